Source: an optimization exercise on an open RTL-to-GDS flow (aim: small area and a short achievable clock period). Production flows keep margins and buffers that such runs may drop. At most, simulation tests tie the RTL to the original design; equivalence was not proved. Order is by start time. A run may have started before the one above it ended, and the first run may already hold edits. The series may have gaps, and a smaller design here may also do less where the tests do not look. For runs 2 to 7, 11 to 13, 19 to 22, 25, 26, 29, 31, 33 and 37 to 49, only the layout was checked, not whether the RTL still works. The clock port is modelled as an ideal driver; clocking choices that lean on that would not hold on a real chip. Power and IR drop assume default switching activity.

===== flow/design.v =====
module mul_pipe(
	input [15:0] numA59,
	input [15:0] numB59,
	input clk_59,
	input reset_59,
	output reg [15:0] Acc_result_59
);
reg sign_A, sign_A1, sign_A2;
reg sign_B, sign_B1, sign_B2;
reg sign_C, sign_C1, sign_C2, sign_C3;
reg [4:0] expA, expA1, expB, expB1;
reg [4:0] expC, expC1, expC2, expC3, expC4, expC5;
reg [9:0] manA, manB, manA1, manB1, manA2, manB2;
reg [10:0] normanA, normanB, normanA1, normanB1;
reg [21:0] proC, proC1;
reg [9:0] manC, manC1, manC2;
always@(numA59,numB59) begin
	sign_A = numA59[15]; 
	sign_B = numB59[15];
	expA   = numA59[14:10];
	expB   = numB59[14:10]; 
	manB = numB59[9:0];
	manA = numA59[9:0];
end
always@(posedge clk_59) begin
	sign_A1 <= sign_A;
	sign_B1 <= sign_B;
	expA1 <= expA;
	expB1 <= expB;
	manA1 <= manA;
	manB1 <= manB;
end
always@(sign_A1, sign_B1, expA1, expB1, manA1, manB1) begin
	if(({sign_A1, expA1, manA1} == 16'b0) || ({sign_B1, expB1, manB1} == 16'b0)) begin	
		sign_C = 0;
		expC = 5'b0;
		normanA = 11'b0; 
		normanB = 11'b0; end
	else begin
		sign_C = sign_A1 ^ sign_B1;
		expC = expA1 + expB1 - 5'b01111;
		normanA = {1'b1, manA1};
		normanB = {1'b1, manB1}; end 
end
always@(posedge clk_59) begin
	sign_C1 <= sign_C;
	expC1 <= expC;
	normanA1 <= normanA;
	normanB1 <= normanB;
end
always@(sign_C1, expC1, normanA1, normanB1) begin
	proC = normanA1 * normanB1;
end
always@(posedge clk_59) begin
	sign_C2 <= sign_C1;
	expC2 <= expC1;
	proC1 <= proC;
end
always@(sign_C2, expC2, proC1) begin
	casex(proC1)
		22'b1xxxxxxxxxxxxxxxxxxxxx:
			  begin
			    manC = proC1[20:11];
			    expC3 = expC2 + 1;
			  end
		22'b01xxxxxxxxxxxxxxxxxxxx:
			  begin
			    manC = proC1[19:10];
			    expC3 = expC2;
			  end
		22'b001xxxxxxxxxxxxxxxxxxx:
			  begin
			    manC = proC1[18:9];
			    expC3 = expC2-1;
			  end
		22'b0001xxxxxxxxxxxxxxxxxx:
			  begin
			    manC = proC1[17:8];
			    expC3 = expC2-2;
			  end
		22'b00001xxxxxxxxxxxxxxxxx:
			  begin
			    manC = proC1[16:7];
			    expC3 = expC2-3;
			  end
		22'b000001xxxxxxxxxxxxxxxx:
			  begin
			    manC = proC1[15:6];
			    expC3 = expC2-4;
			  end
		22'b0000001xxxxxxxxxxxxxxx:
			  begin
			    manC = proC1[14:5];
			    expC3 = expC2-5;
			  end
		22'b00000001xxxxxxxxxxxxxx:
			  begin
			    manC = proC1[13:4];
			    expC3 = expC2-6;
			  end
		22'b000000001xxxxxxxxxxxxx:
			  begin
			    manC = proC1[12:3];
			    expC3 = expC2-7;
			  end
		22'b0000000001xxxxxxxxxxxx:
			  begin
			    manC = proC1[11:2];
			    expC3 = expC2-8;
			  end
		22'b00000000001xxxxxxxxxxx:
			  begin
			    manC = proC1[10:1];
			    expC3 = expC2-9;
			  end
		22'b000000000001xxxxxxxxxx:
			  begin
			    manC = proC1[9:0];
			    expC3 = expC2-10;
			  end
		22'b0000000000001xxxxxxxxx:
			  begin
			    manC = {proC1[8:0],1'b0};
			    expC3 = expC2-11;
			  end
		22'b00000000000001xxxxxxxx:
			  begin
			    manC = {proC1[7:0],2'b00};
			    expC3 = expC2-12;
			  end
		22'b000000000000001xxxxxxx:
			  begin
			    manC = {proC1[6:0],3'b000};
			    expC3 = expC2-13;
			  end
		22'b0000000000000001xxxxxx:
			  begin
			    manC = {proC1[5:0],4'b0000};
			    expC3 = expC2-14;
			  end
		22'b00000000000000001xxxxx:
			  begin
			    manC = {proC1[4:0],5'b0000};
			    expC3 = expC2-15;
			  end
		22'b000000000000000001xxxx:
			  begin
			    manC = {proC1[3:0],6'b0};
			    expC3 = expC2-16;
			  end
		22'b0000000000000000001xxx:
			  begin
			    manC = {proC1[2:0],7'b0};
			    expC3 = expC2-17;
			  end
		22'b00000000000000000001xx:
			  begin
			    manC = {proC1[1:0],8'b0};
			    expC3 = expC2-18;
			  end
		22'b000000000000000000001x:
			  begin
			    manC = {proC1[0],9'b0};
			    expC3 = expC2-19;
			  end
		default:
			  begin
			    manC = 10'b0;
			    expC3 = 5'b0; end
		endcase
end
always@(posedge clk_59) begin
	sign_C3 <= sign_C2;
	manC1 <= manC;
	expC4 <= expC3;
end
always@(sign_C3, manC1, expC4) begin
	Acc_result_59 = {sign_C3, expC4, manC1};
end
endmodule

===== flow/run.sh =====
#!/bin/bash
# synth_recipe.tcl (not shown) runs the flow's synth.tcl, then flattens the netlist and writes it again
# the make line also repeats each setting of config.mk as NAME=value (left out here)
make -C /OpenROAD-flow-scripts/flow DESIGN_CONFIG=/design/flow/config.mk WORK_HOME=/design/flow/orfs CLKGATE_MAP_FILE= SYNTH_SCRIPT=/design/flow/synth_recipe.tcl finish

===== flow/config.mk =====
export PLATFORM = sky130hd
export DESIGN_NAME = mul_pipe
export DESIGN_NICKNAME = mul_pipe
export VERILOG_FILES = /design/flow/design.v
export SDC_FILE = /design/flow/constraint.sdc
export NUM_CORES = 4
export LEC_CHECK = 0
export CAP_MARGIN = 20
export CORE_MARGIN = 2
export CORE_UTILIZATION = 40
export SLEW_MARGIN = 20

===== flow/constraint.sdc =====
create_clock -name core_clock -period 5.0 [get_ports {clk_59}]
set_input_delay 1.0000 -clock core_clock [delete_from_list [all_inputs] [get_ports {clk_59}]]
set_output_delay 1.0000 -clock core_clock [all_outputs]
set_load 0.01 [all_outputs]

==> impl_metrics.py, run 1 <==
metrics = {
    "placed_design": {
        "dp_cells": 1274,
        "pre_cts_ws_ps": -24.5,
        "dp_hpwl_um": 15400,
        "place.gp.congestion": 0.929,
        "io_buffers": 48,
    },
    "yosys": {
        "syn_nets": 1167,
        "synth_cell_type_count": 68,
        "ys_seq_area_share_pct": 24.0,
        "yosys-top-cells-count": "131 x inv_1, 103 x dfxtp_1, 102 x nand2_1, 84 x fa_1, 72 x ha_1",
        "synth.top_cell.area_share_pct": 24.0,
        "synth_edf_count": 0,
        "synthFlopType": "dfxtp_1",
        "yosys_register_bits": 103,
        "netlist_area_sq_mm": 0.00858,
        "synth_top_cell_by_area": "dfxtp_1",
        "yosysWarnings": 1,
        "synth_cells": 977,
        "synth_area_leaders": "dfxtp_1 24%, fa_1 20%, ha_1 11%",
        "avgSynthCellArea_sq_um": 8.78,
        "synth.most_common_cell": "inv_1",
        "async_reset_ff_share_pct": 0,
    },
    "power_and_ir_drop": {
        "leakage_nw": 4.53,
        "powerDensity_mw_per_mm2": 557,
        "vdd_drop_max_uv": 262,
    },
    "worst_setup_path": {
        "worst_r2r_path_depth": 16,
        "cp-start-kind": "flip-flop",
        "required_ps": 5280,
        "crit_chain": "nand2_1 > fa_1 > fa_1 > fa_1 > inv_1 > fa_1 > inv_1 > fa_1 > inv_1 > ha_1 > or3_1 > o211ai_1 > a31oi_2 > a211o_1 > a21oi_2 > xor2_1",
        "r2r-end": "proC1[21]",
        "crit_buf_inv": 3,
        "r2r_slack_ps": 200,
        "crit_path_end_kind": "flip-flop",
        "cp_slowest_cell": "fa_1",
        "r2r_start": "normanB1[2]",
        "crit_fanout": 7,
        "cp.arrival_ps": 5080,
        "slowest_delay_ps": 550,
        "startpoint": "normanB1[2]",
        "cp_common_cell": "fa_1",
        "crit_family": "adder cells",
        "crit_type": "reg -> reg",
    },
    "layout": {
        "area_growth_pct": 15.1,
        "antenna_cells": 0,
        "drive_gt1_share_pct": 10.5,
        "fin_cells": 1292,
        "nets": 1202,
    },
    "sta": {
        "finalClockSkew_ps": 12.4,
        "hold_viol": 0,
        "slew_headroom_pct": 41.3,
        "finalCritPeriodShare_pct": 96.0,
        "rsz0062_at_grt": "no",
        "drv_slew": 0,
        "period_minus_slack_ps": 4800,
        "worst_slack_ps": 199,
        "worst_slew_pin_slew_ps": 878,
        "fmax_mhz": 208,
        "finalSetupViolCount": 0,
        "setup_tns_ps": 0,
        "whs_ps": 330,
    },
    "clock_tree": {
        "clk_pin_slew_worst_paths_ps": 80,
        "cts_buffer_depth": 2,
        "cts_tree": "done",
        "cts_root_buf": "clkbuf_16",
        "numCtsBuffers": 9,
        "htree_levels": 3,
        "clock_sinks": 103,
        "clk_latency_ps": 370,
    },
    "route": {
        "drc": 0,
        "vias": 6743,
        "wl_per_cell_um": 15.2,
        "drt_iter0_markers": 431,
        "drtAntennaViolNets": 0,
        "wl_um": 19600,
        "drt_first_pass_iters": 5,
        "viasPerCell": 5.22,
    },
    "floorplan": {
        "start_util_pct": 40.8,
        "fp.dieW_um": 150,
        "dieHeight_um": 150,
        "rows": 53,
        "dieArea_sq_mm": 0.0226,
        "io_pins": 50,
        "core_area_sq_mm": 0.0210,
    },
    "min_path": {
        "hold_start": "expC1[2]",
        "hp-class": "reg -> reg",
        "whs_path_depth": 0,
        "min_to": "expC2[2]",
    },
    "job": {
        "max_cap_viol_count": 0,
    },
    "global_route": {
        "grt_pass1_wl_um": 33000,
        "grt_pass1_vias": 6796,
        "grt_usage_pct": 18.3,
        "grt_max_degree": 26,
        "antenna_found_initial": 0,
        "grt_overflow": 0,
    },
    "status": {
        "status": "finished clean",
    },
}
layout by cell type (no fill, tap or decap), types with 4 or more instances in the layout:
| cell type | n |
|---|---|
| o21ai_0 | 27 |
| or2_2 | 4 |
| nor4_1 | 13 |
| fa_1 | 83 |
| clkdlybuf4s50_1 | 48 |
| nand2_1 | 102 |
| nor2_1 | 35 |
| a221oi_1 | 14 |
| dfxtp_1 | 86 |
| buf_4 | 44 |
| clkbuf_16 | 9 |
| and2_1 | 70 |
| a22oi_1 | 11 |
| nand3_1 | 16 |
| a31o_2 | 4 |
| dfxtp_2 | 6 |
| o211ai_1 | 7 |
| a222oi_1 | 9 |
| a21o_1 | 10 |
| dfxtp_4 | 11 |
| nor3_1 | 12 |
| and3_1 | 31 |
| xnor2_1 | 15 |
| a211oi_1 | 4 |
| nor2b_1 | 12 |
| xor2_1 | 10 |
| inv_1 | 131 |
| a21oi_1 | 40 |
| ha_1 | 69 |
| o221ai_1 | 4 |
| o22ai_1 | 4 |
| nand4_1 | 5 |
registers in the layout, summed over array words and instances (netlist names), 5 cells and up:
register	count
expC4	5
proC1	22
manA1	10
expC2	5
expC1	5
expA1	5
normanA1	11
normanB1	10
manB1	10
expB1	5
manC1	10
stage by stage:
step / total power, mW / utilization [%] / area (sq um)
floorplan: 3.71 / - / 8580
global placement: 4.57 / 44.9 / 9430
detailed placement: 4.60 / 44.9 / 9430
CTS: 5.40 / 46.5 / 9770
global route: 6.06 / 47.0 / 9880
finish: 5.50 / 47.0 / 9880
kinds of logic (layout without fill, tap and decap cells):
| logic type | Yosys count | in the layout | synth area share (%) |
|---|---|---|---|
| fa+ha+maj | 156 | 156 | 30.1 |
| xor+xnor | 25 | 25 | 2.55 |
| simple gates | 325 | 325 | 20.1 |
| buf+inv | 199 | 239 | 9.09 |
| flops | 103 | 103 | 24.0 |
| compound gates | 166 | 166 | 13.7 |
| mux | 3 | 3 | 0.365 |
per-layer routing:
| metal | track usage [%] | part of all wire, % |
|---|---|---|
| met3 | 2.73 | 5.1 |
| met4 | 6.98 | 3.2 |
| met1 | 23.7 | 45 |
| met5 | 0 | 0 |
| met2 | 31.0 | 46 |
report_power, final:
part / switching [mW] / internal, mW / leakage [nW]
logic: 1.76 / 1.65 / 3.50
registers: 0.311 / 1.05 / 0.872
clock network: 0.365 / 0.370 / 0.157
worst max-delay path by stage:
stage | to | slack [ps] | cells after the start
2_1_floorplan | proC1[21] | 250 | 17
3_3_place_gp | proC1[20] | -10 | 16
3_5_place_dp | proC1[20] | -20 | 15
4_1_cts | proC1[21] | 3 | 17
5_1_grt | proC1[21] | 4 | 16
6_report | proC1[21] | 200 | 16
what timing repair did:
action | in CTS | in global routing
hold buffers | 0 | 0
setup buffers | 0 | 2
setup endpoints to repair | 3 | 6
resized for setup | 4 | 34
pin swaps | 0 | 8
worst register-to-register path, delay by kind of cell (launching register included):
kind                     cells  cell delay [ps]
buffers and inverters        3              140
XOR/XNOR                     1              170
AND/OR/NAND/NOR              2              420
AO/OA/AOI/OAI                4              960
adder cells (fa/ha/maj)      6             2660
flip-flops                   1              400
final cells by class:
| cell class | instances | area, sq um |
|---|---|---|
| fillers | 2026 | 11100 |
| multi-input cells | 675 | 5790 |
| clock inverters | 7 | 98.8 |
| repair buffers | 92 | 811 |
| inverters | 131 | 492 |
| clock buffers | 9 | 225 |
| flip-flops and latches | 103 | 2110 |
| well taps | 275 | 344 |
==> run 2: too many edits to list; what changed since run 1 <==
flow/design.v: 180 -> 250 lines; modules unchanged: 0
  mul_pipe: edited, 180 -> 250 lines, shown in part
==> module mul_pipe as of run 2, first 41 of 250 lines <==
module mul_pipe(
	input [15:0] numA59,
	input [15:0] numB59,
	input clk_59,
	input reset_59,
	output reg [15:0] Acc_result_59
);
wire z1 = (numA59 == 16'h0000) | (numB59 == 16'h0000);
wire s1 = numA59[15] ^ numB59[15];
wire [4:0] e1 = numA59[14:10] + numB59[14:10] + 5'd17;
wire [10:0] bb = {1'b1, numB59[9:0]};
wire [4:0] one1, two1, neg1;
genvar gi;
generate for (gi = 0; gi < 5; gi = gi + 1) begin : benc
	wire b0 = (gi == 0) ? 1'b0 : bb[2*gi-1];
	wire b1 = bb[2*gi];
	wire b2 = bb[2*gi+1];
	assign one1[gi] = b1 ^ b0;
	assign two1[gi] = (b2 & ~b1 & ~b0) | (~b2 & b1 & b0);
	assign neg1[gi] = b2 & ~(b1 & b0);
end endgenerate
reg z2, s2; reg [4:0] e2; reg [9:0] ma2; reg [4:0] one2, two2, neg2; reg b9_2;
always @(posedge clk_59) begin
	z2 <= z1; s2 <= s1; e2 <= e1; ma2 <= numA59[9:0];
	one2 <= one1; two2 <= two1; neg2 <= neg1; b9_2 <= numB59[9];
end
wire pp1 = ((one2[0] & ma2[0])) ^ neg2[0];
wire pp2 = ((one2[0] & ma2[1]) | (two2[0] & ma2[0])) ^ neg2[0];
wire pp3 = ((one2[0] & ma2[2]) | (two2[0] & ma2[1])) ^ neg2[0];
wire pp4 = ((one2[0] & ma2[3]) | (two2[0] & ma2[2])) ^ neg2[0];
wire pp5 = ((one2[0] & ma2[4]) | (two2[0] & ma2[3])) ^ neg2[0];
wire pp6 = ((one2[0] & ma2[5]) | (two2[0] & ma2[4])) ^ neg2[0];
wire pp7 = ((one2[0] & ma2[6]) | (two2[0] & ma2[5])) ^ neg2[0];
wire pp8 = ((one2[0] & ma2[7]) | (two2[0] & ma2[6])) ^ neg2[0];
wire pp9 = ((one2[0] & ma2[8]) | (two2[0] & ma2[7])) ^ neg2[0];
wire pp10 = ((one2[0] & ma2[9]) | (two2[0] & ma2[8])) ^ neg2[0];
wire pp11 = (one2[0] | (two2[0] & ma2[9])) ^ neg2[0];
wire pp12 = (two2[0]) ^ neg2[0];
wire pp13 = ((one2[1] & ma2[0])) ^ neg2[1];
wire pp14 = ((one2[1] & ma2[1]) | (two2[1] & ma2[0])) ^ neg2[1];
wire pp15 = ((one2[1] & ma2[2]) | (two2[1] & ma2[1])) ^ neg2[1];
==> impl_metrics.py, run 2 <==
metrics = {
    "clock_tree": {
        "numCtsBuffers": 17,
        "cts_resized": 0,
        "cts_buffer_depth": 2,
        "clock_sinks": 126,
        "htree_levels": 4,
        "clk_pin_slew_worst_paths_ps": 60,
        "hold_buffers": 0,
        "cts_tree": "done",
        "cts_root_buf": "clkbuf_16",
        "post_cts_buffers": 0,
        "clk_latency_ps": 410,
    },
    "layout": {
        "final_cell_mix": "126 x dfxtp_1, 59 x xnor2_1, 51 x ha_1, 48 x clkdlybuf4s50_1",
        "drive_gt1_share_pct": 6.50,
        "fin_area_sq_mm": 0.00733,
        "nets": 716,
        "area_growth_pct": 19.4,
        "reg.largest.list": "t3: 44 flops, Acc_result_59: 16 flops, ma2: 10 flops",
        "regMostFlops": "t3",
        "final_common_cell": "dfxtp_1",
        "largest_reg_flops": 44,
        "antenna_cells": 0,
    },
    "yosys": {
        "syn_nets": 677,
        "avgSynthCellArea_sq_um": 11.2,
        "async_reset_ff_share_pct": 0,
        "synth_top_cell_by_area": "dfxtp_1",
        "synthAdderAreaFrac_pct": 24.7,
        "synth_edf_count": 0,
        "synth_cell_type_count": 39,
        "yosys-top-cells-count": "126 x dfxtp_1, 59 x xnor2_1, 51 x ha_1, 44 x a22oi_1, 44 x fa_1",
        "ys_seq_area_share_pct": 41.1,
        "synthFlopType": "dfxtp_1",
        "synth.most_common_cell": "dfxtp_1",
        "synth_top_family_by_area": "adder cells",
        "synth_cells": 548,
        "netlist_area_sq_mm": 0.00614,
        "synth_compound_area_share_pct": 9.50,
        "synthMuxAreaShare_pct": 2.94,
        "yosys.area_share.simple_pct": 6.56,
        "synth-xor-area-share_pct": 10.7,
        "yosysWarnings": 1,
        "yosys_register_bits": 126,
        "synth.top_cell.area_share_pct": 41.1,
        "synth_area_leaders": "dfxtp_1 41%, fa_1 14%, ha_1 10%",
    },
    "worst_setup_path": {
        "cp.arrival_ps": 2920,
        "cp_slowest_cell": "fa_1",
        "crit_type": "reg -> reg",
        "r2r_start": "cs4",
        "cp-start-kind": "flip-flop",
        "crit_path_end_kind": "flip-flop",
        "r2r_slack_ps": 2370,
        "startpoint": "cs4",
        "required_ps": 5290,
        "critPathCapture": "Acc_result_59[14]",
        "worst_r2r_path_depth": 12,
        "crit_fanout": 11,
        "r2r-end": "Acc_result_59[14]",
        "crit_chain": "inv_1 > fa_1 > nand2b_1 > a21oi_1 > o32ai_1 > or2_4 > inv_1 > ha_1 > ha_1 > nand3_1 > xor2_1 > nor2_1",
        "slowest_delay_ps": 450,
    },
    "placed_design": {
        "dp_hpwl_um": 8380,
        "io_buffers": 48,
        "place_area_sq_mm": 0.00674,
        "place.gp.congestion": 0.833,
    },
    "global_route": {
        "grt_overflow": 0,
        "grt_max_degree": 17,
        "grt_pass1_vias": 3979,
        "grt_pass1_wl_um": 18700,
        "antenna_found_initial": 0,
        "grt_usage_pct": 14.8,
    },
    "floorplan": {
        "dieArea_sq_mm": 0.0164,
        "io_pins": 50,
        "fp.dieW_um": 128,
        "start_util_pct": 40.7,
        "core_area_sq_mm": 0.0151,
        "rows": 45,
        "dieHeight_um": 128,
    },
    "sta": {
        "period_minus_slack_ps": 2630,
        "rsz0062_at_grt": "no",
        "fmax_mhz": 380,
        "finalSetupViolCount": 0,
        "slew_headroom_pct": 43.0,
        "whs_ps": 325,
        "drv_slew": 0,
        "worst_slew_pin_slew_ps": 853,
        "setup_tns_ps": 0,
        "hold_viol": 0,
        "finalCritPeriodShare_pct": 52.6,
        "finalClockSkew_ps": 8.29,
    },
    "job": {
        "max_cap_viol_count": 0,
    },
    "power_and_ir_drop": {
        "vdd_drop_max_uv": 289,
        "powerDensity_mw_per_mm2": 630,
        "total_power_mw": 4.62,
        "leakage_nw": 3.12,
    },
    "route": {
        "viasPerCell": 4.96,
        "wl_um": 11200,
        "vias": 3905,
        "drt_iter0_markers": 198,
        "drtAntennaViolNets": 0,
        "wl_per_cell_um": 14.2,
        "drc": 0,
        "drt_first_pass_iters": 4,
    },
    "min_path": {
        "hp-class": "reg -> reg",
        "hold_start": "e3[1]",
    },
    "status": {
        "status": "finished clean",
    },
}
## run 2: cell count changes in the layout (fill, tap and decap cells not counted), sizes merged, moves of 40 or more
cell   before  now
fa         84   44
buf        44    0
nand2     102   17
and2       70    1
inv       136   52
xnor2      15   59
## run 2: worst min path at each step
| stage | to | slack, ps | cells after the start |
|---|---|---|---|
| 6_report | e4[1] | 330 | 0 |
| 5_1_grt | e3[1] | 330 | 0 |
| 4_1_cts | z4 | 330 | 0 |
| 3_5_place_dp | e3[3] | 310 | 0 |
| 3_3_place_gp | z4 | 310 | 0 |
| 2_1_floorplan | e3[0] | 310 | 0 |
## run 2: cell type report
cell class | instances | area (sq um)
Clock inverter | 14 | 149
Timing Repair Buffer | 48 | 480
Sequential cell | 126 | 2520
Clock buffer | 18 | 439
Multi-Input combinational cell | 351 | 3340
Fill cell | 1398 | 7760
Inverter | 43 | 161
Tap cell | 188 | 235
## run 2: report_power, final
part,internal (mW),switching [mW],total [mW]
logic,0.932,0.961,1.89
registers,1.36,0.165,1.53
clock network,0.717,0.476,1.19
## run 2: logic make-up after synthesis
logic type | after synthesis
AOI/OAI and AO/OA | 87
adders and majority gates | 95
buffers and inverters | 71
DFF | 126
muxes | 17
and+or+nand+nor | 77
xor gates and xnor gates | 75
## run 2: per-layer routing
layer | global-route usage (%) | vias to the layer above | wire, um
met2 | 23.3 | 111 | 5240
met3 | 4.22 | 14 | 533
met5 | 0 | - | 0
met1 | 18.2 | 1850 | 5270
li1 | - | 1930 | -
met4 | 8.53 | 0 | 146
## run 2: per-stage QoR
| stage | setup slack (ps) | util (%) | instances |
|---|---|---|---|
| 2_1_floorplan | 2630 | - | 548 |
| 3_3_place_gp | 2370 | 44.7 | 756 |
| 3_5_place_dp | 2360 | 44.7 | 756 |
| 4_1_cts | 2380 | 48.6 | 788 |
| 5_1_grt | 2230 | 48.6 | 788 |
| 6_report | 2370 | 48.6 | 788 |
## run 2: worst max-delay path: cells and delay by family (launching register included)
kind	cells	cell delay, ps
buffers and inverters	2	210
adder cells (fa/ha/maj)	3	840
AND/OR/NAND/NOR	4	650
XOR/XNOR	1	130
AO/OA/AOI/OAI	2	390
flip-flops	1	300
==> run 3: changes to the inputs <==
--- a/flow/design.v
+++ b/flow/design.v
@@ -234,14 +234,11 @@
 wire c202 = t3[40] & t3[41];
 wire s203 = t3[42] ^ t3[43];
 wire c204 = t3[42] & t3[43];
-wire [16:5] sl3 = {1'b0, c190, c188, c186, c184, c182, c180, c178, c176, c174, c172, t3[2]} + {1'b0, s191, s189, s187, s185, s183, s181, s179, s177, s175, s173, s171};
-reg [15:10] pl4; reg cs4; reg [21:16] xh4, yh4; reg z4, s4; reg [4:0] e4;
-always @(posedge clk_59) begin
-	z4 <= z3; s4 <= s3; e4 <= e3; pl4 <= sl3[15:10]; cs4 <= sl3[16];
-	xh4 <= {c202, c200, c198, c196, c194, c192}; yh4 <= {s203, s201, s199, s197, s195, s193};
-end
-wire [21:16] ph4 = xh4 + yh4 + cs4;
-wire [21:10] q4 = {ph4, pl4};
+wire [22:5] sl3 = {1'b0, c202, c200, c198, c196, c194, c192, c190, c188, c186, c184, c182, c180, c178, c176, c174, c172, t3[2]} + {1'b0, s203, s201, s199, s197, s195, s193, s191, s189, s187, s185, s183, s181, s179, s177, s175, s173, s171};
+reg [21:10] q4; reg z4, s4; reg [4:0] e4;
+always @(posedge clk_59) begin
+	z4 <= z3; s4 <= s3; e4 <= e3; q4 <= sl3[21:10];
+end
 wire [9:0] m4 = q4[21] ? q4[20:11] : q4[19:10];
 wire [4:0] x4 = e4 + {4'd0, q4[21]};
 always @(posedge clk_59) begin
==> impl_metrics.py, run 3 <==
metrics = {
    "yosys": {
        "netlist_area_sq_mm": 0.00613,
        "async_reset_ff_share_pct": 0,
        "avgSynthCellArea_sq_um": 11.2,
        "synth.most_common_cell": "dfxtp_1",
        "ys_seq_area_share_pct": 38.9,
        "synthAdderAreaFrac_pct": 24.3,
        "yosysWarnings": 1,
        "synth_area_leaders": "dfxtp_1 39%, fa_1 14%, ha_1 11%",
        "yosys-top-cells-count": "119 x dfxtp_1, 63 x xnor2_1, 52 x ha_1, 44 x a22oi_1, 42 x fa_1",
        "synth_top_cell_by_area": "dfxtp_1",
        "synth_compound_area_share_pct": 12.0,
        "synth_top_family_by_area": "adder cells",
        "synthMuxAreaShare_pct": 3.51,
        "synth_cell_type_count": 43,
        "synth.top_cell.area_share_pct": 38.9,
        "synth-xor-area-share_pct": 10.7,
        "synth_cells": 548,
        "yosys.area_share.simple_pct": 6.31,
        "synthFlopType": "dfxtp_1",
        "synth_edf_count": 0,
        "syn_nets": 676,
        "yosys_register_bits": 119,
    },
    "clock_tree": {
        "cts_root_buf": "clkbuf_16",
        "numCtsBuffers": 17,
        "cts_buffer_depth": 2,
        "cts_resized": 0,
        "clock_sinks": 119,
        "clk_pin_slew_worst_paths_ps": 50,
        "post_cts_buffers": 0,
        "hold_buffers": 0,
        "cts_tree": "done",
        "clk_latency_ps": 410,
        "htree_levels": 4,
    },
    "worst_setup_path": {
        "cp-start-kind": "flip-flop",
        "crit_fanout": 11,
        "r2r_slack_ps": 2430,
        "crit_type": "reg -> reg",
        "cp_slowest_cell": "dfxtp_1",
        "crit_family": "adder cells",
        "slowest_delay_ps": 770,
        "crit_buf_inv": 2,
        "cp.arrival_ps": 2840,
        "crit_chain": "inv_1 > xnor2_1 > fa_1 > inv_1 > fa_1",
        "crit_path_end_kind": "flip-flop",
        "required_ps": 5270,
    },
    "layout": {
        "fin_util_pct": 48.4,
        "final_cell_mix": "119 x dfxtp_1, 63 x xnor2_1, 52 x ha_1, 48 x clkdlybuf4s50_1, 44 x a22oi_1",
        "final_common_cell": "dfxtp_1",
        "antenna_cells": 0,
        "largest_reg_flops": 44,
        "nets": 713,
        "area_growth_pct": 19.3,
        "fin_cells": 784,
        "reg.largest.list": "t3: 44 flops, Acc_result_59: 16 flops, q4: 12 flops",
        "drive_gt1_share_pct": 7.05,
        "regMostFlops": "t3",
    },
    "route": {
        "drc": 0,
        "wl_um": 12100,
        "vias": 3909,
        "drt_first_pass_iters": 4,
        "drt_iter0_markers": 282,
        "drtAntennaViolNets": 0,
        "viasPerCell": 4.99,
        "wl_per_cell_um": 15.4,
    },
    "placed_design": {
        "dp_cells": 754,
        "io_buffers": 48,
        "dp_hpwl_um": 8890,
        "place.gp.congestion": 0.901,
    },
    "sta": {
        "whs_ps": 323,
        "finalSetupViolCount": 0,
        "drv_slew": 0,
        "worst_slew_pin_slew_ps": 880,
        "finalCritPeriodShare_pct": 51.4,
        "setup_tns_ps": 0,
        "hold_viol": 0,
        "rsz0062_at_grt": "no",
        "slew_headroom_pct": 41.3,
        "period_minus_slack_ps": 2570,
        "finalClockSkew_ps": 7.47,
        "fmax_mhz": 389,
    },
    "status": {
        "status": "finished clean",
    },
    "power_and_ir_drop": {
        "powerDensity_mw_per_mm2": 665,
        "vdd_drop_max_uv": 291,
        "leakage_nw": 3.11,
        "total_power_mw": 4.86,
    },
    "floorplan": {
        "io_pins": 50,
        "dieHeight_um": 128,
        "core_area_sq_mm": 0.0151,
        "fp.dieW_um": 128,
        "dieArea_sq_mm": 0.0163,
        "rows": 45,
        "start_util_pct": 40.6,
    },
    "global_route": {
        "grt_usage_pct": 16.1,
        "grt_pass1_vias": 4083,
        "grt_overflow": 0,
        "grt_max_degree": 17,
        "grt_pass1_wl_um": 20400,
        "antenna_found_initial": 0,
    },
    "job": {
        "max_cap_viol_count": 0,
    },
    "min_path": {
        "hp-class": "reg -> reg",
    },
}
-- run 3: cell count changes in the layout (fill, tap and decap cells not counted), moves of 5 or more --
cell / previous run / this run
o21ai_0: 12 / 7
inv_1: 43 / 37
nor2_1: 16 / 21
inv_6: 6 / 0
nand2_1: 17 / 12
a21o_1: 4 / 12
dfxtp_1: 126 / 119
mux2i_1: 12 / 17
-- run 3: kinds of logic (layout without fill, tap and decap cells) --
group | after synthesis | count (layout)
AO/OA/AOI/OAI | 98 | 98
flip-flops | 119 | 119
adder cells (fa/ha/maj) | 94 | 94
buffers and inverters | 67 | 115
AND/OR/NAND/NOR | 74 | 74
XOR/XNOR | 75 | 75
multiplexers | 21 | 21
-- run 3: layout make-up --
| cell class | count | area, sq um |
|---|---|---|
| fillers | 1381 | 7780 |
| multi-input cells | 362 | 3490 |
| flip-flops and latches | 119 | 2380 |
| repair buffers | 48 | 480 |
| clock buffers | 21 | 460 |
| well taps | 188 | 235 |
| inverters | 37 | 139 |
| clock inverters | 9 | 126 |
-- run 3: worst paths after layout --
check | from | end | cells after the start
setup / recovery | neg2[2] | t3[15] | 5
hold / removal | e3[4] | e4[4] | 0
setup reg to reg | neg2[2] | t3[15] | 5
hold reg to reg | e3[4] | e4[4] | 0
-- run 3: through the flow --
stage / instance area, sq um / worst slack (ps)
after global routing: 7310 / 2370
after CTS: 7310 / 2480
final: 7310 / 2430
after detailed placement: 6720 / 2350
after floorplan: 6130 / 2760
after global placement: 6720 / 2360
-- run 3: power by group --
part	leakage, nW	switching, mW	total (mW)	internal, mW
combinational	1.82	1.11	2.18	1.07
sequential	1.00	0.195	1.48	1.29
clock	0.289	0.395	1.19	0.799
total	3.11	1.70	4.86	3.16
-- run 3: routing by layer --
metal | vias up | global-route usage, % | routed length, um
li1 | 1937 | - | -
met2 | 86 | 26.0 | 5800
met1 | 1868 | 20.3 | 5620
met5 | - | 0 | 0
met4 | 0 | 7.30 | 218
met3 | 18 | 4.26 | 460
==> run 4: changes to the inputs <==
--- a/flow/design.v
+++ b/flow/design.v
@@ -240,7 +240,8 @@
 	z4 <= z3; s4 <= s3; e4 <= e3; q4 <= sl3[21:10];
 end
 wire [9:0] m4 = q4[21] ? q4[20:11] : q4[19:10];
-wire [4:0] x4 = e4 + {4'd0, q4[21]};
+wire [4:0] e4p = e4 + 5'd1;
+wire [4:0] x4 = q4[21] ? e4p : e4;
 always @(posedge clk_59) begin
 	Acc_result_59 <= z4 ? 16'h0000 : {s4, x4, m4};
 end
--- a/flow/config.mk
+++ b/flow/config.mk
@@ -8,4 +8,5 @@
 export CAP_MARGIN = 20
 export CORE_MARGIN = 2
 export CORE_UTILIZATION = 40
+export SETUP_SLACK_MARGIN = 3.0
 export SLEW_MARGIN = 20
==> impl_metrics.py, run 4 <==
metrics = {
    "power_and_ir_drop": {
        "powerDensity_mw_per_mm2": 678,
        "leakage_nw": 3.20,
        "total_power_mw": 5.28,
        "vdd_drop_max_uv": 333,
    },
    "floorplan": {
        "start_util_pct": 40.7,
        "io_pins": 50,
        "core_area_sq_mm": 0.0151,
        "fp.dieW_um": 128,
        "dieArea_sq_mm": 0.0164,
        "dieHeight_um": 128,
        "rows": 45,
    },
    "sta": {
        "hold_viol": 0,
        "finalSetupViolCount": 0,
        "slew_headroom_pct": 47.9,
        "fmax_mhz": 419,
        "finalCritPeriodShare_pct": 47.8,
        "finalClockSkew_ps": 8.95,
        "worst_slew_pin_slew_ps": 780,
        "setup_tns_ps": 0,
        "drv_slew": 0,
        "rsz0062_at_grt": "yes",
        "period_minus_slack_ps": 2390,
    },
    "worst_setup_path": {
        "cp-start-kind": "flip-flop",
        "startpoint": "t3[5]",
        "crit_type": "reg -> reg",
        "r2r_start": "t3[5]",
        "crit_fanout": 6,
        "cp.arrival_ps": 2670,
        "required_ps": 5280,
        "crit_path_end_kind": "flip-flop",
    },
    "route": {
        "drt_iter0_markers": 273,
        "wl_um": 12800,
        "drtAntennaViolNets": 0,
        "drt_first_pass_iters": 4,
        "drc": 0,
        "vias": 4189,
        "wl_per_cell_um": 15.5,
        "viasPerCell": 5.08,
    },
    "yosys": {
        "yosys_register_bits": 119,
        "yosys-top-cells-count": "119 x dfxtp_1, 62 x xnor2_1, 51 x ha_1, 46 x a22oi_1, 42 x fa_1",
        "synth_top_cell_by_area": "dfxtp_1",
        "async_reset_ff_share_pct": 0,
        "synthFlopType": "dfxtp_1",
        "synth.top_cell.area_share_pct": 38.7,
        "netlist_area_sq_mm": 0.00615,
        "avgSynthCellArea_sq_um": 10.8,
        "synth_area_leaders": "dfxtp_1 39%, fa_1 14%, ha_1 10%",
        "synth.most_common_cell": "dfxtp_1",
        "synth_cell_type_count": 44,
        "ys_seq_area_share_pct": 38.7,
        "syn_nets": 694,
        "yosysWarnings": 1,
        "synth_edf_count": 0,
        "synth_cells": 567,
    },
    "clock_tree": {
        "htree_levels": 4,
        "cts_buffer_depth": 2,
        "clock_sinks": 119,
        "hold_buffers": 0,
        "cts_tree": "done",
        "clk_pin_slew_worst_paths_ps": 50,
        "clk_latency_ps": 410,
        "cts_root_buf": "clkbuf_16",
        "numCtsBuffers": 17,
    },
    "placed_design": {
        "io_buffers": 48,
        "place.gp.congestion": 0.869,
        "dp_hpwl_um": 9310,
        "dp_cells": 770,
    },
    "layout": {
        "area_growth_pct": 26.7,
        "reg.largest.list": "t3: 44 flops, Acc_result_59: 16 flops, q4: 12 flops",
        "fin_cells": 824,
        "largest_reg_flops": 44,
        "nets": 750,
        "fin_util_pct": 51.6,
        "regMostFlops": "t3",
        "final_common_cell": "dfxtp_1",
        "final_cell_mix": "92 x dfxtp_1, 61 x xnor2_1, 42 x a22oi_1, 41 x fa_1, 39 x ha_1",
        "antenna_cells": 0,
        "drive_gt1_share_pct": 19.5,
    },
    "job": {
        "max_cap_viol_count": 0,
    },
    "global_route": {
        "antenna_found_initial": 0,
        "grt_overflow": 0,
        "grt_pass1_wl_um": 20800,
        "grt_max_degree": 17,
        "grt_pass1_vias": 4355,
        "grt_usage_pct": 16.6,
    },
    "min_path": {
        "hp-class": "reg -> reg",
        "hold_start": "e2[0]",
    },
    "status": {
        "status": "finished clean",
    },
}
-- run 4: worst paths after layout --
check / end / slack, ps / cells past startpoint
setup / recovery: q4[21] / 2610 / 9
hold / removal: e3[0] / 330 / 0
setup reg to reg: q4[21] / 2610 / 9
hold reg to reg: e3[0] / 330 / 0
-- run 4: kinds of logic after synthesis --
| logic type | after synthesis | synth area share [%] |
|---|---|---|
| multiplexers | 20 | 3.32 |
| buffers and inverters | 69 | 4.25 |
| flip-flops | 119 | 38.7 |
| AO/OA/AOI/OAI | 100 | 11.1 |
| XOR/XNOR | 77 | 11.0 |
| adder cells (fa/ha/maj) | 93 | 24.1 |
| AND/OR/NAND/NOR | 89 | 7.53 |
-- run 4: layout make-up --
cell class	instances	area (sq um)
repair buffers	70	668
inverters	36	143
well taps	188	235
fillers	1319	7300
flip-flops and latches	119	2450
clock buffers	19	453
multi-input cells	379	3740
clock inverters	13	101
-- run 4: per-stage QoR --
| step | area (sq um) | setup WS [ps] | hold WS [ps] |
|---|---|---|---|
| after floorplan | 6220 | 2700 | 310 |
| after global placement | 6800 | 2430 | 313 |
| after detailed placement | 6800 | 2410 | 314 |
| after CTS | 7600 | 2580 | 328 |
| after global routing | 7790 | 2500 | 329 |
| final | 7790 | 2610 | 326 |
-- run 4: power breakdown --
group	internal [mW]	total (mW)	switching (mW)	leakage [nW]
Combinational	1.37	2.70	1.33	1.94
Sequential	1.29	1.49	0.196	1.01
Clock	0.660	1.09	0.432	0.250
Total	3.33	5.28	1.96	3.20
-- run 4: critical path, stage by stage, from the launching register on --
cell      delay (ps)
dfxtp_2          320
inv_2             40
fa_1             540
inv_2             50
ha_4             150
a311oi_2         250
o21bai_2         130
a221o_2          410
o311ai_2         260
nand4_1          110
-- run 4: layer usage --
metal	share of wire (%)	GRT usage [%]
met1	46	20.7
met5	0	0
met2	48	26.5
met4	1.6	8.21
met3	4.6	4.59
-- run 4: repair_timing --
item	in CTS	in global routing
resized for setup	78	37
pin swaps	13	13
buffers inserted	11	11
endpoints found under the setup margin	61	34
hold endpoints to repair	0	0
==> run 5: changes to the inputs <==
--- a/flow/config.mk
+++ b/flow/config.mk
@@ -5,6 +5,7 @@
 export SDC_FILE = /design/flow/constraint.sdc
 export NUM_CORES = 4
 export LEC_CHECK = 0
+export ABC_CLOCK_PERIOD_IN_PS = 1800
 export CAP_MARGIN = 20
 export CORE_MARGIN = 2
 export CORE_UTILIZATION = 40
==> impl_metrics.py, run 5 <==
metrics = {
    "sta": {
        "fmax_mhz": 419,
        "slew_headroom_pct": 47.9,
        "worst_slew_pin_slew_ps": 780,
        "hold_viol": 0,
        "period_minus_slack_ps": 2390,
        "rsz0062_at_grt": "yes",
        "finalCritPeriodShare_pct": 47.8,
        "finalSetupViolCount": 0,
        "setup_tns_ps": 0,
        "finalClockSkew_ps": 8.95,
        "drv_slew": 0,
    },
    "floorplan": {
        "dieArea_sq_mm": 0.0164,
        "rows": 45,
        "core_area_sq_mm": 0.0151,
        "dieHeight_um": 128,
        "io_pins": 50,
        "fp.dieW_um": 128,
        "start_util_pct": 40.7,
    },
    "layout": {
        "regMostFlops": "t3",
        "fillers": 1319,
        "fin_util_pct": 51.6,
        "final_common_cell": "dfxtp_1",
        "fin_cells": 824,
        "multi_input_area_sq_mm": 0.00374,
        "antenna_cells": 0,
        "ff_latch_area_sq_mm": 0.00245,
        "largest_reg_flops": 44,
        "final_cell_mix": "92 x dfxtp_1, 61 x xnor2_1, 42 x a22oi_1, 41 x fa_1, 39 x ha_1",
        "drive_gt1_share_pct": 19.5,
        "fin_area_sq_mm": 0.00779,
        "reg.largest.list": "t3: 44 flops, Acc_result_59: 16 flops, q4: 12 flops",
        "area_growth_pct": 26.7,
        "nets": 750,
    },
    "route": {
        "drtAntennaViolNets": 0,
        "drc": 0,
        "wl_per_cell_um": 15.5,
        "drt_iter0_markers": 273,
        "wl_um": 12800,
        "drt_first_pass_iters": 4,
        "viasPerCell": 5.08,
        "vias": 4189,
    },
    "yosys": {
        "synth_cell_type_count": 44,
        "synth.most_common_cell": "dfxtp_1",
        "synth_edf_count": 0,
        "synth_cells": 567,
        "synth_area_leaders": "dfxtp_1 39%, fa_1 14%, ha_1 10%",
        "ys_seq_area_share_pct": 38.7,
        "netlist_area_sq_mm": 0.00615,
        "avgSynthCellArea_sq_um": 10.8,
        "yosys_register_bits": 119,
        "syn_nets": 694,
        "yosys-top-cells-count": "119 x dfxtp_1, 62 x xnor2_1, 51 x ha_1, 46 x a22oi_1, 42 x fa_1",
        "yosysWarnings": 1,
        "synth.top_cell.area_share_pct": 38.7,
        "synthFlopType": "dfxtp_1",
        "synth_top_cell_by_area": "dfxtp_1",
        "async_reset_ff_share_pct": 0,
    },
    "placed_design": {
        "place.gp.congestion": 0.869,
        "io_buffers": 48,
        "dp_hpwl_um": 9310,
        "place_area_sq_mm": 0.00680,
        "dp_cells": 770,
    },
    "global_route": {
        "grt_max_degree": 17,
        "grt_overflow": 0,
        "antenna_found_initial": 0,
        "grt_pass1_wl_um": 20800,
        "grt_pass1_vias": 4355,
        "grt_usage_pct": 16.6,
    },
    "min_path": {
        "hp-class": "reg -> reg",
    },
    "worst_setup_path": {
        "required_ps": 5280,
        "r2r_start": "t3[5]",
        "crit_path_end_kind": "flip-flop",
        "startpoint": "t3[5]",
        "r2r-end": "q4[21]",
        "critPathCapture": "q4[21]",
        "crit_type": "reg -> reg",
        "cp.arrival_ps": 2670,
        "r2r_slack_ps": 2610,
        "worst_r2r_path_depth": 9,
        "cp-start-kind": "flip-flop",
        "crit_fanout": 6,
    },
    "clock_tree": {
        "clk_pin_slew_worst_paths_ps": 50,
        "cts_buffer_depth": 2,
        "cts_root_buf": "clkbuf_16",
        "cts_tree": "done",
        "htree_levels": 4,
        "clock_sinks": 119,
        "hold_buffers": 0,
        "numCtsBuffers": 17,
        "clk_latency_ps": 410,
    },
    "power_and_ir_drop": {
        "vdd_drop_max_uv": 333,
        "leakage_nw": 3.20,
        "powerDensity_mw_per_mm2": 678,
    },
    "job": {
        "max_cap_viol_count": 0,
    },
    "status": {
        "status": "finished clean",
    },
}
[run 5: cell counts after synthesis]
Identical to the previous run, type by type.
[run 5: final cells by class]
cell class	instances	area share [%]
multi-input cells	379	48.0
flip-flops and latches	119	31.5
inverters	36	1.83
clock inverters	13	1.30
clock buffers	19	5.81
well taps	188	3.02
repair buffers	70	8.57
[run 5: logic make-up after synthesis]
kind of cell / synth area share, %
compound gates: 11.1
simple gates: 7.53
flops: 38.7
fa+ha+maj: 24.1
buf+inv: 4.25
xor+xnor: 11.0
mux: 3.32
[run 5: timing repair]
item | CTS | global route
pin swaps | 13 | 13
buffers inserted | 11 | 11
endpoints found under the setup margin | 61 | 34
gates resized for setup | 78 | 37
[run 5: how the worst min path moves through the flow]
stage / from / to / slack [ps] / cells past startpoint
2_1_floorplan: e2[0] / e3[0] / 310 / 0
3_3_place_gp: z2 / z3 / 310 / 0
3_5_place_dp: e3[1] / e4[1] / 310 / 0
4_1_cts: e3[1] / e4[1] / 330 / 0
5_1_grt: e2[0] / e3[0] / 330 / 0
6_report: e2[0] / e3[0] / 330 / 0
[run 5: metal layers]
metal	GRT usage (%)	share of wire, %
met3	4.59	4.6
met5	0	0
met2	26.5	48
met1	20.7	46
met4	8.21	1.6
[run 5: through the flow]
step	power (mW)	hold WS [ps]	setup WS, ps
final	5.28	326	2610
after global routing	5.68	329	2500
after CTS	5.21	328	2580
after detailed placement	3.75	314	2410
after global placement	3.71	313	2430
after floorplan	3.20	310	2700
[run 5: power breakdown]
part	internal, mW	switching (mW)	total [mW]
sequential	1.29	0.196	1.49
combinational	1.37	1.33	2.70
clock	0.660	0.432	1.09
total	3.33	1.96	5.28
[run 5: worst max-delay path: stages (launching register included)]
cell	delay [ps]
dfxtp_2	320
inv_2	40
fa_1	540
inv_2	50
ha_4	150
a311oi_2	250
o21bai_2	130
a221o_2	410
o311ai_2	260
nand4_1	110
==> run 6: changes to the inputs <==
--- a/flow/design.v
+++ b/flow/design.v
@@ -234,11 +234,14 @@
 wire c202 = t3[40] & t3[41];
 wire s203 = t3[42] ^ t3[43];
 wire c204 = t3[42] & t3[43];
-wire [22:5] sl3 = {1'b0, c202, c200, c198, c196, c194, c192, c190, c188, c186, c184, c182, c180, c178, c176, c174, c172, t3[2]} + {1'b0, s203, s201, s199, s197, s195, s193, s191, s189, s187, s185, s183, s181, s179, s177, s175, s173, s171};
-reg [21:10] q4; reg z4, s4; reg [4:0] e4;
-always @(posedge clk_59) begin
-	z4 <= z3; s4 <= s3; e4 <= e3; q4 <= sl3[21:10];
-end
+wire [14:5] sl3 = {1'b0, c186, c184, c182, c180, c178, c176, c174, c172, t3[2]} + {1'b0, s187, s185, s183, s181, s179, s177, s175, s173, s171};
+reg [13:10] pl4; reg cs4; reg [21:14] xh4, yh4; reg z4, s4; reg [4:0] e4;
+always @(posedge clk_59) begin
+	z4 <= z3; s4 <= s3; e4 <= e3; pl4 <= sl3[13:10]; cs4 <= sl3[14];
+	xh4 <= {c202, c200, c198, c196, c194, c192, c190, c188}; yh4 <= {s203, s201, s199, s197, s195, s193, s191, s189};
+end
+wire [21:14] ph4 = xh4 + yh4 + cs4;
+wire [21:10] q4 = {ph4, pl4};
 wire [9:0] m4 = q4[21] ? q4[20:11] : q4[19:10];
 wire [4:0] e4p = e4 + 5'd1;
 wire [4:0] x4 = q4[21] ? e4p : e4;
--- a/flow/config.mk
+++ b/flow/config.mk
@@ -5,7 +5,6 @@
 export SDC_FILE = /design/flow/constraint.sdc
 export NUM_CORES = 4
 export LEC_CHECK = 0
-export ABC_CLOCK_PERIOD_IN_PS = 1800
 export CAP_MARGIN = 20
 export CORE_MARGIN = 2
 export CORE_UTILIZATION = 40
==> impl_metrics.py, run 6 <==
metrics = {
    "route": {
        "drc": 0,
        "wl_um": 11900,
        "drt_first_pass_iters": 6,
        "drtAntennaViolNets": 0,
        "drt_iter0_markers": 205,
        "vias": 4000,
        "viasPerCell": 4.65,
        "wl_per_cell_um": 13.8,
    },
    "global_route": {
        "grt_overflow": 0,
        "grt_pass1_wl_um": 19900,
        "grt_usage_pct": 15.4,
        "grt_pass1_vias": 4115,
        "antenna_found_initial": 0,
        "grt_max_degree": 27,
    },
    "layout": {
        "regMostFlops": "t3",
        "nets": 759,
        "fin_area_sq_mm": 0.00812,
        "antenna_cells": 0,
        "reg.largest.list": "t3: 44 flops, Acc_result_59: 16 flops, ma2: 10 flops",
        "fillers": 1343,
        "area_growth_pct": 27.3,
        "largest_reg_flops": 44,
        "drive_gt1_share_pct": 21.3,
        "final_cell_mix": "100 x dfxtp_1, 55 x xnor2_1, 44 x ha_1, 43 x inv_1, 42 x fa_1",
        "final_common_cell": "dfxtp_1",
        "fin_cells": 860,
    },
    "yosys": {
        "synth.top_cell.area_share_pct": 40.2,
        "synth_top_cell_by_area": "dfxtp_1",
        "synth.most_common_cell": "dfxtp_1",
        "synth_cell_type_count": 44,
        "avgSynthCellArea_sq_um": 11.3,
        "netlist_area_sq_mm": 0.00638,
        "synth_area_leaders": "dfxtp_1 40%, fa_1 14%, ha_1 9.8%",
        "syn_nets": 693,
        "async_reset_ff_share_pct": 0,
        "synth_cells": 565,
        "yosys_register_bits": 128,
        "yosys-top-cells-count": "128 x dfxtp_1, 57 x xnor2_1, 50 x ha_1, 48 x inv_1",
        "synthFlopType": "dfxtp_1",
        "synth_edf_count": 0,
        "ys_seq_area_share_pct": 40.2,
        "yosysWarnings": 1,
    },
    "worst_setup_path": {
        "cp-start-kind": "flip-flop",
        "cp_slowest_cell": "or4_1",
        "crit_buf_inv": 1,
        "crit_type": "reg -> reg",
        "cp.arrival_ps": 2480,
        "slowest_delay_ps": 430,
        "crit_path_end_kind": "flip-flop",
        "crit_fanout": 3,
        "required_ps": 5360,
        "crit_family": "adder cells",
        "crit_chain": "fa_2 > inv_1 > fa_1 > nor2b_1 > o31a_1 > or4_1 > a41oi_2 > mux2_4",
    },
    "floorplan": {
        "rows": 46,
        "start_util_pct": 40.6,
        "dieHeight_um": 130,
        "io_pins": 50,
        "core_area_sq_mm": 0.0157,
        "dieArea_sq_mm": 0.0170,
        "fp.dieW_um": 130,
    },
    "sta": {
        "finalClockSkew_ps": 11.5,
        "setup_tns_ps": 0,
        "rsz0062_at_grt": "yes",
        "worst_slew_pin_slew_ps": 832,
        "finalSetupViolCount": 0,
        "drv_slew": 0,
        "finalCritPeriodShare_pct": 42.4,
        "fmax_mhz": 471,
        "period_minus_slack_ps": 2120,
        "worst_slack_ps": 2880,
        "slew_headroom_pct": 44.5,
        "hold_viol": 0,
    },
    "min_path": {
        "hp-class": "reg -> reg",
    },
    "placed_design": {
        "dp_hpwl_um": 8530,
        "place_area_sq_mm": 0.00705,
        "place.gp.congestion": 0.877,
        "pre_cts_ws_ps": 2400,
        "io_buffers": 48,
        "dp_cells": 799,
    },
    "clock_tree": {
        "clock_sinks": 128,
        "clk_pin_slew_worst_paths_ps": 60,
        "numCtsBuffers": 17,
        "clk_latency_ps": 420,
        "cts_buffer_depth": 2,
        "cts_root_buf": "clkbuf_16",
        "htree_levels": 4,
        "cts_tree": "done",
    },
    "power_and_ir_drop": {
        "total_power_mw": 4.94,
        "powerDensity_mw_per_mm2": 608,
        "leakage_nw": 3.44,
        "vdd_drop_max_uv": 278,
    },
    "job": {
        "max_cap_viol_count": 0,
    },
    "status": {
        "status": "finished clean",
    },
}
[run 6: cell types whose count changed after synthesis, sizes merged, moves of 4 or more]
cell | before | now
a211oi | 0 | 4
a21oi | 19 | 10
dfxtp | 119 | 128
inv | 36 | 48
mux2 | 3 | 13
nand2b | 5 | 11
nand3 | 1 | 6
nand4 | 9 | 3
nor2 | 26 | 16
xnor2 | 62 | 58
xor2 | 15 | 11
[run 6: final timing paths]
path,endpoint,slack (ps),cells after the start,startpoint
setup / recovery,Acc_result_59[9],2880,8,yh4[14]
hold / removal,e4[0],320,0,e3[0]
setup reg to reg,Acc_result_59[9],2880,8,yh4[14]
hold reg to reg,e4[0],320,0,e3[0]
[run 6: logic make-up (layout without fill, tap and decap cells)]
logic type      Yosys count  after routing  synth area share (%)
flops                   128            128                  40.2
compound gates           83             83                  9.38
simple gates             86             86                  7.34
xor+xnor                 69             69                  9.89
fa+ha+maj                94             94                  23.6
buf+inv                  78            157                  4.85
mux                      27             27                  4.73
[run 6: where the power goes]
part	switching, mW	total, mW	internal (mW)
registers	0.164	1.55	1.38
logic	0.945	2.12	1.17
clock network	0.474	1.27	0.799
total	1.58	4.94	3.35
[run 6: per-stage QoR]
stage	hold slack (ps)	utilization (%)
after floorplan	310	-
after global placement	313	44.8
after detailed placement	312	44.8
after CTS	326	50.4
after global routing	333	51.7
final	323	51.7
[run 6: cell type report]
cell class | count | area (sq um) | share of cell area, %
clock buffer | 17 | 425 | 5.24
clock inverter | 15 | 195 | 2.40
inverter | 48 | 188 | 2.31
multi-input combinational | 359 | 3670 | 45.2
sequential | 128 | 2640 | 32.5
tap | 216 | 270 | 3.33
timing repair buffer | 77 | 738 | 9.09
[run 6: what timing repair did]
item,in CTS,in global routing
buffers inserted,13,16
gates resized for setup,73,36
endpoints found under the setup margin,69,45
hold buffers,0,0
pin swaps,11,12
[run 6: worst register-to-register path: stages (launching register included)]
cell	delay, ps
dfxtp_2	320
fa_2	410
inv_1	80
fa_1	180
nor2b_1	70
o31a_1	270
or4_1	430
a41oi_2	150
mux2_4	160
[run 6: metal layers]
layer	wire length, um	track usage (%)
met5	0	0
met4	231	8.22
met1	5750	20.5
met3	433	3.65
met2	5460	23.2
==> run 7: changes to the inputs <==
--- a/flow/design.v
+++ b/flow/design.v
@@ -234,13 +234,13 @@
 wire c202 = t3[40] & t3[41];
 wire s203 = t3[42] ^ t3[43];
 wire c204 = t3[42] & t3[43];
-wire [14:5] sl3 = {1'b0, c186, c184, c182, c180, c178, c176, c174, c172, t3[2]} + {1'b0, s187, s185, s183, s181, s179, s177, s175, s173, s171};
-reg [13:10] pl4; reg cs4; reg [21:14] xh4, yh4; reg z4, s4; reg [4:0] e4;
-always @(posedge clk_59) begin
-	z4 <= z3; s4 <= s3; e4 <= e3; pl4 <= sl3[13:10]; cs4 <= sl3[14];
-	xh4 <= {c202, c200, c198, c196, c194, c192, c190, c188}; yh4 <= {s203, s201, s199, s197, s195, s193, s191, s189};
-end
-wire [21:14] ph4 = xh4 + yh4 + cs4;
+wire [16:5] sl3 = {1'b0, c190, c188, c186, c184, c182, c180, c178, c176, c174, c172, t3[2]} + {1'b0, s191, s189, s187, s185, s183, s181, s179, s177, s175, s173, s171};
+reg [15:10] pl4; reg cs4; reg [21:16] xh4, yh4; reg z4, s4; reg [4:0] e4;
+always @(posedge clk_59) begin
+	z4 <= z3; s4 <= s3; e4 <= e3; pl4 <= sl3[15:10]; cs4 <= sl3[16];
+	xh4 <= {c202, c200, c198, c196, c194, c192}; yh4 <= {s203, s201, s199, s197, s195, s193};
+end
+wire [21:16] ph4 = xh4 + yh4 + cs4;
 wire [21:10] q4 = {ph4, pl4};
 wire [9:0] m4 = q4[21] ? q4[20:11] : q4[19:10];
 wire [4:0] e4p = e4 + 5'd1;
==> impl_metrics.py, run 7 <==
metrics = {
    "sta": {
        "worst_slack_ps": 2740,
        "whs_ps": 324,
        "finalClockSkew_ps": 6.45,
        "drv_slew": 0,
        "setup_tns_ps": 0,
        "fmax_mhz": 443,
        "hold_viol": 0,
        "slew_headroom_pct": 41.5,
        "worst_slew_pin_slew_ps": 877,
        "period_minus_slack_ps": 2260,
        "finalSetupViolCount": 0,
        "finalCritPeriodShare_pct": 45.2,
        "rsz0062_at_grt": "yes",
    },
    "floorplan": {
        "rows": 45,
        "dieHeight_um": 128,
        "fp.dieW_um": 128,
        "start_util_pct": 40.7,
        "dieArea_sq_mm": 0.0164,
        "io_pins": 50,
        "core_area_sq_mm": 0.0151,
    },
    "placed_design": {
        "dp_hpwl_um": 9160,
        "pre_cts_ws_ps": 2400,
        "io_buffers": 48,
        "place.gp.congestion": 0.897,
        "place_area_sq_mm": 0.00683,
        "dp_cells": 764,
    },
    "layout": {
        "reg.largest.list": "t3: 44 flops, Acc_result_59: 16 flops, ma2: 10 flops",
        "antenna_cells": 0,
        "drive_gt1_share_pct": 24.6,
        "fillers": 1350,
        "final_cell_mix": "98 x dfxtp_1, 59 x xnor2_1, 42 x ha_1",
        "largest_reg_flops": 44,
        "final_common_cell": "dfxtp_1",
        "fin_cells": 819,
        "fin_util_pct": 52.8,
        "fin_area_sq_mm": 0.00800,
        "regMostFlops": "t3",
        "area_growth_pct": 29.7,
        "nets": 746,
    },
    "worst_setup_path": {
        "crit_fanout": 3,
        "crit_type": "reg -> reg",
        "required_ps": 5300,
        "cp-start-kind": "flip-flop",
        "r2r_slack_ps": 2740,
        "worst_r2r_path_depth": 7,
        "crit_path_end_kind": "flip-flop",
        "cp.arrival_ps": 2560,
        "r2r_start": "t3[5]",
        "r2r-end": "pl4[14]",
    },
    "yosys": {
        "synth_area_leaders": "dfxtp_1 41%, fa_1 14%, ha_1 10%",
        "yosys-top-cells-count": "126 x dfxtp_1, 59 x xnor2_1, 50 x ha_1, 45 x inv_1",
        "synth_cells": 559,
        "ys_seq_area_share_pct": 40.9,
        "netlist_area_sq_mm": 0.00617,
        "synth_top_cell_by_area": "dfxtp_1",
        "synth.most_common_cell": "dfxtp_1",
        "syn_nets": 687,
        "synth_edf_count": 0,
        "avgSynthCellArea_sq_um": 11.0,
        "synth_cell_type_count": 42,
        "synthFlopType": "dfxtp_1",
        "synth.top_cell.area_share_pct": 40.9,
        "yosys_register_bits": 126,
        "yosysWarnings": 1,
        "async_reset_ff_share_pct": 0,
    },
    "power_and_ir_drop": {
        "p_sw_mw": 1.85,
        "vdd_drop_max_uv": 289,
        "powerDensity_mw_per_mm2": 637,
        "power_frac_comb_pct": 45.2,
        "total_power_mw": 5.09,
        "clock_power_share_pct": 24.4,
        "leakage_nw": 3.27,
        "seqPwrFrac_pct": 30.4,
        "swShare_pct": 36.3,
        "p_int_mw": 3.25,
    },
    "global_route": {
        "grt_overflow": 0,
        "grt_max_degree": 18,
        "grt_pass1_wl_um": 21300,
        "antenna_found_initial": 0,
        "grt_pass1_vias": 4393,
        "grt_usage_pct": 16.9,
    },
    "clock_tree": {
        "clk_latency_ps": 410,
        "numCtsBuffers": 17,
        "clock_sinks": 126,
        "hold_buffers": 0,
        "clk_pin_slew_worst_paths_ps": 60,
        "htree_levels": 4,
        "cts_buffer_depth": 2,
        "cts_root_buf": "clkbuf_16",
        "cts_tree": "done",
    },
    "min_path": {
        "hold_start": "s2",
        "hp-class": "reg -> reg",
        "min_to": "s3",
        "whs_path_depth": 0,
    },
    "route": {
        "drt_iter0_markers": 272,
        "wl_um": 13200,
        "vias": 4212,
        "drtAntennaViolNets": 0,
        "drc": 0,
        "drt_first_pass_iters": 5,
        "viasPerCell": 5.14,
        "wl_per_cell_um": 16.1,
    },
    "status": {
        "status": "finished clean",
    },
    "job": {
        "max_cap_viol_count": 0,
    },
}
run 7: cell count changes in the layout (fill, tap and decap cells not counted), moves of 4 or more:
cell      previous run  this run
a21oi_1              7        14
a21oi_2              2        10
buf_12               5         0
inv_6                7         3
mux2_4               7         0
mux2i_1             13         6
nand2_1             13         9
nand2b_1            11         4
nand3_2              0         6
nor2_1              15         7
nor2b_1             13         9
o21ai_2              1         6
xnor2_1             55        59
run 7: how the worst max path moves through the flow:
stage	from	cells after the start	end
2_1_floorplan	t3[5]	7	pl4[14]
3_3_place_gp	numA59[11]	5	e2[3]
3_5_place_dp	numA59[11]	5	e2[3]
4_1_cts	t3[5]	7	pl4[14]
5_1_grt	t3[5]	7	pl4[15]
6_report	t3[5]	7	pl4[14]
run 7: routing by layer:
layer | vias to the layer above | wire, um | track usage (%)
met4 | 0 | 273 | 7.43
met3 | 25 | 653 | 4.84
met5 | - | 0 | 0
met1 | 2030 | 5570 | 19.6
li1 | 2033 | - | -
met2 | 124 | 6670 | 29.1
run 7: final cells by class:
| type | count | area [sq um] | area share, % |
|---|---|---|---|
| Clock inverter | 15 | 185 | 2.31 |
| Sequential cell | 126 | 2590 | 32.4 |
| Tap cell | 188 | 235 | 2.94 |
| Clock buffer | 17 | 425 | 5.32 |
| Multi-Input combinational cell | 357 | 3750 | 46.9 |
| Inverter | 45 | 176 | 2.20 |
| Timing Repair Buffer | 71 | 636 | 7.94 |
run 7: cell families after synthesis:
logic type                 Yosys count  share of synthesized area [%]
xor gates and xnor gates            70                           9.94
buffers and inverters               77                           4.75
and+or+nand+nor                     70                           6.19
adders and majority gates           94                           24.4
muxes                                9                           1.52
DFF                                126                           40.9
AOI/OAI and AO/OA                  113                           12.3
run 7: power by group through the flow:
| stage | clock network (mW) | registers, mW | logic [mW] |
|---|---|---|---|
| after CTS | 1.27 | 1.54 | 1.99 |
| after global routing | 1.32 | 1.58 | 2.60 |
| final | 1.24 | 1.55 | 2.31 |
| after global placement | 0 | 1.55 | 1.79 |
| after detailed placement | 0 | 1.56 | 1.83 |
| after floorplan | 0 | 1.51 | 1.37 |
run 7: what timing repair did:
action                     CTS  global route
buffers inserted             8            14
resized for setup           76            74
cloned                       1             0
setup endpoints to repair   74            46
pin swaps                   14            22
hold endpoints to repair     0             0
run 7: critical path, stage by stage, from the launching register on:
cell and delay (ps):
dfxtp_2 320, fa_1 510, ha_4 290, nand4_1 190
a2111oi_4 450, o31a_1 210, nor2_1 60, xnor2_1 110
==> run 8: changes to the inputs <==
--- a/flow/design.v
+++ b/flow/design.v
@@ -240,7 +240,8 @@
 	z4 <= z3; s4 <= s3; e4 <= e3; pl4 <= sl3[15:10]; cs4 <= sl3[16];
 	xh4 <= {c202, c200, c198, c196, c194, c192}; yh4 <= {s203, s201, s199, s197, s195, s193};
 end
-wire [21:16] ph4 = xh4 + yh4 + cs4;
+wire [6:0] ph4c = {xh4, cs4} + {yh4, cs4};
+wire [21:16] ph4 = ph4c[6:1];
 wire [21:10] q4 = {ph4, pl4};
 wire [9:0] m4 = q4[21] ? q4[20:11] : q4[19:10];
 wire [4:0] e4p = e4 + 5'd1;
==> flow/flow/run.sh (new file) <==
#!/bin/bash
# Standard ORFS layout, with plain buffers (instead of the default delay-style
# buffer) on the input and output ports.
set -euo pipefail
export BUFFER_PORTS_ARGS="-buffer_cell sky130_fd_sc_hd__buf_2"
bash standard.sh synth > synth.log 2>&1
bash standard.sh > layout.log 2>&1
==> flow/standard.sh (new file) <==
#!/bin/bash
# synth_recipe.tcl (not shown) runs the flow's synth.tcl, then flattens the netlist and writes it again
# the make line also repeats each setting of config.mk as NAME=value (left out here)
make -C /OpenROAD-flow-scripts/flow DESIGN_CONFIG=/design/flow/config.mk WORK_HOME=/design/flow/orfs CLKGATE_MAP_FILE= SYNTH_SCRIPT=/design/flow/synth_recipe.tcl "${@:-finish}"
removed: flow/run.sh
==> impl_metrics.py, run 8 <==
metrics = {
    "worst_setup_path": {
        "cp.arrival_ps": 2350,
        "required_ps": 5260,
        "crit_type": "reg -> reg",
        "crit_path_end_kind": "flip-flop",
        "crit_fanout": 6,
        "cp-start-kind": "flip-flop",
    },
    "route": {
        "viasPerCell": 5.16,
        "wl_um": 13100,
        "drt_iter0_markers": 180,
        "drt_first_pass_iters": 5,
        "vias": 4275,
        "drc": 0,
        "wl_per_cell_um": 15.8,
        "drtAntennaViolNets": 0,
    },
    "layout": {
        "regMostFlops": "t3",
        "fin_cells": 829,
        "reg.largest.list": "t3: 44 flops, Acc_result_59: 16 flops, ma2: 10 flops",
        "area_growth_pct": 27.1,
        "largest_reg_flops": 44,
        "final_cell_mix": "94 x dfxtp_1, 60 x xnor2_1, 50 x buf_2, 42 x a22oi_1, 42 x ha_1",
        "fillers": 1340,
        "nets": 756,
        "drive_gt1_share_pct": 32.8,
        "final_common_cell": "dfxtp_1",
        "antenna_cells": 0,
    },
    "sta": {
        "finalClockSkew_ps": 11.4,
        "finalSetupViolCount": 0,
        "fmax_mhz": 478,
        "period_minus_slack_ps": 2090,
        "setup_tns_ps": 0,
        "worst_slew_pin_slew_ps": 863,
        "drv_slew": 0,
        "finalCritPeriodShare_pct": 41.8,
        "rsz0062_at_grt": "yes",
        "worst_slack_ps": 2910,
        "hold_viol": 0,
        "slew_headroom_pct": 42.4,
    },
    "clock_tree": {
        "clk_latency_ps": 410,
        "cts_root_buf": "clkbuf_16",
        "numCtsBuffers": 17,
        "cts_tree": "done",
        "clock_sinks": 126,
        "htree_levels": 4,
        "clk_pin_slew_worst_paths_ps": 60,
        "cts_buffer_depth": 2,
    },
    "yosys": {
        "synth_edf_count": 0,
        "synth_area_leaders": "dfxtp_1 41%, fa_1 14%, ha_1 10%",
        "yosys-top-cells-count": "126 x dfxtp_1, 61 x xnor2_1, 51 x ha_1, 44 x a22oi_1, 43 x fa_1",
        "synth.most_common_cell": "dfxtp_1",
        "synth.top_cell.area_share_pct": 40.6,
        "synthFlopType": "dfxtp_1",
        "synth_top_cell_by_area": "dfxtp_1",
        "netlist_area_sq_mm": 0.00621,
        "synth_cells": 563,
        "avgSynthCellArea_sq_um": 11.0,
        "yosysWarnings": 1,
        "synth_cell_type_count": 44,
        "syn_nets": 691,
        "async_reset_ff_share_pct": 0,
        "yosys_register_bits": 126,
        "ys_seq_area_share_pct": 40.6,
    },
    "global_route": {
        "busiest_layer": "met2",
        "grt_max_degree": 18,
        "grt_pass1_wl_um": 21200,
        "use_met1_pct": 20.6,
        "grt_overflow": 0,
        "grt.met2_usage_pct": 27.1,
        "antenna_found_initial": 0,
        "use_met3_pct": 4.45,
        "grt_usage_pct": 16.3,
        "grt_pass1_vias": 4353,
    },
    "placed_design": {
        "dp_hpwl_um": 9230,
        "place.gp.congestion": 0.861,
        "dp_cells": 768,
        "io_buffers": 48,
        "pre_cts_ws_ps": 2500,
    },
    "power_and_ir_drop": {
        "vdd_drop_max_uv": 287,
        "leakage_nw": 3.33,
        "powerDensity_mw_per_mm2": 669,
    },
    "status": {
        "status": "finished clean",
    },
    "floorplan": {
        "io_pins": 50,
        "start_util_pct": 40.9,
        "core_area_sq_mm": 0.0152,
        "fp.dieW_um": 129,
        "rows": 45,
        "dieArea_sq_mm": 0.0165,
        "dieHeight_um": 129,
    },
    "job": {
        "max_cap_viol_count": 0,
    },
    "min_path": {
        "hp-class": "reg -> reg",
    },
}
-- run 8: metal layers --
layer	up-vias	wire length [um]
met5	-	0
met2	125	6320
met1	2064	5790
met4	0	285
li1	2063	-
met3	23	654
-- run 8: timing repair --
item,CTS,global route
setup endpoints to repair,52,29
buffers inserted,10,17
pin swaps,19,26
hold buffers,0,0
cloned,0,2
resized for setup,62,56
-- run 8: kinds of logic (layout without fill, tap and decap cells) --
kind of cell	after synthesis	after routing	share of synthesized area, %
buffers and inverters	73	150	4.47
xor gates and xnor gates	74	74	10.4
muxes	10	10	1.69
DFF	126	126	40.6
adders and majority gates	94	94	24.1
and+or+nand+nor	72	73	6.57
AOI/OAI and AO/OA	114	114	12.1
-- run 8: final timing paths --
| check | slack, ps | to | start | cells past startpoint |
|---|---|---|---|---|
| max reg2reg | 2910 | Acc_result_59[10] | cs4 | 9 |
| min reg2reg | 320 | e4[4] | e3[4] | 0 |
| min | 320 | e4[4] | e3[4] | 0 |
| max | 2910 | Acc_result_59[10] | cs4 | 9 |
-- run 8: area by class of cell --
type | instances | area [sq um] | area share, %
inverters | 41 | 161 | 2.04
clock buffers | 17 | 425 | 5.39
multi-input cells | 365 | 3790 | 48.0
well taps | 188 | 235 | 2.98
flip-flops and latches | 126 | 2610 | 33.0
clock inverters | 15 | 195 | 2.47
repair buffers | 77 | 483 | 6.12
-- run 8: worst max-delay path, cell delays in order, from the launching register on --
cell and delay (ps):
dfxtp_2 340, inv_2 40, fa_2 380, nand2b_4 180, a2111oi_4 340, buf_4 200, nor2_4 70, buf_4 170
a21oi_1 140, nor3_1 70
-- run 8: stage by stage --
step | power [mW] | cell area (sq um) | util (%) | hold WS (ps)
global placement | 3.34 | 6630 | 43.6 | 309
finish | 5.28 | 7900 | 51.9 | 322
floorplan | 2.95 | 6280 | - | 310
CTS | 4.99 | 7510 | 49.4 | 324
detailed placement | 3.41 | 6630 | 43.6 | 312
global route | 5.69 | 7900 | 51.9 | 330
-- run 8: where the power goes --
group / internal, mW / switching (mW)
combinational: 1.20 / 1.25
sequential: 1.37 / 0.185
clock: 0.802 / 0.479
total: 3.37 / 1.91
==> run 9: changes to the inputs <==
==> flow/run.sh (new file) <==
#!/bin/bash
# synth_recipe.tcl (not shown) runs the flow's synth.tcl, then flattens the netlist and writes it again
# the make line also repeats each setting of config.mk as NAME=value (left out here)
make -C /OpenROAD-flow-scripts/flow DESIGN_CONFIG=/design/flow/config.mk WORK_HOME=/design/flow/orfs CLKGATE_MAP_FILE= SYNTH_SCRIPT=/design/flow/synth_recipe.tcl finish
removed: flow/flow/run.sh
removed: flow/standard.sh
==> impl_metrics.py, run 9 <==
metrics = {
    "status": {
        "status": "finished clean",
    },
    "global_route": {
        "grt_pass1_wl_um": 20900,
        "grt_usage_pct": 16.2,
        "antenna_found_initial": 0,
        "grt_max_degree": 18,
        "grt_pass1_vias": 4192,
        "grt_overflow": 0,
    },
    "worst_setup_path": {
        "slowest_delay_ps": 580,
        "r2r-end": "pl4[11]",
        "crit_family": "adder cells",
        "worst_r2r_path_depth": 7,
        "crit_type": "reg -> reg",
        "r2r_slack_ps": 3000,
        "cp-start-kind": "flip-flop",
        "cp.arrival_ps": 2340,
        "crit_path_end_kind": "flip-flop",
        "r2r_start": "t3[5]",
        "crit_chain": "fa_1 > ha_4 > a21oi_2 > a21boi_2 > or2_4 > a311oi_2 > xnor2_1",
        "crit_fanout": 2,
        "cp_slowest_cell": "fa_1",
        "required_ps": 5330,
        "crit_buf_inv": 0,
    },
    "placed_design": {
        "io_buffers": 48,
        "dp_hpwl_um": 9100,
        "place.gp.congestion": 0.873,
        "pre_cts_ws_ps": 2410,
    },
    "yosys": {
        "netlist_area_sq_mm": 0.00621,
        "syn_nets": 691,
        "yosys-top-cells-count": "126 x dfxtp_1, 61 x xnor2_1, 51 x ha_1, 44 x a22oi_1, 43 x fa_1",
        "avgSynthCellArea_sq_um": 11.0,
        "synth_top_cell_by_area": "dfxtp_1",
        "yosys_register_bits": 126,
        "synthFlopType": "dfxtp_1",
        "ys_seq_area_share_pct": 40.6,
        "synth_cells": 563,
        "synth.top_cell.area_share_pct": 40.6,
        "synth.most_common_cell": "dfxtp_1",
        "synth_cell_type_count": 44,
        "yosysWarnings": 1,
        "synth_area_leaders": "dfxtp_1 41%, fa_1 14%, ha_1 10%",
        "synth_edf_count": 0,
        "async_reset_ff_share_pct": 0,
    },
    "layout": {
        "fillers": 1326,
        "largest_reg_flops": 44,
        "reg.largest.list": "t3: 44 flops, Acc_result_59: 16 flops, ma2: 10 flops",
        "final_common_cell": "dfxtp_1",
        "final_cell_mix": "92 x dfxtp_1, 56 x xnor2_1, 41 x fa_1, 40 x a22oi_1, 40 x ha_1",
        "antenna_cells": 0,
        "multi_input_area_sq_mm": 0.00380,
        "nets": 756,
        "regMostFlops": "t3",
        "drive_gt1_share_pct": 25.4,
        "area_growth_pct": 29.9,
        "ff_latch_area_sq_mm": 0.00262,
    },
    "route": {
        "drc": 0,
        "wl_per_cell_um": 15.6,
        "viasPerCell": 4.99,
        "drt_first_pass_iters": 4,
        "drtAntennaViolNets": 0,
        "wl_um": 13000,
        "drt_iter0_markers": 213,
        "vias": 4133,
    },
    "floorplan": {
        "rows": 45,
        "core_area_sq_mm": 0.0152,
        "io_pins": 50,
        "dieHeight_um": 129,
        "fp.dieW_um": 129,
        "start_util_pct": 40.9,
        "dieArea_sq_mm": 0.0165,
    },
    "min_path": {
        "hold_start": "s3",
        "min_to": "s4",
        "hp-class": "reg -> reg",
        "whs_path_depth": 0,
    },
    "clock_tree": {
        "clk_latency_ps": 410,
        "cts_root_buf": "clkbuf_16",
        "clock_sinks": 126,
        "htree_levels": 4,
        "hold_buffers": 0,
        "cts_buffer_depth": 2,
        "numCtsBuffers": 17,
        "cts_tree": "done",
        "clk_pin_slew_worst_paths_ps": 60,
    },
    "sta": {
        "setup_tns_ps": 0,
        "slew_headroom_pct": 49.4,
        "worst_slack_ps": 3000,
        "worst_slew_pin_slew_ps": 758,
        "drv_slew": 0,
        "finalSetupViolCount": 0,
        "finalClockSkew_ps": 11.7,
        "period_minus_slack_ps": 2000,
        "finalCritPeriodShare_pct": 40.1,
        "hold_viol": 0,
        "fmax_mhz": 499,
        "rsz0062_at_grt": "yes",
        "whs_ps": 326,
    },
    "power_and_ir_drop": {
        "leakage_nw": 3.32,
        "powerDensity_mw_per_mm2": 642,
        "vdd_drop_max_uv": 283,
    },
    "job": {
        "max_cap_viol_count": 0,
    },
}
run 9: what timing repair did:
item | CTS | global route
pin swaps | 28 | 25
endpoints found under the setup margin | 72 | 43
cloned | 1 | 1
gates resized for setup | 99 | 59
buffers inserted | 10 | 17
hold endpoints to repair | 0 | 0
run 9: layout make-up:
type	instances	area share (%)
Clock buffer	18	5.32
Timing Repair Buffer	77	8.89
Tap cell	188	2.92
Inverter	41	2.00
Sequential cell	126	32.4
Multi-Input combinational cell	365	47.1
Clock inverter	14	1.36
run 9: cells by family (layout without fill, tap and decap cells):
family	Yosys count	after routing	share of synthesized area, %
adders and majority gates	94	94	24.1
AOI/OAI and AO/OA	114	114	12.1
DFF	126	126	40.6
xor gates and xnor gates	74	74	10.4
and+or+nand+nor	72	73	6.57
buffers and inverters	73	150	4.47
muxes	10	10	1.69
run 9: routing by layer:
metal / global-route usage, % / share of wire, % / up-vias
met3: 3.70 / 3.7 / 18
met1: 20.9 / 47 / 1957
li1: - / - / 2063
met5: 0 / 0 / -
met4: 5.82 / 1.8 / 0
met2: 26.8 / 47 / 95
run 9: per-stage QoR:
stage	power, mW	cell area, sq um	cells	util, %
after global routing	5.56	8070	829	53.1
after floorplan	2.95	6280	563	-
after CTS	4.95	7720	811	50.8
after detailed placement	3.47	6870	768	45.2
final	5.18	8070	829	53.1
after global placement	3.41	6870	768	45.2
run 9: where the power goes:
part | internal (mW) | total, mW | switching, mW
Clock | 0.642 | 1.11 | 0.466
Combinational | 1.30 | 2.52 | 1.22
Sequential | 1.37 | 1.55 | 0.186
Total | 3.31 | 5.18 | 1.87
run 9: how the worst max path moves through the flow:
stage / end / start / slack, ps / cells past startpoint
floorplan: t3[2] / ma2[2] / 2920 / 8
finish: pl4[11] / t3[5] / 3000 / 7
global placement: e2[3] / numA59[11] / 2420 / 5
CTS: pl4[11] / t3[7] / 2940 / 7
detailed placement: e2[3] / numA59[11] / 2410 / 5
global route: pl4[11] / t3[5] / 2920 / 7
==> run 10: changes to the inputs <==
--- a/flow/config.mk
+++ b/flow/config.mk
@@ -8,5 +8,6 @@
 export CAP_MARGIN = 20
 export CORE_MARGIN = 2
 export CORE_UTILIZATION = 40
+export CTS_BUF_LIST = sky130_fd_sc_hd__clkbuf_8
 export SETUP_SLACK_MARGIN = 3.0
 export SLEW_MARGIN = 20
==> impl_metrics.py, run 10 <==
metrics = {
    "status": {
        "status": "finished clean",
    },
    "sta": {
        "hold_viol": 0,
        "setup_tns_ps": 0,
        "finalSetupViolCount": 0,
        "finalClockSkew_ps": 14.2,
        "drv_slew": 0,
        "fmax_mhz": 487,
        "slew_headroom_pct": 52.7,
        "rsz0062_at_grt": "yes",
        "finalCritPeriodShare_pct": 41.1,
        "worst_slew_pin_slew_ps": 708,
        "period_minus_slack_ps": 2050,
    },
    "yosys": {
        "yosys_register_bits": 126,
        "synth_cells": 563,
        "synth_edf_count": 0,
        "async_reset_ff_share_pct": 0,
        "synth.top_cell.area_share_pct": 40.6,
        "synth_top_cell_by_area": "dfxtp_1",
        "yosys-top-cells-count": "126 x dfxtp_1, 61 x xnor2_1, 51 x ha_1, 44 x a22oi_1, 43 x fa_1",
        "synth.most_common_cell": "dfxtp_1",
        "ys_seq_area_share_pct": 40.6,
        "synth_cell_type_count": 44,
        "synth_area_leaders": "dfxtp_1 41%, fa_1 14%, ha_1 10%",
        "yosysWarnings": 1,
        "synthFlopType": "dfxtp_1",
        "syn_nets": 691,
        "avgSynthCellArea_sq_um": 11.0,
        "netlist_area_sq_mm": 0.00621,
    },
    "clock_tree": {
        "numCtsBuffers": 17,
        "cts_tree": "done",
        "htree_levels": 4,
        "clk_latency_ps": 440,
        "cts_buffer_depth": 2,
        "clk_pin_slew_worst_paths_ps": 70,
        "hold_buffers": 0,
        "cts_root_buf": "clkbuf_8",
        "clock_sinks": 126,
    },
    "route": {
        "wl_met3_um": 587,
        "drt_iter0_markers": 177,
        "viasPerCell": 5.04,
        "wl_per_cell_um": 15.7,
        "drc": 0,
        "drtAntennaViolNets": 0,
        "top_layer_used": "met4",
        "wl_um": 13000,
        "drt_first_pass_iters": 6,
        "wl_met2_um": 6080,
        "wirelength_met1_um": 6050,
        "vias": 4175,
    },
    "global_route": {
        "grt_pass1_wl_um": 20700,
        "grt_pass1_vias": 4130,
        "grt_usage_pct": 16.2,
        "antenna_found_initial": 0,
        "grt_max_degree": 18,
        "grt_overflow": 0,
    },
    "power_and_ir_drop": {
        "power_frac_comb_pct": 50.7,
        "vdd_drop_max_uv": 244,
        "powerDensity_mw_per_mm2": 605,
        "clock_power_share_pct": 16.5,
        "leakage_nw": 3.21,
        "swShare_pct": 38.1,
        "p_int_mw": 2.91,
        "seqPwrFrac_pct": 32.8,
        "p_sw_mw": 1.79,
    },
    "floorplan": {
        "dieHeight_um": 129,
        "rows": 45,
        "io_pins": 50,
        "dieArea_sq_mm": 0.0165,
        "start_util_pct": 40.9,
        "core_area_sq_mm": 0.0152,
        "fp.dieW_um": 129,
    },
    "worst_setup_path": {
        "crit_fanout": 2,
        "crit_path_end_kind": "flip-flop",
        "cp-start-kind": "flip-flop",
        "cp.arrival_ps": 2410,
        "required_ps": 5350,
        "r2r_start": "t3[5]",
        "crit_type": "reg -> reg",
        "startpoint": "t3[5]",
    },
    "layout": {
        "nets": 756,
        "fin_util_pct": 51.0,
        "final_common_cell": "dfxtp_1",
        "regMostFlops": "t3",
        "antenna_cells": 0,
        "final_cell_mix": "93 x dfxtp_1, 57 x xnor2_1, 41 x fa_1, 40 x a22oi_1, 40 x ha_1",
        "drive_gt1_share_pct": 26.5,
        "largest_reg_flops": 44,
        "fillers": 1378,
        "reg.largest.list": "t3: 44 flops, Acc_result_59: 16 flops, ma2: 10 flops",
        "area_growth_pct": 24.9,
    },
    "placed_design": {
        "dp_hpwl_um": 9100,
        "io_buffers": 48,
        "place.gp.congestion": 0.873,
    },
    "min_path": {
        "hold_start": "s3",
        "hp-class": "reg -> reg",
    },
    "job": {
        "max_cap_viol_count": 0,
    },
}
[run 10: power groups by stage]
stage	Combinational, mW	Clock (mW)	Sequential (mW)
finish	2.38	0.774	1.54
global route	2.64	0.851	1.58
CTS	2.19	0.803	1.55
detailed placement	1.90	0	1.57
global placement	1.85	0	1.56
floorplan	1.43	0	1.52
[run 10: path summary, 6_finish.rpt]
| check | endpoint | slack [ps] | depth (start not counted) |
|---|---|---|---|
| max reg2reg | pl4[10] | 2950 | 7 |
| min | s4 | 330 | 0 |
| max | pl4[10] | 2950 | 7 |
| min reg2reg | s4 | 330 | 0 |
[run 10: critical path: stages, from the launching register on]
cell	delay, ps
dfxtp_2	320
fa_1	580
ha_4	210
a21oi_2	130
a21boi_2	100
or2_4	250
a21oi_1	240
xnor2_1	150
[run 10: per-stage QoR]
stage	area (sq um)	power [mW]	hold slack, ps	std cells	setup slack [ps]
after floorplan	6280	2.95	310	563	2920
after global placement	6870	3.41	310	768	2420
after detailed placement	6870	3.47	315	768	2410
after CTS	7500	4.54	334	809	2920
after global routing	7760	5.07	340	829	2900
final	7760	4.69	330	829	2950
[run 10: per-layer routing]
metal / track usage (%) / vias up
li1: - / 2062
met1: 21.0 / 1969
met2: 26.2 / 121
met3: 4.20 / 23
met4: 5.88 / 0
met5: 0 / -
[run 10: final cells by class]
class                   instances  area [sq um]  area share, %
well taps                     188           235           3.03
clock buffers                  17           234           3.02
inverters                      41           161           2.08
repair buffers                 77           647           8.34
flip-flops and latches        126          2620           33.7
multi-input cells             365          3750           48.3
clock inverters                15           114           1.47
[run 10: kinds of logic (layout without fill, tap and decap cells)]
group | count (synthesis) | count (layout) | synth area share, %
XOR/XNOR | 74 | 74 | 10.4
AO/OA/AOI/OAI | 114 | 114 | 12.1
adder cells (fa/ha/maj) | 94 | 94 | 24.1
multiplexers | 10 | 10 | 1.69
buffers and inverters | 73 | 150 | 4.47
flip-flops | 126 | 126 | 40.6
AND/OR/NAND/NOR | 72 | 73 | 6.57
[run 10: repair_timing]
item	CTS	global route
cloned	1	1
setup endpoints to repair	73	44
buffers inserted	8	19
pin swaps	26	23
gates resized for setup	126	52
==> run 11: changes to the inputs <==
--- a/flow/design.v
+++ b/flow/design.v
@@ -235,13 +235,16 @@
 wire s203 = t3[42] ^ t3[43];
 wire c204 = t3[42] & t3[43];
 wire [16:5] sl3 = {1'b0, c190, c188, c186, c184, c182, c180, c178, c176, c174, c172, t3[2]} + {1'b0, s191, s189, s187, s185, s183, s181, s179, s177, s175, s173, s171};
-reg [15:10] pl4; reg cs4; reg [21:16] xh4, yh4; reg z4, s4; reg [4:0] e4;
+wire [21:16] xh3 = {c202, c200, c198, c196, c194, c192};
+wire [21:16] yh3 = {s203, s201, s199, s197, s195, s193};
+wire [21:16] h0 = xh3 + yh3;
+wire [21:16] h1 = xh3 + yh3 + 1'b1;
+reg [15:10] pl4; reg cs4; reg [21:16] h04, h14; reg z4, s4; reg [4:0] e4;
 always @(posedge clk_59) begin
 	z4 <= z3; s4 <= s3; e4 <= e3; pl4 <= sl3[15:10]; cs4 <= sl3[16];
-	xh4 <= {c202, c200, c198, c196, c194, c192}; yh4 <= {s203, s201, s199, s197, s195, s193};
-end
-wire [6:0] ph4c = {xh4, cs4} + {yh4, cs4};
-wire [21:16] ph4 = ph4c[6:1];
+	h04 <= h0; h14 <= h1;
+end
+wire [21:16] ph4 = cs4 ? h14 : h04;
 wire [21:10] q4 = {ph4, pl4};
 wire [9:0] m4 = q4[21] ? q4[20:11] : q4[19:10];
 wire [4:0] e4p = e4 + 5'd1;
==> impl_metrics.py, run 11 <==
metrics = {
    "status": {
        "status": "finished clean",
    },
    "worst_setup_path": {
        "crit_chain": "fa_1 > ha_2 > inv_2 > fa_2 > nor2b_1 > o21a_1 > nor3_2 > nand4bb_1 > xnor2_1",
        "crit_fanout": 3,
        "crit_buf_inv": 1,
        "crit_type": "reg -> reg",
        "required_ps": 5340,
        "cp.arrival_ps": 2650,
        "cp_slowest_cell": "fa_1",
        "crit_path_end_kind": "flip-flop",
        "r2r_slack_ps": 2690,
        "slowest_delay_ps": 540,
        "cp-start-kind": "flip-flop",
        "crit_family": "adder cells",
    },
    "yosys": {
        "synth_edf_count": 0,
        "yosys_register_bits": 126,
        "synth_cell_type_count": 36,
        "synthFlopType": "dfxtp_1",
        "avgSynthCellArea_sq_um": 11.1,
        "synth_area_leaders": "dfxtp_1 40%, fa_1 14%, ha_1 10%",
        "yosys-top-cells-count": "126 x dfxtp_1, 65 x xnor2_1, 52 x ha_1, 44 x a22oi_1, 43 x fa_1",
        "yosysWarnings": 1,
        "synth.most_common_cell": "dfxtp_1",
        "synth.top_cell.area_share_pct": 40.4,
        "synth_cells": 561,
        "async_reset_ff_share_pct": 0,
        "synth_top_cell_by_area": "dfxtp_1",
        "netlist_area_sq_mm": 0.00625,
        "syn_nets": 690,
        "ys_seq_area_share_pct": 40.4,
    },
    "route": {
        "drt_iter0_markers": 146,
        "wl_um": 12000,
        "drt_first_pass_iters": 4,
        "wl_per_cell_um": 14.4,
        "viasPerCell": 4.77,
        "drc": 0,
        "vias": 3988,
        "drtAntennaViolNets": 0,
    },
    "power_and_ir_drop": {
        "vdd_drop_max_uv": 264,
        "clock_power_share_pct": 17.2,
        "p_sw_mw": 1.77,
        "power_frac_comb_pct": 49.5,
        "powerDensity_mw_per_mm2": 628,
        "leakage_nw": 3.16,
        "swShare_pct": 37.2,
        "p_int_mw": 2.99,
        "seqPwrFrac_pct": 33.3,
    },
    "layout": {
        "antenna_cells": 0,
        "fillers": 1424,
        "nets": 742,
        "fin_cells": 836,
        "fin_area_sq_mm": 0.00758,
        "area_growth_pct": 21.3,
        "drive_gt1_share_pct": 21.9,
        "reg.largest.list": "t3: 44 flops, Acc_result_59: 16 flops, ma2: 10 flops",
        "final_cell_mix": "96 x dfxtp_1, 60 x xnor2_1, 42 x ha_1, 41 x fa_1, 40 x inv_1",
        "largest_reg_flops": 44,
        "regMostFlops": "t3",
        "final_common_cell": "dfxtp_1",
    },
    "global_route": {
        "antenna_found_initial": 0,
        "grt_usage_pct": 15.9,
        "grt_overflow": 0,
        "grt_max_degree": 17,
        "grt_pass1_vias": 4203,
        "grt_pass1_wl_um": 20300,
    },
    "floorplan": {
        "start_util_pct": 41.0,
        "rows": 45,
        "fp.dieW_um": 129,
        "dieArea_sq_mm": 0.0166,
        "dieHeight_um": 129,
        "io_pins": 50,
        "core_area_sq_mm": 0.0153,
    },
    "job": {
        "max_cap_viol_count": 0,
    },
    "clock_tree": {
        "clk_latency_ps": 450,
        "cts_root_buf": "clkbuf_8",
        "clock_sinks": 126,
        "clk_pin_slew_worst_paths_ps": 80,
        "hold_buffers": 0,
        "htree_levels": 4,
        "cts_tree": "done",
        "cts_buffer_depth": 2,
        "numCtsBuffers": 17,
    },
    "placed_design": {
        "place_area_sq_mm": 0.00692,
        "io_buffers": 48,
        "dp_cells": 791,
        "place.gp.congestion": 0.858,
        "dp_hpwl_um": 8870,
    },
    "sta": {
        "hold_viol": 0,
        "period_minus_slack_ps": 2310,
        "finalCritPeriodShare_pct": 46.2,
        "rsz0062_at_grt": "yes",
        "slew_headroom_pct": 48.5,
        "setup_tns_ps": 0,
        "finalSetupViolCount": 0,
        "finalClockSkew_ps": 8.68,
        "fmax_mhz": 433,
        "drv_slew": 0,
        "worst_slew_pin_slew_ps": 751,
    },
    "min_path": {
        "hp-class": "reg -> reg",
    },
}
## run 11: cell types whose count changed in the layout (fill, tap and decap cells not counted), sizes merged, moves of 6 or more
cell,before,now
a211oi,2,8
nor2,5,14
nand3,14,4
buf,42,30
o21ai,19,7
mux2i,6,12
a21oi,28,19
nand2,9,21
## run 11: what timing repair did
| action | 4_1_cts | 5_1_grt |
|---|---|---|
| gates resized for setup | 116 | 32 |
| endpoints found under the setup margin | 58 | 27 |
| hold endpoints to repair | 0 | 0 |
| pin swaps | 19 | 18 |
| buffers inserted | 4 | 10 |
## run 11: through the flow
stage	power [mW]	util [%]	worst slack [ps]	hold slack, ps
after floorplan	3.16	-	2830	310
after global placement	3.63	45.4	2440	312
after detailed placement	3.69	45.4	2410	313
after CTS	4.70	48.5	2660	329
after global routing	5.20	49.7	2580	331
final	4.76	49.7	2690	327
## run 11: final timing paths
path	startpoint	cells after the start	to
worst max register to register	t3[30]	9	h14[21]
worst min-delay path	e2[1]	0	e3[1]
worst max-delay path	t3[30]	9	h14[21]
worst min register to register	e2[1]	0	e3[1]
## run 11: cells by family after synthesis
logic type,Yosys count,share of synthesized area (%)
compound gates,93,10.6
xor+xnor,82,11.5
fa+ha+maj,95,24.2
buf+inv,74,4.56
flops,126,40.4
mux,17,2.82
simple gates,74,6.02
## run 11: power by group through the flow
| stage | clock, mW | sequential [mW] | combinational (mW) |
|---|---|---|---|
| after detailed placement | 0 | 1.61 | 2.08 |
| after floorplan | 0 | 1.56 | 1.60 |
| after CTS | 0.844 | 1.59 | 2.27 |
| after global placement | 0 | 1.60 | 2.03 |
| final | 0.818 | 1.58 | 2.36 |
| after global routing | 0.886 | 1.63 | 2.69 |
## run 11: layout make-up
type	instances	area (sq um)	area share, %
multi-input cells	361	3660	48.2
clock buffers	17	234	3.09
inverters	45	171	2.26
repair buffers	62	510	6.73
flip-flops and latches	126	2610	34.4
well taps	211	264	3.48
clock inverters	14	136	1.80
## run 11: routing by layer
layer	up-vias	global-route usage, %	wire length (um)
li1	1996	-	-
met2	83	25.3	5620
met1	1891	20.4	5690
met4	0	6.65	263
met3	18	4.50	468
met5	-	0	0
==> run 12: changes to the inputs <==
--- a/flow/design.v
+++ b/flow/design.v
@@ -234,17 +234,17 @@
 wire c202 = t3[40] & t3[41];
 wire s203 = t3[42] ^ t3[43];
 wire c204 = t3[42] & t3[43];
-wire [16:5] sl3 = {1'b0, c190, c188, c186, c184, c182, c180, c178, c176, c174, c172, t3[2]} + {1'b0, s191, s189, s187, s185, s183, s181, s179, s177, s175, s173, s171};
-wire [21:16] xh3 = {c202, c200, c198, c196, c194, c192};
-wire [21:16] yh3 = {s203, s201, s199, s197, s195, s193};
-wire [21:16] h0 = xh3 + yh3;
-wire [21:16] h1 = xh3 + yh3 + 1'b1;
-reg [15:10] pl4; reg cs4; reg [21:16] h04, h14; reg z4, s4; reg [4:0] e4;
-always @(posedge clk_59) begin
-	z4 <= z3; s4 <= s3; e4 <= e3; pl4 <= sl3[15:10]; cs4 <= sl3[16];
+wire [14:5] sl3 = {1'b0, c186, c184, c182, c180, c178, c176, c174, c172, t3[2]} + {1'b0, s187, s185, s183, s181, s179, s177, s175, s173, s171};
+wire [21:14] xh3 = {c202, c200, c198, c196, c194, c192, c190, c188};
+wire [21:14] yh3 = {s203, s201, s199, s197, s195, s193, s191, s189};
+wire [21:14] h0 = xh3 + yh3;
+wire [21:14] h1 = xh3 + yh3 + 1'b1;
+reg [13:10] pl4; reg cs4; reg [21:14] h04, h14; reg z4, s4; reg [4:0] e4;
+always @(posedge clk_59) begin
+	z4 <= z3; s4 <= s3; e4 <= e3; pl4 <= sl3[13:10]; cs4 <= sl3[14];
 	h04 <= h0; h14 <= h1;
 end
-wire [21:16] ph4 = cs4 ? h14 : h04;
+wire [21:14] ph4 = cs4 ? h14 : h04;
 wire [21:10] q4 = {ph4, pl4};
 wire [9:0] m4 = q4[21] ? q4[20:11] : q4[19:10];
 wire [4:0] e4p = e4 + 5'd1;
--- a/flow/config.mk
+++ b/flow/config.mk
@@ -7,7 +7,9 @@
 export LEC_CHECK = 0
 export CAP_MARGIN = 20
 export CORE_MARGIN = 2
-export CORE_UTILIZATION = 40
-export CTS_BUF_LIST = sky130_fd_sc_hd__clkbuf_8
+export CORE_UTILIZATION = 60
+export CTS_BUF_LIST = sky130_fd_sc_hd__clkbuf_4 sky130_fd_sc_hd__clkbuf_8
+export CTS_CLUSTER_DIAMETER = 60
+export CTS_CLUSTER_SIZE = 30
 export SETUP_SLACK_MARGIN = 3.0
 export SLEW_MARGIN = 20
==> impl_metrics.py, run 12 <==
metrics = {
    "route": {
        "wl_um": 12300,
        "drt_iter0_markers": 209,
        "viasPerCell": 5.50,
        "drtAntennaViolNets": 0,
        "vias": 4257,
        "drt_first_pass_iters": 7,
        "drc": 0,
        "wl_per_cell_um": 15.9,
    },
    "floorplan": {
        "dieHeight_um": 107,
        "rows": 37,
        "dieArea_sq_mm": 0.0115,
        "io_pins": 50,
        "core_area_sq_mm": 0.0103,
        "fp.dieW_um": 107,
        "start_util_pct": 61.7,
    },
    "worst_setup_path": {
        "cp.arrival_ps": 2840,
        "worst_r2r_path_depth": 8,
        "crit_type": "reg -> reg",
        "startpoint": "t3[26]",
        "crit_fanout": 3,
        "r2r_start": "t3[26]",
        "r2r-end": "h14[21]",
        "required_ps": 5320,
        "crit_path_end_kind": "flip-flop",
        "cp-start-kind": "flip-flop",
        "r2r_slack_ps": 2480,
        "critPathCapture": "h14[21]",
    },
    "clock_tree": {
        "cts_root_buf": "clkbuf_8",
        "cts_tree": "done",
        "htree_levels": 4,
        "clk_pin_slew_worst_paths_ps": 80,
        "hold_buffers": 0,
        "clock_sinks": 128,
        "numCtsBuffers": 17,
        "clk_latency_ps": 430,
        "cts_buffer_depth": 2,
    },
    "yosys": {
        "synth.top_cell.area_share_pct": 40.2,
        "netlist_area_sq_mm": 0.00637,
        "synth_top_cell_by_area": "dfxtp_1",
        "synth_cells": 562,
        "yosys_register_bits": 128,
        "syn_nets": 691,
        "synth.most_common_cell": "dfxtp_1",
        "ys_seq_area_share_pct": 40.2,
        "yosysWarnings": 1,
        "synth_area_leaders": "dfxtp_1 40%, fa_1 14%, ha_1 10%",
        "async_reset_ff_share_pct": 0,
        "synth_edf_count": 0,
        "yosys-top-cells-count": "128 x dfxtp_1, 63 x xnor2_1, 52 x ha_1, 44 x a22oi_1, 43 x fa_1",
        "synthFlopType": "dfxtp_1",
        "synth_cell_type_count": 41,
        "avgSynthCellArea_sq_um": 11.3,
    },
    "global_route": {
        "grt_max_degree": 17,
        "antenna_found_initial": 0,
        "grt_pass1_vias": 4245,
        "grt_overflow": 0,
        "grt_usage_pct": 22.2,
        "grt_pass1_wl_um": 19600,
    },
    "sta": {
        "finalCritPeriodShare_pct": 50.5,
        "worst_slack_ps": 2480,
        "worst_slew_pin_slew_ps": 682,
        "finalClockSkew_ps": 10.2,
        "period_minus_slack_ps": 2520,
        "fmax_mhz": 396,
        "finalSetupViolCount": 0,
        "setup_tns_ps": 0,
        "slew_headroom_pct": 54.4,
        "rsz0062_at_grt": "yes",
        "whs_ps": 328,
        "drv_slew": 0,
        "hold_viol": 0,
    },
    "layout": {
        "drive_gt1_share_pct": 24.1,
        "fin_util_pct": 75.9,
        "regMostFlops": "t3",
        "area_growth_pct": 23.0,
        "nets": 754,
        "final_common_cell": "dfxtp_1",
        "antenna_cells": 0,
        "final_cell_mix": "97 x dfxtp_1, 62 x xnor2_1, 42 x a22oi_1, 41 x ha_1, 40 x fa_1",
        "largest_reg_flops": 44,
        "reg.largest.list": "t3: 44 flops, Acc_result_59: 16 flops, ma2: 10 flops",
        "fillers": 674,
    },
    "power_and_ir_drop": {
        "powerDensity_mw_per_mm2": 718,
        "vdd_drop_max_uv": 420,
        "leakage_nw": 3.31,
    },
    "min_path": {
        "hp-class": "reg -> reg",
        "hold_start": "e2[4]",
    },
    "job": {
        "max_cap_viol_count": 0,
    },
    "placed_design": {
        "io_buffers": 48,
        "place.gp.congestion": 0.913,
        "dp_hpwl_um": 8640,
        "pre_cts_ws_ps": 2410,
    },
    "status": {
        "status": "finished clean",
    },
}
==> run 12: critical path, cell delays in order (launching register included) <==
cell	delay, ps
dfxtp_2	340
fa_2	450
ha_4	180
fa_2	340
a211o_1	330
a2111oi_4	310
nand3b_4	200
nand4_1	110
xnor2_1	140
==> run 12: stage by stage <==
stage / instances / total power [mW] / area (sq um)
final: 774 / 5.62 / 7830
after global routing: 774 / 6.00 / 7830
after CTS: 751 / 5.19 / 7560
after detailed placement: 715 / 3.91 / 6950
after global placement: 715 / 3.79 / 6950
after floorplan: 562 / 3.32 / 6430
==> run 12: per-layer routing <==
metal  vias up  share of wire, %  GRT usage [%]
met3        18               5.5           5.35
li1       2055                 -              -
met1      2049                43           27.7
met4         0               1.7           9.65
met2       135                49           36.9
met5         -                 0              0
==> run 12: power by group <==
part           total [mW]  internal (mW)  switching [mW]
Combinational        3.05           1.54            1.51
Clock               0.947          0.549           0.398
Sequential           1.63           1.42           0.207
==> run 12: area by class of cell <==
cell class	count	area [sq um]	share of cell area (%)
multi-input cells	367	3830	48.9
flip-flops and latches	128	2630	33.6
repair buffers	75	623	7.96
clock buffers	21	289	3.69
well taps	136	170	2.17
clock inverters	11	153	1.95
inverters	36	135	1.73
==> run 12: logic make-up after synthesis <==
kind of cell	after synthesis	share of synthesized area, %
AND/OR/NAND/NOR	71	6.03
AO/OA/AOI/OAI	99	11.3
flip-flops	128	40.2
adder cells (fa/ha/maj)	95	23.7
multiplexers	22	3.56
buffers and inverters	67	3.99
XOR/XNOR	80	11.1
==> run 12: how the worst min path moves through the flow <==
| stage | end | slack (ps) | cells past startpoint |
|---|---|---|---|
| CTS | s3 | 330 | 0 |
| detailed placement | s3 | 310 | 0 |
| floorplan | e3[0] | 310 | 0 |
| global placement | z3 | 310 | 0 |
| finish | e3[4] | 330 | 0 |
| global route | e3[4] | 340 | 0 |
==> run 12: timing repair <==
action | 4_1_cts | 5_1_grt
pin swaps | 6 | 21
gates resized for setup | 97 | 48
endpoints found under the setup margin | 61 | 39
setup buffers | 4 | 23
endpoints found under the hold margin | 0 | 0
==> run 13: changes to the inputs <==
--- a/flow/design.v
+++ b/flow/design.v
@@ -234,17 +234,18 @@
 wire c202 = t3[40] & t3[41];
 wire s203 = t3[42] ^ t3[43];
 wire c204 = t3[42] & t3[43];
-wire [14:5] sl3 = {1'b0, c186, c184, c182, c180, c178, c176, c174, c172, t3[2]} + {1'b0, s187, s185, s183, s181, s179, s177, s175, s173, s171};
-wire [21:14] xh3 = {c202, c200, c198, c196, c194, c192, c190, c188};
-wire [21:14] yh3 = {s203, s201, s199, s197, s195, s193, s191, s189};
-wire [21:14] h0 = xh3 + yh3;
-wire [21:14] h1 = xh3 + yh3 + 1'b1;
-reg [13:10] pl4; reg cs4; reg [21:14] h04, h14; reg z4, s4; reg [4:0] e4;
-always @(posedge clk_59) begin
-	z4 <= z3; s4 <= s3; e4 <= e3; pl4 <= sl3[13:10]; cs4 <= sl3[14];
+wire [16:5] sl3 = {1'b0, c190, c188, c186, c184, c182, c180, c178, c176, c174, c172, t3[2]} + {1'b0, s191, s189, s187, s185, s183, s181, s179, s177, s175, s173, s171};
+wire [21:16] xh3 = {c202, c200, c198, c196, c194, c192};
+wire [21:16] yh3 = {s203, s201, s199, s197, s195, s193};
+wire [21:16] h0 = xh3 + yh3;
+wire [6:0] h1c = {xh3, 1'b1} + {yh3, 1'b1};
+wire [21:16] h1 = h1c[6:1];
+reg [15:10] pl4; reg cs4; reg [21:16] h04, h14; reg z4, s4; reg [4:0] e4;
+always @(posedge clk_59) begin
+	z4 <= z3; s4 <= s3; e4 <= e3; pl4 <= sl3[15:10]; cs4 <= sl3[16];
 	h04 <= h0; h14 <= h1;
 end
-wire [21:14] ph4 = cs4 ? h14 : h04;
+wire [21:16] ph4 = cs4 ? h14 : h04;
 wire [21:10] q4 = {ph4, pl4};
 wire [9:0] m4 = q4[21] ? q4[20:11] : q4[19:10];
 wire [4:0] e4p = e4 + 5'd1;
==> impl_metrics.py, run 13 <==
metrics = {
    "clock_tree": {
        "clk_pin_slew_worst_paths_ps": 80,
        "cts_root_buf": "clkbuf_8",
        "cts_buffer_depth": 2,
        "clk_latency_ps": 440,
        "hold_buffers": 0,
        "cts_tree": "done",
        "htree_levels": 4,
        "clock_sinks": 126,
        "numCtsBuffers": 17,
    },
    "worst_setup_path": {
        "critPathCapture": "cs4",
        "crit_family": "compound AO/OA/AOI/OAI gates",
        "crit_path_end_kind": "flip-flop",
        "crit_chain": "fa_1 > ha_4 > a21o_1 > a21o_1 > o211a_1 > a211o_1",
        "cp.arrival_ps": 2440,
        "r2r_slack_ps": 2900,
        "cp_common_cell": "a21o_1",
        "required_ps": 5330,
        "r2r_start": "t3[12]",
        "crit_buf_inv": 0,
        "cp_slowest_cell": "fa_1",
        "cp-start-kind": "flip-flop",
        "r2r-end": "cs4",
        "crit_type": "reg -> reg",
        "crit_fanout": 4,
        "slowest_delay_ps": 570,
        "worst_r2r_path_depth": 6,
        "cp.depth": 6,
        "startpoint": "t3[12]",
    },
    "yosys": {
        "synth_edf_count": 0,
        "synthAdderAreaFrac_pct": 24.0,
        "ys_seq_area_share_pct": 39.5,
        "netlist_area_sq_mm": 0.00638,
        "avgSynthCellArea_sq_um": 11.0,
        "syn_nets": 712,
        "synth_cell_type_count": 39,
        "yosysWarnings": 1,
        "yosys_register_bits": 126,
        "synth.most_common_cell": "dfxtp_1",
        "yosys.area_share.simple_pct": 6.41,
        "synthMuxAreaShare_pct": 3.00,
        "synth_top_cell_by_area": "dfxtp_1",
        "synth-xor-area-share_pct": 10.8,
        "synthFlopType": "dfxtp_1",
        "synth_top_family_by_area": "adder cells",
        "async_reset_ff_share_pct": 0,
        "synth_area_leaders": "dfxtp_1 40%, fa_1 14%, ha_1 10%",
        "synth.top_cell.area_share_pct": 39.5,
        "yosys-top-cells-count": "126 x dfxtp_1, 63 x xnor2_1, 52 x ha_1, 47 x inv_1",
        "synth_cells": 582,
        "synth_compound_area_share_pct": 11.2,
    },
    "route": {
        "drt_first_pass_iters": 5,
        "wl_per_cell_um": 16.6,
        "drtAntennaViolNets": 0,
        "wl_um": 13100,
        "vias": 4483,
        "viasPerCell": 5.66,
        "drc": 0,
        "drt_iter0_markers": 303,
    },
    "global_route": {
        "grt_max_degree": 17,
        "grt_overflow": 0,
        "antenna_found_initial": 0,
        "grt_pass1_vias": 4543,
        "grt_pass1_wl_um": 21200,
        "grt_usage_pct": 24.2,
    },
    "layout": {
        "area_growth_pct": 21.7,
        "reg.largest.list": "t3: 44 flops, Acc_result_59: 16 flops, ma2: 10 flops",
        "final_cell_mix": "92 x dfxtp_1, 63 x xnor2_1, 42 x a22oi_1, 41 x fa_1, 39 x ha_1",
        "regMostFlops": "t3",
        "nets": 773,
        "final_common_cell": "dfxtp_1",
        "largest_reg_flops": 44,
        "antenna_cells": 0,
        "drive_gt1_share_pct": 23.6,
        "fillers": 718,
    },
    "sta": {
        "hold_viol": 0,
        "finalCritPeriodShare_pct": 42.1,
        "slew_headroom_pct": 54.0,
        "finalClockSkew_ps": 8.39,
        "fmax_mhz": 476,
        "worst_slack_ps": 2900,
        "setup_tns_ps": 0,
        "drv_slew": 0,
        "rsz0062_at_grt": "yes",
        "finalSetupViolCount": 0,
        "period_minus_slack_ps": 2100,
        "worst_slew_pin_slew_ps": 689,
    },
    "floorplan": {
        "dieArea_sq_mm": 0.0115,
        "io_pins": 50,
        "dieHeight_um": 107,
        "rows": 37,
        "start_util_pct": 61.8,
        "core_area_sq_mm": 0.0103,
        "fp.dieW_um": 107,
    },
    "status": {
        "status": "finished clean",
    },
    "power_and_ir_drop": {
        "clock_power_share_pct": 17.8,
        "p_sw_mw": 2.08,
        "powerDensity_mw_per_mm2": 691,
        "leakage_nw": 3.29,
        "p_int_mw": 3.29,
        "seqPwrFrac_pct": 29.5,
        "swShare_pct": 38.7,
        "power_frac_comb_pct": 52.8,
        "vdd_drop_max_uv": 464,
    },
    "min_path": {
        "hold_start": "e2[4]",
        "hp-class": "reg -> reg",
        "whs_path_depth": 0,
    },
    "placed_design": {
        "io_buffers": 48,
        "pre_cts_ws_ps": 2400,
        "place.gp.congestion": 0.916,
        "dp_hpwl_um": 9150,
    },
    "job": {
        "max_cap_viol_count": 0,
    },
}
run 13: layout make-up:
cell class                 instances  area, sq um  area share [%]
clock buffer                      17          234            3.01
clock inverter                    15          201            2.59
inverter                          47          184            2.37
multi-input combinational        377         3770            48.6
sequential                       126         2600            33.5
tap                              136          170            2.19
timing repair buffer              74          608            7.82
run 13: cells by family (layout without fill, tap and decap cells):
kind of cell	Yosys count	count (layout)
AOI/OAI and AO/OA	105	105
xor gates and xnor gates	79	79
adders and majority gates	96	96
and+or+nand+nor	79	79
muxes	18	18
DFF	126	126
buffers and inverters	79	153
run 13: timing repair:
| action | CTS | global route |
|---|---|---|
| gates resized for setup | 98 | 58 |
| endpoints found under the setup margin | 58 | 42 |
| endpoints found under the hold margin | 0 | 0 |
| buffers inserted | 4 | 22 |
| pin swaps | 7 | 16 |
run 13: worst min path at each step:
stage | to | slack (ps)
floorplan | e3[0] | 310
global placement | e3[2] | 310
detailed placement | s4 | 310
CTS | s4 | 330
global route | s4 | 330
finish | e3[4] | 330
run 13: power by group through the flow:
stage          Clock [mW]  Sequential (mW)  Combinational (mW)
2_1_floorplan           0             1.55                1.75
3_3_place_gp            0             1.60                2.17
3_5_place_dp            0             1.61                2.28
4_1_cts             0.973             1.59                2.46
5_1_grt              1.02             1.62                3.14
6_report            0.953             1.58                2.83
run 13: routing by layer:
layer  vias up  part of all wire [%]  routed length, um  global-route usage [%]
li1       2099                     -                  -                       -
met1      2174                    42               5560                    29.2
met2       173                    49               6500                    40.1
met3        37                   5.6                737                    5.96
met4         0                   2.6                347                    12.3
met5         -                     0                  0                       0
run 13: stage by stage:
step | area, sq um | hold WS [ps] | util [%] | power [mW] | cells
5_1_grt | 7770 | 333 | 75.3 | 5.78 | 792
3_3_place_gp | 6950 | 310 | 67.4 | 3.77 | 734
3_5_place_dp | 6950 | 312 | 67.4 | 3.89 | 734
6_report | 7770 | 330 | 75.3 | 5.37 | 792
2_1_floorplan | 6450 | 310 | - | 3.30 | 582
4_1_cts | 7520 | 328 | 72.9 | 5.03 | 770
==> run 14: changes to the inputs <==
--- a/flow/design.v
+++ b/flow/design.v
@@ -235,17 +235,13 @@
 wire s203 = t3[42] ^ t3[43];
 wire c204 = t3[42] & t3[43];
 wire [16:5] sl3 = {1'b0, c190, c188, c186, c184, c182, c180, c178, c176, c174, c172, t3[2]} + {1'b0, s191, s189, s187, s185, s183, s181, s179, s177, s175, s173, s171};
-wire [21:16] xh3 = {c202, c200, c198, c196, c194, c192};
-wire [21:16] yh3 = {s203, s201, s199, s197, s195, s193};
-wire [21:16] h0 = xh3 + yh3;
-wire [6:0] h1c = {xh3, 1'b1} + {yh3, 1'b1};
-wire [21:16] h1 = h1c[6:1];
-reg [15:10] pl4; reg cs4; reg [21:16] h04, h14; reg z4, s4; reg [4:0] e4;
+reg [15:10] pl4; reg cs4; reg [21:16] xh4, yh4; reg z4, s4; reg [4:0] e4;
 always @(posedge clk_59) begin
 	z4 <= z3; s4 <= s3; e4 <= e3; pl4 <= sl3[15:10]; cs4 <= sl3[16];
-	h04 <= h0; h14 <= h1;
-end
-wire [21:16] ph4 = cs4 ? h14 : h04;
+	xh4 <= {c202, c200, c198, c196, c194, c192}; yh4 <= {s203, s201, s199, s197, s195, s193};
+end
+wire [6:0] ph4c = {xh4, cs4} + {yh4, cs4};
+wire [21:16] ph4 = ph4c[6:1];
 wire [21:10] q4 = {ph4, pl4};
 wire [9:0] m4 = q4[21] ? q4[20:11] : q4[19:10];
 wire [4:0] e4p = e4 + 5'd1;
==> impl_metrics.py, run 14 <==
metrics = {
    "sta": {
        "slew_headroom_pct": 53.6,
        "worst_slew_pin_slew_ps": 696,
        "whs_ps": 329,
        "setup_tns_ps": 0,
        "period_minus_slack_ps": 2040,
        "fmax_mhz": 490,
        "drv_slew": 0,
        "finalClockSkew_ps": 14.2,
        "finalSetupViolCount": 0,
        "hold_viol": 0,
        "rsz0062_at_grt": "yes",
        "finalCritPeriodShare_pct": 40.8,
    },
    "layout": {
        "final_cell_mix": "96 x dfxtp_1, 59 x xnor2_1, 43 x a22oi_1, 41 x fa_1, 41 x ha_1",
        "final_common_cell": "dfxtp_1",
        "fin_area_sq_mm": 0.00765,
        "area_growth_pct": 23.2,
        "fin_cells": 773,
        "antenna_cells": 0,
        "regMostFlops": "t3",
        "reg.largest.list": "t3: 44 flops, Acc_result_59: 16 flops, ma2: 10 flops",
        "fillers": 751,
        "nets": 752,
        "largest_reg_flops": 44,
        "drive_gt1_share_pct": 25.6,
    },
    "yosys": {
        "synth.most_common_cell": "dfxtp_1",
        "synth-xor-area-share_pct": 10.4,
        "synthMuxAreaShare_pct": 1.69,
        "synth_cell_type_count": 44,
        "yosysWarnings": 1,
        "synthFlopType": "dfxtp_1",
        "synth.top_cell.area_share_pct": 40.6,
        "synth_top_cell_by_area": "dfxtp_1",
        "synth_compound_area_share_pct": 12.1,
        "synth_area_leaders": "dfxtp_1 41%, fa_1 14%, ha_1 10%",
        "synth_cells": 563,
        "synth_top_family_by_area": "adder cells",
        "synth_edf_count": 0,
        "synthAdderAreaFrac_pct": 24.1,
        "syn_nets": 691,
        "netlist_area_sq_mm": 0.00621,
        "async_reset_ff_share_pct": 0,
        "avgSynthCellArea_sq_um": 11.0,
        "yosys-top-cells-count": "126 x dfxtp_1, 61 x xnor2_1, 51 x ha_1, 44 x a22oi_1, 43 x fa_1",
        "yosys_register_bits": 126,
        "ys_seq_area_share_pct": 40.6,
        "yosys.area_share.simple_pct": 6.57,
    },
    "worst_setup_path": {
        "crit_type": "reg -> reg",
        "required_ps": 5320,
        "cp.arrival_ps": 2360,
        "r2r_start": "t3[5]",
        "crit_path_end_kind": "flip-flop",
        "critPathCapture": "pl4[11]",
        "worst_r2r_path_depth": 7,
        "r2r_slack_ps": 2960,
        "crit_fanout": 2,
        "r2r-end": "pl4[11]",
        "cp-start-kind": "flip-flop",
        "startpoint": "t3[5]",
    },
    "global_route": {
        "grt_usage_pct": 23.8,
        "use_met3_pct": 6.56,
        "grt_pass1_wl_um": 20400,
        "grt_overflow": 0,
        "use_met1_pct": 28.4,
        "grt_max_degree": 18,
        "grt_pass1_vias": 4251,
        "busiest_layer": "met2",
        "antenna_found_initial": 0,
        "grt.met2_usage_pct": 40.1,
    },
    "floorplan": {
        "rows": 37,
        "start_util_pct": 61.0,
        "dieHeight_um": 106,
        "fp.dieW_um": 106,
        "core_area_sq_mm": 0.0102,
        "dieArea_sq_mm": 0.0112,
        "io_pins": 50,
    },
    "power_and_ir_drop": {
        "seqPwrFrac_pct": 32.6,
        "p_sw_mw": 1.74,
        "vdd_drop_max_uv": 364,
        "swShare_pct": 36.8,
        "leakage_nw": 3.18,
        "clock_power_share_pct": 18.9,
        "powerDensity_mw_per_mm2": 618,
        "p_int_mw": 2.99,
        "power_frac_comb_pct": 48.5,
    },
    "route": {
        "drt_first_pass_iters": 5,
        "wl_per_cell_um": 16.2,
        "wl_um": 12600,
        "drt_iter0_markers": 200,
        "drtAntennaViolNets": 0,
        "drc": 0,
        "viasPerCell": 5.55,
        "vias": 4294,
    },
    "placed_design": {
        "dp_hpwl_um": 8810,
        "io_buffers": 48,
        "place_area_sq_mm": 0.00680,
        "dp_cells": 716,
        "place.gp.congestion": 0.886,
    },
    "clock_tree": {
        "cts_root_buf": "clkbuf_8",
        "hold_buffers": 0,
        "numCtsBuffers": 17,
        "htree_levels": 4,
        "clock_sinks": 126,
        "clk_pin_slew_worst_paths_ps": 70,
        "cts_buffer_depth": 2,
        "cts_tree": "done",
        "clk_latency_ps": 440,
    },
    "min_path": {
        "hp-class": "reg -> reg",
    },
    "status": {
        "status": "finished clean",
    },
    "job": {
        "max_cap_viol_count": 0,
    },
}
==> run 14: cell count changes after synthesis, sizes merged, moves of 4 or more <==
| cell | delta |
|---|---|
| nand3 | +11 |
| nor2 | -9 |
| nand2b | +4 |
| o21ai | +11 |
| a211oi | -5 |
| nand4 | -4 |
| nand2 | -12 |
| inv | -6 |
| mux2i | -6 |
==> run 14: worst min path at each step <==
stage,start,to,slack [ps],cells after the start
after CTS,e2[1],e3[1],330,0
after global routing,e3[3],e4[3],330,0
after floorplan,e2[0],e3[0],310,0
after global placement,e2[3],e3[3],310,0
final,e2[2],e3[2],330,0
after detailed placement,e2[1],e3[1],310,0
==> run 14: layout make-up <==
| class | instances | area, sq um | share of cell area, % |
|---|---|---|---|
| Tap cell | 136 | 170 | 2.22 |
| Clock inverter | 8 | 105 | 1.37 |
| Clock buffer | 24 | 312 | 4.07 |
| Inverter | 41 | 161 | 2.11 |
| Multi-Input combinational cell | 365 | 3720 | 48.6 |
| Sequential cell | 126 | 2590 | 33.9 |
| Timing Repair Buffer | 73 | 589 | 7.70 |
==> run 14: kinds of logic after synthesis <==
group / count (synthesis)
flops: 126
compound gates: 114
fa+ha+maj: 94
xor+xnor: 74
buf+inv: 73
simple gates: 72
mux: 10
==> run 14: worst max-delay path, cell delays in order, from the launching register on <==
cell	delay, ps
dfxtp_2	320
fa_1	580
ha_4	220
a21oi_2	130
a21boi_2	100
or2_4	250
a311oi_2	230
xnor2_1	100
==> run 14: power by group through the flow <==
stage | Combinational (mW) | Sequential [mW] | Clock, mW
2_1_floorplan | 1.43 | 1.52 | 0
3_3_place_gp | 1.83 | 1.55 | 0
3_5_place_dp | 1.90 | 1.56 | 0
4_1_cts | 2.16 | 1.54 | 0.918
5_1_grt | 2.56 | 1.58 | 0.956
6_report | 2.29 | 1.54 | 0.895
==> run 14: through the flow <==
stage	worst slack, ps	utilization, %	power (mW)
finish	2960	75.1	4.73
global route	2860	75.1	5.10
CTS	2920	73.1	4.62
detailed placement	2330	66.8	3.46
global placement	2400	66.8	3.38
floorplan	2920	-	2.95
==> run 14: timing repair <==
item                       in CTS  in global routing
cloned                          0                  1
setup endpoints to repair      72                 43
pin swaps                      16                 20
setup buffers                   5                 19
gates resized for setup       112                 51
==> run 14: layer usage <==
layer  share of wire [%]  up-vias  wire (um)
met3                 5.8       20        725
met5                   0        -          0
met4                 1.8        0        230
met2                  49      140       6210
met1                  43     2075       5380
li1                    -     2059          -
==> run 15: changes to the inputs <==
==> flow/flow/run.sh (new file) <==
#!/bin/bash
# Standard ORFS layout, with plain buffers (instead of the default delay-style
# buffer) on the input and output ports.
set -euo pipefail
export BUFFER_PORTS_ARGS="-buffer_cell sky130_fd_sc_hd__buf_1"
bash standard.sh synth > synth.log 2>&1
bash standard.sh > layout.log 2>&1
==> flow/standard.sh (new file) <==
#!/bin/bash
# synth_recipe.tcl (not shown) runs the flow's synth.tcl, then flattens the netlist and writes it again
# the make line also repeats each setting of config.mk as NAME=value (left out here)
make -C /OpenROAD-flow-scripts/flow DESIGN_CONFIG=/design/flow/config.mk WORK_HOME=/design/flow/orfs CLKGATE_MAP_FILE= SYNTH_SCRIPT=/design/flow/synth_recipe.tcl "${@:-finish}"
removed: flow/run.sh
==> impl_metrics.py, run 15 <==
metrics = {
    "status": {
        "status": "finished clean",
    },
    "worst_setup_path": {
        "cp-start-kind": "flip-flop",
        "required_ps": 5370,
        "r2r-end": "pl4[11]",
        "r2r_start": "t3[5]",
        "r2r_slack_ps": 2940,
        "crit_path_end_kind": "flip-flop",
        "startpoint": "t3[5]",
        "cp.arrival_ps": 2430,
        "crit_fanout": 2,
        "crit_type": "reg -> reg",
        "worst_r2r_path_depth": 7,
        "critPathCapture": "pl4[11]",
    },
    "power_and_ir_drop": {
        "vdd_drop_max_uv": 316,
        "powerDensity_mw_per_mm2": 650,
        "leakage_nw": 3.04,
    },
    "yosys": {
        "synth_top_cell_by_area": "dfxtp_1",
        "synth_area_leaders": "dfxtp_1 41%, fa_1 14%, ha_1 10%",
        "synthFlopType": "dfxtp_1",
        "synth_cells": 563,
        "syn_nets": 691,
        "synth.most_common_cell": "dfxtp_1",
        "yosys-top-cells-count": "126 x dfxtp_1, 61 x xnor2_1, 51 x ha_1, 44 x a22oi_1, 43 x fa_1",
        "ys_seq_area_share_pct": 40.6,
        "netlist_area_sq_mm": 0.00621,
        "synth.top_cell.area_share_pct": 40.6,
        "yosys_register_bits": 126,
        "avgSynthCellArea_sq_um": 11.0,
        "yosysWarnings": 1,
        "async_reset_ff_share_pct": 0,
        "synth_edf_count": 0,
        "synth_cell_type_count": 44,
    },
    "floorplan": {
        "dieHeight_um": 106,
        "core_area_sq_mm": 0.0102,
        "rows": 37,
        "dieArea_sq_mm": 0.0112,
        "start_util_pct": 61.0,
        "io_pins": 50,
        "fp.dieW_um": 106,
    },
    "sta": {
        "period_minus_slack_ps": 2060,
        "finalClockSkew_ps": 6.69,
        "hold_viol": 0,
        "finalSetupViolCount": 0,
        "finalCritPeriodShare_pct": 41.1,
        "drv_slew": 0,
        "worst_slack_ps": 2940,
        "slew_headroom_pct": 57.1,
        "fmax_mhz": 486,
        "rsz0062_at_grt": "yes",
        "worst_slew_pin_slew_ps": 637,
        "setup_tns_ps": 0,
    },
    "layout": {
        "drive_gt1_share_pct": 21.2,
        "largest_reg_flops": 44,
        "antenna_cells": 0,
        "area_growth_pct": 19.2,
        "ff_latch_area_sq_mm": 0.00259,
        "multi_input_area_sq_mm": 0.00364,
        "nets": 751,
        "final_common_cell": "dfxtp_1",
        "reg.largest.list": "t3: 44 flops, Acc_result_59: 16 flops, ma2: 10 flops",
        "fillers": 740,
        "final_cell_mix": "95 x dfxtp_1, 61 x xnor2_1, 48 x buf_1, 43 x ha_1",
        "regMostFlops": "t3",
    },
    "route": {
        "wl_per_cell_um": 15.8,
        "viasPerCell": 5.48,
        "vias": 4228,
        "drc": 0,
        "drtAntennaViolNets": 0,
        "drt_iter0_markers": 202,
        "wl_um": 12200,
        "drt_first_pass_iters": 5,
    },
    "global_route": {
        "antenna_found_initial": 1,
        "grt_overflow": 0,
        "grt_usage_pct": 23.3,
        "grt_pass1_vias": 4140,
        "grt_pass1_wl_um": 20100,
        "grt_max_degree": 18,
    },
    "clock_tree": {
        "cts_tree": "done",
        "clk_latency_ps": 440,
        "numCtsBuffers": 17,
        "hold_buffers": 0,
        "clock_sinks": 126,
        "clk_pin_slew_worst_paths_ps": 70,
        "htree_levels": 4,
        "cts_root_buf": "clkbuf_8",
        "cts_buffer_depth": 2,
    },
    "job": {
        "max_cap_viol_count": 0,
    },
    "min_path": {
        "whs_path_depth": 0,
        "hold_start": "e2[3]",
        "hp-class": "reg -> reg",
    },
    "placed_design": {
        "place.gp.congestion": 0.871,
        "io_buffers": 48,
        "pre_cts_ws_ps": 2520,
        "dp_hpwl_um": 8650,
    },
}
-- run 15: area by class of cell --
cell class,instances,area share (%)
multi-input combinational,364,49.2
sequential,126,34.9
timing repair buffer,73,4.95
clock buffer,22,3.92
clock inverter,10,2.48
tap,136,2.30
inverter,41,2.18
-- run 15: cell families (layout without fill, tap and decap cells) --
| group | count (synthesis) | count (layout) | synth area share [%] |
|---|---|---|---|
| xor+xnor | 74 | 74 | 10.4 |
| mux | 10 | 10 | 1.69 |
| flops | 126 | 126 | 40.6 |
| compound gates | 114 | 114 | 12.1 |
| buf+inv | 73 | 146 | 4.47 |
| simple gates | 72 | 72 | 6.57 |
| fa+ha+maj | 94 | 94 | 24.1 |
-- run 15: worst min path at each step --
stage,endpoint,slack (ps)
floorplan,e3[0],310
global placement,s3,310
detailed placement,e3[3],310
CTS,e3[3],330
global route,e3[2],330
finish,e3[3],330
-- run 15: worst max-delay path, stage by stage (launching register included) --
cell and delay, ps:
dfxtp_2 320, fa_1 570, ha_4 210, a21oi_2 130
a21boi_2 110, or2_4 250, a311oi_2 260, xnor2_1 140
-- run 15: report_power, final --
group	total [mW]	switching (mW)	internal (mW)
logic	2.24	1.14	1.10
registers	1.54	0.174	1.36
clock network	1.03	0.391	0.644
total	4.81	1.71	3.10
-- run 15: metal layers --
| metal | vias to the layer above | GRT usage (%) | share of wire (%) |
|---|---|---|---|
| met3 | 14 | 6.93 | 5.5 |
| met4 | 0 | 9.30 | 1.4 |
| li1 | 2046 | - | - |
| met1 | 2042 | 29.6 | 44 |
| met5 | - | 0 | 0 |
| met2 | 126 | 37.5 | 49 |
-- run 15: per-stage QoR --
step                hold WS (ps)  utilization, %  power [mW]  instance area (sq um)  instances
CTS                          329            70.4        4.62                   7170        753
detailed placement           313            63.8        3.37                   6500        716
floorplan                    310               -        2.95                   6280        563
global placement             310            63.8        3.30                   6500        716
finish                       328            72.7        4.81                   7400        772
global route                 333            72.7        5.19                   7400        772
-- run 15: what timing repair did --
item | CTS | global route
gates resized for setup | 55 | 28
setup endpoints to repair | 52 | 25
setup buffers | 5 | 19
pin swaps | 13 | 21
==> run 16: changes to the inputs <==
==> flow/run.sh (new file) <==
#!/bin/bash
# synth_recipe.tcl (not shown) runs the flow's synth.tcl, then flattens the netlist and writes it again
# the make line also repeats each setting of config.mk as NAME=value (left out here)
make -C /OpenROAD-flow-scripts/flow DESIGN_CONFIG=/design/flow/config.mk WORK_HOME=/design/flow/orfs CLKGATE_MAP_FILE= SYNTH_SCRIPT=/design/flow/synth_recipe.tcl finish
--- a/flow/config.mk
+++ b/flow/config.mk
@@ -7,9 +7,9 @@
 export LEC_CHECK = 0
 export CAP_MARGIN = 20
 export CORE_MARGIN = 2
-export CORE_UTILIZATION = 60
+export CORE_UTILIZATION = 70
 export CTS_BUF_LIST = sky130_fd_sc_hd__clkbuf_4 sky130_fd_sc_hd__clkbuf_8
 export CTS_CLUSTER_DIAMETER = 60
 export CTS_CLUSTER_SIZE = 30
-export SETUP_SLACK_MARGIN = 3.0
+export SETUP_SLACK_MARGIN = 2.9
 export SLEW_MARGIN = 20
removed: flow/flow/run.sh
removed: flow/standard.sh
==> impl_metrics.py, run 16 <==
metrics = {
    "clock_tree": {
        "clk_pin_slew_worst_paths_ps": 80,
        "clock_sinks": 126,
        "numCtsBuffers": 17,
        "clk_latency_ps": 430,
        "cts_tree": "done",
        "htree_levels": 4,
        "hold_buffers": 0,
        "cts_root_buf": "clkbuf_8",
        "cts_buffer_depth": 2,
    },
    "route": {
        "drc": 0,
        "wl_um": 14800,
        "drtAntennaViolNets": 0,
        "drt_iter0_markers": 315,
        "vias": 4508,
        "wl_per_cell_um": 20.0,
        "viasPerCell": 6.08,
        "drt_first_pass_iters": 5,
    },
    "sta": {
        "worst_slew_pin_slew_ps": 702,
        "finalSetupViolCount": 0,
        "period_minus_slack_ps": 2290,
        "drv_slew": 0,
        "rsz0062_at_grt": "yes",
        "hold_viol": 0,
        "whs_ps": 332,
        "slew_headroom_pct": 53.1,
        "setup_tns_ps": 0,
        "finalClockSkew_ps": 14.7,
        "finalCritPeriodShare_pct": 45.8,
        "fmax_mhz": 436,
    },
    "status": {
        "status": "finished clean",
    },
    "floorplan": {
        "io_pins": 50,
        "core_area_sq_mm": 0.00868,
        "dieHeight_um": 98.2,
        "start_util_pct": 71.6,
        "fp.dieW_um": 98.2,
        "dieArea_sq_mm": 0.00964,
        "rows": 34,
    },
    "worst_setup_path": {
        "crit_buf_inv": 3,
        "cp.arrival_ps": 2580,
        "crit_family": "compound AO/OA/AOI/OAI gates",
        "cp_slowest_cell": "a2111oi_4",
        "crit_fanout": 6,
        "cp-start-kind": "flip-flop",
        "crit_chain": "inv_1 > fa_2 > nand2b_4 > a2111oi_4 > nor2_1 > buf_6 > buf_4 > a21oi_1 > a311oi_1",
        "slowest_delay_ps": 440,
        "crit_path_end_kind": "flip-flop",
        "crit_type": "reg -> reg",
        "required_ps": 5290,
    },
    "min_path": {
        "hp-class": "reg -> reg",
    },
    "power_and_ir_drop": {
        "maxPowerGroup": "combinational cells",
        "total_power_mw": 4.90,
        "pg_clk_uw": 862,
        "power_frac_comb_pct": 50.6,
        "p_seq_mw": 1.56,
        "p_sw_mw": 2.00,
        "comb_power_mw": 2.48,
        "powerDensity_mw_per_mm2": 652,
        "seqPwrFrac_pct": 31.8,
        "p_int_mw": 2.89,
        "swShare_pct": 40.9,
        "leakage_nw": 3.18,
        "clock_power_share_pct": 17.6,
        "vdd_drop_max_uv": 335,
    },
    "global_route": {
        "antenna_found_initial": 0,
        "grt_pass1_vias": 4558,
        "grt_overflow": 0,
        "grt_usage_pct": 28.9,
        "grt_pass1_wl_um": 21900,
        "grt_max_degree": 18,
    },
    "yosys": {
        "synth_edf_count": 0,
        "synthFlopType": "dfxtp_1",
        "synth_top_cell_by_area": "dfxtp_1",
        "synth_area_leaders": "dfxtp_1 41%, fa_1 14%, ha_1 10%",
        "synth_cells": 563,
        "yosysWarnings": 1,
        "netlist_area_sq_mm": 0.00621,
        "async_reset_ff_share_pct": 0,
        "synth_cell_type_count": 44,
        "avgSynthCellArea_sq_um": 11.0,
        "synth.top_cell.area_share_pct": 40.6,
        "ys_seq_area_share_pct": 40.6,
        "yosys_register_bits": 126,
        "synth.most_common_cell": "dfxtp_1",
        "yosys-top-cells-count": "126 x dfxtp_1, 61 x xnor2_1, 51 x ha_1, 44 x a22oi_1, 43 x fa_1",
        "syn_nets": 691,
    },
    "layout": {
        "largest_reg_flops": 44,
        "final_common_cell": "dfxtp_1",
        "reg.largest.list": "t3: 44 flops, Acc_result_59: 16 flops, ma2: 10 flops",
        "area_growth_pct": 21.0,
        "antenna_cells": 0,
        "final_cell_mix": "98 x dfxtp_1, 60 x xnor2_1, 44 x a22oi_1, 44 x ha_1, 41 x fa_1",
        "fillers": 433,
        "nets": 749,
        "regMostFlops": "t3",
        "drive_gt1_share_pct": 19.6,
    },
    "placed_design": {
        "dp_hpwl_um": 9140,
        "io_buffers": 48,
        "place.gp.congestion": 0.922,
    },
    "job": {
        "max_cap_viol_count": 0,
    },
}
==> run 16: cell count changes in the layout (fill, tap and decap cells not counted), sizes merged <==
cell	delta
buf	-49
clkdlybuf4s50	+26
dlygate4sd2	+19
inv	+9
clkbuf	-6
bufinv	-4
dlymetal6s2s	+3
clkinv	-2
clkinvlp	+2
==> run 16: worst register-to-register path, stage by stage (launching register included) <==
cell and delay, ps:
dfxtp_2 350, inv_1 60, fa_2 390, nand2b_4 180, a2111oi_4 440, nor2_1 140, buf_6 170, buf_4 150
a21oi_1 180, a311oi_1 90
==> run 16: what timing repair did <==
| action | CTS | global route |
|---|---|---|
| endpoints found under the hold margin | 0 | 0 |
| cloned | 0 | 0 |
| pin swaps | 7 | 18 |
| resized for setup | 58 | 41 |
| setup buffers | 4 | 17 |
| endpoints found under the setup margin | 60 | 24 |
==> run 16: worst paths after layout <==
kind	depth (start not counted)	end	slack [ps]	startpoint
max	9	Acc_result_59[5]	2710	cs4
min	0	e4[0]	330	e3[0]
max reg2reg	9	Acc_result_59[5]	2710	cs4
min reg2reg	0	e4[0]	330	e3[0]
==> run 16: layer usage <==
metal  up-vias  wire length [um]  GRT usage, %
li1       2042                 -             -
met1      2161              5740          34.6
met2       250              7460          49.9
met3        55              1100          8.59
met4         0               500          10.1
met5         -                 0             0
==> run 16: cell type report <==
| class | count | area [sq um] | area share, % |
|---|---|---|---|
| multi-input cells | 364 | 3620 | 48.2 |
| flip-flops and latches | 126 | 2570 | 34.2 |
| repair buffers | 71 | 644 | 8.58 |
| clock buffers | 17 | 234 | 3.11 |
| inverters | 41 | 158 | 2.10 |
| clock inverters | 15 | 151 | 2.02 |
| well taps | 108 | 135 | 1.80 |
==> run 16: cells by family after synthesis <==
kind of cell / Yosys count / share of synthesized area (%)
and+or+nand+nor: 72 / 6.57
adders and majority gates: 94 / 24.1
muxes: 10 / 1.69
xor gates and xnor gates: 74 / 10.4
buffers and inverters: 73 / 4.47
AOI/OAI and AO/OA: 114 / 12.1
DFF: 126 / 40.6
==> run 16: metrics by stage <==
step                utilization [%]  cell area (sq um)  worst slack [ps]  std cells
floorplan                         -               6230              2890        563
finish                         86.6               7510              2710        742
global route                   86.6               7510              2700        742
CTS                            83.5               7240              2900        725
global placement               77.6               6740              2380        689
detailed placement             77.6               6740              2350        689
==> run 17: changes to the inputs <==
==> flow/flow/run.sh (new file) <==
#!/bin/bash
# Standard ORFS layout, with plain buffers (instead of the default delay-style
# buffer) on the input and output ports.
set -euo pipefail
export BUFFER_PORTS_ARGS="-buffer_cell sky130_fd_sc_hd__buf_1"
bash standard.sh synth > synth.log 2>&1
bash standard.sh > layout.log 2>&1
==> flow/standard.sh (new file) <==
#!/bin/bash
# synth_recipe.tcl (not shown) runs the flow's synth.tcl, then flattens the netlist and writes it again
# the make line also repeats each setting of config.mk as NAME=value (left out here)
make -C /OpenROAD-flow-scripts/flow DESIGN_CONFIG=/design/flow/config.mk WORK_HOME=/design/flow/orfs CLKGATE_MAP_FILE= SYNTH_SCRIPT=/design/flow/synth_recipe.tcl "${@:-finish}"
--- a/flow/config.mk
+++ b/flow/config.mk
@@ -7,9 +7,9 @@
 export LEC_CHECK = 0
 export CAP_MARGIN = 20
 export CORE_MARGIN = 2
-export CORE_UTILIZATION = 70
+export CORE_UTILIZATION = 60
 export CTS_BUF_LIST = sky130_fd_sc_hd__clkbuf_4 sky130_fd_sc_hd__clkbuf_8
 export CTS_CLUSTER_DIAMETER = 60
 export CTS_CLUSTER_SIZE = 30
-export SETUP_SLACK_MARGIN = 2.9
+export SETUP_SLACK_MARGIN = 3.15
 export SLEW_MARGIN = 20
removed: flow/run.sh
==> impl_metrics.py, run 17 <==
metrics = {
    "yosys": {
        "synth_edf_count": 0,
        "synth_top_cell_by_area": "dfxtp_1",
        "syn_nets": 691,
        "synth_compound_area_share_pct": 12.1,
        "synth_top_family_by_area": "adder cells",
        "yosysWarnings": 1,
        "synth_cell_type_count": 44,
        "synth_area_leaders": "dfxtp_1 41%, fa_1 14%, ha_1 10%",
        "synthAdderAreaFrac_pct": 24.1,
        "async_reset_ff_share_pct": 0,
        "yosys-top-cells-count": "126 x dfxtp_1, 61 x xnor2_1, 51 x ha_1, 44 x a22oi_1, 43 x fa_1",
        "synthMuxAreaShare_pct": 1.69,
        "netlist_area_sq_mm": 0.00621,
        "synth-xor-area-share_pct": 10.4,
        "yosys_register_bits": 126,
        "synth.most_common_cell": "dfxtp_1",
        "avgSynthCellArea_sq_um": 11.0,
        "yosys.area_share.simple_pct": 6.57,
        "synthFlopType": "dfxtp_1",
        "synth_cells": 563,
        "ys_seq_area_share_pct": 40.6,
        "synth.top_cell.area_share_pct": 40.6,
    },
    "clock_tree": {
        "clock_sinks": 126,
        "clk_latency_ps": 440,
        "numCtsBuffers": 17,
        "cts_tree": "done",
        "cts_root_buf": "clkbuf_8",
        "htree_levels": 4,
        "cts_buffer_depth": 2,
        "clk_pin_slew_worst_paths_ps": 80,
    },
    "power_and_ir_drop": {
        "powerDensity_mw_per_mm2": 623,
        "clock_power_share_pct": 17.8,
        "seqPwrFrac_pct": 29.9,
        "swShare_pct": 37.8,
        "leakage_nw": 3.44,
        "vdd_drop_max_uv": 371,
        "p_int_mw": 3.25,
        "p_sw_mw": 1.98,
        "power_frac_comb_pct": 52.3,
    },
    "route": {
        "drt_iter0_markers": 331,
        "wl_um": 15400,
        "drt_first_pass_iters": 4,
        "drc": 0,
        "viasPerCell": 5.64,
        "drtAntennaViolNets": 0,
        "wl_per_cell_um": 18.9,
        "vias": 4598,
    },
    "sta": {
        "slew_headroom_pct": 44.6,
        "rsz0062_at_grt": "yes",
        "finalCritPeriodShare_pct": 41.7,
        "fmax_mhz": 479,
        "period_minus_slack_ps": 2090,
        "setup_tns_ps": 0,
        "drv_slew": 0,
        "finalClockSkew_ps": 17.3,
        "finalSetupViolCount": 0,
        "worst_slew_pin_slew_ps": 830,
        "hold_viol": 0,
    },
    "placed_design": {
        "place_area_sq_mm": 0.00660,
        "io_buffers": 48,
        "dp_hpwl_um": 8930,
        "place.gp.congestion": 0.835,
    },
    "floorplan": {
        "dieHeight_um": 106,
        "rows": 37,
        "core_area_sq_mm": 0.0102,
        "start_util_pct": 61.0,
        "dieArea_sq_mm": 0.0112,
        "io_pins": 50,
        "fp.dieW_um": 106,
    },
    "worst_setup_path": {
        "cp-start-kind": "flip-flop",
        "r2r_slack_ps": 2910,
        "crit_fanout": 7,
        "required_ps": 5310,
        "crit_type": "reg -> reg",
        "cp.arrival_ps": 2400,
        "crit_path_end_kind": "flip-flop",
        "worst_r2r_path_depth": 7,
    },
    "global_route": {
        "antenna_found_initial": 0,
        "grt_usage_pct": 25.7,
        "grt_overflow": 0,
        "grt_pass1_vias": 4382,
        "grt_pass1_wl_um": 22000,
        "grt_max_degree": 18,
    },
    "layout": {
        "fin_area_sq_mm": 0.00839,
        "drive_gt1_share_pct": 43.2,
        "nets": 794,
        "final_common_cell": "dfxtp_1",
        "regMostFlops": "t3",
        "area_growth_pct": 35.1,
        "final_cell_mix": "93 x dfxtp_1, 50 x buf_4, 45 x xnor2_1, 38 x ha_1, 33 x inv_1",
        "reg.largest.list": "t3: 44 flops, Acc_result_59: 16 flops, ma2: 10 flops",
        "largest_reg_flops": 44,
        "antenna_cells": 0,
    },
    "min_path": {
        "hp-class": "reg -> reg",
        "whs_path_depth": 0,
    },
    "job": {
        "max_cap_viol_count": 0,
    },
    "status": {
        "status": "finished clean",
    },
}
-- run 17: cell count changes in the layout (fill, tap and decap cells not counted), sizes merged --
cell	delta
buf	+93
clkdlybuf4s50	-26
dlygate4sd2	-19
inv	-5
clkinv	+3
dlymetal6s2s	-3
bufinv	+2
-- run 17: path summary, 6_finish.rpt --
path	endpoint	from
min	z4	z3
max	t3[2]	two2[1]
max reg2reg	t3[2]	two2[1]
min reg2reg	z4	z3
-- run 17: per-layer routing --
layer  wire [um]  share of wire (%)  GRT usage (%)  vias to the layer above
met3         850                5.5           5.75                       45
met2        7650                 50           42.9                      166
li1            -                  -              -                     2140
met1        6500                 42           33.5                     2247
met4         423                2.7           8.18                        0
met5           0                  0              0                        -
-- run 17: power groups by stage --
stage	clock [mW]	combinational [mW]	sequential, mW
3_5_place_dp	0	1.95	1.58
5_1_grt	0.987	2.98	1.59
6_report	0.930	2.73	1.56
4_1_cts	0.937	2.40	1.55
3_3_place_gp	0	1.90	1.57
2_1_floorplan	0	1.57	1.52
-- run 17: cell families after synthesis --
kind of cell	Yosys count
DFF	126
AOI/OAI and AO/OA	114
adders and majority gates	94
xor gates and xnor gates	74
buffers and inverters	73
and+or+nand+nor	72
muxes	10
-- run 17: final cells by class --
class / instances / area, sq um
clock buffers: 17 / 234
clock inverters: 15 / 185
fillers: 564 / 1790
inverters: 41 / 161
multi-input cells: 364 / 4200
flip-flops and latches: 126 / 2630
well taps: 136 / 170
repair buffers: 116 / 812
-- run 17: critical path: stages (launching register included) --
cell     delay, ps
dfxtp_4        400
buf_4          180
a22oi_1        240
xnor2_1        140
ha_1           210
ha_1           280
ha_1           300
a21o_1         210
-- run 17: what timing repair did --
action / 4_1_cts / 5_1_grt
cloned: 0 / 0
hold buffers: 0 / 0
setup endpoints to repair: 76 / 58
buffers inserted: 45 / 22
pin swaps: 62 / 56
resized for setup: 139 / 90
-- run 17: through the flow --
stage               hold slack (ps)  util [%]  instances  power, mW  worst slack (ps)
floorplan                       310         -        563       3.08              3000
global placement                310      64.8        716       3.47              2500
detailed placement              314      64.8        716       3.53              2510
CTS                             333      76.6        793       4.89              2960
global route                    334      82.4        815       5.56              2870
finish                          330      82.4        815       5.22              2910
==> run 18: changes to the inputs <==
--- a/flow/config.mk
+++ b/flow/config.mk
@@ -11,5 +11,5 @@
 export CTS_BUF_LIST = sky130_fd_sc_hd__clkbuf_4 sky130_fd_sc_hd__clkbuf_8
 export CTS_CLUSTER_DIAMETER = 60
 export CTS_CLUSTER_SIZE = 30
-export SETUP_SLACK_MARGIN = 3.15
+export SETUP_SLACK_MARGIN = 3.3
 export SLEW_MARGIN = 20
==> impl_metrics.py, run 18 <==
metrics = {
    "yosys": {
        "yosysWarnings": 1,
        "synth_cell_type_count": 44,
        "synth_top_cell_by_area": "dfxtp_1",
        "yosys-top-cells-count": "126 x dfxtp_1, 61 x xnor2_1, 51 x ha_1, 44 x a22oi_1, 43 x fa_1",
        "avgSynthCellArea_sq_um": 11.0,
        "async_reset_ff_share_pct": 0,
        "synth.top_cell.area_share_pct": 40.6,
        "synthFlopType": "dfxtp_1",
        "ys_seq_area_share_pct": 40.6,
        "netlist_area_sq_mm": 0.00621,
        "synth_area_leaders": "dfxtp_1 41%, fa_1 14%, ha_1 10%",
        "syn_nets": 691,
        "yosys_register_bits": 126,
        "synth_cells": 563,
        "synth.most_common_cell": "dfxtp_1",
        "synth_edf_count": 0,
    },
    "route": {
        "wirelength_met1_um": 7160,
        "viasPerCell": 5.97,
        "drt_iter0_markers": 385,
        "wl_met3_um": 1210,
        "top_layer_used": "met4",
        "vias": 4951,
        "drt_first_pass_iters": 5,
        "wl_per_cell_um": 21.8,
        "drtAntennaViolNets": 0,
        "wl_um": 18000,
        "drc": 0,
        "wl_met2_um": 8800,
    },
    "floorplan": {
        "core_area_sq_mm": 0.0102,
        "dieArea_sq_mm": 0.0112,
        "fp.dieW_um": 106,
        "start_util_pct": 61.0,
        "dieHeight_um": 106,
        "io_pins": 50,
        "rows": 37,
    },
    "sta": {
        "worst_slew_pin_slew_ps": 806,
        "finalClockSkew_ps": 14.6,
        "finalSetupViolCount": 0,
        "period_minus_slack_ps": 2130,
        "fmax_mhz": 469,
        "slew_headroom_pct": 46.2,
        "finalCritPeriodShare_pct": 42.6,
        "hold_viol": 0,
        "setup_tns_ps": 0,
        "drv_slew": 0,
        "rsz0062_at_grt": "yes",
    },
    "layout": {
        "fin_area_sq_mm": 0.00893,
        "drive_gt1_share_pct": 50.4,
        "reg.largest.list": "t3: 44 flops, Acc_result_59: 16 flops, ma2: 10 flops",
        "regMostFlops": "t3",
        "fin_util_pct": 87.7,
        "largest_reg_flops": 44,
        "antenna_cells": 0,
        "area_growth_pct": 43.8,
        "final_cell_mix": "92 x dfxtp_1, 46 x buf_4, 38 x xnor2_1, 36 x a22oi_2, 30 x buf_1",
        "nets": 808,
        "final_common_cell": "dfxtp_1",
    },
    "placed_design": {
        "place.gp.congestion": 0.867,
        "io_buffers": 48,
        "place_area_sq_mm": 0.00680,
        "dp_hpwl_um": 8710,
    },
    "clock_tree": {
        "cts_tree": "done",
        "cts_buffer_depth": 2,
        "numCtsBuffers": 17,
        "clk_latency_ps": 440,
        "clock_sinks": 126,
        "htree_levels": 4,
        "hold_buffers": 0,
        "clk_pin_slew_worst_paths_ps": 80,
        "cts_root_buf": "clkbuf_8",
    },
    "global_route": {
        "grt_pass1_wl_um": 23500,
        "antenna_found_initial": 0,
        "grt_overflow": 0,
        "grt_usage_pct": 27.4,
        "grt_pass1_vias": 4670,
        "grt_max_degree": 18,
    },
    "worst_setup_path": {
        "cp-start-kind": "flip-flop",
        "crit_fanout": 7,
        "cp.arrival_ps": 2460,
        "worst_r2r_path_depth": 7,
        "crit_type": "reg -> reg",
        "crit_path_end_kind": "flip-flop",
        "required_ps": 5330,
    },
    "min_path": {
        "whs_path_depth": 0,
        "hp-class": "reg -> reg",
    },
    "power_and_ir_drop": {
        "leakage_nw": 3.60,
        "powerDensity_mw_per_mm2": 600,
        "vdd_drop_max_uv": 454,
    },
    "job": {
        "max_cap_viol_count": 0,
    },
    "status": {
        "status": "finished clean",
    },
}
## run 18: worst paths after layout
check | from | slack [ps] | to
worst max-delay path | one2[0] | 2870 | t3[2]
worst min-delay path | z3 | 330 | z4
worst max register to register | one2[0] | 2870 | t3[2]
worst min register to register | z3 | 330 | z4
## run 18: power by group
group | leakage (nW) | internal [mW] | switching [mW]
logic | 2.32 | 1.43 | 1.40
clock network | 0.213 | 0.536 | 0.422
registers | 1.07 | 1.37 | 0.204
## run 18: timing repair
action | CTS | global route
resized for setup | 142 | 91
hold endpoints to repair | 0 | 0
setup buffers | 53 | 27
setup endpoints to repair | 82 | 71
pin swaps | 56 | 76
cloned | 1 | 1
## run 18: critical path, stage by stage (launching register included)
cell,delay (ps)
dfxtp_4,410
buf_4,130
a22oi_2,80
xnor2_1,370
fa_2,530
inv_2,100
ha_4,210
a21o_1,180
## run 18: cells by family after synthesis
kind of cell	share of synthesized area (%)
compound gates	12.1
xor+xnor	10.4
fa+ha+maj	24.1
buf+inv	4.47
flops	40.6
mux	1.69
simple gates	6.57
## run 18: per-layer routing
layer	global-route usage, %	vias to the layer above
met5	0	-
met4	12.0	0
met3	6.49	86
met2	45.3	269
met1	34.4	2426
li1	-	2170
## run 18: layout make-up
class	count	area [sq um]
Multi-Input combinational cell	365	4490
Sequential cell	126	2630
Fill cell	433	1250
Timing Repair Buffer	129	1050
Clock buffer	20	275
Tap cell	136	170
Inverter	41	161
Clock inverter	12	155
## run 18: metrics by stage
stage | worst slack (ps) | hold slack (ps) | total power [mW] | cells
2_1_floorplan | 3000 | 310 | 3.21 | 563
3_3_place_gp | 2580 | 311 | 3.52 | 715
3_5_place_dp | 2560 | 313 | 3.60 | 715
4_1_cts | 2970 | 331 | 4.82 | 801
5_1_grt | 2820 | 334 | 5.70 | 829
6_report | 2870 | 331 | 5.36 | 829
==> run 19: changes to the inputs <==
--- a/flow/design.v
+++ b/flow/design.v
@@ -235,13 +235,42 @@
 wire s203 = t3[42] ^ t3[43];
 wire c204 = t3[42] & t3[43];
 wire [16:5] sl3 = {1'b0, c190, c188, c186, c184, c182, c180, c178, c176, c174, c172, t3[2]} + {1'b0, s191, s189, s187, s185, s183, s181, s179, s177, s175, s173, s171};
-reg [15:10] pl4; reg cs4; reg [21:16] xh4, yh4; reg z4, s4; reg [4:0] e4;
+wire [21:16] xh3 = {c202, c200, c198, c196, c194, c192};
+wire [21:16] yh3 = {s203, s201, s199, s197, s195, s193};
+reg [15:10] pl4; reg cs4; reg [21:16] g4, p4; reg z4, s4; reg [4:0] e4;
 always @(posedge clk_59) begin
 	z4 <= z3; s4 <= s3; e4 <= e3; pl4 <= sl3[15:10]; cs4 <= sl3[16];
-	xh4 <= {c202, c200, c198, c196, c194, c192}; yh4 <= {s203, s201, s199, s197, s195, s193};
-end
-wire [6:0] ph4c = {xh4, cs4} + {yh4, cs4};
-wire [21:16] ph4 = ph4c[6:1];
+	g4 <= xh3 & yh3; p4 <= xh3 ^ yh3;
+end
+wire kg0_1 = g4[17] | (p4[17] & g4[16]);
+wire kp0_1 = p4[17] & p4[16];
+wire kg0_2 = g4[18] | (p4[18] & g4[17]);
+wire kp0_2 = p4[18] & p4[17];
+wire kg0_3 = g4[19] | (p4[19] & g4[18]);
+wire kp0_3 = p4[19] & p4[18];
+wire kg0_4 = g4[20] | (p4[20] & g4[19]);
+wire kp0_4 = p4[20] & p4[19];
+wire kg0_5 = g4[21] | (p4[21] & g4[20]);
+wire kp0_5 = p4[21] & p4[20];
+wire kg1_2 = kg0_2 | (kp0_2 & g4[16]);
+wire kp1_2 = kp0_2 & p4[16];
+wire kg1_3 = kg0_3 | (kp0_3 & kg0_1);
+wire kp1_3 = kp0_3 & kp0_1;
+wire kg1_4 = kg0_4 | (kp0_4 & kg0_2);
+wire kp1_4 = kp0_4 & kp0_2;
+wire kg1_5 = kg0_5 | (kp0_5 & kg0_3);
+wire kp1_5 = kp0_5 & kp0_3;
+wire kg2_4 = kg1_4 | (kp1_4 & g4[16]);
+wire kp2_4 = kp1_4 & p4[16];
+wire kg2_5 = kg1_5 | (kp1_5 & kg0_1);
+wire kp2_5 = kp1_5 & kp0_1;
+wire hc0 = g4[16] | (p4[16] & cs4);
+wire hc1 = kg0_1 | (kp0_1 & cs4);
+wire hc2 = kg1_2 | (kp1_2 & cs4);
+wire hc3 = kg1_3 | (kp1_3 & cs4);
+wire hc4 = kg2_4 | (kp2_4 & cs4);
+wire hc5 = kg2_5 | (kp2_5 & cs4);
+wire [21:16] ph4 = {p4[21] ^ hc4, p4[20] ^ hc3, p4[19] ^ hc2, p4[18] ^ hc1, p4[17] ^ hc0, p4[16] ^ cs4};
 wire [21:10] q4 = {ph4, pl4};
 wire [9:0] m4 = q4[21] ? q4[20:11] : q4[19:10];
 wire [4:0] e4p = e4 + 5'd1;
--- a/flow/config.mk
+++ b/flow/config.mk
@@ -11,5 +11,5 @@
 export CTS_BUF_LIST = sky130_fd_sc_hd__clkbuf_4 sky130_fd_sc_hd__clkbuf_8
 export CTS_CLUSTER_DIAMETER = 60
 export CTS_CLUSTER_SIZE = 30
-export SETUP_SLACK_MARGIN = 3.3
+export SETUP_SLACK_MARGIN = 3.0
 export SLEW_MARGIN = 20
==> impl_metrics.py, run 19 <==
metrics = {
    "worst_setup_path": {
        "crit_path_end_kind": "flip-flop",
        "crit_fanout": 3,
        "cp-start-kind": "flip-flop",
        "slowest_delay_ps": 580,
        "cp_slowest_cell": "fa_1",
        "crit_buf_inv": 0,
        "crit_family": "adder cells",
        "crit_chain": "fa_1 > ha_4 > a211oi_4 > nor2_1 > a311o_1 > a211oi_2 > xnor2_1",
        "required_ps": 5360,
        "crit_type": "reg -> reg",
        "cp.arrival_ps": 2580,
    },
    "yosys": {
        "async_reset_ff_share_pct": 0,
        "synth_cells": 554,
        "avgSynthCellArea_sq_um": 11.4,
        "yosys-top-cells-count": "125 x dfxtp_1, 61 x xnor2_1, 52 x ha_1, 44 x a22oi_1, 42 x fa_1",
        "synth_area_leaders": "dfxtp_1 40%, fa_1 13%, ha_1 10%",
        "synth_edf_count": 0,
        "netlist_area_sq_mm": 0.00629,
        "synth_top_cell_by_area": "dfxtp_1",
        "syn_nets": 682,
        "yosys_register_bits": 125,
        "synthMuxAreaShare_pct": 4.69,
        "yosysWarnings": 1,
        "synth.most_common_cell": "dfxtp_1",
        "ys_seq_area_share_pct": 39.8,
        "synth-xor-area-share_pct": 10.1,
        "synth_compound_area_share_pct": 10.3,
        "synth_top_family_by_area": "adder cells",
        "synthAdderAreaFrac_pct": 23.7,
        "yosys.area_share.simple_pct": 7.18,
        "synthFlopType": "dfxtp_1",
        "synth.top_cell.area_share_pct": 39.8,
        "synth_cell_type_count": 43,
    },
    "floorplan": {
        "fp.dieW_um": 106,
        "dieHeight_um": 106,
        "start_util_pct": 61.5,
        "core_area_sq_mm": 0.0102,
        "dieArea_sq_mm": 0.0113,
        "rows": 37,
        "io_pins": 50,
    },
    "route": {
        "wl_um": 12300,
        "wl_per_cell_um": 16.1,
        "drtAntennaViolNets": 0,
        "vias": 4131,
        "drc": 0,
        "viasPerCell": 5.41,
        "drt_iter0_markers": 179,
        "drt_first_pass_iters": 5,
    },
    "layout": {
        "fin_util_pct": 71.7,
        "regMostFlops": "t3",
        "final_cell_mix": "98 x dfxtp_1, 60 x xnor2_1, 48 x buf_1, 47 x ha_1, 40 x fa_1",
        "nets": 743,
        "fin_cells": 764,
        "area_growth_pct": 16.5,
        "drive_gt1_share_pct": 18.9,
        "reg.largest.list": "t3: 44 flops, Acc_result_59: 16 flops, ma2: 10 flops",
        "antenna_cells": 0,
        "fin_area_sq_mm": 0.00733,
        "largest_reg_flops": 44,
        "final_common_cell": "dfxtp_1",
    },
    "placed_design": {
        "io_buffers": 48,
        "pre_cts_ws_ps": 2540,
        "place_area_sq_mm": 0.00656,
        "dp_cells": 709,
        "dp_hpwl_um": 8730,
        "place.gp.congestion": 0.849,
    },
    "sta": {
        "slew_headroom_pct": 56.5,
        "worst_slack_ps": 2790,
        "whs_ps": 327,
        "rsz0062_at_grt": "yes",
        "worst_slew_pin_slew_ps": 651,
        "fmax_mhz": 452,
        "setup_tns_ps": 0,
        "drv_slew": 0,
        "finalSetupViolCount": 0,
        "period_minus_slack_ps": 2210,
        "hold_viol": 0,
        "finalCritPeriodShare_pct": 44.3,
        "finalClockSkew_ps": 10.4,
    },
    "power_and_ir_drop": {
        "seqPwrFrac_pct": 34.7,
        "p_int_mw": 2.89,
        "clock_power_share_pct": 21.0,
        "power_frac_comb_pct": 44.2,
        "vdd_drop_max_uv": 402,
        "swShare_pct": 35.7,
        "powerDensity_mw_per_mm2": 612,
        "p_sw_mw": 1.60,
        "leakage_nw": 3.07,
        "total_power_mw": 4.49,
    },
    "global_route": {
        "grt_pass1_vias": 4039,
        "grt_pass1_wl_um": 19900,
        "use_met1_pct": 29.5,
        "antenna_found_initial": 0,
        "grt_max_degree": 25,
        "busiest_layer": "met2",
        "use_met3_pct": 5.09,
        "grt_overflow": 0,
        "grt_usage_pct": 23.0,
        "grt.met2_usage_pct": 38.6,
    },
    "clock_tree": {
        "cts_tree": "done",
        "clock_sinks": 125,
        "clk_latency_ps": 440,
        "cts_buffer_depth": 2,
        "htree_levels": 4,
        "hold_buffers": 0,
        "numCtsBuffers": 17,
        "cts_root_buf": "clkbuf_8",
        "clk_pin_slew_worst_paths_ps": 80,
    },
    "job": {
        "max_cap_viol_count": 0,
    },
    "min_path": {
        "hp-class": "reg -> reg",
    },
    "status": {
        "status": "finished clean",
    },
}
-- run 19: changes by cell type after synthesis, sizes merged, moves of 3 or more --
cell and change:
nand2b +8, clkbuf -3, inv -4, mux2 +7, nor2 +14, nand2 +4, a21o -3, o21ai -8
a21oi -17, nand3 -11, mux2i +10
-- run 19: power by group through the flow --
stage | Combinational [mW] | Clock, mW | Sequential (mW)
floorplan | 1.38 | 0 | 1.53
global placement | 1.69 | 0 | 1.57
detailed placement | 1.74 | 0 | 1.58
CTS | 1.93 | 0.958 | 1.57
global route | 2.25 | 1.01 | 1.59
finish | 1.99 | 0.944 | 1.56
-- run 19: path summary, 6_finish.rpt --
path | from | to | slack (ps) | cells past startpoint
max | t3[10] | pl4[15] | 2790 | 7
min | z3 | z4 | 330 | 0
max reg2reg | t3[10] | pl4[15] | 2790 | 7
min reg2reg | z3 | z4 | 330 | 0
-- run 19: area by class of cell --
| type | instances | area (sq um) |
|---|---|---|
| Clock inverter | 14 | 179 |
| Sequential cell | 125 | 2570 |
| Tap cell | 136 | 170 |
| Timing Repair Buffer | 71 | 364 |
| Fill cell | 762 | 2900 |
| Multi-Input combinational cell | 363 | 3650 |
| Clock buffer | 18 | 248 |
| Inverter | 37 | 146 |
-- run 19: per-layer routing --
layer  wire length (um)  share of wire, %
met5                  0                 0
met4                153               1.2
met3                720               5.9
met2               5950                48
met1               5450                44
-- run 19: worst reg2reg max path: stages (launching register included) --
cell      delay [ps]
dfxtp_2          330
fa_1             580
ha_4             220
a211oi_4         210
nor2_1            70
a311o_1          310
a211oi_2         270
xnor2_1          160
-- run 19: cell families (layout without fill, tap and decap cells) --
group | Yosys count | count (layout)
buffers and inverters | 66 | 140
AOI/OAI and AO/OA | 86 | 86
DFF | 125 | 125
adders and majority gates | 94 | 94
xor gates and xnor gates | 72 | 72
and+or+nand+nor | 84 | 84
muxes | 27 | 27
-- run 19: what timing repair did --
item,in CTS,in global routing
endpoints found under the setup margin,47,17
gates resized for setup,34,24
setup buffers,4,19
gates cloned,0,0
pin swaps,2,14
==> run 20: changes to the inputs <==
--- a/flow/design.v
+++ b/flow/design.v
@@ -234,43 +234,29 @@
 wire c202 = t3[40] & t3[41];
 wire s203 = t3[42] ^ t3[43];
 wire c204 = t3[42] & t3[43];
-wire [16:5] sl3 = {1'b0, c190, c188, c186, c184, c182, c180, c178, c176, c174, c172, t3[2]} + {1'b0, s191, s189, s187, s185, s183, s181, s179, s177, s175, s173, s171};
-wire [21:16] xh3 = {c202, c200, c198, c196, c194, c192};
-wire [21:16] yh3 = {s203, s201, s199, s197, s195, s193};
-reg [15:10] pl4; reg cs4; reg [21:16] g4, p4; reg z4, s4; reg [4:0] e4;
-always @(posedge clk_59) begin
-	z4 <= z3; s4 <= s3; e4 <= e3; pl4 <= sl3[15:10]; cs4 <= sl3[16];
+wire [18:5] sl3 = {1'b0, c194, c192, c190, c188, c186, c184, c182, c180, c178, c176, c174, c172, t3[2]} + {1'b0, s195, s193, s191, s189, s187, s185, s183, s181, s179, s177, s175, s173, s171};
+wire [21:18] xh3 = {c202, c200, c198, c196};
+wire [21:18] yh3 = {s203, s201, s199, s197};
+reg [17:10] pl4; reg cs4; reg [21:18] g4, p4; reg z4, s4; reg [4:0] e4;
+always @(posedge clk_59) begin
+	z4 <= z3; s4 <= s3; e4 <= e3; pl4 <= sl3[17:10]; cs4 <= sl3[18];
 	g4 <= xh3 & yh3; p4 <= xh3 ^ yh3;
 end
-wire kg0_1 = g4[17] | (p4[17] & g4[16]);
-wire kp0_1 = p4[17] & p4[16];
-wire kg0_2 = g4[18] | (p4[18] & g4[17]);
-wire kp0_2 = p4[18] & p4[17];
-wire kg0_3 = g4[19] | (p4[19] & g4[18]);
-wire kp0_3 = p4[19] & p4[18];
-wire kg0_4 = g4[20] | (p4[20] & g4[19]);
-wire kp0_4 = p4[20] & p4[19];
-wire kg0_5 = g4[21] | (p4[21] & g4[20]);
-wire kp0_5 = p4[21] & p4[20];
-wire kg1_2 = kg0_2 | (kp0_2 & g4[16]);
-wire kp1_2 = kp0_2 & p4[16];
+wire kg0_1 = g4[19] | (p4[19] & g4[18]);
+wire kp0_1 = p4[19] & p4[18];
+wire kg0_2 = g4[20] | (p4[20] & g4[19]);
+wire kp0_2 = p4[20] & p4[19];
+wire kg0_3 = g4[21] | (p4[21] & g4[20]);
+wire kp0_3 = p4[21] & p4[20];
+wire kg1_2 = kg0_2 | (kp0_2 & g4[18]);
+wire kp1_2 = kp0_2 & p4[18];
 wire kg1_3 = kg0_3 | (kp0_3 & kg0_1);
 wire kp1_3 = kp0_3 & kp0_1;
-wire kg1_4 = kg0_4 | (kp0_4 & kg0_2);
-wire kp1_4 = kp0_4 & kp0_2;
-wire kg1_5 = kg0_5 | (kp0_5 & kg0_3);
-wire kp1_5 = kp0_5 & kp0_3;
-wire kg2_4 = kg1_4 | (kp1_4 & g4[16]);
-wire kp2_4 = kp1_4 & p4[16];
-wire kg2_5 = kg1_5 | (kp1_5 & kg0_1);
-wire kp2_5 = kp1_5 & kp0_1;
-wire hc0 = g4[16] | (p4[16] & cs4);
+wire hc0 = g4[18] | (p4[18] & cs4);
 wire hc1 = kg0_1 | (kp0_1 & cs4);
 wire hc2 = kg1_2 | (kp1_2 & cs4);
 wire hc3 = kg1_3 | (kp1_3 & cs4);
-wire hc4 = kg2_4 | (kp2_4 & cs4);
-wire hc5 = kg2_5 | (kp2_5 & cs4);
-wire [21:16] ph4 = {p4[21] ^ hc4, p4[20] ^ hc3, p4[19] ^ hc2, p4[18] ^ hc1, p4[17] ^ hc0, p4[16] ^ cs4};
+wire [21:18] ph4 = {p4[21] ^ hc2, p4[20] ^ hc1, p4[19] ^ hc0, p4[18] ^ cs4};
 wire [21:10] q4 = {ph4, pl4};
 wire [9:0] m4 = q4[21] ? q4[20:11] : q4[19:10];
 wire [4:0] e4p = e4 + 5'd1;
==> impl_metrics.py, run 20 <==
metrics = {
    "status": {
        "status": "finished clean",
    },
    "global_route": {
        "grt_usage_pct": 24.6,
        "grt_pass1_vias": 4380,
        "grt.met2_usage_pct": 40.3,
        "use_met3_pct": 5.64,
        "grt_pass1_wl_um": 21400,
        "antenna_found_initial": 0,
        "grt_overflow": 0,
        "use_met1_pct": 31.8,
        "grt_max_degree": 18,
        "busiest_layer": "met2",
    },
    "worst_setup_path": {
        "cp.arrival_ps": 2470,
        "crit_type": "reg -> reg",
        "required_ps": 5330,
        "r2r_slack_ps": 2870,
        "r2r-end": "pl4[15]",
        "worst_r2r_path_depth": 6,
        "crit_path_end_kind": "flip-flop",
        "crit_fanout": 4,
        "r2r_start": "t3[13]",
        "cp-start-kind": "flip-flop",
    },
    "yosys": {
        "synth.top_cell.area_share_pct": 39.2,
        "avgSynthCellArea_sq_um": 10.8,
        "synth_cells": 582,
        "netlist_area_sq_mm": 0.00628,
        "ys_seq_area_share_pct": 39.2,
        "synth.most_common_cell": "dfxtp_1",
        "synth_area_leaders": "dfxtp_1 39%, fa_1 13%, ha_1 10%",
        "yosys-top-cells-count": "123 x dfxtp_1, 62 x xnor2_1, 52 x ha_1, 44 x a22oi_1, 42 x fa_1",
        "synth_edf_count": 0,
        "synth_top_cell_by_area": "dfxtp_1",
        "yosysWarnings": 1,
        "async_reset_ff_share_pct": 0,
        "syn_nets": 710,
        "synthFlopType": "dfxtp_1",
        "yosys_register_bits": 123,
        "synth_cell_type_count": 43,
    },
    "clock_tree": {
        "cts_buffer_depth": 2,
        "clock_sinks": 123,
        "clk_pin_slew_worst_paths_ps": 70,
        "numCtsBuffers": 17,
        "clk_latency_ps": 440,
        "hold_buffers": 0,
        "cts_tree": "done",
        "cts_root_buf": "clkbuf_8",
        "htree_levels": 4,
    },
    "layout": {
        "largest_reg_flops": 44,
        "multi_input_area_sq_mm": 0.00388,
        "nets": 761,
        "drive_gt1_share_pct": 19.3,
        "fillers": 725,
        "final_common_cell": "dfxtp_1",
        "antenna_cells": 0,
        "final_cell_mix": "95 x dfxtp_1, 61 x xnor2_1, 48 x buf_1",
        "regMostFlops": "t3",
        "area_growth_pct": 19.3,
        "fin_util_pct": 73.2,
        "ff_latch_area_sq_mm": 0.00253,
        "reg.largest.list": "t3: 44 flops, Acc_result_59: 16 flops, ma2: 10 flops",
        "fin_area_sq_mm": 0.00749,
    },
    "placed_design": {
        "io_buffers": 48,
        "place_area_sq_mm": 0.00664,
        "dp_hpwl_um": 9170,
        "place.gp.congestion": 0.901,
    },
    "sta": {
        "slew_headroom_pct": 40.1,
        "period_minus_slack_ps": 2130,
        "rsz0062_at_grt": "yes",
        "setup_tns_ps": 0,
        "hold_viol": 0,
        "finalCritPeriodShare_pct": 42.7,
        "fmax_mhz": 469,
        "worst_slew_pin_slew_ps": 896,
        "drv_slew": 0,
        "finalClockSkew_ps": 8.68,
        "finalSetupViolCount": 0,
    },
    "power_and_ir_drop": {
        "clock_power_share_pct": 17.1,
        "total_power_mw": 5.71,
        "seqPwrFrac_pct": 26.5,
        "p_int_mw": 3.49,
        "leakage_nw": 3.01,
        "swShare_pct": 38.8,
        "p_sw_mw": 2.21,
        "power_frac_comb_pct": 56.4,
        "vdd_drop_max_uv": 455,
        "powerDensity_mw_per_mm2": 762,
    },
    "floorplan": {
        "io_pins": 50,
        "dieArea_sq_mm": 0.0113,
        "dieHeight_um": 106,
        "fp.dieW_um": 106,
        "start_util_pct": 61.4,
        "rows": 37,
        "core_area_sq_mm": 0.0102,
    },
    "route": {
        "drtAntennaViolNets": 0,
        "viasPerCell": 5.69,
        "wl_per_cell_um": 16.7,
        "drt_iter0_markers": 236,
        "vias": 4439,
        "drc": 0,
        "drt_first_pass_iters": 5,
        "wl_um": 13000,
    },
    "job": {
        "max_cap_viol_count": 0,
    },
    "min_path": {
        "hp-class": "reg -> reg",
        "whs_path_depth": 0,
        "min_to": "e3[2]",
        "hold_start": "e2[2]",
    },
}
==> run 20: how the worst max path moves through the flow <==
stage	from	end	slack, ps	cells past startpoint
finish	t3[13]	pl4[15]	2870	6
CTS	t3[13]	pl4[15]	2870	6
global route	t3[13]	pl4[17]	2810	6
detailed placement	neg2[2]	t3[15]	2520	5
global placement	neg2[2]	t3[15]	2560	5
floorplan	t3[13]	pl4[15]	2920	6
==> run 20: worst max-delay path, cell delays in order (launching register included) <==
cell and delay (ps):
dfxtp_2 320, fa_1 590, ha_4 240, a211oi_4 270
o21bai_4 120, a2111oi_4 280, and4b_1 220
==> run 20: layout make-up <==
cell class,instances,area share (%)
clock inverter,9,2.17
timing repair buffer,65,4.21
clock buffer,21,3.86
inverter,36,1.90
sequential,123,33.8
tap,136,2.27
multi-input combinational,390,51.8
==> run 20: power groups by stage <==
stage	logic, mW	registers, mW	clock network [mW]
2_1_floorplan	1.95	1.49	0
3_3_place_gp	2.33	1.53	0
3_5_place_dp	2.40	1.54	0
4_1_cts	2.91	1.52	0.990
5_1_grt	3.56	1.55	1.03
6_report	3.22	1.51	0.975
==> run 20: kinds of logic after synthesis <==
kind of cell | count (synthesis) | synth area share, %
xor+xnor | 70 | 9.76
buf+inv | 69 | 4.12
compound gates | 132 | 13.9
fa+ha+maj | 94 | 23.7
mux | 13 | 2.17
simple gates | 81 | 7.15
flops | 123 | 39.2
==> run 20: metal layers <==
metal  up-vias  routed length [um]
met5         -                   0
met4         0                 291
met3        31                 736
met2       159                6300
met1      2115                5690
li1       2134                   -
==> run 20: what timing repair did <==
action | CTS | global route
setup buffers | 10 | 6
resized for setup | 53 | 31
pin swaps | 7 | 11
endpoints found under the hold margin | 0 | 0
setup endpoints to repair | 36 | 18
==> run 20: through the flow <==
stage | setup WS [ps] | hold WS [ps] | std cells
2_1_floorplan | 2920 | 310 | 582
3_3_place_gp | 2560 | 311 | 734
3_5_place_dp | 2520 | 312 | 734
4_1_cts | 2870 | 328 | 774
5_1_grt | 2810 | 330 | 780
6_report | 2870 | 328 | 780
==> run 21: changes to the inputs <==
--- a/flow/design.v
+++ b/flow/design.v
@@ -195,68 +195,100 @@
 wire c169 = (nn65 & pr76) | (nn65 & c165) | (pr76 & c165);
 wire s170 = ~pr77;
 wire [5:0] lowsum = {1'b0, s82, c79, pp13, pp2, pp1} + {1'b0, s84, s80, s78, 1'b0, neg2[0]};
+wire hx171 = lowsum[5] ^ s86;
+wire ha172 = lowsum[5] & s86;
+wire hx173 = c93 ^ c95;
+wire ha174 = c93 & c95;
+wire hx175 = s110 ^ s108;
+wire ha176 = s110 & s108;
+wire hx177 = c111 ^ c109;
+wire ha178 = c111 & c109;
+wire hx179 = s126 ^ c123;
+wire ha180 = s126 & c123;
+wire hx181 = s132 ^ c129;
+wire ha182 = s132 & c129;
+wire hx183 = s138 ^ c135;
+wire ha184 = s138 & c135;
+wire hx185 = s152 ^ c149;
+wire ha186 = s152 & c149;
+wire hx187 = s158 ^ c153;
+wire ha188 = s158 & c153;
 reg [43:0] t3; reg z3, s3; reg [4:0] e3;
 always @(posedge clk_59) begin
 	z3 <= z2; s3 <= s2; e3 <= e2;
-	t3 <= {s170, c169, s168, c167, s166, c163, s162, c159, c155, c153, s158, s154, c149, s152, s148, c141, s140, c135, s138, s134, c129, s132, s128, c123, s126, s122, c117, s120, s116, c109, c111, c105, s108, s110, s104, c99, s98, c95, c93, s94, s92, lowsum[5], s88, s86};
-end
-wire s171 = t3[0] ^ t3[1];
-wire c172 = t3[0] & t3[1];
-wire s173 = t3[3] ^ t3[4];
-wire c174 = t3[3] & t3[4];
-wire s175 = t3[5] ^ t3[6] ^ t3[7];
-wire c176 = (t3[5] & t3[6]) | (t3[5] & t3[7]) | (t3[6] & t3[7]);
-wire s177 = t3[8] ^ t3[9];
-wire c178 = t3[8] & t3[9];
-wire s179 = t3[10] ^ t3[11] ^ t3[12];
-wire c180 = (t3[10] & t3[11]) | (t3[10] & t3[12]) | (t3[11] & t3[12]);
-wire s181 = t3[13] ^ t3[14] ^ t3[15];
-wire c182 = (t3[13] & t3[14]) | (t3[13] & t3[15]) | (t3[14] & t3[15]);
-wire s183 = t3[16] ^ t3[17] ^ t3[18];
-wire c184 = (t3[16] & t3[17]) | (t3[16] & t3[18]) | (t3[17] & t3[18]);
-wire s185 = t3[19] ^ t3[20] ^ t3[21];
-wire c186 = (t3[19] & t3[20]) | (t3[19] & t3[21]) | (t3[20] & t3[21]);
-wire s187 = t3[22] ^ t3[23] ^ t3[24];
-wire c188 = (t3[22] & t3[23]) | (t3[22] & t3[24]) | (t3[23] & t3[24]);
-wire s189 = t3[25] ^ t3[26] ^ t3[27];
-wire c190 = (t3[25] & t3[26]) | (t3[25] & t3[27]) | (t3[26] & t3[27]);
-wire s191 = t3[28] ^ t3[29];
-wire c192 = t3[28] & t3[29];
-wire s193 = t3[30] ^ t3[31] ^ t3[32];
-wire c194 = (t3[30] & t3[31]) | (t3[30] & t3[32]) | (t3[31] & t3[32]);
-wire s195 = t3[33] ^ t3[34] ^ t3[35];
-wire c196 = (t3[33] & t3[34]) | (t3[33] & t3[35]) | (t3[34] & t3[35]);
-wire s197 = t3[36] ^ t3[37];
-wire c198 = t3[36] & t3[37];
-wire s199 = t3[38] ^ t3[39];
-wire c200 = t3[38] & t3[39];
-wire s201 = t3[40] ^ t3[41];
-wire c202 = t3[40] & t3[41];
-wire s203 = t3[42] ^ t3[43];
-wire c204 = t3[42] & t3[43];
-wire [18:5] sl3 = {1'b0, c194, c192, c190, c188, c186, c184, c182, c180, c178, c176, c174, c172, t3[2]} + {1'b0, s195, s193, s191, s189, s187, s185, s183, s181, s179, s177, s175, s173, s171};
-wire [21:18] xh3 = {c202, c200, c198, c196};
-wire [21:18] yh3 = {s203, s201, s199, s197};
-reg [17:10] pl4; reg cs4; reg [21:18] g4, p4; reg z4, s4; reg [4:0] e4;
-always @(posedge clk_59) begin
-	z4 <= z3; s4 <= s3; e4 <= e3; pl4 <= sl3[17:10]; cs4 <= sl3[18];
+	t3 <= {s170, c169, s168, c167, s166, c163, s162, c159, c155, ha188, hx187, s154, ha186, hx185, s148, c141, s140, ha184, hx183, s134, ha182, hx181, s128, ha180, hx179, s122, c117, s120, s116, ha178, hx177, c105, ha176, hx175, s104, c99, s98, ha174, hx173, s94, s92, s88, ha172, hx171};
+end
+wire s189 = t3[0] ^ t3[2];
+wire c190 = t3[1] | (t3[0] & t3[2]);
+wire s191 = t3[5] ^ t3[7];
+wire c192 = t3[6] | (t3[5] & t3[7]);
+wire s193 = t3[10] ^ t3[12];
+wire c194 = t3[11] | (t3[10] & t3[12]);
+wire s195 = t3[13] ^ t3[15];
+wire c196 = t3[14] | (t3[13] & t3[15]);
+wire s197 = t3[19] ^ t3[21];
+wire c198 = t3[20] | (t3[19] & t3[21]);
+wire s199 = t3[22] ^ t3[24];
+wire c200 = t3[23] | (t3[22] & t3[24]);
+wire s201 = t3[25] ^ t3[27];
+wire c202 = t3[26] | (t3[25] & t3[27]);
+wire s203 = t3[30] ^ t3[32];
+wire c204 = t3[31] | (t3[30] & t3[32]);
+wire s205 = t3[33] ^ t3[35];
+wire c206 = t3[34] | (t3[33] & t3[35]);
+wire s207 = t3[3] ^ t3[4];
+wire c208 = t3[3] & t3[4];
+wire s209 = t3[8] ^ t3[9];
+wire c210 = t3[8] & t3[9];
+wire s211 = t3[16] ^ t3[17] ^ t3[18];
+wire c212 = (t3[16] & t3[17]) | (t3[16] & t3[18]) | (t3[17] & t3[18]);
+wire s213 = t3[28] ^ t3[29];
+wire c214 = t3[28] & t3[29];
+wire s215 = t3[36] ^ t3[37];
+wire c216 = t3[36] & t3[37];
+wire s217 = t3[38] ^ t3[39];
+wire c218 = t3[38] & t3[39];
+wire s219 = t3[40] ^ t3[41];
+wire c220 = t3[40] & t3[41];
+wire s221 = t3[42] ^ t3[43];
+wire c222 = t3[42] & t3[43];
+wire [16:5] sl3 = {1'b0, c202, c200, c198, s197, c196, c194, s193, c192, s191, c190, s189} + {1'b0, s213, s201, s199, c212, s211, s195, c210, s209, c208, s207, 1'b0};
+wire [21:16] xh3 = {c220, c218, c216, c206, c204, s203};
+wire [21:16] yh3 = {s221, s219, s217, s215, s205, c214};
+reg [15:10] pl4; reg cs4; reg [21:16] g4, p4; reg z4, s4; reg [4:0] e4;
+always @(posedge clk_59) begin
+	z4 <= z3; s4 <= s3; e4 <= e3; pl4 <= sl3[15:10]; cs4 <= sl3[16];
 	g4 <= xh3 & yh3; p4 <= xh3 ^ yh3;
 end
-wire kg0_1 = g4[19] | (p4[19] & g4[18]);
-wire kp0_1 = p4[19] & p4[18];
-wire kg0_2 = g4[20] | (p4[20] & g4[19]);
-wire kp0_2 = p4[20] & p4[19];
-wire kg0_3 = g4[21] | (p4[21] & g4[20]);
-wire kp0_3 = p4[21] & p4[20];
-wire kg1_2 = kg0_2 | (kp0_2 & g4[18]);
-wire kp1_2 = kp0_2 & p4[18];
+wire kg0_1 = g4[17] | (p4[17] & g4[16]);
+wire kp0_1 = p4[17] & p4[16];
+wire kg0_2 = g4[18] | (p4[18] & g4[17]);
+wire kp0_2 = p4[18] & p4[17];
+wire kg0_3 = g4[19] | (p4[19] & g4[18]);
+wire kp0_3 = p4[19] & p4[18];
+wire kg0_4 = g4[20] | (p4[20] & g4[19]);
+wire kp0_4 = p4[20] & p4[19];
+wire kg0_5 = g4[21] | (p4[21] & g4[20]);
+wire kp0_5 = p4[21] & p4[20];
+wire kg1_2 = kg0_2 | (kp0_2 & g4[16]);
+wire kp1_2 = kp0_2 & p4[16];
 wire kg1_3 = kg0_3 | (kp0_3 & kg0_1);
 wire kp1_3 = kp0_3 & kp0_1;
-wire hc0 = g4[18] | (p4[18] & cs4);
+wire kg1_4 = kg0_4 | (kp0_4 & kg0_2);
+wire kp1_4 = kp0_4 & kp0_2;
+wire kg1_5 = kg0_5 | (kp0_5 & kg0_3);
+wire kp1_5 = kp0_5 & kp0_3;
+wire kg2_4 = kg1_4 | (kp1_4 & g4[16]);
+wire kp2_4 = kp1_4 & p4[16];
+wire kg2_5 = kg1_5 | (kp1_5 & kg0_1);
+wire kp2_5 = kp1_5 & kp0_1;
+wire hc0 = g4[16] | (p4[16] & cs4);
 wire hc1 = kg0_1 | (kp0_1 & cs4);
 wire hc2 = kg1_2 | (kp1_2 & cs4);
 wire hc3 = kg1_3 | (kp1_3 & cs4);
-wire [21:18] ph4 = {p4[21] ^ hc2, p4[20] ^ hc1, p4[19] ^ hc0, p4[18] ^ cs4};
+wire hc4 = kg2_4 | (kp2_4 & cs4);
+wire hc5 = kg2_5 | (kp2_5 & cs4);
+wire [21:16] ph4 = {p4[21] ^ hc4, p4[20] ^ hc3, p4[19] ^ hc2, p4[18] ^ hc1, p4[17] ^ hc0, p4[16] ^ cs4};
 wire [21:10] q4 = {ph4, pl4};
 wire [9:0] m4 = q4[21] ? q4[20:11] : q4[19:10];
 wire [4:0] e4p = e4 + 5'd1;
==> impl_metrics.py, run 21 <==
metrics = {
    "status": {
        "status": "finished clean",
    },
    "layout": {
        "nets": 767,
        "fin_cells": 781,
        "reg.largest.list": "t3: 44 flops, Acc_result_59: 16 flops, ma2: 10 flops",
        "regMostFlops": "t3",
        "area_growth_pct": 24.5,
        "final_common_cell": "dfxtp_1",
        "drive_gt1_share_pct": 27.9,
        "final_cell_mix": "97 x dfxtp_1, 54 x xnor2_1, 51 x ha_1, 48 x buf_1, 39 x inv_1",
        "antenna_cells": 0,
        "fillers": 687,
        "fin_util_pct": 76.1,
        "largest_reg_flops": 44,
    },
    "route": {
        "vias": 4161,
        "drt_first_pass_iters": 4,
        "drc": 0,
        "drt_iter0_markers": 177,
        "wl_per_cell_um": 15.7,
        "wl_um": 12300,
        "drtAntennaViolNets": 0,
        "viasPerCell": 5.33,
    },
    "floorplan": {
        "fp.dieW_um": 106,
        "dieHeight_um": 106,
        "rows": 37,
        "start_util_pct": 61.1,
        "dieArea_sq_mm": 0.0112,
        "core_area_sq_mm": 0.0102,
        "io_pins": 50,
    },
    "sta": {
        "fmax_mhz": 476,
        "finalSetupViolCount": 0,
        "hold_viol": 0,
        "worst_slack_ps": 2900,
        "finalCritPeriodShare_pct": 42.0,
        "worst_slew_pin_slew_ps": 695,
        "drv_slew": 0,
        "slew_headroom_pct": 53.6,
        "rsz0062_at_grt": "yes",
        "setup_tns_ps": 0,
        "finalClockSkew_ps": 12.5,
        "period_minus_slack_ps": 2100,
    },
    "yosys": {
        "synth_cells": 555,
        "synth.top_cell.area_share_pct": 40.2,
        "synth.most_common_cell": "dfxtp_1",
        "syn_nets": 690,
        "async_reset_ff_share_pct": 0,
        "yosys_register_bits": 125,
        "yosysWarnings": 1,
        "netlist_area_sq_mm": 0.00622,
        "yosys-top-cells-count": "125 x dfxtp_1, 67 x ha_1, 60 x xnor2_1, 44 x a22oi_1, 41 x inv_1",
        "ys_seq_area_share_pct": 40.2,
        "synth_area_leaders": "dfxtp_1 40%, ha_1 13%, fa_1 11%",
        "synth_edf_count": 0,
        "synth_cell_type_count": 41,
        "synth_top_cell_by_area": "dfxtp_1",
        "synthFlopType": "dfxtp_1",
        "avgSynthCellArea_sq_um": 11.2,
    },
    "global_route": {
        "grt_max_degree": 19,
        "grt_pass1_wl_um": 20600,
        "grt_overflow": 0,
        "grt_usage_pct": 23.9,
        "antenna_found_initial": 0,
        "grt_pass1_vias": 4305,
    },
    "clock_tree": {
        "cts_root_buf": "clkbuf_8",
        "numCtsBuffers": 17,
        "cts_buffer_depth": 2,
        "clock_sinks": 125,
        "clk_latency_ps": 430,
        "hold_buffers": 0,
        "htree_levels": 4,
        "cts_tree": "done",
        "clk_pin_slew_worst_paths_ps": 80,
    },
    "placed_design": {
        "io_buffers": 48,
        "pre_cts_ws_ps": 2520,
        "dp_hpwl_um": 8570,
        "place.gp.congestion": 0.903,
        "dp_cells": 710,
    },
    "worst_setup_path": {
        "slowest_delay_ps": 490,
        "crit_path_end_kind": "flip-flop",
        "crit_type": "reg -> reg",
        "cp_common_cell": "fa_2",
        "critPathCapture": "t3[19]",
        "r2r-end": "t3[19]",
        "worst_r2r_path_depth": 6,
        "required_ps": 5390,
        "cp.arrival_ps": 2490,
        "cp_slowest_cell": "fa_2",
        "startpoint": "ma2[9]",
        "cp-start-kind": "flip-flop",
        "crit_chain": "buf_12 > a22oi_2 > xnor2_2 > fa_2 > fa_2 > ha_4",
        "r2r_start": "ma2[9]",
        "r2r_slack_ps": 2900,
        "crit_fanout": 7,
    },
    "power_and_ir_drop": {
        "vdd_drop_max_uv": 425,
        "powerDensity_mw_per_mm2": 568,
        "leakage_nw": 3.30,
        "total_power_mw": 4.40,
    },
    "min_path": {
        "hp-class": "reg -> reg",
    },
    "job": {
        "max_cap_viol_count": 0,
    },
}
-- run 21: cell count changes in the layout (fill, tap and decap cells not counted), sizes merged, moves of 14 or more --
| cell | before | now |
|---|---|---|
| buf | 65 | 87 |
| a21oi | 31 | 13 |
| o21ai | 26 | 9 |
| ha | 52 | 67 |
| inv | 34 | 49 |
| nand3 | 16 | 2 |
-- run 21: stage by stage --
| stage | hold slack (ps) | cell area, sq um |
|---|---|---|
| after floorplan | 310 | 6420 |
| after global routing | 335 | 7750 |
| final | 330 | 7750 |
| after detailed placement | 312 | 6560 |
| after CTS | 330 | 7450 |
| after global placement | 310 | 6560 |
-- run 21: what timing repair did --
item,CTS,global route
buffers inserted,27,12
gates resized for setup,71,31
setup endpoints to repair,37,28
pin swaps,19,32
-- run 21: critical path: cells and delay by family (launching register included) --
kind                     cells  cell delay (ps)
flip-flops                   1              370
XOR/XNOR                     1              140
adder cells (fa/ha/maj)      3             1190
AO/OA/AOI/OAI                1              220
buffers and inverters        1              140
-- run 21: area by class of cell --
type                       count  area, sq um  area share (%)
multi-input combinational    359         3840            49.6
sequential                   125         2590            33.5
timing repair buffer          87          572            7.38
clock buffer                  17          234            3.02
clock inverter                15          173            2.23
tap                          136          170            2.20
inverter                      42          163            2.10
-- run 21: where the power goes --
part | switching [mW] | leakage [nW] | internal [mW]
Sequential | 0.180 | 1.06 | 1.35
Combinational | 0.941 | 2.04 | 1.03
Clock | 0.441 | 0.197 | 0.458
-- run 21: worst min-delay path by stage --
stage,from,endpoint,slack (ps),cells after the start
4_1_cts,e3[4],e4[4],330,0
6_report,e3[2],e4[2],330,0
3_3_place_gp,e2[2],e3[2],310,0
2_1_floorplan,e2[0],e3[0],310,0
3_5_place_dp,e2[3],e3[3],310,0
5_1_grt,e3[2],e4[2],340,0
-- run 21: kinds of logic after synthesis --
logic type | synth area share (%)
muxes | 3.50
and+or+nand+nor | 6.05
AOI/OAI and AO/OA | 10.3
xor gates and xnor gates | 11.1
DFF | 40.2
adders and majority gates | 24.4
buffers and inverters | 4.42
-- run 21: metal layers --
| layer | up-vias | routed length [um] | global-route usage (%) | part of all wire, % |
|---|---|---|---|---|
| met4 | 0 | 157 | 9.40 | 1.3 |
| met5 | - | 0 | 0 | 0 |
| met3 | 18 | 566 | 5.07 | 4.6 |
| met1 | 1997 | 5450 | 30.3 | 44 |
| met2 | 108 | 6090 | 40.0 | 50 |
| li1 | 2038 | - | - | - |
==> run 22: changes to the inputs <==
--- a/flow/design.v
+++ b/flow/design.v
@@ -203,58 +203,60 @@
 wire ha176 = s110 & s108;
 wire hx177 = c111 ^ c109;
 wire ha178 = c111 & c109;
-wire hx179 = s126 ^ c123;
-wire ha180 = s126 & c123;
-wire hx181 = s132 ^ c129;
-wire ha182 = s132 & c129;
-wire hx183 = s138 ^ c135;
-wire ha184 = s138 & c135;
-wire hx185 = s152 ^ c149;
-wire ha186 = s152 & c149;
-wire hx187 = s158 ^ c153;
-wire ha188 = s158 & c153;
+wire hx179 = s120 ^ c117;
+wire ha180 = s120 & c117;
+wire hx181 = s126 ^ c123;
+wire ha182 = s126 & c123;
+wire hx183 = s132 ^ c129;
+wire ha184 = s132 & c129;
+wire hx185 = s138 ^ c135;
+wire ha186 = s138 & c135;
+wire hx187 = s152 ^ c149;
+wire ha188 = s152 & c149;
+wire hx189 = s158 ^ c153;
+wire ha190 = s158 & c153;
 reg [43:0] t3; reg z3, s3; reg [4:0] e3;
 always @(posedge clk_59) begin
 	z3 <= z2; s3 <= s2; e3 <= e2;
-	t3 <= {s170, c169, s168, c167, s166, c163, s162, c159, c155, ha188, hx187, s154, ha186, hx185, s148, c141, s140, ha184, hx183, s134, ha182, hx181, s128, ha180, hx179, s122, c117, s120, s116, ha178, hx177, c105, ha176, hx175, s104, c99, s98, ha174, hx173, s94, s92, s88, ha172, hx171};
+	t3 <= {s170, c169, s168, c167, s166, c163, s162, c159, c155, ha190, hx189, s154, ha188, hx187, s148, c141, s140, ha186, hx185, s134, ha184, hx183, s128, ha182, hx181, s122, ha180, hx179, s116, ha178, hx177, c105, ha176, hx175, s104, c99, s98, ha174, hx173, s94, s92, s88, ha172, hx171};
 end
-wire s189 = t3[0] ^ t3[2];
-wire c190 = t3[1] | (t3[0] & t3[2]);
-wire s191 = t3[5] ^ t3[7];
-wire c192 = t3[6] | (t3[5] & t3[7]);
-wire s193 = t3[10] ^ t3[12];
-wire c194 = t3[11] | (t3[10] & t3[12]);
-wire s195 = t3[13] ^ t3[15];
-wire c196 = t3[14] | (t3[13] & t3[15]);
-wire s197 = t3[19] ^ t3[21];
-wire c198 = t3[20] | (t3[19] & t3[21]);
-wire s199 = t3[22] ^ t3[24];
-wire c200 = t3[23] | (t3[22] & t3[24]);
-wire s201 = t3[25] ^ t3[27];
-wire c202 = t3[26] | (t3[25] & t3[27]);
-wire s203 = t3[30] ^ t3[32];
-wire c204 = t3[31] | (t3[30] & t3[32]);
-wire s205 = t3[33] ^ t3[35];
-wire c206 = t3[34] | (t3[33] & t3[35]);
-wire s207 = t3[3] ^ t3[4];
-wire c208 = t3[3] & t3[4];
-wire s209 = t3[8] ^ t3[9];
-wire c210 = t3[8] & t3[9];
-wire s211 = t3[16] ^ t3[17] ^ t3[18];
-wire c212 = (t3[16] & t3[17]) | (t3[16] & t3[18]) | (t3[17] & t3[18]);
-wire s213 = t3[28] ^ t3[29];
-wire c214 = t3[28] & t3[29];
-wire s215 = t3[36] ^ t3[37];
-wire c216 = t3[36] & t3[37];
-wire s217 = t3[38] ^ t3[39];
-wire c218 = t3[38] & t3[39];
-wire s219 = t3[40] ^ t3[41];
-wire c220 = t3[40] & t3[41];
-wire s221 = t3[42] ^ t3[43];
-wire c222 = t3[42] & t3[43];
-wire [16:5] sl3 = {1'b0, c202, c200, c198, s197, c196, c194, s193, c192, s191, c190, s189} + {1'b0, s213, s201, s199, c212, s211, s195, c210, s209, c208, s207, 1'b0};
-wire [21:16] xh3 = {c220, c218, c216, c206, c204, s203};
-wire [21:16] yh3 = {s221, s219, s217, s215, s205, c214};
+wire s191 = t3[0] ^ t3[2];
+wire c192 = t3[1] | (t3[0] & t3[2]);
+wire s193 = t3[5] ^ t3[7];
+wire c194 = t3[6] | (t3[5] & t3[7]);
+wire s195 = t3[10] ^ t3[12];
+wire c196 = t3[11] | (t3[10] & t3[12]);
+wire s197 = t3[13] ^ t3[15];
+wire c198 = t3[14] | (t3[13] & t3[15]);
+wire s199 = t3[16] ^ t3[18];
+wire c200 = t3[17] | (t3[16] & t3[18]);
+wire s201 = t3[19] ^ t3[21];
+wire c202 = t3[20] | (t3[19] & t3[21]);
+wire s203 = t3[22] ^ t3[24];
+wire c204 = t3[23] | (t3[22] & t3[24]);
+wire s205 = t3[25] ^ t3[27];
+wire c206 = t3[26] | (t3[25] & t3[27]);
+wire s207 = t3[30] ^ t3[32];
+wire c208 = t3[31] | (t3[30] & t3[32]);
+wire s209 = t3[33] ^ t3[35];
+wire c210 = t3[34] | (t3[33] & t3[35]);
+wire s211 = t3[3] ^ t3[4];
+wire c212 = t3[3] & t3[4];
+wire s213 = t3[8] ^ t3[9];
+wire c214 = t3[8] & t3[9];
+wire s215 = t3[28] ^ t3[29];
+wire c216 = t3[28] & t3[29];
+wire s217 = t3[36] ^ t3[37];
+wire c218 = t3[36] & t3[37];
+wire s219 = t3[38] ^ t3[39];
+wire c220 = t3[38] & t3[39];
+wire s221 = t3[40] ^ t3[41];
+wire c222 = t3[40] & t3[41];
+wire s223 = t3[42] ^ t3[43];
+wire c224 = t3[42] & t3[43];
+wire [16:5] sl3 = {1'b0, c206, c204, c202, c200, c198, c196, s195, c194, s193, c192, s191} + {1'b0, s215, s205, s203, s201, s199, s197, c214, s213, c212, s211, 1'b0};
+wire [21:16] xh3 = {c222, c220, c218, c210, c208, s207};
+wire [21:16] yh3 = {s223, s221, s219, s217, s209, c216};
 reg [15:10] pl4; reg cs4; reg [21:16] g4, p4; reg z4, s4; reg [4:0] e4;
 always @(posedge clk_59) begin
 	z4 <= z3; s4 <= s3; e4 <= e3; pl4 <= sl3[15:10]; cs4 <= sl3[16];
==> impl_metrics.py, run 22 <==
metrics = {
    "yosys": {
        "synth_cells": 555,
        "synth-xor-area-share_pct": 11.1,
        "synthAdderAreaFrac_pct": 24.5,
        "synth.most_common_cell": "dfxtp_1",
        "synth_top_family_by_area": "adder cells",
        "yosys.area_share.simple_pct": 6.15,
        "ys_seq_area_share_pct": 40.2,
        "yosys-top-cells-count": "125 x dfxtp_1, 69 x ha_1, 61 x xnor2_1, 44 x a22oi_1, 40 x inv_1",
        "netlist_area_sq_mm": 0.00623,
        "synth_cell_type_count": 39,
        "yosysWarnings": 1,
        "yosys_register_bits": 125,
        "synth_edf_count": 0,
        "syn_nets": 691,
        "synthMuxAreaShare_pct": 3.50,
        "synth_top_cell_by_area": "dfxtp_1",
        "synth_compound_area_share_pct": 10.3,
        "avgSynthCellArea_sq_um": 11.2,
        "async_reset_ff_share_pct": 0,
        "synthFlopType": "dfxtp_1",
        "synth_area_leaders": "dfxtp_1 40%, ha_1 14%, fa_1 11%",
        "synth.top_cell.area_share_pct": 40.2,
    },
    "route": {
        "vias": 4184,
        "drt_first_pass_iters": 4,
        "viasPerCell": 5.41,
        "wl_um": 12300,
        "drtAntennaViolNets": 0,
        "drt_iter0_markers": 168,
        "wl_per_cell_um": 15.9,
        "drc": 0,
    },
    "worst_setup_path": {
        "worst_r2r_path_depth": 6,
        "r2r_slack_ps": 2880,
        "slowest_delay_ps": 550,
        "crit_fanout": 3,
        "r2r-end": "t3[30]",
        "cp_slowest_cell": "fa_1",
        "required_ps": 5340,
        "r2r_start": "b9_2",
        "cp-start-kind": "flip-flop",
        "crit_type": "reg -> reg",
        "cp.arrival_ps": 2460,
        "crit_chain": "mux2_4 > fa_1 > inv_2 > fa_1 > inv_2 > ha_4",
        "crit_path_end_kind": "flip-flop",
    },
    "sta": {
        "rsz0062_at_grt": "yes",
        "period_minus_slack_ps": 2120,
        "slew_headroom_pct": 51.1,
        "drv_slew": 0,
        "hold_viol": 0,
        "finalClockSkew_ps": 10.1,
        "worst_slack_ps": 2880,
        "whs_ps": 330,
        "worst_slew_pin_slew_ps": 733,
        "finalCritPeriodShare_pct": 42.5,
        "finalSetupViolCount": 0,
        "setup_tns_ps": 0,
        "fmax_mhz": 471,
    },
    "clock_tree": {
        "clk_pin_slew_worst_paths_ps": 80,
        "numCtsBuffers": 17,
        "cts_root_buf": "clkbuf_8",
        "cts_buffer_depth": 2,
        "clk_latency_ps": 440,
        "clock_sinks": 125,
        "cts_tree": "done",
        "htree_levels": 4,
    },
    "power_and_ir_drop": {
        "vdd_drop_max_uv": 354,
        "powerDensity_mw_per_mm2": 570,
        "leakage_nw": 3.24,
    },
    "global_route": {
        "grt_pass1_vias": 4164,
        "grt_overflow": 0,
        "grt_pass1_wl_um": 19600,
        "grt_max_degree": 19,
        "antenna_found_initial": 0,
        "grt_usage_pct": 22.8,
    },
    "min_path": {
        "whs_path_depth": 0,
        "hp-class": "reg -> reg",
        "min_to": "e4[2]",
        "hold_start": "e3[2]",
    },
    "layout": {
        "largest_reg_flops": 44,
        "nets": 761,
        "antenna_cells": 0,
        "drive_gt1_share_pct": 27.4,
        "reg.largest.list": "t3: 44 flops, Acc_result_59: 16 flops, ma2: 10 flops",
        "final_cell_mix": "97 x dfxtp_1, 54 x xnor2_1, 54 x ha_1, 48 x buf_1, 34 x inv_1",
        "regMostFlops": "t3",
        "fin_area_sq_mm": 0.00765,
        "final_common_cell": "dfxtp_1",
        "fillers": 719,
        "area_growth_pct": 22.8,
    },
    "floorplan": {
        "dieArea_sq_mm": 0.0112,
        "fp.dieW_um": 106,
        "dieHeight_um": 106,
        "core_area_sq_mm": 0.0102,
        "rows": 37,
        "start_util_pct": 61.1,
        "io_pins": 50,
    },
    "placed_design": {
        "io_buffers": 48,
        "pre_cts_ws_ps": 2340,
        "place_area_sq_mm": 0.00657,
        "place.gp.congestion": 0.895,
        "dp_hpwl_um": 8260,
    },
    "job": {
        "max_cap_viol_count": 0,
    },
    "status": {
        "status": "finished clean",
    },
}
## run 22: cell type report
| type | count | area, sq um | area share, % |
|---|---|---|---|
| repair buffers | 80 | 497 | 6.50 |
| clock inverters | 14 | 150 | 1.96 |
| flip-flops and latches | 125 | 2600 | 34.0 |
| inverters | 40 | 158 | 2.06 |
| multi-input cells | 361 | 3820 | 50.0 |
| well taps | 136 | 170 | 2.23 |
| clock buffers | 18 | 248 | 3.24 |
## run 22: per-stage QoR
stage                     utilization (%)  cells  power [mW]
final                                75.1    774        4.36
after CTS                            71.4    758        4.12
after floorplan                         -    555        2.81
after global routing                 75.1    774        4.72
after global placement               64.5    710        3.09
after detailed placement             64.5    710        3.15
## run 22: worst max path at each step
stage | from | depth (start not counted) | slack, ps | to
2_1_floorplan | ma2[4] | 8 | 2880 | t3[0]
3_3_place_gp | neg2[2] | 6 | 2370 | t3[30]
3_5_place_dp | neg2[2] | 6 | 2340 | t3[30]
4_1_cts | t3[5] | 9 | 2890 | cs4
5_1_grt | ma2[7] | 5 | 2830 | t3[10]
6_report | b9_2 | 6 | 2880 | t3[30]
## run 22: critical path, delay by kind of cell (launching register included)
family                     cells  cell delay (ps)
buffers and inverters          2               80
DFF                            1              380
adders and majority gates      3             1260
muxes                          1              310
## run 22: routing by layer
metal | vias to the layer above | track usage (%) | wire length [um]
li1 | 2023 | - | -
met1 | 2007 | 29.4 | 5410
met2 | 133 | 37.7 | 6040
met3 | 21 | 5.44 | 635
met4 | 0 | 7.80 | 187
met5 | - | 0 | 0
## run 22: logic make-up (layout without fill, tap and decap cells)
group	after synthesis	in the layout
adder cells (fa/ha/maj)	102	102
flip-flops	125	125
XOR/XNOR	77	77
buffers and inverters	69	152
AND/OR/NAND/NOR	72	72
multiplexers	21	21
AO/OA/AOI/OAI	89	89
## run 22: power by group
| part | total, mW | switching, mW | internal [mW] |
|---|---|---|---|
| Sequential | 1.53 | 0.179 | 1.35 |
| Clock | 0.873 | 0.447 | 0.426 |
| Combinational | 1.96 | 0.924 | 1.04 |
## run 22: repair_timing
item	4_1_cts	5_1_grt
hold buffers	0	0
gates cloned	0	0
setup endpoints to repair	42	24
pin swaps	19	33
resized for setup	65	44
setup buffers	16	16
--- run 23: outline of the changes from run 22 ---
flow/design.v: 301 -> 295 lines; modules unchanged: 0
  mul_pipe: edited, 301 -> 295 lines, shown in part
==> module mul_pipe, changes in run 23, first 47 of 175 lines <==
@@ -195,102 +195,96 @@
 wire c169 = (nn65 & pr76) | (nn65 & c165) | (pr76 & c165);
 wire s170 = ~pr77;
 wire [5:0] lowsum = {1'b0, s82, c79, pp13, pp2, pp1} + {1'b0, s84, s80, s78, 1'b0, neg2[0]};
-wire hx171 = lowsum[5] ^ s86;
-wire ha172 = lowsum[5] & s86;
-wire hx173 = c93 ^ c95;
-wire ha174 = c93 & c95;
-wire hx175 = s110 ^ s108;
-wire ha176 = s110 & s108;
-wire hx177 = c111 ^ c109;
-wire ha178 = c111 & c109;
-wire hx179 = s120 ^ c117;
-wire ha180 = s120 & c117;
-wire hx181 = s126 ^ c123;
-wire ha182 = s126 & c123;
-wire hx183 = s132 ^ c129;
-wire ha184 = s132 & c129;
-wire hx185 = s138 ^ c135;
-wire ha186 = s138 & c135;
-wire hx187 = s152 ^ c149;
-wire ha188 = s152 & c149;
-wire hx189 = s158 ^ c153;
-wire ha190 = s158 & c153;
 reg [43:0] t3; reg z3, s3; reg [4:0] e3;
 always @(posedge clk_59) begin
 	z3 <= z2; s3 <= s2; e3 <= e2;
-	t3 <= {s170, c169, s168, c167, s166, c163, s162, c159, c155, ha190, hx189, s154, ha188, hx187, s148, c141, s140, ha186, hx185, s134, ha184, hx183, s128, ha182, hx181, s122, ha180, hx179, s116, ha178, hx177, c105, ha176, hx175, s104, c99, s98, ha174, hx173, s94, s92, s88, ha172, hx171};
-end
-wire s191 = t3[0] ^ t3[2];
-wire c192 = t3[1] | (t3[0] & t3[2]);
-wire s193 = t3[5] ^ t3[7];
-wire c194 = t3[6] | (t3[5] & t3[7]);
-wire s195 = t3[10] ^ t3[12];
-wire c196 = t3[11] | (t3[10] & t3[12]);
-wire s197 = t3[13] ^ t3[15];
-wire c198 = t3[14] | (t3[13] & t3[15]);
-wire s199 = t3[16] ^ t3[18];
-wire c200 = t3[17] | (t3[16] & t3[18]);
-wire s201 = t3[19] ^ t3[21];
-wire c202 = t3[20] | (t3[19] & t3[21]);
-wire s203 = t3[22] ^ t3[24];
-wire c204 = t3[23] | (t3[22] & t3[24]);
-wire s205 = t3[25] ^ t3[27];
-wire c206 = t3[26] | (t3[25] & t3[27]);
-wire s207 = t3[30] ^ t3[32];
-wire c208 = t3[31] | (t3[30] & t3[32]);
==> impl_metrics.py, run 23 <==
metrics = {
    "worst_setup_path": {
        "cp.depth": 5,
        "worst_r2r_path_depth": 5,
        "slowest_delay_ps": 540,
        "cp-start-kind": "flip-flop",
        "r2r_start": "ma2[6]",
        "required_ps": 5310,
        "crit_type": "reg -> reg",
        "crit_fanout": 12,
        "crit_buf_inv": 1,
        "crit_chain": "a22oi_1 > xnor2_1 > fa_1 > inv_1 > fa_1",
        "cp.arrival_ps": 2290,
        "cp_common_cell": "fa_1",
        "r2r_slack_ps": 3020,
        "cp_slowest_cell": "fa_1",
        "r2r-end": "t3[15]",
        "startpoint": "ma2[6]",
        "crit_family": "adder cells",
        "crit_path_end_kind": "flip-flop",
    },
    "yosys": {
        "synth_cell_type_count": 41,
        "synth.top_cell.area_share_pct": 40.8,
        "synth_edf_count": 0,
        "ys_seq_area_share_pct": 40.8,
        "synth_cells": 564,
        "yosys_register_bits": 127,
        "async_reset_ff_share_pct": 0,
        "syn_nets": 692,
        "synth_area_leaders": "dfxtp_1 41%, fa_1 14%, ha_1 10%",
        "synth_top_cell_by_area": "dfxtp_1",
        "yosysWarnings": 1,
        "synthFlopType": "dfxtp_1",
        "synth.most_common_cell": "dfxtp_1",
        "yosys-top-cells-count": "127 x dfxtp_1, 60 x xnor2_1, 52 x ha_1, 45 x a22oi_1, 42 x fa_1",
        "avgSynthCellArea_sq_um": 11.0,
        "netlist_area_sq_mm": 0.00623,
    },
    "placed_design": {
        "dp_hpwl_um": 8760,
        "io_buffers": 48,
        "place.gp.congestion": 0.880,
    },
    "layout": {
        "final_cell_mix": "100 x dfxtp_1, 58 x xnor2_1, 48 x buf_1, 47 x ha_1, 44 x a22oi_1",
        "ff_latch_area_sq_mm": 0.00261,
        "area_growth_pct": 16.9,
        "antenna_cells": 0,
        "reg.largest.list": "t3: 44 flops, Acc_result_59: 16 flops, ma2: 10 flops",
        "fillers": 778,
        "nets": 748,
        "final_common_cell": "dfxtp_1",
        "regMostFlops": "t3",
        "largest_reg_flops": 44,
        "fin_util_pct": 71.5,
        "drive_gt1_share_pct": 17.4,
        "multi_input_area_sq_mm": 0.00354,
    },
    "clock_tree": {
        "clock_sinks": 127,
        "cts_tree": "done",
        "cts_buffer_depth": 2,
        "clk_pin_slew_worst_paths_ps": 90,
        "htree_levels": 4,
        "cts_root_buf": "clkbuf_8",
        "clk_latency_ps": 450,
        "numCtsBuffers": 17,
    },
    "sta": {
        "finalSetupViolCount": 0,
        "hold_viol": 0,
        "finalClockSkew_ps": 18.7,
        "finalCritPeriodShare_pct": 39.5,
        "rsz0062_at_grt": "yes",
        "setup_tns_ps": 0,
        "fmax_mhz": 506,
        "period_minus_slack_ps": 1980,
        "drv_slew": 0,
        "worst_slew_pin_slew_ps": 607,
        "slew_headroom_pct": 59.4,
    },
    "power_and_ir_drop": {
        "vdd_drop_max_uv": 255,
        "total_power_mw": 4.31,
        "leakage_nw": 3.02,
        "powerDensity_mw_per_mm2": 592,
    },
    "route": {
        "drc": 0,
        "viasPerCell": 5.50,
        "drt_iter0_markers": 202,
        "vias": 4231,
        "drt_first_pass_iters": 5,
        "drtAntennaViolNets": 0,
        "wl_per_cell_um": 15.7,
        "wl_um": 12000,
    },
    "global_route": {
        "grt_usage_pct": 22.7,
        "grt_pass1_vias": 4104,
        "grt_max_degree": 18,
        "grt_overflow": 0,
        "grt_pass1_wl_um": 19500,
        "antenna_found_initial": 0,
    },
    "floorplan": {
        "dieHeight_um": 106,
        "fp.dieW_um": 106,
        "io_pins": 50,
        "rows": 37,
        "start_util_pct": 61.1,
        "core_area_sq_mm": 0.0102,
        "dieArea_sq_mm": 0.0112,
    },
    "min_path": {
        "whs_path_depth": 0,
        "hp-class": "reg -> reg",
        "hold_start": "s3",
        "min_to": "s4",
    },
    "job": {
        "max_cap_viol_count": 0,
    },
    "status": {
        "status": "finished clean",
    },
}
==> run 23: cell types whose count changed after synthesis, sizes merged, moves of 4 or more <==
cell | before | now
a21oi | 13 | 27
fa | 33 | 42
ha | 69 | 52
mux2i | 15 | 5
nand3 | 2 | 12
nor2 | 19 | 10
o21ai | 9 | 21
or2 | 10 | 0
xor2 | 15 | 11
==> run 23: power breakdown <==
group          internal, mW  leakage [nW]  switching (mW)
combinational         0.834          1.72           0.882
clock                 0.562         0.227           0.451
sequential             1.37          1.07           0.209
total                  2.77          3.02            1.54
==> run 23: area by class of cell <==
class | count | area share [%]
multi-input cells | 365 | 48.6
inverters | 39 | 2.11
flip-flops and latches | 127 | 35.8
clock buffers | 17 | 3.21
well taps | 136 | 2.34
repair buffers | 70 | 4.88
clock inverters | 15 | 3.03
==> run 23: per-layer routing <==
metal / global-route usage, % / up-vias / part of all wire, %
li1: - / 2056 / -
met1: 28.9 / 2018 / 45
met2: 37.4 / 141 / 47
met3: 5.94 / 16 / 5.5
met4: 8.36 / 0 / 1.9
met5: 0 / - / 0
==> run 23: worst max path at each step <==
stage	endpoint
after global routing	t3[15]
after CTS	t3[15]
final	t3[15]
after detailed placement	t3[15]
after global placement	t3[9]
after floorplan	t3[2]
==> run 23: per-stage QoR <==
| stage | instances | hold slack [ps] | cell area, sq um | setup WS [ps] |
|---|---|---|---|---|
| after floorplan | 564 | 310 | 6280 | 2920 |
| after global placement | 716 | 311 | 6500 | 2550 |
| after detailed placement | 716 | 312 | 6500 | 2560 |
| after CTS | 752 | 326 | 7090 | 2990 |
| after global routing | 769 | 333 | 7280 | 2930 |
| final | 769 | 324 | 7280 | 3020 |
==> run 23: timing repair <==
| item | 4_1_cts | 5_1_grt |
|---|---|---|
| endpoints found under the hold margin | 0 | 0 |
| resized for setup | 39 | 16 |
| buffers inserted | 4 | 17 |
| pin swaps | 4 | 8 |
| hold buffers | 0 | 0 |
| setup endpoints to repair | 35 | 15 |
==> run 23: cell families (layout without fill, tap and decap cells) <==
family                   after synthesis  after routing  synth area share (%)
flip-flops                           127            127                  40.8
AO/OA/AOI/OAI                        119            119                  13.0
adder cells (fa/ha/maj)               94             94                  24.0
buffers and inverters                 72            141                  4.40
XOR/XNOR                              71             71                  9.99
AND/OR/NAND/NOR                       71             71                  6.17
multiplexers                          10             10                  1.71
==> run 24: changes to the inputs <==
--- a/flow/config.mk
+++ b/flow/config.mk
@@ -5,6 +5,7 @@
 export SDC_FILE = /design/flow/constraint.sdc
 export NUM_CORES = 4
 export LEC_CHECK = 0
+export ABC_AREA = 1
 export CAP_MARGIN = 20
 export CORE_MARGIN = 2
 export CORE_UTILIZATION = 60
==> impl_metrics.py, run 24 <==
metrics = {
    "placed_design": {
        "io_buffers": 48,
        "dp_hpwl_um": 9940,
        "place.gp.congestion": 0.958,
    },
    "layout": {
        "ff_latch_area_sq_mm": 0.00259,
        "reg.largest.list": "t3: 44 flops, Acc_result_59: 16 flops, ma2: 10 flops",
        "largest_reg_flops": 44,
        "fillers": 817,
        "final_cell_mix": "107 x dfxtp_1, 90 x nand2_1, 71 x inv_1, 61 x xor2_1, 48 x buf_1",
        "regMostFlops": "t3",
        "multi_input_area_sq_mm": 0.00364,
        "final_common_cell": "dfxtp_1",
        "fin_util_pct": 72.2,
        "antenna_cells": 0,
        "nets": 872,
        "area_growth_pct": 16.0,
        "drive_gt1_share_pct": 19.8,
    },
    "yosys": {
        "synth_area_leaders": "dfxtp_1 39%, fa_1 13%, ha_1 10%",
        "avgSynthCellArea_sq_um": 9.57,
        "synthFlopType": "dfxtp_1",
        "async_reset_ff_share_pct": 0,
        "syn_nets": 805,
        "yosys-top-cells-count": "127 x dfxtp_1, 91 x nand2_1, 80 x inv_1, 62 x xor2_1, 52 x ha_1",
        "synth.most_common_cell": "dfxtp_1",
        "ys_seq_area_share_pct": 39.2,
        "netlist_area_sq_mm": 0.00648,
        "synth_cells": 677,
        "yosysWarnings": 1,
        "synth_edf_count": 0,
        "synth_cell_type_count": 32,
        "synth.top_cell.area_share_pct": 39.2,
        "yosys_register_bits": 127,
        "synth_top_cell_by_area": "dfxtp_1",
    },
    "worst_setup_path": {
        "critPathCapture": "t3[15]",
        "r2r_slack_ps": 2870,
        "slowest_delay_ps": 430,
        "r2r_start": "ma2[2]",
        "crit_path_end_kind": "flip-flop",
        "startpoint": "ma2[2]",
        "cp_slowest_cell": "fa_1",
        "cp-start-kind": "flip-flop",
        "crit_fanout": 7,
        "cp_common_cell": "fa_1",
        "r2r-end": "t3[15]",
        "crit_chain": "clkinvlp_4 > buf_4 > o22ai_1 > xor2_1 > fa_1 > inv_1 > fa_1",
        "cp.arrival_ps": 2430,
        "worst_r2r_path_depth": 7,
        "required_ps": 5300,
        "crit_type": "reg -> reg",
    },
    "global_route": {
        "grt_usage_pct": 25.8,
        "grt_overflow": 0,
        "grt_pass1_vias": 5074,
        "antenna_found_initial": 0,
        "grt_pass1_wl_um": 22900,
        "grt_max_degree": 23,
    },
    "clock_tree": {
        "cts_tree": "done",
        "numCtsBuffers": 17,
        "clock_sinks": 127,
        "cts_root_buf": "clkbuf_8",
        "clk_latency_ps": 440,
        "clk_pin_slew_worst_paths_ps": 80,
        "htree_levels": 4,
        "cts_buffer_depth": 2,
    },
    "sta": {
        "fmax_mhz": 469,
        "rsz0062_at_grt": "yes",
        "hold_viol": 0,
        "slew_headroom_pct": 65.0,
        "finalSetupViolCount": 0,
        "finalClockSkew_ps": 14.7,
        "worst_slew_pin_slew_ps": 524,
        "period_minus_slack_ps": 2130,
        "drv_slew": 0,
        "setup_tns_ps": 0,
        "finalCritPeriodShare_pct": 42.7,
    },
    "route": {
        "drt_first_pass_iters": 4,
        "drt_iter0_markers": 323,
        "drtAntennaViolNets": 0,
        "wl_um": 13600,
        "wl_per_cell_um": 15.3,
        "drc": 0,
        "vias": 4748,
        "viasPerCell": 5.32,
    },
    "floorplan": {
        "rows": 37,
        "dieArea_sq_mm": 0.0116,
        "dieHeight_um": 108,
        "core_area_sq_mm": 0.0104,
        "fp.dieW_um": 108,
        "start_util_pct": 62.2,
        "io_pins": 50,
    },
    "power_and_ir_drop": {
        "vdd_drop_max_uv": 432,
        "leakage_nw": 3.51,
        "powerDensity_mw_per_mm2": 583,
    },
    "status": {
        "status": "finished clean",
    },
    "job": {
        "max_cap_viol_count": 0,
    },
    "min_path": {
        "hp-class": "reg -> reg",
        "whs_path_depth": 0,
        "hold_start": "z3",
    },
}
run 24: power breakdown:
| part | internal, mW | leakage (nW) | total [mW] | switching [mW] |
|---|---|---|---|---|
| clock network | 0.377 | 0.201 | 0.855 | 0.478 |
| registers | 1.37 | 1.07 | 1.57 | 0.198 |
| logic | 0.819 | 2.24 | 1.96 | 1.14 |
| total | 2.56 | 3.51 | 4.38 | 1.82 |
run 24: cell families after synthesis:
| family | Yosys count | share of synthesized area, % |
|---|---|---|
| xor gates and xnor gates | 73 | 9.86 |
| AOI/OAI and AO/OA | 77 | 7.16 |
| and+or+nand+nor | 196 | 13.9 |
| adders and majority gates | 94 | 23.0 |
| buffers and inverters | 110 | 6.85 |
| DFF | 127 | 39.2 |
run 24: critical path, delay by kind of cell, from the launching register on:
family / cells / cell delay (ps)
AO/OA/AOI/OAI: 1 / 150
flip-flops: 1 / 350
adder cells (fa/ha/maj): 2 / 850
XOR/XNOR: 1 / 200
buffers and inverters: 3 / 460
run 24: worst min path at each step:
| stage | endpoint | slack [ps] |
|---|---|---|
| after detailed placement | z3 | 310 |
| final | z4 | 330 |
| after global placement | e4[0] | 310 |
| after floorplan | e3[0] | 310 |
| after CTS | s3 | 330 |
| after global routing | s3 | 330 |
run 24: stage by stage:
step	worst slack, ps	hold slack [ps]	total power [mW]	instance area, sq um	std cells
after floorplan	3000	310	2.96	6520	677
after global placement	2570	310	3.29	6770	844
after CTS	2910	331	4.29	7400	890
after detailed placement	2550	313	3.40	6770	844
final	2870	331	4.38	7520	893
after global routing	2780	331	4.79	7520	893
run 24: final cells by class:
class	count	area share [%]
clock buffer	17	3.11
inverter	93	5.34
clock inverter	15	2.15
sequential	127	34.5
multi-input combinational	440	48.5
tap	136	2.26
timing repair inverter	4	0.283
timing repair buffer	61	3.91
run 24: what timing repair did:
item                       4_1_cts  5_1_grt
buffers inserted                10        3
hold buffers                     0        0
resized for setup               58       25
setup endpoints to repair       35       23
pin swaps                        2       13
cloned                           4        0
run 24: routing by layer:
metal  up-vias  GRT usage [%]  share of wire [%]
met5         -              0                  0
met3        25           6.63                5.1
li1       2321              -                  -
met2       145           45.0                 50
met1      2257           30.9                 43
met4         0           9.25                1.9
==> run 25: changes to the inputs <==
--- a/flow/design.v
+++ b/flow/design.v
@@ -234,30 +234,34 @@
 wire c202 = t3[40] & t3[41];
 wire s203 = t3[42] ^ t3[43];
 wire c204 = t3[42] & t3[43];
-wire [14:5] sl3 = {1'b0, c186, c184, c182, c180, c178, c176, c174, c172, t3[2]} + {1'b0, s187, s185, s183, s181, s179, s177, s175, s173, s171};
-wire [21:14] xh3 = {c202, c200, c198, c196, c194, c192, c190, c188};
-wire [21:14] yh3 = {s203, s201, s199, s197, s195, s193, s191, s189};
-reg [13:10] pl4; reg cs4; reg [21:14] g4, p4; reg z4, s4; reg [4:0] e4;
+wire [12:5] sl3 = {1'b0, c182, c180, c178, c176, c174, c172, t3[2]} + {1'b0, s183, s181, s179, s177, s175, s173, s171};
+wire [21:12] xh3 = {c202, c200, c198, c196, c194, c192, c190, c188, c186, c184};
+wire [21:12] yh3 = {s203, s201, s199, s197, s195, s193, s191, s189, s187, s185};
+reg [11:10] pl4; reg cs4; reg [21:12] g4, p4; reg z4, s4; reg [4:0] e4;
 always @(posedge clk_59) begin
-	z4 <= z3; s4 <= s3; e4 <= e3; pl4 <= sl3[13:10]; cs4 <= sl3[14];
+	z4 <= z3; s4 <= s3; e4 <= e3; pl4 <= sl3[11:10]; cs4 <= sl3[12];
 	g4 <= xh3 & yh3; p4 <= xh3 ^ yh3;
 end
-wire kg0_1 = g4[15] | (p4[15] & g4[14]);
-wire kp0_1 = p4[15] & p4[14];
-wire kg0_2 = g4[16] | (p4[16] & g4[15]);
-wire kp0_2 = p4[16] & p4[15];
-wire kg0_3 = g4[17] | (p4[17] & g4[16]);
-wire kp0_3 = p4[17] & p4[16];
-wire kg0_4 = g4[18] | (p4[18] & g4[17]);
-wire kp0_4 = p4[18] & p4[17];
-wire kg0_5 = g4[19] | (p4[19] & g4[18]);
-wire kp0_5 = p4[19] & p4[18];
-wire kg0_6 = g4[20] | (p4[20] & g4[19]);
-wire kp0_6 = p4[20] & p4[19];
-wire kg0_7 = g4[21] | (p4[21] & g4[20]);
-wire kp0_7 = p4[21] & p4[20];
-wire kg1_2 = kg0_2 | (kp0_2 & g4[14]);
-wire kp1_2 = kp0_2 & p4[14];
+wire kg0_1 = g4[13] | (p4[13] & g4[12]);
+wire kp0_1 = p4[13] & p4[12];
+wire kg0_2 = g4[14] | (p4[14] & g4[13]);
+wire kp0_2 = p4[14] & p4[13];
+wire kg0_3 = g4[15] | (p4[15] & g4[14]);
+wire kp0_3 = p4[15] & p4[14];
+wire kg0_4 = g4[16] | (p4[16] & g4[15]);
+wire kp0_4 = p4[16] & p4[15];
+wire kg0_5 = g4[17] | (p4[17] & g4[16]);
+wire kp0_5 = p4[17] & p4[16];
+wire kg0_6 = g4[18] | (p4[18] & g4[17]);
+wire kp0_6 = p4[18] & p4[17];
+wire kg0_7 = g4[19] | (p4[19] & g4[18]);
+wire kp0_7 = p4[19] & p4[18];
+wire kg0_8 = g4[20] | (p4[20] & g4[19]);
+wire kp0_8 = p4[20] & p4[19];
+wire kg0_9 = g4[21] | (p4[21] & g4[20]);
+wire kp0_9 = p4[21] & p4[20];
+wire kg1_2 = kg0_2 | (kp0_2 & g4[12]);
+wire kp1_2 = kp0_2 & p4[12];
 wire kg1_3 = kg0_3 | (kp0_3 & kg0_1);
 wire kp1_3 = kp0_3 & kp0_1;
 wire kg1_4 = kg0_4 | (kp0_4 & kg0_2);
@@ -268,15 +272,27 @@
 wire kp1_6 = kp0_6 & kp0_4;
 wire kg1_7 = kg0_7 | (kp0_7 & kg0_5);
 wire kp1_7 = kp0_7 & kp0_5;
-wire kg2_4 = kg1_4 | (kp1_4 & g4[14]);
-wire kp2_4 = kp1_4 & p4[14];
+wire kg1_8 = kg0_8 | (kp0_8 & kg0_6);
+wire kp1_8 = kp0_8 & kp0_6;
+wire kg1_9 = kg0_9 | (kp0_9 & kg0_7);
+wire kp1_9 = kp0_9 & kp0_7;
+wire kg2_4 = kg1_4 | (kp1_4 & g4[12]);
+wire kp2_4 = kp1_4 & p4[12];
 wire kg2_5 = kg1_5 | (kp1_5 & kg0_1);
 wire kp2_5 = kp1_5 & kp0_1;
 wire kg2_6 = kg1_6 | (kp1_6 & kg1_2);
 wire kp2_6 = kp1_6 & kp1_2;
 wire kg2_7 = kg1_7 | (kp1_7 & kg1_3);
 wire kp2_7 = kp1_7 & kp1_3;
-wire hc0 = g4[14] | (p4[14] & cs4);
+wire kg2_8 = kg1_8 | (kp1_8 & kg1_4);
+wire kp2_8 = kp1_8 & kp1_4;
+wire kg2_9 = kg1_9 | (kp1_9 & kg1_5);
+wire kp2_9 = kp1_9 & kp1_5;
+wire kg3_8 = kg2_8 | (kp2_8 & g4[12]);
+wire kp3_8 = kp2_8 & p4[12];
+wire kg3_9 = kg2_9 | (kp2_9 & kg0_1);
+wire kp3_9 = kp2_9 & kp0_1;
+wire hc0 = g4[12] | (p4[12] & cs4);
 wire hc1 = kg0_1 | (kp0_1 & cs4);
 wire hc2 = kg1_2 | (kp1_2 & cs4);
 wire hc3 = kg1_3 | (kp1_3 & cs4);
@@ -284,7 +300,9 @@
 wire hc5 = kg2_5 | (kp2_5 & cs4);
 wire hc6 = kg2_6 | (kp2_6 & cs4);
 wire hc7 = kg2_7 | (kp2_7 & cs4);
-wire [21:14] ph4 = {p4[21] ^ hc6, p4[20] ^ hc5, p4[19] ^ hc4, p4[18] ^ hc3, p4[17] ^ hc2, p4[16] ^ hc1, p4[15] ^ hc0, p4[14] ^ cs4};
+wire hc8 = kg3_8 | (kp3_8 & cs4);
+wire hc9 = kg3_9 | (kp3_9 & cs4);
+wire [21:12] ph4 = {p4[21] ^ hc8, p4[20] ^ hc7, p4[19] ^ hc6, p4[18] ^ hc5, p4[17] ^ hc4, p4[16] ^ hc3, p4[15] ^ hc2, p4[14] ^ hc1, p4[13] ^ hc0, p4[12] ^ cs4};
 wire [21:10] q4 = {ph4, pl4};
 wire [9:0] m4 = q4[21] ? q4[20:11] : q4[19:10];
 wire [4:0] e4p = e4 + 5'd1;
--- a/flow/config.mk
+++ b/flow/config.mk
@@ -5,7 +5,6 @@
 export SDC_FILE = /design/flow/constraint.sdc
 export NUM_CORES = 4
 export LEC_CHECK = 0
-export ABC_AREA = 1
 export CAP_MARGIN = 20
 export CORE_MARGIN = 2
 export CORE_UTILIZATION = 60
==> impl_metrics.py, run 25 <==
metrics = {
    "clock_tree": {
        "numCtsBuffers": 17,
        "cts_root_buf": "clkbuf_8",
        "hold_buffers": 0,
        "cts_tree": "done",
        "clk_latency_ps": 430,
        "clock_sinks": 129,
        "htree_levels": 4,
        "cts_buffer_depth": 2,
        "clk_pin_slew_worst_paths_ps": 80,
    },
    "global_route": {
        "grt_usage_pct": 23.4,
        "grt_pass1_wl_um": 20500,
        "grt_overflow": 0,
        "antenna_found_initial": 0,
        "grt_pass1_vias": 4216,
        "grt_max_degree": 17,
    },
    "placed_design": {
        "place.gp.congestion": 0.860,
        "pre_cts_ws_ps": 2430,
        "dp_hpwl_um": 8740,
        "io_buffers": 48,
    },
    "layout": {
        "nets": 765,
        "fillers": 758,
        "largest_reg_flops": 44,
        "final_common_cell": "dfxtp_1",
        "area_growth_pct": 19.0,
        "regMostFlops": "t3",
        "drive_gt1_share_pct": 21.5,
        "antenna_cells": 0,
        "final_cell_mix": "95 x dfxtp_1, 62 x xnor2_1, 48 x ha_1, 48 x buf_1, 41 x fa_1",
        "ff_latch_area_sq_mm": 0.00269,
        "reg.largest.list": "t3: 44 flops, Acc_result_59: 16 flops",
        "multi_input_area_sq_mm": 0.00360,
    },
    "floorplan": {
        "start_util_pct": 61.4,
        "fp.dieW_um": 107,
        "dieHeight_um": 107,
        "dieArea_sq_mm": 0.0114,
        "io_pins": 50,
        "core_area_sq_mm": 0.0103,
        "rows": 37,
    },
    "route": {
        "vias": 4225,
        "wl_um": 12500,
        "drtAntennaViolNets": 0,
        "drc": 0,
        "wl_per_cell_um": 15.9,
        "drt_iter0_markers": 237,
        "drt_first_pass_iters": 5,
        "viasPerCell": 5.38,
    },
    "yosys": {
        "netlist_area_sq_mm": 0.00631,
        "avgSynthCellArea_sq_um": 11.1,
        "yosys_register_bits": 129,
        "ys_seq_area_share_pct": 40.9,
        "synth_top_cell_by_area": "dfxtp_1",
        "yosys-top-cells-count": "129 x dfxtp_1, 64 x xnor2_1, 52 x ha_1, 44 x a22oi_1, 42 x fa_1",
        "synth_cell_type_count": 49,
        "synth.top_cell.area_share_pct": 40.9,
        "async_reset_ff_share_pct": 0,
        "synth_cells": 567,
        "synthFlopType": "dfxtp_1",
        "synth_edf_count": 0,
        "synth.most_common_cell": "dfxtp_1",
        "synth_area_leaders": "dfxtp_1 41%, fa_1 13%, ha_1 10%",
        "yosysWarnings": 1,
        "syn_nets": 695,
    },
    "sta": {
        "finalClockSkew_ps": 15.6,
        "fmax_mhz": 499,
        "finalCritPeriodShare_pct": 40.1,
        "setup_tns_ps": 0,
        "period_minus_slack_ps": 2000,
        "slew_headroom_pct": 51.3,
        "worst_slack_ps": 3000,
        "hold_viol": 0,
        "worst_slew_pin_slew_ps": 730,
        "rsz0062_at_grt": "yes",
        "drv_slew": 0,
        "finalSetupViolCount": 0,
    },
    "power_and_ir_drop": {
        "total_power_mw": 4.40,
        "leakage_nw": 3.12,
        "vdd_drop_max_uv": 326,
        "powerDensity_mw_per_mm2": 586,
    },
    "worst_setup_path": {
        "crit_fanout": 5,
        "crit_path_end_kind": "flip-flop",
        "r2r-end": "Acc_result_59[9]",
        "cp-start-kind": "flip-flop",
        "worst_r2r_path_depth": 7,
        "r2r_slack_ps": 3000,
        "r2r_start": "cs4",
        "required_ps": 5320,
        "cp.arrival_ps": 2320,
        "crit_type": "reg -> reg",
    },
    "min_path": {
        "hold_start": "s3",
        "whs_path_depth": 0,
        "min_to": "s4",
        "hp-class": "reg -> reg",
    },
    "status": {
        "status": "finished clean",
    },
    "job": {
        "max_cap_viol_count": 0,
    },
}
[run 25: cells by family (layout without fill, tap and decap cells)]
group	count (synthesis)	in the layout	synth area share (%)
muxes	12	12	2.00
adders and majority gates	94	94	23.6
AOI/OAI and AO/OA	107	107	12.0
DFF	129	129	40.9
and+or+nand+nor	80	80	6.66
xor gates and xnor gates	74	74	10.4
buffers and inverters	71	154	4.42
[run 25: report_power, final]
part           leakage [nW]  internal, mW  switching, mW  total [mW]
clock network         0.222         0.565          0.423       0.988
logic                  1.80         0.904          0.859        1.76
registers              1.09          1.40          0.248        1.65
[run 25: how the worst max path moves through the flow]
stage / start / to / slack [ps] / cells past startpoint
finish: cs4 / Acc_result_59[9] / 3000 / 7
CTS: p4[12] / Acc_result_59[4] / 2980 / 7
floorplan: one2[0] / t3[2] / 2940 / 8
global placement: p4[12] / Acc_result_59[4] / 2470 / 6
detailed placement: p4[12] / Acc_result_59[4] / 2430 / 6
global route: g4[1] / Acc_result_59[9] / 2900 / 7
[run 25: worst max-delay path: stages, from the launching register on]
cell,delay [ps]
dfxtp_4,360
a211oi_4,300
o21ai_2,120
a21oi_4,210
buf_12,130
xnor2_4,70
or4_1,520
and4_1,170
[run 25: final cells by class]
type | instances | share of cell area [%]
clock inverter | 14 | 2.71
clock buffer | 18 | 3.30
tap | 136 | 2.27
inverter | 41 | 2.15
timing repair buffer | 81 | 5.88
multi-input combinational | 367 | 48.0
sequential | 129 | 35.7
[run 25: repair_timing]
action	in CTS	in global routing
pin swaps	3	16
endpoints found under the hold margin	0	0
endpoints found under the setup margin	47	22
setup buffers	15	18
gates resized for setup	41	42
[run 25: per-layer routing]
metal	global-route usage, %	vias up	wire length (um)	part of all wire, %
li1	-	2075	-	-
met1	32.2	2008	5790	46
met2	36.6	124	5910	47
met3	4.90	18	602	4.8
met4	8.35	0	172	1.4
met5	0	-	0	0
[run 25: per-stage QoR]
step | instances | cell area [sq um] | hold slack [ps] | utilization (%)
after floorplan | 567 | 6360 | 310 | -
after global placement | 721 | 6580 | 311 | 64.0
after detailed placement | 721 | 6580 | 312 | 64.0
after CTS | 768 | 7240 | 330 | 70.4
after global routing | 786 | 7510 | 335 | 73.1
final | 786 | 7510 | 329 | 73.1
## Run 26: large edit since run 25, in outline
flow/design.v: 313 -> 353 lines; modules unchanged: 0
  mul_pipe: edited, 313 -> 353 lines, shown in part
==> module mul_pipe as of run 26, first 41 of 353 lines <==
module mul_pipe(
	input [15:0] numA59,
	input [15:0] numB59,
	input clk_59,
	input reset_59,
	output reg [15:0] Acc_result_59
);
wire z1 = (numA59 == 16'h0000) | (numB59 == 16'h0000);
wire s1 = numA59[15] ^ numB59[15];
wire [4:0] e1 = numA59[14:10] + numB59[14:10] + 5'd17;
wire [10:0] bb = {1'b1, numB59[9:0]};
wire [4:0] one1, two1, neg1;
genvar gi;
generate for (gi = 0; gi < 5; gi = gi + 1) begin : benc
	wire b0 = (gi == 0) ? 1'b0 : bb[2*gi-1];
	wire b1 = bb[2*gi];
	wire b2 = bb[2*gi+1];
	assign one1[gi] = b1 ^ b0;
	assign two1[gi] = (b2 & ~b1 & ~b0) | (~b2 & b1 & b0);
	assign neg1[gi] = b2 & ~(b1 & b0);
end endgenerate
reg z2, s2; reg [4:0] e2; reg [9:0] ma2; reg [4:0] one2, two2, neg2; reg b9_2;
always @(posedge clk_59) begin
	z2 <= z1; s2 <= s1; e2 <= e1; ma2 <= numA59[9:0];
	one2 <= one1; two2 <= two1; neg2 <= neg1; b9_2 <= numB59[9];
end
wire pp1 = ((one2[0] & ma2[0])) ^ neg2[0];
wire pp2 = ((one2[0] & ma2[1]) | (two2[0] & ma2[0])) ^ neg2[0];
wire pp3 = ((one2[0] & ma2[2]) | (two2[0] & ma2[1])) ^ neg2[0];
wire pp4 = ((one2[0] & ma2[3]) | (two2[0] & ma2[2])) ^ neg2[0];
wire pp5 = ((one2[0] & ma2[4]) | (two2[0] & ma2[3])) ^ neg2[0];
wire pp6 = ((one2[0] & ma2[5]) | (two2[0] & ma2[4])) ^ neg2[0];
wire pp7 = ((one2[0] & ma2[6]) | (two2[0] & ma2[5])) ^ neg2[0];
wire pp8 = ((one2[0] & ma2[7]) | (two2[0] & ma2[6])) ^ neg2[0];
wire pp9 = ((one2[0] & ma2[8]) | (two2[0] & ma2[7])) ^ neg2[0];
wire pp10 = ((one2[0] & ma2[9]) | (two2[0] & ma2[8])) ^ neg2[0];
wire pp11 = (one2[0] | (two2[0] & ma2[9])) ^ neg2[0];
wire pp12 = (two2[0]) ^ neg2[0];
wire pp13 = ((one2[1] & ma2[0])) ^ neg2[1];
wire pp14 = ((one2[1] & ma2[1]) | (two2[1] & ma2[0])) ^ neg2[1];
wire pp15 = ((one2[1] & ma2[2]) | (two2[1] & ma2[1])) ^ neg2[1];
==> impl_metrics.py, run 26 <==
metrics = {
    "layout": {
        "reg.largest.list": "t3: 51 flops, Acc_result_59: 16 flops",
        "final_common_cell": "dfxtp_1",
        "multi_input_area_sq_mm": 0.00380,
        "regMostFlops": "t3",
        "final_cell_mix": "104 x dfxtp_1, 68 x ha_1, 56 x xnor2_1, 56 x inv_1, 48 x buf_1",
        "drive_gt1_share_pct": 16.6,
        "area_growth_pct": 13.3,
        "nets": 804,
        "fin_util_pct": 70.0,
        "antenna_cells": 0,
        "ff_latch_area_sq_mm": 0.00279,
        "largest_reg_flops": 51,
        "fillers": 859,
    },
    "power_and_ir_drop": {
        "powerDensity_mw_per_mm2": 570,
        "clock_power_share_pct": 18.3,
        "p_int_mw": 2.78,
        "seqPwrFrac_pct": 39.0,
        "p_sw_mw": 1.58,
        "power_frac_comb_pct": 42.7,
        "vdd_drop_max_uv": 590,
        "total_power_mw": 4.36,
        "swShare_pct": 36.2,
        "leakage_nw": 3.34,
    },
    "global_route": {
        "antenna_found_initial": 0,
        "grt_pass1_vias": 4425,
        "grt_usage_pct": 22.8,
        "grt_overflow": 0,
        "grt_max_degree": 19,
        "grt_pass1_wl_um": 21000,
    },
    "sta": {
        "whs_ps": 329,
        "fmax_mhz": 492,
        "hold_viol": 0,
        "period_minus_slack_ps": 2030,
        "finalClockSkew_ps": 12.1,
        "rsz0062_at_grt": "yes",
        "slew_headroom_pct": 51.6,
        "drv_slew": 0,
        "worst_slack_ps": 2970,
        "setup_tns_ps": 0,
        "finalCritPeriodShare_pct": 40.7,
        "finalSetupViolCount": 0,
        "worst_slew_pin_slew_ps": 724,
    },
    "route": {
        "drc": 0,
        "wl_um": 12500,
        "viasPerCell": 5.43,
        "drt_iter0_markers": 283,
        "vias": 4381,
        "drtAntennaViolNets": 0,
        "wl_per_cell_um": 15.5,
        "drt_first_pass_iters": 5,
    },
    "worst_setup_path": {
        "required_ps": 5360,
        "r2r_start": "t3[17]",
        "crit_path_end_kind": "flip-flop",
        "crit_fanout": 2,
        "cp-start-kind": "flip-flop",
        "cp.arrival_ps": 2390,
        "worst_r2r_path_depth": 8,
        "startpoint": "t3[17]",
        "crit_type": "reg -> reg",
    },
    "floorplan": {
        "core_area_sq_mm": 0.0109,
        "io_pins": 50,
        "dieArea_sq_mm": 0.0121,
        "start_util_pct": 61.8,
        "rows": 38,
        "fp.dieW_um": 110,
        "dieHeight_um": 110,
    },
    "placed_design": {
        "pre_cts_ws_ps": 2690,
        "dp_hpwl_um": 9090,
        "place.gp.congestion": 0.880,
        "io_buffers": 48,
    },
    "yosys": {
        "yosys-top-cells-count": "136 x dfxtp_1, 72 x ha_1, 60 x inv_1, 56 x xnor2_1, 44 x a22oi_1",
        "ys_seq_area_share_pct": 40.3,
        "yosys_register_bits": 136,
        "synth_cell_type_count": 42,
        "syn_nets": 757,
        "async_reset_ff_share_pct": 0,
        "synth_top_cell_by_area": "dfxtp_1",
        "yosysWarnings": 1,
        "avgSynthCellArea_sq_um": 11.1,
        "synthFlopType": "dfxtp_1",
        "netlist_area_sq_mm": 0.00676,
        "synth.top_cell.area_share_pct": 40.3,
        "synth_area_leaders": "dfxtp_1 40%, ha_1 13%, fa_1 13%",
        "synth_cells": 608,
        "synth.most_common_cell": "dfxtp_1",
        "synth_edf_count": 0,
    },
    "job": {
        "max_cap_viol_count": 0,
    },
    "clock_tree": {
        "clk_latency_ps": 440,
        "numCtsBuffers": 17,
        "clk_pin_slew_worst_paths_ps": 70,
        "cts_buffer_depth": 2,
        "cts_root_buf": "clkbuf_8",
        "htree_levels": 4,
        "cts_tree": "done",
        "clock_sinks": 136,
    },
    "min_path": {
        "whs_path_depth": 0,
        "hold_start": "s3",
        "hp-class": "reg -> reg",
    },
    "status": {
        "status": "finished clean",
    },
}
-- run 26: cell families (layout without fill, tap and decap cells) --
| family | Yosys count | count (layout) | synth area share, % |
|---|---|---|---|
| flops | 136 | 136 | 40.3 |
| xor+xnor | 74 | 74 | 9.59 |
| fa+ha+maj | 115 | 115 | 26.1 |
| compound gates | 119 | 119 | 12.0 |
| simple gates | 59 | 59 | 5.04 |
| mux | 10 | 10 | 1.56 |
| buf+inv | 95 | 154 | 5.43 |
-- run 26: layout make-up --
class                           instances  area share (%)
Tap cell                              140            2.29
Clock inverter                          9            1.03
Sequential cell                       136            36.5
Clock buffer                           22            3.55
Inverter                               62            3.12
Timing Repair Buffer                   61            3.84
Multi-Input combinational cell        377            49.7
-- run 26: what timing repair did --
item                                    4_1_cts  5_1_grt
pin swaps                                     8        7
setup buffers                                 5        7
hold buffers                                  0        0
endpoints found under the setup margin       47       16
gates resized for setup                      37       27
-- run 26: through the flow --
| step | area [sq um] | std cells |
|---|---|---|
| finish | 7650 | 807 |
| global route | 7650 | 807 |
| CTS | 7510 | 800 |
| detailed placement | 7040 | 764 |
| global placement | 7040 | 764 |
| floorplan | 6820 | 608 |
-- run 26: final timing paths --
| kind | endpoint | slack [ps] |
|---|---|---|
| max | pl4[11] | 2970 |
| min | s4 | 330 |
| max reg2reg | pl4[11] | 2970 |
| min reg2reg | s4 | 330 |
-- run 26: critical path, stage by stage, from the launching register on --
cell	delay [ps]
dfxtp_2	320
inv_2	30
fa_1	480
fa_1	510
inv_2	50
ha_4	260
inv_2	40
o21bai_4	140
xor2_1	130
-- run 26: per-layer routing --
metal	GRT usage (%)	wire (um)	vias to the layer above
met5	0	0	-
met2	36.1	5960	119
li1	-	-	2147
met1	30.4	5820	2099
met4	8.66	161	0
met3	5.53	572	16
-- run 26: power groups by stage --
| stage | sequential [mW] | clock, mW | combinational (mW) |
|---|---|---|---|
| 6_report | 1.70 | 0.799 | 1.86 |
| 5_1_grt | 1.75 | 0.875 | 2.14 |
| 4_1_cts | 1.70 | 0.825 | 1.80 |
| 3_5_place_dp | 1.72 | 0 | 1.64 |
| 3_3_place_gp | 1.71 | 0 | 1.58 |
| 2_1_floorplan | 1.66 | 0 | 1.27 |
==> run 27: changes to the inputs <==
==> flow/design.v: back to that of run 23 <==
--- a/flow/config.mk
+++ b/flow/config.mk
@@ -11,5 +11,5 @@
 export CTS_BUF_LIST = sky130_fd_sc_hd__clkbuf_4 sky130_fd_sc_hd__clkbuf_8
 export CTS_CLUSTER_DIAMETER = 60
 export CTS_CLUSTER_SIZE = 30
-export SETUP_SLACK_MARGIN = 3.0
+export SETUP_SLACK_MARGIN = 3.1
 export SLEW_MARGIN = 20
==> impl_metrics.py, run 27 <==
metrics = {
    "status": {
        "status": "finished clean",
    },
    "global_route": {
        "use_met3_pct": 5.13,
        "busiest_layer": "met2",
        "use_met1_pct": 29.2,
        "grt.met2_usage_pct": 39.5,
        "antenna_found_initial": 0,
        "grt_pass1_vias": 4248,
        "grt_max_degree": 18,
        "grt_pass1_wl_um": 20100,
        "grt_overflow": 0,
        "grt_usage_pct": 23.4,
    },
    "layout": {
        "largest_reg_flops": 44,
        "nets": 761,
        "antenna_cells": 0,
        "regMostFlops": "t3",
        "final_cell_mix": "95 x dfxtp_1, 52 x xnor2_1, 45 x ha_1, 36 x fa_1, 35 x inv_1",
        "reg.largest.list": "t3: 44 flops, Acc_result_59: 16 flops, ma2: 10 flops",
        "final_common_cell": "dfxtp_1",
        "area_growth_pct": 23.3,
        "drive_gt1_share_pct": 28.3,
    },
    "floorplan": {
        "dieArea_sq_mm": 0.0112,
        "start_util_pct": 61.1,
        "rows": 37,
        "fp.dieW_um": 106,
        "io_pins": 50,
        "core_area_sq_mm": 0.0102,
        "dieHeight_um": 106,
    },
    "route": {
        "vias": 4333,
        "wl_per_cell_um": 16.4,
        "drc": 0,
        "drt_iter0_markers": 188,
        "drt_first_pass_iters": 5,
        "viasPerCell": 5.54,
        "wl_um": 12800,
        "drtAntennaViolNets": 0,
    },
    "yosys": {
        "yosys_register_bits": 127,
        "synth_edf_count": 0,
        "synth_cells": 564,
        "synth_cell_type_count": 41,
        "avgSynthCellArea_sq_um": 11.0,
        "synth_area_leaders": "dfxtp_1 41%, fa_1 14%, ha_1 10%",
        "async_reset_ff_share_pct": 0,
        "synthFlopType": "dfxtp_1",
        "synth.top_cell.area_share_pct": 40.8,
        "synth.most_common_cell": "dfxtp_1",
        "ys_seq_area_share_pct": 40.8,
        "yosysWarnings": 1,
        "synth_top_cell_by_area": "dfxtp_1",
        "netlist_area_sq_mm": 0.00623,
        "yosys-top-cells-count": "127 x dfxtp_1, 60 x xnor2_1, 52 x ha_1, 45 x a22oi_1, 42 x fa_1",
        "syn_nets": 692,
    },
    "clock_tree": {
        "htree_levels": 4,
        "numCtsBuffers": 17,
        "cts_root_buf": "clkbuf_8",
        "hold_buffers": 0,
        "cts_buffer_depth": 2,
        "cts_tree": "done",
        "clk_pin_slew_worst_paths_ps": 80,
        "clk_latency_ps": 440,
        "clock_sinks": 127,
    },
    "power_and_ir_drop": {
        "powerDensity_mw_per_mm2": 566,
        "total_power_mw": 4.35,
        "leakage_nw": 3.19,
        "vdd_drop_max_uv": 322,
    },
    "worst_setup_path": {
        "crit_type": "reg -> reg",
        "cp_slowest_cell": "fa_1",
        "crit_fanout": 3,
        "slowest_delay_ps": 570,
        "crit_chain": "fa_1 > ha_4 > and3_4 > a21oi_4 > o211ai_1 > a211oi_1 > a21oi_1",
        "crit_family": "adder cells",
        "crit_buf_inv": 0,
        "required_ps": 5320,
        "crit_path_end_kind": "flip-flop",
        "cp.arrival_ps": 2260,
        "cp-start-kind": "flip-flop",
    },
    "placed_design": {
        "dp_hpwl_um": 8750,
        "io_buffers": 48,
        "place.gp.congestion": 0.898,
    },
    "sta": {
        "slew_headroom_pct": 59.7,
        "fmax_mhz": 513,
        "finalCritPeriodShare_pct": 39.0,
        "worst_slew_pin_slew_ps": 604,
        "hold_viol": 0,
        "finalClockSkew_ps": 12.7,
        "drv_slew": 0,
        "rsz0062_at_grt": "yes",
        "finalSetupViolCount": 0,
        "setup_tns_ps": 0,
        "period_minus_slack_ps": 1950,
    },
    "min_path": {
        "hp-class": "reg -> reg",
    },
    "job": {
        "max_cap_viol_count": 0,
    },
}
run 27: area by class of cell:
class	count	area (sq um)
repair buffers	83	531
inverters	39	154
fillers	686	2510
clock inverters	12	159
multi-input cells	365	3750
flip-flops and latches	127	2650
well taps	136	170
clock buffers	20	269
run 27: metal layers:
metal  share of wire, %  up-vias
met5                  0        -
met4                2.0        0
li1                   -     2086
met1                 44     2072
met2                 49      148
met3                5.0       27
run 27: worst paths after layout:
| path | start | endpoint | slack [ps] | cells past startpoint |
|---|---|---|---|---|
| setup / recovery | t3[10] | pl4[12] | 3050 | 7 |
| hold / removal | e3[2] | e4[2] | 320 | 0 |
| hold reg to reg | e3[2] | e4[2] | 320 | 0 |
| setup reg to reg | t3[10] | pl4[12] | 3050 | 7 |
run 27: logic make-up (layout without fill, tap and decap cells):
group / after synthesis / after routing / share of synthesized area (%)
flip-flops: 127 / 127 / 40.8
adder cells (fa/ha/maj): 94 / 94 / 24.0
AND/OR/NAND/NOR: 71 / 71 / 6.17
buffers and inverters: 72 / 154 / 4.40
AO/OA/AOI/OAI: 119 / 119 / 13.0
multiplexers: 10 / 10 / 1.71
XOR/XNOR: 71 / 71 / 9.99
run 27: where the power goes:
group | switching [mW] | total (mW) | leakage, nW | internal (mW)
clock | 0.411 | 0.938 | 0.213 | 0.527
combinational | 0.920 | 1.83 | 1.90 | 0.906
sequential | 0.211 | 1.58 | 1.08 | 1.37
run 27: through the flow:
stage / util, % / hold slack (ps) / std cells / instance area (sq um) / worst slack, ps
after CTS: 71.7 / 323 / 766 / 7310 / 3040
after global routing: 75.4 / 331 / 782 / 7680 / 2960
after detailed placement: 64.3 / 312 / 716 / 6550 / 2540
after global placement: 64.3 / 310 / 716 / 6550 / 2560
after floorplan: - / 310 / 564 / 6360 / 3000
final: 75.4 / 321 / 782 / 7680 / 3050
run 27: repair_timing:
item                       CTS  global route
pin swaps                   12            27
gates resized for setup     71            60
setup buffers               18            16
setup endpoints to repair   68            36
run 27: worst reg2reg max path, stage by stage (launching register included):
cell and delay, ps:
dfxtp_2 320, fa_1 570, ha_4 210, and3_4 170
a21oi_4 120, o211ai_1 120, a211oi_1 260, a21oi_1 60
==> run 28: changes to the inputs <==
--- a/flow/config.mk
+++ b/flow/config.mk
@@ -11,5 +11,5 @@
 export CTS_BUF_LIST = sky130_fd_sc_hd__clkbuf_4 sky130_fd_sc_hd__clkbuf_8
 export CTS_CLUSTER_DIAMETER = 60
 export CTS_CLUSTER_SIZE = 30
-export SETUP_SLACK_MARGIN = 3.1
+export SETUP_SLACK_MARGIN = 3.2
 export SLEW_MARGIN = 20
==> impl_metrics.py, run 28 <==
metrics = {
    "yosys": {
        "yosys.area_share.simple_pct": 6.17,
        "yosys_register_bits": 127,
        "yosys-top-cells-count": "127 x dfxtp_1, 60 x xnor2_1, 52 x ha_1, 45 x a22oi_1, 42 x fa_1",
        "syn_nets": 692,
        "avgSynthCellArea_sq_um": 11.0,
        "synth.most_common_cell": "dfxtp_1",
        "synth_area_leaders": "dfxtp_1 41%, fa_1 14%, ha_1 10%",
        "synth_edf_count": 0,
        "synth_top_cell_by_area": "dfxtp_1",
        "synthFlopType": "dfxtp_1",
        "synth_cells": 564,
        "async_reset_ff_share_pct": 0,
        "synth_top_family_by_area": "adder cells",
        "yosysWarnings": 1,
        "netlist_area_sq_mm": 0.00623,
        "synth_compound_area_share_pct": 13.0,
        "ys_seq_area_share_pct": 40.8,
        "synthAdderAreaFrac_pct": 24.0,
        "synth_cell_type_count": 41,
        "synthMuxAreaShare_pct": 1.71,
        "synth.top_cell.area_share_pct": 40.8,
        "synth-xor-area-share_pct": 9.99,
    },
    "worst_setup_path": {
        "cp_slowest_cell": "fa_2",
        "crit_path_end_kind": "flip-flop",
        "critPathCapture": "t3[7]",
        "slowest_delay_ps": 430,
        "r2r_slack_ps": 2950,
        "crit_fanout": 7,
        "crit_type": "reg -> reg",
        "r2r-end": "t3[7]",
        "required_ps": 5300,
        "cp-start-kind": "flip-flop",
        "startpoint": "ma2[5]",
        "worst_r2r_path_depth": 6,
        "cp.arrival_ps": 2350,
        "r2r_start": "ma2[5]",
        "crit_chain": "buf_4 > a22oi_2 > xnor2_2 > fa_1 > inv_1 > fa_2",
    },
    "route": {
        "vias": 4654,
        "wl_met3_um": 924,
        "drtAntennaViolNets": 0,
        "wl_um": 15400,
        "drt_iter0_markers": 291,
        "wirelength_met1_um": 6330,
        "wl_per_cell_um": 18.9,
        "viasPerCell": 5.73,
        "top_layer_used": "met4",
        "wl_met2_um": 7580,
        "drt_first_pass_iters": 6,
        "drc": 0,
    },
    "clock_tree": {
        "clk_pin_slew_worst_paths_ps": 70,
        "clk_latency_ps": 430,
        "htree_levels": 4,
        "cts_tree": "done",
        "cts_buffer_depth": 2,
        "numCtsBuffers": 17,
        "clock_sinks": 127,
        "cts_root_buf": "clkbuf_8",
        "hold_buffers": 0,
    },
    "power_and_ir_drop": {
        "vdd_drop_max_uv": 356,
        "leakage_nw": 3.42,
        "total_power_mw": 4.54,
        "powerDensity_mw_per_mm2": 543,
    },
    "status": {
        "status": "finished clean",
    },
    "sta": {
        "rsz0062_at_grt": "yes",
        "finalCritPeriodShare_pct": 41.0,
        "hold_viol": 0,
        "finalClockSkew_ps": 11.1,
        "period_minus_slack_ps": 2050,
        "fmax_mhz": 488,
        "setup_tns_ps": 0,
        "worst_slew_pin_slew_ps": 715,
        "slew_headroom_pct": 52.3,
        "drv_slew": 0,
        "finalSetupViolCount": 0,
    },
    "layout": {
        "area_growth_pct": 34.2,
        "drive_gt1_share_pct": 41.6,
        "final_common_cell": "dfxtp_1",
        "largest_reg_flops": 44,
        "antenna_cells": 0,
        "nets": 793,
        "final_cell_mix": "90 x dfxtp_1, 45 x buf_4, 40 x xnor2_1, 36 x ha_1, 34 x a22oi_2",
        "reg.largest.list": "t3: 44 flops, Acc_result_59: 16 flops, ma2: 10 flops",
        "regMostFlops": "t3",
    },
    "floorplan": {
        "dieHeight_um": 106,
        "start_util_pct": 61.1,
        "fp.dieW_um": 106,
        "dieArea_sq_mm": 0.0112,
        "rows": 37,
        "core_area_sq_mm": 0.0102,
        "io_pins": 50,
    },
    "global_route": {
        "grt_overflow": 0,
        "grt_pass1_wl_um": 21700,
        "grt_usage_pct": 25.2,
        "grt_pass1_vias": 4546,
        "grt_max_degree": 18,
        "antenna_found_initial": 0,
    },
    "placed_design": {
        "dp_hpwl_um": 8640,
        "place.gp.congestion": 0.884,
        "io_buffers": 48,
    },
    "min_path": {
        "whs_path_depth": 0,
        "hp-class": "reg -> reg",
    },
    "job": {
        "max_cap_viol_count": 0,
    },
}
## run 28: cell types whose count changed in the layout (fill, tap and decap cells not counted), sizes merged
cell	delta
buf	+33
clkinv	-3
clkbuf	-1
clkinvlp	+1
## run 28: per-layer routing
layer | track usage (%) | vias up
li1 | - | 2151
met1 | 31.2 | 2235
met2 | 42.9 | 218
met3 | 5.38 | 50
met4 | 10.2 | 0
met5 | 0 | -
## run 28: critical path: cells and delay by family, from the launching register on
kind / cells / cell delay [ps]
buffers and inverters: 2 / 290
XOR/XNOR: 1 / 160
adder cells (fa/ha/maj): 2 / 840
AO/OA/AOI/OAI: 1 / 240
flip-flops: 1 / 390
## run 28: worst min-delay path by stage
| stage | startpoint | end | slack [ps] |
|---|---|---|---|
| 2_1_floorplan | e2[0] | e3[0] | 310 |
| 5_1_grt | e3[2] | e4[2] | 330 |
| 4_1_cts | e2[1] | e3[1] | 330 |
| 3_3_place_gp | e3[1] | e4[1] | 310 |
| 3_5_place_dp | e2[1] | e3[1] | 310 |
| 6_report | e3[2] | e4[2] | 330 |
## run 28: cell type report
type	instances	area [sq um]
Clock buffer	20	256
Clock inverter	10	140
Fill cell	549	1830
Inverter	39	154
Multi-Input combinational cell	365	4130
Sequential cell	127	2650
Tap cell	136	170
Timing Repair Buffer	115	850
## run 28: what timing repair did
action                     in CTS  in global routing
resized for setup             117                 94
setup buffers                  35                 32
setup endpoints to repair      72                 65
pin swaps                      31                 65
## run 28: cell families (layout without fill, tap and decap cells)
kind of cell               Yosys count  in the layout
muxes                               10             10
buffers and inverters               72            184
and+or+nand+nor                     71             71
adders and majority gates           94             94
DFF                                127            127
AOI/OAI and AO/OA                  119            119
xor gates and xnor gates            71             71
## run 28: power breakdown
part	switching (mW)	leakage (nW)	internal, mW
sequential	0.216	1.08	1.38
clock	0.391	0.195	0.504
combinational	1.02	2.15	1.02
## run 28: per-stage QoR
step	hold WS [ps]	util [%]	std cells	setup WS (ps)	area, sq um
2_1_floorplan	310	-	564	3000	6580
3_3_place_gp	312	65.1	715	2590	6630
3_5_place_dp	313	65.1	715	2530	6630
4_1_cts	329	75.5	780	3010	7690
5_1_grt	331	82.1	812	2910	8360
6_report	329	82.1	812	2950	8360
==> run 29: changes to the inputs <==
--- a/flow/design.v
+++ b/flow/design.v
@@ -17,7 +17,7 @@
 	wire b2 = bb[2*gi+1];
 	assign one1[gi] = b1 ^ b0;
 	assign two1[gi] = (b2 & ~b1 & ~b0) | (~b2 & b1 & b0);
-	assign neg1[gi] = b2 & ~(b1 & b0);
+	assign neg1[gi] = b2;   
 end endgenerate
 reg z2, s2; reg [4:0] e2; reg [9:0] ma2; reg [4:0] one2, two2, neg2; reg b9_2;
 always @(posedge clk_59) begin
--- a/flow/config.mk
+++ b/flow/config.mk
@@ -11,5 +11,5 @@
 export CTS_BUF_LIST = sky130_fd_sc_hd__clkbuf_4 sky130_fd_sc_hd__clkbuf_8
 export CTS_CLUSTER_DIAMETER = 60
 export CTS_CLUSTER_SIZE = 30
-export SETUP_SLACK_MARGIN = 3.2
+export SETUP_SLACK_MARGIN = 3.0
 export SLEW_MARGIN = 20
==> impl_metrics.py, run 29 <==
metrics = {
    "status": {
        "status": "finished clean",
    },
    "clock_tree": {
        "clock_sinks": 126,
        "hold_buffers": 0,
        "numCtsBuffers": 17,
        "cts_buffer_depth": 2,
        "htree_levels": 4,
        "cts_tree": "done",
        "cts_root_buf": "clkbuf_8",
        "clk_pin_slew_worst_paths_ps": 70,
        "clk_latency_ps": 440,
    },
    "yosys": {
        "synth_cells": 550,
        "synth_area_leaders": "dfxtp_1 41%, fa_1 13%, ha_1 9.8%",
        "yosys_register_bits": 126,
        "synth_compound_area_share_pct": 12.5,
        "yosys.area_share.simple_pct": 6.05,
        "avgSynthCellArea_sq_um": 11.2,
        "synth_top_cell_by_area": "dfxtp_1",
        "yosys-top-cells-count": "126 x dfxtp_1, 64 x xnor2_1, 48 x ha_1, 44 x a22oi_1, 41 x fa_1",
        "syn_nets": 673,
        "synth_cell_type_count": 46,
        "synthFlopType": "dfxtp_1",
        "async_reset_ff_share_pct": 0,
        "yosysWarnings": 1,
        "synthMuxAreaShare_pct": 2.10,
        "synth.most_common_cell": "dfxtp_1",
        "ys_seq_area_share_pct": 41.1,
        "synth-xor-area-share_pct": 11.1,
        "synth.top_cell.area_share_pct": 41.1,
        "synth_top_family_by_area": "adder cells",
        "netlist_area_sq_mm": 0.00614,
        "synth_edf_count": 0,
        "synthAdderAreaFrac_pct": 23.1,
    },
    "route": {
        "drt_iter0_markers": 229,
        "viasPerCell": 5.48,
        "vias": 4134,
        "drtAntennaViolNets": 0,
        "drc": 0,
        "drt_first_pass_iters": 5,
        "wl_um": 12000,
        "wl_per_cell_um": 15.9,
    },
    "global_route": {
        "grt_usage_pct": 22.8,
        "antenna_found_initial": 0,
        "busiest_layer": "met2",
        "grt_pass1_wl_um": 19400,
        "grt.met2_usage_pct": 37.3,
        "grt_max_degree": 20,
        "use_met3_pct": 6.49,
        "grt_overflow": 0,
        "use_met1_pct": 29.1,
        "grt_pass1_vias": 4059,
    },
    "sta": {
        "slew_headroom_pct": 51.4,
        "whs_ps": 326,
        "setup_tns_ps": 0,
        "rsz0062_at_grt": "yes",
        "finalSetupViolCount": 0,
        "fmax_mhz": 485,
        "drv_slew": 0,
        "finalCritPeriodShare_pct": 41.3,
        "hold_viol": 0,
        "period_minus_slack_ps": 2060,
        "finalClockSkew_ps": 14.0,
        "worst_slew_pin_slew_ps": 725,
    },
    "placed_design": {
        "dp_hpwl_um": 8610,
        "dp_cells": 701,
        "io_buffers": 48,
        "place.gp.congestion": 0.899,
    },
    "power_and_ir_drop": {
        "total_power_mw": 4.22,
        "powerDensity_mw_per_mm2": 587,
        "leakage_nw": 2.98,
        "vdd_drop_max_uv": 316,
    },
    "floorplan": {
        "dieHeight_um": 105,
        "core_area_sq_mm": 0.00986,
        "rows": 36,
        "start_util_pct": 62.3,
        "fp.dieW_um": 105,
        "dieArea_sq_mm": 0.0111,
        "io_pins": 50,
    },
    "layout": {
        "regMostFlops": "t3",
        "area_growth_pct": 17.0,
        "nets": 732,
        "fin_cells": 754,
        "reg.largest.list": "t3: 44 flops, Acc_result_59: 16 flops, ma2: 10 flops",
        "final_cell_mix": "99 x dfxtp_1, 61 x xnor2_1, 48 x buf_1, 44 x ha_1, 42 x a22oi_1",
        "drive_gt1_share_pct": 18.7,
        "final_common_cell": "dfxtp_1",
        "largest_reg_flops": 44,
        "antenna_cells": 0,
    },
    "worst_setup_path": {
        "crit_path_end_kind": "flip-flop",
        "cp-start-kind": "flip-flop",
        "startpoint": "t3[15]",
        "crit_buf_inv": 1,
        "required_ps": 5310,
        "crit_family": "adder cells",
        "crit_fanout": 2,
        "crit_chain": "fa_1 > ha_4 > a21o_1 > a21oi_2 > nand2_1 > buf_4 > o211ai_1 > o311ai_2",
        "slowest_delay_ps": 590,
        "cp.arrival_ps": 2370,
        "cp_slowest_cell": "fa_1",
        "r2r_start": "t3[15]",
        "crit_type": "reg -> reg",
    },
    "min_path": {
        "hp-class": "reg -> reg",
        "hold_start": "e2[2]",
    },
    "job": {
        "max_cap_viol_count": 0,
    },
}
## run 29: changes by cell type after synthesis, moves of 4 or more
cell,change
a21oi_1,-6
xnor2_1,+4
a21o_1,+4
ha_1,-4
inv_1,-7
## run 29: cell families after synthesis
group,Yosys count
xor gates and xnor gates,78
AOI/OAI and AO/OA,114
adders and majority gates,89
muxes,12
buffers and inverters,64
DFF,126
and+or+nand+nor,67
## run 29: path summary, 6_finish.rpt
check,slack [ps],depth (start not counted),endpoint
min,330,0,e3[2]
min reg2reg,330,0,e3[2]
max reg2reg,2940,8,pl4[13]
max,2940,8,pl4[13]
## run 29: repair_timing
item / CTS / global route
gates resized for setup: 40 / 23
setup buffers: 4 / 18
endpoints found under the setup margin: 39 / 17
pin swaps: 9 / 13
## run 29: area by class of cell
class / instances / area (sq um)
multi-input combinational: 360 / 3500
fill: 726 / 2680
sequential: 126 / 2600
timing repair buffer: 72 / 387
clock buffer: 22 / 303
tap: 133 / 166
inverter: 32 / 128
clock inverter: 9 / 108
## run 29: where the power goes
part	internal (mW)	switching (mW)
clock network	0.506	0.381
registers	1.35	0.199
logic	0.863	0.913
total	2.72	1.49
## run 29: stage by stage
step,util [%],area [sq um],setup WS [ps]
finish,72.9,7190,2940
global route,72.9,7190,2840
CTS,70.6,6960,2940
detailed placement,65.3,6440,2510
global placement,65.3,6440,2580
floorplan,-,6220,2980
## run 29: layer usage
metal	share of wire (%)	vias to the layer above
met5	0	-
met4	1.8	0
met3	5.1	20
met1	45	1971
li1	-	2017
met2	48	126
## run 29: worst reg2reg max path: cells and delay by family (launching register included)
family	cells	cell delay [ps]
adders and majority gates	2	810
AOI/OAI and AO/OA	4	590
DFF	1	320
buffers and inverters	1	130
and+or+nand+nor	1	80
==> run 30: changes to the inputs <==
--- a/flow/design.v
+++ b/flow/design.v
@@ -17,7 +17,7 @@
 	wire b2 = bb[2*gi+1];
 	assign one1[gi] = b1 ^ b0;
 	assign two1[gi] = (b2 & ~b1 & ~b0) | (~b2 & b1 & b0);
-	assign neg1[gi] = b2;   
+	assign neg1[gi] = b2 & ~(b1 & b0);
 end endgenerate
 reg z2, s2; reg [4:0] e2; reg [9:0] ma2; reg [4:0] one2, two2, neg2; reg b9_2;
 always @(posedge clk_59) begin
--- a/flow/config.mk
+++ b/flow/config.mk
@@ -7,9 +7,10 @@
 export LEC_CHECK = 0
 export CAP_MARGIN = 20
 export CORE_MARGIN = 2
-export CORE_UTILIZATION = 60
+export CORE_UTILIZATION = 70
 export CTS_BUF_LIST = sky130_fd_sc_hd__clkbuf_4 sky130_fd_sc_hd__clkbuf_8
 export CTS_CLUSTER_DIAMETER = 60
 export CTS_CLUSTER_SIZE = 30
+export PLACE_DENSITY = 0.75
 export SETUP_SLACK_MARGIN = 3.0
 export SLEW_MARGIN = 20
==> impl_metrics.py, run 30 <==
metrics = {
    "worst_setup_path": {
        "r2r_slack_ps": 3000,
        "r2r_start": "t3[15]",
        "slowest_delay_ps": 590,
        "critPathCapture": "pl4[13]",
        "crit_chain": "fa_1 > ha_4 > and3_4 > a21oi_4 > o211ai_1 > a21oi_2 > xnor2_1",
        "crit_fanout": 4,
        "crit_path_end_kind": "flip-flop",
        "cp-start-kind": "flip-flop",
        "worst_r2r_path_depth": 7,
        "crit_type": "reg -> reg",
        "cp.arrival_ps": 2320,
        "startpoint": "t3[15]",
        "cp_slowest_cell": "fa_1",
        "required_ps": 5320,
        "r2r-end": "pl4[13]",
    },
    "route": {
        "wl_per_cell_um": 16.8,
        "drc": 0,
        "vias": 4271,
        "drt_iter0_markers": 234,
        "viasPerCell": 5.83,
        "wl_um": 12300,
        "drt_first_pass_iters": 5,
        "drtAntennaViolNets": 0,
    },
    "floorplan": {
        "io_pins": 50,
        "start_util_pct": 71.8,
        "dieArea_sq_mm": 0.00967,
        "rows": 34,
        "fp.dieW_um": 98.3,
        "core_area_sq_mm": 0.00868,
        "dieHeight_um": 98.3,
    },
    "clock_tree": {
        "hold_buffers": 0,
        "numCtsBuffers": 17,
        "cts_root_buf": "clkbuf_8",
        "cts_buffer_depth": 2,
        "cts_tree": "done",
        "clock_sinks": 127,
        "htree_levels": 4,
        "clk_latency_ps": 440,
        "clk_pin_slew_worst_paths_ps": 80,
    },
    "yosys": {
        "synth_area_leaders": "dfxtp_1 41%, fa_1 14%, ha_1 10%",
        "synthFlopType": "dfxtp_1",
        "yosysWarnings": 1,
        "synth_cells": 564,
        "synth_top_family_by_area": "adder cells",
        "ys_seq_area_share_pct": 40.8,
        "yosys-top-cells-count": "127 x dfxtp_1, 60 x xnor2_1, 52 x ha_1, 45 x a22oi_1, 42 x fa_1",
        "synth_edf_count": 0,
        "synthMuxAreaShare_pct": 1.71,
        "yosys.area_share.simple_pct": 6.17,
        "synth_compound_area_share_pct": 13.0,
        "synth-xor-area-share_pct": 9.99,
        "synth.top_cell.area_share_pct": 40.8,
        "synth_top_cell_by_area": "dfxtp_1",
        "async_reset_ff_share_pct": 0,
        "netlist_area_sq_mm": 0.00623,
        "synth_cell_type_count": 41,
        "synth.most_common_cell": "dfxtp_1",
        "synthAdderAreaFrac_pct": 24.0,
        "yosys_register_bits": 127,
        "syn_nets": 692,
        "avgSynthCellArea_sq_um": 11.0,
    },
    "sta": {
        "fmax_mhz": 500,
        "hold_viol": 0,
        "finalClockSkew_ps": 16.8,
        "finalSetupViolCount": 0,
        "setup_tns_ps": 0,
        "finalCritPeriodShare_pct": 40.0,
        "rsz0062_at_grt": "yes",
        "worst_slew_pin_slew_ps": 582,
        "drv_slew": 0,
        "period_minus_slack_ps": 2000,
        "slew_headroom_pct": 61.2,
        "whs_ps": 324,
    },
    "placed_design": {
        "dp_hpwl_um": 8630,
        "place.gp.congestion": 0.885,
        "io_buffers": 48,
    },
    "layout": {
        "reg.largest.list": "t3: 44 flops, Acc_result_59: 16 flops, ma2: 10 flops",
        "final_cell_mix": "100 x dfxtp_1, 58 x xnor2_1, 48 x buf_1, 47 x ha_1, 43 x a22oi_1",
        "nets": 739,
        "area_growth_pct": 14.5,
        "multi_input_area_sq_mm": 0.00355,
        "fillers": 529,
        "ff_latch_area_sq_mm": 0.00261,
        "final_common_cell": "dfxtp_1",
        "antenna_cells": 0,
        "drive_gt1_share_pct": 16.5,
        "regMostFlops": "t3",
        "largest_reg_flops": 44,
    },
    "job": {
        "max_cap_viol_count": 0,
    },
    "global_route": {
        "grt_max_degree": 18,
        "grt_pass1_vias": 4390,
        "grt_pass1_wl_um": 20500,
        "grt_overflow": 0,
        "antenna_found_initial": 0,
        "grt_usage_pct": 26.7,
    },
    "power_and_ir_drop": {
        "p_sw_mw": 1.56,
        "leakage_nw": 2.95,
        "seqPwrFrac_pct": 38.1,
        "swShare_pct": 37.3,
        "vdd_drop_max_uv": 279,
        "power_frac_comb_pct": 41.4,
        "powerDensity_mw_per_mm2": 586,
        "clock_power_share_pct": 20.5,
        "p_int_mw": 2.62,
    },
    "min_path": {
        "whs_path_depth": 0,
        "hp-class": "reg -> reg",
    },
    "status": {
        "status": "finished clean",
    },
}
## run 30: changes by cell type after synthesis, moves of 4 or more
cell,before,now
a21oi_1,21,27
xnor2_1,64,60
ha_1,48,52
inv_1,32,39
a21o_1,10,6
## run 30: through the flow
| stage | cells | total power, mW | utilization [%] | setup WS, ps | cell area (sq um) |
|---|---|---|---|---|---|
| 2_1_floorplan | 564 | 2.72 | - | 2920 | 6280 |
| 3_3_place_gp | 688 | 3.03 | 74.5 | 2570 | 6470 |
| 3_5_place_dp | 688 | 3.11 | 74.5 | 2540 | 6470 |
| 4_1_cts | 724 | 4.07 | 80.2 | 3000 | 6960 |
| 5_1_grt | 732 | 4.53 | 82.1 | 2940 | 7130 |
| 6_report | 732 | 4.18 | 82.1 | 3000 | 7130 |
## run 30: cell families after synthesis
logic type | count (synthesis)
mux | 10
buf+inv | 72
fa+ha+maj | 94
xor+xnor | 71
simple gates | 71
compound gates | 119
flops | 127
## run 30: final cells by class
cell class              instances  area share (%)
inverters                      39            2.16
repair buffers                 61            4.07
clock inverters                14            2.05
flip-flops and latches        127            36.6
well taps                     108            1.90
clock buffers                  18            3.39
multi-input cells             365            49.8
## run 30: worst max-delay path, delay by kind of cell, from the launching register on
family | cells | cell delay (ps)
xor gates and xnor gates | 1 | 80
DFF | 1 | 330
AOI/OAI and AO/OA | 3 | 510
adders and majority gates | 2 | 820
and+or+nand+nor | 1 | 150
## run 30: how the worst min path moves through the flow
| stage | startpoint | slack (ps) | end |
|---|---|---|---|
| 4_1_cts | s3 | 320 | s4 |
| 3_3_place_gp | e3[4] | 310 | e4[4] |
| 6_report | s3 | 320 | s4 |
| 5_1_grt | s3 | 340 | s4 |
| 2_1_floorplan | e2[0] | 310 | e3[0] |
| 3_5_place_dp | e2[0] | 310 | e3[0] |
## run 30: repair_timing
item	in CTS	in global routing
setup buffers	4	8
setup endpoints to repair	42	25
gates resized for setup	35	23
pin swaps	2	7
## run 30: routing by layer
metal  track usage (%)  vias up  wire length [um]
li1                  -     2040                 -
met1              33.7     2025              5160
met2              45.2      181              6070
met3              5.94       25               834
met4              10.1        0               208
met5                 0        -                 0
## run 30: power groups by stage
stage,logic (mW),registers (mW),clock network (mW)
after global placement,1.44,1.59,0
final,1.73,1.59,0.857
after floorplan,1.17,1.55,0
after detailed placement,1.50,1.61,0
after global routing,1.99,1.63,0.913
after CTS,1.61,1.59,0.872
==> run 31: changes to the inputs <==
--- a/flow/design.v
+++ b/flow/design.v
@@ -17,7 +17,7 @@
 	wire b2 = bb[2*gi+1];
 	assign one1[gi] = b1 ^ b0;
 	assign two1[gi] = (b2 & ~b1 & ~b0) | (~b2 & b1 & b0);
-	assign neg1[gi] = b2 & ~(b1 & b0);
+	assign neg1[gi] = b2;   
 end endgenerate
 reg z2, s2; reg [4:0] e2; reg [9:0] ma2; reg [4:0] one2, two2, neg2; reg b9_2;
 always @(posedge clk_59) begin
==> impl_metrics.py, run 31 <==
metrics = {
    "global_route": {
        "antenna_found_initial": 0,
        "grt_usage_pct": 26.9,
        "grt_max_degree": 20,
        "grt_overflow": 0,
        "grt_pass1_wl_um": 20100,
        "grt_pass1_vias": 4273,
    },
    "yosys": {
        "synth_cell_type_count": 46,
        "syn_nets": 673,
        "synth_cells": 550,
        "yosysWarnings": 1,
        "netlist_area_sq_mm": 0.00614,
        "synth.top_cell.area_share_pct": 41.1,
        "avgSynthCellArea_sq_um": 11.2,
        "ys_seq_area_share_pct": 41.1,
        "yosys_register_bits": 126,
        "synthFlopType": "dfxtp_1",
        "synth_edf_count": 0,
        "yosys-top-cells-count": "126 x dfxtp_1, 64 x xnor2_1, 48 x ha_1, 44 x a22oi_1, 41 x fa_1",
        "synth_top_cell_by_area": "dfxtp_1",
        "synth_area_leaders": "dfxtp_1 41%, fa_1 13%, ha_1 9.8%",
        "async_reset_ff_share_pct": 0,
        "synth.most_common_cell": "dfxtp_1",
    },
    "floorplan": {
        "io_pins": 50,
        "start_util_pct": 71.5,
        "fp.dieW_um": 97.7,
        "core_area_sq_mm": 0.00859,
        "dieHeight_um": 97.7,
        "rows": 34,
        "dieArea_sq_mm": 0.00954,
    },
    "clock_tree": {
        "cts_root_buf": "clkbuf_8",
        "clock_sinks": 126,
        "clk_latency_ps": 440,
        "numCtsBuffers": 17,
        "cts_tree": "done",
        "clk_pin_slew_worst_paths_ps": 90,
        "htree_levels": 4,
        "cts_buffer_depth": 2,
    },
    "layout": {
        "final_common_cell": "dfxtp_1",
        "regMostFlops": "t3",
        "final_cell_mix": "98 x dfxtp_1, 59 x xnor2_1, 48 x buf_1, 44 x ha_1",
        "reg.largest.list": "t3: 44 flops, Acc_result_59: 16 flops, ma2: 10 flops",
        "largest_reg_flops": 44,
        "fillers": 507,
        "antenna_cells": 0,
        "drive_gt1_share_pct": 20.5,
        "nets": 734,
        "area_growth_pct": 17.1,
    },
    "route": {
        "wl_per_cell_um": 17.4,
        "drtAntennaViolNets": 0,
        "vias": 4280,
        "drc": 0,
        "drt_iter0_markers": 184,
        "wl_um": 12800,
        "drt_first_pass_iters": 5,
        "viasPerCell": 5.85,
    },
    "sta": {
        "setup_tns_ps": 0,
        "whs_ps": 322,
        "hold_viol": 0,
        "finalClockSkew_ps": 17.6,
        "finalSetupViolCount": 0,
        "fmax_mhz": 487,
        "worst_slew_pin_slew_ps": 660,
        "rsz0062_at_grt": "yes",
        "finalCritPeriodShare_pct": 41.1,
        "drv_slew": 0,
        "period_minus_slack_ps": 2050,
        "slew_headroom_pct": 55.9,
    },
    "worst_setup_path": {
        "required_ps": 5300,
        "r2r_slack_ps": 2950,
        "r2r-end": "pl4[13]",
        "crit_path_end_kind": "flip-flop",
        "crit_type": "reg -> reg",
        "cp.arrival_ps": 2360,
        "startpoint": "t3[15]",
        "crit_chain": "fa_1 > ha_4 > a21o_1 > a21oi_1 > nand2_1 > buf_4 > o211ai_1 > o311ai_2",
        "slowest_delay_ps": 580,
        "worst_r2r_path_depth": 8,
        "r2r_start": "t3[15]",
        "crit_fanout": 2,
        "cp_slowest_cell": "fa_1",
        "cp-start-kind": "flip-flop",
    },
    "placed_design": {
        "place.gp.congestion": 0.921,
        "dp_hpwl_um": 8380,
        "io_buffers": 48,
    },
    "status": {
        "status": "finished clean",
    },
    "power_and_ir_drop": {
        "vdd_drop_max_uv": 274,
        "powerDensity_mw_per_mm2": 588,
        "leakage_nw": 2.99,
        "total_power_mw": 4.23,
    },
    "min_path": {
        "whs_path_depth": 0,
        "hold_start": "s3",
        "min_to": "s4",
        "hp-class": "reg -> reg",
    },
    "job": {
        "max_cap_viol_count": 0,
    },
}
## run 31: cell types whose count changed after synthesis, sizes merged, moves of 3 or more
cell and change:
inv -7, a21o +4, nand4 +3, a21oi -5, xor2 +3, xnor2 +4
ha -4, a211oi -3
## run 31: worst max-delay path by stage
stage | end | slack [ps] | depth (start not counted)
final | pl4[13] | 2950 | 8
after global placement | t3[9] | 2580 | 5
after global routing | pl4[13] | 2830 | 8
after CTS | pl4[13] | 2940 | 7
after floorplan | t3[18] | 2980 | 4
after detailed placement | t3[9] | 2560 | 5
## run 31: logic make-up (layout without fill, tap and decap cells)
logic type,Yosys count,count (layout),synth area share (%)
mux,12,12,2.10
simple gates,67,67,6.05
fa+ha+maj,89,89,23.1
compound gates,114,114,12.5
xor+xnor,78,78,11.1
flops,126,126,41.1
buf+inv,64,138,3.97
## run 31: repair_timing
action,in CTS,in global routing
resized for setup,40,27
hold buffers,0,0
endpoints found under the setup margin,42,21
setup buffers,5,19
pin swaps,1,13
## run 31: routing by layer
| layer | wire, um | GRT usage, % | vias up |
|---|---|---|---|
| li1 | - | - | 2030 |
| met1 | 5330 | 34.1 | 2034 |
| met2 | 6290 | 45.1 | 185 |
| met3 | 913 | 5.90 | 31 |
| met4 | 223 | 10.6 | 0 |
| met5 | 0 | 0 | - |
## run 31: area by class of cell
| cell class | instances | area [sq um] | area share, % |
|---|---|---|---|
| Clock buffer | 18 | 248 | 3.44 |
| Timing Repair Buffer | 74 | 413 | 5.74 |
| Clock inverter | 14 | 148 | 2.05 |
| Multi-Input combinational cell | 360 | 3530 | 49.1 |
| Tap cell | 108 | 135 | 1.88 |
| Inverter | 32 | 128 | 1.77 |
| Sequential cell | 126 | 2590 | 36.0 |
## run 31: power by group
group	total [mW]	internal (mW)	switching [mW]	leakage, nW
combinational	1.78	0.861	0.921	1.73
clock	0.881	0.426	0.455	0.193
sequential	1.56	1.36	0.208	1.07
total	4.23	2.64	1.58	2.99
## run 31: per-stage QoR
stage                     instance area (sq um)  util, %  setup slack [ps]  instances
final                                      7190     83.7              2950        732
after global routing                       7190     83.7              2830        732
after CTS                                  6920     80.5              2940        713
after detailed placement                   6410     74.5              2560        676
after global placement                     6410     74.5              2580        676
after floorplan                            6220        -              2980        550
## run 31: worst max-delay path: cells and delay by family (launching register included)
| family | cells | cell delay, ps |
|---|---|---|
| buf+inv | 1 | 130 |
| fa+ha+maj | 2 | 800 |
| simple gates | 1 | 90 |
| flops | 1 | 330 |
| compound gates | 4 | 590 |
==> run 32: changes to the inputs <==
--- a/flow/design.v
+++ b/flow/design.v
@@ -17,7 +17,7 @@
 	wire b2 = bb[2*gi+1];
 	assign one1[gi] = b1 ^ b0;
 	assign two1[gi] = (b2 & ~b1 & ~b0) | (~b2 & b1 & b0);
-	assign neg1[gi] = b2;   
+	assign neg1[gi] = b2 & ~(b1 & b0);
 end endgenerate
 reg z2, s2; reg [4:0] e2; reg [9:0] ma2; reg [4:0] one2, two2, neg2; reg b9_2;
 always @(posedge clk_59) begin
--- a/flow/config.mk
+++ b/flow/config.mk
@@ -14,3 +14,4 @@
 export PLACE_DENSITY = 0.75
 export SETUP_SLACK_MARGIN = 3.0
 export SLEW_MARGIN = 20
+export TNS_END_PERCENT = 0
==> impl_metrics.py, run 32 <==
metrics = {
    "sta": {
        "period_minus_slack_ps": 2050,
        "setup_tns_ps": 0,
        "fmax_mhz": 488,
        "drv_slew": 0,
        "rsz0062_at_grt": "yes",
        "finalClockSkew_ps": 12.0,
        "worst_slew_pin_slew_ps": 636,
        "finalSetupViolCount": 0,
        "slew_headroom_pct": 57.5,
        "finalCritPeriodShare_pct": 41.0,
        "hold_viol": 0,
    },
    "clock_tree": {
        "hold_buffers": 0,
        "clk_pin_slew_worst_paths_ps": 80,
        "numCtsBuffers": 17,
        "clock_sinks": 127,
        "clk_latency_ps": 420,
        "cts_buffer_depth": 2,
        "htree_levels": 4,
        "cts_root_buf": "clkbuf_8",
        "cts_tree": "done",
    },
    "placed_design": {
        "place_area_sq_mm": 0.00644,
        "dp_cells": 687,
        "io_buffers": 48,
        "dp_hpwl_um": 8560,
        "place.gp.congestion": 0.899,
    },
    "global_route": {
        "grt_pass1_vias": 4201,
        "grt_overflow": 0,
        "grt_max_degree": 18,
        "grt_pass1_wl_um": 19800,
        "grt_usage_pct": 26.0,
        "antenna_found_initial": 0,
    },
    "yosys": {
        "synth_area_leaders": "dfxtp_1 41%, fa_1 14%, ha_1 10%",
        "synth.top_cell.area_share_pct": 40.8,
        "yosys-top-cells-count": "127 x dfxtp_1, 60 x xnor2_1, 52 x ha_1, 45 x a22oi_1, 42 x fa_1",
        "yosysWarnings": 1,
        "netlist_area_sq_mm": 0.00623,
        "synth.most_common_cell": "dfxtp_1",
        "async_reset_ff_share_pct": 0,
        "synth_top_cell_by_area": "dfxtp_1",
        "synth_cells": 564,
        "ys_seq_area_share_pct": 40.8,
        "synthFlopType": "dfxtp_1",
        "yosys_register_bits": 127,
        "synth_cell_type_count": 41,
        "syn_nets": 692,
        "avgSynthCellArea_sq_um": 11.0,
        "synth_edf_count": 0,
    },
    "worst_setup_path": {
        "cp-start-kind": "flip-flop",
        "crit_chain": "a22oi_1 > xnor2_1 > fa_1 > fa_1",
        "crit_family": "adder cells",
        "crit_type": "reg -> reg",
        "slowest_delay_ps": 610,
        "cp_slowest_cell": "dfxtp_1",
        "required_ps": 5300,
        "worst_r2r_path_depth": 4,
        "cp.arrival_ps": 2340,
        "crit_fanout": 11,
        "cp_common_cell": "fa_1",
        "crit_buf_inv": 0,
        "cp.depth": 4,
        "crit_path_end_kind": "flip-flop",
    },
    "floorplan": {
        "dieArea_sq_mm": 0.00967,
        "dieHeight_um": 98.3,
        "rows": 34,
        "start_util_pct": 71.8,
        "io_pins": 50,
        "fp.dieW_um": 98.3,
        "core_area_sq_mm": 0.00868,
    },
    "route": {
        "drt_first_pass_iters": 4,
        "drtAntennaViolNets": 0,
        "drt_iter0_markers": 230,
        "wl_per_cell_um": 16.5,
        "wl_um": 11800,
        "drc": 0,
        "vias": 4208,
        "viasPerCell": 5.84,
    },
    "layout": {
        "drive_gt1_share_pct": 13.1,
        "fin_area_sq_mm": 0.00698,
        "area_growth_pct": 12.0,
        "nets": 727,
        "reg.largest.list": "t3: 44 flops, Acc_result_59: 16 flops, ma2: 10 flops",
        "antenna_cells": 0,
        "fin_cells": 720,
        "largest_reg_flops": 44,
        "final_common_cell": "dfxtp_1",
        "fillers": 552,
        "regMostFlops": "t3",
        "final_cell_mix": "102 x dfxtp_1, 60 x xnor2_1, 49 x ha_1, 48 x buf_1, 44 x a22oi_1",
    },
    "status": {
        "status": "finished clean",
    },
    "job": {
        "max_cap_viol_count": 0,
    },
    "power_and_ir_drop": {
        "leakage_nw": 2.89,
        "powerDensity_mw_per_mm2": 603,
        "vdd_drop_max_uv": 276,
        "total_power_mw": 4.21,
    },
    "min_path": {
        "hp-class": "reg -> reg",
        "whs_path_depth": 0,
    },
}
-- run 32: changes by cell type after synthesis, sizes merged, moves of 3 or more --
cell	change
inv	+7
a21oi	+5
a21o	-4
ha	+4
xnor2	-4
a211oi	+3
nand4	-3
xor2	-3
-- run 32: timing repair --
action,CTS,global route
hold endpoints to repair,0,0
resized for setup,13,26
setup buffers,1,0
endpoints found under the setup margin,45,45
pin swaps,1,4
-- run 32: layout make-up --
class,count,area [sq um],area share (%)
flip-flops and latches,127,2580,37.0
inverters,39,146,2.10
multi-input cells,365,3500,50.1
clock inverters,14,181,2.60
well taps,108,135,1.94
clock buffers,18,248,3.55
repair buffers,49,188,2.69
-- run 32: cell families (layout without fill, tap and decap cells) --
| family | after synthesis | in the layout | synth area share, % |
|---|---|---|---|
| simple gates | 71 | 71 | 6.17 |
| mux | 10 | 10 | 1.71 |
| buf+inv | 72 | 120 | 4.40 |
| fa+ha+maj | 94 | 94 | 24.0 |
| compound gates | 119 | 119 | 13.0 |
| flops | 127 | 127 | 40.8 |
| xor+xnor | 71 | 71 | 9.99 |
-- run 32: power by group --
group	total [mW]	internal [mW]	switching [mW]
clock network	0.938	0.516	0.423
registers	1.59	1.37	0.220
logic	1.68	0.776	0.899
-- run 32: worst paths after layout --
path	endpoint	slack, ps	from
hold reg to reg	e4[2]	330	e3[2]
hold / removal	e4[2]	330	e3[2]
setup / recovery	t3[9]	2950	two2[1]
setup reg to reg	t3[9]	2950	two2[1]
-- run 32: stage by stage --
| stage | setup WS [ps] | util, % | hold slack (ps) |
|---|---|---|---|
| detailed placement | 2590 | 74.2 | 312 |
| global placement | 2610 | 74.2 | 312 |
| finish | 2950 | 80.4 | 328 |
| CTS | 2870 | 79.5 | 331 |
| floorplan | 2920 | - | 310 |
| global route | 2860 | 80.4 | 337 |
-- run 32: layer usage --
layer	wire, um	vias up	global-route usage (%)	part of all wire, %
met5	0	-	0	0
met4	223	0	8.96	1.9
met3	812	22	6.16	6.9
met2	5690	178	41.7	48
met1	5120	1997	35.0	43
li1	-	2011	-	-
==> run 33: changes to the inputs <==
--- a/flow/design.v
+++ b/flow/design.v
@@ -17,7 +17,7 @@
 	wire b2 = bb[2*gi+1];
 	assign one1[gi] = b1 ^ b0;
 	assign two1[gi] = (b2 & ~b1 & ~b0) | (~b2 & b1 & b0);
-	assign neg1[gi] = b2 & ~(b1 & b0);
+	assign neg1[gi] = b2;   
 end endgenerate
 reg z2, s2; reg [4:0] e2; reg [9:0] ma2; reg [4:0] one2, two2, neg2; reg b9_2;
 always @(posedge clk_59) begin
==> impl_metrics.py, run 33 <==
metrics = {
    "global_route": {
        "grt_usage_pct": 27.1,
        "grt_pass1_vias": 4321,
        "grt_max_degree": 24,
        "use_met1_pct": 33.5,
        "grt.met2_usage_pct": 45.6,
        "grt_pass1_wl_um": 20300,
        "antenna_found_initial": 0,
        "busiest_layer": "met2",
        "use_met3_pct": 6.69,
        "grt_overflow": 0,
    },
    "sta": {
        "finalClockSkew_ps": 15.1,
        "worst_slew_pin_slew_ps": 715,
        "setup_tns_ps": 0,
        "whs_ps": 325,
        "slew_headroom_pct": 52.0,
        "finalSetupViolCount": 0,
        "drv_slew": 0,
        "fmax_mhz": 466,
        "finalCritPeriodShare_pct": 42.9,
        "rsz0062_at_grt": "yes",
        "hold_viol": 0,
        "period_minus_slack_ps": 2140,
    },
    "yosys": {
        "synth_edf_count": 0,
        "synth.top_cell.area_share_pct": 41.1,
        "synth_cell_type_count": 46,
        "async_reset_ff_share_pct": 0,
        "syn_nets": 673,
        "yosys-top-cells-count": "126 x dfxtp_1, 64 x xnor2_1, 48 x ha_1, 44 x a22oi_1, 41 x fa_1",
        "ys_seq_area_share_pct": 41.1,
        "synth.most_common_cell": "dfxtp_1",
        "synth_cells": 550,
        "avgSynthCellArea_sq_um": 11.2,
        "yosys_register_bits": 126,
        "yosysWarnings": 1,
        "synth_top_cell_by_area": "dfxtp_1",
        "netlist_area_sq_mm": 0.00614,
        "synthFlopType": "dfxtp_1",
        "synth_area_leaders": "dfxtp_1 41%, fa_1 13%, ha_1 9.8%",
    },
    "clock_tree": {
        "cts_root_buf": "clkbuf_8",
        "numCtsBuffers": 17,
        "cts_tree": "done",
        "cts_buffer_depth": 2,
        "clk_pin_slew_worst_paths_ps": 90,
        "htree_levels": 4,
        "clock_sinks": 126,
        "clk_latency_ps": 440,
        "hold_buffers": 0,
    },
    "layout": {
        "antenna_cells": 0,
        "drive_gt1_share_pct": 14.0,
        "area_growth_pct": 12.0,
        "final_cell_mix": "101 x dfxtp_1, 64 x xnor2_1, 48 x buf_1, 44 x a22oi_1, 44 x ha_1",
        "reg.largest.list": "t3: 44 flops, Acc_result_59: 16 flops, ma2: 10 flops",
        "regMostFlops": "t3",
        "final_common_cell": "dfxtp_1",
        "nets": 711,
        "largest_reg_flops": 44,
    },
    "floorplan": {
        "dieHeight_um": 97.7,
        "rows": 34,
        "dieArea_sq_mm": 0.00954,
        "fp.dieW_um": 97.7,
        "core_area_sq_mm": 0.00859,
        "start_util_pct": 71.5,
        "io_pins": 50,
    },
    "route": {
        "drt_first_pass_iters": 5,
        "drt_iter0_markers": 205,
        "drc": 0,
        "drtAntennaViolNets": 0,
        "vias": 4178,
        "wl_per_cell_um": 17.3,
        "wl_um": 12300,
        "viasPerCell": 5.89,
    },
    "min_path": {
        "hp-class": "reg -> reg",
    },
    "worst_setup_path": {
        "cp-start-kind": "flip-flop",
        "required_ps": 5320,
        "crit_path_end_kind": "flip-flop",
        "crit_fanout": 3,
        "cp.arrival_ps": 2460,
        "crit_type": "reg -> reg",
    },
    "placed_design": {
        "dp_hpwl_um": 8700,
        "place.gp.congestion": 0.898,
        "io_buffers": 48,
    },
    "status": {
        "status": "finished clean",
    },
    "power_and_ir_drop": {
        "vdd_drop_max_uv": 336,
        "leakage_nw": 2.84,
        "powerDensity_mw_per_mm2": 619,
        "total_power_mw": 4.26,
    },
    "job": {
        "max_cap_viol_count": 0,
    },
}
run 33: cell types whose count changed in the layout (fill, tap and decap cells not counted), moves of 3 or more:
cell,before,now
inv_1,39,32
nand4_1,3,6
ha_1,49,44
a211oi_1,3,0
xnor2_1,60,64
a21oi_1,23,20
xor2_1,11,14
a21o_1,6,10
run 33: final timing paths:
path	from	end	slack [ps]	depth (start not counted)
max	t3[13]	cs4	2860	7
min	e3[3]	e4[3]	320	0
max reg2reg	t3[13]	cs4	2860	7
min reg2reg	e3[3]	e4[3]	320	0
run 33: critical path, stage by stage (launching register included):
cell	delay (ps)
dfxtp_2	330
fa_1	590
ha_4	220
a21o_1	160
a21oi_1	130
nand2_1	120
or2_4	280
a31o_4	220
run 33: cell families after synthesis:
group	Yosys count	synth area share [%]
mux	12	2.10
xor+xnor	78	11.1
simple gates	67	6.05
fa+ha+maj	89	23.1
buf+inv	64	3.97
compound gates	114	12.5
flops	126	41.1
run 33: report_power, final:
| part | internal (mW) | total [mW] | switching [mW] |
|---|---|---|---|
| logic | 0.846 | 1.81 | 0.964 |
| registers | 1.36 | 1.57 | 0.213 |
| clock network | 0.457 | 0.879 | 0.423 |
| total | 2.66 | 4.26 | 1.60 |
run 33: layout make-up:
| type | instances | area (sq um) |
|---|---|---|
| fillers | 557 | 1710 |
| clock inverters | 14 | 159 |
| clock buffers | 18 | 241 |
| well taps | 108 | 135 |
| flip-flops and latches | 126 | 2560 |
| multi-input cells | 360 | 3450 |
| inverters | 32 | 120 |
| repair buffers | 51 | 210 |
run 33: through the flow:
step / instance area (sq um) / std cells / setup slack (ps) / utilization, %
global route: 6880 / 709 / 2820 / 80.1
detailed placement: 6360 / 675 / 2220 / 74.0
finish: 6880 / 709 / 2860 / 80.1
floorplan: 6170 / 550 / 2920 / -
global placement: 6360 / 675 / 2260 / 74.0
CTS: 6820 / 708 / 2880 / 79.4
run 33: repair_timing:
action / in CTS / in global routing
pin swaps: 7 / 8
hold endpoints to repair: 0 / 0
gates cloned: 0 / 0
setup endpoints to repair: 43 / 35
resized for setup: 21 / 17
buffers inserted: 1 / 1
run 33: metal layers:
metal	wire (um)	part of all wire, %
met5	0	0
met4	216	1.8
met3	615	5.0
met2	6190	50
met1	5260	43
==> run 34: changes to the inputs <==
--- a/flow/design.v
+++ b/flow/design.v
@@ -17,7 +17,7 @@
 	wire b2 = bb[2*gi+1];
 	assign one1[gi] = b1 ^ b0;
 	assign two1[gi] = (b2 & ~b1 & ~b0) | (~b2 & b1 & b0);
-	assign neg1[gi] = b2;   
+	assign neg1[gi] = b2 & ~(b1 & b0);
 end endgenerate
 reg z2, s2; reg [4:0] e2; reg [9:0] ma2; reg [4:0] one2, two2, neg2; reg b9_2;
 always @(posedge clk_59) begin
--- a/flow/config.mk
+++ b/flow/config.mk
@@ -7,11 +7,10 @@
 export LEC_CHECK = 0
 export CAP_MARGIN = 20
 export CORE_MARGIN = 2
-export CORE_UTILIZATION = 70
+export CORE_UTILIZATION = 60
 export CTS_BUF_LIST = sky130_fd_sc_hd__clkbuf_4 sky130_fd_sc_hd__clkbuf_8
 export CTS_CLUSTER_DIAMETER = 60
 export CTS_CLUSTER_SIZE = 30
-export PLACE_DENSITY = 0.75
 export SETUP_SLACK_MARGIN = 3.0
 export SLEW_MARGIN = 20
 export TNS_END_PERCENT = 0
==> impl_metrics.py, run 34 <==
metrics = {
    "power_and_ir_drop": {
        "leakage_nw": 2.91,
        "total_power_mw": 4.07,
        "vdd_drop_max_uv": 373,
        "powerDensity_mw_per_mm2": 576,
    },
    "sta": {
        "finalClockSkew_ps": 14.8,
        "drv_slew": 0,
        "setup_tns_ps": 0,
        "slew_headroom_pct": 55.0,
        "finalSetupViolCount": 0,
        "finalCritPeriodShare_pct": 40.2,
        "fmax_mhz": 498,
        "hold_viol": 0,
        "worst_slew_pin_slew_ps": 674,
        "rsz0062_at_grt": "yes",
        "period_minus_slack_ps": 2010,
    },
    "layout": {
        "area_growth_pct": 13.4,
        "largest_reg_flops": 44,
        "antenna_cells": 0,
        "final_cell_mix": "100 x dfxtp_1, 56 x xnor2_1, 48 x ha_1, 48 x buf_1, 43 x a22oi_1",
        "ff_latch_area_sq_mm": 0.00259,
        "multi_input_area_sq_mm": 0.00354,
        "regMostFlops": "t3",
        "reg.largest.list": "t3: 44 flops, Acc_result_59: 16 flops, ma2: 10 flops",
        "drive_gt1_share_pct": 15.5,
        "nets": 733,
        "fillers": 788,
        "final_common_cell": "dfxtp_1",
    },
    "global_route": {
        "grt_pass1_vias": 4079,
        "grt_overflow": 0,
        "grt_pass1_wl_um": 19500,
        "grt_max_degree": 18,
        "antenna_found_initial": 0,
        "grt_usage_pct": 22.6,
    },
    "yosys": {
        "netlist_area_sq_mm": 0.00623,
        "synthFlopType": "dfxtp_1",
        "synth_top_cell_by_area": "dfxtp_1",
        "syn_nets": 692,
        "synth_area_leaders": "dfxtp_1 41%, fa_1 14%, ha_1 10%",
        "ys_seq_area_share_pct": 40.8,
        "yosys-top-cells-count": "127 x dfxtp_1, 60 x xnor2_1, 52 x ha_1, 45 x a22oi_1, 42 x fa_1",
        "yosys_register_bits": 127,
        "async_reset_ff_share_pct": 0,
        "synth_edf_count": 0,
        "synth_cells": 564,
        "synth_cell_type_count": 41,
        "avgSynthCellArea_sq_um": 11.0,
        "synth.top_cell.area_share_pct": 40.8,
        "synth.most_common_cell": "dfxtp_1",
        "yosysWarnings": 1,
    },
    "route": {
        "vias": 4155,
        "drtAntennaViolNets": 0,
        "wl_per_cell_um": 15.4,
        "viasPerCell": 5.51,
        "drt_iter0_markers": 183,
        "wl_um": 11600,
        "drc": 0,
        "drt_first_pass_iters": 4,
    },
    "placed_design": {
        "dp_hpwl_um": 8650,
        "place.gp.congestion": 0.876,
        "io_buffers": 48,
    },
    "clock_tree": {
        "numCtsBuffers": 17,
        "cts_buffer_depth": 2,
        "cts_tree": "done",
        "clk_pin_slew_worst_paths_ps": 80,
        "cts_root_buf": "clkbuf_8",
        "htree_levels": 4,
        "hold_buffers": 0,
        "clk_latency_ps": 440,
        "clock_sinks": 127,
    },
    "worst_setup_path": {
        "worst_r2r_path_depth": 5,
        "crit_type": "reg -> reg",
        "r2r_start": "ma2[4]",
        "crit_chain": "a22oi_1 > xnor2_2 > fa_1 > inv_1 > fa_1",
        "r2r_slack_ps": 2990,
        "r2r-end": "t3[9]",
        "cp.arrival_ps": 2320,
        "crit_fanout": 12,
        "required_ps": 5310,
        "slowest_delay_ps": 550,
        "cp-start-kind": "flip-flop",
        "cp_common_cell": "fa_1",
        "crit_path_end_kind": "flip-flop",
        "cp_slowest_cell": "fa_1",
    },
    "floorplan": {
        "dieHeight_um": 106,
        "io_pins": 50,
        "fp.dieW_um": 106,
        "dieArea_sq_mm": 0.0112,
        "core_area_sq_mm": 0.0102,
        "rows": 37,
        "start_util_pct": 61.1,
    },
    "min_path": {
        "hp-class": "reg -> reg",
        "min_to": "e3[4]",
        "whs_path_depth": 0,
        "hold_start": "e2[4]",
    },
    "status": {
        "status": "finished clean",
    },
    "job": {
        "max_cap_viol_count": 0,
    },
}
[run 34: cell types whose count changed in the layout (fill, tap and decap cells not counted), moves of 3 or more]
cell      before  now
buf_4          1    7
xnor2_2        0    4
xor2_1        14   11
a21oi_1       20   23
ha_1          44   48
a21o_1        10    6
inv_1         32   37
xnor2_1       64   56
a211oi_1       0    3
nand4_1        6    3
[run 34: power breakdown]
| part | leakage, nW | switching [mW] | internal, mW |
|---|---|---|---|
| Combinational | 1.66 | 0.873 | 0.774 |
| Clock | 0.182 | 0.422 | 0.413 |
| Sequential | 1.07 | 0.214 | 1.37 |
[run 34: stage by stage]
| stage | hold WS [ps] | instance area, sq um | cells | worst slack (ps) | util (%) |
|---|---|---|---|---|---|
| global route | 336 | 7060 | 754 | 2940 | 69.4 |
| detailed placement | 312 | 6470 | 715 | 2510 | 63.5 |
| floorplan | 310 | 6250 | 564 | 2920 | - |
| global placement | 312 | 6470 | 715 | 2610 | 63.5 |
| finish | 330 | 7060 | 754 | 2990 | 69.4 |
| CTS | 331 | 6870 | 747 | 2850 | 67.5 |
[run 34: worst max-delay path: cells and delay by family (launching register included)]
kind,cells,cell delay (ps)
adders and majority gates,2,980
DFF,1,490
AOI/OAI and AO/OA,1,180
buffers and inverters,1,60
xor gates and xnor gates,1,180
[run 34: cells by family after synthesis]
family	share of synthesized area, %
adders and majority gates	24.0
muxes	1.71
buffers and inverters	4.40
and+or+nand+nor	6.17
DFF	40.8
AOI/OAI and AO/OA	13.0
xor gates and xnor gates	9.99
[run 34: final cells by class]
| type | instances | area share [%] |
|---|---|---|
| Clock buffer | 19 | 3.52 |
| Clock inverter | 13 | 1.88 |
| Inverter | 39 | 2.18 |
| Multi-Input combinational cell | 365 | 50.1 |
| Sequential cell | 127 | 36.6 |
| Tap cell | 136 | 2.41 |
| Timing Repair Buffer | 55 | 3.29 |
[run 34: how the worst max path moves through the flow]
stage / start / end / cells after the start
finish: ma2[4] / t3[9] / 5
global route: neg2[3] / t3[9] / 5
CTS: neg2[3] / t3[15] / 5
detailed placement: neg2[2] / t3[9] / 5
global placement: neg2[3] / t3[15] / 5
floorplan: two2[0] / t3[2] / 8
[run 34: layer usage]
layer	share of wire, %	routed length [um]	track usage (%)
met5	0	0	0
met2	46	5370	36.4
met3	5.0	578	5.69
met4	1.6	189	8.27
met1	47	5450	29.6
[run 34: repair_timing]
item                                    in CTS  in global routing
hold endpoints to repair                     0                  0
pin swaps                                    0                  6
buffers inserted                             0                  7
endpoints found under the setup margin      46                 46
gates resized for setup                     10                 40
==> run 35: changes to the inputs <==
--- a/flow/config.mk
+++ b/flow/config.mk
@@ -11,6 +11,6 @@
 export CTS_BUF_LIST = sky130_fd_sc_hd__clkbuf_4 sky130_fd_sc_hd__clkbuf_8
 export CTS_CLUSTER_DIAMETER = 60
 export CTS_CLUSTER_SIZE = 30
-export SETUP_SLACK_MARGIN = 3.0
+export SETUP_SLACK_MARGIN = 3.1
 export SLEW_MARGIN = 20
 export TNS_END_PERCENT = 0
==> impl_metrics.py, run 35 <==
metrics = {
    "status": {
        "status": "finished clean",
    },
    "yosys": {
        "async_reset_ff_share_pct": 0,
        "ys_seq_area_share_pct": 40.8,
        "syn_nets": 692,
        "synth_cells": 564,
        "synth.top_cell.area_share_pct": 40.8,
        "avgSynthCellArea_sq_um": 11.0,
        "yosys-top-cells-count": "127 x dfxtp_1, 60 x xnor2_1, 52 x ha_1, 45 x a22oi_1, 42 x fa_1",
        "synth_area_leaders": "dfxtp_1 41%, fa_1 14%, ha_1 10%",
        "netlist_area_sq_mm": 0.00623,
        "synthFlopType": "dfxtp_1",
        "yosys_register_bits": 127,
        "yosysWarnings": 1,
        "synth_top_cell_by_area": "dfxtp_1",
        "synth_edf_count": 0,
        "synth_cell_type_count": 41,
        "synth.most_common_cell": "dfxtp_1",
    },
    "layout": {
        "final_common_cell": "dfxtp_1",
        "regMostFlops": "t3",
        "nets": 739,
        "largest_reg_flops": 44,
        "final_cell_mix": "101 x dfxtp_1, 59 x xnor2_1, 48 x ha_1, 48 x buf_1, 44 x a22oi_1",
        "drive_gt1_share_pct": 15.4,
        "antenna_cells": 0,
        "fin_area_sq_mm": 0.00714,
        "reg.largest.list": "t3: 44 flops, Acc_result_59: 16 flops, ma2: 10 flops",
        "area_growth_pct": 14.6,
    },
    "route": {
        "viasPerCell": 5.45,
        "drtAntennaViolNets": 0,
        "wl_um": 12000,
        "vias": 4140,
        "drc": 0,
        "drt_iter0_markers": 315,
        "wl_per_cell_um": 15.8,
        "drt_first_pass_iters": 5,
    },
    "worst_setup_path": {
        "cp-start-kind": "flip-flop",
        "r2r_slack_ps": 3020,
        "critPathCapture": "pl4[12]",
        "crit_type": "reg -> reg",
        "required_ps": 5320,
        "r2r_start": "t3[15]",
        "crit_path_end_kind": "flip-flop",
        "worst_r2r_path_depth": 7,
        "cp.arrival_ps": 2300,
        "startpoint": "t3[15]",
        "crit_fanout": 4,
        "r2r-end": "pl4[12]",
    },
    "clock_tree": {
        "htree_levels": 4,
        "hold_buffers": 0,
        "cts_root_buf": "clkbuf_8",
        "clk_latency_ps": 430,
        "clock_sinks": 127,
        "numCtsBuffers": 17,
        "cts_buffer_depth": 2,
        "clk_pin_slew_worst_paths_ps": 80,
        "cts_tree": "done",
    },
    "power_and_ir_drop": {
        "leakage_nw": 2.95,
        "power_frac_comb_pct": 39.0,
        "seqPwrFrac_pct": 38.0,
        "vdd_drop_max_uv": 255,
        "swShare_pct": 36.4,
        "p_sw_mw": 1.52,
        "powerDensity_mw_per_mm2": 585,
        "clock_power_share_pct": 23.0,
        "p_int_mw": 2.65,
    },
    "placed_design": {
        "dp_hpwl_um": 8740,
        "place_area_sq_mm": 0.00650,
        "place.gp.congestion": 0.852,
        "io_buffers": 48,
    },
    "sta": {
        "finalCritPeriodShare_pct": 39.7,
        "period_minus_slack_ps": 1980,
        "finalClockSkew_ps": 11.1,
        "finalSetupViolCount": 0,
        "drv_slew": 0,
        "rsz0062_at_grt": "yes",
        "setup_tns_ps": 0,
        "fmax_mhz": 504,
        "hold_viol": 0,
        "slew_headroom_pct": 59.8,
        "worst_slew_pin_slew_ps": 600,
    },
    "global_route": {
        "grt_pass1_vias": 4149,
        "grt_max_degree": 18,
        "grt_usage_pct": 23.2,
        "antenna_found_initial": 0,
        "grt_pass1_wl_um": 20000,
        "grt_overflow": 0,
    },
    "floorplan": {
        "core_area_sq_mm": 0.0102,
        "rows": 37,
        "start_util_pct": 61.1,
        "fp.dieW_um": 106,
        "dieArea_sq_mm": 0.0112,
        "io_pins": 50,
        "dieHeight_um": 106,
    },
    "min_path": {
        "whs_path_depth": 0,
        "hp-class": "reg -> reg",
        "hold_start": "z3",
    },
    "job": {
        "max_cap_viol_count": 0,
    },
}
-- run 35: cell types whose count changed in the layout (fill, tap and decap cells not counted), moves of 2 or more --
cell and delta:
buf_4 +6, bufinv_16 +2, inv_8 +3, xnor2_1 +3
clkinv_4 -2, dfxtp_2 -6, clkbuf_4 -2, xnor2_2 -3
dfxtp_4 +5
-- run 35: routing by layer --
metal	track usage, %	up-vias	wire, um
met5	0	-	0
met4	7.52	0	132
met3	5.75	17	701
met2	38.1	144	5620
met1	30.3	1935	5530
li1	-	2044	-
-- run 35: timing repair --
action                                  CTS  global route
gates resized for setup                  27            19
pin swaps                                 1             4
endpoints found under the setup margin   69            63
buffers inserted                          0            12
-- run 35: worst max-delay path, stage by stage (launching register included) --
cell and delay [ps]:
dfxtp_1 320, fa_1 580, ha_4 220, and3_1 170
a21oi_2 140, o211ai_1 160, a211oi_1 230, a21oi_1 60
-- run 35: cell type report --
cell class,instances,area (sq um)
clock buffer,17,234
clock inverter,15,201
fill,777,3050
inverter,39,154
multi-input combinational,365,3500
sequential,127,2600
tap,136,170
timing repair buffer,61,278
-- run 35: worst min-delay path by stage --
| stage | slack (ps) | endpoint |
|---|---|---|
| 2_1_floorplan | 310 | e3[0] |
| 3_3_place_gp | 310 | z4 |
| 3_5_place_dp | 310 | z4 |
| 4_1_cts | 330 | z4 |
| 5_1_grt | 340 | e4[1] |
| 6_report | 330 | z4 |
-- run 35: logic make-up (layout without fill, tap and decap cells) --
group | after synthesis | count (layout) | synth area share [%]
AO/OA/AOI/OAI | 119 | 119 | 13.0
XOR/XNOR | 71 | 71 | 9.99
adder cells (fa/ha/maj) | 94 | 94 | 24.0
buffers and inverters | 72 | 132 | 4.40
flip-flops | 127 | 127 | 40.8
multiplexers | 10 | 10 | 1.71
AND/OR/NAND/NOR | 71 | 71 | 6.17
-- run 35: power groups by stage --
stage / registers, mW / clock network (mW) / logic (mW)
global route: 1.62 / 1.03 / 1.88
detailed placement: 1.61 / 0 / 1.51
floorplan: 1.55 / 0 / 1.17
finish: 1.59 / 0.961 / 1.63
global placement: 1.59 / 0 / 1.46
CTS: 1.59 / 0.980 / 1.56
-- run 35: through the flow --
step	std cells	total power, mW	hold slack, ps	util, %	setup slack (ps)
4_1_cts	748	4.13	327	68.6	2950
3_3_place_gp	716	3.05	310	63.8	2560
5_1_grt	760	4.53	339	70.1	2940
3_5_place_dp	716	3.12	312	63.8	2530
2_1_floorplan	564	2.72	310	-	3000
6_report	760	4.17	328	70.1	3020
==> run 36: changes to the inputs <==
--- a/flow/config.mk
+++ b/flow/config.mk
@@ -11,6 +11,6 @@
 export CTS_BUF_LIST = sky130_fd_sc_hd__clkbuf_4 sky130_fd_sc_hd__clkbuf_8
 export CTS_CLUSTER_DIAMETER = 60
 export CTS_CLUSTER_SIZE = 30
-export SETUP_SLACK_MARGIN = 3.1
+export SETUP_SLACK_MARGIN = 3.2
 export SLEW_MARGIN = 20
 export TNS_END_PERCENT = 0
==> impl_metrics.py, run 36 <==
metrics = {
    "sta": {
        "hold_viol": 0,
        "finalClockSkew_ps": 10.1,
        "fmax_mhz": 506,
        "rsz0062_at_grt": "yes",
        "period_minus_slack_ps": 1980,
        "finalCritPeriodShare_pct": 39.5,
        "drv_slew": 0,
        "finalSetupViolCount": 0,
        "setup_tns_ps": 0,
        "slew_headroom_pct": 60.1,
        "worst_slew_pin_slew_ps": 596,
    },
    "yosys": {
        "synthFlopType": "dfxtp_1",
        "ys_seq_area_share_pct": 40.8,
        "synth_cells": 564,
        "yosys_register_bits": 127,
        "synth_top_cell_by_area": "dfxtp_1",
        "syn_nets": 692,
        "synth_area_leaders": "dfxtp_1 41%, fa_1 14%, ha_1 10%",
        "async_reset_ff_share_pct": 0,
        "synth.most_common_cell": "dfxtp_1",
        "avgSynthCellArea_sq_um": 11.0,
        "yosysWarnings": 1,
        "synth_cell_type_count": 41,
        "netlist_area_sq_mm": 0.00623,
        "synth.top_cell.area_share_pct": 40.8,
        "synth_edf_count": 0,
        "yosys-top-cells-count": "127 x dfxtp_1, 60 x xnor2_1, 52 x ha_1, 45 x a22oi_1, 42 x fa_1",
    },
    "power_and_ir_drop": {
        "powerDensity_mw_per_mm2": 590,
        "swShare_pct": 36.5,
        "p_int_mw": 2.68,
        "vdd_drop_max_uv": 254,
        "p_sw_mw": 1.54,
        "seqPwrFrac_pct": 37.6,
        "leakage_nw": 2.95,
        "clock_power_share_pct": 22.8,
        "power_frac_comb_pct": 39.6,
    },
    "layout": {
        "area_growth_pct": 14.8,
        "antenna_cells": 0,
        "final_common_cell": "dfxtp_1",
        "largest_reg_flops": 44,
        "nets": 738,
        "drive_gt1_share_pct": 15.7,
        "regMostFlops": "t3",
        "final_cell_mix": "100 x dfxtp_1, 59 x xnor2_1, 48 x ha_1, 48 x buf_1, 44 x a22oi_1",
        "fin_cells": 759,
        "reg.largest.list": "t3: 44 flops, Acc_result_59: 16 flops, ma2: 10 flops",
    },
    "worst_setup_path": {
        "cp.arrival_ps": 2300,
        "cp-start-kind": "flip-flop",
        "worst_r2r_path_depth": 7,
        "r2r_start": "t3[15]",
        "crit_type": "reg -> reg",
        "required_ps": 5320,
        "cp_slowest_cell": "fa_1",
        "r2r_slack_ps": 3020,
        "crit_fanout": 4,
        "crit_path_end_kind": "flip-flop",
        "crit_chain": "fa_1 > ha_4 > and3_4 > a21oi_4 > o211ai_1 > a211oi_1 > a21oi_1",
        "crit_buf_inv": 0,
        "r2r-end": "pl4[12]",
        "slowest_delay_ps": 590,
        "crit_family": "adder cells",
    },
    "clock_tree": {
        "hold_buffers": 0,
        "cts_tree": "done",
        "clk_pin_slew_worst_paths_ps": 80,
        "clock_sinks": 127,
        "numCtsBuffers": 17,
        "clk_latency_ps": 430,
        "cts_buffer_depth": 2,
        "htree_levels": 4,
        "cts_root_buf": "clkbuf_8",
    },
    "route": {
        "drtAntennaViolNets": 0,
        "vias": 4145,
        "viasPerCell": 5.46,
        "wl_um": 12000,
        "wl_per_cell_um": 15.8,
        "drc": 0,
        "drt_first_pass_iters": 5,
        "drt_iter0_markers": 269,
    },
    "min_path": {
        "min_to": "z4",
        "hold_start": "z3",
        "whs_path_depth": 0,
        "hp-class": "reg -> reg",
    },
    "global_route": {
        "grt_pass1_vias": 4200,
        "grt_usage_pct": 23.5,
        "grt_pass1_wl_um": 20200,
        "antenna_found_initial": 0,
        "grt_max_degree": 18,
        "grt_overflow": 0,
    },
    "floorplan": {
        "rows": 37,
        "dieHeight_um": 106,
        "fp.dieW_um": 106,
        "start_util_pct": 61.1,
        "io_pins": 50,
        "core_area_sq_mm": 0.0102,
        "dieArea_sq_mm": 0.0112,
    },
    "placed_design": {
        "dp_hpwl_um": 8740,
        "dp_cells": 716,
        "io_buffers": 48,
        "place.gp.congestion": 0.852,
    },
    "job": {
        "max_cap_viol_count": 0,
    },
    "status": {
        "status": "finished clean",
    },
}
-- run 36: layout make-up --
cell class	count	area, sq um
clock buffer	17	234
clock inverter	15	201
fill	781	3040
inverter	39	154
multi-input combinational	365	3520
sequential	127	2600
tap	136	170
timing repair buffer	60	270
-- run 36: metal layers --
layer | share of wire, % | GRT usage [%] | vias to the layer above | routed length (um)
met1 | 46 | 30.5 | 1943 | 5580
met3 | 5.2 | 6.00 | 23 | 625
met5 | 0 | 0 | - | 0
met2 | 47 | 38.6 | 141 | 5600
li1 | - | - | 2038 | -
met4 | 1.7 | 7.24 | 0 | 200
-- run 36: power by group through the flow --
stage | Combinational (mW) | Clock (mW) | Sequential, mW
floorplan | 1.17 | 0 | 1.55
global placement | 1.46 | 0 | 1.59
detailed placement | 1.51 | 0 | 1.61
CTS | 1.65 | 0.980 | 1.59
global route | 1.93 | 1.03 | 1.62
finish | 1.67 | 0.961 | 1.58
-- run 36: worst max path at each step --
stage                from      end  slack [ps]  cells past startpoint
6_report           t3[15]  pl4[12]        3020                      7
5_1_grt            t3[15]  pl4[12]        2950                      7
4_1_cts            t3[15]  pl4[12]        3040                      7
3_5_place_dp      neg2[2]   t3[15]        2530                      5
3_3_place_gp      neg2[2]   t3[15]        2560                      5
2_1_floorplan  numA59[11]    e2[3]        3000                      4
-- run 36: kinds of logic (layout without fill, tap and decap cells) --
family,after synthesis,count (layout),synth area share [%]
DFF,127,127,40.8
AOI/OAI and AO/OA,119,119,13.0
adders and majority gates,94,94,24.0
buffers and inverters,72,131,4.40
xor gates and xnor gates,71,71,9.99
and+or+nand+nor,71,71,6.17
muxes,10,10,1.71
-- run 36: what timing repair did --
item | in CTS | in global routing
buffers inserted | 10 | 1
pin swaps | 6 | 1
endpoints found under the setup margin | 73 | 64
gates resized for setup | 45 | 6
-- run 36: stage by stage --
step / utilization, % / hold WS, ps / setup slack (ps) / power [mW] / instance area, sq um
floorplan: - / 310 / 3000 / 2.72 / 6280
global placement: 63.8 / 310 / 2560 / 3.05 / 6500
detailed placement: 63.8 / 312 / 2530 / 3.12 / 6500
CTS: 69.9 / 327 / 3040 / 4.22 / 7120
global route: 70.2 / 339 / 2950 / 4.57 / 7150
finish: 70.2 / 328 / 3020 / 4.22 / 7150
==> run 37: changes to the inputs <==
--- a/flow/design.v
+++ b/flow/design.v
@@ -17,7 +17,7 @@
 	wire b2 = bb[2*gi+1];
 	assign one1[gi] = b1 ^ b0;
 	assign two1[gi] = (b2 & ~b1 & ~b0) | (~b2 & b1 & b0);
-	assign neg1[gi] = b2 & ~(b1 & b0);
+	assign neg1[gi] = b2;   
 end endgenerate
 reg z2, s2; reg [4:0] e2; reg [9:0] ma2; reg [4:0] one2, two2, neg2; reg b9_2;
 always @(posedge clk_59) begin
==> impl_metrics.py, run 37 <==
metrics = {
    "layout": {
        "reg.largest.list": "t3: 44 flops, Acc_result_59: 16 flops, ma2: 10 flops",
        "fin_util_pct": 70.8,
        "antenna_cells": 0,
        "largest_reg_flops": 44,
        "regMostFlops": "t3",
        "final_common_cell": "dfxtp_1",
        "area_growth_pct": 13.7,
        "fillers": 754,
        "final_cell_mix": "104 x dfxtp_1, 64 x xnor2_1, 48 x buf_1, 44 x a22oi_1, 44 x ha_1",
        "drive_gt1_share_pct": 14.0,
        "nets": 715,
    },
    "sta": {
        "slew_headroom_pct": 51.2,
        "fmax_mhz": 483,
        "worst_slack_ps": 2930,
        "drv_slew": 0,
        "period_minus_slack_ps": 2070,
        "finalSetupViolCount": 0,
        "hold_viol": 0,
        "finalClockSkew_ps": 12.7,
        "rsz0062_at_grt": "yes",
        "finalCritPeriodShare_pct": 41.4,
        "setup_tns_ps": 0,
        "worst_slew_pin_slew_ps": 727,
    },
    "route": {
        "wl_per_cell_um": 15.8,
        "drc": 0,
        "vias": 4064,
        "wl_um": 11700,
        "drt_first_pass_iters": 5,
        "drtAntennaViolNets": 0,
        "viasPerCell": 5.51,
        "drt_iter0_markers": 164,
    },
    "clock_tree": {
        "htree_levels": 4,
        "cts_tree": "done",
        "clk_latency_ps": 430,
        "numCtsBuffers": 17,
        "cts_buffer_depth": 2,
        "clk_pin_slew_worst_paths_ps": 70,
        "hold_buffers": 0,
        "cts_root_buf": "clkbuf_8",
        "clock_sinks": 126,
    },
    "floorplan": {
        "start_util_pct": 62.3,
        "dieHeight_um": 105,
        "io_pins": 50,
        "core_area_sq_mm": 0.00986,
        "rows": 36,
        "fp.dieW_um": 105,
        "dieArea_sq_mm": 0.0111,
    },
    "job": {
        "max_cap_viol_count": 0,
    },
    "min_path": {
        "hold_start": "e2[2]",
        "whs_path_depth": 0,
        "hp-class": "reg -> reg",
        "min_to": "e3[2]",
    },
    "yosys": {
        "synth_area_leaders": "dfxtp_1 41%, fa_1 13%, ha_1 9.8%",
        "netlist_area_sq_mm": 0.00614,
        "synth_edf_count": 0,
        "synth.most_common_cell": "dfxtp_1",
        "syn_nets": 673,
        "async_reset_ff_share_pct": 0,
        "yosys-top-cells-count": "126 x dfxtp_1, 64 x xnor2_1, 48 x ha_1, 44 x a22oi_1, 41 x fa_1",
        "ys_seq_area_share_pct": 41.1,
        "synthFlopType": "dfxtp_1",
        "synth.top_cell.area_share_pct": 41.1,
        "synth_cell_type_count": 46,
        "avgSynthCellArea_sq_um": 11.2,
        "yosysWarnings": 1,
        "yosys_register_bits": 126,
        "synth_top_cell_by_area": "dfxtp_1",
        "synth_cells": 550,
    },
    "worst_setup_path": {
        "crit_type": "reg -> reg",
        "r2r_slack_ps": 2930,
        "r2r_start": "t3[13]",
        "required_ps": 5330,
        "crit_path_end_kind": "flip-flop",
        "cp-start-kind": "flip-flop",
        "r2r-end": "cs4",
        "cp.arrival_ps": 2400,
        "worst_r2r_path_depth": 7,
        "crit_fanout": 4,
    },
    "placed_design": {
        "pre_cts_ws_ps": 2520,
        "place.gp.congestion": 0.901,
        "dp_hpwl_um": 8560,
        "io_buffers": 48,
    },
    "global_route": {
        "grt_pass1_vias": 4113,
        "grt_pass1_wl_um": 19700,
        "grt_overflow": 0,
        "grt_max_degree": 20,
        "antenna_found_initial": 0,
        "grt_usage_pct": 23.0,
    },
    "power_and_ir_drop": {
        "vdd_drop_max_uv": 297,
        "powerDensity_mw_per_mm2": 611,
        "leakage_nw": 2.88,
    },
    "status": {
        "status": "finished clean",
    },
}
-- run 37: repair_timing --
action                     CTS  global route
pin swaps                    0             8
gates resized for setup     25             7
buffers inserted             3             2
setup endpoints to repair   71            72
gates cloned                 0             0
-- run 37: final cells by class --
type / instances / area, sq um / share of cell area, %
Sequential cell: 126 / 2560 / 36.6
Inverter: 32 / 120 / 1.72
Multi-Input combinational cell: 360 / 3450 / 49.5
Tap cell: 133 / 166 / 2.38
Clock buffer: 17 / 234 / 3.35
Timing Repair Buffer: 55 / 240 / 3.44
Clock inverter: 15 / 209 / 2.99
-- run 37: metal layers --
layer  up-vias  global-route usage [%]  part of all wire [%]  wire length, um
met3        14                    6.49                   5.4              628
met4         0                    6.76                   1.2              137
met1      1953                    29.6                    46             5330
li1       1985                       -                     -                -
met5         -                       0                     0                0
met2       112                    37.8                    48             5580
-- run 37: cells by family after synthesis --
family / Yosys count / share of synthesized area [%]
mux: 12 / 2.10
xor+xnor: 78 / 11.1
flops: 126 / 41.1
compound gates: 114 / 12.5
fa+ha+maj: 89 / 23.1
simple gates: 67 / 6.05
buf+inv: 64 / 3.97
-- run 37: worst max path at each step --
stage               start      end  slack [ps]  cells after the start
2_1_floorplan  numA59[11]    e2[3]        3000                      4
3_3_place_gp      neg2[4]   t3[30]        2580                      4
3_5_place_dp      neg2[4]    t3[9]        2520                      6
4_1_cts            ma2[9]   t3[15]        2900                      4
5_1_grt             t3[3]  pl4[11]        2850                      7
6_report           t3[13]      cs4        2930                      7
-- run 37: power breakdown --
group,switching (mW),internal (mW)
combinational,0.892,0.848
sequential,0.202,1.36
clock,0.415,0.551
-- run 37: stage by stage --
| step | hold WS [ps] | cells | power [mW] | cell area [sq um] |
|---|---|---|---|---|
| floorplan | 310 | 550 | 2.77 | 6220 |
| global placement | 311 | 701 | 3.12 | 6440 |
| detailed placement | 312 | 701 | 3.19 | 6440 |
| CTS | 330 | 736 | 4.20 | 6940 |
| global route | 336 | 738 | 4.62 | 6980 |
| finish | 329 | 738 | 4.26 | 6980 |
-- run 37: worst max-delay path, cell delays in order, from the launching register on --
cell and delay, ps:
dfxtp_2 320, fa_1 590, ha_4 230, a21o_1 180, a21oi_2 110, nand2_1 70, or2_4 270, a31o_4 210
==> run 38: changes to the inputs <==
--- a/flow/design.v
+++ b/flow/design.v
@@ -234,57 +234,24 @@
 wire c202 = t3[40] & t3[41];
 wire s203 = t3[42] ^ t3[43];
 wire c204 = t3[42] & t3[43];
-wire [14:5] sl3 = {1'b0, c186, c184, c182, c180, c178, c176, c174, c172, t3[2]} + {1'b0, s187, s185, s183, s181, s179, s177, s175, s173, s171};
-wire [21:14] xh3 = {c202, c200, c198, c196, c194, c192, c190, c188};
-wire [21:14] yh3 = {s203, s201, s199, s197, s195, s193, s191, s189};
-reg [13:10] pl4; reg cs4; reg [21:14] g4, p4; reg z4, s4; reg [4:0] e4;
-always @(posedge clk_59) begin
-	z4 <= z3; s4 <= s3; e4 <= e3; pl4 <= sl3[13:10]; cs4 <= sl3[14];
-	g4 <= xh3 & yh3; p4 <= xh3 ^ yh3;
-end
-wire kg0_1 = g4[15] | (p4[15] & g4[14]);
-wire kp0_1 = p4[15] & p4[14];
-wire kg0_2 = g4[16] | (p4[16] & g4[15]);
-wire kp0_2 = p4[16] & p4[15];
-wire kg0_3 = g4[17] | (p4[17] & g4[16]);
-wire kp0_3 = p4[17] & p4[16];
-wire kg0_4 = g4[18] | (p4[18] & g4[17]);
-wire kp0_4 = p4[18] & p4[17];
-wire kg0_5 = g4[19] | (p4[19] & g4[18]);
-wire kp0_5 = p4[19] & p4[18];
-wire kg0_6 = g4[20] | (p4[20] & g4[19]);
-wire kp0_6 = p4[20] & p4[19];
-wire kg0_7 = g4[21] | (p4[21] & g4[20]);
-wire kp0_7 = p4[21] & p4[20];
-wire kg1_2 = kg0_2 | (kp0_2 & g4[14]);
-wire kp1_2 = kp0_2 & p4[14];
-wire kg1_3 = kg0_3 | (kp0_3 & kg0_1);
-wire kp1_3 = kp0_3 & kp0_1;
-wire kg1_4 = kg0_4 | (kp0_4 & kg0_2);
-wire kp1_4 = kp0_4 & kp0_2;
-wire kg1_5 = kg0_5 | (kp0_5 & kg0_3);
-wire kp1_5 = kp0_5 & kp0_3;
-wire kg1_6 = kg0_6 | (kp0_6 & kg0_4);
-wire kp1_6 = kp0_6 & kp0_4;
-wire kg1_7 = kg0_7 | (kp0_7 & kg0_5);
-wire kp1_7 = kp0_7 & kp0_5;
-wire kg2_4 = kg1_4 | (kp1_4 & g4[14]);
-wire kp2_4 = kp1_4 & p4[14];
-wire kg2_5 = kg1_5 | (kp1_5 & kg0_1);
-wire kp2_5 = kp1_5 & kp0_1;
-wire kg2_6 = kg1_6 | (kp1_6 & kg1_2);
-wire kp2_6 = kp1_6 & kp1_2;
-wire kg2_7 = kg1_7 | (kp1_7 & kg1_3);
-wire kp2_7 = kp1_7 & kp1_3;
-wire hc0 = g4[14] | (p4[14] & cs4);
-wire hc1 = kg0_1 | (kp0_1 & cs4);
-wire hc2 = kg1_2 | (kp1_2 & cs4);
-wire hc3 = kg1_3 | (kp1_3 & cs4);
-wire hc4 = kg2_4 | (kp2_4 & cs4);
-wire hc5 = kg2_5 | (kp2_5 & cs4);
-wire hc6 = kg2_6 | (kp2_6 & cs4);
-wire hc7 = kg2_7 | (kp2_7 & cs4);
-wire [21:14] ph4 = {p4[21] ^ hc6, p4[20] ^ hc5, p4[19] ^ hc4, p4[18] ^ hc3, p4[17] ^ hc2, p4[16] ^ hc1, p4[15] ^ hc0, p4[14] ^ cs4};
+wire [13:5] sl3 = {1'b0, c184, c182, c180, c178, c176, c174, c172, t3[2]} + {1'b0, s185, s183, s181, s179, s177, s175, s173, s171};
+wire [21:13] xh3 = {c202, c200, c198, c196, c194, c192, c190, c188, c186};
+wire [21:13] yh3 = {s203, s201, s199, s197, s195, s193, s191, s189, s187};
+wire [21:13] h3 = xh3 + yh3;
+reg [12:10] pl4; reg cs4; reg [21:13] h4; reg z4, s4; reg [4:0] e4;
+always @(posedge clk_59) begin
+	z4 <= z3; s4 <= s3; e4 <= e3; pl4 <= sl3[12:10]; cs4 <= sl3[13];
+	h4 <= h3;
+end
+wire io1 = h4[13];
+wire io2 = h4[13] & h4[14];
+wire io3 = h4[13] & h4[14] & h4[15];
+wire io4 = h4[13] & h4[14] & h4[15] & h4[16];
+wire io5 = h4[13] & h4[14] & h4[15] & h4[16] & h4[17];
+wire io6 = h4[13] & h4[14] & h4[15] & h4[16] & h4[17] & h4[18];
+wire io7 = h4[13] & h4[14] & h4[15] & h4[16] & h4[17] & h4[18] & h4[19];
+wire io8 = h4[13] & h4[14] & h4[15] & h4[16] & h4[17] & h4[18] & h4[19] & h4[20];
+wire [21:13] ph4 = {h4[21] ^ (cs4 & io8), h4[20] ^ (cs4 & io7), h4[19] ^ (cs4 & io6), h4[18] ^ (cs4 & io5), h4[17] ^ (cs4 & io4), h4[16] ^ (cs4 & io3), h4[15] ^ (cs4 & io2), h4[14] ^ (cs4 & io1), h4[13] ^ cs4};
 wire [21:10] q4 = {ph4, pl4};
 wire [9:0] m4 = q4[21] ? q4[20:11] : q4[19:10];
 wire [4:0] e4p = e4 + 5'd1;
==> impl_metrics.py, run 38 <==
metrics = {
    "worst_setup_path": {
        "required_ps": 5320,
        "crit_type": "reg -> reg",
        "cp-start-kind": "flip-flop",
        "crit_fanout": 12,
        "cp.arrival_ps": 2460,
        "worst_r2r_path_depth": 4,
        "crit_path_end_kind": "flip-flop",
    },
    "job": {
        "max_cap_viol_count": 0,
    },
    "power_and_ir_drop": {
        "powerDensity_mw_per_mm2": 594,
        "vdd_drop_max_uv": 279,
        "leakage_nw": 2.88,
        "total_power_mw": 4.13,
    },
    "yosys": {
        "synth_area_leaders": "dfxtp_1 38%, fa_1 14%, ha_1 9.7%",
        "synth_top_cell_by_area": "dfxtp_1",
        "synth.most_common_cell": "dfxtp_1",
        "netlist_area_sq_mm": 0.00620,
        "async_reset_ff_share_pct": 0,
        "ys_seq_area_share_pct": 38.4,
        "yosysWarnings": 1,
        "synth_edf_count": 0,
        "avgSynthCellArea_sq_um": 11.1,
        "syn_nets": 684,
        "yosys_register_bits": 119,
        "synth.top_cell.area_share_pct": 38.4,
        "yosys-top-cells-count": "119 x dfxtp_1, 66 x xnor2_1, 48 x ha_1, 44 x a22oi_1, 42 x fa_1",
        "synthFlopType": "dfxtp_1",
        "synth_cell_type_count": 45,
        "synth_cells": 560,
    },
    "layout": {
        "fin_cells": 747,
        "final_common_cell": "dfxtp_1",
        "nets": 722,
        "fin_util_pct": 68.2,
        "final_cell_mix": "109 x dfxtp_1, 66 x xnor2_1, 48 x buf_1, 44 x a22oi_1, 44 x ha_1",
        "multi_input_area_sq_mm": 0.00363,
        "fillers": 804,
        "largest_reg_flops": 44,
        "drive_gt1_share_pct": 10.3,
        "regMostFlops": "t3",
        "area_growth_pct": 12.0,
        "ff_latch_area_sq_mm": 0.00240,
        "antenna_cells": 0,
        "reg.largest.list": "t3: 44 flops, Acc_result_59: 16 flops, ma2: 10 flops",
    },
    "clock_tree": {
        "clock_sinks": 119,
        "cts_tree": "done",
        "htree_levels": 4,
        "clk_pin_slew_worst_paths_ps": 80,
        "hold_buffers": 0,
        "post_cts_buffers": 0,
        "numCtsBuffers": 17,
        "cts_root_buf": "clkbuf_8",
        "clk_latency_ps": 440,
        "cts_buffer_depth": 2,
    },
    "floorplan": {
        "start_util_pct": 60.9,
        "dieHeight_um": 106,
        "dieArea_sq_mm": 0.0112,
        "core_area_sq_mm": 0.0102,
        "rows": 37,
        "fp.dieW_um": 106,
        "io_pins": 50,
    },
    "route": {
        "drc": 0,
        "wl_um": 11700,
        "viasPerCell": 5.39,
        "wl_per_cell_um": 15.6,
        "drt_iter0_markers": 211,
        "drt_first_pass_iters": 5,
        "vias": 4025,
        "drtAntennaViolNets": 0,
    },
    "sta": {
        "period_minus_slack_ps": 2140,
        "slew_headroom_pct": 49.7,
        "fmax_mhz": 467,
        "rsz0062_at_grt": "yes",
        "worst_slack_ps": 2860,
        "finalCritPeriodShare_pct": 42.8,
        "finalClockSkew_ps": 9.98,
        "finalSetupViolCount": 0,
        "drv_slew": 0,
        "hold_viol": 0,
        "worst_slew_pin_slew_ps": 753,
        "setup_tns_ps": 0,
    },
    "min_path": {
        "whs_path_depth": 0,
        "hp-class": "reg -> reg",
    },
    "global_route": {
        "antenna_found_initial": 0,
        "grt_pass1_wl_um": 20300,
        "grt_overflow": 0,
        "grt_pass1_vias": 4210,
        "grt_usage_pct": 23.5,
        "grt_max_degree": 26,
    },
    "placed_design": {
        "pre_cts_ws_ps": 2530,
        "io_buffers": 48,
        "dp_hpwl_um": 8810,
        "dp_cells": 715,
        "place.gp.congestion": 0.859,
    },
    "status": {
        "status": "finished clean",
    },
}
==> run 38: logic make-up (layout without fill, tap and decap cells) <==
kind of cell / after synthesis / count (layout) / synth area share (%)
AOI/OAI and AO/OA: 108 / 108 / 11.8
adders and majority gates: 90 / 90 / 23.2
muxes: 19 / 19 / 3.23
xor gates and xnor gates: 81 / 81 / 11.6
DFF: 119 / 119 / 38.4
and+or+nand+nor: 79 / 79 / 7.79
buffers and inverters: 64 / 115 / 3.95
==> run 38: routing by layer <==
metal	wire [um]	vias to the layer above	global-route usage, %
met5	0	-	0
met4	140	0	9.02
met3	592	13	6.31
met2	5610	105	38.4
met1	5330	1901	29.7
li1	-	2006	-
==> run 38: cell type report <==
cell class | count | share of cell area [%]
Multi-Input combinational cell | 377 | 52.3
Sequential cell | 119 | 34.6
Clock buffer | 17 | 3.37
Timing Repair Buffer | 49 | 2.76
Clock inverter | 15 | 2.72
Tap cell | 136 | 2.45
Inverter | 34 | 1.84
==> run 38: path summary, 6_finish.rpt <==
kind | startpoint | end | slack, ps
setup / recovery | ma2[6] | t3[9] | 2860
hold / removal | z3 | z4 | 330
setup reg to reg | ma2[6] | t3[9] | 2860
hold reg to reg | z3 | z4 | 330
==> run 38: what timing repair did <==
action,in CTS,in global routing
resized for setup,14,0
hold endpoints to repair,0,0
endpoints found under the setup margin,61,64
==> run 38: report_power, final <==
part	switching, mW	internal [mW]	leakage (nW)
registers	0.215	1.28	1.00
clock network	0.411	0.504	0.214
logic	0.888	0.828	1.66
==> run 38: critical path, cell delays in order (launching register included) <==
cell and delay [ps]:
dfxtp_1 620, a22oi_1 180, xnor2_1 290, fa_1 490
fa_1 450
==> run 38: metrics by stage <==
step	hold WS, ps	instance area, sq um
2_1_floorplan	310	6280
3_3_place_gp	315	6500
3_5_place_dp	312	6500
4_1_cts	331	6950
5_1_grt	335	6950
6_report	329	6950
==> run 39: changes to the inputs <==
--- a/flow/design.v
+++ b/flow/design.v
@@ -234,24 +234,25 @@
 wire c202 = t3[40] & t3[41];
 wire s203 = t3[42] ^ t3[43];
 wire c204 = t3[42] & t3[43];
-wire [13:5] sl3 = {1'b0, c184, c182, c180, c178, c176, c174, c172, t3[2]} + {1'b0, s185, s183, s181, s179, s177, s175, s173, s171};
-wire [21:13] xh3 = {c202, c200, c198, c196, c194, c192, c190, c188, c186};
-wire [21:13] yh3 = {s203, s201, s199, s197, s195, s193, s191, s189, s187};
-wire [21:13] h3 = xh3 + yh3;
-reg [12:10] pl4; reg cs4; reg [21:13] h4; reg z4, s4; reg [4:0] e4;
-always @(posedge clk_59) begin
-	z4 <= z3; s4 <= s3; e4 <= e3; pl4 <= sl3[12:10]; cs4 <= sl3[13];
+wire [12:5] sl3 = {1'b0, c182, c180, c178, c176, c174, c172, t3[2]} + {1'b0, s183, s181, s179, s177, s175, s173, s171};
+wire [21:12] xh3 = {c202, c200, c198, c196, c194, c192, c190, c188, c186, c184};
+wire [21:12] yh3 = {s203, s201, s199, s197, s195, s193, s191, s189, s187, s185};
+wire [21:12] h3 = xh3 + yh3;
+reg [11:10] pl4; reg cs4; reg [21:12] h4; reg z4, s4; reg [4:0] e4;
+always @(posedge clk_59) begin
+	z4 <= z3; s4 <= s3; e4 <= e3; pl4 <= sl3[11:10]; cs4 <= sl3[12];
 	h4 <= h3;
 end
-wire io1 = h4[13];
-wire io2 = h4[13] & h4[14];
-wire io3 = h4[13] & h4[14] & h4[15];
-wire io4 = h4[13] & h4[14] & h4[15] & h4[16];
-wire io5 = h4[13] & h4[14] & h4[15] & h4[16] & h4[17];
-wire io6 = h4[13] & h4[14] & h4[15] & h4[16] & h4[17] & h4[18];
-wire io7 = h4[13] & h4[14] & h4[15] & h4[16] & h4[17] & h4[18] & h4[19];
-wire io8 = h4[13] & h4[14] & h4[15] & h4[16] & h4[17] & h4[18] & h4[19] & h4[20];
-wire [21:13] ph4 = {h4[21] ^ (cs4 & io8), h4[20] ^ (cs4 & io7), h4[19] ^ (cs4 & io6), h4[18] ^ (cs4 & io5), h4[17] ^ (cs4 & io4), h4[16] ^ (cs4 & io3), h4[15] ^ (cs4 & io2), h4[14] ^ (cs4 & io1), h4[13] ^ cs4};
+wire io1 = h4[12];
+wire io2 = h4[12] & h4[13];
+wire io3 = h4[12] & h4[13] & h4[14];
+wire io4 = h4[12] & h4[13] & h4[14] & h4[15];
+wire io5 = h4[12] & h4[13] & h4[14] & h4[15] & h4[16];
+wire io6 = h4[12] & h4[13] & h4[14] & h4[15] & h4[16] & h4[17];
+wire io7 = h4[12] & h4[13] & h4[14] & h4[15] & h4[16] & h4[17] & h4[18];
+wire io8 = h4[12] & h4[13] & h4[14] & h4[15] & h4[16] & h4[17] & h4[18] & h4[19];
+wire io9 = h4[12] & h4[13] & h4[14] & h4[15] & h4[16] & h4[17] & h4[18] & h4[19] & h4[20];
+wire [21:12] ph4 = {h4[21] ^ (cs4 & io9), h4[20] ^ (cs4 & io8), h4[19] ^ (cs4 & io7), h4[18] ^ (cs4 & io6), h4[17] ^ (cs4 & io5), h4[16] ^ (cs4 & io4), h4[15] ^ (cs4 & io3), h4[14] ^ (cs4 & io2), h4[13] ^ (cs4 & io1), h4[12] ^ cs4};
 wire [21:10] q4 = {ph4, pl4};
 wire [9:0] m4 = q4[21] ? q4[20:11] : q4[19:10];
 wire [4:0] e4p = e4 + 5'd1;
==> impl_metrics.py, run 39 <==
metrics = {
    "status": {
        "status": "finished clean",
    },
    "placed_design": {
        "place.gp.congestion": 0.873,
        "pre_cts_ws_ps": 2530,
        "dp_hpwl_um": 8300,
        "io_buffers": 48,
    },
    "yosys": {
        "async_reset_ff_share_pct": 0,
        "synth_edf_count": 0,
        "synth_area_leaders": "dfxtp_1 39%, fa_1 14%, xnor2_1 10%",
        "synth_cells": 558,
        "yosys_register_bits": 119,
        "synth.most_common_cell": "dfxtp_1",
        "netlist_area_sq_mm": 0.00607,
        "synth_cell_type_count": 43,
        "yosysWarnings": 1,
        "yosys-top-cells-count": "119 x dfxtp_1, 69 x xnor2_1, 48 x ha_1, 44 x a22oi_1, 42 x fa_1",
        "syn_nets": 682,
        "avgSynthCellArea_sq_um": 10.9,
        "synth.top_cell.area_share_pct": 39.3,
        "synthFlopType": "dfxtp_1",
        "ys_seq_area_share_pct": 39.3,
        "synth_top_cell_by_area": "dfxtp_1",
    },
    "sta": {
        "drv_slew": 0,
        "slew_headroom_pct": 55.0,
        "worst_slew_pin_slew_ps": 669,
        "finalCritPeriodShare_pct": 43.8,
        "hold_viol": 0,
        "finalSetupViolCount": 0,
        "fmax_mhz": 457,
        "period_minus_slack_ps": 2190,
        "setup_tns_ps": 0,
        "finalClockSkew_ps": 14.3,
        "worst_slack_ps": 2810,
        "rsz0062_at_grt": "yes",
    },
    "route": {
        "drt_first_pass_iters": 5,
        "drt_iter0_markers": 168,
        "drc": 0,
        "wl_per_cell_um": 15.1,
        "wl_um": 11200,
        "vias": 4059,
        "drtAntennaViolNets": 0,
        "viasPerCell": 5.45,
    },
    "clock_tree": {
        "clk_pin_slew_worst_paths_ps": 80,
        "numCtsBuffers": 17,
        "cts_tree": "done",
        "cts_root_buf": "clkbuf_8",
        "hold_buffers": 0,
        "clk_latency_ps": 430,
        "htree_levels": 4,
        "cts_buffer_depth": 2,
        "clock_sinks": 119,
    },
    "floorplan": {
        "dieArea_sq_mm": 0.0109,
        "dieHeight_um": 105,
        "fp.dieW_um": 105,
        "core_area_sq_mm": 0.00977,
        "io_pins": 50,
        "start_util_pct": 62.1,
        "rows": 36,
    },
    "layout": {
        "nets": 723,
        "drive_gt1_share_pct": 12.1,
        "final_cell_mix": "104 x dfxtp_1, 69 x xnor2_1, 48 x buf_1, 44 x a22oi_1, 43 x ha_1",
        "largest_reg_flops": 44,
        "area_growth_pct": 13.0,
        "reg.largest.list": "t3: 44 flops, Acc_result_59: 16 flops",
        "antenna_cells": 0,
        "final_common_cell": "dfxtp_1",
        "regMostFlops": "t3",
        "fillers": 745,
    },
    "worst_setup_path": {
        "required_ps": 5300,
        "crit_path_end_kind": "flip-flop",
        "crit_chain": "a22oi_1 > xnor2_1 > fa_1 > inv_1 > fa_1",
        "crit_fanout": 11,
        "cp-start-kind": "flip-flop",
        "crit_type": "reg -> reg",
        "cp.arrival_ps": 2490,
        "cp_slowest_cell": "dfxtp_1",
        "cp_common_cell": "fa_1",
        "slowest_delay_ps": 640,
    },
    "power_and_ir_drop": {
        "vdd_drop_max_uv": 308,
        "leakage_nw": 2.82,
        "swShare_pct": 36.9,
        "p_sw_mw": 1.56,
        "clock_power_share_pct": 21.2,
        "power_frac_comb_pct": 43.8,
        "p_int_mw": 2.67,
        "seqPwrFrac_pct": 35.0,
        "powerDensity_mw_per_mm2": 617,
    },
    "global_route": {
        "antenna_found_initial": 0,
        "grt_max_degree": 25,
        "grt_pass1_wl_um": 19200,
        "grt_usage_pct": 22.2,
        "grt_overflow": 0,
        "grt_pass1_vias": 4054,
    },
    "job": {
        "max_cap_viol_count": 0,
    },
    "min_path": {
        "hp-class": "reg -> reg",
    },
}
run 39: kinds of logic after synthesis:
group / after synthesis / share of synthesized area, %
AOI/OAI and AO/OA: 106 / 11.7
xor gates and xnor gates: 81 / 11.7
adders and majority gates: 90 / 23.8
buffers and inverters: 69 / 4.29
DFF: 119 / 39.3
muxes: 13 / 2.21
and+or+nand+nor: 80 / 7.13
run 39: layer usage:
metal | vias up | global-route usage (%) | part of all wire [%]
met5 | - | 0 | 0
met4 | 0 | 7.92 | 1.3
met3 | 13 | 4.49 | 5.6
met2 | 121 | 36.9 | 48
met1 | 1935 | 29.0 | 45
li1 | 1990 | - | -
run 39: stage by stage:
stage	std cells	power [mW]	hold WS (ps)	cell area, sq um	util [%]
CTS	744	4.17	326	6810	69.7
finish	745	4.23	328	6860	70.1
global placement	711	3.11	310	6350	64.9
global route	745	4.62	332	6860	70.1
floorplan	558	2.77	310	6120	-
detailed placement	711	3.17	312	6350	64.9
run 39: critical path, delay by kind of cell (launching register included):
family          cells  cell delay [ps]
xor+xnor            1              180
compound gates      1              170
buf+inv             1               60
flops               1              640
fa+ha+maj           2             1010
run 39: final cells by class:
cell class / instances / area (sq um) / area share, %
well taps: 133 / 166 / 2.43
clock buffers: 17 / 234 / 3.41
flip-flops and latches: 119 / 2410 / 35.1
multi-input cells: 370 / 3510 / 51.2
clock inverters: 15 / 176 / 2.57
repair buffers: 52 / 214 / 3.12
inverters: 39 / 146 / 2.14
run 39: worst paths after layout:
kind           start  endpoint  slack [ps]  depth (start not counted)
max          two2[2]    t3[15]        2810                          5
min            e2[3]     e3[3]         330                          0
max reg2reg  two2[2]    t3[15]        2810                          5
min reg2reg    e2[3]     e3[3]         330                          0
run 39: power groups by stage:
| stage | Clock (mW) | Sequential (mW) | Combinational (mW) |
|---|---|---|---|
| finish | 0.899 | 1.48 | 1.85 |
| global route | 0.965 | 1.52 | 2.13 |
| CTS | 0.918 | 1.48 | 1.78 |
| detailed placement | 0 | 1.50 | 1.67 |
| global placement | 0 | 1.49 | 1.62 |
| floorplan | 0 | 1.45 | 1.32 |
run 39: what timing repair did:
action / 4_1_cts / 5_1_grt
setup buffers: 1 / 1
endpoints found under the hold margin: 0 / 0
pin swaps: 5 / 6
endpoints found under the setup margin: 63 / 65
gates resized for setup: 20 / 10
==> run 40: changes to the inputs <==
==> flow/design.v: back to that of run 38 <==
--- a/flow/config.mk
+++ b/flow/config.mk
@@ -11,6 +11,6 @@
 export CTS_BUF_LIST = sky130_fd_sc_hd__clkbuf_4 sky130_fd_sc_hd__clkbuf_8
 export CTS_CLUSTER_DIAMETER = 60
 export CTS_CLUSTER_SIZE = 30
-export SETUP_SLACK_MARGIN = 3.2
+export SETUP_SLACK_MARGIN = 3.0
 export SLEW_MARGIN = 20
-export TNS_END_PERCENT = 0
+export TNS_END_PERCENT = 100
==> impl_metrics.py, run 40 <==
metrics = {
    "status": {
        "status": "finished clean",
    },
    "sta": {
        "whs_ps": 325,
        "setup_tns_ps": 0,
        "finalCritPeriodShare_pct": 42.1,
        "worst_slack_ps": 2900,
        "fmax_mhz": 475,
        "slew_headroom_pct": 51.8,
        "drv_slew": 0,
        "worst_slew_pin_slew_ps": 722,
        "rsz0062_at_grt": "yes",
        "period_minus_slack_ps": 2100,
        "finalClockSkew_ps": 14.0,
        "hold_viol": 0,
        "finalSetupViolCount": 0,
    },
    "yosys": {
        "synth_cell_type_count": 45,
        "synth_area_leaders": "dfxtp_1 38%, fa_1 14%, ha_1 9.7%",
        "netlist_area_sq_mm": 0.00620,
        "synthFlopType": "dfxtp_1",
        "synth.top_cell.area_share_pct": 38.4,
        "yosys-top-cells-count": "119 x dfxtp_1, 66 x xnor2_1, 48 x ha_1, 44 x a22oi_1, 42 x fa_1",
        "synth_cells": 560,
        "avgSynthCellArea_sq_um": 11.1,
        "synth_edf_count": 0,
        "async_reset_ff_share_pct": 0,
        "syn_nets": 684,
        "yosys_register_bits": 119,
        "yosysWarnings": 1,
        "ys_seq_area_share_pct": 38.4,
        "synth_top_cell_by_area": "dfxtp_1",
        "synth.most_common_cell": "dfxtp_1",
    },
    "global_route": {
        "grt_pass1_wl_um": 20200,
        "grt_pass1_vias": 4148,
        "grt_overflow": 0,
        "grt_usage_pct": 23.5,
        "antenna_found_initial": 0,
        "grt_max_degree": 26,
    },
    "worst_setup_path": {
        "cp-start-kind": "flip-flop",
        "cp_slowest_cell": "fa_1",
        "crit_path_end_kind": "flip-flop",
        "required_ps": 5300,
        "cp.arrival_ps": 2410,
        "crit_chain": "fa_1 > ha_2 > fa_2 > a211oi_2 > o21ai_1 > a31oi_1 > xnor2_1",
        "crit_type": "reg -> reg",
        "slowest_delay_ps": 470,
        "worst_r2r_path_depth": 7,
        "crit_fanout": 2,
    },
    "route": {
        "drc": 0,
        "drt_iter0_markers": 248,
        "drt_first_pass_iters": 4,
        "viasPerCell": 5.47,
        "drtAntennaViolNets": 0,
        "vias": 4193,
        "wl_per_cell_um": 15.8,
        "wl_um": 12100,
    },
    "layout": {
        "final_cell_mix": "92 x dfxtp_1, 66 x xnor2_1, 48 x buf_1, 42 x a22oi_1, 40 x ha_1",
        "fin_util_pct": 70.9,
        "reg.largest.list": "t3: 44 flops, Acc_result_59: 16 flops, ma2: 10 flops",
        "largest_reg_flops": 44,
        "regMostFlops": "t3",
        "fin_area_sq_mm": 0.00722,
        "drive_gt1_share_pct": 17.6,
        "antenna_cells": 0,
        "fillers": 786,
        "fin_cells": 766,
        "area_growth_pct": 16.4,
        "final_common_cell": "dfxtp_1",
        "nets": 741,
    },
    "placed_design": {
        "place.gp.congestion": 0.858,
        "dp_cells": 715,
        "io_buffers": 48,
        "place_area_sq_mm": 0.00650,
        "pre_cts_ws_ps": 2550,
        "dp_hpwl_um": 8820,
    },
    "job": {
        "max_cap_viol_count": 0,
    },
    "floorplan": {
        "fp.dieW_um": 106,
        "dieHeight_um": 106,
        "rows": 37,
        "core_area_sq_mm": 0.0102,
        "io_pins": 50,
        "dieArea_sq_mm": 0.0112,
        "start_util_pct": 60.9,
    },
    "min_path": {
        "whs_path_depth": 0,
        "hp-class": "reg -> reg",
    },
    "clock_tree": {
        "clk_latency_ps": 430,
        "cts_buffer_depth": 2,
        "numCtsBuffers": 17,
        "cts_tree": "done",
        "htree_levels": 4,
        "clock_sinks": 119,
        "clk_pin_slew_worst_paths_ps": 70,
        "cts_root_buf": "clkbuf_8",
    },
    "power_and_ir_drop": {
        "vdd_drop_max_uv": 295,
        "powerDensity_mw_per_mm2": 592,
        "total_power_mw": 4.27,
        "leakage_nw": 2.97,
    },
}
[run 40: cell families after synthesis]
group           share of synthesized area [%]
fa+ha+maj                                23.2
mux                                      3.23
simple gates                             7.79
xor+xnor                                 11.6
flops                                    38.4
buf+inv                                  3.95
compound gates                           11.8
[run 40: worst paths after layout]
check        startpoint  slack, ps      to
max              t3[22]       2900  h4[21]
min               e3[0]        330   e4[0]
max reg2reg      t3[22]       2900  h4[21]
min reg2reg       e3[0]        330   e4[0]
[run 40: area by class of cell]
type	instances	area (sq um)	share of cell area (%)
Inverter	34	131	1.82
Timing Repair Buffer	68	372	5.15
Sequential cell	119	2450	33.9
Clock buffer	22	290	4.02
Clock inverter	10	96.3	1.33
Multi-Input combinational cell	377	3710	51.4
Tap cell	136	170	2.36
[run 40: what timing repair did]
item / CTS / global route
resized for setup: 34 / 23
setup buffers: 2 / 16
pin swaps: 4 / 13
cloned: 1 / 0
hold buffers: 0 / 0
endpoints found under the setup margin: 33 / 14
[run 40: metal layers]
metal  global-route usage, %  vias to the layer above  part of all wire (%)
met2                    38.4                      115                    47
met4                    10.6                        0                   2.6
met5                       0                        -                     0
li1                        -                     2052                     -
met1                    29.6                     2001                    45
met3                    5.38                       25                   5.0
[run 40: power breakdown]
part	total, mW	internal [mW]	switching (mW)
logic	1.96	0.991	0.967
registers	1.49	1.28	0.210
clock network	0.822	0.444	0.378
[run 40: worst max-delay path, delay by kind of cell, from the launching register on]
kind | cells | cell delay, ps
compound gates | 3 | 530
flops | 1 | 320
xor+xnor | 1 | 100
fa+ha+maj | 3 | 1030
==> run 41: changes to the inputs <==
==> flow/design.v: back to that of run 39 <==
==> impl_metrics.py, run 41 <==
metrics = {
    "yosys": {
        "avgSynthCellArea_sq_um": 10.9,
        "synth_cells": 558,
        "synth_compound_area_share_pct": 11.7,
        "synthFlopType": "dfxtp_1",
        "yosys-top-cells-count": "119 x dfxtp_1, 69 x xnor2_1, 48 x ha_1, 44 x a22oi_1, 42 x fa_1",
        "syn_nets": 682,
        "synth_top_cell_by_area": "dfxtp_1",
        "synthMuxAreaShare_pct": 2.21,
        "synthAdderAreaFrac_pct": 23.8,
        "yosys_register_bits": 119,
        "netlist_area_sq_mm": 0.00607,
        "synth_top_family_by_area": "adder cells",
        "synth-xor-area-share_pct": 11.7,
        "synth.top_cell.area_share_pct": 39.3,
        "synth.most_common_cell": "dfxtp_1",
        "synth_edf_count": 0,
        "synth_area_leaders": "dfxtp_1 39%, fa_1 14%, xnor2_1 10%",
        "yosys.area_share.simple_pct": 7.13,
        "ys_seq_area_share_pct": 39.3,
        "synth_cell_type_count": 43,
        "yosysWarnings": 1,
        "async_reset_ff_share_pct": 0,
    },
    "worst_setup_path": {
        "critPathCapture": "h4[20]",
        "r2r_start": "t3[21]",
        "cp.arrival_ps": 2510,
        "cp-start-kind": "flip-flop",
        "worst_r2r_path_depth": 9,
        "required_ps": 5330,
        "r2r-end": "h4[20]",
        "crit_path_end_kind": "flip-flop",
        "startpoint": "t3[21]",
        "crit_fanout": 2,
        "crit_type": "reg -> reg",
        "r2r_slack_ps": 2820,
    },
    "floorplan": {
        "rows": 36,
        "io_pins": 50,
        "fp.dieW_um": 105,
        "dieHeight_um": 105,
        "start_util_pct": 62.1,
        "core_area_sq_mm": 0.00977,
        "dieArea_sq_mm": 0.0109,
    },
    "power_and_ir_drop": {
        "vdd_drop_max_uv": 300,
        "leakage_nw": 2.93,
        "powerDensity_mw_per_mm2": 619,
    },
    "sta": {
        "finalClockSkew_ps": 9.22,
        "slew_headroom_pct": 58.2,
        "hold_viol": 0,
        "setup_tns_ps": 0,
        "finalSetupViolCount": 0,
        "worst_slew_pin_slew_ps": 621,
        "period_minus_slack_ps": 2180,
        "rsz0062_at_grt": "yes",
        "fmax_mhz": 460,
        "finalCritPeriodShare_pct": 43.5,
        "drv_slew": 0,
    },
    "layout": {
        "fin_area_sq_mm": 0.00721,
        "nets": 740,
        "fillers": 729,
        "regMostFlops": "t3",
        "multi_input_area_sq_mm": 0.00365,
        "antenna_cells": 0,
        "reg.largest.list": "t3: 44 flops, Acc_result_59: 16 flops",
        "area_growth_pct": 18.9,
        "largest_reg_flops": 44,
        "drive_gt1_share_pct": 20.1,
        "final_common_cell": "dfxtp_1",
        "fin_cells": 760,
        "ff_latch_area_sq_mm": 0.00247,
        "final_cell_mix": "91 x dfxtp_1, 65 x xnor2_1, 48 x buf_1, 41 x a22oi_1, 41 x ha_1",
    },
    "clock_tree": {
        "htree_levels": 4,
        "cts_buffer_depth": 2,
        "clk_pin_slew_worst_paths_ps": 70,
        "cts_root_buf": "clkbuf_8",
        "clock_sinks": 119,
        "cts_tree": "done",
        "clk_latency_ps": 420,
        "numCtsBuffers": 17,
    },
    "placed_design": {
        "place_area_sq_mm": 0.00637,
        "io_buffers": 48,
        "place.gp.congestion": 0.875,
        "dp_cells": 711,
        "dp_hpwl_um": 8320,
    },
    "global_route": {
        "grt_max_degree": 17,
        "use_met1_pct": 30.2,
        "grt_usage_pct": 23.2,
        "antenna_found_initial": 0,
        "use_met3_pct": 5.36,
        "grt_overflow": 0,
        "grt_pass1_wl_um": 20100,
        "grt_pass1_vias": 4269,
        "busiest_layer": "met2",
        "grt.met2_usage_pct": 37.6,
    },
    "route": {
        "drc": 0,
        "wl_um": 11800,
        "drt_iter0_markers": 171,
        "drt_first_pass_iters": 4,
        "wl_per_cell_um": 15.6,
        "vias": 4166,
        "drtAntennaViolNets": 0,
        "viasPerCell": 5.48,
    },
    "status": {
        "status": "finished clean",
    },
    "job": {
        "max_cap_viol_count": 0,
    },
    "min_path": {
        "hp-class": "reg -> reg",
    },
}
[run 41: cell types whose count changed in the layout (fill, tap and decap cells not counted), sizes merged, moves of 3 or more]
cell    delta
o21bai     -3
nand2      +6
mux2i      -4
a21o       -4
nor2       +3
nand4      -4
nand2b     -7
a21oi      +3
[run 41: report_power, final]
part / switching (mW) / internal (mW)
Sequential: 0.194 / 1.28
Combinational: 1.06 / 1.07
Clock: 0.353 / 0.514
Total: 1.60 / 2.86
[run 41: logic make-up (layout without fill, tap and decap cells)]
| kind of cell | count (synthesis) | count (layout) |
|---|---|---|
| mux | 13 | 13 |
| xor+xnor | 81 | 81 |
| fa+ha+maj | 90 | 90 |
| compound gates | 106 | 106 |
| simple gates | 80 | 80 |
| buf+inv | 69 | 138 |
| flops | 119 | 119 |
[run 41: critical path: stages (launching register included)]
cell	delay [ps]
dfxtp_2	320
fa_1	530
ha_2	190
inv_2	40
fa_2	380
inv_2	80
a21oi_4	50
o22ai_2	120
o41a_1	160
xor2_1	200
[run 41: stage by stage]
step                      util [%]  hold slack, ps  power, mW  worst slack, ps
after floorplan                  -             310       2.77             2940
after global placement        65.2             310       3.11             2560
after detailed placement      65.2             312       3.19             2540
after CTS                     70.8             324       4.25             2840
after global routing          73.8             337       4.86             2790
final                         73.8             324       4.47             2820
[run 41: layout make-up]
class	count	share of cell area (%)
Clock buffer	21	3.75
Sequential cell	119	34.2
Multi-Input combinational cell	370	50.6
Inverter	39	2.19
Timing Repair Buffer	69	5.22
Tap cell	133	2.31
Clock inverter	9	1.77
[run 41: timing repair]
action / CTS / global route
setup endpoints to repair: 36 / 15
pin swaps: 11 / 16
gates cloned: 1 / 0
gates resized for setup: 45 / 45
setup buffers: 2 / 16
hold buffers: 0 / 0
[run 41: routing by layer]
metal / up-vias / wire length, um
met5: - / 0
met4: 0 / 216
met3: 21 / 666
met2: 141 / 5720
met1: 1991 / 5220
li1: 2013 / -
[run 41: worst min-delay path by stage]
stage                     cells after the start     to  startpoint  slack [ps]
after global placement                        0  e3[4]       e2[4]         310
after global routing                          0  e4[0]       e3[0]         340
after floorplan                               0  e3[0]       e2[0]         310
final                                         0     s4          s3         320
after detailed placement                      0     z3          z2         310
after CTS                                     0     s4          s3         320
--- run 42: outline of the changes from run 41 ---
flow/design.v: 263 -> 360 lines; modules unchanged: 0
  mul_pipe: edited, 263 -> 360 lines, not shown
--- a/flow/config.mk
+++ b/flow/config.mk
@@ -11,6 +11,6 @@
 export CTS_BUF_LIST = sky130_fd_sc_hd__clkbuf_4 sky130_fd_sc_hd__clkbuf_8
 export CTS_CLUSTER_DIAMETER = 60
 export CTS_CLUSTER_SIZE = 30
-export SETUP_SLACK_MARGIN = 3.0
+export SETUP_SLACK_MARGIN = 3.2
 export SLEW_MARGIN = 20
-export TNS_END_PERCENT = 100
+export TNS_END_PERCENT = 0
==> impl_metrics.py, run 42 <==
metrics = {
    "floorplan": {
        "fp.dieW_um": 106,
        "dieHeight_um": 106,
        "io_pins": 50,
        "core_area_sq_mm": 0.0102,
        "dieArea_sq_mm": 0.0112,
        "start_util_pct": 60.8,
        "rows": 37,
    },
    "job": {
        "max_cap_viol_count": 0,
    },
    "yosys": {
        "netlist_area_sq_mm": 0.00619,
        "synthFlopType": "dfxtp_1",
        "synth_top_cell_by_area": "dfxtp_1",
        "yosys_register_bits": 119,
        "synthMuxAreaShare_pct": 3.74,
        "synthAdderAreaFrac_pct": 23.3,
        "yosysWarnings": 1,
        "syn_nets": 685,
        "ys_seq_area_share_pct": 38.5,
        "synth_cell_type_count": 44,
        "synth.most_common_cell": "dfxtp_1",
        "synth.top_cell.area_share_pct": 38.5,
        "synth_compound_area_share_pct": 11.3,
        "yosys-top-cells-count": "119 x dfxtp_1, 67 x xnor2_1, 48 x ha_1, 44 x a22oi_1, 42 x fa_1",
        "synth-xor-area-share_pct": 11.7,
        "synth_top_family_by_area": "adder cells",
        "synth_cells": 561,
        "synth_area_leaders": "dfxtp_1 38%, fa_1 14%, ha_1 9.7%",
        "yosys.area_share.simple_pct": 7.33,
        "avgSynthCellArea_sq_um": 11.0,
        "synth_edf_count": 0,
        "async_reset_ff_share_pct": 0,
    },
    "power_and_ir_drop": {
        "total_power_mw": 4.14,
        "powerDensity_mw_per_mm2": 596,
        "vdd_drop_max_uv": 316,
        "leakage_nw": 2.88,
    },
    "route": {
        "wl_um": 11200,
        "drt_iter0_markers": 244,
        "wl_per_cell_um": 15.0,
        "viasPerCell": 5.41,
        "drtAntennaViolNets": 0,
        "drt_first_pass_iters": 4,
        "vias": 4039,
        "drc": 0,
    },
    "sta": {
        "slew_headroom_pct": 45.3,
        "setup_tns_ps": 0,
        "finalSetupViolCount": 0,
        "worst_slack_ps": 2830,
        "whs_ps": 327,
        "period_minus_slack_ps": 2170,
        "finalClockSkew_ps": 12.4,
        "drv_slew": 0,
        "hold_viol": 0,
        "rsz0062_at_grt": "yes",
        "finalCritPeriodShare_pct": 43.4,
        "fmax_mhz": 461,
        "worst_slew_pin_slew_ps": 819,
    },
    "min_path": {
        "min_to": "e3[2]",
        "whs_path_depth": 0,
        "hp-class": "reg -> reg",
        "hold_start": "e2[2]",
    },
    "layout": {
        "final_common_cell": "dfxtp_1",
        "area_growth_pct": 12.3,
        "reg.largest.list": "t3: 44 flops, Acc_result_59: 16 flops, ma2: 10 flops",
        "antenna_cells": 0,
        "nets": 722,
        "regMostFlops": "t3",
        "largest_reg_flops": 44,
        "final_cell_mix": "101 x dfxtp_1, 67 x xnor2_1, 48 x buf_1, 44 x a22oi_1, 44 x ha_1",
        "fin_util_pct": 68.3,
        "drive_gt1_share_pct": 12.1,
    },
    "worst_setup_path": {
        "cp-start-kind": "flip-flop",
        "r2r_slack_ps": 2830,
        "r2r-end": "t3[2]",
        "cp.arrival_ps": 2490,
        "crit_path_end_kind": "flip-flop",
        "crit_fanout": 11,
        "worst_r2r_path_depth": 7,
        "crit_type": "reg -> reg",
        "r2r_start": "ma2[0]",
        "required_ps": 5320,
    },
    "clock_tree": {
        "numCtsBuffers": 17,
        "cts_tree": "done",
        "htree_levels": 4,
        "cts_buffer_depth": 2,
        "clk_latency_ps": 440,
        "clk_pin_slew_worst_paths_ps": 70,
        "clock_sinks": 119,
        "cts_root_buf": "clkbuf_8",
    },
    "placed_design": {
        "place.gp.congestion": 0.838,
        "pre_cts_ws_ps": 2500,
        "io_buffers": 48,
        "dp_hpwl_um": 8290,
    },
    "global_route": {
        "grt_pass1_wl_um": 18700,
        "grt_overflow": 0,
        "antenna_found_initial": 0,
        "grt_pass1_vias": 3983,
        "grt_usage_pct": 21.7,
        "grt_max_degree": 26,
    },
    "status": {
        "status": "finished clean",
    },
}
run 42: changes by cell type after synthesis, moves of 4 or more:
cell,change
a21oi_1,-6
mux2i_1,+6
nand2_1,-5
nand2b_1,+6
nand4_1,+4
nor2_1,-5
o21bai_1,+4
run 42: layout make-up:
cell class | count | area [sq um]
fillers | 799 | 3230
well taps | 136 | 170
flip-flops and latches | 119 | 2410
clock inverters | 14 | 174
inverters | 36 | 135
clock buffers | 18 | 248
repair buffers | 50 | 195
multi-input cells | 374 | 3620
run 42: worst max-delay path, stage by stage, from the launching register on:
cell     delay [ps]
dfxtp_1         590
a22oi_1         150
xnor2_1         160
ha_1            220
ha_1            300
ha_1            300
nand2_1          50
o21ai_0         290
run 42: worst max-delay path by stage:
stage	slack, ps	start	end
4_1_cts	2840	t3[24]	h4[21]
3_5_place_dp	2500	neg2[0]	t3[2]
6_report	2830	ma2[0]	t3[2]
3_3_place_gp	2520	neg2[0]	t3[2]
2_1_floorplan	2960	neg2[4]	t3[29]
5_1_grt	2770	t3[24]	h4[21]
run 42: where the power goes:
group | internal (mW) | switching [mW] | total [mW]
Combinational | 0.865 | 0.891 | 1.76
Clock | 0.508 | 0.387 | 0.895
Sequential | 1.28 | 0.210 | 1.49
run 42: logic make-up (layout without fill, tap and decap cells):
group,after synthesis,after routing
flops,119,119
compound gates,104,104
fa+ha+maj,90,90
xor+xnor,82,82
simple gates,76,76
buf+inv,68,118
mux,22,22
run 42: repair_timing:
item                                    in CTS  in global routing
resized for setup                           16                  8
setup buffers                                2                  0
pin swaps                                    7                  1
endpoints found under the setup margin      61                 61
hold buffers                                 0                  0
run 42: layer usage:
metal  global-route usage, %  wire (um)  vias up
met5                       0          0        -
met2                    33.8       5220      107
li1                        -          -     2010
met3                    5.57        589       17
met4                    10.3        180        0
met1                    28.3       5210     1905
run 42: per-stage QoR:
step | area, sq um | instances
3_5_place_dp | 6470 | 713
4_1_cts | 6940 | 747
3_3_place_gp | 6470 | 713
6_report | 6950 | 747
2_1_floorplan | 6280 | 561
5_1_grt | 6950 | 747
==> run 43: changes to the inputs <==
--- a/flow/design.v
+++ b/flow/design.v
@@ -250,6 +250,8 @@
 wire la_p6 = c182 ^ s183;
 wire la_g7 = c184 & s185;
 wire la_p7 = c184 ^ s185;
+wire la_g8 = c186 & s187;
+wire la_p8 = c186 ^ s187;
 wire la_G0_1 = la_g1 | (la_p1 & la_g0);
 wire la_G0_2 = la_g2 | (la_p2 & la_g1);
 wire la_P0_2 = la_p2 & la_p1;
@@ -263,6 +265,8 @@
 wire la_P0_6 = la_p6 & la_p5;
 wire la_G0_7 = la_g7 | (la_p7 & la_g6);
 wire la_P0_7 = la_p7 & la_p6;
+wire la_G0_8 = la_g8 | (la_p8 & la_g7);
+wire la_P0_8 = la_p8 & la_p7;
 wire la_G1_2 = la_G0_2 | (la_P0_2 & la_g0);
 wire la_G1_3 = la_G0_3 | (la_P0_3 & la_G0_1);
 wire la_G1_4 = la_G0_4 | (la_P0_4 & la_G0_2);
@@ -273,33 +277,36 @@
 wire la_P1_6 = la_P0_6 & la_P0_4;
 wire la_G1_7 = la_G0_7 | (la_P0_7 & la_G0_5);
 wire la_P1_7 = la_P0_7 & la_P0_5;
+wire la_G1_8 = la_G0_8 | (la_P0_8 & la_G0_6);
+wire la_P1_8 = la_P0_8 & la_P0_6;
 wire la_G2_4 = la_G1_4 | (la_P1_4 & la_g0);
 wire la_G2_5 = la_G1_5 | (la_P1_5 & la_G0_1);
 wire la_G2_6 = la_G1_6 | (la_P1_6 & la_G1_2);
 wire la_G2_7 = la_G1_7 | (la_P1_7 & la_G1_3);
-wire [12:5] la = {la_p7 ^ la_G2_6, la_p6 ^ la_G2_5, la_p5 ^ la_G2_4, la_p4 ^ la_G1_3, la_p3 ^ la_G1_2, la_p2 ^ la_G0_1, la_p1 ^ la_g0, la_p0};
-wire la_co = la_G2_7;
-wire [13:5] sl3 = {la_co, la};
-wire [21:13] xh3 = {c202, c200, c198, c196, c194, c192, c190, c188, c186};
-wire [21:13] yh3 = {s203, s201, s199, s197, s195, s193, s191, s189, s187};
-wire hs_g0 = c186 & s187;
-wire hs_p0 = c186 ^ s187;
-wire hs_g1 = c188 & s189;
-wire hs_p1 = c188 ^ s189;
-wire hs_g2 = c190 & s191;
-wire hs_p2 = c190 ^ s191;
-wire hs_g3 = c192 & s193;
-wire hs_p3 = c192 ^ s193;
-wire hs_g4 = c194 & s195;
-wire hs_p4 = c194 ^ s195;
-wire hs_g5 = c196 & s197;
-wire hs_p5 = c196 ^ s197;
-wire hs_g6 = c198 & s199;
-wire hs_p6 = c198 ^ s199;
-wire hs_g7 = c200 & s201;
-wire hs_p7 = c200 ^ s201;
-wire hs_g8 = c202 & s203;
-wire hs_p8 = c202 ^ s203;
+wire la_G2_8 = la_G1_8 | (la_P1_8 & la_G1_4);
+wire la_P2_8 = la_P1_8 & la_P1_4;
+wire la_G3_8 = la_G2_8 | (la_P2_8 & la_g0);
+wire [13:5] la = {la_p8 ^ la_G2_7, la_p7 ^ la_G2_6, la_p6 ^ la_G2_5, la_p5 ^ la_G2_4, la_p4 ^ la_G1_3, la_p3 ^ la_G1_2, la_p2 ^ la_G0_1, la_p1 ^ la_g0, la_p0};
+wire la_co = la_G3_8;
+wire [14:5] sl3 = {la_co, la};
+wire [21:14] xh3 = {c202, c200, c198, c196, c194, c192, c190, c188};
+wire [21:14] yh3 = {s203, s201, s199, s197, s195, s193, s191, s189};
+wire hs_g0 = c188 & s189;
+wire hs_p0 = c188 ^ s189;
+wire hs_g1 = c190 & s191;
+wire hs_p1 = c190 ^ s191;
+wire hs_g2 = c192 & s193;
+wire hs_p2 = c192 ^ s193;
+wire hs_g3 = c194 & s195;
+wire hs_p3 = c194 ^ s195;
+wire hs_g4 = c196 & s197;
+wire hs_p4 = c196 ^ s197;
+wire hs_g5 = c198 & s199;
+wire hs_p5 = c198 ^ s199;
+wire hs_g6 = c200 & s201;
+wire hs_p6 = c200 ^ s201;
+wire hs_g7 = c202 & s203;
+wire hs_p7 = c202 ^ s203;
 wire hs_G0_1 = hs_g1 | (hs_p1 & hs_g0);
 wire hs_G0_2 = hs_g2 | (hs_p2 & hs_g1);
 wire hs_P0_2 = hs_p2 & hs_p1;
@@ -313,8 +320,6 @@
 wire hs_P0_6 = hs_p6 & hs_p5;
 wire hs_G0_7 = hs_g7 | (hs_p7 & hs_g6);
 wire hs_P0_7 = hs_p7 & hs_p6;
-wire hs_G0_8 = hs_g8 | (hs_p8 & hs_g7);
-wire hs_P0_8 = hs_p8 & hs_p7;
 wire hs_G1_2 = hs_G0_2 | (hs_P0_2 & hs_g0);
 wire hs_G1_3 = hs_G0_3 | (hs_P0_3 & hs_G0_1);
 wire hs_G1_4 = hs_G0_4 | (hs_P0_4 & hs_G0_2);
@@ -325,31 +330,25 @@
 wire hs_P1_6 = hs_P0_6 & hs_P0_4;
 wire hs_G1_7 = hs_G0_7 | (hs_P0_7 & hs_G0_5);
 wire hs_P1_7 = hs_P0_7 & hs_P0_5;
-wire hs_G1_8 = hs_G0_8 | (hs_P0_8 & hs_G0_6);
-wire hs_P1_8 = hs_P0_8 & hs_P0_6;
 wire hs_G2_4 = hs_G1_4 | (hs_P1_4 & hs_g0);
 wire hs_G2_5 = hs_G1_5 | (hs_P1_5 & hs_G0_1);
 wire hs_G2_6 = hs_G1_6 | (hs_P1_6 & hs_G1_2);
 wire hs_G2_7 = hs_G1_7 | (hs_P1_7 & hs_G1_3);
-wire hs_G2_8 = hs_G1_8 | (hs_P1_8 & hs_G1_4);
-wire hs_P2_8 = hs_P1_8 & hs_P1_4;
-wire hs_G3_8 = hs_G2_8 | (hs_P2_8 & hs_g0);
-wire [21:13] hs = {hs_p8 ^ hs_G2_7, hs_p7 ^ hs_G2_6, hs_p6 ^ hs_G2_5, hs_p5 ^ hs_G2_4, hs_p4 ^ hs_G1_3, hs_p3 ^ hs_G1_2, hs_p2 ^ hs_G0_1, hs_p1 ^ hs_g0, hs_p0};
-wire [21:13] h3 = hs;
-reg [12:10] pl4; reg cs4; reg [21:13] h4; reg z4, s4; reg [4:0] e4;
+wire [21:14] hs = {hs_p7 ^ hs_G2_6, hs_p6 ^ hs_G2_5, hs_p5 ^ hs_G2_4, hs_p4 ^ hs_G1_3, hs_p3 ^ hs_G1_2, hs_p2 ^ hs_G0_1, hs_p1 ^ hs_g0, hs_p0};
+wire [21:14] h3 = hs;
+reg [13:10] pl4; reg cs4; reg [21:14] h4; reg z4, s4; reg [4:0] e4;
 always @(posedge clk_59) begin
-	z4 <= z3; s4 <= s3; e4 <= e3; pl4 <= sl3[12:10]; cs4 <= sl3[13];
+	z4 <= z3; s4 <= s3; e4 <= e3; pl4 <= sl3[13:10]; cs4 <= sl3[14];
 	h4 <= h3;
 end
-wire io1 = h4[13];
-wire io2 = h4[13] & h4[14];
-wire io3 = h4[13] & h4[14] & h4[15];
-wire io4 = h4[13] & h4[14] & h4[15] & h4[16];
-wire io5 = h4[13] & h4[14] & h4[15] & h4[16] & h4[17];
-wire io6 = h4[13] & h4[14] & h4[15] & h4[16] & h4[17] & h4[18];
-wire io7 = h4[13] & h4[14] & h4[15] & h4[16] & h4[17] & h4[18] & h4[19];
-wire io8 = h4[13] & h4[14] & h4[15] & h4[16] & h4[17] & h4[18] & h4[19] & h4[20];
-wire [21:13] ph4 = {h4[21] ^ (cs4 & io8), h4[20] ^ (cs4 & io7), h4[19] ^ (cs4 & io6), h4[18] ^ (cs4 & io5), h4[17] ^ (cs4 & io4), h4[16] ^ (cs4 & io3), h4[15] ^ (cs4 & io2), h4[14] ^ (cs4 & io1), h4[13] ^ cs4};
+wire io1 = h4[14];
+wire io2 = h4[14] & h4[15];
+wire io3 = h4[14] & h4[15] & h4[16];
+wire io4 = h4[14] & h4[15] & h4[16] & h4[17];
+wire io5 = h4[14] & h4[15] & h4[16] & h4[17] & h4[18];
+wire io6 = h4[14] & h4[15] & h4[16] & h4[17] & h4[18] & h4[19];
+wire io7 = h4[14] & h4[15] & h4[16] & h4[17] & h4[18] & h4[19] & h4[20];
+wire [21:14] ph4 = {h4[21] ^ (cs4 & io7), h4[20] ^ (cs4 & io6), h4[19] ^ (cs4 & io5), h4[18] ^ (cs4 & io4), h4[17] ^ (cs4 & io3), h4[16] ^ (cs4 & io2), h4[15] ^ (cs4 & io1), h4[14] ^ cs4};
 wire [21:10] q4 = {ph4, pl4};
 wire [9:0] m4 = q4[21] ? q4[20:11] : q4[19:10];
 wire [4:0] e4p = e4 + 5'd1;
==> impl_metrics.py, run 43 <==
metrics = {
    "sta": {
        "finalSetupViolCount": 0,
        "period_minus_slack_ps": 2090,
        "worst_slew_pin_slew_ps": 655,
        "drv_slew": 0,
        "finalCritPeriodShare_pct": 41.9,
        "slew_headroom_pct": 56.3,
        "setup_tns_ps": 0,
        "fmax_mhz": 478,
        "finalClockSkew_ps": 11.9,
        "hold_viol": 0,
        "rsz0062_at_grt": "yes",
    },
    "floorplan": {
        "io_pins": 50,
        "dieArea_sq_mm": 0.0108,
        "fp.dieW_um": 104,
        "rows": 36,
        "start_util_pct": 61.5,
        "core_area_sq_mm": 0.00977,
        "dieHeight_um": 104,
    },
    "yosys": {
        "synth_top_cell_by_area": "dfxtp_1",
        "netlist_area_sq_mm": 0.00602,
        "synth_top_family_by_area": "adder cells",
        "synth.most_common_cell": "dfxtp_1",
        "yosys-top-cells-count": "119 x dfxtp_1, 68 x xnor2_1, 48 x ha_1, 45 x a22oi_1, 42 x fa_1",
        "synthAdderAreaFrac_pct": 24.0,
        "synth-xor-area-share_pct": 12.1,
        "synth_cells": 548,
        "synthMuxAreaShare_pct": 2.60,
        "async_reset_ff_share_pct": 0,
        "syn_nets": 672,
        "synthFlopType": "dfxtp_1",
        "synth_cell_type_count": 39,
        "synth_edf_count": 0,
        "yosys_register_bits": 119,
        "synth_compound_area_share_pct": 11.1,
        "synth.top_cell.area_share_pct": 39.6,
        "yosys.area_share.simple_pct": 6.43,
        "yosysWarnings": 1,
        "avgSynthCellArea_sq_um": 11.0,
        "synth_area_leaders": "dfxtp_1 40%, fa_1 14%, ha_1 10%",
        "ys_seq_area_share_pct": 39.6,
    },
    "layout": {
        "fin_util_pct": 70.0,
        "final_common_cell": "dfxtp_1",
        "drive_gt1_share_pct": 12.6,
        "regMostFlops": "t3",
        "area_growth_pct": 13.7,
        "antenna_cells": 0,
        "nets": 714,
        "final_cell_mix": "99 x dfxtp_1, 67 x xnor2_1, 48 x buf_1, 44 x a22oi_1, 43 x ha_1",
        "largest_reg_flops": 44,
        "reg.largest.list": "t3: 44 flops, Acc_result_59: 16 flops, ma2: 10 flops",
    },
    "placed_design": {
        "dp_hpwl_um": 8140,
        "io_buffers": 48,
        "place.gp.congestion": 0.898,
    },
    "status": {
        "status": "finished clean",
    },
    "clock_tree": {
        "htree_levels": 4,
        "cts_root_buf": "clkbuf_8",
        "hold_buffers": 0,
        "clk_pin_slew_worst_paths_ps": 70,
        "cts_tree": "done",
        "clk_latency_ps": 430,
        "clock_sinks": 119,
        "cts_buffer_depth": 2,
        "numCtsBuffers": 17,
    },
    "worst_setup_path": {
        "crit_fanout": 2,
        "worst_r2r_path_depth": 8,
        "r2r_slack_ps": 2910,
        "cp-start-kind": "flip-flop",
        "crit_type": "reg -> reg",
        "r2r-end": "h4[20]",
        "startpoint": "t3[25]",
        "critPathCapture": "h4[20]",
        "required_ps": 5350,
        "r2r_start": "t3[25]",
        "crit_path_end_kind": "flip-flop",
        "cp.arrival_ps": 2450,
    },
    "global_route": {
        "grt_max_degree": 24,
        "antenna_found_initial": 0,
        "grt_pass1_vias": 3914,
        "grt_usage_pct": 22.1,
        "grt_pass1_wl_um": 18800,
        "grt_overflow": 0,
    },
    "route": {
        "wl_um": 11300,
        "viasPerCell": 5.41,
        "drtAntennaViolNets": 0,
        "drc": 0,
        "drt_first_pass_iters": 5,
        "wl_per_cell_um": 15.4,
        "drt_iter0_markers": 234,
        "vias": 3978,
    },
    "power_and_ir_drop": {
        "clock_power_share_pct": 22.9,
        "powerDensity_mw_per_mm2": 606,
        "p_int_mw": 2.71,
        "p_sw_mw": 1.44,
        "vdd_drop_max_uv": 329,
        "seqPwrFrac_pct": 35.1,
        "swShare_pct": 34.6,
        "power_frac_comb_pct": 42.0,
        "leakage_nw": 2.86,
    },
    "job": {
        "max_cap_viol_count": 0,
    },
    "min_path": {
        "hp-class": "reg -> reg",
    },
}
-- run 43: changes by cell type in the layout (fill, tap and decap cells not counted), sizes merged, moves of 4 or more --
cell	delta
mux2i	-6
nor2	+9
o21bai	-4
o21ai	-6
nand2b	-10
nand3	+4
a21oi	+9
clkinvlp	-4
clkbuf	+5
-- run 43: per-layer routing --
| metal | vias up | GRT usage (%) | wire length (um) |
|---|---|---|---|
| li1 | 1956 | - | - |
| met1 | 1868 | 30.2 | 5210 |
| met2 | 141 | 35.2 | 5390 |
| met3 | 13 | 5.26 | 610 |
| met4 | 0 | 6.56 | 113 |
| met5 | - | 0 | 0 |
-- run 43: power by group through the flow --
stage	Sequential [mW]	Clock [mW]	Combinational, mW
6_report	1.46	0.948	1.74
5_1_grt	1.49	1.01	1.99
4_1_cts	1.46	0.965	1.68
3_5_place_dp	1.48	0	1.64
3_3_place_gp	1.47	0	1.57
2_1_floorplan	1.44	0	1.29
-- run 43: stage by stage --
| step | worst slack [ps] | cell area (sq um) | hold WS [ps] | total power [mW] | std cells |
|---|---|---|---|---|---|
| after CTS | 2870 | 6770 | 328 | 4.11 | 733 |
| after global placement | 2570 | 6300 | 312 | 3.05 | 701 |
| after detailed placement | 2540 | 6300 | 312 | 3.12 | 701 |
| after floorplan | 2970 | 6070 | 310 | 2.73 | 548 |
| after global routing | 2820 | 6840 | 334 | 4.49 | 735 |
| final | 2910 | 6840 | 326 | 4.15 | 735 |
-- run 43: critical path, cell delays in order (launching register included) --
cell and delay, ps:
dfxtp_1 320, fa_1 470, ha_2 200, fa_2 340, a21o_1 190, a21oi_2 160, o21bai_1 90, a21oi_2 130
xnor2_1 120
-- run 43: final cells by class --
cell class | instances | area, sq um
multi-input cells | 363 | 3460
fillers | 761 | 2930
flip-flops and latches | 119 | 2420
clock buffers | 23 | 285
repair buffers | 52 | 218
well taps | 133 | 166
clock inverters | 8 | 148
inverters | 37 | 139
-- run 43: worst min-delay path by stage --
| stage | startpoint | end | slack, ps | depth (start not counted) |
|---|---|---|---|---|
| finish | e3[3] | e4[3] | 330 | 0 |
| global route | s2 | s3 | 330 | 0 |
| global placement | z3 | z4 | 310 | 0 |
| detailed placement | e3[1] | e4[1] | 310 | 0 |
| CTS | e3[1] | e4[1] | 330 | 0 |
| floorplan | e2[0] | e3[0] | 310 | 0 |
-- run 43: repair_timing --
action,in CTS,in global routing
pin swaps,1,2
gates resized for setup,19,19
endpoints found under the setup margin,69,70
buffers inserted,1,2
==> run 44: changes to the inputs <==
--- a/flow/design.v
+++ b/flow/design.v
@@ -194,7 +194,31 @@
 wire s168 = nn65 ^ pr76 ^ c165;
 wire c169 = (nn65 & pr76) | (nn65 & c165) | (pr76 & c165);
 wire s170 = ~pr77;
-wire [5:0] lowsum = {1'b0, s82, c79, pp13, pp2, pp1} + {1'b0, s84, s80, s78, 1'b0, neg2[0]};
+wire lw_g0 = pp1 & neg2[0];
+wire lw_p0 = pp1 ^ neg2[0];
+wire lw_g1 = pp2 & 1'b0;
+wire lw_p1 = pp2 ^ 1'b0;
+wire lw_g2 = pp13 & s78;
+wire lw_p2 = pp13 ^ s78;
+wire lw_g3 = c79 & s80;
+wire lw_p3 = c79 ^ s80;
+wire lw_g4 = s82 & s84;
+wire lw_p4 = s82 ^ s84;
+wire lw_G0_1 = lw_g1 | (lw_p1 & lw_g0);
+wire lw_G0_2 = lw_g2 | (lw_p2 & lw_g1);
+wire lw_P0_2 = lw_p2 & lw_p1;
+wire lw_G0_3 = lw_g3 | (lw_p3 & lw_g2);
+wire lw_P0_3 = lw_p3 & lw_p2;
+wire lw_G0_4 = lw_g4 | (lw_p4 & lw_g3);
+wire lw_P0_4 = lw_p4 & lw_p3;
+wire lw_G1_2 = lw_G0_2 | (lw_P0_2 & lw_g0);
+wire lw_G1_3 = lw_G0_3 | (lw_P0_3 & lw_G0_1);
+wire lw_G1_4 = lw_G0_4 | (lw_P0_4 & lw_G0_2);
+wire lw_P1_4 = lw_P0_4 & lw_P0_2;
+wire lw_G2_4 = lw_G1_4 | (lw_P1_4 & lw_g0);
+wire [4:0] lw = {lw_p4 ^ lw_G1_3, lw_p3 ^ lw_G1_2, lw_p2 ^ lw_G0_1, lw_p1 ^ lw_g0, lw_p0};
+wire lw_co = lw_G2_4;
+wire [5:0] lowsum = {lw_co, lw};
 reg [43:0] t3; reg z3, s3; reg [4:0] e3;
 always @(posedge clk_59) begin
 	z3 <= z2; s3 <= s2; e3 <= e2;
==> impl_metrics.py, run 44 <==
metrics = {
    "worst_setup_path": {
        "crit_fanout": 3,
        "r2r_start": "t3[25]",
        "crit_type": "reg -> reg",
        "cp-start-kind": "flip-flop",
        "crit_path_end_kind": "flip-flop",
        "cp.arrival_ps": 2420,
        "r2r_slack_ps": 2900,
        "required_ps": 5330,
        "worst_r2r_path_depth": 7,
        "r2r-end": "h4[20]",
    },
    "min_path": {
        "min_to": "e4[2]",
        "hp-class": "reg -> reg",
        "hold_start": "e3[2]",
        "whs_path_depth": 0,
    },
    "placed_design": {
        "io_buffers": 48,
        "dp_cells": 720,
        "dp_hpwl_um": 8470,
        "place.gp.congestion": 0.892,
    },
    "clock_tree": {
        "clock_sinks": 119,
        "cts_root_buf": "clkbuf_8",
        "clk_latency_ps": 430,
        "htree_levels": 4,
        "numCtsBuffers": 17,
        "cts_tree": "done",
        "hold_buffers": 0,
        "cts_buffer_depth": 2,
        "clk_pin_slew_worst_paths_ps": 70,
    },
    "power_and_ir_drop": {
        "clock_power_share_pct": 20.1,
        "power_frac_comb_pct": 44.8,
        "vdd_drop_max_uv": 270,
        "p_sw_mw": 1.50,
        "powerDensity_mw_per_mm2": 595,
        "total_power_mw": 4.20,
        "leakage_nw": 2.95,
        "p_int_mw": 2.70,
        "seqPwrFrac_pct": 35.1,
        "swShare_pct": 35.6,
    },
    "yosys": {
        "synth.most_common_cell": "dfxtp_1",
        "yosys-top-cells-count": "119 x dfxtp_1, 68 x xnor2_1, 48 x ha_1, 44 x a22oi_1, 43 x inv_1",
        "ys_seq_area_share_pct": 38.3,
        "synth_edf_count": 0,
        "syn_nets": 690,
        "synth_cell_type_count": 47,
        "synth_area_leaders": "dfxtp_1 38%, fa_1 14%, ha_1 9.7%",
        "netlist_area_sq_mm": 0.00622,
        "yosys_register_bits": 119,
        "async_reset_ff_share_pct": 0,
        "synthMuxAreaShare_pct": 3.58,
        "synth.top_cell.area_share_pct": 38.3,
        "synth_top_cell_by_area": "dfxtp_1",
        "yosysWarnings": 1,
        "synth_compound_area_share_pct": 10.9,
        "synth-xor-area-share_pct": 11.9,
        "synth_top_family_by_area": "adder cells",
        "synthAdderAreaFrac_pct": 23.2,
        "synth_cells": 566,
        "synthFlopType": "dfxtp_1",
        "yosys.area_share.simple_pct": 7.43,
        "avgSynthCellArea_sq_um": 11.0,
    },
    "floorplan": {
        "rows": 37,
        "core_area_sq_mm": 0.0102,
        "io_pins": 50,
        "start_util_pct": 61.0,
        "dieHeight_um": 106,
        "dieArea_sq_mm": 0.0112,
        "fp.dieW_um": 106,
    },
    "route": {
        "drtAntennaViolNets": 0,
        "vias": 4098,
        "viasPerCell": 5.40,
        "wl_um": 11300,
        "drt_iter0_markers": 293,
        "wl_per_cell_um": 14.9,
        "drt_first_pass_iters": 4,
        "drc": 0,
    },
    "sta": {
        "finalSetupViolCount": 0,
        "drv_slew": 0,
        "worst_slew_pin_slew_ps": 810,
        "fmax_mhz": 477,
        "hold_viol": 0,
        "setup_tns_ps": 0,
        "period_minus_slack_ps": 2100,
        "finalClockSkew_ps": 9.73,
        "rsz0062_at_grt": "yes",
        "slew_headroom_pct": 46.0,
        "finalCritPeriodShare_pct": 41.9,
    },
    "layout": {
        "fin_util_pct": 69.3,
        "fin_cells": 759,
        "nets": 734,
        "drive_gt1_share_pct": 14.3,
        "regMostFlops": "t3",
        "reg.largest.list": "t3: 44 flops, Acc_result_59: 16 flops, ma2: 10 flops",
        "area_growth_pct": 13.6,
        "final_common_cell": "dfxtp_1",
        "largest_reg_flops": 44,
        "final_cell_mix": "96 x dfxtp_1, 68 x xnor2_1, 48 x buf_1, 44 x a22oi_1, 42 x ha_1",
        "antenna_cells": 0,
    },
    "global_route": {
        "grt_pass1_wl_um": 19300,
        "grt_usage_pct": 22.3,
        "grt_pass1_vias": 4007,
        "grt_overflow": 0,
        "grt_max_degree": 26,
        "antenna_found_initial": 0,
    },
    "status": {
        "status": "finished clean",
    },
    "job": {
        "max_cap_viol_count": 0,
    },
}
## run 44: worst max-delay path by stage
stage / cells after the start / start / end
4_1_cts: 7 / t3[25] / h4[20]
3_5_place_dp: 5 / neg2[3] / t3[9]
5_1_grt: 7 / t3[25] / h4[20]
6_report: 7 / t3[25] / h4[20]
2_1_floorplan: 5 / numB59[11] / e2[2]
3_3_place_gp: 5 / neg2[3] / t3[9]
## run 44: cell families (layout without fill, tap and decap cells)
logic type      Yosys count  after routing
mux                      21             21
buf+inv                  75            132
flops                   119            119
compound gates           99             99
simple gates             80             80
xor+xnor                 82             82
fa+ha+maj                90             90
## run 44: power by group through the flow
stage / sequential [mW] / combinational [mW] / clock [mW]
floorplan: 1.44 / 1.41 / 0
global placement: 1.48 / 1.69 / 0
detailed placement: 1.49 / 1.77 / 0
CTS: 1.48 / 1.83 / 0.862
global route: 1.51 / 2.17 / 0.906
finish: 1.47 / 1.88 / 0.845
## run 44: final cells by class
cell class / instances / area [sq um]
well taps: 136 / 170
fillers: 788 / 3120
clock inverters: 7 / 66.3
multi-input cells: 372 / 3640
clock buffers: 25 / 332
repair buffers: 56 / 270
flip-flops and latches: 119 / 2420
inverters: 44 / 169
## run 44: worst max-delay path: stages (launching register included)
cell and delay (ps):
dfxtp_2 320, fa_1 530, ha_2 180, fa_2 200, a21o_1 120, a21oi_2 70
or4b_1 470, o311ai_1 100
## run 44: repair_timing
action                                  CTS  global route
gates resized for setup                  20            13
buffers inserted                          3             3
endpoints found under the setup margin   71            69
pin swaps                                 6             3
gates cloned                              0             1
## run 44: stage by stage
| step | setup WS (ps) | instance area [sq um] | hold WS (ps) |
|---|---|---|---|
| 2_1_floorplan | 2950 | 6300 | 310 |
| 3_3_place_gp | 2590 | 6520 | 312 |
| 3_5_place_dp | 2570 | 6520 | 312 |
| 4_1_cts | 2870 | 6970 | 327 |
| 5_1_grt | 2830 | 7060 | 332 |
| 6_report | 2900 | 7060 | 326 |
## run 44: layer usage
metal,track usage (%),wire length (um),vias to the layer above
li1,-,-,2023
met1,30.5,5190,1938
met2,34.6,5300,123
met3,6.12,700,14
met4,7.24,143,0
met5,0,0,-
==> run 45: changes to the inputs <==
--- a/flow/design.v
+++ b/flow/design.v
@@ -274,8 +274,6 @@
 wire la_p6 = c182 ^ s183;
 wire la_g7 = c184 & s185;
 wire la_p7 = c184 ^ s185;
-wire la_g8 = c186 & s187;
-wire la_p8 = c186 ^ s187;
 wire la_G0_1 = la_g1 | (la_p1 & la_g0);
 wire la_G0_2 = la_g2 | (la_p2 & la_g1);
 wire la_P0_2 = la_p2 & la_p1;
@@ -289,8 +287,6 @@
 wire la_P0_6 = la_p6 & la_p5;
 wire la_G0_7 = la_g7 | (la_p7 & la_g6);
 wire la_P0_7 = la_p7 & la_p6;
-wire la_G0_8 = la_g8 | (la_p8 & la_g7);
-wire la_P0_8 = la_p8 & la_p7;
 wire la_G1_2 = la_G0_2 | (la_P0_2 & la_g0);
 wire la_G1_3 = la_G0_3 | (la_P0_3 & la_G0_1);
 wire la_G1_4 = la_G0_4 | (la_P0_4 & la_G0_2);
@@ -301,36 +297,33 @@
 wire la_P1_6 = la_P0_6 & la_P0_4;
 wire la_G1_7 = la_G0_7 | (la_P0_7 & la_G0_5);
 wire la_P1_7 = la_P0_7 & la_P0_5;
-wire la_G1_8 = la_G0_8 | (la_P0_8 & la_G0_6);
-wire la_P1_8 = la_P0_8 & la_P0_6;
 wire la_G2_4 = la_G1_4 | (la_P1_4 & la_g0);
 wire la_G2_5 = la_G1_5 | (la_P1_5 & la_G0_1);
 wire la_G2_6 = la_G1_6 | (la_P1_6 & la_G1_2);
 wire la_G2_7 = la_G1_7 | (la_P1_7 & la_G1_3);
-wire la_G2_8 = la_G1_8 | (la_P1_8 & la_G1_4);
-wire la_P2_8 = la_P1_8 & la_P1_4;
-wire la_G3_8 = la_G2_8 | (la_P2_8 & la_g0);
-wire [13:5] la = {la_p8 ^ la_G2_7, la_p7 ^ la_G2_6, la_p6 ^ la_G2_5, la_p5 ^ la_G2_4, la_p4 ^ la_G1_3, la_p3 ^ la_G1_2, la_p2 ^ la_G0_1, la_p1 ^ la_g0, la_p0};
-wire la_co = la_G3_8;
-wire [14:5] sl3 = {la_co, la};
-wire [21:14] xh3 = {c202, c200, c198, c196, c194, c192, c190, c188};
-wire [21:14] yh3 = {s203, s201, s199, s197, s195, s193, s191, s189};
-wire hs_g0 = c188 & s189;
-wire hs_p0 = c188 ^ s189;
-wire hs_g1 = c190 & s191;
-wire hs_p1 = c190 ^ s191;
-wire hs_g2 = c192 & s193;
-wire hs_p2 = c192 ^ s193;
-wire hs_g3 = c194 & s195;
-wire hs_p3 = c194 ^ s195;
-wire hs_g4 = c196 & s197;
-wire hs_p4 = c196 ^ s197;
-wire hs_g5 = c198 & s199;
-wire hs_p5 = c198 ^ s199;
-wire hs_g6 = c200 & s201;
-wire hs_p6 = c200 ^ s201;
-wire hs_g7 = c202 & s203;
-wire hs_p7 = c202 ^ s203;
+wire [12:5] la = {la_p7 ^ la_G2_6, la_p6 ^ la_G2_5, la_p5 ^ la_G2_4, la_p4 ^ la_G1_3, la_p3 ^ la_G1_2, la_p2 ^ la_G0_1, la_p1 ^ la_g0, la_p0};
+wire la_co = la_G2_7;
+wire [13:5] sl3 = {la_co, la};
+wire [21:13] xh3 = {c202, c200, c198, c196, c194, c192, c190, c188, c186};
+wire [21:13] yh3 = {s203, s201, s199, s197, s195, s193, s191, s189, s187};
+wire hs_g0 = c186 & s187;
+wire hs_p0 = c186 ^ s187;
+wire hs_g1 = c188 & s189;
+wire hs_p1 = c188 ^ s189;
+wire hs_g2 = c190 & s191;
+wire hs_p2 = c190 ^ s191;
+wire hs_g3 = c192 & s193;
+wire hs_p3 = c192 ^ s193;
+wire hs_g4 = c194 & s195;
+wire hs_p4 = c194 ^ s195;
+wire hs_g5 = c196 & s197;
+wire hs_p5 = c196 ^ s197;
+wire hs_g6 = c198 & s199;
+wire hs_p6 = c198 ^ s199;
+wire hs_g7 = c200 & s201;
+wire hs_p7 = c200 ^ s201;
+wire hs_g8 = c202 & s203;
+wire hs_p8 = c202 ^ s203;
 wire hs_G0_1 = hs_g1 | (hs_p1 & hs_g0);
 wire hs_G0_2 = hs_g2 | (hs_p2 & hs_g1);
 wire hs_P0_2 = hs_p2 & hs_p1;
@@ -344,6 +337,8 @@
 wire hs_P0_6 = hs_p6 & hs_p5;
 wire hs_G0_7 = hs_g7 | (hs_p7 & hs_g6);
 wire hs_P0_7 = hs_p7 & hs_p6;
+wire hs_G0_8 = hs_g8 | (hs_p8 & hs_g7);
+wire hs_P0_8 = hs_p8 & hs_p7;
 wire hs_G1_2 = hs_G0_2 | (hs_P0_2 & hs_g0);
 wire hs_G1_3 = hs_G0_3 | (hs_P0_3 & hs_G0_1);
 wire hs_G1_4 = hs_G0_4 | (hs_P0_4 & hs_G0_2);
@@ -354,25 +349,31 @@
 wire hs_P1_6 = hs_P0_6 & hs_P0_4;
 wire hs_G1_7 = hs_G0_7 | (hs_P0_7 & hs_G0_5);
 wire hs_P1_7 = hs_P0_7 & hs_P0_5;
+wire hs_G1_8 = hs_G0_8 | (hs_P0_8 & hs_G0_6);
+wire hs_P1_8 = hs_P0_8 & hs_P0_6;
 wire hs_G2_4 = hs_G1_4 | (hs_P1_4 & hs_g0);
 wire hs_G2_5 = hs_G1_5 | (hs_P1_5 & hs_G0_1);
 wire hs_G2_6 = hs_G1_6 | (hs_P1_6 & hs_G1_2);
 wire hs_G2_7 = hs_G1_7 | (hs_P1_7 & hs_G1_3);
-wire [21:14] hs = {hs_p7 ^ hs_G2_6, hs_p6 ^ hs_G2_5, hs_p5 ^ hs_G2_4, hs_p4 ^ hs_G1_3, hs_p3 ^ hs_G1_2, hs_p2 ^ hs_G0_1, hs_p1 ^ hs_g0, hs_p0};
-wire [21:14] h3 = hs;
-reg [13:10] pl4; reg cs4; reg [21:14] h4; reg z4, s4; reg [4:0] e4;
+wire hs_G2_8 = hs_G1_8 | (hs_P1_8 & hs_G1_4);
+wire hs_P2_8 = hs_P1_8 & hs_P1_4;
+wire hs_G3_8 = hs_G2_8 | (hs_P2_8 & hs_g0);
+wire [21:13] hs = {hs_p8 ^ hs_G2_7, hs_p7 ^ hs_G2_6, hs_p6 ^ hs_G2_5, hs_p5 ^ hs_G2_4, hs_p4 ^ hs_G1_3, hs_p3 ^ hs_G1_2, hs_p2 ^ hs_G0_1, hs_p1 ^ hs_g0, hs_p0};
+wire [21:13] h3 = hs;
+reg [12:10] pl4; reg cs4; reg [21:13] h4; reg z4, s4; reg [4:0] e4;
 always @(posedge clk_59) begin
-	z4 <= z3; s4 <= s3; e4 <= e3; pl4 <= sl3[13:10]; cs4 <= sl3[14];
+	z4 <= z3; s4 <= s3; e4 <= e3; pl4 <= sl3[12:10]; cs4 <= sl3[13];
 	h4 <= h3;
 end
-wire io1 = h4[14];
-wire io2 = h4[14] & h4[15];
-wire io3 = h4[14] & h4[15] & h4[16];
-wire io4 = h4[14] & h4[15] & h4[16] & h4[17];
-wire io5 = h4[14] & h4[15] & h4[16] & h4[17] & h4[18];
-wire io6 = h4[14] & h4[15] & h4[16] & h4[17] & h4[18] & h4[19];
-wire io7 = h4[14] & h4[15] & h4[16] & h4[17] & h4[18] & h4[19] & h4[20];
-wire [21:14] ph4 = {h4[21] ^ (cs4 & io7), h4[20] ^ (cs4 & io6), h4[19] ^ (cs4 & io5), h4[18] ^ (cs4 & io4), h4[17] ^ (cs4 & io3), h4[16] ^ (cs4 & io2), h4[15] ^ (cs4 & io1), h4[14] ^ cs4};
+wire io1 = h4[13];
+wire io2 = h4[13] & h4[14];
+wire io3 = h4[13] & h4[14] & h4[15];
+wire io4 = h4[13] & h4[14] & h4[15] & h4[16];
+wire io5 = h4[13] & h4[14] & h4[15] & h4[16] & h4[17];
+wire io6 = h4[13] & h4[14] & h4[15] & h4[16] & h4[17] & h4[18];
+wire io7 = h4[13] & h4[14] & h4[15] & h4[16] & h4[17] & h4[18] & h4[19];
+wire io8 = h4[13] & h4[14] & h4[15] & h4[16] & h4[17] & h4[18] & h4[19] & h4[20];
+wire [21:13] ph4 = {h4[21] ^ (cs4 & io8), h4[20] ^ (cs4 & io7), h4[19] ^ (cs4 & io6), h4[18] ^ (cs4 & io5), h4[17] ^ (cs4 & io4), h4[16] ^ (cs4 & io3), h4[15] ^ (cs4 & io2), h4[14] ^ (cs4 & io1), h4[13] ^ cs4};
 wire [21:10] q4 = {ph4, pl4};
 wire [9:0] m4 = q4[21] ? q4[20:11] : q4[19:10];
 wire [4:0] e4p = e4 + 5'd1;
==> impl_metrics.py, run 45 <==
metrics = {
    "clock_tree": {
        "numCtsBuffers": 17,
        "htree_levels": 4,
        "cts_root_buf": "clkbuf_8",
        "clock_sinks": 119,
        "cts_buffer_depth": 2,
        "cts_tree": "done",
        "clk_pin_slew_worst_paths_ps": 70,
        "hold_buffers": 0,
        "clk_latency_ps": 420,
    },
    "power_and_ir_drop": {
        "clock_power_share_pct": 19.0,
        "seqPwrFrac_pct": 37.2,
        "leakage_nw": 2.84,
        "power_frac_comb_pct": 43.9,
        "p_sw_mw": 1.49,
        "powerDensity_mw_per_mm2": 583,
        "p_int_mw": 2.52,
        "swShare_pct": 37.2,
        "total_power_mw": 4.01,
        "vdd_drop_max_uv": 288,
    },
    "worst_setup_path": {
        "required_ps": 5360,
        "r2r_start": "ma2[8]",
        "r2r_slack_ps": 2840,
        "crit_family": "adder cells",
        "cp.arrival_ps": 2520,
        "cp-start-kind": "flip-flop",
        "crit_chain": "a22oi_1 > xor2_1 > fa_1 > inv_1 > fa_1",
        "slowest_delay_ps": 600,
        "cp_common_cell": "fa_1",
        "worst_r2r_path_depth": 5,
        "crit_type": "reg -> reg",
        "crit_path_end_kind": "flip-flop",
        "crit_buf_inv": 1,
        "r2r-end": "t3[18]",
        "cp_slowest_cell": "dfxtp_1",
        "crit_fanout": 12,
    },
    "global_route": {
        "antenna_found_initial": 0,
        "grt_usage_pct": 22.2,
        "grt_pass1_wl_um": 19500,
        "grt_max_degree": 26,
        "grt_pass1_vias": 4156,
        "grt_overflow": 0,
    },
    "floorplan": {
        "rows": 37,
        "start_util_pct": 60.7,
        "fp.dieW_um": 106,
        "core_area_sq_mm": 0.0102,
        "io_pins": 50,
        "dieHeight_um": 106,
        "dieArea_sq_mm": 0.0111,
    },
    "layout": {
        "regMostFlops": "t3",
        "area_growth_pct": 11.2,
        "final_cell_mix": "102 x dfxtp_1, 67 x xnor2_1, 48 x buf_1, 45 x a22oi_1, 44 x ha_1",
        "drive_gt1_share_pct": 11.8,
        "fillers": 808,
        "antenna_cells": 0,
        "fin_util_pct": 67.5,
        "final_common_cell": "dfxtp_1",
        "largest_reg_flops": 44,
        "nets": 720,
        "reg.largest.list": "t3: 44 flops, Acc_result_59: 16 flops, ma2: 10 flops",
    },
    "sta": {
        "finalSetupViolCount": 0,
        "worst_slew_pin_slew_ps": 776,
        "finalCritPeriodShare_pct": 43.1,
        "rsz0062_at_grt": "yes",
        "hold_viol": 0,
        "period_minus_slack_ps": 2160,
        "finalClockSkew_ps": 10.5,
        "drv_slew": 0,
        "slew_headroom_pct": 48.2,
        "fmax_mhz": 464,
        "setup_tns_ps": 0,
        "worst_slack_ps": 2840,
    },
    "yosys": {
        "synth.top_cell.area_share_pct": 38.5,
        "async_reset_ff_share_pct": 0,
        "synth_edf_count": 0,
        "synth.most_common_cell": "dfxtp_1",
        "synth_top_cell_by_area": "dfxtp_1",
        "synth_area_leaders": "dfxtp_1 39%, fa_1 14%, ha_1 9.7%",
        "netlist_area_sq_mm": 0.00618,
        "avgSynthCellArea_sq_um": 11.1,
        "yosysWarnings": 1,
        "synthFlopType": "dfxtp_1",
        "yosys_register_bits": 119,
        "ys_seq_area_share_pct": 38.5,
        "synth_cells": 559,
        "syn_nets": 683,
        "synth_cell_type_count": 42,
        "yosys-top-cells-count": "119 x dfxtp_1, 67 x xnor2_1, 48 x ha_1, 45 x a22oi_1, 42 x fa_1",
    },
    "min_path": {
        "whs_path_depth": 0,
        "min_to": "z4",
        "hp-class": "reg -> reg",
        "hold_start": "z3",
    },
    "route": {
        "drt_iter0_markers": 248,
        "vias": 4087,
        "drt_first_pass_iters": 5,
        "viasPerCell": 5.49,
        "drtAntennaViolNets": 0,
        "drc": 0,
        "wl_per_cell_um": 15.2,
        "wl_um": 11300,
    },
    "placed_design": {
        "dp_hpwl_um": 8450,
        "place.gp.congestion": 0.848,
        "io_buffers": 48,
        "pre_cts_ws_ps": 2470,
    },
    "job": {
        "max_cap_viol_count": 0,
    },
    "status": {
        "status": "finished clean",
    },
}
## run 45: worst max-delay path by stage
stage / from / end / slack [ps] / depth (start not counted)
after CTS: t3[24] / h4[21] / 2860 / 7
final: ma2[8] / t3[18] / 2840 / 5
after detailed placement: neg2[3] / t3[15] / 2470 / 5
after global placement: neg2[3] / t3[15] / 2510 / 5
after global routing: t3[24] / h4[21] / 2720 / 7
after floorplan: neg2[4] / t3[29] / 2960 / 7
## run 45: cell families after synthesis
| family | count (synthesis) | synth area share [%] |
|---|---|---|
| buffers and inverters | 67 | 4.07 |
| multiplexers | 22 | 3.74 |
| AO/OA/AOI/OAI | 103 | 11.3 |
| adder cells (fa/ha/maj) | 90 | 23.3 |
| AND/OR/NAND/NOR | 76 | 7.34 |
| flip-flops | 119 | 38.5 |
| XOR/XNOR | 82 | 11.7 |
## run 45: what timing repair did
action                     4_1_cts  5_1_grt
buffers inserted                 2        0
gates resized for setup         22        0
pin swaps                        7        1
setup endpoints to repair       61       67
## run 45: cell type report
type                            count  area (sq um)  area share [%]
Timing Repair Buffer               50           195            2.84
Sequential cell                   119          2410            35.1
Clock buffer                       19           255            3.71
Tap cell                          136           170            2.47
Inverter                           35           131            1.91
Clock inverter                     13          98.8            1.44
Multi-Input combinational cell    373          3610            52.5
## run 45: power by group through the flow
stage          Combinational [mW]  Sequential [mW]  Clock (mW)
4_1_cts                      1.77             1.49       0.780
5_1_grt                      2.02             1.53       0.824
6_report                     1.76             1.49       0.761
3_3_place_gp                 1.66             1.50           0
3_5_place_dp                 1.71             1.51           0
2_1_floorplan                1.38             1.44           0
## run 45: layer usage
metal / GRT usage (%) / vias to the layer above / share of wire, %
li1: - / 1998 / -
met1: 29.9 / 1924 / 47
met2: 35.4 / 150 / 46
met3: 4.70 / 15 / 5.6
met4: 8.18 / 0 / 1.3
met5: 0 / - / 0
## run 45: per-stage QoR
step                      area, sq um  hold slack, ps  instances
after floorplan                  6280             310        559
after global placement           6470             313        711
after detailed placement         6470             312        711
after CTS                        6880             320        745
after global routing             6880             322        745
final                            6880             323        745
==> run 46: changes to the inputs <==
==> flow/design.v: back to that of run 44 <==
--- a/flow/config.mk
+++ b/flow/config.mk
@@ -11,6 +11,6 @@
 export CTS_BUF_LIST = sky130_fd_sc_hd__clkbuf_4 sky130_fd_sc_hd__clkbuf_8
 export CTS_CLUSTER_DIAMETER = 60
 export CTS_CLUSTER_SIZE = 30
-export SETUP_SLACK_MARGIN = 3.2
+export SETUP_SLACK_MARGIN = 3.0
 export SLEW_MARGIN = 20
-export TNS_END_PERCENT = 0
+export TNS_END_PERCENT = 100
==> impl_metrics.py, run 46 <==
metrics = {
    "sta": {
        "setup_tns_ps": 0,
        "rsz0062_at_grt": "yes",
        "worst_slew_pin_slew_ps": 777,
        "hold_viol": 0,
        "finalClockSkew_ps": 18.2,
        "finalSetupViolCount": 0,
        "fmax_mhz": 476,
        "drv_slew": 0,
        "period_minus_slack_ps": 2100,
        "finalCritPeriodShare_pct": 42.0,
        "whs_ps": 324,
        "slew_headroom_pct": 48.1,
        "worst_slack_ps": 2900,
    },
    "yosys": {
        "synth_cells": 566,
        "yosys_register_bits": 119,
        "synth_edf_count": 0,
        "synth_cell_type_count": 47,
        "synth.most_common_cell": "dfxtp_1",
        "netlist_area_sq_mm": 0.00622,
        "synth.top_cell.area_share_pct": 38.3,
        "async_reset_ff_share_pct": 0,
        "synth_top_cell_by_area": "dfxtp_1",
        "synth_area_leaders": "dfxtp_1 38%, fa_1 14%, ha_1 9.7%",
        "yosys-top-cells-count": "119 x dfxtp_1, 68 x xnor2_1, 48 x ha_1, 44 x a22oi_1, 43 x inv_1",
        "avgSynthCellArea_sq_um": 11.0,
        "synthFlopType": "dfxtp_1",
        "yosysWarnings": 1,
        "syn_nets": 690,
        "ys_seq_area_share_pct": 38.3,
    },
    "power_and_ir_drop": {
        "p_sw_mw": 1.71,
        "swShare_pct": 36.8,
        "seqPwrFrac_pct": 31.8,
        "p_int_mw": 2.94,
        "power_frac_comb_pct": 48.7,
        "vdd_drop_max_uv": 339,
        "clock_power_share_pct": 19.5,
        "leakage_nw": 3.08,
        "powerDensity_mw_per_mm2": 622,
    },
    "layout": {
        "area_growth_pct": 20.3,
        "largest_reg_flops": 44,
        "reg.largest.list": "t3: 44 flops, Acc_result_59: 16 flops, ma2: 10 flops",
        "antenna_cells": 0,
        "final_cell_mix": "90 x dfxtp_1, 64 x xnor2_1, 48 x buf_1, 40 x a22oi_1, 39 x fa_1",
        "drive_gt1_share_pct": 21.5,
        "final_common_cell": "dfxtp_1",
        "nets": 752,
        "regMostFlops": "t3",
    },
    "route": {
        "wl_um": 12600,
        "drtAntennaViolNets": 0,
        "drt_first_pass_iters": 5,
        "drt_iter0_markers": 222,
        "viasPerCell": 5.51,
        "drc": 0,
        "wl_per_cell_um": 16.2,
        "vias": 4279,
    },
    "clock_tree": {
        "cts_tree": "done",
        "cts_root_buf": "clkbuf_8",
        "hold_buffers": 0,
        "clk_pin_slew_worst_paths_ps": 80,
        "numCtsBuffers": 17,
        "clock_sinks": 119,
        "clk_latency_ps": 420,
        "htree_levels": 4,
        "cts_buffer_depth": 2,
    },
    "global_route": {
        "grt_pass1_vias": 4100,
        "antenna_found_initial": 0,
        "grt_usage_pct": 22.5,
        "grt_max_degree": 26,
        "grt_overflow": 0,
        "grt_pass1_wl_um": 19700,
    },
    "floorplan": {
        "dieHeight_um": 106,
        "fp.dieW_um": 106,
        "dieArea_sq_mm": 0.0112,
        "start_util_pct": 61.0,
        "io_pins": 50,
        "rows": 37,
        "core_area_sq_mm": 0.0102,
    },
    "worst_setup_path": {
        "crit_fanout": 3,
        "crit_buf_inv": 0,
        "slowest_delay_ps": 600,
        "crit_path_end_kind": "flip-flop",
        "cp_slowest_cell": "fa_2",
        "r2r-end": "h4[20]",
        "r2r_slack_ps": 2900,
        "cp-start-kind": "flip-flop",
        "r2r_start": "t3[25]",
        "crit_type": "reg -> reg",
        "required_ps": 5330,
        "cp_common_cell": "fa_2",
        "crit_chain": "fa_2 > ha_4 > fa_2 > a21o_1 > a21oi_2 > or4b_1 > o311ai_1",
        "cp.arrival_ps": 2430,
        "worst_r2r_path_depth": 7,
        "crit_family": "adder cells",
    },
    "status": {
        "status": "finished clean",
    },
    "min_path": {
        "min_to": "s3",
        "hold_start": "s2",
        "hp-class": "reg -> reg",
        "whs_path_depth": 0,
    },
    "placed_design": {
        "pre_cts_ws_ps": 2580,
        "io_buffers": 48,
        "dp_hpwl_um": 8560,
        "place.gp.congestion": 0.892,
    },
    "job": {
        "max_cap_viol_count": 0,
    },
}
==> run 46: cell types whose count changed in the layout (fill, tap and decap cells not counted), sizes merged, moves of 3 or more <==
cell    delta
inv        +7
a21oi      +5
nor2       +3
and3       +5
o21ai      -5
buf       +22
a211oi     -5
==> run 46: area by class of cell <==
class                   instances  area, sq um
multi-input cells             372         3800
flip-flops and latches        119         2460
repair buffers                 74          450
clock inverters                12          141
well taps                     136          170
clock buffers                  20          275
inverters                      44          173
fillers                       713         2710
==> run 46: timing repair <==
action / CTS / global route
setup endpoints to repair: 32 / 17
cloned: 1 / 1
pin swaps: 13 / 27
gates resized for setup: 52 / 35
setup buffers: 5 / 18
==> run 46: logic make-up after synthesis <==
group           Yosys count  synth area share, %
simple gates             80                 7.43
compound gates           99                 10.9
xor+xnor                 82                 11.9
buf+inv                  75                 4.71
mux                      21                 3.58
flops                   119                 38.3
fa+ha+maj                90                 23.2
==> run 46: metal layers <==
metal | up-vias | wire, um | GRT usage (%) | share of wire, %
met1 | 2023 | 5630 | 30.5 | 45
met3 | 18 | 665 | 3.77 | 5.3
met5 | - | 0 | 0 | 0
met4 | 0 | 205 | 8.36 | 1.6
met2 | 177 | 6080 | 36.3 | 48
li1 | 2061 | - | - | -
==> run 46: power groups by stage <==
stage          combinational (mW)  sequential (mW)  clock (mW)
2_1_floorplan                1.41             1.44           0
3_3_place_gp                 1.69             1.48           0
3_5_place_dp                 1.77             1.50           0
4_1_cts                      2.00             1.48       0.917
5_1_grt                      2.52             1.52       0.962
6_report                     2.27             1.48       0.906
==> run 46: how the worst max path moves through the flow <==
stage                     from  depth (start not counted)  slack (ps)     end
floorplan           numB59[11]                          5        2950   e2[2]
global placement       neg2[3]                          5        2580   t3[9]
detailed placement     neg2[3]                          5        2580  t3[15]
CTS                     t3[26]                          7        2910  h4[20]
global route            t3[25]                          7        2780  h4[20]
finish                  t3[25]                          7        2900  h4[20]
==> run 46: metrics by stage <==
| stage | instances | utilization (%) | instance area (sq um) | power, mW |
|---|---|---|---|---|
| floorplan | 566 | - | 6310 | 2.85 |
| global placement | 720 | 64.0 | 6520 | 3.17 |
| detailed placement | 720 | 64.0 | 6520 | 3.27 |
| CTS | 758 | 70.3 | 7160 | 4.39 |
| global route | 777 | 73.4 | 7480 | 5.00 |
| finish | 777 | 73.4 | 7480 | 4.65 |
==> run 47: changes to the inputs <==
--- a/flow/config.mk
+++ b/flow/config.mk
@@ -13,4 +13,4 @@
 export CTS_CLUSTER_SIZE = 30
 export SETUP_SLACK_MARGIN = 3.0
 export SLEW_MARGIN = 20
-export TNS_END_PERCENT = 100
+export TNS_END_PERCENT = 0
==> impl_metrics.py, run 47 <==
metrics = {
    "floorplan": {
        "dieHeight_um": 106,
        "dieArea_sq_mm": 0.0112,
        "rows": 37,
        "core_area_sq_mm": 0.0102,
        "io_pins": 50,
        "start_util_pct": 61.0,
        "fp.dieW_um": 106,
    },
    "clock_tree": {
        "clock_sinks": 119,
        "cts_buffer_depth": 2,
        "clk_latency_ps": 430,
        "htree_levels": 4,
        "clk_pin_slew_worst_paths_ps": 70,
        "numCtsBuffers": 17,
        "cts_tree": "done",
        "cts_root_buf": "clkbuf_8",
    },
    "sta": {
        "finalCritPeriodShare_pct": 41.9,
        "slew_headroom_pct": 46.0,
        "fmax_mhz": 477,
        "period_minus_slack_ps": 2100,
        "rsz0062_at_grt": "yes",
        "drv_slew": 0,
        "finalSetupViolCount": 0,
        "finalClockSkew_ps": 9.73,
        "worst_slew_pin_slew_ps": 810,
        "setup_tns_ps": 0,
        "hold_viol": 0,
    },
    "worst_setup_path": {
        "r2r_start": "t3[25]",
        "crit_fanout": 3,
        "cp-start-kind": "flip-flop",
        "r2r_slack_ps": 2900,
        "critPathCapture": "h4[20]",
        "worst_r2r_path_depth": 7,
        "startpoint": "t3[25]",
        "r2r-end": "h4[20]",
        "cp.arrival_ps": 2420,
        "required_ps": 5330,
        "crit_type": "reg -> reg",
        "crit_path_end_kind": "flip-flop",
    },
    "yosys": {
        "async_reset_ff_share_pct": 0,
        "synth_edf_count": 0,
        "syn_nets": 690,
        "yosys_register_bits": 119,
        "synthFlopType": "dfxtp_1",
        "synth_cell_type_count": 47,
        "synth_cells": 566,
        "avgSynthCellArea_sq_um": 11.0,
        "netlist_area_sq_mm": 0.00622,
        "synth.top_cell.area_share_pct": 38.3,
        "synth_top_cell_by_area": "dfxtp_1",
        "yosysWarnings": 1,
        "yosys-top-cells-count": "119 x dfxtp_1, 68 x xnor2_1, 48 x ha_1, 44 x a22oi_1, 43 x inv_1",
        "synth_area_leaders": "dfxtp_1 38%, fa_1 14%, ha_1 9.7%",
        "ys_seq_area_share_pct": 38.3,
        "synth.most_common_cell": "dfxtp_1",
    },
    "route": {
        "drt_first_pass_iters": 4,
        "viasPerCell": 5.40,
        "wl_um": 11300,
        "vias": 4098,
        "drc": 0,
        "drt_iter0_markers": 293,
        "drtAntennaViolNets": 0,
        "wl_per_cell_um": 14.9,
    },
    "power_and_ir_drop": {
        "vdd_drop_max_uv": 270,
        "power_frac_comb_pct": 44.8,
        "p_sw_mw": 1.50,
        "p_int_mw": 2.70,
        "seqPwrFrac_pct": 35.1,
        "swShare_pct": 35.6,
        "powerDensity_mw_per_mm2": 595,
        "clock_power_share_pct": 20.1,
        "leakage_nw": 2.95,
    },
    "global_route": {
        "grt_pass1_wl_um": 19300,
        "antenna_found_initial": 0,
        "grt_pass1_vias": 4007,
        "grt_overflow": 0,
        "grt_max_degree": 26,
        "grt_usage_pct": 22.3,
    },
    "layout": {
        "nets": 734,
        "drive_gt1_share_pct": 14.3,
        "final_common_cell": "dfxtp_1",
        "reg.largest.list": "t3: 44 flops, Acc_result_59: 16 flops, ma2: 10 flops",
        "regMostFlops": "t3",
        "final_cell_mix": "96 x dfxtp_1, 68 x xnor2_1, 48 x buf_1, 44 x a22oi_1, 42 x ha_1",
        "fin_util_pct": 69.3,
        "antenna_cells": 0,
        "fillers": 788,
        "largest_reg_flops": 44,
        "area_growth_pct": 13.6,
    },
    "status": {
        "status": "finished clean",
    },
    "min_path": {
        "hp-class": "reg -> reg",
    },
    "job": {
        "max_cap_viol_count": 0,
    },
    "placed_design": {
        "dp_hpwl_um": 8470,
        "place.gp.congestion": 0.892,
        "io_buffers": 48,
    },
}
[run 47: cell counts after synthesis]
No cell type changed its count.
[run 47: how the worst min path moves through the flow]
| stage | startpoint | to | slack [ps] | depth (start not counted) |
|---|---|---|---|---|
| CTS | e2[3] | e3[3] | 330 | 0 |
| finish | e3[2] | e4[2] | 330 | 0 |
| global placement | z3 | z4 | 310 | 0 |
| floorplan | e2[0] | e3[0] | 310 | 0 |
| detailed placement | z2 | z3 | 310 | 0 |
| global route | e3[3] | e4[3] | 330 | 0 |
[run 47: metrics by stage]
stage                     total power [mW]  hold WS (ps)  worst slack (ps)  instances  cell area (sq um)
after global placement                3.17           312              2590        720               6520
final                                 4.20           326              2900        759               7060
after CTS                             4.17           327              2870        755               6970
after floorplan                       2.85           310              2950        566               6300
after global routing                  4.59           332              2830        759               7060
after detailed placement              3.26           312              2570        720               6520
[run 47: logic make-up after synthesis]
family / share of synthesized area, %
compound gates: 10.9
fa+ha+maj: 23.2
flops: 38.3
xor+xnor: 11.9
simple gates: 7.43
mux: 3.58
buf+inv: 4.71
[run 47: repair_timing]
item,4_1_cts,5_1_grt
hold buffers,0,0
pin swaps,6,3
cloned,0,1
endpoints found under the setup margin,34,39
gates resized for setup,20,13
setup buffers,3,3
[run 47: final cells by class]
class / count / area (sq um) / share of cell area, %
flip-flops and latches: 119 / 2420 / 34.2
repair buffers: 56 / 270 / 3.83
multi-input cells: 372 / 3640 / 51.5
inverters: 44 / 169 / 2.39
well taps: 136 / 170 / 2.41
clock inverters: 7 / 66.3 / 0.939
clock buffers: 25 / 332 / 4.70
[run 47: critical path: stages, from the launching register on]
cell and delay [ps]:
dfxtp_2 320, fa_1 530, ha_2 180, fa_2 200, a21o_1 120, a21oi_2 70, or4b_1 470, o311ai_1 100
[run 47: layer usage]
| metal | vias to the layer above | share of wire [%] | global-route usage [%] | wire length (um) |
|---|---|---|---|---|
| met4 | 0 | 1.3 | 7.24 | 143 |
| met2 | 123 | 47 | 34.6 | 5300 |
| li1 | 2023 | - | - | - |
| met1 | 1938 | 46 | 30.5 | 5190 |
| met5 | - | 0 | 0 | 0 |
| met3 | 14 | 6.2 | 6.12 | 700 |
[run 47: power groups by stage]
stage / registers (mW) / logic (mW) / clock network (mW)
floorplan: 1.44 / 1.41 / 0
global placement: 1.48 / 1.69 / 0
detailed placement: 1.49 / 1.77 / 0
CTS: 1.48 / 1.83 / 0.862
global route: 1.51 / 2.17 / 0.906
finish: 1.47 / 1.88 / 0.845
==> run 48: changes to the inputs <==
==> flow/flow/run.sh (replaced) <==
#!/bin/bash
# Standard ORFS layout, with plain buffers (instead of the default delay-style
# buffer) on the input and output ports, and flip-flops that drive six or more
# loads given their strongest drive before clock tree synthesis.
set -euo pipefail
export BUFFER_PORTS_ARGS="-buffer_cell sky130_fd_sc_hd__buf_1"
export PRE_CTS_TCL="$PWD/flow/upsize.tcl"
bash standard.sh synth > synth.log 2>&1
bash standard.sh > layout.log 2>&1
==> flow/flow/upsize.tcl (new file) <==
# Before clock tree synthesis: give flip-flops that drive many loads directly the
# strongest drive of their own cell family (same function, larger drive).
set n 0
foreach inst [get_cells *] {
  set ref [get_property $inst ref_name]
  if {![string match "sky130_fd_sc_hd__dfxtp_*" $ref] || $ref eq "sky130_fd_sc_hd__dfxtp_4"} continue
  set fo 0
  foreach q [get_pins -of_objects $inst -filter "direction == output"] {
    set net [get_nets -quiet -of_objects $q]
    if {$net eq ""} continue
    incr fo [llength [get_pins -quiet -of_objects $net -filter "direction == input"]]
  }
  if {$fo >= 6} {
    replace_cell $inst sky130_fd_sc_hd__dfxtp_4
    incr n
  }
}
puts "upsize.tcl: $n flip-flops set to dfxtp_4"
--- a/flow/config.mk
+++ b/flow/config.mk
@@ -11,6 +11,6 @@
 export CTS_BUF_LIST = sky130_fd_sc_hd__clkbuf_4 sky130_fd_sc_hd__clkbuf_8
 export CTS_CLUSTER_DIAMETER = 60
 export CTS_CLUSTER_SIZE = 30
-export SETUP_SLACK_MARGIN = 3.0
+export SETUP_SLACK_MARGIN = 3.2
 export SLEW_MARGIN = 20
 export TNS_END_PERCENT = 0
==> impl_metrics.py, run 48 <==
metrics = {
    "yosys": {
        "netlist_area_sq_mm": 0.00622,
        "async_reset_ff_share_pct": 0,
        "ys_seq_area_share_pct": 38.3,
        "yosysWarnings": 1,
        "synth.top_cell.area_share_pct": 38.3,
        "yosys-top-cells-count": "119 x dfxtp_1, 68 x xnor2_1, 48 x ha_1, 44 x a22oi_1, 43 x inv_1",
        "synth.most_common_cell": "dfxtp_1",
        "avgSynthCellArea_sq_um": 11.0,
        "synth_cells": 566,
        "synth_edf_count": 0,
        "synth_area_leaders": "dfxtp_1 38%, fa_1 14%, ha_1 9.7%",
        "synthFlopType": "dfxtp_1",
        "syn_nets": 690,
        "synth_top_cell_by_area": "dfxtp_1",
        "yosys_register_bits": 119,
        "synth_cell_type_count": 47,
    },
    "global_route": {
        "grt_pass1_vias": 4085,
        "antenna_found_initial": 0,
        "grt_overflow": 0,
        "grt_max_degree": 26,
        "grt_usage_pct": 22.8,
        "grt_pass1_wl_um": 19700,
    },
    "route": {
        "vias": 4128,
        "drc": 0,
        "drt_iter0_markers": 336,
        "wl_per_cell_um": 15.2,
        "drtAntennaViolNets": 0,
        "drt_first_pass_iters": 6,
        "viasPerCell": 5.44,
        "wl_um": 11500,
    },
    "layout": {
        "ff_latch_area_sq_mm": 0.00249,
        "drive_gt1_share_pct": 14.9,
        "regMostFlops": "t3",
        "reg.largest.list": "t3: 44 flops, Acc_result_59: 16 flops, ma2: 10 flops",
        "area_growth_pct": 14.0,
        "multi_input_area_sq_mm": 0.00364,
        "final_common_cell": "dfxtp_1",
        "fin_cells": 759,
        "antenna_cells": 0,
        "nets": 734,
        "fillers": 799,
        "largest_reg_flops": 44,
        "final_cell_mix": "89 x dfxtp_1, 68 x xnor2_1, 48 x buf_1, 44 x a22oi_1, 43 x ha_1",
    },
    "floorplan": {
        "fp.dieW_um": 106,
        "start_util_pct": 61.0,
        "rows": 37,
        "io_pins": 50,
        "core_area_sq_mm": 0.0102,
        "dieHeight_um": 106,
        "dieArea_sq_mm": 0.0112,
    },
    "clock_tree": {
        "clk_latency_ps": 420,
        "hold_buffers": 0,
        "clock_sinks": 119,
        "clk_pin_slew_worst_paths_ps": 70,
        "cts_tree": "done",
        "numCtsBuffers": 17,
    },
    "sta": {
        "setup_tns_ps": 0,
        "finalClockSkew_ps": 11.4,
        "rsz0062_at_grt": "yes",
        "finalCritPeriodShare_pct": 42.2,
        "period_minus_slack_ps": 2110,
        "hold_viol": 0,
        "worst_slack_ps": 2890,
        "drv_slew": 0,
        "fmax_mhz": 474,
        "worst_slew_pin_slew_ps": 403,
        "finalSetupViolCount": 0,
        "slew_headroom_pct": 72.9,
    },
    "placed_design": {
        "dp_cells": 720,
        "place.gp.congestion": 0.892,
        "dp_hpwl_um": 8470,
        "io_buffers": 48,
        "pre_cts_ws_ps": 2570,
    },
    "worst_setup_path": {
        "cp.arrival_ps": 2430,
        "crit_type": "reg -> reg",
        "crit_fanout": 3,
        "cp-start-kind": "flip-flop",
        "required_ps": 5320,
        "crit_path_end_kind": "flip-flop",
        "worst_r2r_path_depth": 7,
    },
    "power_and_ir_drop": {
        "vdd_drop_max_uv": 259,
        "total_power_mw": 4.12,
        "leakage_nw": 2.94,
        "powerDensity_mw_per_mm2": 581,
    },
    "status": {
        "status": "finished clean",
    },
    "min_path": {
        "whs_path_depth": 0,
        "hp-class": "reg -> reg",
    },
    "job": {
        "max_cap_viol_count": 0,
    },
}
## run 48: cell types whose count changed in the layout (fill, tap and decap cells not counted), sizes merged
cell	delta
clkinvlp	-1
clkinv	+5
inv	+1
clkbuf	-5
## run 48: timing repair
action | in CTS | in global routing
gates resized for setup | 6 | 5
pin swaps | 6 | 5
cloned | 0 | 1
endpoints found under the setup margin | 56 | 65
setup buffers | 3 | 3
## run 48: path summary, 6_finish.rpt
check | end | start | slack [ps]
worst max-delay path | h4[20] | t3[25] | 2890
worst min-delay path | e4[2] | e3[2] | 320
worst max register to register | h4[20] | t3[25] | 2890
worst min register to register | e4[2] | e3[2] | 320
## run 48: cells by family after synthesis
logic type,after synthesis,share of synthesized area (%)
adder cells (fa/ha/maj),90,23.2
flip-flops,119,38.3
buffers and inverters,75,4.71
XOR/XNOR,82,11.9
AO/OA/AOI/OAI,99,10.9
multiplexers,21,3.58
AND/OR/NAND/NOR,80,7.43
## run 48: final cells by class
type	instances	share of cell area (%)
tap	136	2.40
multi-input combinational	372	51.4
clock inverter	12	1.18
clock buffer	20	3.71
inverter	44	2.38
sequential	119	35.1
timing repair buffer	56	3.81
## run 48: power by group
part / switching, mW / internal, mW
clock network: 0.356 / 0.405
registers: 0.190 / 1.29
logic: 0.952 / 0.928
## run 48: metal layers
| layer | share of wire, % | track usage, % | vias to the layer above |
|---|---|---|---|
| li1 | - | - | 2028 |
| met1 | 45 | 30.6 | 1960 |
| met2 | 48 | 35.9 | 134 |
| met3 | 6.6 | 6.43 | 6 |
| met4 | 0.63 | 7.14 | 0 |
| met5 | 0 | 0 | - |
## run 48: critical path, cell delays in order, from the launching register on
cell and delay (ps):
dfxtp_2 320, fa_1 530, ha_2 180, fa_2 190, a21o_1 130, a21oi_2 70, or4b_4 490, o311ai_2 100
## run 48: stage by stage
step / utilization, % / area [sq um] / hold slack (ps)
finish: 69.6 / 7080 / 320
global route: 69.6 / 7080 / 325
CTS: 68.9 / 7020 / 322
detailed placement: 64.0 / 6520 / 312
global placement: 64.0 / 6520 / 312
floorplan: - / 6300 / 310
==> run 49: changes to the inputs <==
==> flow/design.v: back to that of run 45 <==
==> impl_metrics.py, run 49 <==
metrics = {
    "sta": {
        "drv_slew": 0,
        "period_minus_slack_ps": 2160,
        "finalClockSkew_ps": 10.9,
        "finalSetupViolCount": 0,
        "hold_viol": 0,
        "fmax_mhz": 463,
        "worst_slew_pin_slew_ps": 517,
        "rsz0062_at_grt": "yes",
        "setup_tns_ps": 0,
        "slew_headroom_pct": 65.4,
        "finalCritPeriodShare_pct": 43.2,
    },
    "yosys": {
        "ys_seq_area_share_pct": 38.5,
        "synth_cell_type_count": 42,
        "synth.top_cell.area_share_pct": 38.5,
        "syn_nets": 683,
        "async_reset_ff_share_pct": 0,
        "netlist_area_sq_mm": 0.00618,
        "synth_area_leaders": "dfxtp_1 39%, fa_1 14%, ha_1 9.7%",
        "yosysWarnings": 1,
        "synth_cells": 559,
        "yosys-top-cells-count": "119 x dfxtp_1, 67 x xnor2_1, 48 x ha_1, 45 x a22oi_1, 42 x fa_1",
        "avgSynthCellArea_sq_um": 11.1,
        "synth_top_cell_by_area": "dfxtp_1",
        "synth.most_common_cell": "dfxtp_1",
        "yosys_register_bits": 119,
        "synth_edf_count": 0,
        "synthFlopType": "dfxtp_1",
    },
    "layout": {
        "nets": 720,
        "final_common_cell": "dfxtp_1",
        "multi_input_area_sq_mm": 0.00361,
        "regMostFlops": "t3",
        "ff_latch_area_sq_mm": 0.00249,
        "area_growth_pct": 12.4,
        "final_cell_mix": "91 x dfxtp_1, 67 x xnor2_1, 48 x buf_1, 45 x a22oi_1, 44 x ha_1",
        "reg.largest.list": "t3: 44 flops, Acc_result_59: 16 flops, ma2: 10 flops",
        "drive_gt1_share_pct": 13.6,
        "largest_reg_flops": 44,
        "fillers": 791,
        "fin_util_pct": 68.2,
        "antenna_cells": 0,
    },
    "worst_setup_path": {
        "required_ps": 5300,
        "cp_slowest_cell": "fa_1",
        "startpoint": "neg2[0]",
        "worst_r2r_path_depth": 7,
        "crit_type": "reg -> reg",
        "r2r_start": "neg2[0]",
        "crit_chain": "inv_1 > xnor2_1 > fa_1 > inv_1 > ha_1 > a21oi_1 > o21ai_0",
        "cp_common_cell": "inv_1",
        "r2r_slack_ps": 2840,
        "cp-start-kind": "flip-flop",
        "crit_path_end_kind": "flip-flop",
        "r2r-end": "t3[2]",
        "cp.arrival_ps": 2460,
        "crit_fanout": 12,
        "slowest_delay_ps": 520,
    },
    "floorplan": {
        "start_util_pct": 60.7,
        "core_area_sq_mm": 0.0102,
        "dieArea_sq_mm": 0.0111,
        "rows": 37,
        "fp.dieW_um": 106,
        "dieHeight_um": 106,
        "io_pins": 50,
    },
    "global_route": {
        "grt_pass1_vias": 4192,
        "grt_max_degree": 26,
        "antenna_found_initial": 0,
        "grt_pass1_wl_um": 19700,
        "grt_usage_pct": 22.5,
        "grt_overflow": 0,
    },
    "route": {
        "wl_um": 11500,
        "drtAntennaViolNets": 0,
        "drt_first_pass_iters": 5,
        "drc": 0,
        "wl_per_cell_um": 15.4,
        "vias": 4084,
        "drt_iter0_markers": 234,
        "viasPerCell": 5.48,
    },
    "clock_tree": {
        "clk_latency_ps": 420,
        "cts_tree": "done",
        "numCtsBuffers": 17,
        "hold_buffers": 0,
        "clk_pin_slew_worst_paths_ps": 80,
        "clock_sinks": 119,
    },
    "job": {
        "max_cap_viol_count": 0,
    },
    "placed_design": {
        "dp_hpwl_um": 8450,
        "io_buffers": 48,
        "place.gp.congestion": 0.848,
    },
    "power_and_ir_drop": {
        "vdd_drop_max_uv": 288,
        "total_power_mw": 4.01,
        "leakage_nw": 2.85,
        "powerDensity_mw_per_mm2": 577,
    },
    "min_path": {
        "whs_path_depth": 0,
        "min_to": "e4[3]",
        "hold_start": "e3[3]",
        "hp-class": "reg -> reg",
    },
    "status": {
        "status": "finished clean",
    },
}
-- run 49: cell type report --
cell class                 count  area share (%)
sequential                   119            35.8
timing repair buffer          50            2.81
multi-input combinational    373            52.0
tap                          136            2.45
clock buffer                  19            3.67
inverter                      35            1.89
clock inverter                13            1.42
-- run 49: stage by stage --
step	setup WS (ps)	std cells	area [sq um]	hold WS, ps
2_1_floorplan	2960	559	6280	310
3_3_place_gp	2510	711	6470	313
3_5_place_dp	2470	711	6470	312
4_1_cts	2850	745	6950	326
5_1_grt	2710	745	6950	336
6_report	2840	745	6950	326
-- run 49: power breakdown --
part           switching [mW]  internal, mW  total (mW)
clock network           0.391         0.365       0.756
logic                   0.890         0.872        1.76
registers               0.208          1.28        1.49
-- run 49: timing repair --
action | 4_1_cts | 5_1_grt
endpoints found under the setup margin | 51 | 64
pin swaps | 7 | 1
gates resized for setup | 2 | 0
buffers inserted | 2 | 0
-- run 49: per-layer routing --
| metal | share of wire, % | track usage, % | wire, um | vias to the layer above |
|---|---|---|---|---|
| met1 | 46 | 30.0 | 5290 | 1938 |
| li1 | - | - | - | 1999 |
| met3 | 5.3 | 4.64 | 611 | 15 |
| met5 | 0 | 0 | 0 | - |
| met2 | 47 | 35.9 | 5400 | 132 |
| met4 | 1.3 | 9.59 | 148 | 0 |
-- run 49: how the worst max path moves through the flow --
stage,to,slack [ps],cells past startpoint
after floorplan,t3[29],2960,7
after global placement,t3[15],2510,5
after detailed placement,t3[15],2470,5
after CTS,h4[21],2850,7
after global routing,h4[21],2710,7
final,t3[2],2840,7
-- run 49: logic make-up after synthesis --
logic type      share of synthesized area, %
flops                                   38.5
compound gates                          11.3
fa+ha+maj                               23.3
xor+xnor                                11.7
simple gates                            7.34
buf+inv                                 4.07
mux                                     3.74
-- run 49: worst max-delay path: cells and delay by family (launching register included) --
family	cells	cell delay (ps)
xor gates and xnor gates	1	290
adders and majority gates	2	760
AOI/OAI and AO/OA	2	240
DFF	1	480
buffers and inverters	2	260
==> run 50: changes to the inputs <==
==> flow/design.v: back to that of run 23 <==
==> impl_metrics.py, run 50 <==
metrics = {
    "status": {
        "status": "finished clean",
    },
    "route": {
        "wl_per_cell_um": 16.0,
        "viasPerCell": 5.51,
        "drt_first_pass_iters": 5,
        "drtAntennaViolNets": 0,
        "drc": 0,
        "wl_um": 12300,
        "vias": 4238,
        "drt_iter0_markers": 288,
    },
    "clock_tree": {
        "clock_sinks": 127,
        "numCtsBuffers": 17,
        "clk_latency_ps": 430,
        "clk_pin_slew_worst_paths_ps": 80,
        "cts_tree": "done",
    },
    "worst_setup_path": {
        "crit_type": "reg -> reg",
        "required_ps": 5320,
        "crit_path_end_kind": "flip-flop",
        "cp.arrival_ps": 2300,
        "cp-start-kind": "flip-flop",
        "crit_fanout": 4,
    },
    "floorplan": {
        "rows": 37,
        "dieArea_sq_mm": 0.0112,
        "io_pins": 50,
        "dieHeight_um": 106,
        "start_util_pct": 61.1,
        "core_area_sq_mm": 0.0102,
        "fp.dieW_um": 106,
    },
    "layout": {
        "nets": 748,
        "area_growth_pct": 16.9,
        "fin_area_sq_mm": 0.00728,
        "drive_gt1_share_pct": 17.4,
        "regMostFlops": "t3",
        "final_common_cell": "dfxtp_1",
        "reg.largest.list": "t3: 44 flops, Acc_result_59: 16 flops, ma2: 10 flops",
        "final_cell_mix": "97 x dfxtp_1, 59 x xnor2_1, 48 x ha_1, 48 x buf_1, 44 x a22oi_1",
        "antenna_cells": 0,
        "largest_reg_flops": 44,
        "fillers": 754,
        "fin_cells": 769,
    },
    "placed_design": {
        "io_buffers": 48,
        "place.gp.congestion": 0.852,
        "place_area_sq_mm": 0.00650,
        "dp_cells": 716,
        "dp_hpwl_um": 8740,
    },
    "sta": {
        "finalCritPeriodShare_pct": 39.6,
        "worst_slew_pin_slew_ps": 607,
        "setup_tns_ps": 0,
        "rsz0062_at_grt": "yes",
        "hold_viol": 0,
        "fmax_mhz": 505,
        "finalSetupViolCount": 0,
        "period_minus_slack_ps": 1980,
        "drv_slew": 0,
        "finalClockSkew_ps": 10.0,
        "slew_headroom_pct": 59.4,
    },
    "power_and_ir_drop": {
        "vdd_drop_max_uv": 254,
        "leakage_nw": 3.01,
        "powerDensity_mw_per_mm2": 581,
    },
    "yosys": {
        "yosys-top-cells-count": "127 x dfxtp_1, 60 x xnor2_1, 52 x ha_1, 45 x a22oi_1, 42 x fa_1",
        "synth_top_cell_by_area": "dfxtp_1",
        "synth.top_cell.area_share_pct": 40.8,
        "synth.most_common_cell": "dfxtp_1",
        "synthFlopType": "dfxtp_1",
        "syn_nets": 692,
        "async_reset_ff_share_pct": 0,
        "avgSynthCellArea_sq_um": 11.0,
        "synth_cell_type_count": 41,
        "yosys_register_bits": 127,
        "synth_cells": 564,
        "ys_seq_area_share_pct": 40.8,
        "synth_area_leaders": "dfxtp_1 41%, fa_1 14%, ha_1 10%",
        "yosysWarnings": 1,
        "netlist_area_sq_mm": 0.00623,
        "synth_edf_count": 0,
    },
    "global_route": {
        "grt_pass1_vias": 4220,
        "grt_overflow": 0,
        "busiest_layer": "met2",
        "use_met3_pct": 5.63,
        "use_met1_pct": 30.3,
        "grt_pass1_wl_um": 20400,
        "grt_usage_pct": 23.7,
        "grt_max_degree": 18,
        "antenna_found_initial": 0,
        "grt.met2_usage_pct": 39.7,
    },
    "job": {
        "max_cap_viol_count": 0,
    },
    "min_path": {
        "hp-class": "reg -> reg",
    },
}
run 50: cell types whose count changed after synthesis, moves of 4 or more:
cell | previous run | this run
xnor2_1 | 67 | 60
nand3_1 | 4 | 12
inv_1 | 35 | 39
a21oi_1 | 14 | 27
o21bai_1 | 5 | 1
ha_1 | 48 | 52
nand2b_1 | 17 | 5
mux2i_1 | 16 | 5
dfxtp_1 | 119 | 127
run 50: kinds of logic (layout without fill, tap and decap cells):
group,count (synthesis),count (layout),share of synthesized area (%)
AND/OR/NAND/NOR,71,71,6.17
AO/OA/AOI/OAI,119,119,13.0
flip-flops,127,127,40.8
XOR/XNOR,71,71,9.99
multiplexers,10,10,1.71
adder cells (fa/ha/maj),94,94,24.0
buffers and inverters,72,141,4.40
run 50: report_power, final:
group          switching (mW)  internal [mW]  leakage (nW)
registers               0.210           1.37          1.08
logic                   0.884          0.801          1.72
clock network           0.449          0.512         0.211
total                    1.54           2.68          3.01
run 50: final cells by class:
class	count	area, sq um	area share, %
Clock buffer	17	234	3.21
Clock inverter	15	201	2.77
Inverter	39	154	2.11
Multi-Input combinational cell	365	3510	48.3
Sequential cell	127	2650	36.4
Tap cell	136	170	2.34
Timing Repair Buffer	70	353	4.85
run 50: per-stage QoR:
stage / power [mW] / util [%] / worst slack, ps / hold WS, ps
3_5_place_dp: 3.12 / 63.8 / 2530 / 312
4_1_cts: 4.22 / 70.6 / 3040 / 323
2_1_floorplan: 2.72 / - / 3000 / 310
3_3_place_gp: 3.05 / 63.8 / 2560 / 310
6_report: 4.23 / 71.5 / 3020 / 328
5_1_grt: 4.58 / 71.5 / 2950 / 339
run 50: critical path, stage by stage, from the launching register on:
cell	delay [ps]
dfxtp_2	320
fa_1	590
ha_4	230
and3_4	170
a21oi_4	120
o211ai_1	150
a211oi_1	230
a21oi_1	60
run 50: per-layer routing:
metal	vias to the layer above	wire [um]
met5	-	0
met4	0	191
met1	1980	5510
met3	28	773
li1	2060	-
met2	170	5860
run 50: path summary, 6_finish.rpt:
check             startpoint  slack, ps      end  depth (start not counted)
setup reg to reg      t3[15]       3020  pl4[12]                          7
hold / removal            z3        330       z4                          0
hold reg to reg           z3        330       z4                          0
setup / recovery      t3[15]       3020  pl4[12]                          7
run 50: what timing repair did:
item                                    in CTS  in global routing
pin swaps                                    6                  2
resized for setup                           11                  2
hold buffers                                 0                  0
endpoints found under the setup margin      53                 61
setup buffers                               10                 11
==> run 51: changes to the inputs <==
==> flow/flow/run.sh (replaced) <==
#!/bin/bash
# Standard ORFS layout, with plain buffers (instead of the default delay-style
# buffer) on the input and output ports.
set -euo pipefail
export BUFFER_PORTS_ARGS="-buffer_cell sky130_fd_sc_hd__buf_1"
bash standard.sh synth > synth.log 2>&1
bash standard.sh > layout.log 2>&1
--- a/flow/config.mk
+++ b/flow/config.mk
@@ -7,10 +7,11 @@
 export LEC_CHECK = 0
 export CAP_MARGIN = 20
 export CORE_MARGIN = 2
-export CORE_UTILIZATION = 60
+export CORE_UTILIZATION = 70
 export CTS_BUF_LIST = sky130_fd_sc_hd__clkbuf_4 sky130_fd_sc_hd__clkbuf_8
 export CTS_CLUSTER_DIAMETER = 60
 export CTS_CLUSTER_SIZE = 30
+export PLACE_DENSITY = 0.75
 export SETUP_SLACK_MARGIN = 3.2
 export SLEW_MARGIN = 20
 export TNS_END_PERCENT = 0
removed: flow/flow/upsize.tcl
==> impl_metrics.py, run 51 <==
metrics = {
    "route": {
        "viasPerCell": 5.73,
        "wl_um": 11800,
        "drt_iter0_markers": 184,
        "drc": 0,
        "wl_per_cell_um": 16.1,
        "drtAntennaViolNets": 0,
        "vias": 4192,
        "drt_first_pass_iters": 5,
    },
    "floorplan": {
        "io_pins": 50,
        "fp.dieW_um": 98.3,
        "rows": 34,
        "start_util_pct": 71.8,
        "dieHeight_um": 98.3,
        "core_area_sq_mm": 0.00868,
        "dieArea_sq_mm": 0.00967,
    },
    "sta": {
        "period_minus_slack_ps": 1980,
        "finalCritPeriodShare_pct": 39.6,
        "fmax_mhz": 505,
        "worst_slew_pin_slew_ps": 617,
        "slew_headroom_pct": 58.7,
        "setup_tns_ps": 0,
        "hold_viol": 0,
        "rsz0062_at_grt": "yes",
        "finalClockSkew_ps": 17.5,
        "finalSetupViolCount": 0,
        "drv_slew": 0,
    },
    "layout": {
        "final_cell_mix": "99 x dfxtp_1, 60 x xnor2_1, 48 x buf_1, 47 x ha_1, 43 x a22oi_1",
        "antenna_cells": 0,
        "area_growth_pct": 13.8,
        "fin_area_sq_mm": 0.00708,
        "nets": 738,
        "fillers": 493,
        "fin_cells": 731,
        "ff_latch_area_sq_mm": 0.00260,
        "multi_input_area_sq_mm": 0.00353,
        "largest_reg_flops": 44,
        "regMostFlops": "t3",
        "drive_gt1_share_pct": 16.1,
        "final_common_cell": "dfxtp_1",
        "reg.largest.list": "t3: 44 flops, Acc_result_59: 16 flops, ma2: 10 flops",
    },
    "power_and_ir_drop": {
        "p_sw_mw": 1.57,
        "leakage_nw": 2.93,
        "seqPwrFrac_pct": 38.2,
        "powerDensity_mw_per_mm2": 586,
        "p_int_mw": 2.58,
        "vdd_drop_max_uv": 343,
        "power_frac_comb_pct": 41.2,
        "total_power_mw": 4.15,
        "swShare_pct": 37.9,
        "clock_power_share_pct": 20.6,
    },
    "yosys": {
        "yosysWarnings": 1,
        "synth-xor-area-share_pct": 9.99,
        "synth_cell_type_count": 41,
        "netlist_area_sq_mm": 0.00623,
        "synth_cells": 564,
        "ys_seq_area_share_pct": 40.8,
        "synthMuxAreaShare_pct": 1.71,
        "synth_top_family_by_area": "adder cells",
        "synth_top_cell_by_area": "dfxtp_1",
        "async_reset_ff_share_pct": 0,
        "yosys_register_bits": 127,
        "synth_edf_count": 0,
        "synthFlopType": "dfxtp_1",
        "yosys.area_share.simple_pct": 6.17,
        "synthAdderAreaFrac_pct": 24.0,
        "synth.most_common_cell": "dfxtp_1",
        "yosys-top-cells-count": "127 x dfxtp_1, 60 x xnor2_1, 52 x ha_1, 45 x a22oi_1, 42 x fa_1",
        "syn_nets": 692,
        "synth_compound_area_share_pct": 13.0,
        "synth_area_leaders": "dfxtp_1 41%, fa_1 14%, ha_1 10%",
        "avgSynthCellArea_sq_um": 11.0,
        "synth.top_cell.area_share_pct": 40.8,
    },
    "clock_tree": {
        "numCtsBuffers": 17,
        "cts_tree": "done",
        "htree_levels": 4,
        "cts_root_buf": "clkbuf_8",
        "clk_pin_slew_worst_paths_ps": 90,
        "cts_buffer_depth": 2,
        "clock_sinks": 127,
        "hold_buffers": 0,
        "clk_latency_ps": 430,
    },
    "worst_setup_path": {
        "crit_fanout": 3,
        "r2r_start": "t3[12]",
        "startpoint": "t3[12]",
        "cp.arrival_ps": 2290,
        "crit_path_end_kind": "flip-flop",
        "r2r_slack_ps": 3020,
        "crit_type": "reg -> reg",
        "cp-start-kind": "flip-flop",
        "r2r-end": "pl4[12]",
        "worst_r2r_path_depth": 7,
        "critPathCapture": "pl4[12]",
        "required_ps": 5310,
    },
    "placed_design": {
        "dp_hpwl_um": 8670,
        "io_buffers": 48,
        "place.gp.congestion": 0.893,
        "place_area_sq_mm": 0.00647,
        "dp_cells": 688,
    },
    "global_route": {
        "grt_overflow": 0,
        "grt_max_degree": 18,
        "grt_pass1_vias": 4332,
        "antenna_found_initial": 0,
        "grt_usage_pct": 26.8,
        "grt_pass1_wl_um": 20300,
    },
    "min_path": {
        "hp-class": "reg -> reg",
    },
    "job": {
        "max_cap_viol_count": 0,
    },
    "status": {
        "status": "finished clean",
    },
}
[run 51: changes by cell type in the layout (fill, tap and decap cells not counted), moves of 2 or more]
cell / change
bufinv_16: -3
dfxtp_4: -20
clkinv_4: -2
buf_4: -7
dfxtp_1: +2
clkinv_8: +3
dfxtp_2: +18
inv_6: +2
[run 51: how the worst min path moves through the flow]
stage	slack, ps	startpoint	depth (start not counted)	to
2_1_floorplan	310	e2[0]	0	e3[0]
3_3_place_gp	310	z3	0	z4
3_5_place_dp	310	e2[0]	0	e3[0]
4_1_cts	330	e2[0]	0	e3[0]
5_1_grt	340	e3[4]	0	e4[4]
6_report	330	e2[0]	0	e3[0]
[run 51: timing repair]
action | in CTS | in global routing
buffers inserted | 9 | 2
pin swaps | 6 | 7
gates resized for setup | 41 | 10
setup endpoints to repair | 73 | 67
hold endpoints to repair | 0 | 0
[run 51: metrics by stage]
stage          utilization [%]  worst slack, ps  hold slack, ps
5_1_grt                   81.6             2930             338
4_1_cts                   81.1             3030             327
2_1_floorplan                -             3000             310
6_report                  81.6             3020             327
3_3_place_gp              74.5             2590             310
3_5_place_dp              74.5             2560             312
[run 51: worst max-delay path, cell delays in order (launching register included)]
cell and delay (ps):
dfxtp_2 330, fa_2 600, ha_4 210, and3_4 170
a21oi_4 120, o211ai_1 140, a211oi_1 230, a21oi_1 60
[run 51: cell families (layout without fill, tap and decap cells)]
| logic type | after synthesis | in the layout |
|---|---|---|
| AO/OA/AOI/OAI | 119 | 119 |
| XOR/XNOR | 71 | 71 |
| buffers and inverters | 72 | 131 |
| flip-flops | 127 | 127 |
| adder cells (fa/ha/maj) | 94 | 94 |
| AND/OR/NAND/NOR | 71 | 71 |
| multiplexers | 10 | 10 |
[run 51: routing by layer]
layer / GRT usage [%] / vias up / part of all wire [%]
met5: 0 / - / 0
met2: 44.0 / 158 / 49
li1: - / 2036 / -
met4: 10.1 / 0 / 1.2
met3: 6.87 / 14 / 6.1
met1: 34.2 / 1984 / 44
[run 51: final cells by class]
type | count | area share [%]
multi-input combinational | 365 | 49.8
sequential | 127 | 36.7
timing repair buffer | 60 | 3.81
clock buffer | 17 | 3.30
clock inverter | 15 | 2.31
inverter | 39 | 2.17
tap | 108 | 1.91
[run 51: power by group through the flow]
stage	Combinational (mW)	Sequential, mW	Clock [mW]
floorplan	1.17	1.55	0
global placement	1.44	1.59	0
detailed placement	1.51	1.61	0
CTS	1.66	1.59	0.876
global route	1.96	1.63	0.921
finish	1.71	1.58	0.855
==> run 52: changes to the inputs <==
--- a/flow/config.mk
+++ b/flow/config.mk
@@ -7,11 +7,11 @@
 export LEC_CHECK = 0
 export CAP_MARGIN = 20
 export CORE_MARGIN = 2
-export CORE_UTILIZATION = 70
+export CORE_UTILIZATION = 50
 export CTS_BUF_LIST = sky130_fd_sc_hd__clkbuf_4 sky130_fd_sc_hd__clkbuf_8
 export CTS_CLUSTER_DIAMETER = 60
 export CTS_CLUSTER_SIZE = 30
-export PLACE_DENSITY = 0.75
+export PLACE_DENSITY = 0.6
 export SETUP_SLACK_MARGIN = 3.2
 export SLEW_MARGIN = 20
 export TNS_END_PERCENT = 0
==> impl_metrics.py, run 52 <==
metrics = {
    "status": {
        "status": "finished clean",
    },
    "floorplan": {
        "start_util_pct": 51.6,
        "core_area_sq_mm": 0.0121,
        "io_pins": 50,
        "dieArea_sq_mm": 0.0134,
        "rows": 40,
        "dieHeight_um": 116,
        "fp.dieW_um": 116,
    },
    "global_route": {
        "grt_pass1_vias": 4170,
        "grt_overflow": 0,
        "antenna_found_initial": 0,
        "grt_max_degree": 18,
        "grt_usage_pct": 19.4,
        "grt_pass1_wl_um": 19800,
    },
    "route": {
        "viasPerCell": 5.18,
        "drc": 0,
        "wl_um": 11900,
        "drtAntennaViolNets": 0,
        "wl_per_cell_um": 14.9,
        "drt_iter0_markers": 246,
        "drt_first_pass_iters": 5,
        "vias": 4122,
    },
    "yosys": {
        "synthFlopType": "dfxtp_1",
        "synth.top_cell.area_share_pct": 40.8,
        "yosys_register_bits": 127,
        "async_reset_ff_share_pct": 0,
        "syn_nets": 692,
        "netlist_area_sq_mm": 0.00623,
        "avgSynthCellArea_sq_um": 11.0,
        "ys_seq_area_share_pct": 40.8,
        "yosysWarnings": 1,
        "synth_edf_count": 0,
        "synth_top_cell_by_area": "dfxtp_1",
        "synth_area_leaders": "dfxtp_1 41%, fa_1 14%, ha_1 10%",
        "synth.most_common_cell": "dfxtp_1",
        "yosys-top-cells-count": "127 x dfxtp_1, 60 x xnor2_1, 52 x ha_1, 45 x a22oi_1, 42 x fa_1",
        "synth_cells": 564,
        "synth_cell_type_count": 41,
    },
    "worst_setup_path": {
        "required_ps": 5320,
        "crit_path_end_kind": "flip-flop",
        "crit_fanout": 4,
        "crit_type": "reg -> reg",
        "cp_slowest_cell": "fa_1",
        "cp-start-kind": "flip-flop",
        "slowest_delay_ps": 590,
        "crit_chain": "fa_1 > ha_4 > and3_1 > a21oi_2 > o211ai_1 > a211oi_1 > a21oi_1",
        "cp.arrival_ps": 2350,
    },
    "sta": {
        "finalCritPeriodShare_pct": 40.6,
        "slew_headroom_pct": 59.4,
        "drv_slew": 0,
        "worst_slew_pin_slew_ps": 607,
        "setup_tns_ps": 0,
        "worst_slack_ps": 2970,
        "finalSetupViolCount": 0,
        "hold_viol": 0,
        "fmax_mhz": 493,
        "period_minus_slack_ps": 2030,
        "rsz0062_at_grt": "yes",
        "finalClockSkew_ps": 9.91,
    },
    "power_and_ir_drop": {
        "clock_power_share_pct": 22.5,
        "p_int_mw": 2.68,
        "swShare_pct": 35.1,
        "power_frac_comb_pct": 39.4,
        "total_power_mw": 4.13,
        "vdd_drop_max_uv": 193,
        "powerDensity_mw_per_mm2": 571,
        "leakage_nw": 2.97,
        "seqPwrFrac_pct": 38.1,
        "p_sw_mw": 1.45,
    },
    "layout": {
        "fillers": 1050,
        "fin_area_sq_mm": 0.00723,
        "ff_latch_area_sq_mm": 0.00261,
        "drive_gt1_share_pct": 16.2,
        "area_growth_pct": 16.2,
        "final_cell_mix": "101 x dfxtp_1, 59 x xnor2_1, 48 x ha_1, 48 x buf_1, 43 x a22oi_1",
        "regMostFlops": "t3",
        "largest_reg_flops": 44,
        "final_common_cell": "dfxtp_1",
        "nets": 744,
        "reg.largest.list": "t3: 44 flops, Acc_result_59: 16 flops, ma2: 10 flops",
        "antenna_cells": 0,
        "multi_input_area_sq_mm": 0.00351,
    },
    "placed_design": {
        "place.gp.congestion": 0.842,
        "dp_hpwl_um": 8880,
        "place_area_sq_mm": 0.00654,
        "pre_cts_ws_ps": 2540,
        "io_buffers": 48,
    },
    "clock_tree": {
        "htree_levels": 4,
        "clock_sinks": 127,
        "numCtsBuffers": 17,
        "hold_buffers": 0,
        "cts_root_buf": "clkbuf_8",
        "clk_pin_slew_worst_paths_ps": 70,
        "clk_latency_ps": 430,
        "cts_tree": "done",
        "cts_buffer_depth": 2,
    },
    "min_path": {
        "hp-class": "reg -> reg",
    },
    "job": {
        "max_cap_viol_count": 0,
    },
}
[run 52: final timing paths]
kind	start	endpoint	slack [ps]	depth (start not counted)
setup / recovery	t3[13]	pl4[12]	2970	7
hold / removal	e2[3]	e3[3]	330	0
setup reg to reg	t3[13]	pl4[12]	2970	7
hold reg to reg	e2[3]	e3[3]	330	0
[run 52: worst max-delay path, delay by kind of cell, from the launching register on]
kind	cells	cell delay, ps
AOI/OAI and AO/OA	4	610
adders and majority gates	2	810
DFF	1	320
and+or+nand+nor	1	170
[run 52: cell families after synthesis]
| group | synth area share, % |
|---|---|
| adders and majority gates | 24.0 |
| buffers and inverters | 4.40 |
| AOI/OAI and AO/OA | 13.0 |
| and+or+nand+nor | 6.17 |
| DFF | 40.8 |
| muxes | 1.71 |
| xor gates and xnor gates | 9.99 |
[run 52: area by class of cell]
type / instances / share of cell area (%)
Inverter: 39 / 2.13
Timing Repair Buffer: 66 / 4.50
Clock buffer: 17 / 3.23
Clock inverter: 14 / 2.68
Multi-Input combinational cell: 365 / 48.5
Sequential cell: 127 / 36.0
Tap cell: 168 / 2.91
[run 52: what timing repair did]
action,in CTS,in global routing
gates resized for setup,38,13
pin swaps,1,4
setup endpoints to repair,73,69
buffers inserted,2,15
[run 52: per-stage QoR]
stage | std cells | hold slack, ps | util [%]
after floorplan | 564 | 310 | -
after global placement | 748 | 311 | 54.2
after detailed placement | 748 | 314 | 54.2
after CTS | 781 | 331 | 58.6
after global routing | 796 | 337 | 60.0
final | 796 | 329 | 60.0
[run 52: per-layer routing]
metal  vias to the layer above  global-route usage [%]  routed length (um)
met3                        16                    5.02                 489
met2                        98                    32.3                5730
met1                      1965                    24.0                5540
li1                       2043                       -                   -
met5                         -                       0                   0
met4                         0                    8.11                 144
[run 52: power groups by stage]
stage / combinational (mW) / sequential (mW) / clock (mW)
6_report: 1.63 / 1.57 / 0.930
5_1_grt: 1.87 / 1.61 / 1.00
4_1_cts: 1.59 / 1.58 / 0.958
3_5_place_dp: 1.50 / 1.60 / 0
3_3_place_gp: 1.48 / 1.59 / 0
2_1_floorplan: 1.17 / 1.55 / 0

re-timing with driven ports:
The results above use ideal ports. As a check the final layouts listed here were re-extracted and re-timed, cells and wires unchanged. Step 1: set_driving_cell puts a clkbuf_16 on clk_59 and a buf_2 on each other input, an assumption about the parent block. Step 2 adds t to the input delays and takes it off the output delays; t is the mean of the earliest and latest rising clock arrival at the registers after step 1. Input paths then give back, and output paths get back, about the clock's delay inside the block. Slacks: ideal ports / drivers / drivers and shift; pairs: ideal ports / drivers.
run | t (ns) | slack for setup (ns) | slew at the worst register clock pin (ns)
run 1 | 0.404 | 0.199 / 0.199 / 0.199 | 0.08 / 0.08
run 2 | 0.450 | 2.370 / 2.370 / 2.356 | 0.06 / 0.06
run 3 | 0.443 | 2.430 / 2.430 / 2.324 | 0.05 / 0.05
run 4 | 0.448 | 2.612 / 2.612 / 2.605 | 0.06 / 0.06
run 5 | 0.448 | 2.612 / 2.612 / 2.605 | 0.06 / 0.06
run 6 | 0.451 | 2.878 / 2.878 / 2.583 | 0.06 / 0.06
run 7 | 0.451 | 2.742 / 2.742 / 2.588 | 0.06 / 0.06
run 8 | 0.444 | 2.908 / 2.908 / 2.815 | 0.06 / 0.06
run 9 | 0.445 | 2.995 / 2.995 / 2.603 | 0.06 / 0.06
run 10 | 0.461 | 2.947 / 2.947 / 2.600 | 0.08 / 0.08
run 11 | 0.480 | 2.692 / 2.692 / 2.558 | 0.08 / 0.08
run 12 | 0.465 | 2.476 / 2.476 / 2.476 | 0.08 / 0.08
run 13 | 0.469 | 2.897 / 2.897 / 2.632 | 0.08 / 0.08
run 14 | 0.467 | 2.959 / 2.959 / 2.550 | 0.08 / 0.08
run 15 | 0.468 | 2.943 / 2.943 / 2.752 | 0.07 / 0.07
run 16 | 0.459 | 2.709 / 2.709 / 2.513 | 0.09 / 0.09
run 17 | 0.469 | 2.913 / 2.913 / 2.790 | 0.09 / 0.09
run 18 | 0.470 | 2.870 / 2.870 / 2.826 | 0.08 / 0.08
run 19 | 0.468 | 2.787 / 2.787 / 2.731 | 0.08 / 0.08
run 20 | 0.472 | 2.866 / 2.866 / 2.739 | 0.07 / 0.07
run 21 | 0.464 | 2.900 / 2.900 / 2.779 | 0.08 / 0.08
run 22 | 0.468 | 2.876 / 2.876 / 2.808 | 0.08 / 0.08
run 23 | 0.477 | 3.025 / 3.025 / 2.732 | 0.09 / 0.09
run 24 | 0.467 | 2.867 / 2.867 / 2.762 | 0.09 / 0.09
run 25 | 0.457 | 2.997 / 2.997 / 2.712 | 0.08 / 0.08
run 26 | 0.465 | 2.966 / 2.966 / 2.771 | 0.07 / 0.07
run 27 | 0.469 | 3.050 / 3.050 / 2.805 | 0.08 / 0.08
run 28 | 0.459 | 2.952 / 2.952 / 2.807 | 0.08 / 0.08
run 29 | 0.466 | 2.936 / 2.936 / 2.799 | 0.07 / 0.07
run 30 | 0.462 | 3.002 / 3.002 / 2.788 | 0.09 / 0.09
run 31 | 0.462 | 2.945 / 2.945 / 2.770 | 0.09 / 0.09
run 32 | 0.448 | 2.952 / 2.952 / 2.758 | 0.08 / 0.08
run 33 | 0.464 | 2.855 / 2.855 / 2.777 | 0.09 / 0.09
run 34 | 0.469 | 2.991 / 2.991 / 2.763 | 0.08 / 0.08
run 35 | 0.460 | 3.015 / 3.015 / 2.773 | 0.08 / 0.08
run 36 | 0.463 | 3.023 / 3.023 / 2.772 | 0.08 / 0.08
run 37 | 0.461 | 2.928 / 2.928 / 2.768 | 0.08 / 0.08
run 38 | 0.470 | 2.860 / 2.860 / 2.713 | 0.08 / 0.08
run 39 | 0.453 | 2.811 / 2.811 / 2.790 | 0.08 / 0.08
run 40 | 0.462 | 2.897 / 2.897 / 2.744 | 0.08 / 0.08
run 41 | 0.449 | 2.824 / 2.824 / 2.785 | 0.07 / 0.07
run 42 | 0.467 | 2.830 / 2.830 / 2.794 | 0.07 / 0.07
run 43 | 0.457 | 2.906 / 2.906 / 2.785 | 0.07 / 0.07
run 44 | 0.465 | 2.904 / 2.904 / 2.772 | 0.07 / 0.07
run 45 | 0.449 | 2.843 / 2.843 / 2.761 | 0.08 / 0.08
run 46 | 0.447 | 2.900 / 2.900 / 2.786 | 0.08 / 0.08
run 47 | 0.465 | 2.904 / 2.904 / 2.772 | 0.07 / 0.07
run 48 | 0.455 | 2.891 / 2.891 / 2.771 | 0.07 / 0.07
run 49 | 0.452 | 2.840 / 2.840 / 2.770 | 0.08 / 0.08
run 50 | 0.462 | 3.021 / 3.021 / 2.777 | 0.09 / 0.09
run 51 | 0.456 | 3.018 / 3.018 / 2.769 | 0.09 / 0.09
run 52 | 0.462 | 2.971 / 2.971 / 2.692 | 0.07 / 0.07
After both steps every run listed still meets setup and hold. The setup slack of run 14, which loses most, moves by 0.000 ns with the drivers and by -0.409 ns with both steps.
